What follows belongs to an exercise in optimizing a design on an open flow for small area, a short achievable clock period and few clock cycles; a production flow would make more cautious choices.
RTL that was checked went through simulation tests only; none was proved equivalent to the original.
The runs stand in the order in which they began. Some may have run side by side, so a run need not build on the results above it, and the first need not be the original design.
The series may have gaps, and a smaller design here may also do less where the tests do not look.
For runs 2 to 8, 13 to 15, 18, 21, 22, 26 to 28, 30, 32, 34 to 37, 41, 44, 48 and 49, only the layout was checked, not whether the RTL still works.
No activity file was given, so power comes from the tool's default toggle rates.

## design/flow/run.sh

```bash
#!/bin/bash
# synth_recipe.tcl (not shown) runs the flow's synth.tcl, then flattens the netlist and writes it again
# the make line also repeats each setting of config.mk as NAME=value (left out here)
make -C /OpenROAD-flow-scripts/flow DESIGN_CONFIG=/design/flow/config.mk WORK_HOME=/design/flow/orfs CLKGATE_MAP_FILE= SYNTH_SCRIPT=/design/flow/synth_recipe.tcl finish
```

## design/flow/config.mk

```make
export PLATFORM = sky130hd
export DESIGN_NAME = rs_cudu_v2
export DESIGN_NICKNAME = rs_cudu_v2
export VERILOG_FILES = /design/flow/design.v
export SDC_FILE = /design/flow/constraint.sdc
export NUM_CORES = 4
export LEC_CHECK = 0
export CAP_MARGIN = 20
export CORE_MARGIN = 2
export CORE_UTILIZATION = 40
export SLEW_MARGIN = 20
```

## design/flow/constraint.sdc

```tcl
create_clock -name core_clock -period 5.0 [get_ports {clock}]
set_input_delay 1.0000 -clock core_clock [delete_from_list [all_inputs] [get_ports {clock}]]
set_output_delay 1.0000 -clock core_clock [all_outputs]
set_load 0.01 [all_outputs]
```

## design/flow/design.v

```verilog
module rs_cu_v1(
						input 		clock,reset, 		 
						input 		start,		 		 
						output reg 	done,					 
						input 		bsign,neq0,			 
						output reg 	ldn,lda,ldt,ldp,
										ldb,ldq,selq,ldm,
										selm,decn,ldo,		 
						output[3:0] state					 
);
reg [3:0] ps,ns;
parameter [3:0] 	s0=0,s1=1,s2=2,s3=3,s4=4,
						s5=5,s6=6,s7=7,s8=8;
assign state=ps;
always@(*)
	case(ps)
		s0	:	if(start) 
				ns<=s1;
				else 
				ns<=s0;
		s1	:	ns<=s2;
		s2	:	ns<=s3;
		s3	:	ns<=s4;	 
		s4	:	ns<=s5;
		s5	:	ns<=s6;
		s6	:	ns<=s7;	 
		s7	:	ns<=s8;
		s8	:	if(neq0) 
				ns<=s0;
				else 
				ns<=s4;
		default	:	ns<=s0;
	endcase
always@(posedge clock,posedge reset)
if(reset) ps<=s0;else ps<=ns;
always@(*)
	begin
		{ldn,decn,lda,ldt,ldp,ldb,ldq,selq,ldm,selm,ldo}=0;
		done=0;
		case(ps)
			s1	:	begin ldn=1;lda=1;ldt=1;ldp=1;	end
			s2	:	begin ldb=1;							end
			s3	:	if(bsign) 
					begin ldq=1;selq=1;ldm=1;selm=1;	end
					else 
					begin ldq=1;selq=0;ldm=1;selm=0;	end
			s4	:	begin decn=1;							end
			s5	:	begin ldt=1;ldp=1;					end
			s6	:	begin ldb=1;							end
			s7	:	if(bsign) 
					begin ldq=1;selq=1;ldm=1;selm=1;	end
					else 
					begin ldq=1;selq=0;ldm=1;selm=0;	end
			s8	:	if(neq0) 
					begin done=1;ldo=1;					end
		endcase
	end
endmodule
module rs_du_v2(	
						input clock,reset,					 
						input ldn,lda,ldt,ldp,
								ldb,ldq,selq,ldm,
								selm,decn,ldo,		 			 
						output bsign,neq0,					 
						input  [19:0] data_in,				 
						output reg [9:0] data_out			 
);	
reg [19:0] a,p,b,m;
reg [10:0] t;
reg [9:0] q,out;
reg [3:0] n;
reg bneg;	 
assign bsign	=	bneg;
assign neq0		=	(n==0);
always@(posedge clock,posedge reset)
	begin
		if(reset)a<=0;
		else if(lda)a<=data_in;
		else a<=a;
	end
always@(posedge clock,posedge reset)
	if(reset)n<=9;
	else if(ldn)n<=9;
	else if(decn)n<=n-1;
	else	n<=n;
always@(posedge clock,posedge reset)
	if(reset)t<=0;
	else if(ldt)
			begin
				case(n)
					9	:	t[1 :0]			<={			2'b01};
					8	:	t[2 :0]			<={q[9:9],	2'b01};
					7	:	t[3 :0]			<={q[9:8],	2'b01};
					6	:	t[4 :0]			<={q[9:7],	2'b01};
					5	:	t[5 :0]			<={q[9:6],	2'b01};
					4	:	t[6 :0]			<={q[9:5],	2'b01};
					3	:	t[7 :0]			<={q[9:4],	2'b01};
					2	:	t[8 :0]			<={q[9:3],	2'b01};
					1	:	t[9 :0]			<={q[9:2],	2'b01};
					0	:	t[10:0]			<={q[9:1],	2'b01};
				endcase
			end
	else t<=t;
always@(posedge clock,posedge reset)
	if(reset)p<=0;
	else if(ldp)
			begin
				case(n)
					9	:	p[19:18]		<={			data_in[19:18]};
					8	:	p[19:16]		<={m[19:18],		a[17:16]};
					7	:	p[19:14]		<={m[19:16],		a[15:14]};
					6	:	p[19:12]		<={m[19:14],		a[13:12]};
					5	:	p[19:10]		<={m[19:12],		a[11:10]};
					4	:	p[19: 8]		<={m[19:10],		a[9 : 8]};
					3	:	p[19: 6]		<={m[19: 8],		a[7 : 6]};
					2	:	p[19: 4]		<={m[19: 6],		a[5 : 4]};
					1	:	p[19: 2]		<={m[19: 4],		a[3 : 2]};
					0	:	p[19: 0]		<={m[19: 2],		a[1 : 0]};
				endcase
			end
	else	p<=p;
always@(posedge clock,posedge reset)
	if(reset)begin b<=0;bneg<=0;end
	else if(ldb)
			begin
				case(n)
					9	:	{bneg,b[19:18]}	<=	{1'b0,{			data_in[19:18]}}	-	{1'b0,{			2'b01}};
					8	:	{bneg,b[19:16]}	<=	{1'b0,{m[19:18],		a[17:16]}}	-	{1'b0,{q[9:9],	2'b01}};
					7	:	{bneg,b[19:14]}	<=	{1'b0,{m[19:16],		a[15:14]}}	-	{1'b0,{q[9:8],	2'b01}};
					6	:	{bneg,b[19:12]}	<=	{1'b0,{m[19:14],		a[13:12]}}	-	{1'b0,{q[9:7],	2'b01}};
					5	:	{bneg,b[19:10]}	<=	{1'b0,{m[19:12],		a[11:10]}}	-	{1'b0,{q[9:6],	2'b01}};
					4	:	{bneg,b[19: 8]}	<=	{1'b0,{m[19:10],		a[9 : 8]}}	-	{1'b0,{q[9:5],	2'b01}};
					3	:	{bneg,b[19: 6]}	<=	{1'b0,{m[19: 8],		a[7 : 6]}}	-	{1'b0,{q[9:4],	2'b01}};
					2	:	{bneg,b[19: 4]}	<=	{1'b0,{m[19: 6],		a[5 : 4]}}	-	{1'b0,{q[9:3],	2'b01}};
					1	:	{bneg,b[19: 2]}	<=	{1'b0,{m[19: 4],		a[3 : 2]}}	-	{1'b0,{q[9:2],	2'b01}};
					0	:	{bneg,b[19: 0]}	<=	{1'b0,{m[19: 2],		a[1 : 0]}}	-	{1'b0,{q[9:1],	2'b01}};
				endcase
			end
	else	b<=b;
always@(posedge clock,posedge reset)
	if(reset)m<=0;
	else if(ldm)
			begin
				case(selm)
					1	:	case(n)
								9	:	m[19:18]<=p[19:18];
								8	:	m[19:16]<=p[19:16];
								7	:	m[19:14]<=p[19:14];
								6	:	m[19:12]<=p[19:12];
								5	:	m[19:10]<=p[19:10];
								4	:	m[19: 8]<=p[19: 8];
								3	:	m[19: 6]<=p[19: 6];
								2	:	m[19: 4]<=p[19: 4];
								1	:	m[19: 2]<=p[19: 2];
								0	:	m[19: 0]<=p[19: 0];
							endcase
					0	:	case(n)
								9	:	m[19:18]<=b[19:18];
								8	:	m[19:16]<=b[19:16];
								7	:	m[19:14]<=b[19:14];
								6	:	m[19:12]<=b[19:12];
								5	:	m[19:10]<=b[19:10];
								4	:	m[19: 8]<=b[19: 8];
								3	:	m[19: 6]<=b[19: 6];
								2	:	m[19: 4]<=b[19: 4];
								1	:	m[19: 2]<=b[19: 2];
								0	:	m[19: 0]<=b[19: 0];
							endcase
				endcase
			end
always@(posedge clock,posedge reset)
	begin
		if(reset)q<=0;
		else if(ldq)
			case(selq)
				1	:	q[n]<=0;
				0	:	q[n]<=1;
				endcase
		else q<=q;
	end
always@(posedge clock,posedge reset)
	begin
		if(reset)data_out<=0;
		else if(ldo) data_out<=q;
	end
endmodule
module rs_cudu_v2(	
							input clock,reset,
							input sqrt_start,input  [19:0] data_in,
							output sqrt_done,output [9:0] data_out
);
wire ldn,lda,ldt,ldp,ldb,ldq,selq,ldm,selm,decn,ldo; 
wire bsign,neq0; 
rs_cu_v1	u1	(
						.clock(clock),.reset(reset),.start(sqrt_start),.done(sqrt_done),.state(),
						.bsign(bsign),.neq0(neq0),.ldn(ldn),.lda(lda),.ldt(ldt),.ldp(ldp),
						.ldb(ldb),.ldq(ldq),.selq(selq),.ldm(ldm),.selm(selm),.decn(decn),.ldo(ldo)
);
rs_du_v2	u2	(
						.clock(clock),.reset(reset),
						.bsign(bsign),.neq0(neq0),.ldn(ldn),.lda(ldn),.ldt(ldt),.ldp(ldp),
						.ldb(ldb),.ldq(ldq),.selq(selq),.ldm(ldm),.selm(selm),.decn(decn),.ldo(ldo),
						.data_in(data_in),.data_out(data_out)						
);
endmodule
```

==> results.rst, run 1 <==
.. list-table::
   :header-rows: 1

   * - Metric
     - Value
   * - Relative area change from synthesis to final layout
     - 10.6%
   * - Clock tree from TritonCTS
     - built
   * - Width of the chip
     - about 150 um
   * - Initial Util
     - between 40% and 50%
   * - Finish-stage setup viols
     - 0
   * - RSZ-0062 raised after global routing
     - false
   * - Yosys warnings
     - 2
   * - Antenna violations before repair
     - 0
   * - Clk Tree Root Cell
     - sky130_fd_sc_hd__clkbuf_16
   * - Top FF cell, synth
     - sky130_fd_sc_hd__dfrtp_1
   * - Count of buffering cells on the critical path with inverters included
     - 3
   * - Final core occ
     - roughly 45%
   * - Flip-flop and latch count after synthesis
     - roughly 100
   * - Post-synthesis cell count
     - roughly 1000
   * - Worst setup SP type
     - flop
   * - Worst-case setup slack after placement
     - just over 1 ns
   * - GRT met2 Usage
     - between 30% and 40%
   * - Number of max-cap violations
     - 0
   * - # fillers
     - ~2000
   * - Count of nets after finishing
     - ~1100
   * - Mean post-synth cell area
     - between 8 and 9 um^2
   * - Maximum clock rate
     - about 230 MHz
   * - Buffers from clock root to sink, at most
     - 2
   * - # resized after CTS
     - 0
   * - PnR worst setup slack
     - 0.633 ns
   * - Die area
     - 21500 um^2
   * - Dpl hpwl
     - 18.3 mm
   * - Final Hold Vio Count
     - 0
   * - Clock sink count
     - about 100
   * - Drt wl/cell
     - 19.2 um
   * - Placeable core region
     - between 20000 and 25000 um^2
   * - Met1 Resource Use GR
     - roughly 33%
   * - Per-cell via count in the routed design
     - ~6
   * - CP peak stage delay
     - between 0.8 and 0.9 ns
   * - Total clock buffers created by CTS
     - 9
   * - Share of flip-flops with an asynchronous set or reset after synthesis
     - 100%
   * - Number of core rows
     - 52
   * - Drc violations
     - 0
   * - Worst rel slew slack
     - between 20% and 30%
   * - Transition at the pin with the smallest max-transition slack
     - 1.08 ns
   * - Initial DRC count
     - 656
   * - Worst EP required
     - approximately 4.0 ns
   * - Total routing resource utilization after global routing
     - 23.0%
   * - Post-synthesis net count
     - ~1100
   * - Wire length of the first global-routing pass
     - slightly below 40 mm
   * - Crit path arrival time
     - roughly 3.4 ns
   * - Post-Route Hold Slack
     - about 0.49 ns
   * - Aggregate negative setup slack
     - 0 ns
   * - CP cell instances
     - inv_1 > ha_1 > nand2_1 > or4_1 > inv_1 > clkdlybuf4s50_1
   * - Critical path endpoint category
     - output pin
   * - Buffers inserted by post-CTS timing repair
     - 0
   * - Count of antenna diodes in the layout
     - 0
   * - Total via count in the routed design
     - roughly 7500
   * - Result of the run
     - complete, no violations
   * - Seq/Total Area, Yosys
     - ~31%
   * - Count of different cell masters after synthesis
     - just over 80
   * - Fraction of final layout cells sized beyond drive strength 1
     - approximately 6%
   * - Post-route antenna net violation count
     - 0
   * - Final cycle utilization of the critical path
     - between 80 and 90%
   * - Vert. Die Dim
     - approximately 150 um
   * - Standard cell with the maximum stage delay on the critical path
     - sky130_fd_sc_hd__or4_1
   * - Final count of pins violating max slew
     - 0
   * - Minimum clock period
     - 4.37 ns
   * - Routing layer with the top usage in global route
     - met2
   * - DRT Pass-1 Iters
     - 5
   * - Fraction of met3 tracks used by global routing
     - just under 4%
   * - Netlist area before placement
     - ~8100 um^2
   * - Total Routed Length
     - 24.6 mm
   * - H-tree depth reported by CTS
     - 3
   * - Vias in the first global route
     - roughly 7200
   * - Number of enable-type register cells in the synthesized netlist
     - 0
   * - Skew-Pair Late Insertion Delay
     - approximately 0.37 ns
   * - Most common cell type on the critical path
     - sky130_fd_sc_hd__inv_1
   * - Cell family contributing the most delay on the critical path
     - simple AND/OR/NAND/NOR gates
   * - WS Path Type
     - reg -> out
   * - CP max FO
     - 20
   * - Hold-fix buffers, CTS
     - 0
   * - Number of input and output port buffers inserted
     - 33
   * - Clock input transition at the sequential cells of the worst setup and hold paths
     - approximately 0.090 ns
   * - GP Congestion
     - 0.951
   * - Worst min-delay path category
     - reg -> reg
   * - Overflow left after global routing
     - 0
   * - Fin Clk Skew
     - 0.0136 ns
   * - Number of primary I/O pins
     - 34
   * - Largest net degree at the start of global routing
     - 47
## layout by cell type (no fill, tap or decap), drive strengths merged, types with 6 or more instances in the layout
cell type	count
nor4	12
xor2	15
clkbuf	9
a211oi	16
or3	9
a221oi	10
buf	7
xnor2	34
nand2	103
mux2i	24
ha	58
o21a	17
nor2b	8
o211ai	10
clkdlybuf4s50	33
or2	7
nand3	18
nand4	7
o21bai	6
o21ai	84
nand2b	12
or4	7
and2	12
a21oi	90
a31oi	9
nor3	29
inv	47
a21o	8
nor2	103
dfrtp	99
o22ai	15
## cell usage after synthesis (9+ instances only)
library cell | number | area share, %
sky130_fd_sc_hd__nor2_1 | 102 | 4.7
sky130_fd_sc_hd__nand2_1 | 100 | 4.6
sky130_fd_sc_hd__dfrtp_1 | 99 | 30
sky130_fd_sc_hd__a21oi_1 | 90 | 5.5
sky130_fd_sc_hd__o21ai_0 | 78 | 4.8
sky130_fd_sc_hd__ha_1 | 58 | 8.9
sky130_fd_sc_hd__inv_1 | 43 | 2.0
sky130_fd_sc_hd__clkbuf_1 | 34 | 1.6
sky130_fd_sc_hd__xnor2_1 | 34 | 3.7
sky130_fd_sc_hd__nor3_1 | 28 | 1.7
sky130_fd_sc_hd__mux2i_1 | 24 | 3.0
sky130_fd_sc_hd__nand3_1 | 17 | 1.0
sky130_fd_sc_hd__o21a_1 | 17 | 1.6
sky130_fd_sc_hd__o22ai_1 | 15 | 1.2
sky130_fd_sc_hd__xor2_1 | 15 | 1.6
sky130_fd_sc_hd__a211oi_1 | 14 | 1.3
sky130_fd_sc_hd__nand2b_1 | 12 | 0.92
sky130_fd_sc_hd__and2_1 | 11 | 0.85
sky130_fd_sc_hd__nor4_1 | 11 | 0.85
sky130_fd_sc_hd__o211ai_1 | 10 | 0.92
sky130_fd_sc_hd__a221oi_1 | 9 | 0.97
sky130_fd_sc_hd__a31oi_1 | 9 | 0.69
sky130_fd_sc_hd__or3_1 | 9 | 0.69
## flip-flops by register name (all words and copies together) (netlist names), named ones only
| name | flops |
|---|---|
| u1.ps | 4 |
| u2.a | 18 |
| u2.m | 18 |
| u2.n | 4 |
| u2.data_out | 10 |
| u2.p | 18 |
| u2.b | 18 |
| u2.bneg | 1 |
## cells by family (layout without fill, tap and decap cells)
logic type / after synthesis / after routing / synth area share, %
and+or+nand+nor: 344 / 344 / 20.2
adders and majority gates: 58 / 58 / 8.93
DFF: 101 / 101 / 31.1
buffers and inverters: 87 / 100 / 4.19
muxes: 28 / 28 / 3.51
AOI/OAI and AO/OA: 329 / 329 / 26.8
xor gates and xnor gates: 49 / 49 / 5.28
## cell type report
cell class              instances  area (um^2)  share of cell area (%)
multi-input cells             808         5260                    58.5
flip-flops and latches        101         2530                    28.1
repair buffers                 40          383                    4.26
well taps                     270          338                    3.76
clock buffers                   9          225                    2.50
inverters                      44          168                    1.86
clock inverters                 7         86.3                   0.960
## worst register-to-register path, cell delays in order (launching register included)
cell,delay (ns)
sky130_fd_sc_hd__dfstp_2,0.60
sky130_fd_sc_hd__inv_1,0.08
sky130_fd_sc_hd__ha_1,0.36
sky130_fd_sc_hd__o31ai_2,0.92
sky130_fd_sc_hd__nand2_1,0.40
sky130_fd_sc_hd__a221o_1,0.43
sky130_fd_sc_hd__o41ai_1,0.29
sky130_fd_sc_hd__a41oi_1,0.08
## per-layer routing
| metal | vias to the layer above | routed length (um) |
|---|---|---|
| met1 | 3633 | 11600 |
| met4 | 0 | 308 |
| met2 | 209 | 11300 |
| li1 | 3671 | - |
| met3 | 25 | 1340 |
| met5 | - | 0 |
## final timing paths
kind / startpoint / to / slack, ns / cells after the start
min in group asynchronous: reset / u2.a[0]$_DFFE_PP0P_ / 1.05 / 2
hold / removal: u2.data_out[3]$_DFFE_PP0P_ / u2.data_out[3]$_DFFE_PP0P_ / 0.49 / 2
max in group asynchronous: reset / u2.m[11]$_DFFE_PP0P_ / 3.10 / 3
setup reg to reg: u2.n[0]$_DFFE_PP1P_ / u2.b[16]$_DFFE_PP0P_ / 1.73 / 7
setup / recovery: u2.n[1]$_DFFE_PP0P_ / sqrt_done / 0.63 / 6
hold reg to reg: u2.data_out[3]$_DFFE_PP0P_ / u2.data_out[3]$_DFFE_PP0P_ / 0.49 / 2
## metrics by stage
stage / instance area [um^2] / std cells
2_1_floorplan: 8130 / 996
3_3_place_gp: 8680 / 1263
3_5_place_dp: 8680 / 1263
4_1_cts: 8990 / 1279
5_1_grt: 8990 / 1279
6_report: 8990 / 1279
Testbench counts, summed over its fixed seeds: cycles 196,008.
Power of run 1 is not shown: the default activity estimate is doubtful for this run.
==> run 2, diff against run 1 <==
==> design/flow/design.v (replaced) <==
module rs_cudu_v2(
	input clock, reset,
	input sqrt_start, input [19:0] data_in,
	output sqrt_done, output [9:0] data_out
);
reg [2:0] cnt;		 
reg [9:0] q;		 
reg [10:0] r;		 
reg [1:0] pr;		 
assign sqrt_done = (cnt == 3'd7);
assign data_out = q;
function [6:0] seed;
	input [5:0] d;
	case (d)
		6'd0: seed = {3'd0, 4'd0};
		6'd1: seed = {3'd1, 4'd0};
		6'd2: seed = {3'd1, 4'd1};
		6'd3: seed = {3'd1, 4'd2};
		6'd4: seed = {3'd2, 4'd0};
		6'd5: seed = {3'd2, 4'd1};
		6'd6: seed = {3'd2, 4'd2};
		6'd7: seed = {3'd2, 4'd3};
		6'd8: seed = {3'd2, 4'd4};
		6'd9: seed = {3'd3, 4'd0};
		6'd10: seed = {3'd3, 4'd1};
		6'd11: seed = {3'd3, 4'd2};
		6'd12: seed = {3'd3, 4'd3};
		6'd13: seed = {3'd3, 4'd4};
		6'd14: seed = {3'd3, 4'd5};
		6'd15: seed = {3'd3, 4'd6};
		6'd16: seed = {3'd4, 4'd0};
		6'd17: seed = {3'd4, 4'd1};
		6'd18: seed = {3'd4, 4'd2};
		6'd19: seed = {3'd4, 4'd3};
		6'd20: seed = {3'd4, 4'd4};
		6'd21: seed = {3'd4, 4'd5};
		6'd22: seed = {3'd4, 4'd6};
		6'd23: seed = {3'd4, 4'd7};
		6'd24: seed = {3'd4, 4'd8};
		6'd25: seed = {3'd5, 4'd0};
		6'd26: seed = {3'd5, 4'd1};
		6'd27: seed = {3'd5, 4'd2};
		6'd28: seed = {3'd5, 4'd3};
		6'd29: seed = {3'd5, 4'd4};
		6'd30: seed = {3'd5, 4'd5};
		6'd31: seed = {3'd5, 4'd6};
		6'd32: seed = {3'd5, 4'd7};
		6'd33: seed = {3'd5, 4'd8};
		6'd34: seed = {3'd5, 4'd9};
		6'd35: seed = {3'd5, 4'd10};
		6'd36: seed = {3'd6, 4'd0};
		6'd37: seed = {3'd6, 4'd1};
		6'd38: seed = {3'd6, 4'd2};
		6'd39: seed = {3'd6, 4'd3};
		6'd40: seed = {3'd6, 4'd4};
		6'd41: seed = {3'd6, 4'd5};
		6'd42: seed = {3'd6, 4'd6};
		6'd43: seed = {3'd6, 4'd7};
		6'd44: seed = {3'd6, 4'd8};
		6'd45: seed = {3'd6, 4'd9};
		6'd46: seed = {3'd6, 4'd10};
		6'd47: seed = {3'd6, 4'd11};
		6'd48: seed = {3'd6, 4'd12};
		6'd49: seed = {3'd7, 4'd0};
		6'd50: seed = {3'd7, 4'd1};
		6'd51: seed = {3'd7, 4'd2};
		6'd52: seed = {3'd7, 4'd3};
		6'd53: seed = {3'd7, 4'd4};
		6'd54: seed = {3'd7, 4'd5};
		6'd55: seed = {3'd7, 4'd6};
		6'd56: seed = {3'd7, 4'd7};
		6'd57: seed = {3'd7, 4'd8};
		6'd58: seed = {3'd7, 4'd9};
		6'd59: seed = {3'd7, 4'd10};
		6'd60: seed = {3'd7, 4'd11};
		6'd61: seed = {3'd7, 4'd12};
		6'd62: seed = {3'd7, 4'd13};
		6'd63: seed = {3'd7, 4'd14};
	endcase
endfunction
wire [2:0] q0;
wire [3:0] r0;
assign {q0, r0} = seed(data_in[19:14]);
wire neg = r[10];
wire [9:0] hi = r[9:0] + ({1'b0, q[8:0]} ^ {10{~neg}}) + {9'd0, |pr};
wire [11:0] sum = {hi, pr - 2'd1};
always @(posedge clock, posedge reset)
	if (reset) cnt <= 3'd0;
	else if (sqrt_start) cnt <= 3'd1;
	else if (cnt == 3'd7) cnt <= 3'd0;
	else if (cnt != 3'd0) cnt <= cnt + 3'd1;
always @(posedge clock) begin
	if (sqrt_start) begin
		q <= {7'd0, q0};
		r <= {7'd0, r0};
	end else begin
		if (cnt != 3'd0) q <= {q[8:0], ~sum[11]};
		r <= sum[10:0];
	end
	case (cnt)
		3'd0: pr <= data_in[13:12];
		3'd1: pr <= data_in[11:10];
		3'd2: pr <= data_in[9:8];
		3'd3: pr <= data_in[7:6];
		3'd4: pr <= data_in[5:4];
		3'd5: pr <= data_in[3:2];
		default: pr <= data_in[1:0];
	endcase
end
endmodule
==> results.rst, run 2 <==
.. list-table::
   :header-rows: 1

   * - Metric
     - Value
   * - Finish-stage setup viols
     - 0 (unchanged)
   * - Transition at the pin with the smallest max-transition slack
     - 0.794 ns (-0.284 ns)
   * - Total clock buffers created by CTS
     - 3 (-6)
   * - Largest registers
     - r (11), q (10), cnt (3)
   * - Worst Hold Path EP
     - q[9]$_SDFFE_PP0N_
   * - Netlist area before placement
     - 1820 um^2 (-78%)
   * - Critical path endpoint category
     - flop
   * - Cells on Worst Hold Path
     - 2 (unchanged)
   * - GP Congestion
     - 0.804 (-15%)
   * - Overflow left after global routing
     - 0 (unchanged)
   * - Count of antenna diodes in the layout
     - 0 (unchanged)
   * - Clock input transition at the sequential cells of the worst setup and hold paths
     - 0.10 ns (about the same)
   * - Most frequent cells in the layout
     - sky130_fd_sc_hd__clkdlybuf4s50_1, sky130_fd_sc_hd__dfxtp_1, sky130_fd_sc_hd__inv_1, sky130_fd_sc_hd__ha_1, sky130_fd_sc_hd__a21oi_1
   * - Routed length on met3
     - 159 um (-88%)
   * - Largest reg by FF count
     - r
   * - WS Path Type
     - reg -> reg
   * - Met1 Resource Use GR
     - 22.8% (-9.7 points)
   * - FF-to-FF path depth
     - 9 (+2)
   * - Placeable core region
     - 4380 um^2 (-78%)
   * - Hold-fix buffers, CTS
     - 0 (unchanged)
   * - Clock tree from TritonCTS
     - built
   * - RSZ-0062 raised after global routing
     - false
   * - Initial Util
     - 41.5% (+1.1 points)
   * - Number of input and output port buffers inserted
     - 33 (unchanged)
   * - Total routing resource utilization after global routing
     - 16.1% (-7.0 points)
   * - Crit path arrival time
     - 3.17 ns (-0.20 ns)
   * - Number of max-cap violations
     - 0 (unchanged)
   * - Mean post-synth cell area
     - 8.55 um^2 (+4.7%)
   * - Flip-flop and latch count after synthesis
     - 26 (-74%)
   * - Top FF cell, synth
     - sky130_fd_sc_hd__dfxtp_1
   * - PnR worst setup slack
     - 2.00 ns (+1.36 ns)
   * - Post-synthesis cell count
     - 213 (-79%)
   * - Worst setup SP type
     - flop
   * - CP max FO
     - 10 (-50%)
   * - Drt wl/cell
     - 12.9 um (-33%)
   * - Aggregate negative setup slack
     - 0 ns (unchanged)
   * - Dpl hpwl
     - 2.90 mm (-84%)
   * - Routing layer with the top usage in global route
     - met2
   * - Area of placed instances
     - 2180 um^2 (-75%)
   * - Total area of sequential cells
     - 566 um^2 (-78%)
   * - Count of nets after finishing
     - 286 (-74%)
   * - Fraction of post-synthesis cell area in the top cell type by area
     - 22.0% (-8.5 points)
   * - DP Cell Count
     - 289 (-77%)
   * - Max reg flops
     - 11
   * - Worst-case setup slack after placement
     - 2.01 ns (+0.977 ns)
   * - Biggest area consumer among synthesized cells
     - sky130_fd_sc_hd__dfxtp_1
   * - Post-route standard cell area excluding fillers
     - 2250 um^2 (-75%)
   * - Final core occ
     - 51.3% (+6.6 points)
   * - Vias in the first global route
     - 1552 (-78%)
   * - Per-cell via count in the routed design
     - 5.41 (-8.2%)
   * - Drc violations
     - 0 (unchanged)
   * - Post-synthesis net count
     - 257 (-76%)
   * - Wire length of the first global-routing pass
     - 6.76 mm (-83%)
   * - Die area
     - 5110 um^2 (-76%)
   * - Worst rel slew slack
     - 46.9% (+19 points)
   * - Final cycle utilization of the critical path
     - 60.1% (-27 points)
   * - # fillers
     - 433 (-78%)
   * - Total Routed Length
     - 3.77 mm (-85%)
   * - Skew-Pair Late Insertion Delay
     - 0.27 ns (-0.10 ns)
   * - Fraction of final layout cells sized beyond drive strength 1
     - 4.15% (-1.7 points)
   * - Result of the run
     - complete, no violations
   * - Number of core rows
     - 24 (-54%)
   * - Final count of pins violating max slew
     - 0 (unchanged)
   * - Cell with the most instances after synthesis
     - sky130_fd_sc_hd__dfxtp_1
   * - Fraction of met3 tracks used by global routing
     - 3.94% (+0.094 points)
   * - H-tree depth reported by CTS
     - 1 (-2)
   * - Width of the chip
     - 71.5 um (-51%)
   * - Relative area change from synthesis to final layout
     - 23.5%
   * - Buffers inserted by post-CTS timing repair
     - 0 (unchanged)
   * - Area of combinational cells with multiple inputs
     - 1140 um^2 (-78%)
   * - Minimum clock period
     - 3.00 ns (-1.36 ns)
==> run 2: changes by cell type after synthesis, moves of 39 or more <==
cell / before / now
sky130_fd_sc_hd__dfrtp_1: 99 / 3
sky130_fd_sc_hd__nor2_1: 102 / 13
sky130_fd_sc_hd__nand2_1: 100 / 17
sky130_fd_sc_hd__a21oi_1: 90 / 18
sky130_fd_sc_hd__o21ai_0: 78 / 11
sky130_fd_sc_hd__ha_1: 58 / 19
==> run 2: how the worst max path moves through the flow <==
| stage | startpoint | to | slack [ns] | depth (start not counted) |
|---|---|---|---|---|
| final | r[10]$_SDFF_PP0_ | r[10]$_SDFF_PP0_ | 2.00 | 9 |
| after global routing | r[10]$_SDFF_PP0_ | r[10]$_SDFF_PP0_ | 1.76 | 9 |
| after CTS | r[10]$_SDFF_PP0_ | r[10]$_SDFF_PP0_ | 2.00 | 9 |
| after detailed placement | sqrt_start | q[0]$_DFFE_PP_ | 2.01 | 4 |
| after global placement | data_in[15] | r[1]$_DFF_P_ | 1.98 | 7 |
| after floorplan | r[10]$_SDFF_PP0_ | r[10]$_SDFF_PP0_ | 2.33 | 10 |
==> run 2: logic make-up after synthesis <==
| kind of cell | synth area share, % |
|---|---|
| AOI/OAI and AO/OA | 21.2 |
| xor gates and xnor gates | 6.73 |
| adders and majority gates | 15.3 |
| buffers and inverters | 6.19 |
| DFF | 31.1 |
| muxes | 4.12 |
| and+or+nand+nor | 15.5 |
==> run 2: worst max-delay path, cell delays in order (launching register included) <==
cell	delay, ns
sky130_fd_sc_hd__dfxtp_1	0.68
sky130_fd_sc_hd__xnor2_1	0.18
sky130_fd_sc_hd__fa_1	0.46
sky130_fd_sc_hd__inv_1	0.09
sky130_fd_sc_hd__fa_1	0.23
sky130_fd_sc_hd__nor2b_4	0.06
sky130_fd_sc_hd__o31a_1	0.26
sky130_fd_sc_hd__or4_1	0.41
sky130_fd_sc_hd__a31oi_1	0.21
sky130_fd_sc_hd__mux2_1	0.33
==> run 2: power breakdown <==
group          switching [mW]  leakage [nW]  total, mW  internal [mW]
clock                  0.0711        0.0339      0.158         0.0872
combinational           0.428         0.637      0.827          0.398
sequential             0.0650         0.234      0.363          0.298
==> run 2: cell type report <==
cell class | instances | area share, %
well taps | 52 | 2.89
repair buffers | 34 | 15.0
clock buffers | 4 | 2.95
multi-input cells | 158 | 50.8
flip-flops and latches | 26 | 25.2
inverters | 19 | 3.17
==> run 3, diff against run 2 <==
--- a/design/flow/config.mk
+++ b/design/flow/config.mk
@@ -10,2 +10,3 @@
 export CORE_UTILIZATION = 40
+export SETUP_SLACK_MARGIN = 2.5
 export SLEW_MARGIN = 20
==> results.rst, run 3 <==
.. list-table::
   :header-rows: 1

   * - Metric
     - Value
   * - Flip-flop and latch count after synthesis
     - 26 (unchanged)
   * - Post-route standard cell area excluding fillers
     - 2270 um^2 (+1.0%)
   * - Total area of sequential cells
     - 569 um^2 (+0.66%)
   * - Final count of pins violating max slew
     - 0 (unchanged)
   * - Overflow left after global routing
     - 0 (unchanged)
   * - Synth Area in Compound Gates
     - 21.2% (unchanged)
   * - Hold-fix buffers, CTS
     - 0 (unchanged)
   * - Worst setup SP type
     - flop
   * - Die area
     - 5110 um^2 (unchanged)
   * - H-tree depth reported by CTS
     - 1 (unchanged)
   * - Wire length of the first global-routing pass
     - 6.82 mm (+0.92%)
   * - Finish-stage setup viols
     - 0 (unchanged)
   * - Total clock buffers created by CTS
     - 3 (unchanged)
   * - Cell with the most instances after synthesis
     - sky130_fd_sc_hd__dfxtp_1
   * - Fraction of synthesized area in multiplexers
     - 4.12% (unchanged)
   * - Minimum clock period
     - 2.60 ns (-0.402 ns)
   * - Top FF cell, synth
     - sky130_fd_sc_hd__dfxtp_1
   * - Worst setup path startpoint
     - q[0]$_DFFE_PP_
   * - Area of placed instances
     - 2190 um^2 (+0.57%)
   * - Post-synthesis cell count
     - 213 (unchanged)
   * - Dpl hpwl
     - 2.85 mm (-1.4%)
   * - Initial Util
     - 41.5% (unchanged)
   * - Clk Tree Root Cell
     - sky130_fd_sc_hd__clkbuf_8
   * - RSZ-0062 raised after global routing
     - true
   * - Mean post-synth cell area
     - 8.55 um^2 (unchanged)
   * - Drt wl/cell
     - 13.0 um (+1.4%)
   * - GP Congestion
     - 0.795 (-1.2%)
   * - Number of core rows
     - 24 (unchanged)
   * - Placeable core region
     - 4380 um^2 (unchanged)
   * - Number of input and output port buffers inserted
     - 33 (unchanged)
   * - Biggest area consumer among synthesized cells
     - sky130_fd_sc_hd__dfxtp_1
   * - Standard cell with the maximum stage delay on the critical path
     - sky130_fd_sc_hd__edfxtp_1
   * - Fraction of final layout cells sized beyond drive strength 1
     - 7.85% (+3.7 points)
   * - CP cell instances
     - xnor2_2 > fa_2 > inv_2 > fa_2 > nor2b_4 > o31a_1 > or4_1 > a31oi_1 > mux2_1
   * - Per-cell via count in the routed design
     - 5.34 (-1.2%)
   * - Total Routed Length
     - 3.83 mm (+1.7%)
   * - Drc violations
     - 0 (unchanged)
   * - CP max FO
     - 3 (-7)
   * - Clock input transition at the sequential cells of the worst setup and hold paths
     - 0.09 ns (about the same)
   * - FF-to-FF path depth
     - 9 (unchanged)
   * - Critical path endpoint category
     - flop
   * - Netlist area before placement
     - 1820 um^2 (unchanged)
   * - Width of the chip
     - 71.5 um (unchanged)
   * - Post-synthesis net count
     - 257 (unchanged)
   * - PnR worst setup slack
     - 2.40 ns (+0.402 ns)
   * - Skew-Pair Late Insertion Delay
     - 0.27 ns (about the same)
   * - Post-synthesis share of cell area spent on full adders, half adders and majority gates
     - 15.3% (unchanged)
   * - Fraction of post-synthesis cell area in the top cell type by area
     - 22.0% (unchanged)
   * - Endpoint of the most critical setup path
     - r[10]$_SDFF_PP0_
   * - Result of the run
     - complete, no violations
   * - Vias in the first global route
     - 1591 (+2.5%)
   * - Aggregate negative setup slack
     - 0 ns (unchanged)
   * - Largest registers
     - r (11), q (10), cnt (3)
   * - Largest reg by FF count
     - r
   * - Crit path arrival time
     - 2.77 ns (-0.40 ns)
   * - Clock tree from TritonCTS
     - built
   * - # fillers
     - 438 (+1.2%)
   * - Area of combinational cells with multiple inputs
     - 1170 um^2 (+2.1%)
   * - Most frequent cells in the layout
     - sky130_fd_sc_hd__clkdlybuf4s50_1, sky130_fd_sc_hd__ha_1, sky130_fd_sc_hd__dfxtp_1, sky130_fd_sc_hd__a21oi_1
   * - Total routing resource utilization after global routing
     - 16.3% (+0.23 points)
   * - Xor/xnor cell area share of the yosys netlist
     - 6.74% (unchanged)
   * - WS Path Type
     - reg -> reg
   * - Relative area change from synthesis to final layout
     - 24.7%
   * - Number of max-cap violations
     - 0 (unchanged)
   * - CP peak stage delay
     - 0.44 ns (-0.24 ns)
   * - Transition at the pin with the smallest max-transition slack
     - 0.778 ns (-0.0161 ns)
   * - Final cycle utilization of the critical path
     - 52.0% (-8.0 points)
   * - Main combinational cell family by area after synthesis
     - compound AO/OA/AOI/OAI gates
   * - Max reg flops
     - 11 (unchanged)
   * - Worst rel slew slack
     - 48.0% (+1.1 points)
   * - Most common cell type on the critical path
     - sky130_fd_sc_hd__fa_2
## run 3: kinds of logic after synthesis
family / Yosys count
xor gates and xnor gates: 14
adders and majority gates: 21
AOI/OAI and AO/OA: 60
and+or+nand+nor: 56
buffers and inverters: 29
muxes: 7
DFF: 26
## run 3: layer usage
layer	GRT usage [%]	wire length (um)	vias to the layer above
met5	0	0	-
met4	1.89	0	0
met3	3.38	92	0
met2	26.2	1740	19
met1	23.3	2010	738
li1	-	-	814
## run 3: layout make-up
cell class	instances	share of cell area, %
inverters	19	3.14
well taps	52	2.87
clock buffers	4	2.42
multi-input cells	158	51.3
repair buffers	35	15.2
flip-flops and latches	26	25.1
## run 3: report_power, final
group	internal, mW	switching (mW)	total (mW)
clock network	0.0704	0.0656	0.136
registers	0.300	0.0659	0.366
logic	0.413	0.430	0.843
total	0.784	0.561	1.34
## run 3: metrics by stage
stage / utilization, % / instances
after floorplan: - / 213
after global placement: 50.1 / 289
after detailed placement: 50.1 / 289
after CTS: 51.6 / 294
after global routing: 51.8 / 294
final: 51.8 / 294
## run 3: how the worst min path moves through the flow
stage                       from                 to  depth (start not counted)
2_1_floorplan  q[9]$_SDFFE_PP0N_  q[9]$_SDFFE_PP0N_                          2
3_3_place_gp   q[9]$_SDFFE_PP0N_  q[9]$_SDFFE_PP0N_                          2
3_5_place_dp   q[9]$_SDFFE_PP0N_  q[9]$_SDFFE_PP0N_                          2
4_1_cts        q[9]$_SDFFE_PP0N_  q[9]$_SDFFE_PP0N_                          2
5_1_grt        q[9]$_SDFFE_PP0N_  q[9]$_SDFFE_PP0N_                          2
6_report       q[9]$_SDFFE_PP0N_  q[9]$_SDFFE_PP0N_                          2
## run 3: worst max-delay path, delay by kind of cell (launching register included)
family,cells,cell delay (ns)
XOR/XNOR,1,0.17
buffers and inverters,1,0.06
adder cells (fa/ha/maj),2,0.57
flip-flops,1,0.44
AND/OR/NAND/NOR,2,0.45
multiplexers,1,0.33
AO/OA/AOI/OAI,2,0.47
## run 3: repair_timing
| item | 4_1_cts | 5_1_grt |
|---|---|---|
| setup buffers | 1 | 0 |
| gates resized for setup | 10 | 3 |
| pin swaps | 0 | 2 |
| endpoints found under the setup margin | 4 | 2 |
==> run 4, diff against run 3 <==
--- a/design/flow/config.mk
+++ b/design/flow/config.mk
@@ -10,3 +10,3 @@
 export CORE_UTILIZATION = 40
-export SETUP_SLACK_MARGIN = 2.5
+export SETUP_SLACK_MARGIN = 3.0
 export SLEW_MARGIN = 20
==> results.rst, run 4 <==
.. list-table::
   :header-rows: 1

   * - Metric
     - Value
   * - Overflow left after global routing
     - 0 (unchanged)
   * - Final Hold Vio Count
     - 0
   * - Post-synthesis cell count
     - 213 (unchanged)
   * - Final cycle utilization of the critical path
     - 52.1% (about the same)
   * - Relative area change from synthesis to final layout
     - 37.9%
   * - CP peak stage delay
     - 0.46 ns (+0.02 ns)
   * - Width of the chip
     - 71.5 um (unchanged)
   * - Post-synthesis net count
     - 257 (unchanged)
   * - Final core occ
     - 57.3% (+5.5 points)
   * - Minimum clock period
     - 2.60 ns (+0.00182 ns)
   * - H-tree depth reported by CTS
     - 1 (unchanged)
   * - Largest reg by FF count
     - r
   * - Worst min-delay path category
     - reg -> reg
   * - Dpl hpwl
     - 2.87 mm (+0.37%)
   * - Total clock buffers created by CTS
     - 3 (unchanged)
   * - Finish-stage setup viols
     - 0 (unchanged)
   * - Count of different cell masters after synthesis
     - 42
   * - Fraction of final layout cells sized beyond drive strength 1
     - 25.1% (+17 points)
   * - Top FF cell, synth
     - sky130_fd_sc_hd__dfxtp_1
   * - Clock input transition at the sequential cells of the worst setup and hold paths
     - 0.10 ns (about the same)
   * - Mean post-synth cell area
     - 8.55 um^2 (unchanged)
   * - CP cell instances
     - xnor2_2 > fa_2 > inv_2 > fa_2 > nor2b_4 > o31a_1 > or4_1 > a31oi_1 > mux2_1
   * - Vias in the first global route
     - 1499 (-5.8%)
   * - # fillers
     - 403 (-8.0%)
   * - Critical path endpoint category
     - flop
   * - Fraction of post-synthesis cell area in the top cell type by area
     - 22.0% (unchanged)
   * - Worst setup SP type
     - flop
   * - Clk Tree Root Cell
     - sky130_fd_sc_hd__clkbuf_8
   * - Largest cells by area after synthesis
     - sky130_fd_sc_hd__dfxtp_1, sky130_fd_sc_hd__ha_1, sky130_fd_sc_hd__a21oi_1
   * - Standard cell with the maximum stage delay on the critical path
     - sky130_fd_sc_hd__edfxtp_1
   * - Wire length of the first global-routing pass
     - 6.71 mm (-1.7%)
   * - GP Congestion
     - 0.834 (+4.9%)
   * - PnR worst setup slack
     - 2.40 ns (-0.00182 ns)
   * - Most frequent cells in the layout
     - sky130_fd_sc_hd__nand2_1, sky130_fd_sc_hd__inv_1, sky130_fd_sc_hd__a21oi_1, sky130_fd_sc_hd__ha_1, sky130_fd_sc_hd__clkdlybuf4s50_1
   * - Worst setup path startpoint
     - q[0]$_DFFE_PP_
   * - Biggest area consumer among synthesized cells
     - sky130_fd_sc_hd__dfxtp_1
   * - Skew-Pair Late Insertion Delay
     - 0.28 ns (about the same)
   * - Crit path arrival time
     - 2.78 ns (about the same)
   * - Total Routed Length
     - 4.05 mm (+5.7%)
   * - Drt wl/cell
     - 13.2 um (+1.2%)
   * - CP max FO
     - 2 (-1)
   * - WS Path Type
     - reg -> reg
   * - Hold-fix buffers, CTS
     - 0 (unchanged)
   * - Number of max-cap violations
     - 0 (unchanged)
   * - Netlist area before placement
     - 1820 um^2 (unchanged)
   * - Drc violations
     - 0 (unchanged)
   * - Per-cell via count in the routed design
     - 5.40 (+1.1%)
   * - Endpoint of the most critical setup path
     - r[10]$_SDFF_PP0_
   * - FF-to-FF path depth
     - 9 (unchanged)
   * - Most common cell type on the critical path
     - sky130_fd_sc_hd__fa_2
   * - Clock tree from TritonCTS
     - built
   * - Clock sink count
     - 26
   * - Final count of pins violating max slew
     - 0 (unchanged)
   * - Non-Filler Instances
     - 307 (+4.4%)
   * - Die area
     - 5110 um^2 (unchanged)
   * - Largest registers
     - r (11), q (10), cnt (3)
   * - Worst rel slew slack
     - 60.9% (+13 points)
   * - Initial Util
     - 41.5% (unchanged)
   * - RSZ-0062 raised after global routing
     - true
   * - Number of core rows
     - 24 (unchanged)
   * - Result of the run
     - complete, no violations
   * - DP Cell Count
     - 289 (unchanged)
   * - Total routing resource utilization after global routing
     - 16.3% (about the same)
   * - Flip-flop and latch count after synthesis
     - 26 (unchanged)
   * - Number of input and output port buffers inserted
     - 33 (unchanged)
   * - Placeable core region
     - 4380 um^2 (unchanged)
   * - Worst-case setup slack after placement
     - about 2.1 ns
   * - Aggregate negative setup slack
     - 0 ns (unchanged)
   * - Number of enable-type register cells in the synthesized netlist
     - 3
   * - R2r startpoint
     - q[0]$_DFFE_PP_
   * - Transition at the pin with the smallest max-transition slack
     - 0.571 ns (-0.207 ns)
==> run 4: worst max-delay path: cells and delay by family (launching register included) <==
family,cells,cell delay [ns]
flops,1,0.46
buf+inv,1,0.06
mux,1,0.34
xor+xnor,1,0.17
simple gates,2,0.44
compound gates,2,0.46
fa+ha+maj,2,0.56
==> run 4: per-layer routing <==
metal | global-route usage (%) | wire [um] | vias up
met5 | 0 | 0 | -
met4 | 4.40 | 42 | 0
met2 | 26.5 | 1890 | 33
met1 | 22.3 | 1980 | 775
met3 | 2.95 | 147 | 6
li1 | - | - | 845
==> run 4: logic make-up (layout without fill, tap and decap cells) <==
logic type	after synthesis	after routing	share of synthesized area, %
compound gates	60	60	21.2
simple gates	56	56	15.5
buf+inv	29	71	6.19
flops	26	26	31.1
fa+ha+maj	21	21	15.3
xor+xnor	14	14	6.73
mux	7	7	4.12
==> run 4: area by class of cell <==
cell class / instances / area (um^2) / share of cell area [%]
Multi-Input combinational cell: 158 / 1280 / 50.8
Sequential cell: 26 / 578 / 23.0
Timing Repair Buffer: 48 / 437 / 17.4
Inverter: 19 / 88.8 / 3.54
Clock buffer: 4 / 66.3 / 2.64
Tap cell: 52 / 65.1 / 2.59
==> run 4: repair_timing <==
| action | in CTS | in global routing |
|---|---|---|
| setup endpoints to repair | 27 | 16 |
| pin swaps | 6 | 10 |
| buffers inserted | 8 | 6 |
| resized for setup | 59 | 21 |
==> run 4: stage by stage <==
stage	total power, mW	area [um^2]	hold WS (ns)
6_report	1.58	2510	0.460
5_1_grt	1.73	2510	0.489
3_3_place_gp	1.22	2260	0.446
2_1_floorplan	1.02	1930	0.476
4_1_cts	1.46	2430	0.464
3_5_place_dp	1.21	2260	0.447
==> run 4: where the power goes <==
group	leakage (nW)	switching, mW	internal (mW)
logic	0.777	0.504	0.545
clock network	0.0339	0.0718	0.0872
registers	0.236	0.0668	0.302
==> run 4: how the worst min path moves through the flow <==
stage	startpoint	end	slack (ns)	depth (start not counted)
2_1_floorplan	q[9]$_SDFFE_PP0N_	q[9]$_SDFFE_PP0N_	0.48	2
3_3_place_gp	q[9]$_SDFFE_PP0N_	q[9]$_SDFFE_PP0N_	0.45	2
3_5_place_dp	q[9]$_SDFFE_PP0N_	q[9]$_SDFFE_PP0N_	0.45	2
4_1_cts	q[9]$_SDFFE_PP0N_	q[9]$_SDFFE_PP0N_	0.46	2
5_1_grt	q[9]$_SDFFE_PP0N_	q[9]$_SDFFE_PP0N_	0.49	2
6_report	q[9]$_SDFFE_PP0N_	q[9]$_SDFFE_PP0N_	0.46	2
==> run 5, diff against run 4 <==
--- a/design/flow/config.mk
+++ b/design/flow/config.mk
@@ -7,2 +7,3 @@
 export LEC_CHECK = 0
+export ABC_CLOCK_PERIOD_IN_PS = 2000
 export CAP_MARGIN = 20
@@ -10,3 +11,3 @@
 export CORE_UTILIZATION = 40
-export SETUP_SLACK_MARGIN = 3.0
+export SETUP_SLACK_MARGIN = 2.5
 export SLEW_MARGIN = 20
==> results.rst, run 5 <==
.. list-table::
   :header-rows: 1

   * - Metric
     - Value
   * - Number of enable-type register cells in the synthesized netlist
     - 3 (unchanged)
   * - Fraction of met3 tracks used by global routing
     - 3.38% (+0.42 points)
   * - Met1 layer wirelength in the final routing
     - 2.01 mm (+1.4%)
   * - Hold Startpoint
     - q[9]$_SDFFE_PP0N_
   * - Crit path arrival time
     - 2.77 ns (about the same)
   * - Final count of pins violating max slew
     - 0 (unchanged)
   * - Netlist area before placement
     - 1820 um^2 (unchanged)
   * - Per-cell via count in the routed design
     - 5.34 (-1.1%)
   * - Vias in the first global route
     - 1591 (+6.1%)
   * - PnR worst setup slack
     - 2.40 ns (+0.00182 ns)
   * - Top FF cell, synth
     - sky130_fd_sc_hd__dfxtp_1
   * - FF-to-FF path depth
     - 9 (unchanged)
   * - Largest cells by area after synthesis
     - sky130_fd_sc_hd__dfxtp_1, sky130_fd_sc_hd__ha_1, sky130_fd_sc_hd__a21oi_1
   * - Fraction of post-synthesis cell area in the top cell type by area
     - 22.0% (unchanged)
   * - Flip-flop and latch count after synthesis
     - 26 (unchanged)
   * - WS Path Type
     - reg -> reg
   * - Most frequent cells in the layout
     - sky130_fd_sc_hd__clkdlybuf4s50_1, sky130_fd_sc_hd__ha_1, sky130_fd_sc_hd__dfxtp_1, sky130_fd_sc_hd__a21oi_1
   * - Routed length on met3
     - 92 um (-37%)
   * - Skew-Pair Late Insertion Delay
     - 0.27 ns (about the same)
   * - Width of the chip
     - 71.5 um (unchanged)
   * - R2r startpoint
     - q[0]$_DFFE_PP_
   * - Post-synthesis cell count
     - 213 (unchanged)
   * - Post-Route Hold Slack
     - 0.457 ns (-0.00310 ns)
   * - Post-synthesis net count
     - 257 (unchanged)
   * - Placeable core region
     - 4380 um^2 (unchanged)
   * - Aggregate negative setup slack
     - 0 ns (unchanged)
   * - Net Switching
     - 0.561 mW (-13%)
   * - Clock tree from TritonCTS
     - built
   * - Critical path endpoint category
     - flop
   * - Hold-fix buffers, CTS
     - 0 (unchanged)
   * - Top routing layer used
     - met3
   * - Total Routed Length
     - 3.83 mm (-5.4%)
   * - GP Congestion
     - 0.795 (-4.7%)
   * - # fillers
     - 438 (+8.7%)
   * - Internal portion of total power
     - 0.784 mW (-16%)
   * - Overflow left after global routing
     - 0 (unchanged)
   * - Transition at the pin with the smallest max-transition slack
     - 0.778 ns (+0.207 ns)
   * - GRT met2 Usage
     - 26.2% (-0.31 points)
   * - RSZ-0062 raised after global routing
     - true
   * - Dpl hpwl
     - 2.85 mm (-0.37%)
   * - Largest reg by FF count
     - r
   * - Biggest area consumer among synthesized cells
     - sky130_fd_sc_hd__dfxtp_1
   * - Worst setup path startpoint
     - q[0]$_DFFE_PP_
   * - Relative contribution of the clock network to total power
     - 10.1% (about the same)
   * - Fraction of power consumed by combinational cells
     - 62.7% (-3.8 points)
   * - Total clock buffers created by CTS
     - 3 (unchanged)
   * - Wire length of the first global-routing pass
     - 6.82 mm (+1.8%)
   * - Worst-case setup slack after placement
     - 2.07 ns (-0.0421 ns)
   * - Die area
     - 5110 um^2 (unchanged)
   * - Finish-stage setup viols
     - 0 (unchanged)
   * - Final core occ
     - 51.8% (-5.5 points)
   * - Result of the run
     - complete, no violations
   * - Number of max-cap violations
     - 0 (unchanged)
   * - Mean post-synth cell area
     - 8.55 um^2 (unchanged)
   * - Drt wl/cell
     - 13.0 um (-1.2%)
   * - Worst rel slew slack
     - 48.0% (-13 points)
   * - Worst EP required
     - 5.17 ns
   * - Relative area change from synthesis to final layout
     - 24.7%
   * - Cells on Worst Hold Path
     - 2 (unchanged)
   * - Final cycle utilization of the critical path
     - 52.0% (about the same)
   * - Largest registers
     - r (11), q (10), cnt (3)
   * - Fraction of final layout cells sized beyond drive strength 1
     - 7.85% (-17 points)
   * - Clock input transition at the sequential cells of the worst setup and hold paths
     - 0.09 ns (about the same)
   * - Number of input and output port buffers inserted
     - 33 (unchanged)
   * - Drc violations
     - 0 (unchanged)
   * - Clk Tree Root Cell
     - sky130_fd_sc_hd__clkbuf_8
   * - Clock sink count
     - 26 (unchanged)
   * - Count of different cell masters after synthesis
     - 42 (unchanged)
   * - Final Hold Vio Count
     - 0 (unchanged)
   * - Number of core rows
     - 24 (unchanged)
   * - H-tree depth reported by CTS
     - 1 (unchanged)
==> run 5: per-stage QoR <==
step           instances  cell area [um^2]
4_1_cts              294              2260
3_3_place_gp         289              2190
5_1_grt              294              2270
6_report             294              2270
2_1_floorplan        213              1840
3_5_place_dp         289              2190
==> run 5: kinds of logic (layout without fill, tap and decap cells) <==
| group | Yosys count | after routing | share of synthesized area [%] |
|---|---|---|---|
| AOI/OAI and AO/OA | 60 | 60 | 21.2 |
| xor gates and xnor gates | 14 | 14 | 6.73 |
| adders and majority gates | 21 | 21 | 15.3 |
| buffers and inverters | 29 | 58 | 6.19 |
| DFF | 26 | 26 | 31.1 |
| muxes | 7 | 7 | 4.12 |
| and+or+nand+nor | 56 | 56 | 15.5 |
==> run 5: area by class of cell <==
cell class	count	area [um^2]	share of cell area (%)
Clock buffer	4	55.1	2.42
Inverter	19	71.3	3.14
Multi-Input combinational cell	158	1170	51.3
Sequential cell	26	569	25.1
Tap cell	52	65.1	2.87
Timing Repair Buffer	35	344	15.2
==> run 5: worst max-delay path by stage <==
stage | endpoint | slack, ns | depth (start not counted)
after floorplan | r[10]$_SDFF_PP0_ | 2.42 | 9
final | r[10]$_SDFF_PP0_ | 2.40 | 9
after detailed placement | r[1]$_DFF_P_ | 2.07 | 7
after global routing | r[10]$_SDFF_PP0_ | 2.29 | 11
after CTS | r[10]$_SDFF_PP0_ | 2.37 | 9
after global placement | r[1]$_DFF_P_ | 2.12 | 7
==> run 5: repair_timing <==
item	in CTS	in global routing
gates cloned	0	0
setup endpoints to repair	4	2
gates resized for setup	10	3
pin swaps	0	2
setup buffers	1	0
==> run 5: power by group through the flow <==
stage	Sequential (mW)	Combinational, mW	Clock, mW
2_1_floorplan	0.347	0.670	0
4_1_cts	0.366	0.847	0.141
3_3_place_gp	0.372	0.834	0
6_report	0.366	0.843	0.136
5_1_grt	0.377	0.959	0.148
3_5_place_dp	0.371	0.833	0
==> run 5: worst max-delay path, stage by stage, from the launching register on <==
cell and delay (ns):
sky130_fd_sc_hd__edfxtp_1 0.44, sky130_fd_sc_hd__xnor2_2 0.17, sky130_fd_sc_hd__fa_2 0.36, sky130_fd_sc_hd__inv_2 0.06, sky130_fd_sc_hd__fa_2 0.21, sky130_fd_sc_hd__nor2b_4 0.05, sky130_fd_sc_hd__o31a_1 0.26, sky130_fd_sc_hd__or4_1 0.40
sky130_fd_sc_hd__a31oi_1 0.21, sky130_fd_sc_hd__mux2_1 0.33
==> run 6, diff against run 5 <==
--- a/design/flow/design.v
+++ b/design/flow/design.v
@@ -9,3 +9,4 @@
 reg [1:0] pr;		 
-assign sqrt_done = (cnt == 3'd7);
+reg done;
+assign sqrt_done = done;
 assign data_out = q;
@@ -84,3 +85,24 @@
 wire neg = r[10];
-wire [9:0] hi = r[9:0] + ({1'b0, q[8:0]} ^ {10{~neg}}) + {9'd0, |pr};
+wire [9:0] ha = r[9:0];
+wire [9:0] hb = {1'b0, q[8:0]} ^ {10{~neg}};
+wire [9:0] hp = ha ^ hb;
+wire [9:0] gg [0:4];
+wire [9:0] pp [0:4];
+assign gg[0] = (ha & hb) | {9'd0, hp[0] & (|pr)};
+assign pp[0] = hp;
+genvar l, i;
+generate
+	for (l = 0; l < 4; l = l + 1) begin : lvl
+		for (i = 0; i < 10; i = i + 1) begin : bitn
+			if (i >= (1 << l)) begin : m
+				assign gg[l+1][i] = gg[l][i] | (pp[l][i] & gg[l][i-(1<<l)]);
+				assign pp[l+1][i] = pp[l][i] & pp[l][i-(1<<l)];
+			end else begin : k
+				assign gg[l+1][i] = gg[l][i];
+				assign pp[l+1][i] = pp[l][i];
+			end
+		end
+	end
+endgenerate
+wire [9:0] hi = hp ^ {gg[4][8:0], |pr};
 wire [11:0] sum = {hi, pr - 2'd1};
@@ -91,2 +113,5 @@
 	else if (cnt != 3'd0) cnt <= cnt + 3'd1;
+always @(posedge clock, posedge reset)
+	if (reset) done <= 1'b0;
+	else done <= (cnt == 3'd6);
 always @(posedge clock) begin
==> results.rst, run 6 <==
.. list-table::
   :header-rows: 1

   * - Metric
     - Value
   * - Most frequent cells in the layout
     - sky130_fd_sc_hd__clkdlybuf4s50_1, sky130_fd_sc_hd__nand2_1, sky130_fd_sc_hd__a21oi_1, sky130_fd_sc_hd__ha_1, sky130_fd_sc_hd__dfxtp_1
   * - Post-route standard cell area excluding fillers
     - 2320 um^2 (+2.1%)
   * - Netlist area before placement
     - 1920 um^2 (+5.4%)
   * - Biggest area consumer among synthesized cells
     - sky130_fd_sc_hd__dfxtp_1
   * - Wire length of the first global-routing pass
     - 7.18 mm (+5.2%)
   * - Post-synthesis net count
     - 274 (+6.6%)
   * - Worst rel slew slack
     - 49.6% (+1.6 points)
   * - Placeable core region
     - 4660 um^2 (+6.3%)
   * - Largest cells by area after synthesis
     - sky130_fd_sc_hd__dfxtp_1, sky130_fd_sc_hd__ha_1, sky130_fd_sc_hd__a21oi_1
   * - Die area
     - 5360 um^2 (+5.1%)
   * - Clock input transition at the sequential cells of the worst setup and hold paths
     - 0.09 ns (about the same)
   * - Drc violations
     - 0 (unchanged)
   * - Fraction of synthesized area in multiplexers
     - 2.67% (-1.4 points)
   * - Area of placed instances
     - 2260 um^2 (+2.9%)
   * - Clock sink count
     - 27 (+3.8%)
   * - Worst setup path startpoint
     - r[10]$_SDFF_PP0_
   * - Transition at the pin with the smallest max-transition slack
     - 0.754 ns (-0.0245 ns)
   * - Overflow left after global routing
     - 0 (unchanged)
   * - Dpl hpwl
     - 3.01 mm (+5.5%)
   * - Skew-Pair Late Insertion Delay
     - 0.27 ns (about the same)
   * - Number of max-cap violations
     - 0 (unchanged)
   * - Main combinational cell family by area after synthesis
     - compound AO/OA/AOI/OAI gates
   * - Fraction of final layout cells sized beyond drive strength 1
     - 2.73% (-5.1 points)
   * - Per-cell via count in the routed design
     - 5.26 (-1.5%)
   * - Relative area change from synthesis to final layout
     - 20.9%
   * - Xor/xnor cell area share of the yosys netlist
     - 6.39% (-0.34 points)
   * - Buffers from clock root to sink, at most
     - 2
   * - Count of different cell masters after synthesis
     - 47 (+12%)
   * - Endpoint of the most critical setup path
     - r[10]$_SDFF_PP0_
   * - Vias in the first global route
     - 1617 (+1.6%)
   * - Met2 routed WL
     - around 1.8 mm
   * - RSZ-0062 raised after global routing
     - false
   * - Number of input and output port buffers inserted
     - 33 (unchanged)
   * - Synth Area in Compound Gates
     - 20.2% (-1.0 points)
   * - Final core occ
     - 49.8% (-2.0 points)
   * - Final count of pins violating max slew
     - 0 (unchanged)
   * - Critical path endpoint category
     - flop
   * - Drt wl/cell
     - 12.9 um (-0.81%)
   * - Mean post-synth cell area
     - 8.34 um^2 (-2.4%)
   * - WS Path Type
     - reg -> reg
   * - Net Switching
     - 0.578 mW (+3.1%)
   * - Flip-flop and latch count after synthesis
     - 27 (+3.8%)
   * - Relative contribution of the clock network to total power
     - 9.3% (-0.8 points)
   * - Fraction of power consumed by combinational cells
     - 62.2% (-0.5 points)
   * - Met1 layer wirelength in the final routing
     - 2.04 mm (+1.6%)
   * - R2r startpoint
     - r[10]$_SDFF_PP0_
   * - Crit path arrival time
     - 2.48 ns (-0.29 ns)
   * - Result of the run
     - complete, no violations
   * - Post-Synth Simple-Gate Area
     - 18.3% (+2.8 points)
   * - Internal portion of total power
     - 0.745 mW (-4.9%)
   * - Non-Filler Instances
     - 310 (+5.4%)
   * - Finish-stage setup viols
     - 0 (unchanged)
   * - Number of enable-type register cells in the synthesized netlist
     - 3 (unchanged)
   * - Clk Tree Root Cell
     - sky130_fd_sc_hd__clkbuf_8
   * - Total clock buffers created by CTS
     - 3 (unchanged)
   * - Buffers inserted by post-CTS timing repair
     - 0 (-1)
   * - Largest registers
     - r (11), q (10), cnt (3)
   * - Fraction of post-synthesis cell area in the top cell type by area
     - 20.9% (-1.1 points)
   * - Post-synthesis cell count
     - 230 (+8.0%)
   * - Number of core rows
     - 25 (+4.2%)
   * - Final Hold Vio Count
     - 0 (unchanged)
   * - Clock tree from TritonCTS
     - built
   * - Aggregate negative setup slack
     - 0 ns (unchanged)
   * - Width of the chip
     - 73.2 um (+2.5%)
   * - Top FF cell, synth
     - sky130_fd_sc_hd__dfxtp_1
   * - FF-to-FF path depth
     - 9 (unchanged)
   * - GP Congestion
     - 0.821 (+3.3%)
   * - H-tree depth reported by CTS
     - 1 (unchanged)
   * - DP Cell Count
     - 306 (+5.9%)
   * - Final cycle utilization of the critical path
     - 46.3% (-5.8 points)
   * - Total Routed Length
     - 4.01 mm (+4.6%)
-- run 6: power by group through the flow --
stage | logic (mW) | registers (mW) | clock network [mW]
floorplan | 0.658 | 0.355 | 0
detailed placement | 0.823 | 0.380 | 0
finish | 0.823 | 0.377 | 0.124
global placement | 0.815 | 0.383 | 0
CTS | 0.835 | 0.378 | 0.130
global route | 0.962 | 0.391 | 0.136
-- run 6: critical path, cell delays in order, from the launching register on --
cell and delay, ns:
sky130_fd_sc_hd__dfxtp_2 0.54, sky130_fd_sc_hd__xnor2_1 0.16, sky130_fd_sc_hd__fa_1 0.43, sky130_fd_sc_hd__inv_1 0.09, sky130_fd_sc_hd__fa_1 0.17, sky130_fd_sc_hd__nor2b_1 0.07, sky130_fd_sc_hd__o31a_1 0.27, sky130_fd_sc_hd__o21ai_0 0.26
sky130_fd_sc_hd__xor2_1 0.17, sky130_fd_sc_hd__nor2_1 0.05
-- run 6: final cells by class --
| cell class | instances | area (um^2) |
|---|---|---|
| flip-flops and latches | 27 | 592 |
| well taps | 54 | 67.6 |
| multi-input cells | 174 | 1200 |
| fillers | 459 | 2340 |
| repair buffers | 34 | 352 |
| clock buffers | 4 | 45.0 |
| inverters | 17 | 63.8 |
-- run 6: through the flow --
step | hold WS, ns | worst slack (ns)
final | 0.455 | 2.69
after global routing | 0.486 | 2.52
after detailed placement | 0.442 | 2.12
after global placement | 0.441 | 2.17
after floorplan | 0.421 | 2.89
after CTS | 0.456 | 2.47
-- run 6: how the worst min path moves through the flow --
stage	start	to	cells past startpoint
after floorplan	pr[0]$_DFF_P_	r[0]$_DFF_P_	1
after global placement	q[9]$_SDFFE_PP0N_	q[9]$_SDFFE_PP0N_	2
final	q[9]$_SDFFE_PP0N_	q[9]$_SDFFE_PP0N_	2
after CTS	pr[0]$_DFF_P_	r[0]$_DFF_P_	1
after global routing	pr[0]$_DFF_P_	r[0]$_DFF_P_	1
after detailed placement	pr[0]$_DFF_P_	r[0]$_DFF_P_	1
-- run 6: per-layer routing --
metal	up-vias	GRT usage [%]
met4	0	3.50
met2	27	26.8
met5	-	0
li1	865	-
met3	2	3.45
met1	737	23.1
-- run 6: timing repair --
item / 4_1_cts / 5_1_grt
setup endpoints to repair: 6 / 8
resized for setup: 3 / 6
pin swaps: 1 / 1
hold buffers: 0 / 0
==> run 7, diff against run 6 <==
--- a/design/flow/design.v
+++ b/design/flow/design.v
@@ -1 +1,11 @@
+module nr_step(
+	input [10:0] r, input [9:0] q, input [1:0] p,
+	output [10:0] r_n, output [9:0] q_n
+);
+wire neg = r[10];
+wire ci = |p;
+wire [9:0] hi = r[9:0] + ({1'b0, q[8:0]} ^ {10{~neg}}) + {9'd0, ci};
+assign r_n = {hi[8:0], p - 2'd1};
+assign q_n = {q[8:0], ~hi[9]};
+endmodule
 module rs_cudu_v2(
@@ -6,2 +16,3 @@
 reg [2:0] cnt;		 
+reg done;
 reg [9:0] q;		 
@@ -9,3 +20,2 @@
 reg [1:0] pr;		 
-reg done;
 assign sqrt_done = done;
@@ -84,26 +94,12 @@
 assign {q0, r0} = seed(data_in[19:14]);
-wire neg = r[10];
-wire [9:0] ha = r[9:0];
-wire [9:0] hb = {1'b0, q[8:0]} ^ {10{~neg}};
-wire [9:0] hp = ha ^ hb;
-wire [9:0] gg [0:4];
-wire [9:0] pp [0:4];
-assign gg[0] = (ha & hb) | {9'd0, hp[0] & (|pr)};
-assign pp[0] = hp;
-genvar l, i;
-generate
-	for (l = 0; l < 4; l = l + 1) begin : lvl
-		for (i = 0; i < 10; i = i + 1) begin : bitn
-			if (i >= (1 << l)) begin : m
-				assign gg[l+1][i] = gg[l][i] | (pp[l][i] & gg[l][i-(1<<l)]);
-				assign pp[l+1][i] = pp[l][i] & pp[l][i-(1<<l)];
-			end else begin : k
-				assign gg[l+1][i] = gg[l][i];
-				assign pp[l+1][i] = pp[l][i];
-			end
-		end
-	end
-endgenerate
-wire [9:0] hi = hp ^ {gg[4][8:0], |pr};
-wire [11:0] sum = {hi, pr - 2'd1};
+wire [10:0] ss [0:1];
+wire [9:0] sq [0:1];
+assign ss[0] = {7'd0, r0};
+assign sq[0] = {7'd0, q0};
+nr_step t0 (.r(ss[0]), .q(sq[0]), .p(data_in[13:12]), .r_n(ss[1]), .q_n(sq[1]));
+wire [10:0] rs [0:1];
+wire [9:0] qs [0:1];
+assign rs[0] = r;
+assign qs[0] = q;
+nr_step s0 (.r(rs[0]), .q(qs[0]), .p(pr[1:0]), .r_n(rs[1]), .q_n(qs[1]));
 always @(posedge clock, posedge reset)
@@ -111,3 +107,3 @@
 	else if (sqrt_start) cnt <= 3'd1;
-	else if (cnt == 3'd7) cnt <= 3'd0;
+	else if (cnt == 3'd6) cnt <= 3'd0;
 	else if (cnt != 3'd0) cnt <= cnt + 3'd1;
@@ -115,18 +111,17 @@
 	if (reset) done <= 1'b0;
-	else done <= (cnt == 3'd6);
+	else done <= (cnt == 3'd5);
 always @(posedge clock) begin
 	if (sqrt_start) begin
-		q <= {7'd0, q0};
-		r <= {7'd0, r0};
+		q <= sq[1];
+		r <= ss[1];
 	end else begin
-		if (cnt != 3'd0) q <= {q[8:0], ~sum[11]};
-		r <= sum[10:0];
+		if (cnt != 3'd0) q <= qs[1];
+		r <= rs[1];
 	end
 	case (cnt)
-		3'd0: pr <= data_in[13:12];
-		3'd1: pr <= data_in[11:10];
-		3'd2: pr <= data_in[9:8];
-		3'd3: pr <= data_in[7:6];
-		3'd4: pr <= data_in[5:4];
-		3'd5: pr <= data_in[3:2];
+		3'd0: pr <= data_in[11:10];
+		3'd1: pr <= data_in[9:8];
+		3'd2: pr <= data_in[7:6];
+		3'd3: pr <= data_in[5:4];
+		3'd4: pr <= data_in[3:2];
 		default: pr <= data_in[1:0];
--- a/design/flow/config.mk
+++ b/design/flow/config.mk
@@ -7,3 +7,2 @@
 export LEC_CHECK = 0
-export ABC_CLOCK_PERIOD_IN_PS = 2000
 export CAP_MARGIN = 20
==> results.rst, run 7 <==
.. list-table::
   :header-rows: 1

   * - Metric
     - Value
   * - Count of buffering cells on the critical path with inverters included
     - 2 (+1)
   * - DRT Pass-1 Iters
     - 4
   * - Netlist area before placement
     - 2040 um^2 (+6.6%)
   * - Transition at the pin with the smallest max-transition slack
     - 0.883 ns (+0.130 ns)
   * - CP cell instances
     - buf_12 > nor2b_4 > a21o_1 > nand2_2 > buf_6 > o221ai_4 > a21oi_2 > ha_1 > a21o_1 > a21oi_4 > and3_1 > a31oi_1
   * - Number of enable-type register cells in the synthesized netlist
     - 4 (+1)
   * - DP Cell Count
     - 332 (+8.5%)
   * - WS Path Type
     - in -> reg
   * - GP Congestion
     - 0.836 (+1.9%)
   * - Number of core rows
     - 26 (+4.0%)
   * - Die area
     - 5700 um^2 (+6.2%)
   * - Relative area change from synthesis to final layout
     - 44.7%
   * - Cells on Worst Hold Path
     - 2 (unchanged)
   * - Clk Tree Root Cell
     - sky130_fd_sc_hd__clkbuf_8
   * - Cell family contributing the most delay on the critical path
     - compound AO/OA/AOI/OAI gates
   * - Wire length of the first global-routing pass
     - 7.65 mm (+6.4%)
   * - CP peak stage delay
     - 0.31 ns (-0.23 ns)
   * - # fillers
     - 465 (+1.3%)
   * - Drc violations
     - 0 (unchanged)
   * - Critical path endpoint category
     - flop
   * - # resized after CTS
     - 83 (+80)
   * - Share of flip-flops with an asynchronous set or reset after synthesis
     - between 10 and 15%
   * - Drt wl/cell
     - 14.4 um (+11%)
   * - Flip-flop and latch count after synthesis
     - 27 (unchanged)
   * - Total via count in the routed design
     - between 1500 and 2000
   * - Buffers from clock root to sink, at most
     - 2 (unchanged)
   * - Count of nets after finishing
     - roughly 330
   * - Clock sink count
     - 27 (unchanged)
   * - Clock tree from TritonCTS
     - built
   * - Aggregate negative setup slack
     - 0 ns (unchanged)
   * - Vias in the first global route
     - 1632 (+0.93%)
   * - Count of different cell masters after synthesis
     - 47 (unchanged)
   * - Number of max-cap violations
     - 0 (unchanged)
   * - Buffers inserted by post-CTS timing repair
     - 16 (+16)
   * - Skew-Pair Late Insertion Delay
     - 0.27 ns (about the same)
   * - Finish-stage setup viols
     - 0 (unchanged)
   * - Top cells by instance count after synthesis
     - sky130_fd_sc_hd__nand2_1, sky130_fd_sc_hd__a21oi_1, sky130_fd_sc_hd__nor2_1
   * - Largest registers
     - r (11), q (10), cnt (3)
   * - Total clock buffers created by CTS
     - 3 (unchanged)
   * - Standard cell with the maximum stage delay on the critical path
     - sky130_fd_sc_hd__ha_1
   * - Most common cell type on the critical path
     - sky130_fd_sc_hd__a21o_1
   * - Depth of the critical timing path with buffers and inverters included
     - 12 (+3)
   * - H-tree depth reported by CTS
     - 1 (unchanged)
   * - Overflow left after global routing
     - 0 (unchanged)
   * - Post-synthesis cell count
     - 241 (+4.8%)
   * - RSZ-0062 raised after global routing
     - true
   * - Non-Filler Instances
     - 359 (+16%)
   * - Most frequent cells in the layout
     - sky130_fd_sc_hd__clkdlybuf4s50_1, sky130_fd_sc_hd__nand2_1, sky130_fd_sc_hd__nor2_1, sky130_fd_sc_hd__buf_4, sky130_fd_sc_hd__dfxtp_1
   * - Clock input transition at the sequential cells of the worst setup and hold paths
     - 0.09 ns (about the same)
   * - Final Hold Vio Count
     - 0 (unchanged)
   * - Fraction of post-synthesis cell area in the top cell type by area
     - 18.6% (-2.3 points)
   * - Total Routed Length
     - 5.18 mm (+29%)
   * - Mean post-synth cell area
     - 8.48 um^2 (+1.7%)
   * - Placeable core region
     - 5010 um^2 (+7.5%)
   * - Crit path arrival time
     - 2.73 ns (+0.25 ns)
   * - Width of the chip
     - 75.5 um (+3.1%)
   * - Per-cell via count in the routed design
     - 5.18 (-1.5%)
   * - Dpl hpwl
     - 3.42 mm (+13%)
   * - Post-synthesis net count
     - 284 (+3.6%)
   * - Result of the run
     - complete, no violations
   * - Largest cells by area after synthesis
     - sky130_fd_sc_hd__dfxtp_1, sky130_fd_sc_hd__ha_1, sky130_fd_sc_hd__edfxtp_1
   * - Biggest area consumer among synthesized cells
     - sky130_fd_sc_hd__dfxtp_1
   * - Number of input and output port buffers inserted
     - 33 (unchanged)
   * - Top FF cell, synth
     - sky130_fd_sc_hd__dfxtp_1
   * - FF-to-FF path depth
     - 8 (-1)
   * - Hold-fix buffers, CTS
     - 0 (unchanged)
   * - Final cycle utilization of the critical path
     - 54.2% (+7.9 points)
   * - Final count of pins violating max slew
     - 0 (unchanged)
   * - Worst rel slew slack
     - 41.1% (-8.5 points)
   * - Fraction of final layout cells sized beyond drive strength 1
     - 26.0% (+23 points)
   * - Total routing resource utilization after global routing
     - between 10% and 20%
[run 7: cell count changes after synthesis, moves of 4 or more]
cell / previous run / this run
sky130_fd_sc_hd__mux2i_1: 4 / 11
sky130_fd_sc_hd__nor2_1: 16 / 21
sky130_fd_sc_hd__nor2b_1: 7 / 1
sky130_fd_sc_hd__a21o_1: 0 / 4
[run 7: cells by family after synthesis]
group | Yosys count | share of synthesized area (%)
AOI/OAI and AO/OA | 66 | 22.2
xor gates and xnor gates | 13 | 5.57
adders and majority gates | 20 | 13.7
buffers and inverters | 31 | 6.43
DFF | 27 | 29.4
muxes | 12 | 5.94
and+or+nand+nor | 72 | 16.8
[run 7: area by class of cell]
type / count / area [um^2] / area share (%)
tap: 70 / 87.6 / 2.96
timing repair buffer: 57 / 629 / 21.3
inverter: 18 / 80.1 / 2.71
sequential: 27 / 604 / 20.4
clock buffer: 4 / 45.0 / 1.52
multi-input combinational: 183 / 1510 / 51.1
[run 7: power by group]
part | internal, mW | switching (mW) | total, mW
sequential | 0.290 | 0.0570 | 0.347
combinational | 0.413 | 0.455 | 0.868
clock | 0.0572 | 0.0694 | 0.127
[run 7: per-stage QoR]
| step | hold slack (ns) | instance area (um^2) | setup WS, ns | utilization [%] |
|---|---|---|---|---|
| 2_1_floorplan | 0.452 | 2130 | 2.19 | - |
| 3_3_place_gp | 0.485 | 2460 | 1.32 | 49.2 |
| 3_5_place_dp | 0.485 | 2460 | 1.29 | 49.2 |
| 4_1_cts | 0.507 | 2810 | 2.33 | 56.1 |
| 5_1_grt | 0.534 | 2960 | 2.21 | 59.1 |
| 6_report | 0.500 | 2960 | 2.29 | 59.1 |
[run 7: per-layer routing]
metal  wire (um)  vias to the layer above  share of wire, %  global-route usage [%]
met4          21                        0              0.41                    2.92
met3         214                        5               4.1                    3.70
met1        2370                      865                46                    25.4
li1            -                      945                 -                       -
met5           0                        -                 0                       0
met2        2570                       45                50                    27.8
[run 7: worst paths after layout]
| check | startpoint | end | slack, ns |
|---|---|---|---|
| worst max-delay path | data_in[17] | q[0]$_DFFE_PP_ | 2.29 |
| worst min-delay path | q[9]$_SDFFE_PP0P_ | q[9]$_SDFFE_PP0P_ | 0.50 |
| worst max register to register | q[0]$_DFFE_PP_ | r[10]$_DFF_P_ | 2.39 |
| worst min register to register | q[9]$_SDFFE_PP0P_ | q[9]$_SDFFE_PP0P_ | 0.50 |
| max in group asynchronous | reset | cnt[2]$_DFFE_PP0P_ | 3.96 |
| min in group asynchronous | reset | done$_DFF_PP0_ | 0.89 |
==> run 8, diff against run 7 <==
==> design/flow/design.v (replaced) <==
module nr_step(
	input [10:0] r, input [9:0] q, input [1:0] p,
	output [10:0] r_n, output [9:0] q_n
);
wire neg = r[10];
wire ci = |p;
wire [9:0] hi = r[9:0] + ({1'b0, q[8:0]} ^ {10{~neg}}) + {9'd0, ci};
assign r_n = {hi[8:0], p - 2'd1};
assign q_n = {q[8:0], ~hi[9]};
endmodule
module rs_cudu_v2(
	input clock, reset,
	input sqrt_start, input [19:0] data_in,
	output sqrt_done, output [9:0] data_out
);
reg [2:0] cnt;		 
reg done;
reg [9:0] q;		 
reg [10:0] r;		 
reg [1:0] pr;		 
assign sqrt_done = done;
assign data_out = q;
function [4:0] seed;
	input [3:0] d;
	case (d)
		4'd0: seed = {2'd0, 3'd0};
		4'd1: seed = {2'd1, 3'd0};
		4'd2: seed = {2'd1, 3'd1};
		4'd3: seed = {2'd1, 3'd2};
		4'd4: seed = {2'd2, 3'd0};
		4'd5: seed = {2'd2, 3'd1};
		4'd6: seed = {2'd2, 3'd2};
		4'd7: seed = {2'd2, 3'd3};
		4'd8: seed = {2'd2, 3'd4};
		4'd9: seed = {2'd3, 3'd0};
		4'd10: seed = {2'd3, 3'd1};
		4'd11: seed = {2'd3, 3'd2};
		4'd12: seed = {2'd3, 3'd3};
		4'd13: seed = {2'd3, 3'd4};
		4'd14: seed = {2'd3, 3'd5};
		4'd15: seed = {2'd3, 3'd6};
	endcase
endfunction
wire [1:0] q0;
wire [2:0] r0;
assign {q0, r0} = seed(data_in[19:16]);
wire [10:0] ss [0:2];
wire [9:0] sq [0:2];
assign ss[0] = {8'd0, r0};
assign sq[0] = {8'd0, q0};
nr_step t0 (.r(ss[0]), .q(sq[0]), .p(data_in[15:14]), .r_n(ss[1]), .q_n(sq[1]));
nr_step t1 (.r(ss[1]), .q(sq[1]), .p(data_in[13:12]), .r_n(ss[2]), .q_n(sq[2]));
wire [10:0] rs [0:1];
wire [9:0] qs [0:1];
assign rs[0] = r;
assign qs[0] = q;
nr_step s0 (.r(rs[0]), .q(qs[0]), .p(pr[1:0]), .r_n(rs[1]), .q_n(qs[1]));
always @(posedge clock, posedge reset)
	if (reset) cnt <= 3'd0;
	else if (sqrt_start) cnt <= 3'd1;
	else if (cnt == 3'd6) cnt <= 3'd0;
	else if (cnt != 3'd0) cnt <= cnt + 3'd1;
always @(posedge clock, posedge reset)
	if (reset) done <= 1'b0;
	else done <= (cnt == 3'd5);
always @(posedge clock) begin
	if (sqrt_start) begin
		q <= sq[2];
		r <= ss[2];
	end else begin
		if (cnt != 3'd0) q <= qs[1];
		r <= rs[1];
	end
	case (cnt)
		3'd0: pr <= data_in[11:10];
		3'd1: pr <= data_in[9:8];
		3'd2: pr <= data_in[7:6];
		3'd3: pr <= data_in[5:4];
		3'd4: pr <= data_in[3:2];
		default: pr <= data_in[1:0];
	endcase
end
endmodule
==> results.rst, run 8 <==
.. list-table::
   :header-rows: 1

   * - Metric
     - Value
   * - Clk Tree Root Cell
     - sky130_fd_sc_hd__clkbuf_8
   * - Post-synthesis cell count
     - 219 (-9.1%)
   * - Count of different cell masters after synthesis
     - 45 (-4.3%)
   * - Sequential share of power
     - 24.9% (-1.0 points)
   * - Aggregate negative setup slack
     - 0 ns (unchanged)
   * - Clock input transition at the sequential cells of the worst setup and hold paths
     - 0.10 ns (about the same)
   * - Clock tree from TritonCTS
     - built
   * - DRT Pass-1 Iters
     - 4 (unchanged)
   * - Number of max-cap violations
     - 0 (unchanged)
   * - Number of enable-type register cells in the synthesized netlist
     - 4 (unchanged)
   * - Count of nets after finishing
     - 315 (-5.4%)
   * - Dpl hpwl
     - 3.50 mm (+2.3%)
   * - Skew-Pair Late Insertion Delay
     - 0.27 ns (about the same)
   * - Top FF cell, synth
     - sky130_fd_sc_hd__dfxtp_1
   * - Worst rel slew slack
     - 58.0% (+17 points)
   * - Relative contribution of the clock network to total power
     - 8.9% (-0.5 points)
   * - Placeable core region
     - 4790 um^2 (-4.5%)
   * - Finish-stage setup viols
     - 0 (unchanged)
   * - Netlist area before placement
     - 2010 um^2 (-1.8%)
   * - Share of flip-flops with an asynchronous set or reset after synthesis
     - 14.8% (unchanged)
   * - Largest power group
     - combinational cells
   * - Relative area change from synthesis to final layout
     - 37.4%
   * - Post-Route Hold Slack
     - 0.488 ns (-0.0120 ns)
   * - Biggest area consumer among synthesized cells
     - sky130_fd_sc_hd__dfxtp_1
   * - Flip-flop and latch count after synthesis
     - 27 (unchanged)
   * - Reported clock group power
     - 0.126 mW (about the same)
   * - Most frequent cells in the layout
     - sky130_fd_sc_hd__clkdlybuf4s50_1, sky130_fd_sc_hd__nor2_1, sky130_fd_sc_hd__dfxtp_1, sky130_fd_sc_hd__nand2_1, sky130_fd_sc_hd__buf_4
   * - Result of the run
     - complete, no violations
   * - Net Sw Frac
     - 42.3% (-1.0 points)
   * - Number of primary I/O pins
     - 34
   * - Total via count in the routed design
     - 1642 (-12%)
   * - Buffers from clock root to sink, at most
     - 2 (unchanged)
   * - Final cycle utilization of the critical path
     - 79.2% (+25 points)
   * - WS Path Type
     - in -> reg
   * - Fraction of post-synthesis cell area in the top cell type by area
     - 18.9% (+0.34 points)
   * - CP cell instances
     - buf_12 > inv_8 > ha_4 > mux2i_4 > fa_2 > inv_2 > fa_2 > nor2_4 > inv_2 > ha_4 > inv_4 > fa_2 > fa_2 > a21o_1 > a21oi_2 > a21oi_1 > or3_4 > o31ai_1
   * - Total routing resource utilization after global routing
     - 17.7% (+0.043 points)
   * - Internal portion of total power
     - 0.816 mW (+7.4%)
   * - Vias in the first global route
     - 1617 (-0.92%)
   * - Lkg Pwr
     - between 1 and 1.5 nW
   * - Largest registers
     - r (11), q (10), cnt (3)
   * - Post-synthesis net count
     - 267 (-6.0%)
   * - Overflow left after global routing
     - 0 (unchanged)
   * - Drc violations
     - 0 (unchanged)
   * - Width of the chip
     - 74.9 um (-0.84%)
   * - Top cells by instance count after synthesis
     - sky130_fd_sc_hd__nor2_1, sky130_fd_sc_hd__dfxtp_1, sky130_fd_sc_hd__ha_1
   * - Combinational gate power
     - 0.936 mW (+7.8%)
   * - H-tree depth reported by CTS
     - 1 (unchanged)
   * - Critical path endpoint category
     - flop
   * - Clock sink count
     - 27 (unchanged)
   * - CP peak stage delay
     - 0.41 ns (+0.10 ns)
   * - Number of input and output port buffers inserted
     - 33 (unchanged)
   * - Vert. Die Dim
     - between 70 and 80 um
   * - Fraction of power consumed by combinational cells
     - 66.2% (+1.5 points)
   * - Fraction of final layout cells sized beyond drive strength 1
     - 23.7% (-2.3 points)
   * - Total clock buffers created by CTS
     - 3 (unchanged)
   * - Power density of the placed cells
     - between 500 and 600 nW/um^2
   * - Largest cells by area after synthesis
     - sky130_fd_sc_hd__dfxtp_1, sky130_fd_sc_hd__ha_1, sky130_fd_sc_hd__mux2i_1
   * - Most common cell type on the critical path
     - sky130_fd_sc_hd__fa_2
   * - Crit path arrival time
     - 4.15 ns (+1.42 ns)
   * - Standard cell with the maximum stage delay on the critical path
     - sky130_fd_sc_hd__fa_2
   * - Mean post-synth cell area
     - 9.17 um^2 (+8.1%)
   * - Largest reg by FF count
     - r
   * - RSZ-0062 raised after global routing
     - true
   * - Net Switching
     - 0.598 mW (+2.9%)
   * - Hold-fix buffers, CTS
     - 0 (unchanged)
   * - Final count of pins violating max slew
     - 0 (unchanged)
   * - Transition at the pin with the smallest max-transition slack
     - 0.629 ns (-0.255 ns)
   * - Wire length of the first global-routing pass
     - 7.52 mm (-1.6%)
   * - Total Routed Length
     - 4.52 mm (-13%)
   * - Number of core rows
     - 25 (-3.8%)
==> run 8: changes by cell type after synthesis, sizes merged, moves of 4 or more <==
cell | previous run | this run
a21oi | 22 | 11
nand2 | 22 | 17
xor2 | 2 | 7
a21boi | 0 | 4
buf | 7 | 3
mux2i | 11 | 15
nand2b | 5 | 1
nor3 | 8 | 4
==> run 8: through the flow <==
stage | utilization, % | setup WS, ns | area (um^2) | instances
finish | 57.7 | 1.04 | 2760 | 333
floorplan | - | 0.807 | 2100 | 219
global placement | 52.2 | 0.0919 | 2500 | 315
CTS | 56.6 | 0.982 | 2710 | 330
detailed placement | 52.2 | 0.0274 | 2500 | 315
global route | 57.7 | 0.939 | 2760 | 333
==> run 8: per-layer routing <==
metal | routed length (um) | track usage (%) | share of wire, %
met1 | 2180 | 24.9 | 48
met2 | 2180 | 28.8 | 48
met3 | 94 | 1.20 | 2.1
met4 | 67 | 6.55 | 1.5
met5 | 0 | 0 | 0
==> run 8: what timing repair did <==
action,in CTS,in global routing
buffers inserted,11,3
resized for setup,41,6
pin swaps,21,10
hold endpoints to repair,0,0
setup endpoints to repair,11,11
==> run 8: final timing paths <==
check	endpoint	from	cells past startpoint	slack, ns
hold reg to reg	r[0]$_DFF_P_	pr[0]$_DFF_P_	1	0.49
min in group asynchronous	done$_DFF_PP0_	reset	2	0.90
setup reg to reg	r[10]$_DFF_P_	r[10]$_DFF_P_	8	2.31
setup / recovery	r[8]$_DFF_P_	data_in[16]	18	1.04
max in group asynchronous	cnt[0]$_DFFE_PP0P_	reset	2	3.94
hold / removal	r[0]$_DFF_P_	pr[0]$_DFF_P_	1	0.49
==> run 8: final cells by class <==
cell class	count	area, um^2
flip-flops and latches	27	601
multi-input cells	168	1480
clock inverters	1	5.00
clock buffers	3	41.3
well taps	67	83.8
repair buffers	51	475
inverters	16	75.1
fillers	425	2030
==> run 8: worst max-delay path: cells and delay by family <==
kind                     cells  cell delay, ns
adder cells (fa/ha/maj)      6            1.77
AO/OA/AOI/OAI                4            0.46
AND/OR/NAND/NOR              2            0.46
buffers and inverters        5            0.29
multiplexers                 1            0.16
==> run 8: kinds of logic (layout without fill, tap and decap cells) <==
kind of cell	after synthesis	after routing	synth area share (%)
XOR/XNOR	21	21	9.16
AO/OA/AOI/OAI	48	48	16.3
buffers and inverters	24	71	4.67
multiplexers	17	17	8.60
adder cells (fa/ha/maj)	25	25	17.8
flip-flops	27	27	29.9
AND/OR/NAND/NOR	57	57	13.6
==> run 9, diff against run 8 <==
==> design/flow/design.v (replaced) <==
module nr_step(
	input [10:0] r, input [9:0] q, input [1:0] p,
	output [10:0] r_n, output [9:0] q_n
);
wire neg = r[10];
wire ci = |p;
wire [9:0] hi = r[9:0] + ({1'b0, q[8:0]} ^ {10{~neg}}) + {9'd0, ci};
assign r_n = {hi[8:0], p - 2'd1};
assign q_n = {q[8:0], ~hi[9]};
endmodule
module rs_cudu_v2(
	input clock, reset,
	input sqrt_start, input [19:0] data_in,
	output sqrt_done, output [9:0] data_out
);
reg [2:0] cnt;		 
reg done;
reg [9:0] q;		 
reg [10:0] r;		 
reg [1:0] pr;		 
assign sqrt_done = done;
assign data_out = q;
function [6:0] seed;
	input [5:0] d;
	case (d)
		6'd0: seed = {3'd0, 4'd0};
		6'd1: seed = {3'd1, 4'd0};
		6'd2: seed = {3'd1, 4'd1};
		6'd3: seed = {3'd1, 4'd2};
		6'd4: seed = {3'd2, 4'd0};
		6'd5: seed = {3'd2, 4'd1};
		6'd6: seed = {3'd2, 4'd2};
		6'd7: seed = {3'd2, 4'd3};
		6'd8: seed = {3'd2, 4'd4};
		6'd9: seed = {3'd3, 4'd0};
		6'd10: seed = {3'd3, 4'd1};
		6'd11: seed = {3'd3, 4'd2};
		6'd12: seed = {3'd3, 4'd3};
		6'd13: seed = {3'd3, 4'd4};
		6'd14: seed = {3'd3, 4'd5};
		6'd15: seed = {3'd3, 4'd6};
		6'd16: seed = {3'd4, 4'd0};
		6'd17: seed = {3'd4, 4'd1};
		6'd18: seed = {3'd4, 4'd2};
		6'd19: seed = {3'd4, 4'd3};
		6'd20: seed = {3'd4, 4'd4};
		6'd21: seed = {3'd4, 4'd5};
		6'd22: seed = {3'd4, 4'd6};
		6'd23: seed = {3'd4, 4'd7};
		6'd24: seed = {3'd4, 4'd8};
		6'd25: seed = {3'd5, 4'd0};
		6'd26: seed = {3'd5, 4'd1};
		6'd27: seed = {3'd5, 4'd2};
		6'd28: seed = {3'd5, 4'd3};
		6'd29: seed = {3'd5, 4'd4};
		6'd30: seed = {3'd5, 4'd5};
		6'd31: seed = {3'd5, 4'd6};
		6'd32: seed = {3'd5, 4'd7};
		6'd33: seed = {3'd5, 4'd8};
		6'd34: seed = {3'd5, 4'd9};
		6'd35: seed = {3'd5, 4'd10};
		6'd36: seed = {3'd6, 4'd0};
		6'd37: seed = {3'd6, 4'd1};
		6'd38: seed = {3'd6, 4'd2};
		6'd39: seed = {3'd6, 4'd3};
		6'd40: seed = {3'd6, 4'd4};
		6'd41: seed = {3'd6, 4'd5};
		6'd42: seed = {3'd6, 4'd6};
		6'd43: seed = {3'd6, 4'd7};
		6'd44: seed = {3'd6, 4'd8};
		6'd45: seed = {3'd6, 4'd9};
		6'd46: seed = {3'd6, 4'd10};
		6'd47: seed = {3'd6, 4'd11};
		6'd48: seed = {3'd6, 4'd12};
		6'd49: seed = {3'd7, 4'd0};
		6'd50: seed = {3'd7, 4'd1};
		6'd51: seed = {3'd7, 4'd2};
		6'd52: seed = {3'd7, 4'd3};
		6'd53: seed = {3'd7, 4'd4};
		6'd54: seed = {3'd7, 4'd5};
		6'd55: seed = {3'd7, 4'd6};
		6'd56: seed = {3'd7, 4'd7};
		6'd57: seed = {3'd7, 4'd8};
		6'd58: seed = {3'd7, 4'd9};
		6'd59: seed = {3'd7, 4'd10};
		6'd60: seed = {3'd7, 4'd11};
		6'd61: seed = {3'd7, 4'd12};
		6'd62: seed = {3'd7, 4'd13};
		6'd63: seed = {3'd7, 4'd14};
	endcase
endfunction
wire [2:0] q0;
wire [3:0] r0;
assign {q0, r0} = seed(data_in[19:14]);
wire [10:0] rs [0:1];
wire [9:0] qs [0:1];
assign rs[0] = r;
assign qs[0] = q;
nr_step s0 (.r(rs[0]), .q(qs[0]), .p(pr[1:0]), .r_n(rs[1]), .q_n(qs[1]));
always @(posedge clock, posedge reset)
	if (reset) cnt <= 3'd0;
	else if (sqrt_start) cnt <= 3'd1;
	else if (cnt == 3'd7) cnt <= 3'd0;
	else if (cnt != 3'd0) cnt <= cnt + 3'd1;
always @(posedge clock, posedge reset)
	if (reset) done <= 1'b0;
	else done <= (cnt == 3'd6);
always @(posedge clock) begin
	if (sqrt_start) begin
		q <= {7'd0, q0};
		r <= {7'd0, r0};
	end else begin
		if (cnt != 3'd0) q <= qs[1];
		r <= rs[1];
	end
	case (cnt)
		3'd0: pr <= data_in[13:12];
		3'd1: pr <= data_in[11:10];
		3'd2: pr <= data_in[9:8];
		3'd3: pr <= data_in[7:6];
		3'd4: pr <= data_in[5:4];
		3'd5: pr <= data_in[3:2];
		default: pr <= data_in[1:0];
	endcase
end
endmodule
==> results.rst, run 9 <==
.. list-table::
   :header-rows: 1

   * - Metric
     - Value
   * - Result of the run
     - complete, no violations
   * - Vert. Die Dim
     - 71.8 um (-4.1%)
   * - Clock tree from TritonCTS
     - built
   * - H-tree depth reported by CTS
     - 1 (unchanged)
   * - Standard cell with the maximum stage delay on the critical path
     - sky130_fd_sc_hd__clkdlybuf4s50_1
   * - Post-route antenna net violation count
     - 0
   * - Largest cells by area after synthesis
     - sky130_fd_sc_hd__dfxtp_1, sky130_fd_sc_hd__ha_1, sky130_fd_sc_hd__xnor2_1
   * - CP peak stage delay
     - 0.72 ns (+0.31 ns)
   * - Vias in the first global route
     - 1535 (-5.1%)
   * - CP cell instances
     - clkdlybuf4s50_1 > nand2b_1 > a21oi_1 > a211oi_1 > a211o_1 > o21ai_1
   * - Aggregate negative setup slack
     - 0 ns (unchanged)
   * - Fraction of post-synthesis cell area in the top cell type by area
     - 21.8% (+2.9 points)
   * - Skew-Pair Late Insertion Delay
     - 0.27 ns (about the same)
   * - WS Path Type
     - in -> reg
   * - Relative area change from synthesis to final layout
     - 21.9%
   * - Flip-flop and latch count after synthesis
     - 27 (unchanged)
   * - Count of nets after finishing
     - 288 (-8.6%)
   * - Post-synthesis net count
     - 259 (-3.0%)
   * - Maximum vdd ir drop
     - about 0.26 mV
   * - Critical R2R Capture
     - r[8]$_SDFF_PP0_
   * - FF-to-FF path depth
     - 9 (+1)
   * - Maximum clock rate
     - between 400 and 500 MHz
   * - Initial Util
     - approximately two fifths
   * - Post-route standard cell area excluding fillers
     - 2240 um^2 (-19%)
   * - Most common cell after layout, fill and taps aside
     - sky130_fd_sc_hd__clkdlybuf4s50_1
   * - DRT Pass-1 Iters
     - 4 (unchanged)
   * - Buffers from clock root to sink, at most
     - 2 (unchanged)
   * - R2r startpoint
     - q[0]$_DFFE_PP_
   * - Placeable core region
     - 4380 um^2 (-8.4%)
   * - Largest reg by FF count
     - r
   * - Total routing resource utilization after global routing
     - 16.6% (-1.1 points)
   * - RSZ-0062 raised after global routing
     - true
   * - Final cycle utilization of the critical path
     - 47.5% (-32 points)
   * - Biggest area consumer among synthesized cells
     - sky130_fd_sc_hd__dfxtp_1
   * - Yosys warnings
     - 1
   * - Power density of the placed cells
     - 600 nW/um^2 (+17%)
   * - Number of core rows
     - 24 (-4.0%)
   * - Reg2reg setup slack
     - 2.76 ns (+0.45 ns)
   * - Largest net degree at the start of global routing
     - 27
   * - Netlist area before placement
     - 1840 um^2 (-8.5%)
   * - Largest registers
     - r (11), q (10), cnt (3)
   * - Mean post-synth cell area
     - 8.54 um^2 (-6.8%)
   * - DP Cell Count
     - 291 (-7.6%)
   * - Final count of pins violating max slew
     - 0 (unchanged)
   * - Clock sink count
     - 27 (unchanged)
   * - Hold Startpoint
     - pr[0]$_DFF_P_
   * - Count of different cell masters after synthesis
     - 50 (+11%)
   * - Area of placed instances
     - 2190 um^2 (-12%)
   * - Worst rel slew slack
     - 36.6% (-21 points)
   * - Transition at the pin with the smallest max-transition slack
     - 0.951 ns (+0.322 ns)
   * - Total clock buffers created by CTS
     - 3 (unchanged)
   * - Non-Filler Instances
     - 295 (-11%)
   * - Width of the chip
     - 71.8 um (-4.1%)
   * - Drc violations
     - 0 (unchanged)
   * - Buffers inserted by post-CTS timing repair
     - 0 (-11)
   * - Most frequent cells in the layout
     - sky130_fd_sc_hd__clkdlybuf4s50_1, sky130_fd_sc_hd__nand2_1, sky130_fd_sc_hd__ha_1, sky130_fd_sc_hd__dfxtp_1
   * - Crit path arrival time
     - 2.51 ns (-1.64 ns)
   * - Number of input and output port buffers inserted
     - 33 (unchanged)
   * - Wire length of the first global-routing pass
     - 6.90 mm (-8.3%)
   * - Number of enable-type register cells in the synthesized netlist
     - 3 (-1)
   * - Number of max-cap violations
     - 0 (unchanged)
   * - Overflow left after global routing
     - 0 (unchanged)
   * - Top FF cell, synth
     - sky130_fd_sc_hd__dfxtp_1
   * - Lkg Pwr
     - 0.914 nW (-20%)
   * - Dpl hpwl
     - 3.07 mm (-12%)
   * - Total via count in the routed design
     - 1574 (-4.1%)
   * - Fraction of final layout cells sized beyond drive strength 1
     - 4.12% (-20 points)
   * - Worst Hold Path EP
     - r[0]$_DFF_P_
   * - Top cells by instance count after synthesis
     - sky130_fd_sc_hd__nand2_1, sky130_fd_sc_hd__dfxtp_1, sky130_fd_sc_hd__ha_1
   * - Finish-stage setup viols
     - 0 (unchanged)
   * - Number of primary I/O pins
     - 34 (unchanged)
[run 9: worst max-delay path by stage]
stage | from | end | slack, ns | depth (start not counted)
2_1_floorplan | q[0]$_DFFE_PP_ | r[8]$_SDFF_PP0_ | 2.93 | 9
3_3_place_gp | sqrt_start | q[2]$_DFFE_PP_ | 2.08 | 3
3_5_place_dp | sqrt_start | q[2]$_DFFE_PP_ | 2.03 | 3
4_1_cts | data_in[19] | r[0]$_DFF_P_ | 2.54 | 6
5_1_grt | data_in[17] | r[0]$_DFF_P_ | 2.47 | 6
6_report | data_in[17] | r[0]$_DFF_P_ | 2.62 | 6
[run 9: final cells by class]
cell class,instances,area [um^2]
sequential,27,594
tap,52,65.1
timing repair buffer,33,332
fill,436,2150
inverter,19,71.3
clock buffer,4,45.0
multi-input combinational,160,1130
[run 9: where the power goes]
part / switching [mW] / internal, mW / leakage (nW) / total, mW
sequential: 0.0655 / 0.308 / 0.248 / 0.373
combinational: 0.446 / 0.399 / 0.643 / 0.845
clock: 0.0678 / 0.0571 / 0.0228 / 0.125
total: 0.579 / 0.764 / 0.914 / 1.34
[run 9: cell families (layout without fill, tap and decap cells)]
kind of cell               count (synthesis)  after routing  synth area share, %
AOI/OAI and AO/OA                         62             62                 22.7
xor gates and xnor gates                  16             16                 7.63
adders and majority gates                 21             21                 15.1
buffers and inverters                     28             56                 6.27
DFF                                       27             27                 32.2
muxes                                      2              2                 1.16
and+or+nand+nor                           59             59                 15.0
[run 9: what timing repair did]
action / 4_1_cts / 5_1_grt
hold buffers: 0 / 0
gates resized for setup: 2 / 2
pin swaps: 0 / 0
setup endpoints to repair: 7 / 7
cloned: 0 / 0
[run 9: worst max-delay path, delay by kind of cell]
kind	cells	cell delay (ns)
AO/OA/AOI/OAI	4	0.56
buffers and inverters	1	0.72
AND/OR/NAND/NOR	1	0.23
[run 9: per-stage QoR]
stage                     total power [mW]  hold slack (ns)  setup slack (ns)  utilization [%]
final                                 1.34            0.421              2.62             51.1
after global routing                  1.50            0.449              2.47             51.1
after CTS                             1.36            0.426              2.54             50.9
after detailed placement              1.23            0.413              2.03             49.9
after global placement                1.23            0.412              2.08             49.9
after floorplan                       1.02            0.404              2.93                -
[run 9: routing by layer]
layer  routed length (um)  global-route usage (%)
met5                    0                       0
met1                 1990                    23.4
met4                   43                    3.98
met2                 1760                    26.1
met3                  126                    3.38
Testbench counts for the RTL of run 9, summed over its fixed seeds: cycles 32,008.
==> run 10, diff against run 9 <==
==> design/flow/flow/run.sh (new file) <==
#!/bin/bash
# The standard layout, with plain buf_1 cells as the port buffers.
set -euo pipefail
export BUFFER_PORTS_ARGS="-buffer_cell sky130_fd_sc_hd__buf_1"
bash standard.sh > make_finish.log 2>&1
==> design/flow/standard.sh (new file) <==
#!/bin/bash
# synth_recipe.tcl (not shown) runs the flow's synth.tcl, then flattens the netlist and writes it again
# the make line also repeats each setting of config.mk as NAME=value (left out here)
make -C /OpenROAD-flow-scripts/flow DESIGN_CONFIG=/design/flow/config.mk WORK_HOME=/design/flow/orfs CLKGATE_MAP_FILE= SYNTH_SCRIPT=/design/flow/synth_recipe.tcl "${@:-finish}"
removed: design/flow/run.sh
==> results.rst, run 10 <==
.. list-table::
   :header-rows: 1

   * - Metric
     - Value
   * - Result of the run
     - complete, no violations
   * - Worst Hold Path EP
     - r[0]$_DFF_P_
   * - Fraction of post-synthesis cell area in the top cell type by area
     - 21.8% (unchanged)
   * - Total via count in the routed design
     - 1557 (-1.1%)
   * - Count of buffering cells on the critical path with inverters included
     - 1 (unchanged)
   * - Relative area change from synthesis to final layout
     - 11.1%
   * - Count of different cell masters after synthesis
     - 50 (unchanged)
   * - Final count of pins violating max slew
     - 0 (unchanged)
   * - Reg2reg setup slack
     - 2.78 ns (+0.02 ns)
   * - DP Cell Count
     - 292 (+0.34%)
   * - Most common cell after layout, fill and taps aside
     - sky130_fd_sc_hd__buf_1
   * - Transition at the pin with the smallest max-transition slack
     - 0.780 ns (-0.170 ns)
   * - Non-Filler Instances
     - 296 (+0.34%)
   * - Routed length on met3
     - 144 um (+14%)
   * - Routing layer with the top usage in global route
     - met2
   * - Total clock buffers created by CTS
     - 3 (unchanged)
   * - Worst-case setup slack after placement
     - 2.59 ns (+0.561 ns)
   * - Number of max-cap violations
     - 0 (unchanged)
   * - Clock sink count
     - 27 (unchanged)
   * - Total power draw
     - 1.32 mW (-1.6%)
   * - Number of primary I/O pins
     - 34 (unchanged)
   * - # resized after CTS
     - 0 (-2)
   * - Count of nets after finishing
     - 289 (+0.35%)
   * - Area of placed instances
     - 1990 um^2 (-9.1%)
   * - Sequential share of power
     - 28.2% (+0.4 points)
   * - Met2 routed WL
     - 1.80 mm (+2.0%)
   * - Top FF cell, synth
     - sky130_fd_sc_hd__dfxtp_1
   * - Top routing layer used
     - met4
   * - Net Switching
     - 0.592 mW (+2.2%)
   * - Power density of the placed cells
     - 648 nW/um^2 (+7.9%)
   * - Vert. Die Dim
     - 71.8 um (unchanged)
   * - R2r startpoint
     - r[10]$_SDFF_PP0_
   * - Number of core rows
     - 24 (unchanged)
   * - CP cell instances
     - xnor2_1 > fa_1 > inv_1 > fa_1 > nor2b_1 > o31a_1 > o21a_1 > o21a_1 > nor3_1
   * - Critical R2R Capture
     - r[8]$_SDFF_PP0_
   * - Number of input and output port buffers inserted
     - 33 (unchanged)
   * - Number of enable-type register cells in the synthesized netlist
     - 3 (unchanged)
   * - Relative contribution of the clock network to total power
     - 10.0% (+0.7 points)
   * - Top cells by instance count after synthesis
     - sky130_fd_sc_hd__nand2_1, sky130_fd_sc_hd__dfxtp_1, sky130_fd_sc_hd__ha_1
   * - Final core occ
     - 46.5% (-4.5 points)
   * - FF-to-FF path depth
     - 9 (unchanged)
   * - Final cycle utilization of the critical path
     - 44.4% (-3.1 points)
   * - DRT Pass-1 Iters
     - 6 (+2)
   * - Post-Route Hold Slack
     - 0.430 ns (+0.00857 ns)
   * - Maximum clock rate
     - 450 MHz (+7.0%)
   * - RSZ-0062 raised after global routing
     - false
   * - Post-synthesis net count
     - 259 (unchanged)
   * - Internal portion of total power
     - 0.729 mW (-4.5%)
   * - Vias in the first global route
     - 1534 (-0.065%)
   * - Fraction of power consumed by combinational cells
     - 61.8% (-1.1 points)
   * - Clock tree from TritonCTS
     - built
   * - Dpl hpwl
     - 3.00 mm (-2.5%)
   * - H-tree depth reported by CTS
     - 1 (unchanged)
   * - Aggregate negative setup slack
     - 0 ns (unchanged)
   * - Crit path arrival time
     - 2.42 ns (-0.09 ns)
   * - Buffers inserted by post-CTS timing repair
     - 0 (unchanged)
   * - Wire length of the first global-routing pass
     - 6.80 mm (-1.5%)
   * - Initial Util
     - 41.9% (unchanged)
   * - Flip-flop and latch count after synthesis
     - 27 (unchanged)
   * - Mean post-synth cell area
     - 8.54 um^2 (unchanged)
   * - Yosys warnings
     - 1 (unchanged)
   * - Largest reg by FF count
     - r
   * - Fraction of met3 tracks used by global routing
     - 3.23% (-0.14 points)
   * - Fraction of final layout cells sized beyond drive strength 1
     - 4.92% (+0.80 points)
   * - Post-route standard cell area excluding fillers
     - 2040 um^2 (-8.8%)
   * - Lkg Pwr
     - 0.825 nW (-9.8%)
   * - CP peak stage delay
     - 0.51 ns (-0.21 ns)
   * - Drc violations
     - 0 (unchanged)
   * - Post-route antenna net violation count
     - 0 (unchanged)
   * - Netlist area before placement
     - 1840 um^2 (unchanged)
   * - Largest registers
     - r (11), q (10), cnt (3)
-- run 10: cell types whose count changed in the layout (fill, tap and decap cells not counted) --
cell,change
sky130_fd_sc_hd__dlymetal6s2s_1,-1
sky130_fd_sc_hd__buf_1,+33
sky130_fd_sc_hd__dlygate4sd2_1,-1
sky130_fd_sc_hd__inv_6,+1
sky130_fd_sc_hd__dfxtp_4,-1
sky130_fd_sc_hd__clkbuf_1,-1
sky130_fd_sc_hd__dfxtp_2,+1
sky130_fd_sc_hd__buf_4,+1
sky130_fd_sc_hd__clkdlybuf4s50_1,-31
-- run 10: worst register-to-register path, cell delays in order, from the launching register on --
cell and delay [ns]:
sky130_fd_sc_hd__dfxtp_2 0.51, sky130_fd_sc_hd__xnor2_1 0.15, sky130_fd_sc_hd__fa_1 0.42, sky130_fd_sc_hd__inv_1 0.09
sky130_fd_sc_hd__fa_1 0.17, sky130_fd_sc_hd__nor2b_1 0.06, sky130_fd_sc_hd__o31a_1 0.27, sky130_fd_sc_hd__o21a_1 0.19
sky130_fd_sc_hd__o21a_1 0.16, sky130_fd_sc_hd__nor3_1 0.12
-- run 10: worst max path at each step --
stage	from	endpoint	slack, ns	cells after the start
after CTS	r[10]$_SDFF_PP0_	r[8]$_SDFF_PP0_	2.56	9
after floorplan	q[0]$_DFFE_PP_	r[8]$_SDFF_PP0_	2.93	9
after detailed placement	data_in[19]	q[0]$_DFFE_PP_	2.59	6
final	r[10]$_SDFF_PP0_	r[8]$_SDFF_PP0_	2.78	9
after global routing	r[10]$_SDFF_PP0_	r[8]$_SDFF_PP0_	2.57	9
after global placement	data_in[19]	r[0]$_DFF_P_	2.63	6
-- run 10: cells by family after synthesis --
group                    count (synthesis)  share of synthesized area [%]
adder cells (fa/ha/maj)                 21                           15.1
buffers and inverters                   28                           6.27
AO/OA/AOI/OAI                           62                           22.7
flip-flops                              27                           32.2
AND/OR/NAND/NOR                         59                           15.0
multiplexers                             2                           1.16
XOR/XNOR                                16                           7.63
-- run 10: power by group through the flow --
stage,logic [mW],registers (mW),clock network [mW]
2_1_floorplan,0.664,0.357,0
3_3_place_gp,0.811,0.379,0
3_5_place_dp,0.815,0.377,0
4_1_cts,0.826,0.373,0.137
5_1_grt,0.939,0.384,0.143
6_report,0.817,0.372,0.133
-- run 10: final cells by class --
class                   count  area (um^2)  share of cell area (%)
flip-flops and latches     27          592                    29.0
inverters                  19         71.3                    3.49
well taps                  52         65.1                    3.19
multi-input cells         160         1130                    55.4
repair buffers             34          131                    6.44
clock inverters             1         8.76                   0.429
clock buffers               3         41.3                    2.02
==> run 11, diff against run 10 <==
--- a/design/flow/config.mk
+++ b/design/flow/config.mk
@@ -10,3 +10,3 @@
 export CORE_UTILIZATION = 40
-export SETUP_SLACK_MARGIN = 2.5
+export SETUP_SLACK_MARGIN = 3.1
 export SLEW_MARGIN = 20
==> results.rst, run 11 <==
.. list-table::
   :header-rows: 1

   * - Metric
     - Value
   * - Result of the run
     - complete, no violations
   * - Maximum clock rate
     - 462 MHz (+2.5%)
   * - Aggregate negative setup slack
     - 0 ns (unchanged)
   * - Combinational gate power
     - 0.893 mW (+9.3%)
   * - Total area of sequential cells
     - 601 um^2 (+1.5%)
   * - Initial Util
     - 41.9% (unchanged)
   * - RSZ-0062 raised after global routing
     - true
   * - Max reg flops
     - 11
   * - FF-to-FF path depth
     - 9 (unchanged)
   * - Most common cell after layout, fill and taps aside
     - sky130_fd_sc_hd__buf_1
   * - Flop+latch power
     - 0.376 mW (+1%)
   * - Number of core rows
     - 24 (unchanged)
   * - Share of flip-flops with an asynchronous set or reset after synthesis
     - around 15%
   * - Internal portion of total power
     - 0.786 mW (+7.7%)
   * - Total via count in the routed design
     - 1573 (+1.0%)
   * - Fraction of final layout cells sized beyond drive strength 1
     - 15.3% (+10 points)
   * - R2r startpoint
     - q[0]$_DFFE_PP_
   * - Relative area change from synthesis to final layout
     - 17.1%
   * - Critical R2R Capture
     - r[8]$_SDFF_PP0_
   * - Largest registers
     - r (11), q (10), cnt (3)
   * - Worst Hold Path EP
     - r[0]$_DFF_P_
   * - Seq/Total Area, Yosys
     - roughly a third
   * - H-tree depth reported by CTS
     - 1 (unchanged)
   * - Yosys warnings
     - 1 (unchanged)
   * - Clk Tree Root Cell
     - sky130_fd_sc_hd__clkbuf_8
   * - DP Cell Count
     - 292 (unchanged)
   * - Worst min-delay path category
     - reg -> reg
   * - Final count of pins violating max slew
     - 0 (unchanged)
   * - Vias in the first global route
     - 1537 (+0.20%)
   * - Number of input and output port buffers inserted
     - 33 (unchanged)
   * - Number of max-cap violations
     - 0 (unchanged)
   * - Sequential share of power
     - 26.8% (-1.4 points)
   * - Number of primary I/O pins
     - 34 (unchanged)
   * - Top cells by instance count after synthesis
     - sky130_fd_sc_hd__nand2_1, sky130_fd_sc_hd__dfxtp_1, sky130_fd_sc_hd__ha_1
   * - Count of nets after finishing
     - 293 (+1.4%)
   * - Final cycle utilization of the critical path
     - 43.3% (-1.1 points)
   * - Largest reg by FF count
     - r
   * - Count of different cell masters after synthesis
     - 50 (unchanged)
   * - Reported clock group power
     - 0.133 mW (about the same)
   * - Non-Filler Instances
     - 300 (+1.4%)
   * - Dpl hpwl
     - 2.92 mm (-2.7%)
   * - Vert. Die Dim
     - 71.8 um (unchanged)
   * - Post-route antenna net violation count
     - 0 (unchanged)
   * - Crit path arrival time
     - 2.37 ns (-0.05 ns)
   * - Area of combinational cells with multiple inputs
     - 1190 um^2 (+5.3%)
   * - Per-cell via count in the routed design
     - roughly 5.2
   * - Fraction of post-synthesis cell area in the top cell type by area
     - 21.8% (unchanged)
   * - DRT Pass-1 Iters
     - 6 (unchanged)
   * - Number of enable-type register cells in the synthesized netlist
     - 3 (unchanged)
   * - Flip-flop and latch count after synthesis
     - 27 (unchanged)
   * - Lkg Pwr
     - 0.878 nW (+6.4%)
   * - Wire length of the first global-routing pass
     - 6.82 mm (+0.41%)
   * - Clock tree from TritonCTS
     - built
   * - Final Hold Vio Count
     - 0
   * - Total clock buffers created by CTS
     - 3 (unchanged)
   * - Post-synthesis net count
     - 259 (unchanged)
   * - Power density of the placed cells
     - 652 nW/um^2 (+0.69%)
   * - Clock sink count
     - 27 (unchanged)
   * - Top FF cell, synth
     - sky130_fd_sc_hd__dfxtp_1
   * - Net Sw Frac
     - 44.0%
   * - Net Switching
     - 0.617 mW (+4.2%)
   * - Initial DRC count
     - 42
   * - Netlist area before placement
     - 1840 um^2 (unchanged)
   * - Largest power group
     - combinational cells
   * - Transition at the pin with the smallest max-transition slack
     - 0.481 ns (-0.299 ns)
   * - Drc violations
     - 0 (unchanged)
   * - Fraction of power consumed by combinational cells
     - 63.7% (+1.9 points)
   * - Relative contribution of the clock network to total power
     - 9.5% (-0.5 points)
   * - Reg2reg setup slack
     - 2.83 ns (+0.05 ns)
   * - Total routing resource utilization after global routing
     - 16.3%
   * - Mean post-synth cell area
     - 8.54 um^2 (unchanged)
-- run 11: stage by stage --
step                hold WS [ns]  power [mW]  instance area, um^2  util [%]  worst slack, ns
global placement           0.416        1.20                 2020      46.1             2.58
finish                     0.441        1.40                 2150      49.1             2.83
floorplan                  0.404        1.03                 1880         -             2.95
global route               0.460        1.55                 2150      49.1             2.75
CTS                        0.435        1.37                 2110      48.1             2.87
detailed placement         0.420        1.20                 2020      46.1             2.60
-- run 11: what timing repair did --
item | CTS | global route
endpoints found under the setup margin | 18 | 19
resized for setup | 10 | 14
buffers inserted | 3 | 1
hold buffers | 0 | 0
endpoints found under the hold margin | 0 | 0
-- run 11: worst max path at each step --
stage                   start          endpoint  cells after the start
6_report       q[0]$_DFFE_PP_   r[8]$_SDFF_PP0_                      9
5_1_grt        q[0]$_DFFE_PP_   r[8]$_SDFF_PP0_                      9
4_1_cts        q[0]$_DFFE_PP_  r[10]$_SDFF_PP0_                      9
3_5_place_dp      data_in[19]    q[0]$_DFFE_PP_                      6
3_3_place_gp      data_in[18]    q[0]$_DFFE_PP_                      6
2_1_floorplan  q[0]$_DFFE_PP_   r[8]$_SDFF_PP0_                      9
-- run 11: worst max-delay path, cell delays in order (launching register included) --
cell	delay (ns)
sky130_fd_sc_hd__edfxtp_1	0.46
sky130_fd_sc_hd__xnor2_2	0.18
sky130_fd_sc_hd__fa_2	0.38
sky130_fd_sc_hd__inv_2	0.07
sky130_fd_sc_hd__fa_2	0.20
sky130_fd_sc_hd__nor2b_2	0.05
sky130_fd_sc_hd__o31a_1	0.29
sky130_fd_sc_hd__o21a_1	0.20
sky130_fd_sc_hd__o21a_1	0.16
sky130_fd_sc_hd__nor3_1	0.12
-- run 11: area by class of cell --
class / count / share of cell area (%)
sequential: 27 / 27.9
inverter: 19 / 3.32
tap: 52 / 3.03
clock buffer: 3 / 1.92
clock inverter: 1 / 0.407
timing repair buffer: 38 / 8.03
multi-input combinational: 160 / 55.4
-- run 11: cell families after synthesis --
logic type | after synthesis | share of synthesized area, %
flops | 27 | 32.2
xor+xnor | 16 | 7.63
buf+inv | 28 | 6.27
mux | 2 | 1.16
compound gates | 62 | 22.7
fa+ha+maj | 21 | 15.1
simple gates | 59 | 15.0
-- run 11: layer usage --
layer  part of all wire, %  GRT usage (%)  up-vias
met5                     0              0        -
met4                  0.46           2.94        0
met3                   3.4           3.52        2
met2                    44           25.0       34
li1                      -              -      827
met1                    52           23.9      710
==> run 12, diff against run 11 <==
--- a/design/flow/config.mk
+++ b/design/flow/config.mk
@@ -10,3 +10,3 @@
 export CORE_UTILIZATION = 40
-export SETUP_SLACK_MARGIN = 3.1
+export SETUP_SLACK_MARGIN = 2.8
 export SLEW_MARGIN = 20
==> results.rst, run 12 <==
.. list-table::
   :header-rows: 1

   * - Metric
     - Value
   * - Result of the run
     - complete, no violations
   * - Synth Area in Compound Gates
     - 22.7% (unchanged)
   * - Fraction of post-synthesis cell area in the top cell type by area
     - 21.8% (unchanged)
   * - Seq/Total Area, Yosys
     - 32.2% (unchanged)
   * - Dpl hpwl
     - 3.00 mm (+2.8%)
   * - Top routing layer used
     - met4
   * - Count of different cell masters after synthesis
     - 50 (unchanged)
   * - Total clock buffers created by CTS
     - 3 (unchanged)
   * - GRT met2 Usage
     - 27.8% (+2.8 points)
   * - Fraction of final layout cells sized beyond drive strength 1
     - 8.94% (-6.4 points)
   * - Per-cell via count in the routed design
     - 5.28 (+0.74%)
   * - Post-route antenna net violation count
     - 0 (unchanged)
   * - Xor/xnor cell area share of the yosys netlist
     - 7.63% (unchanged)
   * - Worst min-delay path category
     - reg -> reg
   * - Max reg flops
     - 11 (unchanged)
   * - Fraction of power consumed by combinational cells
     - 63.0% (-0.7 points)
   * - Mean post-synth cell area
     - 8.54 um^2 (unchanged)
   * - DRT Pass-1 Iters
     - 4 (-2)
   * - Yosys warnings
     - 1 (unchanged)
   * - Post-Synth Simple-Gate Area
     - 15.0% (unchanged)
   * - Worst Hold Path EP
     - r[0]$_DFF_P_
   * - Count of nets after finishing
     - 291 (-0.68%)
   * - Flop+latch power
     - 0.374 mW (about the same)
   * - Met1 layer wirelength in the final routing
     - 1.98 mm (-2.7%)
   * - Vert. Die Dim
     - 71.8 um (unchanged)
   * - Reported clock group power
     - 0.132 mW (about the same)
   * - Lkg Pwr
     - 0.843 nW (-3.9%)
   * - Maximum clock rate
     - 467 MHz (+1.1%)
   * - Largest reg by FF count
     - r
   * - Hold-fix buffers, CTS
     - 0 (unchanged)
   * - Largest registers
     - r (11), q (10), cnt (3)
   * - Clock tree from TritonCTS
     - built
   * - Routed length on met3
     - 129 um (-2.3%)
   * - Relative contribution of the clock network to total power
     - 9.7% (+0.2 points)
   * - Most common cell after layout, fill and taps aside
     - sky130_fd_sc_hd__buf_1
   * - Top cells by instance count after synthesis
     - sky130_fd_sc_hd__nand2_1, sky130_fd_sc_hd__dfxtp_1, sky130_fd_sc_hd__ha_1
   * - Top FF cell, synth
     - sky130_fd_sc_hd__dfxtp_1
   * - Crit path arrival time
     - 2.35 ns (-0.02 ns)
   * - Total power draw
     - 1.37 mW (-2.3%)
   * - Main combinational cell family by area after synthesis
     - compound AO/OA/AOI/OAI gates
   * - Wire length of the first global-routing pass
     - 6.84 mm (+0.19%)
   * - Power density of the placed cells
     - 658 nW/um^2 (+0.85%)
   * - Drc violations
     - 0 (unchanged)
   * - Number of input and output port buffers inserted
     - 33 (unchanged)
   * - Number of enable-type register cells in the synthesized netlist
     - 3 (unchanged)
   * - H-tree depth reported by CTS
     - 1 (unchanged)
   * - Total routing resource utilization after global routing
     - 16.4% (+0.079 points)
   * - Combinational gate power
     - 0.864 mW (-3.2%)
   * - Clk Tree Root Cell
     - sky130_fd_sc_hd__clkbuf_8
   * - Net Switching
     - 0.613 mW (-0.67%)
   * - Aggregate negative setup slack
     - 0 ns (unchanged)
   * - R2r startpoint
     - q[0]$_DFFE_PP_
   * - Relative area change from synthesis to final layout
     - 13.5%
   * - Critical R2R Capture
     - r[8]$_SDFF_PP0_
   * - Flip-flop and latch count after synthesis
     - 27 (unchanged)
   * - RSZ-0062 raised after global routing
     - true
   * - Final count of pins violating max slew
     - 0 (unchanged)
   * - Fraction of met3 tracks used by global routing
     - 3.23% (-0.28 points)
   * - Vias in the first global route
     - 1538 (+0.065%)
   * - Number of primary I/O pins
     - 34 (unchanged)
   * - FF-to-FF path depth
     - 9 (unchanged)
   * - Met2 routed WL
     - 1.81 mm (+4.2%)
   * - Post-synthesis net count
     - 259 (unchanged)
   * - Fraction of synthesized area in multiplexers
     - 1.16% (unchanged)
   * - Number of core rows
     - 24 (unchanged)
   * - Largest power group
     - combinational cells
   * - Met1 Resource Use GR
     - 22.1% (-1.8 points)
   * - Net Sw Frac
     - 44.7% (+0.72 points)
   * - Total via count in the routed design
     - 1574 (+0.064%)
   * - Routing layer with the top usage in global route
     - met2
   * - Post-synthesis share of cell area spent on full adders, half adders and majority gates
     - 15.1% (unchanged)
-- run 12: layout make-up --
cell class	count	area, um^2	area share, %
well taps	52	65.1	3.12
inverters	19	71.3	3.42
repair buffers	36	148	7.08
multi-input cells	160	1160	55.5
flip-flops and latches	27	594	28.5
clock inverters	1	8.76	0.420
clock buffers	3	41.3	1.98
-- run 12: worst max-delay path by stage --
| stage | startpoint | to | slack [ns] | cells past startpoint |
|---|---|---|---|---|
| 6_report | q[0]$_DFFE_PP_ | r[8]$_SDFF_PP0_ | 2.86 | 9 |
| 5_1_grt | pr[0]$_DFF_P_ | r[8]$_SDFF_PP0_ | 2.73 | 11 |
| 4_1_cts | q[0]$_DFFE_PP_ | r[8]$_SDFF_PP0_ | 2.83 | 9 |
| 3_5_place_dp | data_in[19] | q[0]$_DFFE_PP_ | 2.59 | 6 |
| 3_3_place_gp | data_in[19] | r[0]$_DFF_P_ | 2.63 | 6 |
| 2_1_floorplan | q[0]$_DFFE_PP_ | r[8]$_SDFF_PP0_ | 2.93 | 9 |
-- run 12: metrics by stage --
step           hold slack [ns]  setup WS [ns]  area, um^2  cells  util (%)
3_5_place_dp             0.416           2.59        1990    292      45.4
4_1_cts                  0.432           2.83        2050    297      46.8
6_report                 0.430           2.86        2080    298      47.5
2_1_floorplan            0.404           2.93        1840    215         -
5_1_grt                  0.454           2.73        2080    298      47.5
3_3_place_gp             0.416           2.63        1990    292      45.4
-- run 12: what timing repair did --
item                                    4_1_cts  5_1_grt
pin swaps                                     0        1
endpoints found under the setup margin        3        4
resized for setup                             2        8
buffers inserted                              1        1
gates cloned                                  0        0
-- run 12: cells by family (layout without fill, tap and decap cells) --
kind of cell / count (synthesis) / count (layout)
AO/OA/AOI/OAI: 62 / 62
AND/OR/NAND/NOR: 59 / 59
XOR/XNOR: 16 / 16
buffers and inverters: 28 / 59
flip-flops: 27 / 27
adder cells (fa/ha/maj): 21 / 21
multiplexers: 2 / 2
-- run 12: critical path, cell delays in order, from the launching register on --
cell	delay [ns]
sky130_fd_sc_hd__edfxtp_1	0.43
sky130_fd_sc_hd__xnor2_1	0.17
sky130_fd_sc_hd__fa_2	0.38
sky130_fd_sc_hd__inv_2	0.07
sky130_fd_sc_hd__fa_2	0.19
sky130_fd_sc_hd__nor2b_2	0.05
sky130_fd_sc_hd__o31a_1	0.33
sky130_fd_sc_hd__o21a_1	0.20
sky130_fd_sc_hd__o21a_1	0.18
sky130_fd_sc_hd__nor3_2	0.09
==> run 13, diff against run 12 <==
==> design/flow/design.v (replaced) <==
module nr_step(
	input [9:0] r, input [9:0] q, input [1:0] p,
	output [9:0] r_n, output [9:0] q_n
);
wire [9:0] a = r;
wire [9:0] b = {q[0], q[8:1] ^ {8{q[0]}}, 1'b0};
wire ci = |p;
wire [9:0] hi = a + b + {9'd0, ci};
assign r_n = {hi[7:0], p - 2'd1};
assign q_n = {q[8:0], ~hi[9]};
endmodule
module rs_cudu_v2(
	input clock, reset,
	input sqrt_start, input [19:0] data_in,
	output sqrt_done, output [9:0] data_out
);
reg [2:0] cnt;		 
reg [9:0] q;		 
reg [9:0] r;		 
reg [1:0] pr;		 
assign sqrt_done = (cnt == 3'd7);
assign data_out = q;
function [12:0] seed;
	input [5:0] d;
	case (d)
		6'd0: seed = {3'd0, 10'd1023};
		6'd1: seed = {3'd1, 10'd0};
		6'd2: seed = {3'd1, 10'd1};
		6'd3: seed = {3'd1, 10'd2};
		6'd4: seed = {3'd2, 10'd1019};
		6'd5: seed = {3'd2, 10'd1020};
		6'd6: seed = {3'd2, 10'd1021};
		6'd7: seed = {3'd2, 10'd1022};
		6'd8: seed = {3'd2, 10'd1023};
		6'd9: seed = {3'd3, 10'd0};
		6'd10: seed = {3'd3, 10'd1};
		6'd11: seed = {3'd3, 10'd2};
		6'd12: seed = {3'd3, 10'd3};
		6'd13: seed = {3'd3, 10'd4};
		6'd14: seed = {3'd3, 10'd5};
		6'd15: seed = {3'd3, 10'd6};
		6'd16: seed = {3'd4, 10'd1015};
		6'd17: seed = {3'd4, 10'd1016};
		6'd18: seed = {3'd4, 10'd1017};
		6'd19: seed = {3'd4, 10'd1018};
		6'd20: seed = {3'd4, 10'd1019};
		6'd21: seed = {3'd4, 10'd1020};
		6'd22: seed = {3'd4, 10'd1021};
		6'd23: seed = {3'd4, 10'd1022};
		6'd24: seed = {3'd4, 10'd1023};
		6'd25: seed = {3'd5, 10'd0};
		6'd26: seed = {3'd5, 10'd1};
		6'd27: seed = {3'd5, 10'd2};
		6'd28: seed = {3'd5, 10'd3};
		6'd29: seed = {3'd5, 10'd4};
		6'd30: seed = {3'd5, 10'd5};
		6'd31: seed = {3'd5, 10'd6};
		6'd32: seed = {3'd5, 10'd7};
		6'd33: seed = {3'd5, 10'd8};
		6'd34: seed = {3'd5, 10'd9};
		6'd35: seed = {3'd5, 10'd10};
		6'd36: seed = {3'd6, 10'd1011};
		6'd37: seed = {3'd6, 10'd1012};
		6'd38: seed = {3'd6, 10'd1013};
		6'd39: seed = {3'd6, 10'd1014};
		6'd40: seed = {3'd6, 10'd1015};
		6'd41: seed = {3'd6, 10'd1016};
		6'd42: seed = {3'd6, 10'd1017};
		6'd43: seed = {3'd6, 10'd1018};
		6'd44: seed = {3'd6, 10'd1019};
		6'd45: seed = {3'd6, 10'd1020};
		6'd46: seed = {3'd6, 10'd1021};
		6'd47: seed = {3'd6, 10'd1022};
		6'd48: seed = {3'd6, 10'd1023};
		6'd49: seed = {3'd7, 10'd0};
		6'd50: seed = {3'd7, 10'd1};
		6'd51: seed = {3'd7, 10'd2};
		6'd52: seed = {3'd7, 10'd3};
		6'd53: seed = {3'd7, 10'd4};
		6'd54: seed = {3'd7, 10'd5};
		6'd55: seed = {3'd7, 10'd6};
		6'd56: seed = {3'd7, 10'd7};
		6'd57: seed = {3'd7, 10'd8};
		6'd58: seed = {3'd7, 10'd9};
		6'd59: seed = {3'd7, 10'd10};
		6'd60: seed = {3'd7, 10'd11};
		6'd61: seed = {3'd7, 10'd12};
		6'd62: seed = {3'd7, 10'd13};
		6'd63: seed = {3'd7, 10'd14};
	endcase
endfunction
wire [2:0] q0;
wire [9:0] r0;
assign {q0, r0} = seed(data_in[19:14]);
wire [9:0] r_n, q_n;
nr_step s0 (.r(r), .q(q), .p(pr), .r_n(r_n), .q_n(q_n));
always @(posedge clock, posedge reset)
	if (reset) cnt <= 3'd0;
	else if (sqrt_start) cnt <= 3'd1;
	else if (cnt == 3'd7) cnt <= 3'd0;
	else if (cnt != 3'd0) cnt <= cnt + 3'd1;
always @(posedge clock) begin
	if (sqrt_start) begin
		q <= {7'd0, q0};
		r <= r0;
	end else begin
		if (cnt != 3'd0) q <= q_n;
		r <= r_n;
	end
	case (cnt)
		3'd0: pr <= data_in[13:12];
		3'd1: pr <= data_in[11:10];
		3'd2: pr <= data_in[9:8];
		3'd3: pr <= data_in[7:6];
		3'd4: pr <= data_in[5:4];
		3'd5: pr <= data_in[3:2];
		default: pr <= data_in[1:0];
	endcase
end
endmodule
==> results.rst, run 13 <==
.. list-table::
   :header-rows: 1

   * - Metric
     - Value
   * - Mean post-synth cell area
     - 8.90 um^2 (+4.1%)
   * - Wire length of the first global-routing pass
     - 5.79 mm (-15%)
   * - Count of antenna diodes in the layout
     - 0
   * - Count of buffering cells on the critical path with inverters included
     - 2 (+1)
   * - Post-route standard cell area excluding fillers
     - 1990 um^2 (-4.3%)
   * - Cell family contributing the most delay on the critical path
     - compound AO/OA/AOI/OAI gates
   * - Placeable core region
     - between 4000 and 5000 um^2
   * - Netlist area before placement
     - around 1700 um^2
   * - Vias in the first global route
     - 1356 (-12%)
   * - Number of enable-type register cells in the synthesized netlist
     - 3 (unchanged)
   * - Worst-case setup slack after placement
     - 2.63 ns (+0.0393 ns)
   * - DRT Pass-1 Iters
     - 4 (unchanged)
   * - Final count of pins violating max slew
     - 0 (unchanged)
   * - RSZ-0062 raised after global routing
     - true
   * - Post-Route Hold Slack
     - 0.439 ns (+0.00941 ns)
   * - Non-Filler Instances
     - 279 (-6.4%)
   * - Lkg Pwr
     - 0.848 nW (+0.64%)
   * - Largest cells by area after synthesis
     - sky130_fd_sc_hd__dfxtp_1, sky130_fd_sc_hd__ha_1, sky130_fd_sc_hd__xor2_1
   * - Finish-stage setup viols
     - 0
   * - Yosys warnings
     - 1 (unchanged)
   * - Vert. Die Dim
     - 69.0 um (-3.8%)
   * - Worst rel slew slack
     - roughly 66%
   * - Largest registers
     - q (10), r (10), cnt (3)
   * - Number of primary I/O pins
     - 34 (unchanged)
   * - H-tree depth reported by CTS
     - 1 (unchanged)
   * - Top cells by instance count after synthesis
     - sky130_fd_sc_hd__nand2_1, sky130_fd_sc_hd__dfxtp_1, sky130_fd_sc_hd__ha_1
   * - Final core occ
     - 49.5% (+2.0 points)
   * - Clk Tree Root Cell
     - sky130_fd_sc_hd__clkbuf_8
   * - Worst min-delay path category
     - reg -> reg
   * - Total clock buffers created by CTS
     - 3 (unchanged)
   * - Hold-fix buffers, CTS
     - 0 (unchanged)
   * - Cell with the most instances after synthesis
     - sky130_fd_sc_hd__nand2_1
   * - Per-cell via count in the routed design
     - 5.05 (-4.4%)
   * - Relative area change from synthesis to final layout
     - 18.0%
   * - Seq/Total Area, Yosys
     - 32.3% (+0.12 points)
   * - Post-synthesis net count
     - 232 (-10%)
   * - PnR worst setup slack
     - 2.77 ns (-0.0841 ns)
   * - Antenna violations before repair
     - 0
   * - Flip-flop and latch count after synthesis
     - 25 (-7.4%)
   * - Minimum clock period
     - about 2.2 ns
   * - Worst EP required
     - just over 5 ns
   * - Count of nets after finishing
     - 272 (-6.5%)
   * - Most common cell after layout, fill and taps aside
     - sky130_fd_sc_hd__buf_1
   * - Power density of the placed cells
     - 659 nW/um^2 (+0.24%)
   * - Worst setup SP type
     - flop
   * - Aggregate negative setup slack
     - 0 ns (unchanged)
   * - CP cell instances
     - buf_4 > xor2_1 > ha_1 > a211oi_1 > o21bai_1 > buf_4 > o21ai_0 > xor2_1 > o21ai_1
   * - Dpl hpwl
     - 2.50 mm (-17%)
   * - Result of the run
     - complete, no violations
   * - Number of core rows
     - 23 (-4.2%)
   * - Fin Clk Skew
     - ~0.0038 ns
   * - Fraction of post-synthesis cell area in the top cell type by area
     - 22.5% (+0.70 points)
   * - Top FF cell, synth
     - sky130_fd_sc_hd__dfxtp_1
   * - Total routing resource utilization after global routing
     - 14.5% (-1.9 points)
   * - Total power draw
     - 1.31 mW (-4.1%)
   * - Skew-Pair Late Insertion Delay
     - 0.27 ns
   * - Number of input and output port buffers inserted
     - 33 (unchanged)
   * - Overflow left after global routing
     - 0
   * - Post-route antenna net violation count
     - 0 (unchanged)
   * - Drc violations
     - 0 (unchanged)
   * - Count of different cell masters after synthesis
     - 47 (-6.0%)
   * - Crit path arrival time
     - 2.38 ns (+0.03 ns)
   * - Maximum clock rate
     - 449 MHz (-3.8%)
   * - Fraction of final layout cells sized beyond drive strength 1
     - 12.7% (+3.7 points)
   * - DP Cell Count
     - 266 (-8.9%)
   * - Clock tree from TritonCTS
     - built
   * - CP peak stage delay
     - 0.43 ns (about the same)
   * - Buffers from clock root to sink, at most
     - 2
   * - Total via count in the routed design
     - 1409 (-10%)
   * - Area of placed instances
     - 1840 um^2 (-7.6%)
   * - Standard cell with the maximum stage delay on the critical path
     - sky130_fd_sc_hd__edfxtp_1
==> run 13: cell types whose count changed after synthesis, moves of 3 or more <==
| cell | change |
|---|---|
| sky130_fd_sc_hd__xnor2_1 | -12 |
| sky130_fd_sc_hd__xor2_1 | +11 |
| sky130_fd_sc_hd__nor2_1 | -5 |
| sky130_fd_sc_hd__nand2b_1 | +4 |
| sky130_fd_sc_hd__nor3_1 | -4 |
| sky130_fd_sc_hd__a21oi_1 | -3 |
| sky130_fd_sc_hd__inv_1 | -3 |
==> run 13: metal layers <==
metal	share of wire (%)	GRT usage (%)	wire, um	vias to the layer above
met5	0	0	0	-
met4	1.2	4.58	41	0
met3	4.0	2.78	134	4
met2	49	25.9	1630	25
met1	46	17.6	1540	637
li1	-	-	-	743
==> run 13: path summary, 6_finish.rpt <==
| path | start | endpoint | slack [ns] | depth (start not counted) |
|---|---|---|---|---|
| min in group asynchronous | reset | cnt[2]$_DFFE_PP0P_ | 0.54 | 2 |
| setup / recovery | q[0]$_DFFE_PP_ | r[9]$_DFF_P_ | 2.77 | 9 |
| setup reg to reg | q[0]$_DFFE_PP_ | r[9]$_DFF_P_ | 2.77 | 9 |
| hold reg to reg | pr[0]$_DFF_P_ | r[0]$_DFF_P_ | 0.44 | 1 |
| max in group asynchronous | reset | cnt[2]$_DFFE_PP0P_ | 4.33 | 2 |
| hold / removal | pr[0]$_DFF_P_ | r[0]$_DFF_P_ | 0.44 | 1 |
==> run 13: final cells by class <==
type	instances	area [um^2]	share of cell area, %
clock buffer	3	41.3	2.07
clock inverter	1	5.00	0.251
inverter	15	56.3	2.82
multi-input combinational	142	1080	54.0
sequential	25	547	27.4
tap	50	62.6	3.14
timing repair buffer	43	206	10.4
==> run 13: cell families (layout without fill, tap and decap cells) <==
| family | Yosys count | count (layout) | synth area share (%) |
|---|---|---|---|
| xor+xnor | 15 | 15 | 7.77 |
| flops | 25 | 25 | 32.3 |
| buf+inv | 23 | 62 | 6.07 |
| fa+ha+maj | 19 | 19 | 14.5 |
| mux | 3 | 3 | 1.85 |
| compound gates | 52 | 52 | 21.4 |
| simple gates | 53 | 53 | 16.1 |
==> run 13: report_power, final <==
group | switching (mW) | leakage [nW] | internal, mW
clock network | 0.0661 | 0.0255 | 0.0559
registers | 0.0545 | 0.225 | 0.290
logic | 0.449 | 0.598 | 0.399
total | 0.570 | 0.848 | 0.745
==> run 13: what timing repair did <==
action	in CTS	in global routing
pin swaps	0	3
gates resized for setup	3	8
buffers inserted	5	4
setup endpoints to repair	4	6
==> run 14, diff against run 13 <==
--- a/design/flow/design.v
+++ b/design/flow/design.v
@@ -20,3 +20,4 @@
 reg [1:0] pr;		 
-assign sqrt_done = (cnt == 3'd7);
+reg done;
+assign sqrt_done = done;
 assign data_out = q;
@@ -101,2 +102,5 @@
 	else if (cnt != 3'd0) cnt <= cnt + 3'd1;
+always @(posedge clock, posedge reset)
+	if (reset) done <= 1'b0;
+	else done <= (cnt == 3'd6);
 always @(posedge clock) begin
==> results.rst, run 14 <==
.. list-table::
   :header-rows: 1

   * - Metric
     - Value
   * - Result of the run
     - complete, no violations
   * - Sequential share of power
     - 25.9% (-0.3 points)
   * - Total area of sequential cells
     - 571 um^2 (+4.3%)
   * - Worst setup SP type
     - flop
   * - Worst EP required
     - 5.21 ns (+0.05 ns)
   * - Synth Area in Compound Gates
     - 22.1% (+0.70 points)
   * - Top cells by instance count after synthesis
     - sky130_fd_sc_hd__nand2_1, sky130_fd_sc_hd__dfxtp_1, sky130_fd_sc_hd__ha_1
   * - Total power draw
     - 1.36 mW (+3.5%)
   * - Critical R2R Capture
     - r[8]$_DFF_P_
   * - Total via count in the routed design
     - 1403 (-0.43%)
   * - Buffers from clock root to sink, at most
     - 2 (unchanged)
   * - Power density of the placed cells
     - 677 nW/um^2 (+2.6%)
   * - Cell with the most instances after synthesis
     - sky130_fd_sc_hd__nand2_1
   * - Total routing resource utilization after global routing
     - 15.4% (+0.87 points)
   * - Aggregate negative setup slack
     - 0 ns (unchanged)
   * - Wire length of the first global-routing pass
     - 6.11 mm (+5.5%)
   * - Number of enable-type register cells in the synthesized netlist
     - 3 (unchanged)
   * - Drc violations
     - 0 (unchanged)
   * - PnR worst setup slack
     - 2.81 ns (+0.0362 ns)
   * - Main combinational cell family by area after synthesis
     - compound AO/OA/AOI/OAI gates
   * - Worst-case setup slack after placement
     - 2.61 ns (-0.0179 ns)
   * - Clock tree from TritonCTS
     - built
   * - Area of combinational cells with multiple inputs
     - 1060 um^2 (-1.0%)
   * - Count of antenna diodes in the layout
     - 0 (unchanged)
   * - Hold-fix buffers, CTS
     - 0 (unchanged)
   * - Number of primary I/O pins
     - 34 (unchanged)
   * - Number of input and output port buffers inserted
     - 33 (unchanged)
   * - Post-synthesis net count
     - 230 (-0.86%)
   * - Fraction of post-synthesis cell area in the top cell type by area
     - 22.2% (-0.26 points)
   * - Vert. Die Dim
     - 69.4 um (+0.56%)
   * - Final count of pins violating max slew
     - 0 (unchanged)
   * - FF-to-FF path depth
     - 8 (-1)
   * - RSZ-0062 raised after global routing
     - true
   * - Yosys warnings
     - 1 (unchanged)
   * - Seq/Total Area, Yosys
     - 33.4% (+1.1 points)
   * - Worst rel slew slack
     - 54.2% (-12 points)
   * - Skew-Pair Late Insertion Delay
     - 0.28 ns (about the same)
   * - Fraction of synthesized area in multiplexers
     - 1.83% (-0.022 points)
   * - Largest cells by area after synthesis
     - sky130_fd_sc_hd__dfxtp_1, sky130_fd_sc_hd__ha_1, sky130_fd_sc_hd__xor2_1
   * - Count of nets after finishing
     - 269 (-1.1%)
   * - DP Cell Count
     - 265 (-0.38%)
   * - H-tree depth reported by CTS
     - 1 (unchanged)
   * - Count of different cell masters after synthesis
     - 50 (+6.4%)
   * - Per-cell via count in the routed design
     - 5.08 (+0.66%)
   * - Post-Synth Simple-Gate Area
     - 15.0% (-1.1 points)
   * - Number of core rows
     - 23 (unchanged)
   * - Net Switching
     - 0.572 mW (+0.37%)
   * - Fraction of final layout cells sized beyond drive strength 1
     - 11.1% (-1.6 points)
   * - Flip-flop and latch count after synthesis
     - 26 (+4.0%)
   * - Post-synthesis share of cell area spent on full adders, half adders and majority gates
     - 14.3% (-0.17 points)
   * - Relative contribution of the clock network to total power
     - 11.6% (+2.3 points)
   * - Reg2reg setup slack
     - 2.81 ns (+0.04 ns)
   * - Mean post-synth cell area
     - 9.10 um^2 (+2.3%)
   * - Cells on Worst Hold Path
     - 1 (unchanged)
   * - Total clock buffers created by CTS
     - 3 (unchanged)
   * - Worst Hold Path EP
     - r[0]$_DFF_P_
   * - Netlist area before placement
     - 1710 um^2 (+1.2%)
   * - Clock input transition at the sequential cells of the worst setup and hold paths
     - approximately 0.090 ns
   * - Clk Tree Root Cell
     - sky130_fd_sc_hd__clkbuf_8
   * - Initial DRC count
     - 83
   * - Minimum clock period
     - 2.19 ns (-0.0362 ns)
   * - Finish-stage setup viols
     - 0 (unchanged)
   * - Most common cell type on the critical path
     - sky130_fd_sc_hd__o21a_1
   * - Worst min-delay path category
     - reg -> reg
   * - Standard cell with the maximum stage delay on the critical path
     - sky130_fd_sc_hd__edfxtp_1
   * - CP cell instances
     - buf_6 > xor2_1 > ha_1 > nor2b_4 > o31a_1 > o21a_1 > o21a_1 > o31ai_2
   * - Top FF cell, synth
     - sky130_fd_sc_hd__dfxtp_1
   * - Post-route antenna net violation count
     - 0 (unchanged)
   * - Overflow left after global routing
     - 0 (unchanged)
   * - Largest registers
     - q (10), r (10), cnt (3)
   * - Antenna violations before repair
     - 0 (unchanged)
-- run 14: worst max path at each step --
stage              startpoint             end  slack (ns)  cells after the start
6_report       q[0]$_DFFE_PP_    r[8]$_DFF_P_        2.81                      8
5_1_grt        q[0]$_DFFE_PP_    r[8]$_DFF_P_        2.71                      8
4_1_cts        q[0]$_DFFE_PP_  q[0]$_DFFE_PP_        2.80                      7
3_5_place_dp   q[0]$_DFFE_PP_  q[0]$_DFFE_PP_        2.61                      7
3_3_place_gp      data_in[14]  q[0]$_DFFE_PP_        2.67                      7
2_1_floorplan  q[0]$_DFFE_PP_  q[0]$_DFFE_PP_        2.83                      8
-- run 14: per-layer routing --
layer	wire, um	share of wire, %	up-vias	track usage, %
li1	-	-	737	-
met1	1630	48	630	20.6
met2	1540	46	31	25.3
met3	156	4.6	5	2.33
met4	46	1.4	0	5.23
met5	0	0	-	0
-- run 14: repair_timing --
item | 4_1_cts | 5_1_grt
buffers inserted | 3 | 4
pin swaps | 0 | 5
resized for setup | 0 | 9
endpoints found under the setup margin | 5 | 6
-- run 14: per-stage QoR --
stage	instance area (um^2)	util, %	hold slack [ns]
floorplan	1710	-	0.411
global placement	1860	45.9	0.440
detailed placement	1860	45.9	0.432
CTS	1950	48.1	0.445
global route	2010	49.6	0.456
finish	2010	49.6	0.438
-- run 14: final cells by class --
class | instances | area share [%]
clock buffer | 4 | 3.30
inverter | 15 | 2.80
multi-input combinational | 140 | 52.9
sequential | 26 | 28.4
tap | 50 | 3.11
timing repair buffer | 41 | 9.51
-- run 14: power groups by stage --
| stage | combinational, mW | sequential (mW) | clock, mW |
|---|---|---|---|
| final | 0.851 | 0.353 | 0.157 |
| after global routing | 0.976 | 0.364 | 0.169 |
| after CTS | 0.783 | 0.349 | 0.159 |
| after floorplan | 0.627 | 0.346 | 0 |
| after detailed placement | 0.745 | 0.368 | 0 |
| after global placement | 0.748 | 0.367 | 0 |
-- run 14: logic make-up (layout without fill, tap and decap cells) --
logic type | after synthesis | in the layout
buffers and inverters | 22 | 60
muxes | 3 | 3
and+or+nand+nor | 49 | 49
adders and majority gates | 19 | 19
AOI/OAI and AO/OA | 54 | 54
xor gates and xnor gates | 15 | 15
DFF | 26 | 26
-- run 14: worst max-delay path, delay by kind of cell (launching register included) --
family          cells  cell delay, ns
simple gates        1            0.15
fa+ha+maj           1            0.35
xor+xnor            1            0.13
flops               1            0.51
buf+inv             1            0.17
compound gates      4            0.81
==> run 15, diff against run 14 <==
--- a/design/flow/design.v
+++ b/design/flow/design.v
@@ -7,3 +7,4 @@
 wire ci = |p;
-wire [9:0] hi = a + b + {9'd0, ci};
+wire [10:0] s = {a, ci} + {b, ci};	 
+wire [9:0] hi = s[10:1];
 assign r_n = {hi[7:0], p - 2'd1};
==> results.rst, run 15 <==
.. list-table::
   :header-rows: 1

   * - Metric
     - Value
   * - Initial DRC count
     - 68 (-18%)
   * - Routing layer with the top usage in global route
     - met2
   * - Top FF cell, synth
     - sky130_fd_sc_hd__dfxtp_1
   * - Count of buffering cells on the critical path with inverters included
     - 1 (unchanged)
   * - Largest registers
     - q (10), r (10), cnt (3)
   * - Number of input and output port buffers inserted
     - 33 (unchanged)
   * - Overflow left after global routing
     - 0 (unchanged)
   * - Vert. Die Dim
     - 67.9 um (-2.1%)
   * - Reg2reg setup slack
     - 2.81 ns (about the same)
   * - Fraction of met3 tracks used by global routing
     - 2.63% (+0.31 points)
   * - Yosys warnings
     - 1 (unchanged)
   * - CP cell instances
     - buf_4 > xor2_1 > ha_1 > a211oi_2 > o21bai_2 > a21oi_2 > or4_1 > and3_1
   * - Sequential share of power
     - 25.5% (-0.4 points)
   * - RSZ-0062 raised after global routing
     - true
   * - Netlist area before placement
     - 1630 um^2 (-4.5%)
   * - Buffers from clock root to sink, at most
     - 2 (unchanged)
   * - Flip-flop and latch count after synthesis
     - 26 (unchanged)
   * - Top cells by instance count after synthesis
     - sky130_fd_sc_hd__nand2_1, sky130_fd_sc_hd__dfxtp_1, sky130_fd_sc_hd__a21oi_1, sky130_fd_sc_hd__ha_1, sky130_fd_sc_hd__xor2_1
   * - Total via count in the routed design
     - 1388 (-1.1%)
   * - Per-cell via count in the routed design
     - 5.10 (+0.39%)
   * - Largest cells by area after synthesis
     - sky130_fd_sc_hd__dfxtp_1, sky130_fd_sc_hd__ha_1, sky130_fd_sc_hd__xor2_1
   * - Cells on Worst Hold Path
     - 1 (unchanged)
   * - Cell family contributing the most delay on the critical path
     - simple AND/OR/NAND/NOR gates
   * - Worst min-delay path category
     - reg -> reg
   * - Most frequent cells in the layout
     - sky130_fd_sc_hd__buf_1, sky130_fd_sc_hd__nand2_1, sky130_fd_sc_hd__dfxtp_1, sky130_fd_sc_hd__a21oi_1, sky130_fd_sc_hd__ha_1
   * - Seq/Total Area, Yosys
     - 34.9% (+1.6 points)
   * - GRT met2 Usage
     - 26.0% (+0.66 points)
   * - Aggregate negative setup slack
     - 0 ns (unchanged)
   * - Result of the run
     - complete, no violations
   * - Post-synthesis net count
     - 225 (-2.2%)
   * - Final count of pins violating max slew
     - 0 (unchanged)
   * - Post-route antenna net violation count
     - 0 (unchanged)
   * - Worst setup SP type
     - flop
   * - Clk Tree Root Cell
     - sky130_fd_sc_hd__clkbuf_8
   * - Fraction of power consumed by combinational cells
     - between 60 and 70%
   * - Hold-fix buffers, CTS
     - 0 (unchanged)
   * - Wire length of the first global-routing pass
     - 5.87 mm (-3.8%)
   * - Cell with the most instances after synthesis
     - sky130_fd_sc_hd__nand2_1
   * - Fraction of final layout cells sized beyond drive strength 1
     - 8.56% (-2.5 points)
   * - Power density of the placed cells
     - 712 nW/um^2 (+5.2%)
   * - Maximum vdd ir drop
     - ~0.33 mV
   * - Finish-stage setup viols
     - 0 (unchanged)
   * - Antenna violations before repair
     - 0 (unchanged)
   * - Standard cell with the maximum stage delay on the critical path
     - sky130_fd_sc_hd__edfxtp_1
   * - Total clock buffers created by CTS
     - 3 (unchanged)
   * - Worst EP required
     - 5.03 ns (-0.18 ns)
   * - Share of flip-flops with an asynchronous set or reset after synthesis
     - between 10% and 20%
   * - Count of different cell masters after synthesis
     - 41 (-18%)
   * - FF-to-FF path depth
     - 8 (unchanged)
   * - Clock input transition at the sequential cells of the worst setup and hold paths
     - 0.08 ns (about the same)
   * - Drc violations
     - 0 (unchanged)
   * - Depth of the critical timing path with buffers and inverters included
     - 8 (unchanged)
   * - Clock tree from TritonCTS
     - built
   * - Count of antenna diodes in the layout
     - 0 (unchanged)
   * - Minimum clock period
     - 2.19 ns (-0.00378 ns)
   * - Relative contribution of the clock network to total power
     - 11.1% (-0.5 points)
   * - Mean post-synth cell area
     - 8.88 um^2 (-2.4%)
   * - WS Path Type
     - reg -> reg
   * - Total power draw
     - 1.37 mW (+0.51%)
   * - Worst rel slew slack
     - 60.7% (+6.4 points)
   * - Number of enable-type register cells in the synthesized netlist
     - 3 (unchanged)
   * - Count of nets after finishing
     - 264 (-1.9%)
   * - Net Switching
     - 0.579 mW (+1.2%)
   * - H-tree depth reported by CTS
     - 1 (unchanged)
   * - Worst Hold Path EP
     - r[0]$_DFF_P_
   * - Fin Clk Skew
     - a little under 0.01 ns
   * - Number of core rows
     - 23 (unchanged)
   * - Skew-Pair Late Insertion Delay
     - 0.27 ns (about the same)
   * - Met1 Resource Use GR
     - 22.6% (+2.0 points)
   * - Fraction of post-synthesis cell area in the top cell type by area
     - 23.3% (+1.0 points)
   * - Critical R2R Capture
     - q[0]$_DFFE_PP_
-- run 15: changes by cell type after synthesis, sizes merged, moves of 3 or more --
cell    delta
a211oi     +3
a31oi      +3
o21a       -4
nand2b     -3
inv        -4
a21oi      +3
-- run 15: final cells by class --
class | instances | area (um^2)
inverter | 11 | 41.3
tap | 50 | 62.6
fill | 405 | 2050
multi-input combinational | 141 | 1000
clock buffer | 4 | 66.3
timing repair buffer | 40 | 176
sequential | 26 | 571
-- run 15: layer usage --
layer	share of wire [%]	wire, um
met1	48	1580
met2	48	1580
met3	3.4	111
met4	0.82	27
met5	0	0
-- run 15: cells by family (layout without fill, tap and decap cells) --
group | Yosys count | count (layout) | synth area share, %
AO/OA/AOI/OAI | 53 | 53 | 21.0
XOR/XNOR | 18 | 18 | 9.65
flip-flops | 26 | 26 | 34.9
buffers and inverters | 17 | 55 | 4.06
multiplexers | 5 | 5 | 3.22
AND/OR/NAND/NOR | 47 | 47 | 13.4
adder cells (fa/ha/maj) | 18 | 18 | 13.8
-- run 15: power groups by stage --
stage / clock network, mW / registers [mW] / logic (mW)
2_1_floorplan: 0 / 0.350 / 0.653
3_3_place_gp: 0 / 0.373 / 0.780
3_5_place_dp: 0 / 0.373 / 0.773
4_1_cts: 0.157 / 0.350 / 0.854
5_1_grt: 0.166 / 0.361 / 0.999
6_report: 0.152 / 0.349 / 0.867
-- run 15: metrics by stage --
step / setup WS (ns) / cell area [um^2] / hold slack, ns / instances / utilization (%)
after floorplan: 2.81 / 1650 / 0.411 / 184 / -
after global placement: 2.56 / 1810 / 0.432 / 262 / 45.5
after detailed placement: 2.50 / 1810 / 0.433 / 262 / 45.5
after CTS: 2.81 / 1910 / 0.445 / 271 / 48.1
after global routing: 2.68 / 1920 / 0.478 / 272 / 48.4
final: 2.81 / 1920 / 0.438 / 272 / 48.4
-- run 15: worst max-delay path by stage --
stage / from / to / slack [ns]
final: q[0]$_DFFE_PP_ / q[0]$_DFFE_PP_ / 2.81
after floorplan: q[0]$_DFFE_PP_ / q[0]$_DFFE_PP_ / 2.81
after global placement: data_in[14] / r[6]$_DFF_P_ / 2.56
after CTS: data_in[14] / r[5]$_DFF_P_ / 2.81
after global routing: q[0]$_DFFE_PP_ / q[0]$_DFFE_PP_ / 2.68
after detailed placement: data_in[14] / r[5]$_DFF_P_ / 2.50
-- run 15: what timing repair did --
action	in CTS	in global routing
resized for setup	0	2
pin swaps	2	2
endpoints found under the setup margin	2	10
buffers inserted	5	1
==> run 16, diff against run 15 <==
--- a/design/flow/design.v
+++ b/design/flow/design.v
@@ -7,4 +7,13 @@
 wire ci = |p;
-wire [10:0] s = {a, ci} + {b, ci};	 
-wire [9:0] hi = s[10:1];
+wire [9:0] h = a ^ b;
+wire [9:0] g0 = (a & b) | {9'd0, h[0] & ci};
+wire [9:0] p0 = h;
+wire [9:0] g1 = g0 | (p0 & {g0[8:0], 1'b0});
+wire [9:0] p1 = p0 & {p0[8:0], 1'b0};
+wire [9:0] g2 = g1 | (p1 & {g1[7:0], 2'b0});
+wire [9:0] p2 = p1 & {p1[7:0], 2'b0};
+wire [9:0] g3 = g2 | (p2 & {g2[5:0], 4'b0});
+wire [9:0] p3 = p2 & {p2[5:0], 4'b0};
+wire [9:0] g4 = g3 | (p3 & {g3[1:0], 8'b0});
+wire [9:0] hi = h ^ {g4[8:0], ci};
 assign r_n = {hi[7:0], p - 2'd1};
==> results.rst, run 16 <==
.. list-table::
   :header-rows: 1

   * - Metric
     - Value
   * - Flip-flop and latch count after synthesis
     - 26 (unchanged)
   * - Maximum vdd ir drop
     - 0.336 mV (+1.3%)
   * - Post-Route Hold Slack
     - 0.435 ns (-0.00305 ns)
   * - Overflow left after global routing
     - 0 (unchanged)
   * - Finish-stage setup viols
     - 0 (unchanged)
   * - Clk Tree Root Cell
     - sky130_fd_sc_hd__clkbuf_8
   * - Mean post-synth cell area
     - 8.91 um^2 (+0.35%)
   * - Worst rel slew slack
     - 50.5% (-10 points)
   * - Power density of the placed cells
     - 689 nW/um^2 (-3.2%)
   * - Post-route standard cell area excluding fillers
     - 1940 um^2 (+0.78%)
   * - Depth of the critical timing path with buffers and inverters included
     - 8 (unchanged)
   * - Share of flip-flops with an asynchronous set or reset after synthesis
     - 15.4% (unchanged)
   * - Total Routed Length
     - 3.40 mm
   * - Worst setup path startpoint
     - q[0]$_DFFE_PP_
   * - GP Congestion
     - 0.820
   * - Final cycle utilization of the critical path
     - a little over two fifths
   * - Standard cell with the maximum stage delay on the critical path
     - sky130_fd_sc_hd__edfxtp_1
   * - Post-route antenna net violation count
     - 0 (unchanged)
   * - Drc violations
     - 0 (unchanged)
   * - Biggest area consumer among synthesized cells
     - sky130_fd_sc_hd__dfxtp_1
   * - FF-to-FF path depth
     - 8 (unchanged)
   * - RSZ-0062 raised after global routing
     - true
   * - Vias in the first global route
     - roughly 1300
   * - Post-synthesis share of cell area spent on full adders, half adders and majority gates
     - 14.7% (+0.93 points)
   * - Fraction of post-synthesis cell area in the top cell type by area
     - 22.8% (-0.45 points)
   * - Largest registers
     - q (10), r (10), cnt (3)
   * - Synth Area in Compound Gates
     - 21.2% (+0.19 points)
   * - Skew-Pair Late Insertion Delay
     - 0.27 ns (about the same)
   * - Main combinational cell family by area after synthesis
     - compound AO/OA/AOI/OAI gates
   * - Critical R2R Capture
     - q[0]$_DFFE_PP_
   * - Total clock buffers created by CTS
     - 3 (unchanged)
   * - Largest cells by area after synthesis
     - sky130_fd_sc_hd__dfxtp_1, sky130_fd_sc_hd__ha_1, sky130_fd_sc_hd__xor2_1
   * - Buffers from clock root to sink, at most
     - 2 (unchanged)
   * - Number of core rows
     - 23 (unchanged)
   * - Area of placed instances
     - 1830 um^2 (+1.2%)
   * - Worst min-delay path category
     - reg -> reg
   * - Top cells by instance count after synthesis
     - sky130_fd_sc_hd__nand2_1, sky130_fd_sc_hd__dfxtp_1, sky130_fd_sc_hd__ha_1
   * - Clock input transition at the sequential cells of the worst setup and hold paths
     - 0.09 ns (about the same)
   * - Fin Clk Skew
     - 0.0125 ns (+0.00266 ns)
   * - Post-Synth Simple-Gate Area
     - 14.0% (+0.56 points)
   * - Cell family contributing the most delay on the critical path
     - compound AO/OA/AOI/OAI gates
   * - Non-Filler Instances
     - 273 (+0.37%)
   * - Initial DRC count
     - 57 (-16%)
   * - Count of different cell masters after synthesis
     - 42 (+2.4%)
   * - Count of antenna diodes in the layout
     - 0 (unchanged)
   * - Count of nets after finishing
     - 266 (+0.76%)
   * - # fillers
     - 398 (-1.7%)
   * - Fraction of synthesized area in multiplexers
     - 3.08% (-0.14 points)
   * - Result of the run
     - complete, no violations
   * - WS Path Type
     - reg -> reg
   * - Xor/xnor cell area share of the yosys netlist
     - 7.88% (-1.8 points)
   * - Number of input and output port buffers inserted
     - 33 (unchanged)
   * - CP cell instances
     - buf_4 > xor2_1 > ha_1 > a21oi_2 > o21ai_0 > nor3b_1 > o21a_1 > nor3_2
   * - Number of enable-type register cells in the synthesized netlist
     - 3 (unchanged)
   * - Minimum clock period
     - 2.11 ns (-0.0743 ns)
   * - DP Cell Count
     - 265 (+1.1%)
   * - Vert. Die Dim
     - 68.6 um (+0.93%)
   * - Seq/Total Area, Yosys
     - 34.2% (-0.68 points)
   * - Hold-fix buffers, CTS
     - 0 (unchanged)
   * - Area of combinational cells with multiple inputs
     - 1020 um^2 (+1.9%)
   * - Total via count in the routed design
     - 1399 (+0.79%)
   * - Per-cell via count in the routed design
     - 5.12 (+0.42%)
   * - Post-synthesis net count
     - 229 (+1.8%)
   * - Most frequent cells in the layout
     - sky130_fd_sc_hd__buf_1, sky130_fd_sc_hd__nand2_1, sky130_fd_sc_hd__dfxtp_1, sky130_fd_sc_hd__ha_1, sky130_fd_sc_hd__a21oi_1
   * - Reg2reg setup slack
     - 2.89 ns (+0.07 ns)
   * - Netlist area before placement
     - 1670 um^2 (+2.0%)
   * - Clock tree from TritonCTS
     - built
   * - Total area of sequential cells
     - 571 um^2 (unchanged)
   * - Count of buffering cells on the critical path with inverters included
     - 1 (unchanged)
   * - Top FF cell, synth
     - sky130_fd_sc_hd__dfxtp_1
   * - Fraction of final layout cells sized beyond drive strength 1
     - 7.17% (-1.4 points)
==> run 16: changes by cell type after synthesis, moves of 3 or more <==
cell                      change
sky130_fd_sc_hd__nor3_1       +3
sky130_fd_sc_hd__inv_1        +3
sky130_fd_sc_hd__a22oi_1      +3
sky130_fd_sc_hd__o21a_1       +5
sky130_fd_sc_hd__o21ai_0      -5
==> run 16: report_power, final <==
part / internal [mW] / switching, mW / total [mW]
logic: 0.374 / 0.455 / 0.828
registers: 0.298 / 0.0522 / 0.350
clock network: 0.0870 / 0.0687 / 0.156
total: 0.759 / 0.576 / 1.33
==> run 16: cell families (layout without fill, tap and decap cells) <==
| kind of cell | after synthesis | in the layout |
|---|---|---|
| compound gates | 54 | 54 |
| xor+xnor | 15 | 15 |
| fa+ha+maj | 19 | 19 |
| buf+inv | 20 | 56 |
| flops | 26 | 26 |
| mux | 5 | 5 |
| simple gates | 48 | 48 |
==> run 16: how the worst min path moves through the flow <==
stage	start	endpoint	cells after the start
finish	pr[0]$_DFF_P_	r[0]$_DFF_P_	1
global route	pr[0]$_DFF_P_	r[0]$_DFF_P_	1
CTS	pr[0]$_DFF_P_	r[0]$_DFF_P_	1
detailed placement	pr[0]$_DFF_P_	r[0]$_DFF_P_	1
global placement	pr[0]$_DFF_P_	r[0]$_DFF_P_	1
floorplan	pr[0]$_DFF_P_	r[0]$_DFF_P_	1
==> run 16: what timing repair did <==
action | CTS | global route
buffers inserted | 4 | 0
resized for setup | 0 | 4
endpoints found under the setup margin | 2 | 4
pin swaps | 0 | 0
==> run 16: routing by layer <==
layer,wire [um],global-route usage (%),share of wire (%),up-vias
met1,1620,20.8,48,641
met5,0,0,0,-
li1,-,-,-,728
met2,1610,27.2,47,28
met4,21,3.00,0.62,0
met3,145,2.76,4.3,2
==> run 16: metrics by stage <==
stage | worst slack (ns) | power, mW
after floorplan | 2.93 | 0.979
after global placement | 2.76 | 1.13
after detailed placement | 2.77 | 1.14
after CTS | 2.89 | 1.31
after global routing | 2.71 | 1.47
final | 2.89 | 1.33
==> run 16: final cells by class <==
type | count | area share (%)
inverters | 14 | 2.71
flip-flops and latches | 26 | 29.5
multi-input cells | 141 | 52.8
repair buffers | 38 | 8.33
well taps | 50 | 3.23
clock buffers | 4 | 3.42
Testbench counts for the RTL of run 16, summed over its fixed seeds: cycles 32,008.
==> run 17, diff against run 16 <==
==> design/flow/flow/run.sh (replaced) <==
#!/bin/bash
# The standard layout, with plain buf_1 cells as the port buffers and no
# half/full adder cells, so that ABC maps the adders itself.
set -euo pipefail
export BUFFER_PORTS_ARGS="-buffer_cell sky130_fd_sc_hd__buf_1"
export DONT_USE_CELLS="sky130_fd_sc_hd__ha_1 sky130_fd_sc_hd__ha_2 sky130_fd_sc_hd__ha_4 sky130_fd_sc_hd__fa_1 sky130_fd_sc_hd__fa_2 sky130_fd_sc_hd__fa_4 sky130_fd_sc_hd__fah_1 sky130_fd_sc_hd__fahcin_1 sky130_fd_sc_hd__fahcon_1"
bash standard.sh > make_finish.log 2>&1
==> results.rst, run 17 <==
.. list-table::
   :header-rows: 1

   * - Metric
     - Value
   * - Final core occ
     - 48.4%
   * - Post-synthesis net count
     - 229 (unchanged)
   * - Biggest area consumer among synthesized cells
     - sky130_fd_sc_hd__dfxtp_1
   * - Largest cells by area after synthesis
     - sky130_fd_sc_hd__dfxtp_1, sky130_fd_sc_hd__ha_1, sky130_fd_sc_hd__xor2_1
   * - Drc violations
     - 0 (unchanged)
   * - # fillers
     - 398 (unchanged)
   * - Top FF cell, synth
     - sky130_fd_sc_hd__dfxtp_1
   * - Minimum clock period
     - 2.11 ns (unchanged)
   * - Top cells by instance count after synthesis
     - sky130_fd_sc_hd__nand2_1, sky130_fd_sc_hd__dfxtp_1, sky130_fd_sc_hd__ha_1
   * - Number of input and output port buffers inserted
     - 33 (unchanged)
   * - Fin Clk Skew
     - 0.0125 ns (unchanged)
   * - WS Path Type
     - reg -> reg
   * - RSZ-0062 raised after global routing
     - true
   * - Number of enable-type register cells in the synthesized netlist
     - 3 (unchanged)
   * - Mean post-synth cell area
     - 8.91 um^2 (unchanged)
   * - Count of antenna diodes in the layout
     - 0 (unchanged)
   * - Finish-stage setup viols
     - 0 (unchanged)
   * - Count of buffering cells on the critical path with inverters included
     - 1 (unchanged)
   * - Width of the chip
     - a little under 70 um
   * - Result of the run
     - complete, no violations
   * - Per-cell via count in the routed design
     - 5.12 (unchanged)
   * - CP cell instances
     - buf_4 > xor2_1 > ha_1 > a21oi_2 > o21ai_0 > nor3b_1 > o21a_1 > nor3_2
   * - Total Routed Length
     - 3.40 mm (unchanged)
   * - Worst-case setup slack after placement
     - 2.77 ns (unchanged)
   * - Area of placed instances
     - 1830 um^2 (unchanged)
   * - GP Congestion
     - 0.820 (unchanged)
   * - Most frequent cells in the layout
     - sky130_fd_sc_hd__buf_1, sky130_fd_sc_hd__nand2_1, sky130_fd_sc_hd__dfxtp_1, sky130_fd_sc_hd__ha_1, sky130_fd_sc_hd__a21oi_1
   * - Maximum vdd ir drop
     - 0.336 mV (unchanged)
   * - Yosys warnings
     - 1
   * - Total clock buffers created by CTS
     - 3 (unchanged)
   * - Count of nets after finishing
     - 266 (unchanged)
   * - Post-route antenna net violation count
     - 0 (unchanged)
   * - Skew-Pair Late Insertion Delay
     - 0.27 ns (about the same)
   * - Final count of pins violating max slew
     - 0
   * - Hold-fix buffers, CTS
     - 0 (unchanged)
   * - Netlist area before placement
     - 1670 um^2 (unchanged)
   * - Clock tree from TritonCTS
     - built
   * - Cell family contributing the most delay on the critical path
     - compound AO/OA/AOI/OAI gates
   * - Critical path endpoint category
     - flop
   * - Number of core rows
     - 23 (unchanged)
   * - Post-route standard cell area excluding fillers
     - 1940 um^2 (unchanged)
   * - Total power draw
     - 1.33 mW (unchanged)
   * - Fraction of final layout cells sized beyond drive strength 1
     - 7.17% (unchanged)
   * - Vias in the first global route
     - 1295 (unchanged)
   * - Largest registers
     - q (10), r (10), cnt (3)
   * - Fraction of post-synthesis cell area in the top cell type by area
     - 22.8% (unchanged)
   * - Worst min-delay path category
     - reg -> reg
   * - Clock sink count
     - 26
   * - Worst rel slew slack
     - 50.5% (unchanged)
   * - Number of max-cap violations
     - 0
   * - Share of flip-flops with an asynchronous set or reset after synthesis
     - 15.4% (unchanged)
   * - Clock input transition at the sequential cells of the worst setup and hold paths
     - 0.09 ns (about the same)
   * - Initial DRC count
     - 57 (unchanged)
   * - Count of different cell masters after synthesis
     - 42 (unchanged)
   * - Drt wl/cell
     - around 12 um
   * - Seq/Total Area, Yosys
     - 34.2% (unchanged)
   * - Transition at the pin with the smallest max-transition slack
     - about 0.74 ns
   * - Overflow left after global routing
     - 0 (unchanged)
   * - Total area of sequential cells
     - 571 um^2 (unchanged)
   * - Final cycle utilization of the critical path
     - 42.2% (unchanged)
   * - Clk Tree Root Cell
     - sky130_fd_sc_hd__clkbuf_8
   * - Maximum clock rate
     - 473 MHz
   * - Area of combinational cells with multiple inputs
     - 1020 um^2 (unchanged)
   * - Placeable core region
     - 4000 um^2
   * - Buffers from clock root to sink, at most
     - 2 (unchanged)
   * - Total via count in the routed design
     - 1399 (unchanged)
   * - PnR worst setup slack
     - 2.89 ns (unchanged)
   * - Flip-flop and latch count after synthesis
     - 26 (unchanged)
   * - Standard cell with the maximum stage delay on the critical path
     - sky130_fd_sc_hd__edfxtp_1
   * - Vert. Die Dim
     - 68.6 um (unchanged)
   * - Power density of the placed cells
     - 689 nW/um^2 (unchanged)
[run 17: cell counts after synthesis]
Identical to the previous run, type by type.
[run 17: final timing paths]
| check | slack (ns) | start | depth (start not counted) | to |
|---|---|---|---|---|
| setup reg to reg | 2.89 | q[0]$_DFFE_PP_ | 8 | q[0]$_DFFE_PP_ |
| setup / recovery | 2.89 | q[0]$_DFFE_PP_ | 8 | q[0]$_DFFE_PP_ |
| max in group asynchronous | 4.30 | reset | 2 | cnt[1]$_DFFE_PP0P_ |
| hold reg to reg | 0.43 | pr[0]$_DFF_P_ | 1 | r[0]$_DFF_P_ |
| hold / removal | 0.43 | pr[0]$_DFF_P_ | 1 | r[0]$_DFF_P_ |
| min in group asynchronous | 0.56 | reset | 2 | done$_DFF_PP0_ |
[run 17: per-stage QoR]
step	std cells	hold slack [ns]
2_1_floorplan	187	0.411
3_3_place_gp	265	0.418
3_5_place_dp	265	0.427
4_1_cts	273	0.440
5_1_grt	273	0.486
6_report	273	0.435
[run 17: timing repair]
item | CTS | global route
setup buffers | 4 | 0
gates cloned | 0 | 0
resized for setup | 0 | 4
endpoints found under the setup margin | 2 | 4
[run 17: cells by family (layout without fill, tap and decap cells)]
| group | Yosys count | after routing | share of synthesized area [%] |
|---|---|---|---|
| AO/OA/AOI/OAI | 54 | 54 | 21.2 |
| XOR/XNOR | 15 | 15 | 7.88 |
| flip-flops | 26 | 26 | 34.2 |
| adder cells (fa/ha/maj) | 19 | 19 | 14.7 |
| multiplexers | 5 | 5 | 3.08 |
| AND/OR/NAND/NOR | 48 | 48 | 14.0 |
| buffers and inverters | 20 | 56 | 4.96 |
[run 17: report_power, final]
part	switching (mW)	internal (mW)	leakage [nW]
Combinational	0.455	0.374	0.558
Clock	0.0687	0.0870	0.0339
Sequential	0.0522	0.298	0.239
Total	0.576	0.759	0.831
[run 17: final cells by class]
cell class / instances / share of cell area, %
Multi-Input combinational cell: 141 / 52.8
Sequential cell: 26 / 29.5
Timing Repair Buffer: 38 / 8.33
Clock buffer: 4 / 3.42
Tap cell: 50 / 3.23
Inverter: 14 / 2.71
[run 17: layer usage]
| layer | part of all wire [%] | up-vias | wire (um) | global-route usage, % |
|---|---|---|---|---|
| met3 | 4.3 | 2 | 145 | 2.76 |
| met4 | 0.62 | 0 | 21 | 3.00 |
| li1 | - | 728 | - | - |
| met2 | 47 | 28 | 1610 | 27.2 |
| met1 | 48 | 641 | 1620 | 20.8 |
| met5 | 0 | - | 0 | 0 |
==> run 18, diff against run 17 <==
--- a/design/flow/design.v
+++ b/design/flow/design.v
@@ -1,3 +1,3 @@
 module nr_step(
-	input [9:0] r, input [9:0] q, input [1:0] p,
+	input [9:0] r, input [9:0] q, input [1:0] p, input neg,
 	output [9:0] r_n, output [9:0] q_n
@@ -5,3 +5,3 @@
 wire [9:0] a = r;
-wire [9:0] b = {q[0], q[8:1] ^ {8{q[0]}}, 1'b0};
+wire [9:0] b = {~neg, q[8:1] ^ {8{~neg}}, 1'b0};
 wire ci = |p;
@@ -30,4 +30,4 @@
 reg [1:0] pr;		 
-reg done;
-assign sqrt_done = done;
+reg neg;		 
+assign sqrt_done = (cnt == 3'd7);
 assign data_out = q;
@@ -106,3 +106,3 @@
 wire [9:0] r_n, q_n;
-nr_step s0 (.r(r), .q(q), .p(pr), .r_n(r_n), .q_n(q_n));
+nr_step s0 (.r(r), .q(q), .p(pr), .neg(neg), .r_n(r_n), .q_n(q_n));
 always @(posedge clock, posedge reset)
@@ -112,5 +112,2 @@
 	else if (cnt != 3'd0) cnt <= cnt + 3'd1;
-always @(posedge clock, posedge reset)
-	if (reset) done <= 1'b0;
-	else done <= (cnt == 3'd6);
 always @(posedge clock) begin
@@ -119,2 +116,3 @@
 		r <= r0;
+		neg <= ~q0[0];
 	end else begin
@@ -122,2 +120,3 @@
 		r <= r_n;
+		neg <= ~q_n[0];
 	end
==> design/flow/flow/run.sh (replaced) <==
#!/bin/bash
# The standard layout, with plain buf_1 cells as the port buffers.
set -euo pipefail
export BUFFER_PORTS_ARGS="-buffer_cell sky130_fd_sc_hd__buf_1"
bash standard.sh > make_finish.log 2>&1
==> results.rst, run 18 <==
.. list-table::
   :header-rows: 1

   * - Metric
     - Value
   * - Critical path endpoint category
     - output pin
   * - Skew-Pair Late Insertion Delay
     - 0.27 ns (about the same)
   * - Post-route antenna net violation count
     - 0 (unchanged)
   * - Count of different cell masters after synthesis
     - 47 (+12%)
   * - Initial DRC count
     - 66 (+16%)
   * - Total power draw
     - 1.37 mW (+2.8%)
   * - WS Path Type
     - reg -> out
   * - FF-to-FF path depth
     - 7 (-1)
   * - Worst-case setup slack after placement
     - 2.68 ns (-0.0904 ns)
   * - Non-Filler Instances
     - 269 (-1.5%)
   * - Clock sink count
     - 26 (unchanged)
   * - Internal portion of total power
     - 0.791 mW (+4.2%)
   * - Cells on Worst Hold Path
     - 1 (unchanged)
   * - Worst rel slew slack
     - 57.8% (+7.3 points)
   * - Per-cell via count in the routed design
     - 5.21 (+1.6%)
   * - PnR worst setup slack
     - 2.83 ns (-0.0621 ns)
   * - Hold Startpoint
     - pr[0]$_DFF_P_
   * - CP cell instances
     - ha_4 > ha_4 > buf_6
   * - Share of flip-flops with an asynchronous set or reset after synthesis
     - 11.5% (-3.8 points)
   * - DP Cell Count
     - 261 (-1.5%)
   * - Maximum clock rate
     - 460 MHz (-2.9%)
   * - Fraction of final layout cells sized beyond drive strength 1
     - 12.3% (+5.2 points)
   * - Final core occ
     - 49.1% (+0.71 points)
   * - Count of nets after finishing
     - 262 (-1.5%)
   * - Power density of the placed cells
     - 693 nW/um^2 (+0.59%)
   * - Worst Hold Path EP
     - r[0]$_DFF_P_
   * - Maximum vdd ir drop
     - 0.348 mV (+3.4%)
   * - Yosys warnings
     - 1 (unchanged)
   * - Number of enable-type register cells in the synthesized netlist
     - 3 (unchanged)
   * - Minimum clock period
     - 2.17 ns (+0.0621 ns)
   * - RSZ-0062 raised after global routing
     - true
   * - Number of max-cap violations
     - 0 (unchanged)
   * - Vias in the first global route
     - 1339 (+3.4%)
   * - Total clock buffers created by CTS
     - 3 (unchanged)
   * - Aggregate negative setup slack
     - 0 ns
   * - Final cycle utilization of the critical path
     - 43.5% (+1.2 points)
   * - Result of the run
     - complete, no violations
   * - Seq/Total Area, Yosys
     - 33.7% (-0.58 points)
   * - Net Switching
     - 0.581 mW (+0.94%)
   * - Netlist area before placement
     - 1680 um^2 (+0.83%)
   * - Top FF cell, synth
     - sky130_fd_sc_hd__dfxtp_1
   * - # fillers
     - 404 (+1.5%)
   * - Drt wl/cell
     - 12.5 um (+0.47%)
   * - Reg2reg setup slack
     - 2.97 ns (+0.08 ns)
   * - Net Sw Frac
     - 42.4% (-0.78 points)
   * - Post-route standard cell area excluding fillers
     - 1980 um^2 (+2.2%)
   * - R2r startpoint
     - q[2]$_DFFE_PP_
   * - Fraction of power consumed by combinational cells
     - 61.3% (-0.8 points)
   * - Hold-fix buffers, CTS
     - 0 (unchanged)
   * - Mean post-synth cell area
     - 9.13 um^2 (+2.5%)
   * - GP Congestion
     - 0.830 (+1.3%)
   * - Drc violations
     - 0 (unchanged)
   * - Total area of sequential cells
     - 569 um^2 (-0.22%)
   * - Number of input and output port buffers inserted
     - 33 (unchanged)
   * - Sequential share of power
     - 27.5% (+1.2 points)
   * - Area of placed instances
     - 1830 um^2 (+0.14%)
   * - Standard cell with the maximum stage delay on the critical path
     - sky130_fd_sc_hd__dfrtp_1
   * - Post-synthesis net count
     - 226 (-1.3%)
   * - Most frequent cells in the layout
     - sky130_fd_sc_hd__buf_1, sky130_fd_sc_hd__nand2_1, sky130_fd_sc_hd__dfxtp_1, sky130_fd_sc_hd__ha_1
   * - Fraction of post-synthesis cell area in the top cell type by area
     - 23.8% (+1.0 points)
   * - Total Routed Length
     - 3.37 mm (-1.0%)
   * - Fin Clk Skew
     - 0.0105 ns (-0.00201 ns)
   * - Clock tree from TritonCTS
     - built
   * - Final count of pins violating max slew
     - 0 (unchanged)
   * - Biggest area consumer among synthesized cells
     - sky130_fd_sc_hd__dfxtp_1
   * - Count of antenna diodes in the layout
     - 0 (unchanged)
   * - Area of combinational cells with multiple inputs
     - 1050 um^2 (+3.1%)
   * - Vert. Die Dim
     - 68.8 um (+0.39%)
   * - Buffers from clock root to sink, at most
     - 2 (unchanged)
   * - Width of the chip
     - 68.8 um (+0.39%)
   * - Top cells by instance count after synthesis
     - sky130_fd_sc_hd__dfxtp_1, sky130_fd_sc_hd__nand2_1, sky130_fd_sc_hd__ha_1
-- run 18: changes by cell type after synthesis, moves of 2 or more --
cell / change
sky130_fd_sc_hd__o21ai_0: -6
sky130_fd_sc_hd__a221oi_1: +3
sky130_fd_sc_hd__a22oi_1: -4
sky130_fd_sc_hd__a31oi_1: -2
sky130_fd_sc_hd__nand2_1: -2
sky130_fd_sc_hd__xnor2_1: +8
sky130_fd_sc_hd__a211oi_2: +2
sky130_fd_sc_hd__a21oi_1: -3
sky130_fd_sc_hd__o21ai_1: +9
sky130_fd_sc_hd__xor2_1: -8
sky130_fd_sc_hd__a21o_1: -2
-- run 18: layer usage --
layer / GRT usage (%) / wire (um)
met5: 0 / 0
met3: 2.92 / 136
met1: 21.6 / 1610
met4: 3.68 / 21
met2: 26.1 / 1600
-- run 18: worst max path at each step --
stage / cells after the start / startpoint / end
final: 3 / cnt[0]$_DFFE_PP0P_ / sqrt_done
after global routing: 3 / cnt[0]$_DFFE_PP0P_ / sqrt_done
after CTS: 3 / cnt[0]$_DFFE_PP0P_ / sqrt_done
after detailed placement: 6 / data_in[18] / q[0]$_DFFE_PP_
after global placement: 6 / data_in[18] / q[0]$_DFFE_PP_
after floorplan: 7 / data_in[14] / q[0]$_DFFE_PP_
-- run 18: cell type report --
cell class	count	area share (%)
repair buffers	38	8.60
clock buffers	4	3.35
well taps	50	3.16
multi-input cells	136	53.3
inverters	15	2.84
flip-flops and latches	26	28.8
-- run 18: cells by family after synthesis --
| logic type | count (synthesis) | synth area share (%) |
|---|---|---|
| adders and majority gates | 19 | 14.6 |
| muxes | 5 | 3.05 |
| AOI/OAI and AO/OA | 54 | 22.6 |
| and+or+nand+nor | 43 | 12.4 |
| xor gates and xnor gates | 15 | 7.82 |
| DFF | 26 | 33.7 |
| buffers and inverters | 22 | 5.81 |
-- run 18: power by group through the flow --
stage               combinational [mW]  sequential, mW  clock [mW]
floorplan                        0.679           0.352           0
global placement                 0.808           0.374           0
detailed placement               0.811           0.375           0
CTS                              0.831           0.368       0.157
global route                     0.958           0.388       0.165
finish                           0.841           0.378       0.153
-- run 18: timing repair --
| item | 4_1_cts | 5_1_grt |
|---|---|---|
| setup endpoints to repair | 3 | 11 |
| pin swaps | 0 | 1 |
| setup buffers | 2 | 2 |
| gates resized for setup | 2 | 11 |
-- run 18: critical path, delay by kind of cell (launching register included) --
family | cells | cell delay [ns]
adder cells (fa/ha/maj) | 2 | 0.35
flip-flops | 1 | 0.44
buffers and inverters | 1 | 0.11
==> run 19, diff against run 18 <==
--- a/design/flow/design.v
+++ b/design/flow/design.v
@@ -31,3 +31,4 @@
 reg neg;		 
-assign sqrt_done = (cnt == 3'd7);
+reg done;
+assign sqrt_done = done;
 assign data_out = q;
@@ -112,2 +113,5 @@
 	else if (cnt != 3'd0) cnt <= cnt + 3'd1;
+always @(posedge clock, posedge reset)
+	if (reset) done <= 1'b0;
+	else done <= (cnt == 3'd6);
 always @(posedge clock) begin
--- a/design/flow/config.mk
+++ b/design/flow/config.mk
@@ -10,3 +10,3 @@
 export CORE_UTILIZATION = 40
-export SETUP_SLACK_MARGIN = 2.8
+export SETUP_SLACK_MARGIN = 3.0
 export SLEW_MARGIN = 20
==> results.rst, run 19 <==
.. list-table::
   :header-rows: 1

   * - Metric
     - Value
   * - Result of the run
     - complete, no violations
   * - Final cycle utilization of the critical path
     - 40.2% (-3.3 points)
   * - Minimum clock period
     - 2.01 ns (-0.165 ns)
   * - RSZ-0062 raised after global routing
     - true
   * - Post-synthesis net count
     - 232 (+2.7%)
   * - Post-Synth Simple-Gate Area
     - 13.1% (+0.67 points)
   * - Seq/Total Area, Yosys
     - 34.8% (+1.1 points)
   * - GP Congestion
     - 0.811 (-2.3%)
   * - Count of buffering cells on the critical path with inverters included
     - 0 (-1)
   * - Total clock buffers created by CTS
     - 3 (unchanged)
   * - Xor/xnor cell area share of the yosys netlist
     - 7.73% (-0.086 points)
   * - CP cell instances
     - xnor2_1 > ha_1 > o21ai_1 > o21bai_1 > a21oi_2 > o311a_1 > and2_1
   * - Internal portion of total power
     - 0.810 mW (+2.5%)
   * - # fillers
     - 384 (-5.0%)
   * - Power density of the placed cells
     - 681 nW/um^2 (-1.7%)
   * - Netlist area before placement
     - 1700 um^2 (+1.1%)
   * - Fraction of final layout cells sized beyond drive strength 1
     - 16.1% (+3.8 points)
   * - Fraction of post-synthesis cell area in the top cell type by area
     - 23.6% (-0.26 points)
   * - Synth Area in Compound Gates
     - 21.6% (-1.1 points)
   * - Vert. Die Dim
     - 69.2 um (+0.52%)
   * - Initial DRC count
     - 60 (-9.1%)
   * - Hold-fix buffers, CTS
     - 0 (unchanged)
   * - Share of flip-flops with an asynchronous set or reset after synthesis
     - 14.8% (+3.3 points)
   * - Worst rel slew slack
     - 78.2% (+20 points)
   * - Yosys warnings
     - 1 (unchanged)
   * - DRT Pass-1 Iters
     - 4
   * - Total via count in the routed design
     - ~1500
   * - Relative contribution of the clock network to total power
     - around 9.1%
   * - Sequential share of power
     - 27.6% (about the same)
   * - Post-synthesis share of cell area spent on full adders, half adders and majority gates
     - 14.4% (-0.16 points)
   * - Count of antenna diodes in the layout
     - 0 (unchanged)
   * - Net Sw Frac
     - 42.1% (-0.21 points)
   * - Count of nets after finishing
     - 273 (+4.2%)
   * - Skew-Pair Late Insertion Delay
     - 0.28 ns (about the same)
   * - Number of enable-type register cells in the synthesized netlist
     - 3 (unchanged)
   * - Net Switching
     - 0.590 mW (+1.6%)
   * - Fin Clk Skew
     - 0.00553 ns (-0.00498 ns)
   * - Crit path arrival time
     - ~2.1 ns
   * - Standard cell with the maximum stage delay on the critical path
     - sky130_fd_sc_hd__edfxtp_1
   * - Maximum vdd ir drop
     - 0.252 mV (-27%)
   * - Per-cell via count in the routed design
     - 5.21 (about the same)
   * - Final count of pins violating max slew
     - 0 (unchanged)
   * - Cell family contributing the most delay on the critical path
     - compound AO/OA/AOI/OAI gates
   * - Post-route antenna net violation count
     - 0 (unchanged)
   * - CP max FO
     - 4
   * - Width of the chip
     - 69.2 um (+0.52%)
   * - Biggest area consumer among synthesized cells
     - sky130_fd_sc_hd__dfxtp_1
   * - Number of input and output port buffers inserted
     - 33 (unchanged)
   * - Total Routed Length
     - 3.56 mm (+5.8%)
   * - Most frequent cells in the layout
     - sky130_fd_sc_hd__buf_1, sky130_fd_sc_hd__nand2_1, sky130_fd_sc_hd__dfxtp_1, sky130_fd_sc_hd__ha_1, sky130_fd_sc_hd__a21oi_1
   * - Number of max-cap violations
     - 0 (unchanged)
   * - CP peak stage delay
     - roughly 0.45 ns
   * - Maximum clock rate
     - 498 MHz (+8.2%)
   * - Vias in the first global route
     - 1447 (+8.1%)
   * - Critical path endpoint category
     - flop
   * - Mean post-synth cell area
     - 8.94 um^2 (-2.1%)
   * - Clock tree from TritonCTS
     - built
   * - Largest cells by area after synthesis
     - sky130_fd_sc_hd__dfxtp_1, sky130_fd_sc_hd__ha_1, sky130_fd_sc_hd__dfrtp_1
   * - Top FF cell, synth
     - sky130_fd_sc_hd__dfxtp_1
   * - Drt wl/cell
     - 12.7 um (+1.6%)
   * - Worst EP required
     - around 5.0 ns
   * - Fraction of synthesized area in multiplexers
     - 3.02% (-0.034 points)
   * - Fraction of power consumed by combinational cells
     - 63.3% (+2.0 points)
   * - Main combinational cell family by area after synthesis
     - compound AO/OA/AOI/OAI gates
   * - WS Path Type
     - reg -> reg
   * - Drc violations
     - 0 (unchanged)
   * - Count of different cell masters after synthesis
     - 43 (-8.5%)
   * - Top cells by instance count after synthesis
     - sky130_fd_sc_hd__nand2_1, sky130_fd_sc_hd__dfxtp_1, sky130_fd_sc_hd__ha_1
   * - Buffers from clock root to sink, at most
     - 2 (unchanged)
   * - Clock sink count
     - 27 (+3.8%)
   * - Aggregate negative setup slack
     - 0 ns (unchanged)
==> run 19: changes by cell type after synthesis, moves of 2 or more <==
cell,change
sky130_fd_sc_hd__a211oi_2,-2
sky130_fd_sc_hd__a31oi_1,+2
sky130_fd_sc_hd__o21ai_0,+7
sky130_fd_sc_hd__a211oi_1,+2
sky130_fd_sc_hd__a221oi_1,-2
sky130_fd_sc_hd__a22oi_1,+4
sky130_fd_sc_hd__o21ai_1,-8
sky130_fd_sc_hd__nand2b_1,+2
==> run 19: stage by stage <==
step           setup WS, ns  cell area, um^2  power [mW]  cells  util, %
2_1_floorplan          3.00             1730        1.02    190        -
3_3_place_gp           2.68             1880        1.16    267     46.3
3_5_place_dp           2.63             1880        1.16    267     46.3
4_1_cts                3.00             2010        1.39    278     49.5
5_1_grt                2.88             2060        1.54    280     50.7
6_report               2.99             2060        1.40    280     50.7
==> run 19: cell type report <==
cell class | count | area, um^2 | share of cell area (%)
clock inverters | 1 | 6.26 | 0.304
clock buffers | 3 | 41.3 | 2.01
inverters | 15 | 56.3 | 2.74
repair buffers | 43 | 213 | 10.3
multi-input cells | 141 | 1080 | 52.6
well taps | 50 | 62.6 | 3.04
flip-flops and latches | 27 | 596 | 29.0
==> run 19: final timing paths <==
kind / depth (start not counted) / to / slack (ns) / startpoint
min in group asynchronous: 2 / done$_DFF_PP0_ / 0.56 / reset
hold / removal: 1 / r[0]$_DFF_P_ / 0.43 / pr[0]$_DFF_P_
hold reg to reg: 1 / r[0]$_DFF_P_ / 0.43 / pr[0]$_DFF_P_
setup / recovery: 7 / q[0]$_DFFE_PP_ / 2.99 / q[2]$_DFFE_PP_
setup reg to reg: 7 / q[0]$_DFFE_PP_ / 2.99 / q[2]$_DFFE_PP_
max in group asynchronous: 2 / cnt[2]$_DFFE_PP0P_ / 4.30 / reset
==> run 19: power by group through the flow <==
stage	Sequential [mW]	Clock (mW)	Combinational [mW]
2_1_floorplan	0.362	0	0.655
3_3_place_gp	0.386	0	0.776
3_5_place_dp	0.384	0	0.780
4_1_cts	0.386	0.133	0.875
5_1_grt	0.399	0.141	1.00
6_report	0.386	0.128	0.887
==> run 19: what timing repair did <==
item                       in CTS  in global routing
setup buffers                   7                  2
gates resized for setup        12                  9
setup endpoints to repair      16                  6
cloned                          0                  0
pin swaps                       9                  4
==> run 19: routing by layer <==
layer	vias up	GRT usage [%]	wire [um]	share of wire (%)
li1	746	-	-	-
met1	670	19.9	1590	45
met2	35	27.8	1760	50
met3	7	2.03	130	3.6
met4	0	6.54	74	2.1
met5	-	0	0	0
Testbench counts for the RTL of run 19, summed over its fixed seeds: cycles 32,008.
==> run 20, diff against run 19 <==
--- a/design/flow/config.mk
+++ b/design/flow/config.mk
@@ -10,3 +10,3 @@
 export CORE_UTILIZATION = 40
-export SETUP_SLACK_MARGIN = 3.0
+export SETUP_SLACK_MARGIN = 2.8
 export SLEW_MARGIN = 20
==> results.rst, run 20 <==
.. list-table::
   :header-rows: 1

   * - Metric
     - Value
   * - Result of the run
     - complete, no violations
   * - Final count of pins violating max slew
     - 0 (unchanged)
   * - Top cells by instance count after synthesis
     - sky130_fd_sc_hd__nand2_1, sky130_fd_sc_hd__dfxtp_1, sky130_fd_sc_hd__ha_1
   * - Count of nets after finishing
     - 264 (-3.3%)
   * - Sequential share of power
     - 29.9% (+2.3 points)
   * - Clock sink count
     - 27 (unchanged)
   * - RSZ-0062 raised after global routing
     - true
   * - # resized after CTS
     - 2 (-10)
   * - Net Switching
     - 0.552 mW (-6.5%)
   * - CP peak stage delay
     - 0.35 ns (-0.10 ns)
   * - Top FF cell, synth
     - sky130_fd_sc_hd__dfxtp_1
   * - Minimum clock period
     - 2.09 ns (+0.0770 ns)
   * - Fraction of post-synthesis cell area in the top cell type by area
     - 23.6% (unchanged)
   * - Drc violations
     - 0 (unchanged)
   * - Number of input and output port buffers inserted
     - 33 (unchanged)
   * - CP cell instances
     - buf_1 > nor3_1 > a211oi_1 > o21ai_1 > o311a_1 > and2_1
   * - Drt wl/cell
     - 12.3 um (-3.5%)
   * - Total clock buffers created by CTS
     - 3 (unchanged)
   * - Buffers from clock root to sink, at most
     - 2 (unchanged)
   * - Cell family contributing the most delay on the critical path
     - compound AO/OA/AOI/OAI gates
   * - Maximum vdd ir drop
     - 0.280 mV (+11%)
   * - Fin Clk Skew
     - 0.00360 ns (-0.00193 ns)
   * - Internal portion of total power
     - 0.732 mW (-9.7%)
   * - Combinational gate power
     - 0.774 mW (-13%)
   * - Number of max-cap violations
     - 0 (unchanged)
   * - Initial DRC count
     - 68 (+13%)
   * - Clock tree from TritonCTS
     - built
   * - Seq/Total Area, Yosys
     - 34.8% (unchanged)
   * - Post-route antenna net violation count
     - 0 (unchanged)
   * - Wire length of the first global-routing pass
     - approximately 6 mm
   * - Fraction of power consumed by combinational cells
     - 60.3% (-3.0 points)
   * - Total Routed Length
     - 3.33 mm (-6.6%)
   * - Buffers inserted by post-CTS timing repair
     - 0 (-7)
   * - Most frequent cells in the layout
     - sky130_fd_sc_hd__buf_1, sky130_fd_sc_hd__nand2_1, sky130_fd_sc_hd__dfxtp_1, sky130_fd_sc_hd__ha_1, sky130_fd_sc_hd__inv_1
   * - Standard cell with the maximum stage delay on the critical path
     - sky130_fd_sc_hd__a211oi_1
   * - Skew-Pair Late Insertion Delay
     - 0.28 ns (about the same)
   * - Net Sw Frac
     - 43.0% (+0.83 points)
   * - Worst EP required
     - 5.04 ns (about the same)
   * - CP max FO
     - 7 (+3)
   * - Yosys warnings
     - 1 (unchanged)
   * - Post-synthesis net count
     - 232 (unchanged)
   * - Relative contribution of the clock network to total power
     - 9.8% (+0.7 points)
   * - Biggest area consumer among synthesized cells
     - sky130_fd_sc_hd__dfxtp_1
   * - Aggregate negative setup slack
     - 0 ns (unchanged)
   * - Count of antenna diodes in the layout
     - 0 (unchanged)
   * - Fraction of final layout cells sized beyond drive strength 1
     - 5.88% (-10 points)
   * - Largest power group
     - combinational cells
   * - # fillers
     - 396 (+3.1%)
   * - Mean post-synth cell area
     - 8.94 um^2 (unchanged)
   * - Largest cells by area after synthesis
     - sky130_fd_sc_hd__dfxtp_1, sky130_fd_sc_hd__ha_1, sky130_fd_sc_hd__dfrtp_1
   * - Worst rel slew slack
     - 67.1% (-11 points)
   * - Hold-fix buffers, CTS
     - 0 (unchanged)
   * - Final cycle utilization of the critical path
     - 41.7% (+1.5 points)
   * - DRT Pass-1 Iters
     - 4 (unchanged)
   * - Critical path endpoint category
     - flop
   * - Count of different cell masters after synthesis
     - 43 (unchanged)
   * - Count of buffering cells on the critical path with inverters included
     - 1 (+1)
   * - Power density of the placed cells
     - 671 nW/um^2 (-1.6%)
   * - GP Congestion
     - 0.887 (+9.4%)
   * - Vias in the first global route
     - 1318 (-8.9%)
   * - Width of the chip
     - 69.2 um (unchanged)
   * - Total via count in the routed design
     - 1409 (-3.4%)
   * - Share of flip-flops with an asynchronous set or reset after synthesis
     - 14.8% (unchanged)
   * - Maximum clock rate
     - 479 MHz (-3.7%)
   * - Flop+latch power
     - 0.384 mW (about the same)
   * - Reported clock group power
     - 0.126 mW (about the same)
   * - Final core occ
     - 47.2% (-3.5 points)
   * - Vert. Die Dim
     - 69.2 um (unchanged)
   * - Per-cell via count in the routed design
     - 5.20 (-0.15%)
   * - WS Path Type
     - in -> reg
   * - Crit path arrival time
     - 2.13 ns (+0.08 ns)
run 20: cell counts after synthesis:
No cell type changed its count.
run 20: area by class of cell:
type	count	area [um^2]	share of cell area (%)
multi-input cells	141	1020	53.5
flip-flops and latches	27	594	31.0
repair buffers	34	131	6.86
well taps	50	62.6	3.27
inverters	15	56.3	2.94
clock buffers	3	41.3	2.16
clock inverters	1	5.00	0.261
run 20: logic make-up (layout without fill, tap and decap cells):
logic type / after synthesis / after routing / share of synthesized area [%]
xor+xnor: 15 / 15 / 7.73
buf+inv: 22 / 53 / 5.38
simple gates: 47 / 47 / 13.1
mux: 5 / 5 / 3.02
fa+ha+maj: 19 / 19 / 14.4
flops: 27 / 27 / 34.8
compound gates: 55 / 55 / 21.6
run 20: final timing paths:
path | start | end | slack (ns) | cells past startpoint
max | data_in[16] | q[0]$_DFFE_PP_ | 2.91 | 6
min | pr[0]$_DFF_P_ | r[0]$_DFF_P_ | 0.43 | 1
max reg2reg | q[2]$_DFFE_PP_ | q[0]$_DFFE_PP_ | 2.92 | 7
min reg2reg | pr[0]$_DFF_P_ | r[0]$_DFF_P_ | 0.43 | 1
max in group asynchronous | reset | cnt[0]$_DFFE_PP0P_ | 4.30 | 2
min in group asynchronous | reset | done$_DFF_PP0_ | 0.55 | 2
run 20: routing by layer:
layer | wire length, um | global-route usage, %
met1 | 1590 | 19.3
met2 | 1560 | 23.8
met3 | 135 | 2.47
met4 | 44 | 5.01
met5 | 0 | 0
run 20: worst reg2reg max path, stage by stage, from the launching register on:
cell and delay, ns:
sky130_fd_sc_hd__edfxtp_1 0.44, sky130_fd_sc_hd__xnor2_1 0.16, sky130_fd_sc_hd__ha_1 0.34, sky130_fd_sc_hd__o21ai_0 0.10, sky130_fd_sc_hd__o21bai_1 0.21, sky130_fd_sc_hd__a21oi_2 0.11, sky130_fd_sc_hd__o311a_1 0.34, sky130_fd_sc_hd__and2_1 0.14
run 20: stage by stage:
| stage | cell area (um^2) | cells | setup WS [ns] | hold WS [ns] | total power [mW] |
|---|---|---|---|---|---|
| finish | 1910 | 271 | 2.91 | 0.430 | 1.28 |
| floorplan | 1700 | 190 | 2.88 | 0.411 | 1.01 |
| global placement | 1860 | 267 | 2.68 | 0.421 | 1.16 |
| global route | 1910 | 271 | 2.76 | 0.446 | 1.42 |
| CTS | 1910 | 271 | 2.88 | 0.436 | 1.30 |
| detailed placement | 1860 | 267 | 2.62 | 0.422 | 1.16 |
==> run 21, diff against run 20 <==
--- a/design/flow/design.v
+++ b/design/flow/design.v
@@ -8,12 +8,24 @@
 wire [9:0] h = a ^ b;
-wire [9:0] g0 = (a & b) | {9'd0, h[0] & ci};
-wire [9:0] p0 = h;
-wire [9:0] g1 = g0 | (p0 & {g0[8:0], 1'b0});
-wire [9:0] p1 = p0 & {p0[8:0], 1'b0};
-wire [9:0] g2 = g1 | (p1 & {g1[7:0], 2'b0});
-wire [9:0] p2 = p1 & {p1[7:0], 2'b0};
-wire [9:0] g3 = g2 | (p2 & {g2[5:0], 4'b0});
-wire [9:0] p3 = p2 & {p2[5:0], 4'b0};
-wire [9:0] g4 = g3 | (p3 & {g3[1:0], 8'b0});
-wire [9:0] hi = h ^ {g4[8:0], ci};
+wire [9:0] g = a & b;
+wire G0_m = g[0] | (h[0] & ci);
+wire G1_m = g[1] | (h[1] & G0_m);
+wire G2_m = g[2] | (h[2] & G1_m);
+wire G4_3 = g[4] | (h[4] & g[3]);
+wire P4_3 = h[4] & h[3];
+wire G3_m = g[3] | (h[3] & G2_m);
+wire G4_m = G4_3 | (P4_3 & G2_m);
+wire G6_5 = g[6] | (h[6] & g[5]);
+wire P6_5 = h[6] & h[5];
+wire G8_7 = g[8] | (h[8] & g[7]);
+wire P8_7 = h[8] & h[7];
+wire G7_5 = g[7] | (h[7] & G6_5);
+wire P7_5 = h[7] & P6_5;
+wire G8_5 = G8_7 | (P8_7 & G6_5);
+wire P8_5 = P8_7 & P6_5;
+wire G5_m = g[5] | (h[5] & G4_m);
+wire G6_m = G6_5 | (P6_5 & G4_m);
+wire G7_m = G7_5 | (P7_5 & G4_m);
+wire G8_m = G8_5 | (P8_5 & G4_m);
+wire [9:0] cy = {G8_m, G7_m, G6_m, G5_m, G4_m, G3_m, G2_m, G1_m, G0_m, ci};
+wire [9:0] hi = h ^ cy;
 assign r_n = {hi[7:0], p - 2'd1};
==> results.rst, run 21 <==
.. list-table::
   :header-rows: 1

   * - Metric
     - Value
   * - Count of antenna diodes in the layout
     - 0 (unchanged)
   * - Final cycle utilization of the critical path
     - 49.4% (+7.6 points)
   * - Net Sw Frac
     - 42.8% (-0.22 points)
   * - Per-cell via count in the routed design
     - 5.12 (-1.6%)
   * - Skew-Pair Late Insertion Delay
     - 0.28 ns (about the same)
   * - Total Routed Length
     - 3.25 mm (-2.3%)
   * - # fillers
     - 416 (+5.1%)
   * - Number of input and output port buffers inserted
     - 33 (unchanged)
   * - GP Congestion
     - 0.775 (-13%)
   * - Maximum clock rate
     - 405 MHz (-15%)
   * - CP peak stage delay
     - 0.51 ns (+0.16 ns)
   * - Top cells by instance count after synthesis
     - sky130_fd_sc_hd__dfxtp_1, sky130_fd_sc_hd__inv_1, sky130_fd_sc_hd__nand2_1
   * - Worst rel slew slack
     - 52.6% (-14 points)
   * - Drc violations
     - 0 (unchanged)
   * - Number of max-cap violations
     - 0 (unchanged)
   * - Yosys warnings
     - 1 (unchanged)
   * - Fraction of power consumed by combinational cells
     - 58.2% (-2.1 points)
   * - Total clock buffers created by CTS
     - 3 (unchanged)
   * - Fraction of final layout cells sized beyond drive strength 1
     - 12.7% (+6.8 points)
   * - Count of nets after finishing
     - 257 (-2.7%)
   * - Flop+latch power
     - 0.385 mW (about the same)
   * - Clock tree from TritonCTS
     - built
   * - Finish-stage setup viols
     - 0
   * - PnR worst setup slack
     - 2.53 ns (-0.382 ns)
   * - Largest cells by area after synthesis
     - sky130_fd_sc_hd__dfxtp_1, sky130_fd_sc_hd__ha_1, sky130_fd_sc_hd__dfrtp_1
   * - Final core occ
     - 47.8% (+0.62 points)
   * - Fin Clk Skew
     - 0.00123 ns (-0.00237 ns)
   * - Relative contribution of the clock network to total power
     - 10.8% (+1.0 points)
   * - Aggregate negative setup slack
     - 0 ns (unchanged)
   * - Result of the run
     - complete, no violations
   * - Vias in the first global route
     - 1279 (-3.0%)
   * - Minimum clock period
     - 2.47 ns (+0.382 ns)
   * - CP cell instances
     - inv_2 > ha_4 > inv_2 > ha_4 > inv_2 > fa_2 > fa_2 > nand3b_1 > and2_4 > fa_2 > o21ai_1
   * - Top FF cell, synth
     - sky130_fd_sc_hd__dfxtp_1
   * - DRT Pass-1 Iters
     - 5 (+1)
   * - Combinational gate power
     - 0.719 mW (-7.1%)
   * - Fraction of post-synthesis cell area in the top cell type by area
     - 23.9% (+0.30 points)
   * - Wire length of the first global-routing pass
     - 5.58 mm (-4.7%)
   * - Most frequent cells in the layout
     - sky130_fd_sc_hd__buf_1, sky130_fd_sc_hd__nand2_1, sky130_fd_sc_hd__dfxtp_1, sky130_fd_sc_hd__inv_1, sky130_fd_sc_hd__ha_1
   * - Crit path arrival time
     - 2.63 ns (+0.50 ns)
   * - H-tree depth reported by CTS
     - 1
   * - Vert. Die Dim
     - 68.8 um (-0.59%)
   * - Total power draw
     - 1.24 mW (-3.6%)
   * - Count of different cell masters after synthesis
     - 41 (-4.7%)
   * - Width of the chip
     - 68.8 um (-0.59%)
   * - Largest power group
     - combinational cells
   * - CP max FO
     - 2 (-5)
   * - Cell family contributing the most delay on the critical path
     - adder cells
   * - Final count of pins violating max slew
     - 0 (unchanged)
   * - Worst-case setup slack after placement
     - 2.43 ns (-0.192 ns)
   * - Reg2reg setup slack
     - 2.53 ns (-0.39 ns)
   * - Net Switching
     - 0.529 mW (-4.1%)
   * - Post-Route Hold Slack
     - 0.438 ns (+0.00770 ns)
   * - Power density of the placed cells
     - 642 nW/um^2 (-4.2%)
   * - Mean post-synth cell area
     - 9.17 um^2 (+2.5%)
   * - Sequential share of power
     - 31.1% (+1.2 points)
   * - WS Path Type
     - reg -> reg
   * - Clock sink count
     - 27 (unchanged)
   * - Seq/Total Area, Yosys
     - 35.2% (+0.44 points)
   * - Standard cell with the maximum stage delay on the critical path
     - sky130_fd_sc_hd__fa_2
   * - Drt wl/cell
     - 12.4 um (+0.66%)
   * - Initial DRC count
     - 46 (-32%)
   * - Internal portion of total power
     - 0.708 mW (-3.3%)
   * - RSZ-0062 raised after global routing
     - true
   * - Count of buffering cells on the critical path with inverters included
     - 3 (+2)
   * - Post-synthesis net count
     - 226 (-2.6%)
   * - Total via count in the routed design
     - 1346 (-4.5%)
   * - Maximum vdd ir drop
     - 0.312 mV (+11%)
   * - Critical path endpoint category
     - flop
   * - Post-route antenna net violation count
     - 0 (unchanged)
   * - Worst EP required
     - 5.16 ns (+0.12 ns)
run 21: cells by family (layout without fill, tap and decap cells):
family          count (synthesis)  count (layout)  synth area share [%]
mux                             6               6                  3.73
buf+inv                        29              59                  7.61
flops                          27              27                  35.2
xor+xnor                       13              13                  6.79
simple gates                   45              45                  12.2
compound gates                 43              43                  17.8
fa+ha+maj                      20              20                  16.7
run 21: path summary, 6_finish.rpt:
kind	end	start	cells past startpoint
worst max-delay path	r[7]$_DFF_P_	pr[0]$_DFF_P_	11
worst min-delay path	r[0]$_DFF_P_	pr[0]$_DFF_P_	1
worst max register to register	r[7]$_DFF_P_	pr[0]$_DFF_P_	11
worst min register to register	r[0]$_DFF_P_	pr[0]$_DFF_P_	1
max in group asynchronous	cnt[0]$_DFFE_PP0P_	reset	2
min in group asynchronous	cnt[2]$_DFFE_PP0P_	reset	2
run 21: routing by layer:
metal	track usage, %	up-vias	part of all wire, %
li1	-	687	-
met1	20.2	614	47
met2	25.8	40	46
met3	4.38	5	6.1
met4	3.68	0	0.95
met5	0	-	0
run 21: worst register-to-register path, stage by stage (launching register included):
cell and delay [ns]:
sky130_fd_sc_hd__dfxtp_2 0.34, sky130_fd_sc_hd__inv_2 0.04, sky130_fd_sc_hd__ha_4 0.15, sky130_fd_sc_hd__inv_2 0.06, sky130_fd_sc_hd__ha_4 0.12, sky130_fd_sc_hd__inv_2 0.03, sky130_fd_sc_hd__fa_2 0.33, sky130_fd_sc_hd__fa_2 0.35
sky130_fd_sc_hd__nand3b_1 0.20, sky130_fd_sc_hd__and2_4 0.17, sky130_fd_sc_hd__fa_2 0.51, sky130_fd_sc_hd__o21ai_1 0.06
run 21: area by class of cell:
type | instances | area [um^2] | area share, %
clock inverters | 1 | 8.76 | 0.455
well taps | 50 | 62.6 | 3.25
clock buffers | 3 | 41.3 | 2.14
repair buffers | 35 | 139 | 7.21
multi-input cells | 127 | 1010 | 52.2
inverters | 20 | 75.1 | 3.90
flip-flops and latches | 27 | 593 | 30.8
run 21: through the flow:
| step | instances | cell area [um^2] |
|---|---|---|
| 2_1_floorplan | 183 | 1690 |
| 3_3_place_gp | 258 | 1830 |
| 3_5_place_dp | 258 | 1830 |
| 4_1_cts | 263 | 1930 |
| 5_1_grt | 263 | 1930 |
| 6_report | 263 | 1930 |
run 21: repair_timing:
item | in CTS | in global routing
resized for setup | 13 | 0
buffers inserted | 1 | 0
hold buffers | 0 | 0
pin swaps | 3 | 1
endpoints found under the setup margin | 6 | 6
==> run 22, diff against run 21 <==
--- a/design/flow/design.v
+++ b/design/flow/design.v
@@ -11,19 +11,17 @@
 wire G1_m = g[1] | (h[1] & G0_m);
+wire G3_2 = g[3] | (h[3] & g[2]);
+wire P3_2 = h[3] & h[2];
+wire G5_4 = g[5] | (h[5] & g[4]);
+wire P5_4 = h[5] & h[4];
+wire G7_6 = g[7] | (h[7] & g[6]);
+wire P7_6 = h[7] & h[6];
+wire G3_m = G3_2 | (P3_2 & G1_m);
+wire G7_4 = G7_6 | (P7_6 & G5_4);
+wire P7_4 = P7_6 & P5_4;
+wire G7_m = G7_4 | (P7_4 & G3_m);
+wire G5_m = G5_4 | (P5_4 & G3_m);
 wire G2_m = g[2] | (h[2] & G1_m);
-wire G4_3 = g[4] | (h[4] & g[3]);
-wire P4_3 = h[4] & h[3];
-wire G3_m = g[3] | (h[3] & G2_m);
-wire G4_m = G4_3 | (P4_3 & G2_m);
-wire G6_5 = g[6] | (h[6] & g[5]);
-wire P6_5 = h[6] & h[5];
-wire G8_7 = g[8] | (h[8] & g[7]);
-wire P8_7 = h[8] & h[7];
-wire G7_5 = g[7] | (h[7] & G6_5);
-wire P7_5 = h[7] & P6_5;
-wire G8_5 = G8_7 | (P8_7 & G6_5);
-wire P8_5 = P8_7 & P6_5;
-wire G5_m = g[5] | (h[5] & G4_m);
-wire G6_m = G6_5 | (P6_5 & G4_m);
-wire G7_m = G7_5 | (P7_5 & G4_m);
-wire G8_m = G8_5 | (P8_5 & G4_m);
+wire G4_m = g[4] | (h[4] & G3_m);
+wire G6_m = g[6] | (h[6] & G5_m);
+wire G8_m = g[8] | (h[8] & G7_m);
 wire [9:0] cy = {G8_m, G7_m, G6_m, G5_m, G4_m, G3_m, G2_m, G1_m, G0_m, ci};
==> results.rst, run 22 <==
.. list-table::
   :header-rows: 1

   * - Metric
     - Value
   * - RSZ-0062 raised after global routing
     - true
   * - PnR worst setup slack
     - 2.86 ns (+0.330 ns)
   * - Worst min-delay path category
     - reg -> reg
   * - Post-route standard cell area excluding fillers
     - 1950 um^2 (+1.4%)
   * - Worst EP required
     - 5.17 ns (about the same)
   * - Number of input and output port buffers inserted
     - 33 (unchanged)
   * - Fraction of synthesized area in multiplexers
     - 3.67% (-0.063 points)
   * - Xor/xnor cell area share of the yosys netlist
     - 6.67% (-0.11 points)
   * - Result of the run
     - complete, no violations
   * - CP max FO
     - 2 (unchanged)
   * - H-tree depth reported by CTS
     - 1 (unchanged)
   * - Number of max-cap violations
     - 0 (unchanged)
   * - Vias in the first global route
     - 1314 (+2.7%)
   * - Count of antenna diodes in the layout
     - 0 (unchanged)
   * - Standard cell with the maximum stage delay on the critical path
     - sky130_fd_sc_hd__fa_1
   * - Clock tree from TritonCTS
     - built
   * - Wire length of the first global-routing pass
     - 5.76 mm (+3.2%)
   * - Skew-Pair Late Insertion Delay
     - 0.28 ns (about the same)
   * - WS Path Type
     - reg -> reg
   * - Synth Area in Compound Gates
     - 15.8% (-2.1 points)
   * - Total via count in the routed design
     - 1343 (-0.22%)
   * - Aggregate negative setup slack
     - 0 ns (unchanged)
   * - Total Routed Length
     - 3.13 mm (-3.7%)
   * - Largest cells by area after synthesis
     - sky130_fd_sc_hd__dfxtp_1, sky130_fd_sc_hd__ha_1, sky130_fd_sc_hd__dfrtp_1
   * - Finish-stage setup viols
     - 0 (unchanged)
   * - Minimum clock period
     - 2.14 ns (-0.330 ns)
   * - Area of placed instances
     - 1850 um^2 (+1.4%)
   * - Fraction of final layout cells sized beyond drive strength 1
     - 12.4% (-0.23 points)
   * - GP Congestion
     - 0.763 (-1.5%)
   * - Final cycle utilization of the critical path
     - 42.8% (-6.6 points)
   * - Final count of pins violating max slew
     - 0 (unchanged)
   * - Post-synthesis net count
     - 229 (+1.3%)
   * - DRT Pass-1 Iters
     - 5 (unchanged)
   * - Fraction of post-synthesis cell area in the top cell type by area
     - 23.5% (-0.40 points)
   * - Mean post-synth cell area
     - 9.23 um^2 (+0.62%)
   * - Post-Synth Simple-Gate Area
     - 15.7% (+3.5 points)
   * - Total clock buffers created by CTS
     - 3 (unchanged)
   * - CP peak stage delay
     - 0.40 ns (-0.11 ns)
   * - Top FF cell, synth
     - sky130_fd_sc_hd__dfxtp_1
   * - FF-to-FF path depth
     - 12 (+1)
   * - Worst-case setup slack after placement
     - 2.69 ns (+0.262 ns)
   * - Count of nets after finishing
     - 262 (+1.9%)
   * - Crit path arrival time
     - 2.30 ns (-0.33 ns)
   * - Worst rel slew slack
     - 67.6% (+15 points)
   * - Fin Clk Skew
     - 0.00534 ns (+0.00411 ns)
   * - Yosys warnings
     - 1 (unchanged)
   * - Reg2reg setup slack
     - 2.86 ns (+0.33 ns)
   * - Initial DRC count
     - 50 (+8.7%)
   * - Most frequent cells in the layout
     - sky130_fd_sc_hd__buf_1, sky130_fd_sc_hd__nand2_1, sky130_fd_sc_hd__dfxtp_1, sky130_fd_sc_hd__inv_1, sky130_fd_sc_hd__ha_1
   * - Main combinational cell family by area after synthesis
     - adder cells
   * - Vert. Die Dim
     - 69.3 um (+0.81%)
   * - Seq/Total Area, Yosys
     - 34.6% (-0.59 points)
   * - Maximum clock rate
     - 468 MHz (+15%)
   * - Post-Route Hold Slack
     - 0.427 ns (-0.0105 ns)
   * - Initial Util
     - between 40% and 50%
   * - Width of the chip
     - 69.3 um (+0.81%)
   * - R2r startpoint
     - pr[0]$_DFF_P_
   * - Count of different cell masters after synthesis
     - 39 (-4.9%)
   * - Per-cell via count in the routed design
     - 5.03 (-1.7%)
   * - Clock sink count
     - 27 (unchanged)
   * - Drc violations
     - 0 (unchanged)
   * - Cells on Worst Hold Path
     - 1 (unchanged)
   * - Top cells by instance count after synthesis
     - sky130_fd_sc_hd__nand2_1, sky130_fd_sc_hd__dfxtp_1, sky130_fd_sc_hd__ha_1, sky130_fd_sc_hd__inv_1, sky130_fd_sc_hd__a21oi_1
   * - Drt wl/cell
     - 11.7 um (-5.1%)
   * - Hold Startpoint
     - pr[0]$_DFF_P_
   * - Power density of the placed cells
     - 649 nW/um^2 (+1.1%)
   * - Critical R2R Capture
     - r[8]$_DFF_P_
   * - Worst Hold Path EP
     - r[0]$_DFF_P_
   * - Total power draw
     - 1.27 mW (+2.5%)
   * - CP cell instances
     - inv_1 > ha_2 > inv_2 > ha_2 > inv_2 > fa_2 > nand2b_4 > a21oi_4 > nand2b_4 > fa_1 > inv_1 > o21ai_0
   * - Post-route antenna net violation count
     - 0 (unchanged)
-- run 22: cell types whose count changed after synthesis, sizes merged, moves of 3 or more --
cell	before	now
a21o	0	3
buf	8	5
nand2	20	24
nand3	1	4
inv	20	17
nand2b	1	9
-- run 22: critical path: cells and delay by family, from the launching register on --
family / cells / cell delay (ns)
buffers and inverters: 4 / 0.18
AND/OR/NAND/NOR: 2 / 0.29
flip-flops: 1 / 0.33
AO/OA/AOI/OAI: 2 / 0.18
adder cells (fa/ha/maj): 4 / 1.05
-- run 22: area by class of cell --
cell class | instances | area [um^2]
Inverter | 17 | 63.8
Tap cell | 50 | 62.6
Clock buffer | 3 | 41.3
Clock inverter | 1 | 5.00
Sequential cell | 27 | 596
Multi-Input combinational cell | 134 | 1050
Fill cell | 409 | 2100
Timing Repair Buffer | 35 | 139
-- run 22: through the flow --
step           cells  utilization, %
5_1_grt          267            48.1
4_1_cts          266            47.3
2_1_floorplan    185               -
6_report         267            48.1
3_3_place_gp     262            45.7
3_5_place_dp     262            45.7
-- run 22: kinds of logic after synthesis --
kind of cell	Yosys count
AO/OA/AOI/OAI	39
XOR/XNOR	13
adder cells (fa/ha/maj)	21
buffers and inverters	24
flip-flops	27
multiplexers	6
AND/OR/NAND/NOR	55
-- run 22: routing by layer --
layer  global-route usage (%)  share of wire, %  vias up
met5                        0                 0        -
met4                     7.19               2.3        0
met1                     18.4                46      616
met2                     24.6                48       33
li1                         -                 -      689
met3                     2.03               3.8        5
-- run 22: worst max path at each step --
| stage | startpoint | to | slack (ns) | cells past startpoint |
|---|---|---|---|---|
| after CTS | pr[0]$_DFF_P_ | r[8]$_DFF_P_ | 2.81 | 12 |
| after floorplan | pr[0]$_DFF_P_ | r[8]$_DFF_P_ | 2.88 | 12 |
| after global placement | neg$_DFF_P_ | r[8]$_DFF_P_ | 2.73 | 8 |
| after detailed placement | neg$_DFF_P_ | r[8]$_DFF_P_ | 2.69 | 8 |
| after global routing | q[2]$_DFFE_PP_ | r[7]$_DFF_P_ | 2.73 | 8 |
| final | pr[0]$_DFF_P_ | r[8]$_DFF_P_ | 2.86 | 12 |
-- run 22: where the power goes --
group / internal [mW] / switching, mW
combinational: 0.362 / 0.388
clock: 0.0560 / 0.0712
sequential: 0.316 / 0.0751
total: 0.734 / 0.535
-- run 22: repair_timing --
| item | CTS | global route |
|---|---|---|
| buffers inserted | 0 | 1 |
| hold endpoints to repair | 0 | 0 |
| setup endpoints to repair | 5 | 9 |
| gates resized for setup | 5 | 8 |
| hold buffers | 0 | 0 |
| pin swaps | 1 | 3 |
==> run 23, diff against run 22 <==
--- a/design/flow/design.v
+++ b/design/flow/design.v
@@ -8,22 +8,12 @@
 wire [9:0] h = a ^ b;
-wire [9:0] g = a & b;
-wire G0_m = g[0] | (h[0] & ci);
-wire G1_m = g[1] | (h[1] & G0_m);
-wire G3_2 = g[3] | (h[3] & g[2]);
-wire P3_2 = h[3] & h[2];
-wire G5_4 = g[5] | (h[5] & g[4]);
-wire P5_4 = h[5] & h[4];
-wire G7_6 = g[7] | (h[7] & g[6]);
-wire P7_6 = h[7] & h[6];
-wire G3_m = G3_2 | (P3_2 & G1_m);
-wire G7_4 = G7_6 | (P7_6 & G5_4);
-wire P7_4 = P7_6 & P5_4;
-wire G7_m = G7_4 | (P7_4 & G3_m);
-wire G5_m = G5_4 | (P5_4 & G3_m);
-wire G2_m = g[2] | (h[2] & G1_m);
-wire G4_m = g[4] | (h[4] & G3_m);
-wire G6_m = g[6] | (h[6] & G5_m);
-wire G8_m = g[8] | (h[8] & G7_m);
-wire [9:0] cy = {G8_m, G7_m, G6_m, G5_m, G4_m, G3_m, G2_m, G1_m, G0_m, ci};
-wire [9:0] hi = h ^ cy;
+wire [9:0] g0 = (a & b) | {9'd0, h[0] & ci};
+wire [9:0] p0 = h;
+wire [9:0] g1 = g0 | (p0 & {g0[8:0], 1'b0});
+wire [9:0] p1 = p0 & {p0[8:0], 1'b0};
+wire [9:0] g2 = g1 | (p1 & {g1[7:0], 2'b0});
+wire [9:0] p2 = p1 & {p1[7:0], 2'b0};
+wire [9:0] g3 = g2 | (p2 & {g2[5:0], 4'b0});
+wire [9:0] p3 = p2 & {p2[5:0], 4'b0};
+wire [9:0] g4 = g3 | (p3 & {g3[1:0], 8'b0});
+wire [9:0] hi = h ^ {g4[8:0], ci};
 assign r_n = {hi[7:0], p - 2'd1};
--- a/design/flow/config.mk
+++ b/design/flow/config.mk
@@ -7,2 +7,3 @@
 export LEC_CHECK = 0
+export ABC_AREA = 1
 export CAP_MARGIN = 20
==> results.rst, run 23 <==
.. list-table::
   :header-rows: 1

   * - Metric
     - Value
   * - RSZ-0062 raised after global routing
     - false
   * - Post-synthesis cell count
     - between 200 and 250
   * - Clock tree from TritonCTS
     - built
   * - Post-synthesis net count
     - 279 (+22%)
   * - Non-Filler Instances
     - 321 (+20%)
   * - Sequential share of power
     - 29.7% (-1.1 points)
   * - Lkg Pwr
     - 0.929 nW
   * - Largest cells by area after synthesis
     - sky130_fd_sc_hd__dfxtp_1, sky130_fd_sc_hd__ha_1, sky130_fd_sc_hd__nand2_1
   * - Combinational gate power
     - 0.829 mW (+11%)
   * - Dpl hpwl
     - around 3 mm
   * - Fraction of power consumed by combinational cells
     - 61.3% (+2.1 points)
   * - Number of input and output port buffers inserted
     - 33 (unchanged)
   * - Fraction of post-synthesis cell area in the top cell type by area
     - 22.1% (-1.3 points)
   * - Area of placed instances
     - 1950 um^2 (+5.4%)
   * - Hold-fix buffers, CTS
     - 0 (unchanged)
   * - Area of combinational cells with multiple inputs
     - 1050 um^2 (+0.48%)
   * - Drt wl/cell
     - 11.5 um (-1.6%)
   * - Yosys warnings
     - 1 (unchanged)
   * - Post-route antenna net violation count
     - 0 (unchanged)
   * - # fillers
     - 458 (+12%)
   * - H-tree depth reported by CTS
     - 1 (unchanged)
   * - Final core occ
     - 45.9% (-2.2 points)
   * - Count of antenna diodes in the layout
     - 0 (unchanged)
   * - Worst EP required
     - 5.02 ns (-0.15 ns)
   * - Skew-Pair Late Insertion Delay
     - 0.27 ns (about the same)
   * - Net Sw Frac
     - 47.0% (+4.8 points)
   * - Mean post-synth cell area
     - 7.63 um^2 (-17%)
   * - Fin Clk Skew
     - 0.00710 ns (+0.00176 ns)
   * - Wire length of the first global-routing pass
     - 6.55 mm (+14%)
   * - Largest power group
     - combinational cells
   * - Number of max-cap violations
     - 0 (unchanged)
   * - PnR worst setup slack
     - 3.02 ns (+0.160 ns)
   * - Top cells by instance count after synthesis
     - sky130_fd_sc_hd__nand2_1, sky130_fd_sc_hd__inv_1, sky130_fd_sc_hd__nand3_1, sky130_fd_sc_hd__nor2_1, sky130_fd_sc_hd__dfxtp_1
   * - Worst min-delay path category
     - reg -> reg
   * - Flop+latch power
     - 0.401 mW (+3%)
   * - WS Path Type
     - reg -> reg
   * - CP max FO
     - 9 (+7)
   * - Clock sink count
     - 27 (unchanged)
   * - Final count of pins violating max slew
     - 0 (unchanged)
   * - Top FF cell, synth
     - sky130_fd_sc_hd__dfxtp_1
   * - Result of the run
     - complete, no violations
   * - Maximum clock rate
     - 505 MHz (+8.1%)
   * - Total area of sequential cells
     - 592 um^2 (-0.63%)
   * - GP Congestion
     - 0.786 (+3.1%)
   * - Width of the chip
     - 71.2 um (+2.8%)
   * - Fraction of final layout cells sized beyond drive strength 1
     - 8.18% (-4.3 points)
   * - Drc violations
     - 0 (unchanged)
   * - Internal portion of total power
     - 0.717 mW (-2.3%)
   * - Seq/Total Area, Yosys
     - 32.7% (-1.9 points)
   * - Most frequent cells in the layout
     - sky130_fd_sc_hd__nand2_1, sky130_fd_sc_hd__buf_1, sky130_fd_sc_hd__inv_1, sky130_fd_sc_hd__nor2_1, sky130_fd_sc_hd__nand3_1
   * - Minimum clock period
     - 1.98 ns (-0.160 ns)
   * - Worst-case setup slack after placement
     - 2.84 ns (+0.150 ns)
   * - Net Switching
     - 0.635 mW (+19%)
   * - Total Routed Length
     - 3.71 mm (+18%)
   * - Initial Util
     - 41.5% (-0.54 points)
   * - Vias in the first global route
     - 1472 (+12%)
   * - Initial DRC count
     - 56 (+12%)
   * - Worst rel slew slack
     - 69.2% (+1.7 points)
   * - Reported clock group power
     - 0.122 mW (-4%)
   * - Vert. Die Dim
     - 71.2 um (+2.8%)
   * - Post-route standard cell area excluding fillers
     - 2000 um^2 (+2.4%)
   * - Crit path arrival time
     - 2.00 ns (-0.30 ns)
   * - Relative contribution of the clock network to total power
     - 9.0% (-1.0 points)
   * - Per-cell via count in the routed design
     - 4.91 (-2.5%)
   * - Finish-stage setup viols
     - 0 (unchanged)
   * - Final cycle utilization of the critical path
     - 39.6% (-3.2 points)
   * - DRT Pass-1 Iters
     - 4 (-1)
   * - Aggregate negative setup slack
     - 0 ns (unchanged)
   * - Total clock buffers created by CTS
     - 3 (unchanged)
   * - Power density of the placed cells
     - 676 nW/um^2 (+4.0%)
   * - Total via count in the routed design
     - 1575 (+17%)
-- run 23: per-stage QoR --
| stage | hold WS, ns | total power [mW] |
|---|---|---|
| 2_1_floorplan | 0.411 | 1.07 |
| 3_3_place_gp | 0.425 | 1.22 |
| 3_5_place_dp | 0.432 | 1.23 |
| 4_1_cts | 0.443 | 1.36 |
| 5_1_grt | 0.452 | 1.52 |
| 6_report | 0.442 | 1.35 |
-- run 23: timing repair --
item | 4_1_cts | 5_1_grt
resized for setup | 0 | 1
setup endpoints to repair | 0 | 2
buffers inserted | 0 | 0
-- run 23: critical path, stage by stage, from the launching register on --
cell	delay, ns
sky130_fd_sc_hd__dfxtp_2	0.49
sky130_fd_sc_hd__xor2_1	0.28
sky130_fd_sc_hd__inv_1	0.07
sky130_fd_sc_hd__ha_1	0.29
sky130_fd_sc_hd__nand2_1	0.05
sky130_fd_sc_hd__nor2_1	0.09
sky130_fd_sc_hd__nand3_1	0.12
sky130_fd_sc_hd__nand3_1	0.12
sky130_fd_sc_hd__nand2_1	0.06
sky130_fd_sc_hd__nand3_1	0.09
sky130_fd_sc_hd__nand2_1	0.06
-- run 23: path summary, 6_finish.rpt --
kind / slack, ns / to / depth (start not counted) / start
max: 3.02 / q[0]$_DFFE_PP_ / 10 / neg$_DFF_P_
min: 0.44 / r[0]$_DFF_P_ / 1 / pr[0]$_DFF_P_
max reg2reg: 3.02 / q[0]$_DFFE_PP_ / 10 / neg$_DFF_P_
min reg2reg: 0.44 / r[0]$_DFF_P_ / 1 / pr[0]$_DFF_P_
max in group asynchronous: 4.29 / done$_DFF_PP0_ / 2 / reset
min in group asynchronous: 0.57 / cnt[1]$_DFFE_PP0P_ / 2 / reset
-- run 23: logic make-up (layout without fill, tap and decap cells) --
logic type               count (synthesis)  in the layout  share of synthesized area, %
AND/OR/NAND/NOR                        110            110                          27.7
flip-flops                              27             27                          32.7
XOR/XNOR                                11             11                          5.33
buffers and inverters                   35             67                          9.20
AO/OA/AOI/OAI                           34             34                          11.0
multiplexers                             1              1                         0.554
adder cells (fa/ha/maj)                 19             19                          13.6
-- run 23: metal layers --
metal	share of wire (%)	vias to the layer above	GRT usage, %
li1	-	841	-
met1	49	706	21.8
met2	47	26	26.6
met3	3.1	2	2.95
met4	0.22	0	1.26
met5	0	-	0
-- run 23: final cells by class --
type	instances	share of cell area [%]
flip-flops and latches	27	29.6
multi-input cells	175	52.5
well taps	52	3.25
clock buffers	4	2.25
repair buffers	34	6.57
inverters	29	5.82
Testbench counts for the RTL of run 23, summed over its fixed seeds: cycles 32,008.
==> run 24, diff against run 23 <==
--- a/design/flow/config.mk
+++ b/design/flow/config.mk
@@ -11,3 +11,3 @@
 export CORE_UTILIZATION = 40
-export SETUP_SLACK_MARGIN = 2.8
+export SETUP_SLACK_MARGIN = 2.6
 export SLEW_MARGIN = 20
==> results.rst, run 24 <==
.. list-table::
   :header-rows: 1

   * - Metric
     - Value
   * - Worst-case setup slack after placement
     - 2.84 ns (unchanged)
   * - Fraction of power consumed by combinational cells
     - 61.3% (about the same)
   * - Top FF cell, synth
     - sky130_fd_sc_hd__dfxtp_1
   * - Initial Util
     - 41.5% (unchanged)
   * - CP cell instances
     - xor2_1 > inv_1 > ha_1 > nand2_1 > nor2_1 > nand3_1 > nand3_1 > nand2_1 > nand3_1 > nand2_1
   * - # fillers
     - 458 (unchanged)
   * - Dpl hpwl
     - 3.00 mm (unchanged)
   * - Drt wl/cell
     - 11.5 um (unchanged)
   * - R2r startpoint
     - neg$_DFF_P_
   * - Cells on Worst Hold Path
     - 1 (unchanged)
   * - Finish-stage setup viols
     - 0 (unchanged)
   * - Per-cell via count in the routed design
     - 4.91 (unchanged)
   * - Largest net degree at the start of global routing
     - 19
   * - Total clock buffers created by CTS
     - 3 (unchanged)
   * - Crit path arrival time
     - 2.16 ns (+0.16 ns)
   * - H-tree depth reported by CTS
     - 1 (unchanged)
   * - Minimum clock period
     - 2.13 ns (+0.156 ns)
   * - Power density of the placed cells
     - 675 nW/um^2 (about the same)
   * - GP Congestion
     - 0.786 (unchanged)
   * - CP peak stage delay
     - 0.64 ns (+0.15 ns)
   * - Width of the chip
     - 71.2 um (unchanged)
   * - Worst rel slew slack
     - 67.5% (-1.8 points)
   * - Wire length of the first global-routing pass
     - 6.55 mm (unchanged)
   * - Routed length on met3
     - 116 um (unchanged)
   * - Total via count in the routed design
     - 1575 (unchanged)
   * - Reg2reg setup slack
     - 2.87 ns (-0.16 ns)
   * - Clock sink count
     - 27 (unchanged)
   * - Result of the run
     - complete, no violations
   * - Fraction of final layout cells sized beyond drive strength 1
     - 7.81% (-0.37 points)
   * - Post-route standard cell area excluding fillers
     - 2000 um^2 (about the same)
   * - PnR worst setup slack
     - 2.87 ns (-0.156 ns)
   * - Fin Clk Skew
     - 0.00710 ns (unchanged)
   * - Met1 layer wirelength in the final routing
     - 1.82 mm (unchanged)
   * - Net Switching
     - 0.635 mW (unchanged)
   * - CP max FO
     - 9 (unchanged)
   * - Number of max-cap violations
     - 0 (unchanged)
   * - Total Routed Length
     - 3.71 mm (unchanged)
   * - Worst Hold Path EP
     - r[0]$_DFF_P_
   * - FF-to-FF path depth
     - 10 (unchanged)
   * - Seq/Total Area, Yosys
     - 32.7% (unchanged)
   * - RSZ-0062 raised after global routing
     - false
   * - Fraction of post-synthesis cell area in the top cell type by area
     - 22.1% (unchanged)
   * - Initial DRC count
     - 56 (unchanged)
   * - Sequential share of power
     - 29.6% (about the same)
   * - Count of antenna diodes in the layout
     - 0 (unchanged)
   * - Lkg Pwr
     - 0.929 nW (about the same)
   * - Post-route antenna net violation count
     - 0 (unchanged)
   * - Net Sw Frac
     - 47.0% (+0.050 points)
   * - Internal portion of total power
     - 0.715 mW (-0.20%)
   * - Yosys warnings
     - 1 (unchanged)
   * - Number of input and output port buffers inserted
     - 33 (unchanged)
   * - Met2 routed WL
     - 1.76 mm (unchanged)
   * - DRT Pass-1 Iters
     - 4 (unchanged)
   * - Mean post-synth cell area
     - 7.63 um^2 (unchanged)
   * - Final cycle utilization of the critical path
     - 42.7% (+3.1 points)
   * - Hold-fix buffers, CTS
     - 0 (unchanged)
   * - Final count of pins violating max slew
     - 0 (unchanged)
   * - Hold Startpoint
     - pr[0]$_DFF_P_
   * - Top routing layer used
     - met4
   * - Area of placed instances
     - 1950 um^2 (unchanged)
   * - Relative contribution of the clock network to total power
     - 9.0% (about the same)
   * - Most frequent cells in the layout
     - sky130_fd_sc_hd__nand2_1, sky130_fd_sc_hd__buf_1, sky130_fd_sc_hd__inv_1, sky130_fd_sc_hd__nor2_1, sky130_fd_sc_hd__nand3_1
   * - Aggregate negative setup slack
     - 0 ns (unchanged)
   * - Skew-Pair Late Insertion Delay
     - 0.27 ns (about the same)
   * - Top cells by instance count after synthesis
     - sky130_fd_sc_hd__nand2_1, sky130_fd_sc_hd__inv_1, sky130_fd_sc_hd__nand3_1, sky130_fd_sc_hd__nor2_1, sky130_fd_sc_hd__dfxtp_1
   * - Vert. Die Dim
     - 71.2 um (unchanged)
   * - Drc violations
     - 0 (unchanged)
   * - Worst EP required
     - 5.02 ns (about the same)
   * - Maximum clock rate
     - 468 MHz (-7.3%)
   * - WS Path Type
     - reg -> reg
   * - Standard cell with the maximum stage delay on the critical path
     - sky130_fd_sc_hd__dfxtp_1
==> run 24: changes by cell type in the layout (fill, tap and decap cells not counted) <==
cell                      change
sky130_fd_sc_hd__dfxtp_1      +1
sky130_fd_sc_hd__dfxtp_2      -1
==> run 24: worst max-delay path by stage <==
stage	start	to	slack (ns)
2_1_floorplan	data_in[14]	q[0]$_DFFE_PP_	3.00
3_3_place_gp	data_in[14]	q[0]$_DFFE_PP_	2.87
3_5_place_dp	data_in[14]	q[0]$_DFFE_PP_	2.84
4_1_cts	neg$_DFF_P_	q[0]$_DFFE_PP_	2.83
5_1_grt	neg$_DFF_P_	q[0]$_DFFE_PP_	2.70
6_report	neg$_DFF_P_	q[0]$_DFFE_PP_	2.87
==> run 24: metrics by stage <==
| stage | std cells | utilization [%] | hold slack (ns) | total power, mW |
|---|---|---|---|---|
| floorplan | 237 | - | 0.411 | 1.07 |
| global placement | 317 | 44.9 | 0.425 | 1.22 |
| detailed placement | 317 | 44.9 | 0.432 | 1.23 |
| CTS | 321 | 45.9 | 0.443 | 1.36 |
| global route | 321 | 45.9 | 0.452 | 1.52 |
| finish | 321 | 45.9 | 0.442 | 1.35 |
==> run 24: kinds of logic after synthesis <==
group / share of synthesized area, %
muxes: 0.554
xor gates and xnor gates: 5.33
AOI/OAI and AO/OA: 11.0
adders and majority gates: 13.6
and+or+nand+nor: 27.7
DFF: 32.7
buffers and inverters: 9.20
==> run 24: metal layers <==
layer,GRT usage [%],up-vias
met3,2.95,2
met1,21.8,706
met2,26.6,26
met5,0,-
li1,-,841
met4,1.26,0
==> run 24: power by group through the flow <==
stage	Sequential [mW]	Combinational, mW	Clock [mW]
floorplan	0.379	0.690	0
global placement	0.406	0.817	0
detailed placement	0.406	0.826	0
CTS	0.401	0.833	0.127
global route	0.416	0.965	0.135
finish	0.400	0.828	0.122
==> run 24: cell type report <==
cell class                 count  area, um^2  area share, %
sequential                    27         591           29.5
inverter                      29         116           5.82
clock buffer                   4        45.0           2.25
timing repair buffer          34         131           6.57
tap                           52        65.1           3.25
multi-input combinational    175        1050           52.6
==> run 24: critical path, delay by kind of cell (launching register included) <==
kind | cells | cell delay [ns]
buf+inv | 1 | 0.07
simple gates | 7 | 0.59
flops | 1 | 0.64
fa+ha+maj | 1 | 0.29
xor+xnor | 1 | 0.30
==> run 25, diff against run 24 <==
==> design/flow/flow/run.sh (replaced) <==
#!/bin/bash
# The standard layout, with plain buf_1 cells as the port buffers and no
# half/full adder cells (added to the platform's don't-use list), so that
# ABC maps the adders from plain gates.
set -euo pipefail
export BUFFER_PORTS_ARGS="-buffer_cell sky130_fd_sc_hd__buf_1"
DU="sky130_fd_sc_hd__probe_p_8 sky130_fd_sc_hd__probec_p_8 sky130_fd_sc_hd__lpflow_bleeder_1 sky130_fd_sc_hd__lpflow_clkbufkapwr_1 sky130_fd_sc_hd__lpflow_clkbufkapwr_16 sky130_fd_sc_hd__lpflow_clkbufkapwr_2 sky130_fd_sc_hd__lpflow_clkbufkapwr_4 sky130_fd_sc_hd__lpflow_clkbufkapwr_8 sky130_fd_sc_hd__lpflow_clkinvkapwr_1 sky130_fd_sc_hd__lpflow_clkinvkapwr_16 sky130_fd_sc_hd__lpflow_clkinvkapwr_2 sky130_fd_sc_hd__lpflow_clkinvkapwr_4 sky130_fd_sc_hd__lpflow_clkinvkapwr_8 sky130_fd_sc_hd__lpflow_decapkapwr_12 sky130_fd_sc_hd__lpflow_decapkapwr_3 sky130_fd_sc_hd__lpflow_decapkapwr_4 sky130_fd_sc_hd__lpflow_decapkapwr_6 sky130_fd_sc_hd__lpflow_decapkapwr_8 sky130_fd_sc_hd__lpflow_inputiso0n_1 sky130_fd_sc_hd__lpflow_inputiso0p_1 sky130_fd_sc_hd__lpflow_inputiso1n_1 sky130_fd_sc_hd__lpflow_inputiso1p_1 sky130_fd_sc_hd__lpflow_inputisolatch_1 sky130_fd_sc_hd__lpflow_isobufsrc_1 sky130_fd_sc_hd__lpflow_isobufsrc_16 sky130_fd_sc_hd__lpflow_isobufsrc_2 sky130_fd_sc_hd__lpflow_isobufsrc_4 sky130_fd_sc_hd__lpflow_isobufsrc_8 sky130_fd_sc_hd__lpflow_isobufsrckapwr_16 sky130_fd_sc_hd__lpflow_lsbuf_lh_hl_isowell_tap_1 sky130_fd_sc_hd__lpflow_lsbuf_lh_hl_isowell_tap_2 sky130_fd_sc_hd__lpflow_lsbuf_lh_hl_isowell_tap_4 sky130_fd_sc_hd__lpflow_lsbuf_lh_isowell_4 sky130_fd_sc_hd__lpflow_lsbuf_lh_isowell_tap_1 sky130_fd_sc_hd__lpflow_lsbuf_lh_isowell_tap_2 sky130_fd_sc_hd__lpflow_lsbuf_lh_isowell_tap_4 sky130_fd_sc_hd__ha_1 sky130_fd_sc_hd__ha_2 sky130_fd_sc_hd__ha_4 sky130_fd_sc_hd__fa_1 sky130_fd_sc_hd__fa_2 sky130_fd_sc_hd__fa_4"
bash standard.sh "DONT_USE_CELLS=$DU" finish > make_finish.log 2>&1
--- a/design/flow/config.mk
+++ b/design/flow/config.mk
@@ -7,3 +7,2 @@
 export LEC_CHECK = 0
-export ABC_AREA = 1
 export CAP_MARGIN = 20
@@ -11,3 +10,3 @@
 export CORE_UTILIZATION = 40
-export SETUP_SLACK_MARGIN = 2.6
+export SETUP_SLACK_MARGIN = 2.8
 export SLEW_MARGIN = 20
==> results.rst, run 25 <==
.. list-table::
   :header-rows: 1

   * - Metric
     - Value
   * - Result of the run
     - complete, no violations
   * - Post-Synth Simple-Gate Area
     - 16.8% (-11 points)
   * - RSZ-0062 raised after global routing
     - true
   * - Count of different cell masters after synthesis
     - between 40 and 50
   * - PnR worst setup slack
     - 2.73 ns (-0.132 ns)
   * - Top FF cell, synth
     - sky130_fd_sc_hd__dfxtp_1
   * - Post-synthesis share of cell area spent on full adders, half adders and majority gates
     - 1.27% (-12 points)
   * - Fraction of final layout cells sized beyond drive strength 1
     - 11.5% (+3.7 points)
   * - WS Path Type
     - reg -> reg
   * - Power density of the placed cells
     - 596 nW/um^2 (-12%)
   * - Wire length of the first global-routing pass
     - 6.58 mm (+0.41%)
   * - # fillers
     - 434 (-5.2%)
   * - Count of antenna diodes in the layout
     - 0 (unchanged)
   * - CP peak stage delay
     - 0.44 ns (-0.20 ns)
   * - Number of max-cap violations
     - 0 (unchanged)
   * - Width of the chip
     - 70.5 um (-1.0%)
   * - Cell with the most instances after synthesis
     - sky130_fd_sc_hd__nand2_1
   * - Total area of sequential cells
     - 597 um^2 (+1.1%)
   * - Initial DRC count
     - 52 (-7.1%)
   * - Total via count in the routed design
     - 1558 (-1.1%)
   * - Worst EP required
     - 5.03 ns (about the same)
   * - Post-route antenna net violation count
     - 0 (unchanged)
   * - Count of buffering cells on the critical path with inverters included
     - 1 (unchanged)
   * - Xor/xnor cell area share of the yosys netlist
     - 15.1% (+9.8 points)
   * - Total clock buffers created by CTS
     - 3 (unchanged)
   * - CP cell instances
     - xnor2_2 > maj3_2 > maj3_2 > a222oi_1 > buf_4 > o2bb2ai_2 > xnor2_2 > o21a_1
   * - Total Routed Length
     - 3.79 mm (+2.2%)
   * - Main combinational cell family by area after synthesis
     - compound AO/OA/AOI/OAI gates
   * - Cell family contributing the most delay on the critical path
     - adder cells
   * - Initial Util
     - 41.2% (-0.32 points)
   * - Skew-Pair Late Insertion Delay
     - 0.28 ns (about the same)
   * - Post-route standard cell area excluding fillers
     - 2060 um^2 (+3.0%)
   * - Most frequent cells in the layout
     - sky130_fd_sc_hd__buf_1, sky130_fd_sc_hd__nand2_1, sky130_fd_sc_hd__nor2_1, sky130_fd_sc_hd__xnor2_1, sky130_fd_sc_hd__dfxtp_1
   * - FF-to-FF path depth
     - 8 (-2)
   * - Endpoint of the most critical setup path
     - q[0]$_DFFE_PP_
   * - Seq/Total Area, Yosys
     - 33.4% (+0.72 points)
   * - Maximum clock rate
     - 441 MHz (-5.8%)
   * - Per-cell via count in the routed design
     - 5.11 (+4.1%)
   * - Fraction of post-synthesis cell area in the top cell type by area
     - 22.6% (+0.49 points)
   * - Worst-case setup slack after placement
     - 1.89 ns (-0.950 ns)
   * - Synth Area in Compound Gates
     - 20.7% (+9.7 points)
   * - R2r startpoint
     - q[1]$_DFFE_PP_
   * - Fraction of synthesized area in multiplexers
     - 7.00% (+6.4 points)
   * - Area of placed instances
     - 1890 um^2 (-3.3%)
   * - Largest net degree at the start of global routing
     - 32 (+13)
   * - Depth of the critical timing path with buffers and inverters included
     - 8 (-2)
   * - Yosys warnings
     - 1 (unchanged)
   * - Aggregate negative setup slack
     - 0 ns (unchanged)
   * - Area of combinational cells with multiple inputs
     - 1120 um^2 (+6.3%)
   * - CP max FO
     - 2 (-7)
   * - Vert. Die Dim
     - 70.5 um (-1.0%)
   * - Flip-flop and latch count after synthesis
     - 27
   * - Final cycle utilization of the critical path
     - 45.3% (+2.6 points)
   * - DRT Pass-1 Iters
     - 4 (unchanged)
   * - Drc violations
     - 0 (unchanged)
   * - Minimum clock period
     - 2.27 ns (+0.132 ns)
   * - Worst rel slew slack
     - 37.0% (-30 points)
   * - GP Congestion
     - 0.758 (-3.6%)
   * - Clock sink count
     - 27 (unchanged)
   * - H-tree depth reported by CTS
     - 1 (unchanged)
   * - Mean post-synth cell area
     - 7.90 um^2 (+3.5%)
   * - Worst setup path startpoint
     - q[1]$_DFFE_PP_
   * - Total power draw
     - 1.23 mW (-9.1%)
   * - Finish-stage setup viols
     - 0 (unchanged)
   * - Dpl hpwl
     - 2.59 mm (-14%)
   * - Clock input transition at the sequential cells of the worst setup and hold paths
     - 0.10 ns
   * - Top cells by instance count after synthesis
     - sky130_fd_sc_hd__nand2_1, sky130_fd_sc_hd__dfxtp_1, sky130_fd_sc_hd__nor2_1
   * - Fin Clk Skew
     - 0.00964 ns (+0.00254 ns)
   * - Crit path arrival time
     - 2.30 ns (+0.14 ns)
   * - Lkg Pwr
     - 0.788 nW (-15%)
   * - Hold-fix buffers, CTS
     - 0 (unchanged)
-- run 25: cell types whose count changed after synthesis, sizes merged, moves of 6 or more --
cell    previous run  this run
xor2               3         9
xnor2              8        19
clkbuf             0        18
a21oi              9        16
mux2i              1         9
inv               29         7
nand3             23         4
nand4              7         0
ha                18         0
nand2             51        32
-- run 25: per-stage QoR --
step / cells / util, % / hold WS, ns
final: 305 / 48.0 / 0.457
after global routing: 305 / 48.0 / 0.510
after CTS: 302 / 46.8 / 0.457
after detailed placement: 291 / 44.0 / 0.442
after global placement: 291 / 44.0 / 0.438
after floorplan: 224 / - / 0.461
-- run 25: worst min-delay path by stage --
stage               depth (start not counted)         startpoint  slack, ns                 to
floorplan                                   1      pr[0]$_DFF_P_       0.46       r[0]$_DFF_P_
global placement                            2  q[9]$_SDFFE_PP0P_       0.44  q[9]$_SDFFE_PP0P_
detailed placement                          2  q[9]$_SDFFE_PP0P_       0.44  q[9]$_SDFFE_PP0P_
CTS                                         2  q[9]$_SDFFE_PP0P_       0.46  q[9]$_SDFFE_PP0P_
global route                                2  q[9]$_SDFFE_PP0P_       0.51  q[9]$_SDFFE_PP0P_
finish                                      2  q[9]$_SDFFE_PP0P_       0.46  q[9]$_SDFFE_PP0P_
-- run 25: kinds of logic (layout without fill, tap and decap cells) --
logic type / Yosys count / after routing
compound gates: 59 / 59
xor+xnor: 29 / 29
fa+ha+maj: 2 / 2
buf+inv: 26 / 55
flops: 27 / 27
mux: 11 / 11
simple gates: 70 / 70
-- run 25: final cells by class --
cell class | instances | area share (%)
Clock buffer | 3 | 2.00
Tap cell | 52 | 3.16
Clock inverter | 1 | 0.304
Multi-Input combinational cell | 171 | 54.3
Timing Repair Buffer | 44 | 10.0
Sequential cell | 27 | 29.0
Inverter | 7 | 1.28
-- run 25: report_power, final --
group	internal, mW	switching (mW)
combinational	0.379	0.342
clock	0.0570	0.0706
sequential	0.288	0.0898
-- run 25: what timing repair did --
item                                    in CTS  in global routing
endpoints found under the setup margin       7                  5
setup buffers                                7                  3
gates cloned                                 0                  0
pin swaps                                    5                  3
resized for setup                            6                  8
-- run 25: layer usage --
layer	GRT usage [%]	share of wire (%)	routed length (um)	vias to the layer above
met2	27.3	47	1770	32
met3	1.44	2.9	110	4
met1	21.4	49	1870	694
li1	-	-	-	828
met5	0	0	0	-
met4	5.13	1.0	38	0
==> run 26, diff against run 25 <==
--- a/design/flow/design.v
+++ b/design/flow/design.v
@@ -1,22 +1 @@
-module nr_step(
-	input [9:0] r, input [9:0] q, input [1:0] p, input neg,
-	output [9:0] r_n, output [9:0] q_n
-);
-wire [9:0] a = r;
-wire [9:0] b = {~neg, q[8:1] ^ {8{~neg}}, 1'b0};
-wire ci = |p;
-wire [9:0] h = a ^ b;
-wire [9:0] g0 = (a & b) | {9'd0, h[0] & ci};
-wire [9:0] p0 = h;
-wire [9:0] g1 = g0 | (p0 & {g0[8:0], 1'b0});
-wire [9:0] p1 = p0 & {p0[8:0], 1'b0};
-wire [9:0] g2 = g1 | (p1 & {g1[7:0], 2'b0});
-wire [9:0] p2 = p1 & {p1[7:0], 2'b0};
-wire [9:0] g3 = g2 | (p2 & {g2[5:0], 4'b0});
-wire [9:0] p3 = p2 & {p2[5:0], 4'b0};
-wire [9:0] g4 = g3 | (p3 & {g3[1:0], 8'b0});
-wire [9:0] hi = h ^ {g4[8:0], ci};
-assign r_n = {hi[7:0], p - 2'd1};
-assign q_n = {q[8:0], ~hi[9]};
-endmodule
 module rs_cudu_v2(
@@ -106,4 +85,17 @@
 assign {q0, r0} = seed(data_in[19:14]);
-wire [9:0] r_n, q_n;
-nr_step s0 (.r(r), .q(q), .p(pr), .neg(neg), .r_n(r_n), .q_n(q_n));
+wire [9:0] b = {~neg, q[8:1] ^ {8{~neg}}, 1'b0};
+wire ci = |pr;
+wire [9:0] h = r ^ b;
+wire [9:0] g0 = (r & b) | {9'd0, h[0] & ci};
+wire [9:0] p0 = h;
+wire [9:0] g1 = g0 | (p0 & {g0[8:0], 1'b0});
+wire [9:0] p1 = p0 & {p0[8:0], 1'b0};
+wire [9:0] g2 = g1 | (p1 & {g1[7:0], 2'b0});
+wire [9:0] p2 = p1 & {p1[7:0], 2'b0};
+wire [9:0] g3 = g2 | (p2 & {g2[5:0], 4'b0});
+wire [9:0] p3 = p2 & {p2[5:0], 4'b0};
+wire [9:0] g4 = g3 | (p3 & {g3[1:0], 8'b0});
+wire [9:0] hi = h ^ {g4[8:0], ci};
+wire [9:0] r_n = {hi[7:0], pr - 2'd1};
+wire [9:0] q_n = {q[8:0], ~hi[9]};
 always @(posedge clock, posedge reset)
==> design/flow/run.sh (new file) <==
#!/bin/bash
# synth_recipe.tcl (not shown) runs the flow's synth.tcl, then flattens the netlist and writes it again
# the make line also repeats each setting of config.mk as NAME=value (left out here)
make -C /OpenROAD-flow-scripts/flow DESIGN_CONFIG=/design/flow/config.mk WORK_HOME=/design/flow/orfs CLKGATE_MAP_FILE= SYNTH_SCRIPT=/design/flow/synth_recipe.tcl finish
removed: design/flow/flow/run.sh
removed: design/flow/standard.sh
==> results.rst, run 26 <==
.. list-table::
   :header-rows: 1

   * - Metric
     - Value
   * - Top cells by instance count after synthesis
     - sky130_fd_sc_hd__nand2_1, sky130_fd_sc_hd__dfxtp_1, sky130_fd_sc_hd__ha_1
   * - Seq/Total Area, Yosys
     - 32.8% (-0.63 points)
   * - Relative contribution of the clock network to total power
     - 9.4% (-1.0 points)
   * - Relative area change from synthesis to final layout
     - 27.6%
   * - Internal portion of total power
     - 0.777 mW (+7.2%)
   * - FF-to-FF path depth
     - 6 (-2)
   * - Drc violations
     - 0 (unchanged)
   * - Minimum clock period
     - 2.20 ns (-0.0678 ns)
   * - Net Sw Frac
     - 43.9% (+3.0 points)
   * - Clock input transition at the sequential cells of the worst setup and hold paths
     - 0.11 ns (about the same)
   * - Top FF cell, synth
     - sky130_fd_sc_hd__dfxtp_1
   * - Per-cell via count in the routed design
     - 5.34 (+4.6%)
   * - Result of the run
     - complete, no violations
   * - Worst Hold Path EP
     - r[0]$_DFF_P_
   * - DP Cell Count
     - 285 (-2.1%)
   * - Final core occ
     - 52.8% (+4.9 points)
   * - RSZ-0062 raised after global routing
     - true
   * - Net Switching
     - 0.608 mW (+21%)
   * - Final cycle utilization of the critical path
     - 44.0% (-1.4 points)
   * - Cell with the most instances after synthesis
     - sky130_fd_sc_hd__nand2_1
   * - # fillers
     - 429 (-1.2%)
   * - Area of placed instances
     - 2150 um^2 (+14%)
   * - Non-Filler Instances
     - 291 (-4.6%)
   * - Hold Startpoint
     - pr[0]$_DFF_P_
   * - Total Routed Length
     - 3.83 mm (+1.0%)
   * - Reg2reg setup slack
     - between 2 and 3 ns
   * - Worst-case setup slack after placement
     - 2.12 ns (+0.232 ns)
   * - Most frequent cells in the layout
     - sky130_fd_sc_hd__nand2_1, sky130_fd_sc_hd__clkdlybuf4s50_1, sky130_fd_sc_hd__ha_1, sky130_fd_sc_hd__nor2_1, sky130_fd_sc_hd__dfxtp_1
   * - Sequential share of power
     - 28.1% (-2.7 points)
   * - Total clock buffers created by CTS
     - 3 (unchanged)
   * - Initial Util
     - 41.4% (+0.21 points)
   * - Worst EP required
     - 5.05 ns (+0.02 ns)
   * - Aggregate negative setup slack
     - 0 ns (unchanged)
   * - Finish-stage setup viols
     - 0 (unchanged)
   * - Largest net degree at the start of global routing
     - 34 (+6.3%)
   * - Post-route standard cell area excluding fillers
     - 2300 um^2 (+12%)
   * - Crit path arrival time
     - 2.25 ns (-0.05 ns)
   * - Cells on Worst Hold Path
     - 1 (-1)
   * - Skew-Pair Late Insertion Delay
     - 0.28 ns (about the same)
   * - Fin Clk Skew
     - 0.0128 ns (+0.00313 ns)
   * - Lkg Pwr
     - 1.01 nW (+28%)
   * - Count of different cell masters after synthesis
     - 49 (+20%)
   * - Flip-flop and latch count after synthesis
     - 27 (unchanged)
   * - Total via count in the routed design
     - 1555 (-0.19%)
   * - Width of the chip
     - 71.1 um (+0.89%)
   * - Count of nets after finishing
     - 282
   * - Fraction of post-synthesis cell area in the top cell type by area
     - 22.2% (-0.42 points)
   * - Wire length of the first global-routing pass
     - 6.65 mm (+1.2%)
   * - R2r startpoint
     - neg$_DFF_P_
   * - Dpl hpwl
     - 2.83 mm (+9.1%)
   * - Clock sink count
     - 27 (unchanged)
   * - Fraction of final layout cells sized beyond drive strength 1
     - 15.1% (+3.6 points)
   * - Vert. Die Dim
     - 71.1 um (+0.89%)
   * - Yosys warnings
     - 1 (unchanged)
   * - Number of max-cap violations
     - 0 (unchanged)
   * - WS Path Type
     - in -> reg
   * - Total area of sequential cells
     - 602 um^2 (+0.84%)
   * - PnR worst setup slack
     - 2.80 ns (+0.0678 ns)
   * - Fraction of power consumed by combinational cells
     - 62.4% (+3.6 points)
   * - CP max FO
     - 5 (+3)
   * - Count of antenna diodes in the layout
     - 0 (unchanged)
   * - Initial DRC count
     - 58 (+12%)
   * - Total power draw
     - 1.38 mW (+13%)
   * - Post-Route Hold Slack
     - 0.444 ns (-0.0129 ns)
   * - DRT Pass-1 Iters
     - 4 (unchanged)
   * - Maximum clock rate
     - 455 MHz (+3.1%)
   * - Post-route antenna net violation count
     - 0 (unchanged)
   * - Hold-fix buffers, CTS
     - 0 (unchanged)
   * - Area of combinational cells with multiple inputs
     - 1170 um^2 (+4.5%)
   * - GP Congestion
     - 0.817 (+7.7%)
   * - H-tree depth reported by CTS
     - 1 (unchanged)
## run 26: critical path, cell delays in order
cell	delay (ns)
sky130_fd_sc_hd__clkdlybuf4s50_1	0.41
sky130_fd_sc_hd__inv_2	0.10
sky130_fd_sc_hd__ha_4	0.16
sky130_fd_sc_hd__o211ai_1	0.09
sky130_fd_sc_hd__a32o_1	0.27
sky130_fd_sc_hd__a211o_1	0.22
## run 26: worst max path at each step
| stage | start | to | slack (ns) | depth (start not counted) |
|---|---|---|---|---|
| after floorplan | data_in[17] | q[0]$_DFFE_PP_ | 2.83 | 5 |
| after global placement | data_in[19] | q[0]$_DFFE_PP_ | 2.14 | 5 |
| after detailed placement | data_in[19] | q[0]$_DFFE_PP_ | 2.12 | 5 |
| after CTS | data_in[19] | q[0]$_DFFE_PP_ | 2.74 | 5 |
| after global routing | data_in[15] | q[0]$_DFFE_PP_ | 2.76 | 6 |
| final | data_in[15] | q[0]$_DFFE_PP_ | 2.80 | 6 |
## run 26: cells by family (layout without fill, tap and decap cells)
group | count (synthesis) | after routing | synth area share (%)
muxes | 6 | 6 | 3.54
DFF | 27 | 27 | 32.8
buffers and inverters | 23 | 54 | 6.04
adders and majority gates | 19 | 19 | 13.6
AOI/OAI and AO/OA | 54 | 54 | 20.3
xor gates and xnor gates | 13 | 13 | 6.32
and+or+nand+nor | 66 | 66 | 17.5
## run 26: power groups by stage
stage               sequential (mW)  clock, mW  combinational (mW)
floorplan                     0.362          0               0.674
global placement              0.391          0               0.841
detailed placement            0.391          0               0.843
CTS                           0.388      0.136               0.838
global route                  0.406      0.145               0.998
finish                        0.390      0.130               0.865
## run 26: repair_timing
item / 4_1_cts / 5_1_grt
pin swaps: 1 / 1
endpoints found under the setup margin: 18 / 14
cloned: 0 / 1
buffers inserted: 1 / 0
gates resized for setup: 23 / 25
## run 26: area by class of cell
| cell class | count | share of cell area [%] |
|---|---|---|
| multi-input cells | 158 | 50.7 |
| flip-flops and latches | 27 | 26.2 |
| well taps | 52 | 2.83 |
| clock buffers | 3 | 1.79 |
| clock inverters | 1 | 0.272 |
| repair buffers | 36 | 15.9 |
| inverters | 14 | 2.28 |
## run 26: metal layers
layer / part of all wire (%) / vias up / GRT usage (%)
met5: 0 / - / 0
met4: 0.65 / 0 / 3.77
met3: 4.3 / 2 / 3.13
met2: 47 / 33 / 27.2
met1: 48 / 722 / 21.6
li1: - / 798 / -
==> run 27, diff against run 26 <==
==> design/flow/flow/run.sh (new file) <==
#!/bin/bash
# The standard layout, with plain buf_1 cells as the port buffers.
set -euo pipefail
export BUFFER_PORTS_ARGS="-buffer_cell sky130_fd_sc_hd__buf_1"
bash standard.sh > make_finish.log 2>&1
==> design/flow/standard.sh (new file) <==
#!/bin/bash
# synth_recipe.tcl (not shown) runs the flow's synth.tcl, then flattens the netlist and writes it again
# the make line also repeats each setting of config.mk as NAME=value (left out here)
make -C /OpenROAD-flow-scripts/flow DESIGN_CONFIG=/design/flow/config.mk WORK_HOME=/design/flow/orfs CLKGATE_MAP_FILE= SYNTH_SCRIPT=/design/flow/synth_recipe.tcl "${@:-finish}"
removed: design/flow/run.sh
==> results.rst, run 27 <==
.. list-table::
   :header-rows: 1

   * - Metric
     - Value
   * - Post-route standard cell area excluding fillers
     - 2000 um^2 (-13%)
   * - Endpoint of the most critical setup path
     - q[0]$_DFFE_PP_
   * - CP max FO
     - 8 (+3)
   * - Yosys warnings
     - 1 (unchanged)
   * - Final Hold Vio Count
     - 0
   * - Skew-Pair Late Insertion Delay
     - 0.27 ns (about the same)
   * - Worst min-delay path category
     - reg -> reg
   * - WS Path Type
     - in -> reg
   * - Fin Clk Skew
     - 0.00848 ns (-0.00429 ns)
   * - Area of placed instances
     - 1940 um^2 (-9.6%)
   * - Worst EP required
     - 5.03 ns (-0.02 ns)
   * - Worst setup path startpoint
     - data_in[17]
   * - Cell with the most instances after synthesis
     - sky130_fd_sc_hd__nand2_1
   * - Seq/Total Area, Yosys
     - 32.8% (unchanged)
   * - Dpl hpwl
     - 2.74 mm (-3.1%)
   * - Non-Filler Instances
     - 289 (-0.69%)
   * - Top FF cell, synth
     - sky130_fd_sc_hd__dfxtp_1
   * - Wire length of the first global-routing pass
     - 6.31 mm (-5.2%)
   * - Post-route antenna net violation count
     - 0 (unchanged)
   * - Top cells by instance count after synthesis
     - sky130_fd_sc_hd__nand2_1, sky130_fd_sc_hd__dfxtp_1, sky130_fd_sc_hd__ha_1
   * - Buffers inserted by post-CTS timing repair
     - 0 (-1)
   * - Total power draw
     - 1.33 mW (-4.0%)
   * - Post-synthesis cell count
     - between 200 and 250
   * - Flip-flop and latch count after synthesis
     - 27 (unchanged)
   * - Drc violations
     - 0 (unchanged)
   * - Relative area change from synthesis to final layout
     - 11.0%
   * - Number of enable-type register cells in the synthesized netlist
     - 3
   * - Initial Util
     - 41.4% (unchanged)
   * - Standard cell with the maximum stage delay on the critical path
     - sky130_fd_sc_hd__o32a_1
   * - Worst-case setup slack after placement
     - 2.44 ns (+0.315 ns)
   * - Clock sink count
     - 27 (unchanged)
   * - Number of primary I/O pins
     - 34
   * - Total Routed Length
     - 3.55 mm (-7.3%)
   * - Result of the run
     - complete, no violations
   * - Clock tree from TritonCTS
     - built
   * - Maximum clock rate
     - 470 MHz (+3.4%)
   * - Largest registers
     - q (10), r (10), cnt (3)
   * - Fraction of post-synthesis cell area in the top cell type by area
     - 22.2% (unchanged)
   * - Largest net degree at the start of global routing
     - 34 (unchanged)
   * - H-tree depth reported by CTS
     - 1 (unchanged)
   * - CP peak stage delay
     - 0.30 ns (-0.11 ns)
   * - Vert. Die Dim
     - 71.1 um (unchanged)
   * - FF-to-FF path depth
     - 6 (unchanged)
   * - Fraction of final layout cells sized beyond drive strength 1
     - 6.75% (-8.3 points)
   * - Crit path arrival time
     - 2.15 ns (-0.10 ns)
   * - Lkg Pwr
     - 0.806 nW (-20%)
   * - Per-cell via count in the routed design
     - 5.19 (-2.8%)
   * - Reg2reg setup slack
     - 2.91 ns (-0.04 ns)
   * - Power density of the placed cells
     - about 660 nW/um^2
   * - Final core occ
     - 45.9% (-6.9 points)
   * - Initial DRC count
     - 65 (+12%)
   * - Most frequent cells in the layout
     - sky130_fd_sc_hd__buf_1, sky130_fd_sc_hd__nand2_1, sky130_fd_sc_hd__dfxtp_1, sky130_fd_sc_hd__ha_1, sky130_fd_sc_hd__nor2_1
   * - Number of max-cap violations
     - 0 (unchanged)
   * - Number of input and output port buffers inserted
     - 33
   * - DP Cell Count
     - 285 (unchanged)
   * - PnR worst setup slack
     - 2.87 ns (+0.0724 ns)
   * - Width of the chip
     - 71.1 um (unchanged)
   * - CP cell instances
     - buf_1 > nor2_1 > o32a_1 > a32o_1 > a211o_1
   * - RSZ-0062 raised after global routing
     - true
   * - Hold-fix buffers, CTS
     - 0 (unchanged)
   * - DRT Pass-1 Iters
     - 4 (unchanged)
   * - Count of nets after finishing
     - 280 (-0.71%)
   * - GP Congestion
     - 0.799 (-2.3%)
   * - Clock input transition at the sequential cells of the worst setup and hold paths
     - 0.09 ns (-0.02 ns)
   * - Total via count in the routed design
     - 1501 (-3.5%)
   * - Post-Route Hold Slack
     - 0.438 ns (-0.00624 ns)
   * - Total clock buffers created by CTS
     - 3 (unchanged)
   * - Count of antenna diodes in the layout
     - 0 (unchanged)
   * - Finish-stage setup viols
     - 0 (unchanged)
   * - Final cycle utilization of the critical path
     - 42.5% (-1.4 points)
   * - Minimum clock period
     - 2.13 ns (-0.0724 ns)
-- run 27: cell counts after synthesis --
No cell type changed its count.
-- run 27: cell families (layout without fill, tap and decap cells) --
| kind of cell | after synthesis | after routing | synth area share, % |
|---|---|---|---|
| simple gates | 66 | 66 | 17.5 |
| fa+ha+maj | 19 | 19 | 13.6 |
| compound gates | 54 | 54 | 20.3 |
| mux | 6 | 6 | 3.54 |
| xor+xnor | 13 | 13 | 6.32 |
| buf+inv | 23 | 52 | 6.04 |
| flops | 27 | 27 | 32.8 |
-- run 27: cell type report --
type                    count  area (um^2)
multi-input cells         158         1110
well taps                  52         65.1
repair buffers             34          133
inverters                  14         52.6
fillers                   431         2350
flip-flops and latches     27          594
clock buffers               4         45.0
-- run 27: critical path: cells and delay by family --
| family | cells | cell delay (ns) |
|---|---|---|
| AO/OA/AOI/OAI | 3 | 0.79 |
| AND/OR/NAND/NOR | 1 | 0.11 |
| buffers and inverters | 1 | 0.26 |
-- run 27: where the power goes --
part           switching [mW]  internal [mW]
sequential             0.0706          0.314
combinational           0.446          0.373
clock                  0.0680         0.0571
-- run 27: repair_timing --
action,in CTS,in global routing
setup endpoints to repair,1,4
gates resized for setup,3,2
endpoints found under the hold margin,0,0
-- run 27: worst min path at each step --
stage / from / to / slack [ns] / cells after the start
floorplan: pr[0]$_DFF_P_ / r[0]$_DFF_P_ / 0.41 / 1
global placement: pr[0]$_DFF_P_ / r[0]$_DFF_P_ / 0.42 / 1
detailed placement: pr[0]$_DFF_P_ / r[0]$_DFF_P_ / 0.43 / 1
CTS: pr[0]$_DFF_P_ / r[0]$_DFF_P_ / 0.44 / 1
global route: pr[0]$_DFF_P_ / r[0]$_DFF_P_ / 0.46 / 1
finish: pr[0]$_DFF_P_ / r[0]$_DFF_P_ / 0.44 / 1
-- run 27: routing by layer --
metal	share of wire [%]	track usage (%)
met5	0	0
met4	0.34	1.89
met3	4.1	3.85
met2	48	25.9
met1	48	20.6
==> run 28, diff against run 27 <==
==> design/flow/design.v (replaced) <==
module nr_step(
	input [9:0] r, input [9:0] q, input [1:0] p, input neg,
	output [9:0] r_n, output [9:0] q_n
);
wire [9:0] a = r;
wire [9:0] b = {~neg, q[8:1] ^ {8{~neg}}, 1'b0};
wire ci = |p;
wire [9:0] h = a ^ b;
wire [9:0] g0 = (a & b) | {9'd0, h[0] & ci};
wire [9:0] p0 = h;
wire [9:0] g1 = g0 | (p0 & {g0[8:0], 1'b0});
wire [9:0] p1 = p0 & {p0[8:0], 1'b0};
wire [9:0] g2 = g1 | (p1 & {g1[7:0], 2'b0});
wire [9:0] p2 = p1 & {p1[7:0], 2'b0};
wire [9:0] g3 = g2 | (p2 & {g2[5:0], 4'b0});
wire [9:0] p3 = p2 & {p2[5:0], 4'b0};
wire [9:0] g4 = g3 | (p3 & {g3[1:0], 8'b0});
wire [9:0] hi = h ^ {g4[8:0], ci};
assign r_n = {hi[7:0], p - 2'd1};
assign q_n = {q[8:0], ~hi[9]};
endmodule
module rs_cudu_v2(
	input clock, reset,
	input sqrt_start, input [19:0] data_in,
	output sqrt_done, output [9:0] data_out
);
reg [3:0] cnt;		 
reg [9:0] q;		 
reg [9:0] r;		 
reg [1:0] pr;		 
reg neg;		 
reg done;
assign sqrt_done = done;
assign data_out = q;
function [11:0] seed;
	input [3:0] d;
	case (d)
		4'd0: seed = {2'd0, 10'd1023};
		4'd1: seed = {2'd1, 10'd0};
		4'd2: seed = {2'd1, 10'd1};
		4'd3: seed = {2'd1, 10'd2};
		4'd4: seed = {2'd2, 10'd1019};
		4'd5: seed = {2'd2, 10'd1020};
		4'd6: seed = {2'd2, 10'd1021};
		4'd7: seed = {2'd2, 10'd1022};
		4'd8: seed = {2'd2, 10'd1023};
		4'd9: seed = {2'd3, 10'd0};
		4'd10: seed = {2'd3, 10'd1};
		4'd11: seed = {2'd3, 10'd2};
		4'd12: seed = {2'd3, 10'd3};
		4'd13: seed = {2'd3, 10'd4};
		4'd14: seed = {2'd3, 10'd5};
		4'd15: seed = {2'd3, 10'd6};
	endcase
endfunction
wire [1:0] q0;
wire [9:0] r0;
assign {q0, r0} = seed(data_in[19:16]);
wire [9:0] r_n, q_n;
nr_step s0 (.r(r), .q(q), .p(pr), .neg(neg), .r_n(r_n), .q_n(q_n));
always @(posedge clock, posedge reset)
	if (reset) cnt <= 4'd0;
	else if (sqrt_start) cnt <= 4'd1;
	else if (cnt == 4'd8) cnt <= 4'd0;
	else if (cnt != 4'd0) cnt <= cnt + 4'd1;
always @(posedge clock, posedge reset)
	if (reset) done <= 1'b0;
	else done <= (cnt == 4'd7);
always @(posedge clock) begin
	if (sqrt_start) begin
		q <= {8'd0, q0};
		r <= r0;
		neg <= ~q0[0];
	end else begin
		if (cnt != 4'd0) q <= q_n;
		r <= r_n;
		neg <= ~q_n[0];
	end
	case (cnt)
		4'd0: pr <= data_in[15:14];
		4'd1: pr <= data_in[13:12];
		4'd2: pr <= data_in[11:10];
		4'd3: pr <= data_in[9:8];
		4'd4: pr <= data_in[7:6];
		4'd5: pr <= data_in[5:4];
		4'd6: pr <= data_in[3:2];
		default: pr <= data_in[1:0];
	endcase
end
endmodule
--- a/design/flow/config.mk
+++ b/design/flow/config.mk
@@ -10,3 +10,3 @@
 export CORE_UTILIZATION = 40
-export SETUP_SLACK_MARGIN = 2.8
+export SETUP_SLACK_MARGIN = 3.0
 export SLEW_MARGIN = 20
==> results.rst, run 28 <==
.. list-table::
   :header-rows: 1

   * - Metric
     - Value
   * - Result of the run
     - complete, no violations
   * - Dpl hpwl
     - 2.67 mm (-2.7%)
   * - Top FF cell, synth
     - sky130_fd_sc_hd__dfxtp_1
   * - Crit path arrival time
     - 2.15 ns (about the same)
   * - Final count of pins violating max slew
     - 0
   * - Total via count in the routed design
     - 1491 (-0.67%)
   * - GP Congestion
     - 0.870 (+8.9%)
   * - Total clock buffers created by CTS
     - 3 (unchanged)
   * - Initial DRC count
     - 43 (-34%)
   * - Minimum clock period
     - 2.11 ns (-0.0126 ns)
   * - Clock input transition at the sequential cells of the worst setup and hold paths
     - 0.09 ns (about the same)
   * - Total area of sequential cells
     - 611 um^2 (+2.7%)
   * - Worst-case setup slack after placement
     - 2.56 ns (+0.122 ns)
   * - Post-Route Hold Slack
     - 0.433 ns (-0.00424 ns)
   * - Largest cells by area after synthesis
     - sky130_fd_sc_hd__dfxtp_1, sky130_fd_sc_hd__ha_1, sky130_fd_sc_hd__dfrtp_1
   * - Number of input and output port buffers inserted
     - 33 (unchanged)
   * - Relative area change from synthesis to final layout
     - 20.4%
   * - PnR worst setup slack
     - 2.89 ns (+0.0126 ns)
   * - Yosys warnings
     - 1 (unchanged)
   * - Fraction of final layout cells sized beyond drive strength 1
     - 13.5% (+6.8 points)
   * - Most frequent cells in the layout
     - sky130_fd_sc_hd__buf_1, sky130_fd_sc_hd__nand2_1, sky130_fd_sc_hd__dfxtp_1, sky130_fd_sc_hd__a21oi_1, sky130_fd_sc_hd__inv_1
   * - Clock sink count
     - 28 (+3.7%)
   * - Count of antenna diodes in the layout
     - 0 (unchanged)
   * - Worst min-delay path category
     - reg -> reg
   * - Maximum clock rate
     - 473 MHz (+0.60%)
   * - Area of combinational cells with multiple inputs
     - 1060 um^2 (-5.0%)
   * - Drc violations
     - 0 (unchanged)
   * - Final Hold Vio Count
     - 0 (unchanged)
   * - H-tree depth reported by CTS
     - 1 (unchanged)
   * - Number of enable-type register cells in the synthesized netlist
     - 2 (-1)
   * - Top cells by instance count after synthesis
     - sky130_fd_sc_hd__nand2_1, sky130_fd_sc_hd__dfxtp_1, sky130_fd_sc_hd__a21oi_1
   * - Post-route antenna net violation count
     - 0 (unchanged)
   * - Total routing resource utilization after global routing
     - roughly 15%
   * - Finish-stage setup viols
     - 0 (unchanged)
   * - Per-cell via count in the routed design
     - 5.20 (about the same)
   * - Final core occ
     - 50.7% (+4.8 points)
   * - Post-route standard cell area excluding fillers
     - 2040 um^2 (+2.2%)
   * - Post-synthesis cell count
     - 199 (-4.3%)
   * - Area of placed instances
     - 1870 um^2 (-3.5%)
   * - Clock tree from TritonCTS
     - built
   * - FF-to-FF path depth
     - 6 (unchanged)
   * - Fraction of post-synthesis cell area in the top cell type by area
     - 24.8% (+2.6 points)
   * - Skew-Pair Late Insertion Delay
     - 0.27 ns (about the same)
   * - CP max FO
     - 9 (+1)
   * - Non-Filler Instances
     - 287 (-0.69%)
   * - Worst setup path startpoint
     - neg$_DFF_P_
   * - Final cycle utilization of the critical path
     - 42.3% (-0.25 points)
   * - Flip-flop and latch count after synthesis
     - 28 (+3.7%)
   * - Initial Util
     - 42.1% (+0.73 points)
   * - Lkg Pwr
     - 0.844 nW (+4.8%)
   * - Total Routed Length
     - 3.52 mm (-0.87%)
   * - Count of nets after finishing
     - 277 (-1.1%)
   * - Width of the chip
     - 69.2 um (-2.8%)
   * - Endpoint of the most critical setup path
     - q[0]$_DFFE_PP_
   * - Worst EP required
     - 5.03 ns (about the same)
   * - RSZ-0062 raised after global routing
     - true
   * - WS Path Type
     - reg -> reg
   * - Seq/Total Area, Yosys
     - 35.7% (+2.9 points)
   * - Largest net degree at the start of global routing
     - 21 (-38%)
   * - Total power draw
     - 1.36 mW (+2.6%)
   * - Vert. Die Dim
     - 69.2 um (-2.8%)
   * - DP Cell Count
     - 276 (-3.2%)
   * - Power density of the placed cells
     - 667 nW/um^2 (+0.38%)
   * - # fillers
     - 410 (-4.9%)
   * - Cell with the most instances after synthesis
     - sky130_fd_sc_hd__nand2_1
   * - Clk Tree Root Cell
     - sky130_fd_sc_hd__clkbuf_8
   * - Wire length of the first global-routing pass
     - 5.96 mm (-5.5%)
   * - Number of max-cap violations
     - 0 (unchanged)
   * - Vias in the first global route
     - approximately 1400
   * - Largest registers
     - q (10), r (10), cnt (4)
   * - DRT Pass-1 Iters
     - 4 (unchanged)
[run 28: what timing repair did]
item | 4_1_cts | 5_1_grt
endpoints found under the setup margin | 7 | 9
gates cloned | 0 | 0
pin swaps | 5 | 1
setup buffers | 6 | 1
gates resized for setup | 10 | 11
hold buffers | 0 | 0
[run 28: cell families (layout without fill, tap and decap cells)]
kind of cell,count (synthesis),count (layout),synth area share (%)
compound gates,55,55,20.9
xor+xnor,11,11,5.67
fa+ha+maj,16,16,12.2
buf+inv,24,62,5.53
flops,28,28,35.7
mux,5,5,3.17
simple gates,60,60,16.8
[run 28: metal layers]
| layer | track usage, % | part of all wire, % | vias to the layer above | wire length (um) |
|---|---|---|---|---|
| met2 | 25.2 | 46 | 41 | 1620 |
| met1 | 19.1 | 47 | 675 | 1640 |
| met3 | 2.92 | 5.4 | 6 | 190 |
| li1 | - | - | 769 | - |
| met4 | 4.14 | 1.7 | 0 | 59 |
| met5 | 0 | 0 | - | 0 |
[run 28: critical path: stages (launching register included)]
cell	delay, ns
sky130_fd_sc_hd__dfxtp_4	0.41
sky130_fd_sc_hd__xnor2_1	0.14
sky130_fd_sc_hd__ha_1	0.36
sky130_fd_sc_hd__nand4_1	0.14
sky130_fd_sc_hd__or4_4	0.53
sky130_fd_sc_hd__a21bo_1	0.20
sky130_fd_sc_hd__o211a_1	0.11
[run 28: how the worst min path moves through the flow]
stage             startpoint           end  slack [ns]  cells after the start
5_1_grt        pr[0]$_DFF_P_  r[0]$_DFF_P_        0.45                      1
3_3_place_gp   pr[0]$_DFF_P_  r[0]$_DFF_P_        0.43                      1
3_5_place_dp   pr[0]$_DFF_P_  r[0]$_DFF_P_        0.43                      1
4_1_cts        pr[0]$_DFF_P_  r[0]$_DFF_P_        0.45                      1
2_1_floorplan  pr[0]$_DFF_P_  r[0]$_DFF_P_        0.41                      1
6_report       pr[0]$_DFF_P_  r[0]$_DFF_P_        0.43                      1
[run 28: final cells by class]
class                   count  share of cell area, %
well taps                  50                   3.06
inverters                  17                   3.12
multi-input cells         147                   51.7
clock buffers               4                   2.69
flip-flops and latches     28                   29.9
repair buffers             41                   9.61
[run 28: power by group]
group	internal, mW	leakage [nW]	switching (mW)
logic	0.404	0.556	0.444
clock network	0.0704	0.0288	0.0680
registers	0.313	0.259	0.0640
total	0.787	0.844	0.576
==> run 29, diff against run 28 <==
==> design/flow/design.v: back to that of run 19 <==
--- a/design/flow/config.mk
+++ b/design/flow/config.mk
@@ -10,3 +10,3 @@
 export CORE_UTILIZATION = 40
-export SETUP_SLACK_MARGIN = 3.0
+export SETUP_SLACK_MARGIN = 2.9
 export SLEW_MARGIN = 20
==> results.rst, run 29 <==
.. list-table::
   :header-rows: 1

   * - Metric
     - Value
   * - Clock sink count
     - 27 (-3.6%)
   * - Initial Util
     - 41.9% (-0.27 points)
   * - Flip-flop and latch count after synthesis
     - 27 (-3.6%)
   * - Number of input and output port buffers inserted
     - 33 (unchanged)
   * - Clock input transition at the sequential cells of the worst setup and hold paths
     - 0.10 ns (about the same)
   * - Count of antenna diodes in the layout
     - 0 (unchanged)
   * - Fraction of met3 tracks used by global routing
     - 2.33% (-0.60 points)
   * - Cell with the most instances after synthesis
     - sky130_fd_sc_hd__nand2_1
   * - Fraction of power consumed by combinational cells
     - 62.6% (+0.4 points)
   * - Total via count in the routed design
     - 1428 (-4.2%)
   * - Maximum clock rate
     - 480 MHz (+1.4%)
   * - Top FF cell, synth
     - sky130_fd_sc_hd__dfxtp_1
   * - Worst EP required
     - 5.21 ns (+0.18 ns)
   * - Largest registers
     - q (10), r (10), cnt (3)
   * - CP cell instances
     - xnor2_1 > ha_1 > buf_4 > nor2b_4 > o31a_1 > o21a_1 > o21a_1 > o31ai_2
   * - Vert. Die Dim
     - 69.2 um (about the same)
   * - Power density of the placed cells
     - 694 nW/um^2 (+4.0%)
   * - Internal portion of total power
     - 0.781 mW (-0.77%)
   * - Worst min-delay path category
     - reg -> reg
   * - Final cycle utilization of the critical path
     - 41.7% (-0.58 points)
   * - Post-route antenna net violation count
     - 0 (unchanged)
   * - Relative contribution of the clock network to total power
     - 9.4% (-0.8 points)
   * - Largest net degree at the start of global routing
     - 31 (+48%)
   * - Top routing layer used
     - met4
   * - Crit path arrival time
     - 2.29 ns (+0.14 ns)
   * - Minimum clock period
     - 2.08 ns (-0.0290 ns)
   * - Largest cells by area after synthesis
     - sky130_fd_sc_hd__dfxtp_1, sky130_fd_sc_hd__ha_1, sky130_fd_sc_hd__dfrtp_1
   * - CP peak stage delay
     - 0.45 ns (-0.08 ns)
   * - Total clock buffers created by CTS
     - 3 (unchanged)
   * - Overflow left after global routing
     - 0
   * - Routing layer with the top usage in global route
     - met2
   * - Number of enable-type register cells in the synthesized netlist
     - 3 (+1)
   * - Vias in the first global route
     - 1364 (-1.9%)
   * - Most frequent cells in the layout
     - sky130_fd_sc_hd__buf_1, sky130_fd_sc_hd__nand2_1, sky130_fd_sc_hd__dfxtp_1, sky130_fd_sc_hd__ha_1, sky130_fd_sc_hd__inv_1
   * - Top cells by instance count after synthesis
     - sky130_fd_sc_hd__nand2_1, sky130_fd_sc_hd__dfxtp_1, sky130_fd_sc_hd__ha_1
   * - Lkg Pwr
     - 0.805 nW (-4.7%)
   * - Dpl hpwl
     - 2.61 mm (-2.1%)
   * - Relative area change from synthesis to final layout
     - 16.2%
   * - Fraction of final layout cells sized beyond drive strength 1
     - 10.2% (-3.3 points)
   * - Initial DRC count
     - 87 (+100%)
   * - Net Switching
     - 0.588 mW (+2.2%)
   * - Final count of pins violating max slew
     - 0 (unchanged)
   * - GRT met2 Usage
     - 25.6% (+0.43 points)
   * - Result of the run
     - complete, no violations
   * - RSZ-0062 raised after global routing
     - true
   * - CP max FO
     - 4 (-5)
   * - Met1 layer wirelength in the final routing
     - 1.69 mm (+2.7%)
   * - DRT Pass-1 Iters
     - 4 (unchanged)
   * - H-tree depth reported by CTS
     - 1 (unchanged)
   * - Wire length of the first global-routing pass
     - 6.04 mm (+1.3%)
   * - Fraction of post-synthesis cell area in the top cell type by area
     - 23.6% (-1.2 points)
   * - Most common cell type on the critical path
     - sky130_fd_sc_hd__o21a_1
   * - Count of buffering cells on the critical path with inverters included
     - 1 (+1)
   * - # fillers
     - 396 (-3.4%)
   * - Total routing resource utilization after global routing
     - 15.1% (+0.25 points)
   * - Clock tree from TritonCTS
     - built
   * - Standard cell with the maximum stage delay on the critical path
     - sky130_fd_sc_hd__edfxtp_1
   * - Total Routed Length
     - 3.53 mm (+0.34%)
   * - GP Congestion
     - 0.850 (-2.3%)
   * - Yosys warnings
     - 1 (unchanged)
   * - Width of the chip
     - 69.2 um (about the same)
   * - Net Sw Frac
     - 43.0% (+0.72 points)
   * - Met2 routed WL
     - 1.70 mm (+4.6%)
   * - Total power draw
     - 1.37 mW (+0.47%)
   * - WS Path Type
     - reg -> reg
   * - Drc violations
     - 0 (unchanged)
   * - Sequential share of power
     - 28.0% (+0.3 points)
   * - Post-synthesis cell count
     - 190 (-4.5%)
   * - Number of max-cap violations
     - 0 (unchanged)
   * - Cell family contributing the most delay on the critical path
     - compound AO/OA/AOI/OAI gates
   * - Count of nets after finishing
     - 268 (-3.2%)
## run 29: kinds of logic after synthesis
family,Yosys count,synth area share (%)
muxes,5,3.02
adders and majority gates,19,14.4
DFF,27,34.8
buffers and inverters,22,5.38
and+or+nand+nor,47,13.1
AOI/OAI and AO/OA,55,21.6
xor gates and xnor gates,15,7.73
## run 29: power groups by stage
| stage | Combinational (mW) | Sequential [mW] | Clock (mW) |
|---|---|---|---|
| after global routing | 0.971 | 0.396 | 0.142 |
| final | 0.857 | 0.384 | 0.128 |
| after floorplan | 0.653 | 0.362 | 0 |
| after global placement | 0.775 | 0.387 | 0 |
| after CTS | 0.786 | 0.383 | 0.132 |
| after detailed placement | 0.779 | 0.386 | 0 |
## run 29: cell type report
cell class / count / area [um^2] / share of cell area, %
Sequential cell: 27 / 594 / 30.1
Tap cell: 50 / 62.6 / 3.17
Inverter: 15 / 56.3 / 2.85
Multi-Input combinational cell: 141 / 1050 / 53.3
Timing Repair Buffer: 38 / 161 / 8.17
Clock inverter: 1 / 6.26 / 0.317
Clock buffer: 3 / 41.3 / 2.09
## run 29: repair_timing
| item | 4_1_cts | 5_1_grt |
|---|---|---|
| buffers inserted | 0 | 4 |
| hold buffers | 0 | 0 |
| gates resized for setup | 2 | 9 |
| endpoints found under the setup margin | 6 | 3 |
| endpoints found under the hold margin | 0 | 0 |
| pin swaps | 0 | 5 |
## run 29: final timing paths
kind,startpoint,to,slack [ns],cells past startpoint
max,q[2]$_DFFE_PP_,r[8]$_DFF_P_,2.92,8
min,pr[0]$_DFF_P_,r[0]$_DFF_P_,0.44,1
max reg2reg,q[2]$_DFFE_PP_,r[8]$_DFF_P_,2.92,8
min reg2reg,pr[0]$_DFF_P_,r[0]$_DFF_P_,0.44,1
max in group asynchronous,reset,cnt[0]$_DFFE_PP0P_,4.31,2
min in group asynchronous,reset,done$_DFF_PP0_,0.55,2
## run 29: through the flow
| step | std cells | hold slack, ns | setup slack [ns] | cell area, um^2 |
|---|---|---|---|---|
| floorplan | 190 | 0.411 | 2.95 | 1700 |
| global placement | 267 | 0.421 | 2.71 | 1860 |
| detailed placement | 267 | 0.431 | 2.71 | 1860 |
| CTS | 271 | 0.444 | 2.89 | 1910 |
| global route | 275 | 0.467 | 2.83 | 1970 |
| finish | 275 | 0.444 | 2.92 | 1970 |
Testbench counts for the RTL of run 29, summed over its fixed seeds: cycles 32,008.
==> run 30, diff against run 29 <==
--- a/design/flow/design.v
+++ b/design/flow/design.v
@@ -111,3 +111,2 @@
 	else if (sqrt_start) cnt <= 3'd1;
-	else if (cnt == 3'd7) cnt <= 3'd0;
 	else if (cnt != 3'd0) cnt <= cnt + 3'd1;
--- a/design/flow/config.mk
+++ b/design/flow/config.mk
@@ -10,3 +10,3 @@
 export CORE_UTILIZATION = 40
-export SETUP_SLACK_MARGIN = 2.9
+export SETUP_SLACK_MARGIN = 2.8
 export SLEW_MARGIN = 20
==> results.rst, run 30 <==
.. list-table::
   :header-rows: 1

   * - Metric
     - Value
   * - WS Path Type
     - reg -> reg
   * - Fraction of final layout cells sized beyond drive strength 1
     - 8.44% (-1.8 points)
   * - DP Cell Count
     - 269 (+0.75%)
   * - Relative area change from synthesis to final layout
     - 14.2%
   * - Clock input transition at the sequential cells of the worst setup and hold paths
     - 0.09 ns (about the same)
   * - Dpl hpwl
     - 2.49 mm (-4.4%)
   * - Largest cells by area after synthesis
     - sky130_fd_sc_hd__dfxtp_1, sky130_fd_sc_hd__ha_1, sky130_fd_sc_hd__dfrtp_1
   * - Total power draw
     - 1.30 mW (-5.2%)
   * - Clock tree from TritonCTS
     - built
   * - Count of nets after finishing
     - 267 (-0.37%)
   * - Total via count in the routed design
     - 1370 (-4.1%)
   * - Seq/Total Area, Yosys
     - 34.8%
   * - Total clock buffers created by CTS
     - 3 (unchanged)
   * - Cell with the most instances after synthesis
     - sky130_fd_sc_hd__nand2_1
   * - Largest registers
     - q (10), r (10), cnt (3)
   * - Worst-case setup slack after placement
     - 2.64 ns (-0.0738 ns)
   * - Worst min-delay path category
     - reg -> reg
   * - Top routing layer used
     - met4
   * - PnR worst setup slack
     - 2.88 ns (-0.0342 ns)
   * - Wire length of the first global-routing pass
     - 5.71 mm (-5.5%)
   * - Post-synthesis cell count
     - 192 (+1.1%)
   * - GP Congestion
     - 0.820 (-3.5%)
   * - Crit path arrival time
     - 2.32 ns (+0.03 ns)
   * - Yosys warnings
     - 1 (unchanged)
   * - Lkg Pwr
     - 0.784 nW (-2.6%)
   * - Buffers inserted by post-CTS timing repair
     - 0 (unchanged)
   * - Non-Filler Instances
     - 275 (unchanged)
   * - Number of enable-type register cells in the synthesized netlist
     - 3 (unchanged)
   * - Vert. Die Dim
     - 69.1 um (-0.10%)
   * - Width of the chip
     - 69.1 um (-0.10%)
   * - Die area
     - about 4800 um^2
   * - Final cycle utilization of the critical path
     - 42.4% (+0.68 points)
   * - Most frequent cells in the layout
     - sky130_fd_sc_hd__buf_1, sky130_fd_sc_hd__nand2_1, sky130_fd_sc_hd__dfxtp_1, sky130_fd_sc_hd__a21oi_1, sky130_fd_sc_hd__ha_1
   * - Power density of the placed cells
     - 671 nW/um^2 (-3.3%)
   * - Overflow left after global routing
     - 0 (unchanged)
   * - Total Routed Length
     - 3.28 mm (-7.1%)
   * - Flip-flop and latch count after synthesis
     - 27 (unchanged)
   * - Final count of pins violating max slew
     - 0 (unchanged)
   * - Met2 routed WL
     - 1.56 mm (-7.9%)
   * - Top FF cell, synth
     - sky130_fd_sc_hd__dfxtp_1
   * - Post-route antenna net violation count
     - 0 (unchanged)
   * - DRT Pass-1 Iters
     - 4 (unchanged)
   * - Initial DRC count
     - 50 (-43%)
   * - Top cells by instance count after synthesis
     - sky130_fd_sc_hd__nand2_1, sky130_fd_sc_hd__dfxtp_1, sky130_fd_sc_hd__a21oi_1
   * - H-tree depth reported by CTS
     - 1 (unchanged)
   * - Netlist area before placement
     - around 1700 um^2
   * - Worst EP required
     - 5.21 ns (about the same)
   * - RSZ-0062 raised after global routing
     - false
   * - Minimum clock period
     - 2.12 ns (+0.0342 ns)
   * - Placeable core region
     - between 4000 and 5000 um^2
   * - Count of antenna diodes in the layout
     - 0 (unchanged)
   * - Result of the run
     - complete, no violations
   * - Reg2reg setup slack
     - 2.88 ns (-0.03 ns)
   * - Maximum clock rate
     - 472 MHz (-1.6%)
   * - Number of core rows
     - 23
   * - Hold-fix buffers, CTS
     - 0 (unchanged)
   * - Number of max-cap violations
     - 0 (unchanged)
   * - Total routing resource utilization after global routing
     - 14.6% (-0.46 points)
   * - Initial Util
     - 42.1% (+0.21 points)
   * - Fraction of post-synthesis cell area in the top cell type by area
     - 23.6% (+0.052 points)
   * - Drc violations
     - 0 (unchanged)
   * - Clk Tree Root Cell
     - sky130_fd_sc_hd__clkbuf_8
   * - Mean post-synth cell area
     - 8.83 um^2
   * - Number of input and output port buffers inserted
     - 33 (unchanged)
   * - # resized after CTS
     - 1 (-1)
   * - Largest net degree at the start of global routing
     - 30 (-3.2%)
   * - Vias in the first global route
     - 1277 (-6.4%)
   * - Finish-stage setup viols
     - 0
   * - CP max FO
     - 3 (-1)
   * - Met1 layer wirelength in the final routing
     - 1.57 mm (-6.9%)
   * - Clock sink count
     - 27 (unchanged)
run 30: cells by family (layout without fill, tap and decap cells):
group                    Yosys count  after routing  synth area share (%)
flip-flops                        27             27                  34.8
multiplexers                       5              5                  3.17
adder cells (fa/ha/maj)           18             18                  13.7
AO/OA/AOI/OAI                     55             55                  20.8
buffers and inverters             22             55                  5.39
AND/OR/NAND/NOR                   51             51                  14.8
XOR/XNOR                          14             14                  7.23
run 30: final cells by class:
| class | instances | area [um^2] |
|---|---|---|
| inverters | 15 | 56.3 |
| fillers | 397 | 2090 |
| clock buffers | 3 | 41.3 |
| clock inverters | 1 | 5.00 |
| repair buffers | 36 | 146 |
| flip-flops and latches | 27 | 594 |
| well taps | 50 | 62.6 |
| multi-input cells | 143 | 1030 |
run 30: power breakdown:
| part | internal (mW) | switching (mW) |
|---|---|---|
| combinational | 0.380 | 0.410 |
| sequential | 0.314 | 0.0706 |
| clock | 0.0560 | 0.0681 |
| total | 0.750 | 0.549 |
run 30: worst paths after layout:
kind | from | end | depth (start not counted)
worst min register to register | pr[0]$_DFF_P_ | r[0]$_DFF_P_ | 1
worst min-delay path | pr[0]$_DFF_P_ | r[0]$_DFF_P_ | 1
worst max register to register | q[2]$_DFFE_PP_ | r[8]$_DFF_P_ | 8
worst max-delay path | q[2]$_DFFE_PP_ | r[8]$_DFF_P_ | 8
min in group asynchronous | reset | cnt[1]$_DFFE_PP0P_ | 2
max in group asynchronous | reset | cnt[2]$_DFFE_PP0P_ | 2
run 30: metal layers:
| layer | GRT usage, % | vias to the layer above |
|---|---|---|
| li1 | - | 734 |
| met1 | 18.7 | 608 |
| met5 | 0 | - |
| met2 | 24.7 | 23 |
| met4 | 6.54 | 0 |
| met3 | 1.75 | 5 |
run 30: metrics by stage:
step           area (um^2)  utilization (%)  hold WS [ns]
5_1_grt               1940             48.0         0.452
6_report              1940             48.0         0.442
2_1_floorplan         1700                -         0.411
3_3_place_gp          1850             46.0         0.431
4_1_cts               1900             47.2         0.445
3_5_place_dp          1850             46.0         0.432
run 30: critical path: stages, from the launching register on:
cell and delay (ns):
sky130_fd_sc_hd__edfxtp_1 0.47, sky130_fd_sc_hd__xnor2_1 0.23, sky130_fd_sc_hd__ha_2 0.31, sky130_fd_sc_hd__buf_4 0.15
sky130_fd_sc_hd__nor2b_4 0.12, sky130_fd_sc_hd__o31a_1 0.26, sky130_fd_sc_hd__o21a_1 0.19, sky130_fd_sc_hd__o21a_1 0.18
sky130_fd_sc_hd__o31ai_2 0.15
==> run 31, diff against run 30 <==
--- a/design/flow/design.v
+++ b/design/flow/design.v
@@ -111,2 +111,3 @@
 	else if (sqrt_start) cnt <= 3'd1;
+	else if (cnt == 3'd7) cnt <= 3'd0;
 	else if (cnt != 3'd0) cnt <= cnt + 3'd1;
--- a/design/flow/config.mk
+++ b/design/flow/config.mk
@@ -7,2 +7,3 @@
 export LEC_CHECK = 0
+export ABC_CLOCK_PERIOD_IN_PS = 2000
 export CAP_MARGIN = 20
==> results.rst, run 31 <==
.. list-table::
   :header-rows: 1

   * - Metric
     - Value
   * - FF-to-FF path depth
     - 7 (-1)
   * - Total area of sequential cells
     - 594 um^2 (unchanged)
   * - GRT met2 Usage
     - 23.8% (-0.85 points)
   * - Count of antenna diodes in the layout
     - 0 (unchanged)
   * - Die area
     - 4790 um^2 (+0.20%)
   * - Count of buffering cells on the critical path with inverters included
     - 1 (unchanged)
   * - Result of the run
     - complete, no violations
   * - Mean post-synth cell area
     - 8.94 um^2 (+1.3%)
   * - Number of core rows
     - 23 (unchanged)
   * - Lkg Pwr
     - 0.773 nW (-1.3%)
   * - Standard cell with the maximum stage delay on the critical path
     - sky130_fd_sc_hd__a211oi_1
   * - Final count of pins violating max slew
     - 0 (unchanged)
   * - # fillers
     - 396 (-0.25%)
   * - Maximum vdd ir drop
     - 0.280 mV
   * - Finish-stage setup viols
     - 0 (unchanged)
   * - Number of input and output port buffers inserted
     - 33 (unchanged)
   * - H-tree depth reported by CTS
     - 1 (unchanged)
   * - CP max FO
     - 7 (+4)
   * - WS Path Type
     - in -> reg
   * - CP peak stage delay
     - 0.35 ns (-0.12 ns)
   * - Vias in the first global route
     - 1318 (+3.2%)
   * - Top FF cell, synth
     - sky130_fd_sc_hd__dfxtp_1
   * - Wire length of the first global-routing pass
     - 5.86 mm (+2.7%)
   * - Flip-flop and latch count after synthesis
     - 27 (unchanged)
   * - Final core occ
     - 47.2% (-0.86 points)
   * - Cell family contributing the most delay on the critical path
     - compound AO/OA/AOI/OAI gates
   * - Depth of the critical timing path with buffers and inverters included
     - 6 (-2)
   * - Cells on Worst Hold Path
     - 1 (unchanged)
   * - Most frequent cells in the layout
     - sky130_fd_sc_hd__buf_1, sky130_fd_sc_hd__nand2_1, sky130_fd_sc_hd__dfxtp_1, sky130_fd_sc_hd__ha_1, sky130_fd_sc_hd__inv_1
   * - Placeable core region
     - 4060 um^2 (+0.71%)
   * - Routing layer with the top usage in global route
     - met2
   * - RSZ-0062 raised after global routing
     - true
   * - Top cells by instance count after synthesis
     - sky130_fd_sc_hd__nand2_1, sky130_fd_sc_hd__dfxtp_1, sky130_fd_sc_hd__ha_1
   * - Worst EP required
     - 5.04 ns (-0.17 ns)
   * - Number of max-cap violations
     - 0 (unchanged)
   * - Crit path arrival time
     - 2.13 ns (-0.19 ns)
   * - Worst min-delay path category
     - reg -> reg
   * - Area of combinational cells with multiple inputs
     - 1020 um^2 (-0.61%)
   * - Total via count in the routed design
     - 1409 (+2.8%)
   * - Clock tree from TritonCTS
     - built
   * - Clock sink count
     - 27 (unchanged)
   * - GP Congestion
     - 0.887 (+8.1%)
   * - Initial Util
     - 41.9% (-0.21 points)
   * - Initial DRC count
     - 68 (+36%)
   * - Critical R2R Capture
     - q[0]$_DFFE_PP_
   * - Yosys warnings
     - 1 (unchanged)
   * - Cell with the most instances after synthesis
     - sky130_fd_sc_hd__nand2_1
   * - Number of enable-type register cells in the synthesized netlist
     - 3 (unchanged)
   * - Dpl hpwl
     - 2.61 mm (+4.7%)
   * - Width of the chip
     - 69.2 um (+0.10%)
   * - Clk Tree Root Cell
     - sky130_fd_sc_hd__clkbuf_8
   * - Fraction of post-synthesis cell area in the top cell type by area
     - 23.6% (-0.052 points)
   * - Worst Hold Path EP
     - r[0]$_DFF_P_
   * - Maximum clock rate
     - 479 MHz (+1.5%)
   * - Worst setup path startpoint
     - data_in[16]
   * - R2r startpoint
     - q[2]$_DFFE_PP_
   * - Post-synthesis cell count
     - 190 (-1.0%)
   * - Total Routed Length
     - 3.33 mm (+1.6%)
   * - Met1 Resource Use GR
     - 19.3% (+0.62 points)
   * - Largest registers
     - q (10), r (10), cnt (3)
   * - Reg2reg setup slack
     - 2.92 ns (+0.04 ns)
   * - Largest cells by area after synthesis
     - sky130_fd_sc_hd__dfxtp_1, sky130_fd_sc_hd__ha_1, sky130_fd_sc_hd__dfrtp_1
   * - Total routing resource utilization after global routing
     - 14.5% (-0.11 points)
   * - Post-route antenna net violation count
     - 0 (unchanged)
   * - Drc violations
     - 0 (unchanged)
   * - Minimum clock period
     - 2.09 ns (-0.0322 ns)
   * - Count of nets after finishing
     - 264 (-1.1%)
   * - Power density of the placed cells
     - 671 nW/um^2 (about the same)
   * - Number of primary I/O pins
     - 34
   * - Overflow left after global routing
     - 0 (unchanged)
   * - Seq/Total Area, Yosys
     - 34.8% (-0.077 points)
-- run 31: changes by cell type in the layout (fill, tap and decap cells not counted), moves of 2 or more --
cell / delta
sky130_fd_sc_hd__nor2_1: +2
sky130_fd_sc_hd__nand2_1: -2
sky130_fd_sc_hd__buf_4: -2
sky130_fd_sc_hd__ha_1: +2
sky130_fd_sc_hd__mux2i_1: +2
sky130_fd_sc_hd__a21oi_1: -4
sky130_fd_sc_hd__mux2_2: -2
sky130_fd_sc_hd__nand2b_1: -5
-- run 31: kinds of logic after synthesis --
group / count (synthesis) / share of synthesized area [%]
mux: 5 / 3.02
flops: 27 / 34.8
xor+xnor: 15 / 7.73
compound gates: 55 / 21.6
simple gates: 47 / 13.1
fa+ha+maj: 19 / 14.4
buf+inv: 22 / 5.38
-- run 31: per-stage QoR --
stage | cell area (um^2) | total power [mW] | worst slack [ns] | hold WS (ns) | instances
after global routing | 1910 | 1.42 | 2.76 | 0.446 | 271
after floorplan | 1700 | 1.01 | 2.88 | 0.411 | 190
after detailed placement | 1860 | 1.16 | 2.62 | 0.422 | 267
final | 1910 | 1.28 | 2.91 | 0.430 | 271
after global placement | 1860 | 1.16 | 2.68 | 0.421 | 267
after CTS | 1910 | 1.30 | 2.88 | 0.436 | 271
-- run 31: power breakdown --
group | total, mW | internal (mW) | switching [mW]
Combinational | 0.774 | 0.362 | 0.412
Sequential | 0.384 | 0.314 | 0.0698
Clock | 0.126 | 0.0560 | 0.0701
-- run 31: worst max-delay path by stage --
stage | end | slack [ns]
2_1_floorplan | q[0]$_DFFE_PP_ | 2.88
3_3_place_gp | q[0]$_DFFE_PP_ | 2.68
3_5_place_dp | q[0]$_DFFE_PP_ | 2.62
4_1_cts | q[0]$_DFFE_PP_ | 2.88
5_1_grt | q[0]$_DFFE_PP_ | 2.76
6_report | q[0]$_DFFE_PP_ | 2.91
-- run 31: final cells by class --
cell class / count / share of cell area [%]
Multi-Input combinational cell: 141 / 53.5
Sequential cell: 27 / 31.0
Timing Repair Buffer: 34 / 6.86
Tap cell: 50 / 3.27
Inverter: 15 / 2.94
Clock buffer: 3 / 2.16
Clock inverter: 1 / 0.261
-- run 31: timing repair --
item,in CTS,in global routing
endpoints found under the setup margin,3,3
buffers inserted,0,0
resized for setup,2,3
-- run 31: metal layers --
layer	vias up	share of wire, %
met5	-	0
met4	0	1.3
met3	4	4.1
met2	30	47
met1	645	48
li1	730	-
Testbench counts for the RTL of run 31, summed over its fixed seeds: cycles 32,008.
==> run 32, diff against run 31 <==
--- a/design/flow/design.v
+++ b/design/flow/design.v
@@ -111,3 +111,2 @@
 	else if (sqrt_start) cnt <= 3'd1;
-	else if (cnt == 3'd7) cnt <= 3'd0;
 	else if (cnt != 3'd0) cnt <= cnt + 3'd1;
@@ -118,3 +117,3 @@
 	if (sqrt_start) begin
-		q <= {7'd0, q0};
+		q <= {q[8], 6'd0, q0};
 		r <= r0;
--- a/design/flow/config.mk
+++ b/design/flow/config.mk
@@ -7,3 +7,2 @@
 export LEC_CHECK = 0
-export ABC_CLOCK_PERIOD_IN_PS = 2000
 export CAP_MARGIN = 20
==> results.rst, run 32 <==
.. list-table::
   :header-rows: 1

   * - Metric
     - Value
   * - RSZ-0062 raised after global routing
     - true
   * - Die area
     - 4790 um^2 (+0.20%)
   * - Vias in the first global route
     - 1278 (-3.0%)
   * - GP Congestion
     - 0.782 (-12%)
   * - Worst min-delay path category
     - reg -> reg
   * - Total routing resource utilization after global routing
     - 15.9% (+1.4 points)
   * - Power density of the placed cells
     - 698 nW/um^2 (+4.1%)
   * - Number of core rows
     - 23 (unchanged)
   * - Initial Util
     - 42.0% (+0.092 points)
   * - Overflow left after global routing
     - 0 (unchanged)
   * - Xor/xnor cell area share of the yosys netlist
     - 6.69% (-1.0 points)
   * - Flip-flop and latch count after synthesis
     - 27 (unchanged)
   * - Largest cells by area after synthesis
     - sky130_fd_sc_hd__dfxtp_1, sky130_fd_sc_hd__ha_1, sky130_fd_sc_hd__edfxtp_1
   * - Vert. Die Dim
     - just under 70 um
   * - Initial DRC count
     - 44 (-35%)
   * - H-tree depth reported by CTS
     - 1 (unchanged)
   * - Total via count in the routed design
     - 1384 (-1.8%)
   * - Antenna violations before repair
     - 0
   * - Worst rel slew slack
     - roughly three fifths
   * - Number of input and output port buffers inserted
     - 33 (unchanged)
   * - Width of the chip
     - 69.2 um (+0.10%)
   * - # resized after CTS
     - 4 (+2)
   * - Top cells by instance count after synthesis
     - sky130_fd_sc_hd__dfxtp_1, sky130_fd_sc_hd__ha_1, sky130_fd_sc_hd__inv_1
   * - Worst setup SP type
     - flop
   * - Number of primary I/O pins
     - 34 (unchanged)
   * - Wire length of the first global-routing pass
     - 6.14 mm (+4.8%)
   * - Result of the run
     - complete, no violations
   * - WS Path Type
     - reg -> reg
   * - Most frequent cells in the layout
     - sky130_fd_sc_hd__buf_1, sky130_fd_sc_hd__dfxtp_1, sky130_fd_sc_hd__ha_1, sky130_fd_sc_hd__inv_1, sky130_fd_sc_hd__nand2_1
   * - Post-synthesis share of cell area spent on full adders, half adders and majority gates
     - 13.7% (-0.77 points)
   * - Maximum clock rate
     - 468 MHz (-2.4%)
   * - Finish-stage setup viols
     - 0 (unchanged)
   * - Fraction of synthesized area in multiplexers
     - 3.31% (+0.29 points)
   * - Cell with the most instances after synthesis
     - sky130_fd_sc_hd__dfxtp_1
   * - Mean post-synth cell area
     - 9.31 um^2 (+4.1%)
   * - Clock tree from TritonCTS
     - built
   * - Clk Tree Root Cell
     - sky130_fd_sc_hd__clkbuf_8
   * - Post-synthesis net count
     - roughly 220
   * - Final core occ
     - 48.9% (+1.7 points)
   * - Placeable core region
     - 4060 um^2 (unchanged)
   * - Worst EP required
     - 5.19 ns (+0.15 ns)
   * - Post-Synth Simple-Gate Area
     - 12.6% (-0.54 points)
   * - Most common cell after layout, fill and taps aside
     - sky130_fd_sc_hd__buf_1
   * - Main combinational cell family by area after synthesis
     - compound AO/OA/AOI/OAI gates
   * - Post-route antenna net violation count
     - 0 (unchanged)
   * - Share of flip-flops with an asynchronous set or reset after synthesis
     - between 10% and 20%
   * - Post-synthesis cell count
     - 183 (-3.7%)
   * - Worst-case setup slack after placement
     - 2.33 ns (-0.294 ns)
   * - Final count of pins violating max slew
     - 0 (unchanged)
   * - Largest registers
     - q (10), r (10), cnt (3)
   * - PnR worst setup slack
     - 2.86 ns (-0.0517 ns)
   * - Count of antenna diodes in the layout
     - 0 (unchanged)
   * - Maximum vdd ir drop
     - 0.221 mV (-21%)
   * - Fraction of post-synthesis cell area in the top cell type by area
     - 22.3% (-1.2 points)
   * - Crit path arrival time
     - 2.33 ns (+0.20 ns)
   * - Synth Area in Compound Gates
     - 23.6% (+2.0 points)
   * - Minimum clock period
     - 2.14 ns (+0.0517 ns)
   * - Number of enable-type register cells in the synthesized netlist
     - 4 (+1)
   * - Count of nets after finishing
     - 261 (-1.1%)
   * - Dpl hpwl
     - 2.88 mm (+10%)
   * - Yosys warnings
     - 1 (unchanged)
   * - Seq/Total Area, Yosys
     - 35.3% (+0.51 points)
   * - Clock sink count
     - 27 (unchanged)
   * - Top FF cell, synth
     - sky130_fd_sc_hd__dfxtp_1
   * - Lkg Pwr
     - 0.829 nW (+7.2%)
   * - Drc violations
     - 0 (unchanged)
   * - CP max FO
     - 3 (-4)
   * - Total Routed Length
     - 3.73 mm (+12%)
   * - Clock input transition at the sequential cells of the worst setup and hold paths
     - 0.09 ns
   * - Buffers inserted by post-CTS timing repair
     - 0 (unchanged)
   * - Number of max-cap violations
     - 0 (unchanged)
run 32: cell count changes in the layout (fill, tap and decap cells not counted), sizes merged, moves of 2 or more:
| cell | change |
|---|---|
| nand2 | -9 |
| a22o | +7 |
| a21oi | -5 |
| buf | +3 |
| xor2 | -3 |
| a21o | +2 |
| and2 | +2 |
| nor2b | +2 |
run 32: layer usage:
layer  global-route usage [%]  part of all wire, %  routed length (um)
met1                     22.0                   48                1800
met2                     25.6                   48                1800
met4                     4.58                 0.56                  21
met5                        0                    0                   0
met3                     2.47                  3.0                 110
run 32: final cells by class:
| type | instances | area [um^2] |
|---|---|---|
| fillers | 388 | 2070 |
| multi-input cells | 136 | 1060 |
| flip-flops and latches | 27 | 604 |
| repair buffers | 37 | 155 |
| well taps | 50 | 62.6 |
| inverters | 15 | 56.3 |
| clock buffers | 3 | 41.3 |
| clock inverters | 1 | 7.51 |
run 32: worst paths after layout:
| path | from | to | slack [ns] | depth (start not counted) |
|---|---|---|---|---|
| max in group asynchronous | reset | cnt[1]$_DFFE_PP0P_ | 4.27 | 2 |
| min | pr[0]$_DFF_P_ | r[0]$_DFF_P_ | 0.44 | 1 |
| min reg2reg | pr[0]$_DFF_P_ | r[0]$_DFF_P_ | 0.44 | 1 |
| max reg2reg | q[1]$_DFFE_PP_ | neg$_DFF_P_ | 2.86 | 7 |
| max | q[1]$_DFFE_PP_ | neg$_DFF_P_ | 2.86 | 7 |
| min in group asynchronous | reset | done$_DFF_PP0_ | 0.57 | 2 |
run 32: per-stage QoR:
| stage | power (mW) | instances | cell area, um^2 | hold WS [ns] |
|---|---|---|---|---|
| final | 1.38 | 269 | 1980 | 0.442 |
| after global routing | 1.52 | 269 | 1980 | 0.457 |
| after CTS | 1.31 | 265 | 1930 | 0.448 |
| after detailed placement | 1.16 | 261 | 1860 | 0.433 |
| after global placement | 1.16 | 261 | 1860 | 0.430 |
| after floorplan | 1.00 | 183 | 1700 | 0.411 |
run 32: critical path, cell delays in order, from the launching register on:
cell	delay (ns)
sky130_fd_sc_hd__edfxtp_1	0.48
sky130_fd_sc_hd__xnor2_2	0.18
sky130_fd_sc_hd__ha_1	0.34
sky130_fd_sc_hd__a211oi_2	0.28
sky130_fd_sc_hd__nor2_2	0.08
sky130_fd_sc_hd__a31oi_4	0.24
sky130_fd_sc_hd__mux2_4	0.32
sky130_fd_sc_hd__a211oi_2	0.13
run 32: where the power goes:
group	internal, mW	switching, mW
sequential	0.316	0.0729
clock	0.0565	0.0694
combinational	0.412	0.458
==> run 33, diff against run 32 <==
--- a/design/flow/design.v
+++ b/design/flow/design.v
@@ -111,2 +111,3 @@
 	else if (sqrt_start) cnt <= 3'd1;
+	else if (cnt == 3'd7) cnt <= 3'd0;
 	else if (cnt != 3'd0) cnt <= cnt + 3'd1;
@@ -117,3 +118,3 @@
 	if (sqrt_start) begin
-		q <= {q[8], 6'd0, q0};
+		q <= {7'd0, q0};
 		r <= r0;
==> design/flow/run.sh (new file) <==
#!/bin/bash
# synth_recipe.tcl (not shown) runs the flow's synth.tcl, then flattens the netlist and writes it again
# the make line also repeats each setting of config.mk as NAME=value (left out here)
make -C /OpenROAD-flow-scripts/flow DESIGN_CONFIG=/design/flow/config.mk WORK_HOME=/design/flow/orfs CLKGATE_MAP_FILE= SYNTH_SCRIPT=/design/flow/synth_recipe.tcl finish
removed: design/flow/flow/run.sh
removed: design/flow/standard.sh
==> results.rst, run 33 <==
.. list-table::
   :header-rows: 1

   * - Metric
     - Value
   * - Top routing layer used
     - met4
   * - Total via count in the routed design
     - 1469 (+6.1%)
   * - FF-to-FF path depth
     - 7 (unchanged)
   * - Count of antenna diodes in the layout
     - 0 (unchanged)
   * - Total Routed Length
     - 3.92 mm (+5.2%)
   * - Reg2reg setup slack
     - 2.88 ns (+0.02 ns)
   * - Result of the run
     - complete, no violations
   * - Relative contribution of the clock network to total power
     - 9.1% (about the same)
   * - CP max FO
     - 30 (+27)
   * - Clock tree from TritonCTS
     - built
   * - Non-Filler Instances
     - 274 (+1.9%)
   * - Routed length on met3
     - 141 um (+28%)
   * - Clock sink count
     - 27 (unchanged)
   * - Width of the chip
     - 69.2 um (-0.10%)
   * - Antenna violations before repair
     - 0 (unchanged)
   * - Crit path arrival time
     - 2.19 ns (-0.14 ns)
   * - Clock input transition at the sequential cells of the worst setup and hold paths
     - 0.10 ns (about the same)
   * - Cell family contributing the most delay on the critical path
     - buffers and inverters
   * - Maximum vdd ir drop
     - 0.225 mV (+1.9%)
   * - GRT met2 Usage
     - 30.6% (+4.9 points)
   * - Placeable core region
     - 4060 um^2 (unchanged)
   * - Post-synthesis net count
     - 232 (+3.6%)
   * - R2r startpoint
     - q[2]$_DFFE_PP_
   * - Power density of the placed cells
     - 630 nW/um^2 (-9.7%)
   * - GP Congestion
     - 0.856 (+9.6%)
   * - Initial DRC count
     - 74 (+68%)
   * - Number of max-cap violations
     - 0 (unchanged)
   * - Net Switching
     - 0.614 mW (+2.4%)
   * - Vert. Die Dim
     - 69.2 um (-0.10%)
   * - Internal portion of total power
     - 0.791 mW (+0.86%)
   * - CP cell instances
     - clkdlybuf4s15_2 > nand2b_1 > o311a_1 > and2_1
   * - Number of enable-type register cells in the synthesized netlist
     - 3 (-1)
   * - Most frequent cells in the layout
     - sky130_fd_sc_hd__nand2_1, sky130_fd_sc_hd__ha_1, sky130_fd_sc_hd__clkdlybuf4s50_1, sky130_fd_sc_hd__a21oi_1, sky130_fd_sc_hd__dfxtp_1
   * - Count of buffering cells on the critical path with inverters included
     - 1 (+1)
   * - Finish-stage setup viols
     - 0 (unchanged)
   * - Worst min-delay path category
     - reg -> reg
   * - Fraction of met3 tracks used by global routing
     - 2.47% (unchanged)
   * - Endpoint of the most critical setup path
     - q[0]$_DFFE_PP_
   * - Drc violations
     - 0 (unchanged)
   * - Top FF cell, synth
     - sky130_fd_sc_hd__dfxtp_1
   * - Post-route antenna net violation count
     - 0 (unchanged)
   * - Dpl hpwl
     - 2.95 mm (+2.4%)
   * - Worst EP required
     - 5.04 ns (-0.15 ns)
   * - Flip-flop and latch count after synthesis
     - 27 (unchanged)
   * - Initial Util
     - 41.9% (-0.092 points)
   * - Net Sw Frac
     - 43.7% (+0.37 points)
   * - RSZ-0062 raised after global routing
     - true
   * - Cell with the most instances after synthesis
     - sky130_fd_sc_hd__nand2_1
   * - Wire length of the first global-routing pass
     - 6.68 mm (+8.8%)
   * - Lkg Pwr
     - 1.01 nW (+22%)
   * - Routing layer with the top usage in global route
     - met2
   * - Top cells by instance count after synthesis
     - sky130_fd_sc_hd__nand2_1, sky130_fd_sc_hd__dfxtp_1, sky130_fd_sc_hd__ha_1
   * - Most common cell after layout, fill and taps aside
     - sky130_fd_sc_hd__nand2_1
   * - Number of input and output port buffers inserted
     - 33 (unchanged)
   * - Standard cell with the maximum stage delay on the critical path
     - sky130_fd_sc_hd__clkdlybuf4s15_2
   * - Minimum clock period
     - 2.15 ns (+0.0117 ns)
   * - Largest registers
     - q (10), r (10), cnt (3)
   * - Worst setup path startpoint
     - sqrt_start
   * - H-tree depth reported by CTS
     - 1 (unchanged)
   * - Vias in the first global route
     - 1485 (+16%)
   * - Post-synthesis cell count
     - 190 (+3.8%)
   * - Number of core rows
     - 23 (unchanged)
   * - Count of nets after finishing
     - 267 (+2.3%)
   * - Critical R2R Capture
     - q[0]$_DFFE_PP_
   * - # fillers
     - 353 (-9.0%)
   * - Sequential share of power
     - 27.5% (-0.6 points)
   * - Largest cells by area after synthesis
     - sky130_fd_sc_hd__dfxtp_1, sky130_fd_sc_hd__ha_1, sky130_fd_sc_hd__dfrtp_1
   * - Worst setup SP type
     - input pin
   * - Worst Hold Path EP
     - r[0]$_DFF_P_
   * - Met2 routed WL
     - 1.97 mm (+9.4%)
   * - Clk Tree Root Cell
     - sky130_fd_sc_hd__clkbuf_8
[run 33: changes by cell type after synthesis, sizes merged, moves of 2 or more]
cell / before / now
clkbuf: 4 / 2
a21o: 3 / 1
nand2: 12 / 21
a21oi: 10 / 15
xor2: 3 / 6
buf: 1 / 5
nor2b: 5 / 3
a22o: 7 / 0
and2: 4 / 2
[run 33: cells by family (layout without fill, tap and decap cells)]
logic type	after synthesis	count (layout)	synth area share (%)
AO/OA/AOI/OAI	55	55	21.6
AND/OR/NAND/NOR	47	47	13.1
flip-flops	27	27	34.8
buffers and inverters	22	56	5.38
adder cells (fa/ha/maj)	19	19	14.4
XOR/XNOR	15	15	7.73
multiplexers	5	5	3.02
[run 33: timing repair]
| action | CTS | global route |
|---|---|---|
| buffers inserted | 3 | 1 |
| pin swaps | 4 | 5 |
| gates resized for setup | 32 | 15 |
| setup endpoints to repair | 30 | 12 |
[run 33: metrics by stage]
step | hold slack, ns | utilization [%] | cell area, um^2 | total power [mW] | setup slack [ns]
2_1_floorplan | 0.411 | - | 1700 | 1.01 | 2.88
3_3_place_gp | 0.421 | 50.7 | 2060 | 1.19 | 1.95
3_5_place_dp | 0.426 | 50.7 | 2060 | 1.23 | 1.90
4_1_cts | 0.441 | 53.6 | 2170 | 1.37 | 2.74
5_1_grt | 0.458 | 54.9 | 2230 | 1.54 | 2.77
6_report | 0.435 | 54.9 | 2230 | 1.41 | 2.85
[run 33: worst reg2reg max path, stage by stage (launching register included)]
cell and delay (ns):
sky130_fd_sc_hd__edfxtp_1 0.46, sky130_fd_sc_hd__xnor2_1 0.16, sky130_fd_sc_hd__ha_1 0.36, sky130_fd_sc_hd__o21ai_0 0.14, sky130_fd_sc_hd__o21bai_2 0.18, sky130_fd_sc_hd__a21oi_2 0.10
sky130_fd_sc_hd__o311a_1 0.34, sky130_fd_sc_hd__and2_1 0.14
[run 33: final cells by class]
type / instances / area, um^2 / share of cell area, %
sequential: 27 / 601 / 26.9
clock inverter: 1 / 7.51 / 0.337
timing repair buffer: 37 / 364 / 16.3
tap: 50 / 62.6 / 2.81
inverter: 15 / 56.3 / 2.53
clock buffer: 3 / 41.3 / 1.85
multi-input combinational: 141 / 1100 / 49.2
[run 33: power groups by stage]
stage / clock network, mW / registers [mW] / logic, mW
finish: 0.128 / 0.386 / 0.892
global route: 0.141 / 0.397 / 1.00
CTS: 0.130 / 0.383 / 0.858
detailed placement: 0 / 0.388 / 0.839
global placement: 0 / 0.386 / 0.808
floorplan: 0 / 0.362 / 0.653
Testbench counts for the RTL of run 33, summed over its fixed seeds: cycles 32,008.
==> run 34, diff against run 33 <==
==> design/flow/design.v (replaced) <==
module nr_step(
	input [9:0] r, input [9:0] q, input [1:0] p, input neg,
	output [9:0] r_n, output [9:0] q_n
);
wire [9:0] a = r;
wire [9:0] b = {~neg, q[8:1] ^ {8{~neg}}, 1'b0};
wire ci = |p;
wire [9:0] h = a ^ b;
wire [9:0] g0 = (a & b) | {9'd0, h[0] & ci};
wire [9:0] p0 = h;
wire [9:0] g1 = g0 | (p0 & {g0[8:0], 1'b0});
wire [9:0] p1 = p0 & {p0[8:0], 1'b0};
wire [9:0] g2 = g1 | (p1 & {g1[7:0], 2'b0});
wire [9:0] p2 = p1 & {p1[7:0], 2'b0};
wire [9:0] g3 = g2 | (p2 & {g2[5:0], 4'b0});
wire [9:0] p3 = p2 & {p2[5:0], 4'b0};
wire [9:0] g4 = g3 | (p3 & {g3[1:0], 8'b0});
wire [9:0] hi = h ^ {g4[8:0], ci};
assign r_n = {hi[7:0], p - 2'd1};
assign q_n = {q[8:0], ~hi[9]};
endmodule
module rs_cudu_v2(
	input clock, reset,
	input sqrt_start, input [19:0] data_in,
	output sqrt_done, output [9:0] data_out
);
reg [2:0] cnt;		 
reg [9:0] q;		 
reg [9:0] r;		 
reg [3:0] pr;		 
reg neg;		 
reg done;
assign sqrt_done = done;
assign data_out = q;
function [11:0] seed;
	input [3:0] d;
	case (d)
		4'd0: seed = {2'd0, 10'd1023};
		4'd1: seed = {2'd1, 10'd0};
		4'd2: seed = {2'd1, 10'd1};
		4'd3: seed = {2'd1, 10'd2};
		4'd4: seed = {2'd2, 10'd1019};
		4'd5: seed = {2'd2, 10'd1020};
		4'd6: seed = {2'd2, 10'd1021};
		4'd7: seed = {2'd2, 10'd1022};
		4'd8: seed = {2'd2, 10'd1023};
		4'd9: seed = {2'd3, 10'd0};
		4'd10: seed = {2'd3, 10'd1};
		4'd11: seed = {2'd3, 10'd2};
		4'd12: seed = {2'd3, 10'd3};
		4'd13: seed = {2'd3, 10'd4};
		4'd14: seed = {2'd3, 10'd5};
		4'd15: seed = {2'd3, 10'd6};
	endcase
endfunction
wire [1:0] q0;
wire [9:0] r0;
assign {q0, r0} = seed(data_in[19:16]);
wire [9:0] rc [0:2];
wire [9:0] qc [0:2];
assign rc[0] = r;
assign qc[0] = q;
nr_step s0 (.r(rc[0]), .q(qc[0]), .p(pr[3:2]), .neg(neg), .r_n(rc[1]), .q_n(qc[1]));
nr_step s1 (.r(rc[1]), .q(qc[1]), .p(pr[1:0]), .neg(~qc[1][0]), .r_n(rc[2]), .q_n(qc[2]));
wire [9:0] r_n = rc[2];
wire [9:0] q_n = qc[2];
always @(posedge clock, posedge reset)
	if (reset) cnt <= 3'd0;
	else if (sqrt_start) cnt <= 3'd1;
	else if (cnt == 3'd4) cnt <= 3'd0;
	else if (cnt != 3'd0) cnt <= cnt + 3'd1;
always @(posedge clock, posedge reset)
	if (reset) done <= 1'b0;
	else done <= (cnt == 3'd3);
always @(posedge clock) begin
	if (sqrt_start) begin
		q <= {8'd0, q0};
		r <= r0;
		neg <= ~q0[0];
	end else begin
		if (cnt != 3'd0) q <= q_n;
		r <= r_n;
		neg <= ~q_n[0];
	end
	case (cnt)
		3'd0: pr <= data_in[15:12];
		3'd1: pr <= data_in[11:8];
		3'd2: pr <= data_in[7:4];
		default: pr <= data_in[3:0];
	endcase
end
endmodule
==> design/flow/flow/run.sh (new file) <==
#!/bin/bash
# The standard layout, with plain buf_1 cells as the port buffers.
set -euo pipefail
export BUFFER_PORTS_ARGS="-buffer_cell sky130_fd_sc_hd__buf_1"
bash standard.sh > make_finish.log 2>&1
==> design/flow/standard.sh (new file) <==
#!/bin/bash
# synth_recipe.tcl (not shown) runs the flow's synth.tcl, then flattens the netlist and writes it again
# the make line also repeats each setting of config.mk as NAME=value (left out here)
make -C /OpenROAD-flow-scripts/flow DESIGN_CONFIG=/design/flow/config.mk WORK_HOME=/design/flow/orfs CLKGATE_MAP_FILE= SYNTH_SCRIPT=/design/flow/synth_recipe.tcl "${@:-finish}"
--- a/design/flow/config.mk
+++ b/design/flow/config.mk
@@ -10,3 +10,3 @@
 export CORE_UTILIZATION = 40
-export SETUP_SLACK_MARGIN = 2.8
+export SETUP_SLACK_MARGIN = 2.0
 export SLEW_MARGIN = 20
removed: design/flow/run.sh
==> results.rst, run 34 <==
.. list-table::
   :header-rows: 1

   * - Metric
     - Value
   * - Final count of pins violating max slew
     - 0
   * - Post-route antenna net violation count
     - 0 (unchanged)
   * - Vias in the first global route
     - 1663 (+12%)
   * - CP cell instances
     - xnor2_2 > ha_1 > a21o_2 > a2111oi_4 > o21ai_2 > a21oi_4 > xnor2_4 > xor2_1 > ha_1 > a21o_1 > a211oi_2 > o21ai_1 > a31oi_1 > xnor2_1 > xnor2_2 > o21a_1
   * - CP peak stage delay
     - between 0.4 and 0.5 ns
   * - Width of the chip
     - 75.4 um (+9.0%)
   * - Total Routed Length
     - 4.52 mm (+15%)
   * - H-tree depth reported by CTS
     - 2 (+1)
   * - Post-synthesis net count
     - 272 (+17%)
   * - Buffers from clock root to sink, at most
     - 2
   * - Minimum clock period
     - 3.96 ns (+1.81 ns)
   * - Most frequent cells in the layout
     - sky130_fd_sc_hd__buf_1, sky130_fd_sc_hd__ha_1, sky130_fd_sc_hd__inv_1, sky130_fd_sc_hd__dfxtp_1, sky130_fd_sc_hd__nand2_1
   * - DRT Pass-1 Iters
     - 4
   * - Netlist area before placement
     - 2040 um^2
   * - Number of input and output port buffers inserted
     - 33 (unchanged)
   * - Largest registers
     - q (10), r (10), pr (4)
   * - Die area
     - between 5000 and 6000 um^2
   * - Critical path endpoint category
     - flop
   * - Cell family contributing the most delay on the critical path
     - compound AO/OA/AOI/OAI gates
   * - Drt wl/cell
     - approximately 13 um
   * - Fraction of final layout cells sized beyond drive strength 1
     - between 10% and 20%
   * - Vert. Die Dim
     - 75.4 um (+9.0%)
   * - Largest net degree at the start of global routing
     - 29
   * - Cell with the most instances after synthesis
     - sky130_fd_sc_hd__ha_1
   * - Fin Clk Skew
     - about 0.0045 ns
   * - Fraction of post-synthesis cell area in the top cell type by area
     - 22.6%
   * - Clk Tree Root Cell
     - sky130_fd_sc_hd__clkbuf_8
   * - Count of different cell masters after synthesis
     - 37
   * - Count of nets after finishing
     - 323 (+21%)
   * - Top FF cell, synth
     - sky130_fd_sc_hd__dfxtp_1
   * - Clock sink count
     - 29 (+7.4%)
   * - Dpl hpwl
     - 3.12 mm (+5.7%)
   * - Drc violations
     - 0 (unchanged)
   * - Initial DRC count
     - 36 (-51%)
   * - Final cycle utilization of the critical path
     - between 70% and 80%
   * - Total via count in the routed design
     - 1659 (+13%)
   * - Relative area change from synthesis to final layout
     - 23.0%
   * - # fillers
     - 467 (+32%)
   * - Maximum clock rate
     - about 250 MHz
   * - Flip-flop and latch count after synthesis
     - 29 (+7.4%)
   * - Initial Util
     - 42.3% (+0.44 points)
   * - Count of buffering cells on the critical path with inverters included
     - 0 (-1)
   * - Standard cell with the maximum stage delay on the critical path
     - sky130_fd_sc_hd__edfxtp_1
   * - Biggest area consumer among synthesized cells
     - sky130_fd_sc_hd__dfxtp_1
   * - Share of flip-flops with an asynchronous set or reset after synthesis
     - approximately 14%
   * - Finish-stage setup viols
     - 0 (unchanged)
   * - Number of enable-type register cells in the synthesized netlist
     - 2 (-1)
   * - WS Path Type
     - reg -> reg
   * - Post-synthesis cell count
     - 221 (+16%)
   * - Per-cell via count in the routed design
     - between 4 and 5
   * - Final Hold Vio Count
     - 0
   * - Crit path arrival time
     - 4.00 ns (+1.81 ns)
   * - Skew-Pair Late Insertion Delay
     - 0.28 ns
   * - Most common cell after layout, fill and taps aside
     - sky130_fd_sc_hd__buf_1
   * - Overflow left after global routing
     - 0
   * - Worst min-delay path category
     - reg -> reg
   * - RSZ-0062 raised after global routing
     - true
   * - Placeable core region
     - 4820 um^2 (+19%)
   * - Transition at the pin with the smallest max-transition slack
     - roughly 0.64 ns
   * - GP Congestion
     - 0.773 (-9.8%)
   * - Number of max-cap violations
     - 0 (unchanged)
   * - Seq/Total Area, Yosys
     - a little under a third
   * - CP max FO
     - 6 (-80%)
   * - Clock input transition at the sequential cells of the worst setup and hold paths
     - 0.06 ns (-0.04 ns)
   * - Hold-fix buffers, CTS
     - 0
   * - Top cells by instance count after synthesis
     - sky130_fd_sc_hd__ha_1, sky130_fd_sc_hd__dfxtp_1, sky130_fd_sc_hd__inv_1
   * - Total clock buffers created by CTS
     - 5
   * - Worst setup SP type
     - flop
   * - Antenna violations before repair
     - 0 (unchanged)
   * - Number of core rows
     - 25 (+8.7%)
   * - Yosys warnings
     - 1
   * - Aggregate negative setup slack
     - 0 ns
   * - Clock tree from TritonCTS
     - built
   * - Mean post-synth cell area
     - roughly 9.2 um^2
   * - Worst EP required
     - 5.04 ns (about the same)
   * - Total routing resource utilization after global routing
     - ~17%
   * - Largest cells by area after synthesis
     - sky130_fd_sc_hd__dfxtp_1, sky130_fd_sc_hd__ha_1, sky130_fd_sc_hd__xnor2_1
   * - Count of antenna diodes in the layout
     - 0 (unchanged)
   * - Number of primary I/O pins
     - 34
   * - Worst rel slew slack
     - 57.4%
   * - Wire length of the first global-routing pass
     - 7.34 mm (+9.9%)
   * - Result of the run
     - complete, no violations
run 34: changes by cell type in the layout (fill, tap and decap cells not counted), sizes merged, moves of 8 or more:
cell / previous run / this run
dlygate4sd2: 10 / 0
o21ai: 11 / 22
clkdlybuf4s50: 15 / 0
xor2: 6 / 14
xnor2: 9 / 19
buf: 4 / 51
ha: 18 / 26
inv: 15 / 23
run 34: path summary, 6_finish.rpt:
check,from,endpoint,slack [ns],depth (start not counted)
min in group asynchronous,reset,cnt[2]$_DFFE_PP0P_,0.56,2
hold reg to reg,pr[0]$_DFF_P_,r[0]$_DFF_P_,0.44,1
setup / recovery,q[1]$_DFFE_PP_,q[0]$_DFFE_PP_,1.04,16
max in group asynchronous,reset,cnt[0]$_DFFE_PP0P_,4.28,2
setup reg to reg,q[1]$_DFFE_PP_,q[0]$_DFFE_PP_,1.04,16
hold / removal,pr[0]$_DFF_P_,r[0]$_DFF_P_,0.44,1
run 34: final cells by class:
cell class                      count  area [um^2]  share of cell area (%)
Clock inverter                      2         10.0                   0.399
Tap cell                           67         83.8                    3.34
Clock buffer                        6         72.6                    2.89
Inverter                           23         86.3                    3.44
Multi-Input combinational cell    162         1340                    53.6
Timing Repair Buffer               51          283                    11.3
Sequential cell                    29          628                    25.0
run 34: kinds of logic (layout without fill, tap and decap cells):
group / after synthesis / in the layout / synth area share (%)
AOI/OAI and AO/OA: 59 / 59 / 18.8
and+or+nand+nor: 39 / 39 / 9.52
xor gates and xnor gates: 33 / 33 / 15.5
buffers and inverters: 30 / 82 / 6.38
DFF: 29 / 29 / 30.4
adders and majority gates: 28 / 28 / 17.9
muxes: 3 / 3 / 1.47
run 34: per-stage QoR:
stage | cells | setup WS [ns] | utilization [%] | cell area, um^2 | hold slack [ns]
after floorplan | 221 | 1.15 | - | 2040 | 0.411
after global placement | 315 | 0.864 | 46.0 | 2220 | 0.432
after detailed placement | 315 | 0.779 | 46.0 | 2220 | 0.429
after CTS | 335 | 1.22 | 50.2 | 2420 | 0.443
after global routing | 340 | 0.800 | 52.1 | 2510 | 0.489
final | 340 | 1.04 | 52.1 | 2510 | 0.438
run 34: metal layers:
layer	global-route usage, %	vias to the layer above	share of wire (%)
li1	-	854	-
met4	5.85	0	1.4
met5	0	-	0
met3	3.70	7	3.9
met1	22.9	769	47
met2	28.2	29	47
run 34: what timing repair did:
action | 4_1_cts | 5_1_grt
pin swaps | 5 | 8
buffers inserted | 12 | 5
endpoints found under the setup margin | 9 | 9
resized for setup | 9 | 8
Power of run 34 is not shown: default switching activity piles up to over one toggle a cycle in this logic, so the estimate is an artifact.
==> run 35, diff against run 34 <==
--- a/design/flow/config.mk
+++ b/design/flow/config.mk
@@ -10,3 +10,3 @@
 export CORE_UTILIZATION = 40
-export SETUP_SLACK_MARGIN = 2.0
+export SETUP_SLACK_MARGIN = 2.3
 export SLEW_MARGIN = 20
==> results.rst, run 35 <==
.. list-table::
   :header-rows: 1

   * - Metric
     - Value
   * - Result of the run
     - complete, no violations
   * - Initial DRC count
     - 50 (+39%)
   * - Maximum clock rate
     - 262 MHz (+3.7%)
   * - Drt wl/cell
     - 12.8 um (-3.6%)
   * - Vias in the first global route
     - 1671 (+0.48%)
   * - Post-synthesis share of cell area spent on full adders, half adders and majority gates
     - 17.9% (unchanged)
   * - WS Path Type
     - reg -> reg
   * - Biggest area consumer among synthesized cells
     - sky130_fd_sc_hd__dfxtp_1
   * - Final count of pins violating max slew
     - 0 (unchanged)
   * - Clk Tree Root Cell
     - sky130_fd_sc_hd__clkbuf_8
   * - RSZ-0062 raised after global routing
     - true
   * - Number of core rows
     - 25 (unchanged)
   * - Relative area change from synthesis to final layout
     - 21.5%
   * - Synth Area in Compound Gates
     - 18.8% (unchanged)
   * - Netlist area before placement
     - 2040 um^2 (unchanged)
   * - Worst setup path startpoint
     - q[1]$_DFFE_PP_
   * - Worst EP required
     - 5.04 ns (about the same)
   * - Flip-flop and latch count after synthesis
     - 29 (unchanged)
   * - Post-Synth Simple-Gate Area
     - 9.52% (unchanged)
   * - Number of max-cap violations
     - 0 (unchanged)
   * - Most common cell after layout, fill and taps aside
     - sky130_fd_sc_hd__buf_1
   * - GP Congestion
     - 0.780 (+0.92%)
   * - Overflow left after global routing
     - 0 (unchanged)
   * - Initial Util
     - 42.3% (unchanged)
   * - Count of antenna diodes in the layout
     - 0 (unchanged)
   * - Clock tree from TritonCTS
     - built
   * - Hold-fix buffers, CTS
     - 0 (unchanged)
   * - Number of primary I/O pins
     - 34 (unchanged)
   * - Cells on Worst Hold Path
     - 1 (unchanged)
   * - Minimum clock period
     - 3.82 ns (-0.143 ns)
   * - Per-cell via count in the routed design
     - 4.93 (+0.96%)
   * - Die area
     - 5680 um^2 (unchanged)
   * - Buffers from clock root to sink, at most
     - 2 (unchanged)
   * - Number of input and output port buffers inserted
     - 33 (unchanged)
   * - PnR worst setup slack
     - 1.18 ns (+0.143 ns)
   * - Clock input transition at the sequential cells of the worst setup and hold paths
     - 0.06 ns (about the same)
   * - Skew-Pair Late Insertion Delay
     - 0.28 ns (about the same)
   * - Count of nets after finishing
     - 321 (-0.62%)
   * - Drc violations
     - 0 (unchanged)
   * - Critical path endpoint category
     - flop
   * - Total Routed Length
     - 4.33 mm (-4.2%)
   * - Dpl hpwl
     - 3.16 mm (+1.3%)
   * - Top FF cell, synth
     - sky130_fd_sc_hd__dfxtp_1
   * - Share of flip-flops with an asynchronous set or reset after synthesis
     - 13.8% (unchanged)
   * - Total clock buffers created by CTS
     - 5 (unchanged)
   * - Wire length of the first global-routing pass
     - 7.60 mm (+3.5%)
   * - Total area of sequential cells
     - 628 um^2 (unchanged)
   * - Yosys warnings
     - 1 (unchanged)
   * - Aggregate negative setup slack
     - 0 ns (unchanged)
   * - Transition at the pin with the smallest max-transition slack
     - 0.647 ns (+0.00933 ns)
   * - Total via count in the routed design
     - 1665 (+0.36%)
   * - Seq/Total Area, Yosys
     - 30.4% (unchanged)
   * - Width of the chip
     - 75.4 um (unchanged)
   * - R2r startpoint
     - q[1]$_DFFE_PP_
   * - Worst rel slew slack
     - 56.8% (-0.62 points)
   * - Mean post-synth cell area
     - 9.22 um^2 (unchanged)
   * - Fraction of final layout cells sized beyond drive strength 1
     - 18.5% (-0.60 points)
   * - DRT Pass-1 Iters
     - 4 (unchanged)
   * - Most frequent cells in the layout
     - sky130_fd_sc_hd__buf_1, sky130_fd_sc_hd__ha_1, sky130_fd_sc_hd__inv_1, sky130_fd_sc_hd__dfxtp_1
   * - Clock sink count
     - 29 (unchanged)
   * - Count of different cell masters after synthesis
     - 37 (unchanged)
   * - Cell with the most instances after synthesis
     - sky130_fd_sc_hd__ha_1
   * - Area of combinational cells with multiple inputs
     - 1340 um^2 (unchanged)
   * - Final cycle utilization of the critical path
     - 76.4% (-2.9 points)
   * - Hold Startpoint
     - pr[0]$_DFF_P_
   * - Total routing resource utilization after global routing
     - 17.8% (+0.48 points)
   * - Post-route antenna net violation count
     - 0 (unchanged)
   * - CP max FO
     - 7 (+1)
   * - Top cells by instance count after synthesis
     - sky130_fd_sc_hd__ha_1, sky130_fd_sc_hd__dfxtp_1, sky130_fd_sc_hd__inv_1
   * - Worst-case setup slack after placement
     - 0.765 ns (-0.0134 ns)
   * - H-tree depth reported by CTS
     - 2 (unchanged)
==> run 35: stage by stage <==
step | util [%] | area (um^2) | cells | hold WS [ns]
6_report | 51.4 | 2480 | 338 | 0.438
2_1_floorplan | - | 2040 | 221 | 0.411
4_1_cts | 51.0 | 2460 | 337 | 0.440
5_1_grt | 51.4 | 2480 | 338 | 0.475
3_3_place_gp | 46.0 | 2220 | 315 | 0.430
3_5_place_dp | 46.0 | 2220 | 315 | 0.430
==> run 35: worst paths after layout <==
check	slack [ns]	end
min in group asynchronous	0.56	cnt[2]$_DFFE_PP0P_
setup / recovery	1.18	q[0]$_DFFE_PP_
setup reg to reg	1.18	q[0]$_DFFE_PP_
max in group asynchronous	4.29	cnt[0]$_DFFE_PP0P_
hold / removal	0.44	r[0]$_DFF_P_
hold reg to reg	0.44	r[0]$_DFF_P_
==> run 35: area by class of cell <==
cell class | instances | area share, %
multi-input cells | 162 | 54.3
flip-flops and latches | 29 | 25.4
repair buffers | 49 | 10.2
inverters | 23 | 3.49
well taps | 67 | 3.39
clock buffers | 6 | 2.93
clock inverters | 2 | 0.404
==> run 35: cell families after synthesis <==
logic type      Yosys count
xor+xnor                 33
simple gates             39
fa+ha+maj                28
flops                    29
mux                       3
compound gates           59
buf+inv                  30
==> run 35: routing by layer <==
metal,global-route usage (%),vias to the layer above,wire length [um]
li1,-,859,-
met1,22.8,777,2030
met2,29.7,23,2060
met3,3.70,6,162
met4,6.43,0,75
met5,0,-,0
==> run 35: timing repair <==
action                                  CTS  global route
endpoints found under the setup margin    9             9
resized for setup                        16             2
setup buffers                            14             1
pin swaps                                14             4
==> run 35: worst max-delay path, stage by stage (launching register included) <==
cell	delay [ns]
sky130_fd_sc_hd__edfxtp_1	0.46
sky130_fd_sc_hd__xnor2_2	0.18
sky130_fd_sc_hd__ha_1	0.29
sky130_fd_sc_hd__a21o_2	0.22
sky130_fd_sc_hd__a2111oi_4	0.34
sky130_fd_sc_hd__o21ai_2	0.11
sky130_fd_sc_hd__a21oi_4	0.19
sky130_fd_sc_hd__xnor2_4	0.16
sky130_fd_sc_hd__xor2_1	0.19
sky130_fd_sc_hd__ha_1	0.35
sky130_fd_sc_hd__a21o_1	0.19
sky130_fd_sc_hd__a211oi_2	0.21
sky130_fd_sc_hd__o21ai_2	0.10
sky130_fd_sc_hd__a31oi_1	0.16
sky130_fd_sc_hd__xnor2_1	0.13
sky130_fd_sc_hd__xnor2_2	0.15
sky130_fd_sc_hd__o21a_1	0.16
Power of run 35 is left out for the same reason.
==> run 36, diff against run 35 <==
==> design/flow/design.v (replaced) <==
module nr_step(
	input [9:0] r, input [9:0] q, input [1:0] p, input neg,
	output [9:0] r_n, output [9:0] q_n
);
wire [9:0] a = r;
wire [9:0] b = {~neg, q[8:0] ^ {9{~neg}}};
wire ci = |p;
wire [9:0] h = a ^ b;
wire [9:0] g0 = (a & b) | {9'd0, h[0] & ci};
wire [9:0] p0 = h;
wire [9:0] g1 = g0 | (p0 & {g0[8:0], 1'b0});
wire [9:0] p1 = p0 & {p0[8:0], 1'b0};
wire [9:0] g2 = g1 | (p1 & {g1[7:0], 2'b0});
wire [9:0] p2 = p1 & {p1[7:0], 2'b0};
wire [9:0] g3 = g2 | (p2 & {g2[5:0], 4'b0});
wire [9:0] p3 = p2 & {p2[5:0], 4'b0};
wire [9:0] g4 = g3 | (p3 & {g3[1:0], 8'b0});
wire [9:0] hi = h ^ {g4[8:0], ci};
assign r_n = {hi[7:0], p - 2'd1};
assign q_n = {q[8:0], ~hi[9]};
endmodule
module rs_cudu_v2(
	input clock, reset,
	input sqrt_start, input [19:0] data_in,
	output sqrt_done, output [9:0] data_out
);
reg [2:0] cnt;		 
reg [9:0] q;		 
reg [9:0] r;		 
reg [1:0] pr;		 
reg neg;		 
reg done;
assign sqrt_done = done;
assign data_out = q;
function [12:0] seed;
	input [5:0] d;
	case (d)
		6'd0: seed = {3'd0, 10'd0};
		6'd1: seed = {3'd1, 10'd0};
		6'd2: seed = {3'd1, 10'd1};
		6'd3: seed = {3'd1, 10'd2};
		6'd4: seed = {3'd2, 10'd0};
		6'd5: seed = {3'd2, 10'd1};
		6'd6: seed = {3'd2, 10'd2};
		6'd7: seed = {3'd2, 10'd3};
		6'd8: seed = {3'd2, 10'd4};
		6'd9: seed = {3'd3, 10'd0};
		6'd10: seed = {3'd3, 10'd1};
		6'd11: seed = {3'd3, 10'd2};
		6'd12: seed = {3'd3, 10'd3};
		6'd13: seed = {3'd3, 10'd4};
		6'd14: seed = {3'd3, 10'd5};
		6'd15: seed = {3'd3, 10'd6};
		6'd16: seed = {3'd4, 10'd0};
		6'd17: seed = {3'd4, 10'd1};
		6'd18: seed = {3'd4, 10'd2};
		6'd19: seed = {3'd4, 10'd3};
		6'd20: seed = {3'd4, 10'd4};
		6'd21: seed = {3'd4, 10'd5};
		6'd22: seed = {3'd4, 10'd6};
		6'd23: seed = {3'd4, 10'd7};
		6'd24: seed = {3'd4, 10'd8};
		6'd25: seed = {3'd5, 10'd0};
		6'd26: seed = {3'd5, 10'd1};
		6'd27: seed = {3'd5, 10'd2};
		6'd28: seed = {3'd5, 10'd3};
		6'd29: seed = {3'd5, 10'd4};
		6'd30: seed = {3'd5, 10'd5};
		6'd31: seed = {3'd5, 10'd6};
		6'd32: seed = {3'd5, 10'd7};
		6'd33: seed = {3'd5, 10'd8};
		6'd34: seed = {3'd5, 10'd9};
		6'd35: seed = {3'd5, 10'd10};
		6'd36: seed = {3'd6, 10'd0};
		6'd37: seed = {3'd6, 10'd1};
		6'd38: seed = {3'd6, 10'd2};
		6'd39: seed = {3'd6, 10'd3};
		6'd40: seed = {3'd6, 10'd4};
		6'd41: seed = {3'd6, 10'd5};
		6'd42: seed = {3'd6, 10'd6};
		6'd43: seed = {3'd6, 10'd7};
		6'd44: seed = {3'd6, 10'd8};
		6'd45: seed = {3'd6, 10'd9};
		6'd46: seed = {3'd6, 10'd10};
		6'd47: seed = {3'd6, 10'd11};
		6'd48: seed = {3'd6, 10'd12};
		6'd49: seed = {3'd7, 10'd0};
		6'd50: seed = {3'd7, 10'd1};
		6'd51: seed = {3'd7, 10'd2};
		6'd52: seed = {3'd7, 10'd3};
		6'd53: seed = {3'd7, 10'd4};
		6'd54: seed = {3'd7, 10'd5};
		6'd55: seed = {3'd7, 10'd6};
		6'd56: seed = {3'd7, 10'd7};
		6'd57: seed = {3'd7, 10'd8};
		6'd58: seed = {3'd7, 10'd9};
		6'd59: seed = {3'd7, 10'd10};
		6'd60: seed = {3'd7, 10'd11};
		6'd61: seed = {3'd7, 10'd12};
		6'd62: seed = {3'd7, 10'd13};
		6'd63: seed = {3'd7, 10'd14};
	endcase
endfunction
wire [2:0] q0;
wire [9:0] r0;
assign {q0, r0} = seed(data_in[19:14]);
wire [9:0] rc [0:1];
wire [9:0] qc [0:1];
assign rc[0] = r;
assign qc[0] = q;
nr_step s0 (.r(rc[0]), .q(qc[0]), .p(pr[1:0]), .neg(neg), .r_n(rc[1]), .q_n(qc[1]));
wire [9:0] r_n = rc[1];
wire [9:0] q_n = qc[1];
always @(posedge clock, posedge reset)
	if (reset) cnt <= 3'd0;
	else if (sqrt_start) cnt <= 3'd1;
	else if (cnt != 3'd0) cnt <= cnt + 3'd1;
always @(posedge clock, posedge reset)
	if (reset) done <= 1'b0;
	else done <= (cnt == 3'd6);
always @(posedge clock) begin
	if (sqrt_start) begin
		q <= {7'd0, q0};
		r <= r0;
		neg <= 1'b0;
	end else begin
		if (cnt != 3'd0) q <= q_n;
		r <= r_n;
		neg <= ~q_n[0];
	end
	case (cnt)
		3'd0: pr <= data_in[13:12];
		3'd1: pr <= data_in[11:10];
		3'd2: pr <= data_in[9:8];
		3'd3: pr <= data_in[7:6];
		3'd4: pr <= data_in[5:4];
		3'd5: pr <= data_in[3:2];
		default: pr <= data_in[1:0];
	endcase
end
endmodule
--- a/design/flow/config.mk
+++ b/design/flow/config.mk
@@ -10,3 +10,3 @@
 export CORE_UTILIZATION = 40
-export SETUP_SLACK_MARGIN = 2.3
+export SETUP_SLACK_MARGIN = 2.8
 export SLEW_MARGIN = 20
==> results.rst, run 36 <==
.. list-table::
   :header-rows: 1

   * - Metric
     - Value
   * - Met1 Resource Use GR
     - 24.2% (+1.4 points)
   * - Final cycle utilization of the critical path
     - 41.1% (-35 points)
   * - Seq/Total Area, Yosys
     - 31.0% (+0.58 points)
   * - Total Routed Length
     - 4.10 mm (-5.3%)
   * - H-tree depth reported by CTS
     - 1 (-1)
   * - Result of the run
     - complete, no violations
   * - Worst rel slew slack
     - 63.9% (+7.1 points)
   * - GRT met2 Usage
     - 24.8% (-4.8 points)
   * - Worst EP required
     - 5.19 ns (+0.15 ns)
   * - Post-route antenna net violation count
     - 0 (unchanged)
   * - Share of flip-flops with an asynchronous set or reset after synthesis
     - 14.8% (+1.0 points)
   * - Width of the chip
     - 73.0 um (-3.2%)
   * - Vias in the first global route
     - 1491 (-11%)
   * - Die area
     - 5330 um^2 (-6.3%)
   * - Final core occ
     - 45.9% (-5.6 points)
   * - Number of input and output port buffers inserted
     - 33 (unchanged)
   * - Routing layer with the top usage in global route
     - met2
   * - WS Path Type
     - reg -> reg
   * - Critical path endpoint category
     - flop
   * - Flip-flop and latch count after synthesis
     - 27 (-6.9%)
   * - Non-Filler Instances
     - 307 (-9.2%)
   * - GP Congestion
     - 0.791 (+1.4%)
   * - Dpl hpwl
     - 3.01 mm (-4.5%)
   * - Number of max-cap violations
     - 0 (unchanged)
   * - Clock input transition at the sequential cells of the worst setup and hold paths
     - 0.10 ns (+0.04 ns)
   * - Drc violations
     - 0 (unchanged)
   * - Per-cell via count in the routed design
     - 5.34 (+8.3%)
   * - Netlist area before placement
     - 1900 um^2 (-6.6%)
   * - Met2 routed WL
     - 1.82 mm (-12%)
   * - Transition at the pin with the smallest max-transition slack
     - 0.540 ns (-0.107 ns)
   * - Skew-Pair Late Insertion Delay
     - 0.28 ns (about the same)
   * - RSZ-0062 raised after global routing
     - false
   * - Yosys warnings
     - 1 (unchanged)
   * - Routed length on met3
     - 114 um (-30%)
   * - Fraction of final layout cells sized beyond drive strength 1
     - 9.09% (-9.4 points)
   * - CP max FO
     - 3 (-4)
   * - DP Cell Count
     - 300 (-4.8%)
   * - Area of placed instances
     - 2040 um^2 (-7.8%)
   * - Total via count in the routed design
     - 1638 (-1.6%)
   * - Cell with the most instances after synthesis
     - sky130_fd_sc_hd__nand2_1
   * - Buffers from clock root to sink, at most
     - 2 (unchanged)
   * - Top routing layer used
     - met4
   * - Post-route standard cell area excluding fillers
     - 2140 um^2 (-14%)
   * - Clock sink count
     - 27 (-6.9%)
   * - Final count of pins violating max slew
     - 0 (unchanged)
   * - Clock tree from TritonCTS
     - built
   * - Aggregate negative setup slack
     - 0 ns (unchanged)
   * - Worst-case setup slack after placement
     - 2.60 ns (+1.83 ns)
   * - Biggest area consumer among synthesized cells
     - sky130_fd_sc_hd__dfxtp_1
   * - Mean post-synth cell area
     - 8.61 um^2 (-6.6%)
   * - Top cells by instance count after synthesis
     - sky130_fd_sc_hd__nand2_1, sky130_fd_sc_hd__dfxtp_1, sky130_fd_sc_hd__ha_1
   * - Fraction of post-synthesis cell area in the top cell type by area
     - 21.0%
   * - Most frequent cells in the layout
     - sky130_fd_sc_hd__buf_1, sky130_fd_sc_hd__nand2_1, sky130_fd_sc_hd__dfxtp_1, sky130_fd_sc_hd__ha_1, sky130_fd_sc_hd__a21oi_1
   * - Number of core rows
     - 25 (unchanged)
   * - Minimum clock period
     - 2.06 ns (-1.76 ns)
   * - Drt wl/cell
     - 13.3 um (+4.2%)
   * - Maximum clock rate
     - 486 MHz (+86%)
   * - Number of primary I/O pins
     - 34 (unchanged)
   * - Top FF cell, synth
     - sky130_fd_sc_hd__dfxtp_1
   * - Clk Tree Root Cell
     - sky130_fd_sc_hd__clkbuf_8
   * - Most common cell after layout, fill and taps aside
     - sky130_fd_sc_hd__buf_1
   * - Fraction of met3 tracks used by global routing
     - 3.04% (-0.67 points)
   * - PnR worst setup slack
     - 2.94 ns (+1.76 ns)
   * - Total clock buffers created by CTS
     - 3 (-2)
   * - Wire length of the first global-routing pass
     - 6.93 mm (-8.7%)
   * - Count of antenna diodes in the layout
     - 0 (unchanged)
   * - Met1 layer wirelength in the final routing
     - 2.10 mm (+3.5%)
   * - Initial DRC count
     - 114 (+130%)
   * - Count of nets after finishing
     - 297 (-7.5%)
   * - Overflow left after global routing
     - 0 (unchanged)
   * - Initial Util
     - 40.8% (-1.5 points)
-- run 36: worst max-delay path, cell delays in order (launching register included) --
cell and delay [ns]:
sky130_fd_sc_hd__edfxtp_1 0.44, sky130_fd_sc_hd__xnor2_2 0.16, sky130_fd_sc_hd__fa_2 0.38, sky130_fd_sc_hd__inv_1 0.09
sky130_fd_sc_hd__fa_2 0.20, sky130_fd_sc_hd__nor2b_1 0.05, sky130_fd_sc_hd__o21a_1 0.20, sky130_fd_sc_hd__o21a_1 0.21
sky130_fd_sc_hd__o211ai_1 0.23
-- run 36: kinds of logic after synthesis --
| family | count (synthesis) | synth area share (%) |
|---|---|---|
| AOI/OAI and AO/OA | 65 | 24.0 |
| and+or+nand+nor | 74 | 19.5 |
| DFF | 27 | 31.0 |
| adders and majority gates | 20 | 13.9 |
| buffers and inverters | 23 | 5.92 |
| muxes | 1 | 0.592 |
| xor gates and xnor gates | 11 | 5.06 |
-- run 36: cell type report --
class / instances / area [um^2] / share of cell area, %
Timing Repair Buffer: 37 / 158 / 7.38
Multi-Input combinational cell: 171 / 1210 / 56.9
Clock buffer: 3 / 41.3 / 1.93
Tap cell: 54 / 67.6 / 3.16
Sequential cell: 27 / 594 / 27.8
Inverter: 14 / 52.6 / 2.46
Clock inverter: 1 / 8.76 / 0.410
-- run 36: final timing paths --
kind                                    from                  to  slack [ns]  cells past startpoint
min in group asynchronous              reset      done$_DFF_PP0_        0.55                      2
setup / recovery              q[0]$_DFFE_PP_     r[8]$_SDFF_PP0_        2.94                      8
hold reg to reg            q[9]$_SDFFE_PP0P_   q[9]$_SDFFE_PP0P_        0.47                      2
hold / removal             q[9]$_SDFFE_PP0P_   q[9]$_SDFFE_PP0P_        0.47                      2
max in group asynchronous              reset  cnt[0]$_DFFE_PP0P_        4.31                      2
setup reg to reg              q[0]$_DFFE_PP_     r[8]$_SDFF_PP0_        2.94                      8
-- run 36: power groups by stage --
| stage | Sequential, mW | Combinational, mW | Clock, mW |
|---|---|---|---|
| 3_5_place_dp | 0.372 | 0.807 | 0 |
| 6_report | 0.369 | 0.856 | 0.133 |
| 2_1_floorplan | 0.353 | 0.667 | 0 |
| 3_3_place_gp | 0.374 | 0.809 | 0 |
| 5_1_grt | 0.378 | 0.964 | 0.145 |
| 4_1_cts | 0.373 | 0.824 | 0.138 |
-- run 36: timing repair --
item | CTS | global route
endpoints found under the setup margin | 7 | 17
hold endpoints to repair | 0 | 0
setup buffers | 0 | 3
pin swaps | 0 | 3
gates resized for setup | 4 | 5
==> run 37, diff against run 36 <==
--- a/design/flow/design.v
+++ b/design/flow/design.v
@@ -31,4 +31,3 @@
 reg neg;		 
-reg done;
-assign sqrt_done = done;
+assign sqrt_done = (cnt == 3'd7);
 assign data_out = q;
@@ -117,5 +116,2 @@
 	else if (cnt != 3'd0) cnt <= cnt + 3'd1;
-always @(posedge clock, posedge reset)
-	if (reset) done <= 1'b0;
-	else done <= (cnt == 3'd6);
 always @(posedge clock) begin
==> results.rst, run 37 <==
.. list-table::
   :header-rows: 1

   * - Metric
     - Value
   * - Routing layer with the top usage in global route
     - met2
   * - Fraction of post-synthesis cell area in the top cell type by area
     - 21.2% (+0.21 points)
   * - Number of input and output port buffers inserted
     - 33 (unchanged)
   * - Share of flip-flops with an asynchronous set or reset after synthesis
     - 11.5% (-3.3 points)
   * - Dpl hpwl
     - 2.98 mm (-1.1%)
   * - Seq/Total Area, Yosys
     - 30.0% (-1.0 points)
   * - Top cells by instance count after synthesis
     - sky130_fd_sc_hd__nand2_1, sky130_fd_sc_hd__dfxtp_1, sky130_fd_sc_hd__ha_1
   * - FF-to-FF path depth
     - 6 (-2)
   * - CP cell instances
     - ha_4 > ha_2 > buf_2
   * - Biggest area consumer among synthesized cells
     - sky130_fd_sc_hd__dfxtp_1
   * - Clock input transition at the sequential cells of the worst setup and hold paths
     - 0.09 ns (about the same)
   * - Critical path endpoint category
     - output pin
   * - Total via count in the routed design
     - 1635 (-0.18%)
   * - Wire length of the first global-routing pass
     - 6.74 mm (-2.8%)
   * - RSZ-0062 raised after global routing
     - false
   * - Final core occ
     - 48.2% (+2.3 points)
   * - Area of combinational cells with multiple inputs
     - 1230 um^2 (+1.5%)
   * - Aggregate negative setup slack
     - 0 ns (unchanged)
   * - Skew-Pair Late Insertion Delay
     - 0.27 ns (about the same)
   * - Width of the chip
     - 72.6 um (-0.47%)
   * - Final cycle utilization of the critical path
     - 43.2% (+2.1 points)
   * - Critical R2R Capture
     - r[9]$_SDFF_PP0_
   * - Per-cell via count in the routed design
     - 5.36 (+0.47%)
   * - Total clock buffers created by CTS
     - 3 (unchanged)
   * - CP peak stage delay
     - 0.44 ns (about the same)
   * - GP Congestion
     - 0.798 (+0.94%)
   * - GRT met2 Usage
     - 24.9% (+0.10 points)
   * - Top FF cell, synth
     - sky130_fd_sc_hd__dfxtp_1
   * - Initial DRC count
     - 57 (-50%)
   * - R2r startpoint
     - q[1]$_DFFE_PP_
   * - Worst Hold Path EP
     - q[9]$_SDFFE_PP0P_
   * - Depth of the critical timing path with buffers and inverters included
     - 3 (-5)
   * - Most frequent cells in the layout
     - sky130_fd_sc_hd__buf_1, sky130_fd_sc_hd__nand2_1, sky130_fd_sc_hd__dfxtp_1, sky130_fd_sc_hd__ha_1, sky130_fd_sc_hd__a21oi_1
   * - Initial Util
     - 42.4% (+1.6 points)
   * - Number of core rows
     - 24 (-4.0%)
   * - Clock tree from TritonCTS
     - built
   * - Maximum clock rate
     - 463 MHz (-4.8%)
   * - Number of primary I/O pins
     - 34 (unchanged)
   * - Buffers from clock root to sink, at most
     - 2 (unchanged)
   * - Most common cell after layout, fill and taps aside
     - sky130_fd_sc_hd__buf_1
   * - Yosys warnings
     - 1 (unchanged)
   * - Transition at the pin with the smallest max-transition slack
     - 0.603 ns (+0.0633 ns)
   * - Total area of sequential cells
     - 571 um^2 (-4.0%)
   * - Fraction of final layout cells sized beyond drive strength 1
     - 10.3% (+1.2 points)
   * - Result of the run
     - complete, no violations
   * - Cell with the most instances after synthesis
     - sky130_fd_sc_hd__nand2_1
   * - Cells on Worst Hold Path
     - 2 (unchanged)
   * - PnR worst setup slack
     - 2.84 ns (-0.104 ns)
   * - Standard cell with the maximum stage delay on the critical path
     - sky130_fd_sc_hd__dfrtp_2
   * - Count of antenna diodes in the layout
     - 0 (unchanged)
   * - Clk Tree Root Cell
     - sky130_fd_sc_hd__clkbuf_8
   * - Met1 Resource Use GR
     - 22.8% (-1.4 points)
   * - Count of nets after finishing
     - 298 (+0.34%)
   * - WS Path Type
     - reg -> out
   * - DP Cell Count
     - 297 (-1.0%)
   * - Worst EP required
     - 4.00 ns (-1.19 ns)
   * - Flip-flop and latch count after synthesis
     - 26 (-3.7%)
   * - Drt wl/cell
     - 13.2 um (-1.2%)
   * - Total Routed Length
     - 4.02 mm (-1.8%)
   * - Fraction of met3 tracks used by global routing
     - 3.18% (+0.14 points)
   * - Netlist area before placement
     - 1880 um^2 (-0.99%)
   * - Die area
     - 5280 um^2 (-0.93%)
   * - Drc violations
     - 0 (unchanged)
   * - Vias in the first global route
     - 1500 (+0.60%)
   * - Area of placed instances
     - 2020 um^2 (-1.0%)
   * - Hold Startpoint
     - q[9]$_SDFFE_PP0P_
   * - Number of max-cap violations
     - 0 (unchanged)
   * - Overflow left after global routing
     - 0 (unchanged)
   * - Final count of pins violating max slew
     - 0 (unchanged)
   * - Worst rel slew slack
     - 59.8% (-4.1 points)
   * - H-tree depth reported by CTS
     - 1 (unchanged)
[run 37: changes by cell type after synthesis]
cell,before,now
sky130_fd_sc_hd__ha_1,18,19
sky130_fd_sc_hd__dfrtp_1,4,3
sky130_fd_sc_hd__and2_1,1,0
[run 37: logic make-up after synthesis]
kind of cell | synth area share (%)
adder cells (fa/ha/maj) | 14.7
XOR/XNOR | 5.11
flip-flops | 30.0
buffers and inverters | 5.98
AND/OR/NAND/NOR | 19.3
multiplexers | 0.598
AO/OA/AOI/OAI | 24.2
[run 37: worst min-delay path, cell delays in order (launching register included)]
cell and delay (ns):
sky130_fd_sc_hd__dfxtp_1 0.32, sky130_fd_sc_hd__nand2_1 0.05, sky130_fd_sc_hd__a21oi_1 0.05
[run 37: power breakdown]
part / total, mW / switching [mW] / internal, mW
Combinational: 0.868 / 0.469 / 0.399
Sequential: 0.360 / 0.0612 / 0.298
Clock: 0.137 / 0.0666 / 0.0704
[run 37: worst max-delay path by stage]
stage / from / end / slack (ns)
2_1_floorplan: neg$_SDFF_PP0_ / r[9]$_SDFF_PP0_ / 2.87
3_3_place_gp: data_in[15] / r[1]$_DFF_P_ / 2.63
3_5_place_dp: neg$_SDFF_PP0_ / r[9]$_SDFF_PP0_ / 2.59
4_1_cts: q[0]$_DFFE_PP_ / r[9]$_SDFF_PP0_ / 2.81
5_1_grt: q[1]$_DFFE_PP_ / r[9]$_SDFF_PP0_ / 2.79
6_report: cnt[1]$_DFFE_PP0P_ / sqrt_done / 2.84
[run 37: per-layer routing]
metal | share of wire, % | wire length (um) | vias up
met5 | 0 | 0 | -
met4 | 1.0 | 42 | 0
met3 | 6.7 | 270 | 4
met2 | 43 | 1730 | 57
met1 | 49 | 1980 | 728
li1 | - | - | 846
[run 37: cell type report]
class | instances | area share [%]
well taps | 52 | 3.04
repair buffers | 38 | 7.71
clock buffers | 4 | 2.57
flip-flops and latches | 26 | 26.6
inverters | 14 | 2.45
multi-input cells | 171 | 57.6
[run 37: repair_timing]
| item | in CTS | in global routing |
|---|---|---|
| pin swaps | 0 | 2 |
| hold endpoints to repair | 0 | 0 |
| gates resized for setup | 4 | 9 |
| buffers inserted | 2 | 2 |
| endpoints found under the setup margin | 8 | 13 |
==> run 38, diff against run 37 <==
==> design/flow/design.v (replaced) <==
module seed_lut(input [5:0] d, output [2:0] q0, output [9:0] r0);
function [12:0] seed;
	input [5:0] d;
	case (d)
		6'd0: seed = {3'd0, 10'd1023};
		6'd1: seed = {3'd1, 10'd0};
		6'd2: seed = {3'd1, 10'd1};
		6'd3: seed = {3'd1, 10'd2};
		6'd4: seed = {3'd2, 10'd1019};
		6'd5: seed = {3'd2, 10'd1020};
		6'd6: seed = {3'd2, 10'd1021};
		6'd7: seed = {3'd2, 10'd1022};
		6'd8: seed = {3'd2, 10'd1023};
		6'd9: seed = {3'd3, 10'd0};
		6'd10: seed = {3'd3, 10'd1};
		6'd11: seed = {3'd3, 10'd2};
		6'd12: seed = {3'd3, 10'd3};
		6'd13: seed = {3'd3, 10'd4};
		6'd14: seed = {3'd3, 10'd5};
		6'd15: seed = {3'd3, 10'd6};
		6'd16: seed = {3'd4, 10'd1015};
		6'd17: seed = {3'd4, 10'd1016};
		6'd18: seed = {3'd4, 10'd1017};
		6'd19: seed = {3'd4, 10'd1018};
		6'd20: seed = {3'd4, 10'd1019};
		6'd21: seed = {3'd4, 10'd1020};
		6'd22: seed = {3'd4, 10'd1021};
		6'd23: seed = {3'd4, 10'd1022};
		6'd24: seed = {3'd4, 10'd1023};
		6'd25: seed = {3'd5, 10'd0};
		6'd26: seed = {3'd5, 10'd1};
		6'd27: seed = {3'd5, 10'd2};
		6'd28: seed = {3'd5, 10'd3};
		6'd29: seed = {3'd5, 10'd4};
		6'd30: seed = {3'd5, 10'd5};
		6'd31: seed = {3'd5, 10'd6};
		6'd32: seed = {3'd5, 10'd7};
		6'd33: seed = {3'd5, 10'd8};
		6'd34: seed = {3'd5, 10'd9};
		6'd35: seed = {3'd5, 10'd10};
		6'd36: seed = {3'd6, 10'd1011};
		6'd37: seed = {3'd6, 10'd1012};
		6'd38: seed = {3'd6, 10'd1013};
		6'd39: seed = {3'd6, 10'd1014};
		6'd40: seed = {3'd6, 10'd1015};
		6'd41: seed = {3'd6, 10'd1016};
		6'd42: seed = {3'd6, 10'd1017};
		6'd43: seed = {3'd6, 10'd1018};
		6'd44: seed = {3'd6, 10'd1019};
		6'd45: seed = {3'd6, 10'd1020};
		6'd46: seed = {3'd6, 10'd1021};
		6'd47: seed = {3'd6, 10'd1022};
		6'd48: seed = {3'd6, 10'd1023};
		6'd49: seed = {3'd7, 10'd0};
		6'd50: seed = {3'd7, 10'd1};
		6'd51: seed = {3'd7, 10'd2};
		6'd52: seed = {3'd7, 10'd3};
		6'd53: seed = {3'd7, 10'd4};
		6'd54: seed = {3'd7, 10'd5};
		6'd55: seed = {3'd7, 10'd6};
		6'd56: seed = {3'd7, 10'd7};
		6'd57: seed = {3'd7, 10'd8};
		6'd58: seed = {3'd7, 10'd9};
		6'd59: seed = {3'd7, 10'd10};
		6'd60: seed = {3'd7, 10'd11};
		6'd61: seed = {3'd7, 10'd12};
		6'd62: seed = {3'd7, 10'd13};
		6'd63: seed = {3'd7, 10'd14};
	endcase
endfunction
assign {q0, r0} = seed(d);
endmodule
module pair_mux(input [2:0] cnt, input [19:0] d, output reg [1:0] pr);
always @(*)
	case (cnt)
		3'd0: pr = d[13:12];
		3'd1: pr = d[11:10];
		3'd2: pr = d[9:8];
		3'd3: pr = d[7:6];
		3'd4: pr = d[5:4];
		3'd5: pr = d[3:2];
		default: pr = d[1:0];
	endcase
endmodule
module nr_step(
	input [9:0] r, input [9:0] q, input [1:0] p, input neg,
	output [9:0] r_n, output [9:0] q_n
);
wire [9:0] a = r;
wire [9:0] b = {~neg, q[8:1] ^ {8{~neg}}, 1'b0};
wire ci = |p;
wire [9:0] h = a ^ b;
wire [9:0] g0 = (a & b) | {9'd0, h[0] & ci};
wire [9:0] p0 = h;
wire [9:0] g1 = g0 | (p0 & {g0[8:0], 1'b0});
wire [9:0] p1 = p0 & {p0[8:0], 1'b0};
wire [9:0] g2 = g1 | (p1 & {g1[7:0], 2'b0});
wire [9:0] p2 = p1 & {p1[7:0], 2'b0};
wire [9:0] g3 = g2 | (p2 & {g2[5:0], 4'b0});
wire [9:0] p3 = p2 & {p2[5:0], 4'b0};
wire [9:0] g4 = g3 | (p3 & {g3[1:0], 8'b0});
wire [9:0] hi = h ^ {g4[8:0], ci};
assign r_n = {hi[7:0], p - 2'd1};
assign q_n = {q[8:0], ~hi[9]};
endmodule
module rs_cudu_v2(
	input clock, reset,
	input sqrt_start, input [19:0] data_in,
	output sqrt_done, output [9:0] data_out
);
reg [2:0] cnt;		 
reg [9:0] q;		 
reg [9:0] r;		 
reg [1:0] pr;		 
reg neg;		 
reg done;
assign sqrt_done = done;
assign data_out = q;
wire [2:0] q0;
wire [9:0] r0;
seed_lut u_seed (.d(data_in[19:14]), .q0(q0), .r0(r0));
wire [9:0] rc [0:1];
wire [9:0] qc [0:1];
assign rc[0] = r;
assign qc[0] = q;
nr_step s0 (.r(rc[0]), .q(qc[0]), .p(pr[1:0]), .neg(neg), .r_n(rc[1]), .q_n(qc[1]));
wire [9:0] r_n = rc[1];
wire [9:0] q_n = qc[1];
always @(posedge clock, posedge reset)
	if (reset) cnt <= 3'd0;
	else if (sqrt_start) cnt <= 3'd1;
	else if (cnt != 3'd0) cnt <= cnt + 3'd1;
always @(posedge clock, posedge reset)
	if (reset) done <= 1'b0;
	else done <= (cnt == 3'd6);
wire [1:0] pr_n;
pair_mux u_pair (.cnt(cnt), .d(data_in), .pr(pr_n));
always @(posedge clock) begin
	if (sqrt_start) begin
		q <= {7'd0, q0};
		r <= r0;
		neg <= ~q0[0];
	end else begin
		if (cnt != 3'd0) q <= q_n;
		r <= r_n;
		neg <= ~q_n[0];
	end
	pr <= pr_n;
end
endmodule
==> results.rst, run 38 <==
.. list-table::
   :header-rows: 1

   * - Metric
     - Value
   * - Result of the run
     - complete, no violations
   * - Worst EP required
     - 5.03 ns (+1.03 ns)
   * - Post-synthesis net count
     - between 200 and 250
   * - Wire length of the first global-routing pass
     - 5.92 mm (-12%)
   * - Share of flip-flops with an asynchronous set or reset after synthesis
     - 14.8% (+3.3 points)
   * - Count of nets after finishing
     - 261 (-12%)
   * - Transition at the pin with the smallest max-transition slack
     - 0.473 ns (-0.130 ns)
   * - WS Path Type
     - in -> reg
   * - Flip-flop and latch count after synthesis
     - 27 (+3.8%)
   * - Drc violations
     - 0 (unchanged)
   * - Routing layer with the top usage in global route
     - met2
   * - PnR worst setup slack
     - 2.91 ns (+0.0712 ns)
   * - Count of antenna diodes in the layout
     - 0 (unchanged)
   * - Worst rel slew slack
     - 68.3% (+8.5 points)
   * - Final cycle utilization of the critical path
     - 41.8% (-1.4 points)
   * - Clock tree from TritonCTS
     - built
   * - Skew-Pair Late Insertion Delay
     - 0.28 ns (about the same)
   * - Biggest area consumer among synthesized cells
     - sky130_fd_sc_hd__dfxtp_1
   * - Fraction of met3 tracks used by global routing
     - 3.45% (+0.28 points)
   * - Vias in the first global route
     - 1325 (-12%)
   * - DP Cell Count
     - 265 (-11%)
   * - Met1 Resource Use GR
     - 21.9% (-0.87 points)
   * - Critical path endpoint category
     - flop
   * - GP Congestion
     - 0.735 (-7.9%)
   * - Aggregate negative setup slack
     - 0 ns (unchanged)
   * - Final core occ
     - 47.2% (-1.0 points)
   * - Number of max-cap violations
     - 0 (unchanged)
   * - Number of primary I/O pins
     - 34 (unchanged)
   * - Most common cell after layout, fill and taps aside
     - sky130_fd_sc_hd__buf_1
   * - Clk Tree Root Cell
     - sky130_fd_sc_hd__clkbuf_8
   * - Initial DRC count
     - 63 (+11%)
   * - Number of core rows
     - 23 (-4.2%)
   * - Post-route standard cell area excluding fillers
     - between 1500 and 2000 um^2
   * - Width of the chip
     - 68.5 um (-5.7%)
   * - Cell with the most instances after synthesis
     - sky130_fd_sc_hd__nand2_1
   * - RSZ-0062 raised after global routing
     - true
   * - CP max FO
     - 11
   * - Overflow left after global routing
     - 0 (unchanged)
   * - Total routing resource utilization after global routing
     - between 10% and 20%
   * - Netlist area before placement
     - 1660 um^2 (-12%)
   * - Fraction of final layout cells sized beyond drive strength 1
     - 5.94% (-4.3 points)
   * - Number of input and output port buffers inserted
     - 33 (unchanged)
   * - Drt wl/cell
     - 12.6 um (-4.8%)
   * - Total clock buffers created by CTS
     - 3 (unchanged)
   * - Maximum clock rate
     - 479 MHz (+3.4%)
   * - Per-cell via count in the routed design
     - 5.13 (-4.4%)
   * - Yosys warnings
     - 3 (+2)
   * - Top cells by instance count after synthesis
     - sky130_fd_sc_hd__nand2_1, sky130_fd_sc_hd__a21oi_1, sky130_fd_sc_hd__dfxtp_1
   * - Power density of the placed cells
     - between 600 and 700 nW/um^2
   * - Total area of sequential cells
     - 592 um^2 (+3.7%)
   * - Seq/Total Area, Yosys
     - 35.5% (+5.5 points)
   * - Relative area change from synthesis to final layout
     - 13.5%
   * - Dpl hpwl
     - 2.59 mm (-13%)
   * - Worst setup SP type
     - input pin
   * - Total via count in the routed design
     - 1379 (-16%)
   * - Total Routed Length
     - 3.38 mm (-16%)
   * - Largest cells by area after synthesis
     - sky130_fd_sc_hd__dfxtp_1, sky130_fd_sc_hd__ha_1, sky130_fd_sc_hd__a21oi_1
   * - Final count of pins violating max slew
     - 0 (unchanged)
   * - # fillers
     - a little under 400
   * - Top FF cell, synth
     - sky130_fd_sc_hd__dfxtp_1
   * - Fraction of post-synthesis cell area in the top cell type by area
     - 24.1% (+2.8 points)
   * - Area of combinational cells with multiple inputs
     - 1000 um^2 (-19%)
   * - Most frequent cells in the layout
     - sky130_fd_sc_hd__buf_1, sky130_fd_sc_hd__nand2_1, sky130_fd_sc_hd__a21oi_1, sky130_fd_sc_hd__dfxtp_1, sky130_fd_sc_hd__ha_1
   * - Initial Util
     - 41.6% (-0.83 points)
   * - Clock input transition at the sequential cells of the worst setup and hold paths
     - 0.10 ns (about the same)
   * - Mean post-synth cell area
     - just under 9 um^2
   * - Die area
     - 4690 um^2 (-11%)
   * - H-tree depth reported by CTS
     - 1 (unchanged)
   * - Buffers from clock root to sink, at most
     - 2 (unchanged)
   * - GRT met2 Usage
     - 27.5% (+2.6 points)
   * - Area of placed instances
     - 1820 um^2 (-9.7%)
run 38: cell types whose count changed in the layout (fill, tap and decap cells not counted), moves of 5 or more:
cell / delta
sky130_fd_sc_hd__nor2b_1: -9
sky130_fd_sc_hd__a21o_1: -5
sky130_fd_sc_hd__nand2b_1: +5
sky130_fd_sc_hd__xor2_1: +5
sky130_fd_sc_hd__nor3_1: -5
sky130_fd_sc_hd__nor2_1: -7
run 38: per-layer routing:
layer	routed length, um	share of wire (%)
met5	0	0
met4	34	1.0
met3	135	4.0
met2	1590	47
met1	1620	48
run 38: where the power goes:
part           switching (mW)  leakage, nW  internal (mW)
combinational           0.417        0.498          0.336
clock                  0.0745       0.0261         0.0586
sequential             0.0655        0.248          0.311
run 38: worst paths after layout:
| check | startpoint | endpoint | slack, ns | cells past startpoint |
|---|---|---|---|---|
| min in group asynchronous | reset | done$_DFF_PP0_ | 0.55 | 2 |
| setup / recovery | data_in[19] | q[0]$_DFFE_PP_ | 2.91 | 6 |
| hold reg to reg | pr[0]$_DFF_P_ | r[0]$_DFF_P_ | 0.44 | 1 |
| setup reg to reg | pr[0]$_DFF_P_ | r[8]$_DFF_P_ | 2.93 | 11 |
| hold / removal | pr[0]$_DFF_P_ | r[0]$_DFF_P_ | 0.44 | 1 |
| max in group asynchronous | reset | cnt[1]$_DFFE_PP0P_ | 4.31 | 2 |
run 38: cells by family after synthesis:
group,count (synthesis),synth area share [%]
adders and majority gates,18,14.0
and+or+nand+nor,49,14.2
DFF,27,35.5
xor gates and xnor gates,15,7.90
muxes,5,3.09
AOI/OAI and AO/OA,54,20.4
buffers and inverters,19,4.89
run 38: cell type report:
class,instances,area share [%]
Clock inverter,1,0.464
Sequential cell,27,31.3
Clock buffer,3,2.19
Multi-Input combinational cell,141,53.1
Inverter,13,2.58
Timing Repair Buffer,34,6.96
Tap cell,50,3.31
run 38: what timing repair did:
item,4_1_cts,5_1_grt
setup endpoints to repair,3,8
gates resized for setup,1,4
setup buffers,0,0
pin swaps,0,1
run 38: worst max-delay path, cell delays in order:
cell	delay, ns
sky130_fd_sc_hd__buf_1	0.32
sky130_fd_sc_hd__nor2b_1	0.09
sky130_fd_sc_hd__a211oi_1	0.30
sky130_fd_sc_hd__a21oi_1	0.08
sky130_fd_sc_hd__a22oi_1	0.22
sky130_fd_sc_hd__nand3_1	0.11
Testbench counts for the RTL of run 38, summed over its fixed seeds: cycles 32,008.
==> run 39, diff against run 38 <==
--- a/design/flow/config.mk
+++ b/design/flow/config.mk
@@ -9,3 +9,4 @@
 export CORE_MARGIN = 2
-export CORE_UTILIZATION = 40
+export CORE_UTILIZATION = 55
+export CTS_BUF_LIST = sky130_fd_sc_hd__clkbuf_8
 export SETUP_SLACK_MARGIN = 2.8
==> results.rst, run 39 <==
.. list-table::
   :header-rows: 1

   * - Metric
     - Value
   * - Clock tree from TritonCTS
     - built
   * - Xor/xnor cell area share of the yosys netlist
     - 7.90% (unchanged)
   * - Final count of pins violating max slew
     - 0 (unchanged)
   * - Net Switching
     - 0.560 mW (+0.63%)
   * - Internal portion of total power
     - 0.705 mW (-0.13%)
   * - Net Sw Frac
     - 44.3% (+0.19 points)
   * - GP Congestion
     - 0.853 (+16%)
   * - Worst setup path startpoint
     - pr[0]$_DFF_P_
   * - Power density of the placed cells
     - 681 nW/um^2 (+1.8%)
   * - Initial Util
     - 59.3% (+18 points)
   * - R2r startpoint
     - pr[0]$_DFF_P_
   * - Most common cell type on the critical path
     - sky130_fd_sc_hd__inv_1
   * - Clk Tree Root Cell
     - sky130_fd_sc_hd__clkbuf_8
   * - DP Cell Count
     - 246 (-7.2%)
   * - CP cell instances
     - inv_1 > ha_1 > inv_1 > ha_2 > inv_1 > fa_1 > nand2b_1 > a21oi_2 > o21a_1 > nor3_1 > o31ai_1
   * - Count of nets after finishing
     - 261 (unchanged)
   * - Main combinational cell family by area after synthesis
     - compound AO/OA/AOI/OAI gates
   * - Sequential share of power
     - 29.8% (about the same)
   * - WS Path Type
     - reg -> reg
   * - CP peak stage delay
     - 0.39 ns (+0.07 ns)
   * - Most common cell after layout, fill and taps aside
     - sky130_fd_sc_hd__buf_1
   * - Overflow left after global routing
     - 0 (unchanged)
   * - Width of the chip
     - 59.0 um (-14%)
   * - Clock input transition at the sequential cells of the worst setup and hold paths
     - 0.09 ns (about the same)
   * - Cell family contributing the most delay on the critical path
     - adder cells
   * - Total clock buffers created by CTS
     - 3 (unchanged)
   * - Initial DRC count
     - 126 (+100%)
   * - Count of buffering cells on the critical path with inverters included
     - 3 (+2)
   * - Total via count in the routed design
     - 1427 (+3.5%)
   * - Post-synthesis share of cell area spent on full adders, half adders and majority gates
     - 14.0% (unchanged)
   * - Most frequent cells in the layout
     - sky130_fd_sc_hd__buf_1, sky130_fd_sc_hd__nand2_1, sky130_fd_sc_hd__a21oi_1, sky130_fd_sc_hd__dfxtp_1, sky130_fd_sc_hd__ha_1
   * - Wire length of the first global-routing pass
     - 5.69 mm (-4.0%)
   * - Result of the run
     - complete, no violations
   * - Top FF cell, synth
     - sky130_fd_sc_hd__dfxtp_1
   * - Mean post-synth cell area
     - 8.89 um^2 (unchanged)
   * - Worst setup SP type
     - flop
   * - Hold Startpoint
     - pr[0]$_DFF_P_
   * - Cell with the most instances after synthesis
     - sky130_fd_sc_hd__nand2_1
   * - Critical path endpoint category
     - flop
   * - Relative area change from synthesis to final layout
     - 11.7%
   * - Die area
     - 3480 um^2 (-26%)
   * - Top cells by instance count after synthesis
     - sky130_fd_sc_hd__nand2_1, sky130_fd_sc_hd__a21oi_1, sky130_fd_sc_hd__dfxtp_1
   * - Drc violations
     - 0 (unchanged)
   * - Number of input and output port buffers inserted
     - 33 (unchanged)
   * - Number of primary I/O pins
     - 34 (unchanged)
   * - Share of flip-flops with an asynchronous set or reset after synthesis
     - 14.8% (unchanged)
   * - RSZ-0062 raised after global routing
     - true
   * - Total routing resource utilization after global routing
     - 21.9% (+5.2 points)
   * - Seq/Total Area, Yosys
     - 35.5% (unchanged)
   * - Vias in the first global route
     - 1340 (+1.1%)
   * - Buffers from clock root to sink, at most
     - 2 (unchanged)
   * - Dpl hpwl
     - 2.61 mm (+0.77%)
   * - Drt wl/cell
     - 13.3 um (+6.2%)
   * - Number of max-cap violations
     - 0 (unchanged)
   * - CP max FO
     - 3 (-8)
   * - Biggest area consumer among synthesized cells
     - sky130_fd_sc_hd__dfxtp_1
   * - Fraction of post-synthesis cell area in the top cell type by area
     - 24.1% (unchanged)
   * - Final cycle utilization of the critical path
     - 42.0% (+0.18 points)
   * - Aggregate negative setup slack
     - 0 ns (unchanged)
   * - Standard cell with the maximum stage delay on the critical path
     - sky130_fd_sc_hd__fa_1
   * - Worst rel slew slack
     - 68.7% (+0.34 points)
   * - Post-synthesis net count
     - 228 (unchanged)
   * - Worst EP required
     - 5.20 ns (+0.17 ns)
   * - Count of antenna diodes in the layout
     - 0 (unchanged)
   * - DRT Pass-1 Iters
     - 15
   * - Number of core rows
     - 19 (-17%)
   * - Relative contribution of the clock network to total power
     - 9.7% (-0.8 points)
   * - Buffers inserted by post-CTS timing repair
     - 0 (unchanged)
   * - Maximum clock rate
     - 477 MHz (-0.43%)
   * - Skew-Pair Late Insertion Delay
     - 0.27 ns (about the same)
   * - # fillers
     - 252 (-35%)
==> run 39: cell counts after synthesis <==
Identical to the previous run, type by type.
==> run 39: power groups by stage <==
stage,sequential (mW),clock [mW],combinational (mW)
floorplan,0.360,0,0.616
global placement,0.378,0,0.720
detailed placement,0.381,0,0.746
CTS,0.377,0.126,0.755
global route,0.387,0.133,0.875
finish,0.377,0.123,0.765
==> run 39: cells by family after synthesis <==
family / Yosys count
and+or+nand+nor: 49
muxes: 5
adders and majority gates: 18
xor gates and xnor gates: 15
buffers and inverters: 19
DFF: 27
AOI/OAI and AO/OA: 54
==> run 39: path summary, 6_finish.rpt <==
kind                                       to  slack, ns  depth (start not counted)
setup / recovery                 r[8]$_DFF_P_       2.90                         11
min in group asynchronous  cnt[0]$_DFFE_PP0P_       0.57                          2
max in group asynchronous  cnt[2]$_DFFE_PP0P_       4.28                          2
hold reg to reg                  r[0]$_DFF_P_       0.43                          1
setup reg to reg                 r[8]$_DFF_P_       2.90                         11
hold / removal                   r[0]$_DFF_P_       0.43                          1
==> run 39: cell type report <==
| class | count | area, um^2 | share of cell area (%) |
|---|---|---|---|
| repair buffers | 34 | 133 | 7.14 |
| clock buffers | 3 | 41.3 | 2.22 |
| inverters | 13 | 48.8 | 2.63 |
| clock inverters | 1 | 5.00 | 0.269 |
| well taps | 31 | 38.8 | 2.09 |
| multi-input cells | 141 | 1000 | 53.8 |
| flip-flops and latches | 27 | 592 | 31.9 |
==> run 39: metrics by stage <==
step           utilization [%]  hold slack, ns  worst slack, ns  area [um^2]
3_5_place_dp              64.2           0.432             2.62         1800
5_1_grt                   66.2           0.463             2.74         1860
2_1_floorplan                -           0.411             2.99         1660
4_1_cts                   65.9           0.447             2.82         1850
6_report                  66.2           0.435             2.90         1860
3_3_place_gp              64.2           0.417             2.71         1800
==> run 39: routing by layer <==
metal | vias up | routed length [um] | track usage (%)
met5 | - | 0 | 0
met4 | 0 | 50 | 8.77
met3 | 5 | 114 | 4.59
met2 | 35 | 1590 | 37.5
met1 | 668 | 1580 | 26.7
li1 | 719 | - | -
==> run 39: timing repair <==
item,CTS,global route
endpoints found under the hold margin,0,0
cloned,0,0
gates resized for setup,1,4
setup endpoints to repair,3,5
==> run 40, diff against run 39 <==
--- a/design/flow/config.mk
+++ b/design/flow/config.mk
@@ -9,3 +9,3 @@
 export CORE_MARGIN = 2
-export CORE_UTILIZATION = 55
+export CORE_UTILIZATION = 48
 export CTS_BUF_LIST = sky130_fd_sc_hd__clkbuf_8
==> results.rst, run 40 <==
.. list-table::
   :header-rows: 1

   * - Metric
     - Value
   * - Result of the run
     - complete, no violations
   * - Net Switching
     - 0.571 mW (+2.0%)
   * - CP peak stage delay
     - 0.40 ns (about the same)
   * - Maximum clock rate
     - 474 MHz (-0.60%)
   * - Number of primary I/O pins
     - 34 (unchanged)
   * - Worst min-delay path category
     - reg -> reg
   * - # fillers
     - 329 (+31%)
   * - Area of combinational cells with multiple inputs
     - 1010 um^2 (+1.0%)
   * - Met1 layer wirelength in the final routing
     - 1.57 mm (-0.51%)
   * - Aggregate negative setup slack
     - 0 ns (unchanged)
   * - Most common cell type on the critical path
     - sky130_fd_sc_hd__inv_1
   * - DRT Pass-1 Iters
     - 4 (-11)
   * - Power density of the placed cells
     - 687 nW/um^2 (+0.83%)
   * - CP cell instances
     - inv_1 > ha_1 > inv_1 > ha_2 > inv_1 > fa_1 > nand2b_4 > a21oi_2 > o21a_1 > nor3_1 > o31ai_1
   * - Critical path endpoint category
     - flop
   * - Most common cell after layout, fill and taps aside
     - sky130_fd_sc_hd__buf_1
   * - Width of the chip
     - 62.9 um (+6.6%)
   * - Initial Util
     - 49.8% (-9.4 points)
   * - Buffers from clock root to sink, at most
     - 2 (unchanged)
   * - Net Sw Frac
     - 43.9% (-0.39 points)
   * - Internal portion of total power
     - 0.730 mW (+3.6%)
   * - Sequential share of power
     - 29.2% (-0.6 points)
   * - Hold-fix buffers, CTS
     - 0
   * - Top routing layer used
     - met4
   * - Standard cell with the maximum stage delay on the critical path
     - sky130_fd_sc_hd__fa_1
   * - CP max FO
     - 3 (unchanged)
   * - Total via count in the routed design
     - 1411 (-1.1%)
   * - Final cycle utilization of the critical path
     - 42.2% (+0.25 points)
   * - Total clock buffers created by CTS
     - 3 (unchanged)
   * - Overflow left after global routing
     - 0 (unchanged)
   * - PnR worst setup slack
     - 2.89 ns (-0.0126 ns)
   * - Top FF cell, synth
     - sky130_fd_sc_hd__dfxtp_1
   * - RSZ-0062 raised after global routing
     - true
   * - Cells on Worst Hold Path
     - 1 (unchanged)
   * - WS Path Type
     - reg -> reg
   * - Total routing resource utilization after global routing
     - 18.4% (-3.5 points)
   * - Share of flip-flops with an asynchronous set or reset after synthesis
     - 14.8% (unchanged)
   * - Clk Tree Root Cell
     - sky130_fd_sc_hd__clkbuf_8
   * - Worst setup SP type
     - flop
   * - Clock tree from TritonCTS
     - built
   * - Worst EP required
     - 5.19 ns (about the same)
   * - Routed length on met3
     - 125 um (+9.6%)
   * - FF-to-FF path depth
     - 11 (unchanged)
   * - Largest cells by area after synthesis
     - sky130_fd_sc_hd__dfxtp_1, sky130_fd_sc_hd__ha_1, sky130_fd_sc_hd__a21oi_1
   * - Skew-Pair Late Insertion Delay
     - 0.27 ns (about the same)
   * - Most frequent cells in the layout
     - sky130_fd_sc_hd__buf_1, sky130_fd_sc_hd__nand2_1, sky130_fd_sc_hd__a21oi_1, sky130_fd_sc_hd__dfxtp_1, sky130_fd_sc_hd__ha_1
   * - DP Cell Count
     - 261 (+6.1%)
   * - Dpl hpwl
     - 2.73 mm (+4.9%)
   * - Non-Filler Instances
     - approximately 270
   * - R2r startpoint
     - pr[0]$_DFF_P_
   * - Worst Hold Path EP
     - r[0]$_DFF_P_
   * - Vias in the first global route
     - 1331 (-0.67%)
   * - Number of max-cap violations
     - 0 (unchanged)
   * - Wire length of the first global-routing pass
     - 5.89 mm (+3.6%)
   * - Post-synthesis net count
     - 228 (unchanged)
   * - Worst-case setup slack after placement
     - 2.67 ns (+0.0496 ns)
   * - Number of input and output port buffers inserted
     - 33 (unchanged)
   * - GP Congestion
     - 0.791 (-7.2%)
   * - Hold Startpoint
     - pr[0]$_DFF_P_
   * - Met2 routed WL
     - 1.74 mm (+9.1%)
   * - Final count of pins violating max slew
     - 0 (unchanged)
   * - Count of nets after finishing
     - 262 (+0.38%)
   * - Cell family contributing the most delay on the critical path
     - adder cells
   * - Relative area change from synthesis to final layout
     - 14.0%
   * - Critical R2R Capture
     - r[8]$_DFF_P_
   * - Mean post-synth cell area
     - 8.89 um^2 (unchanged)
   * - Depth of the critical timing path with buffers and inverters included
     - 11 (unchanged)
   * - Drc violations
     - 0 (unchanged)
   * - Fraction of post-synthesis cell area in the top cell type by area
     - 24.1% (unchanged)
   * - Count of antenna diodes in the layout
     - 0 (unchanged)
   * - Clock input transition at the sequential cells of the worst setup and hold paths
     - 0.09 ns (about the same)
[run 40: layer usage]
layer / GRT usage (%) / vias up
met5: 0 / -
met1: 22.8 / 657
met3: 2.70 / 2
met2: 33.5 / 31
met4: 4.17 / 0
li1: - / 721
[run 40: worst max path at each step]
stage,from,endpoint,slack (ns)
CTS,pr[0]$_DFF_P_,r[8]$_DFF_P_,2.80
finish,pr[0]$_DFF_P_,r[8]$_DFF_P_,2.89
global placement,data_in[19],q[0]$_DFFE_PP_,2.74
detailed placement,data_in[19],q[0]$_DFFE_PP_,2.67
global route,pr[0]$_DFF_P_,r[8]$_DFF_P_,2.77
floorplan,data_in[19],q[0]$_DFFE_PP_,2.99
[run 40: what timing repair did]
item | CTS | global route
pin swaps | 0 | 2
setup buffers | 0 | 1
resized for setup | 1 | 5
endpoints found under the setup margin | 3 | 3
[run 40: power groups by stage]
stage	Combinational, mW	Clock, mW	Sequential, mW
4_1_cts	0.758	0.129	0.380
6_report	0.798	0.124	0.380
3_5_place_dp	0.750	0	0.384
5_1_grt	0.901	0.136	0.392
3_3_place_gp	0.726	0	0.381
2_1_floorplan	0.616	0	0.360
[run 40: area by class of cell]
class                           instances  share of cell area, %
Clock buffer                            3                   2.18
Clock inverter                          1                  0.264
Inverter                               13                   2.57
Multi-Input combinational cell        141                   53.3
Sequential cell                        27                   31.4
Tap cell                               46                   3.04
Timing Repair Buffer                   35                   7.33
[run 40: cell families (layout without fill, tap and decap cells)]
logic type | count (synthesis) | count (layout) | synth area share, %
buffers and inverters | 19 | 52 | 4.89
muxes | 5 | 5 | 3.09
DFF | 27 | 27 | 35.5
adders and majority gates | 18 | 18 | 14.0
and+or+nand+nor | 49 | 49 | 14.2
AOI/OAI and AO/OA | 54 | 54 | 20.4
xor gates and xnor gates | 15 | 15 | 7.90
[run 40: through the flow]
step                instance area [um^2]  hold WS, ns  util [%]
floorplan                           1660        0.411         -
global placement                    1820        0.416      54.5
detailed placement                  1820        0.432      54.5
CTS                                 1870        0.446      55.9
global route                        1900        0.486      56.8
finish                              1900        0.439      56.8
==> run 41, diff against run 40 <==
--- a/design/flow/design.v
+++ b/design/flow/design.v
@@ -91,2 +91,8 @@
 wire ci = |p;
+wire [9:0] hi;
+ks_add10 u_add (.a(a), .b(b), .ci(ci), .s(hi));
+assign r_n = {hi[7:0], p - 2'd1};
+assign q_n = {q[8:0], ~hi[9]};
+endmodule
+module ks_add10(input [9:0] a, input [9:0] b, input ci, output [9:0] s);
 wire [9:0] h = a ^ b;
@@ -101,5 +107,3 @@
 wire [9:0] g4 = g3 | (p3 & {g3[1:0], 8'b0});
-wire [9:0] hi = h ^ {g4[8:0], ci};
-assign r_n = {hi[7:0], p - 2'd1};
-assign q_n = {q[8:0], ~hi[9]};
+assign s = h ^ {g4[8:0], ci};
 endmodule
--- a/design/flow/config.mk
+++ b/design/flow/config.mk
@@ -9,4 +9,3 @@
 export CORE_MARGIN = 2
-export CORE_UTILIZATION = 48
-export CTS_BUF_LIST = sky130_fd_sc_hd__clkbuf_8
+export CORE_UTILIZATION = 40
 export SETUP_SLACK_MARGIN = 2.8
==> results.rst, run 41 <==
.. list-table::
   :header-rows: 1

   * - Metric
     - Value
   * - CP cell instances
     - xnor2_2 > ha_1 > a211oi_1 > o21bai_1 > a21oi_2 > nor4_1 > or3_1
   * - Total routing resource utilization after global routing
     - 16.4% (-2.0 points)
   * - Drc violations
     - 0 (unchanged)
   * - WS Path Type
     - reg -> reg
   * - Most common cell after layout, fill and taps aside
     - sky130_fd_sc_hd__buf_1
   * - Most frequent cells in the layout
     - sky130_fd_sc_hd__buf_1, sky130_fd_sc_hd__nand2_1, sky130_fd_sc_hd__dfxtp_1, sky130_fd_sc_hd__a21oi_1, sky130_fd_sc_hd__ha_1
   * - Post-synthesis net count
     - 228 (unchanged)
   * - Share of flip-flops with an asynchronous set or reset after synthesis
     - 14.8% (unchanged)
   * - Power density of the placed cells
     - 661 nW/um^2 (-3.7%)
   * - Worst setup SP type
     - flop
   * - Final Hold Vio Count
     - 0
   * - Crit path arrival time
     - 2.24 ns
   * - # fillers
     - 384 (+17%)
   * - Clock tree from TritonCTS
     - built
   * - Number of max-cap violations
     - 0 (unchanged)
   * - CP max FO
     - 3 (unchanged)
   * - Skew-Pair Late Insertion Delay
     - 0.27 ns (about the same)
   * - Worst min-delay path category
     - reg -> reg
   * - Relative area change from synthesis to final layout
     - 16.7%
   * - Clock input transition at the sequential cells of the worst setup and hold paths
     - 0.09 ns (about the same)
   * - Final cycle utilization of the critical path
     - 44.3% (+2.1 points)
   * - Critical path endpoint category
     - flop
   * - Maximum clock rate
     - 452 MHz (-4.7%)
   * - Top cells by instance count after synthesis
     - sky130_fd_sc_hd__dfxtp_1, sky130_fd_sc_hd__nand2_1, sky130_fd_sc_hd__a21oi_1
   * - Top FF cell, synth
     - sky130_fd_sc_hd__dfxtp_1
   * - Cell family contributing the most delay on the critical path
     - compound AO/OA/AOI/OAI gates
   * - Aggregate negative setup slack
     - 0 ns (unchanged)
   * - Initial Util
     - 41.7% (-8.1 points)
   * - Sequential share of power
     - 29.3% (about the same)
   * - Overflow left after global routing
     - 0 (unchanged)
   * - Number of input and output port buffers inserted
     - 33 (unchanged)
   * - Total via count in the routed design
     - 1417 (+0.43%)
   * - DP Cell Count
     - 264 (+1.1%)
   * - Net Sw Frac
     - 42.6% (-1.3 points)
   * - Area of placed instances
     - 1840 um^2 (+1.2%)
   * - Worst-case setup slack after placement
     - 2.43 ns (-0.237 ns)
   * - Net Switching
     - 0.549 mW (-3.9%)
   * - Count of antenna diodes in the layout
     - 0 (unchanged)
   * - Standard cell with the maximum stage delay on the critical path
     - sky130_fd_sc_hd__edfxtp_1
   * - Dpl hpwl
     - 2.56 mm (-6.2%)
   * - Non-Filler Instances
     - 271 (+1.9%)
   * - Internal portion of total power
     - 0.739 mW (+1.2%)
   * - Largest cells by area after synthesis
     - sky130_fd_sc_hd__dfxtp_1, sky130_fd_sc_hd__ha_1, sky130_fd_sc_hd__dfrtp_1
   * - Width of the chip
     - 68.6 um (+9.1%)
   * - Clk Tree Root Cell
     - sky130_fd_sc_hd__clkbuf_8
   * - Buffers from clock root to sink, at most
     - 2 (unchanged)
   * - Vias in the first global route
     - 1334 (+0.23%)
   * - Post-Route Hold Slack
     - 0.437 ns (-0.00258 ns)
   * - Number of primary I/O pins
     - 34 (unchanged)
   * - Final count of pins violating max slew
     - 0 (unchanged)
   * - Final core occ
     - 48.7% (-8.1 points)
   * - DRT Pass-1 Iters
     - 4 (unchanged)
   * - Mean post-synth cell area
     - 8.93 um^2 (+0.38%)
   * - CP peak stage delay
     - 0.48 ns (+0.08 ns)
   * - RSZ-0062 raised after global routing
     - true
   * - Post-synthesis cell count
     - about 190
   * - Total clock buffers created by CTS
     - 3 (unchanged)
   * - Count of buffering cells on the critical path with inverters included
     - 0
   * - Post-route standard cell area excluding fillers
     - 1950 um^2 (+2.8%)
   * - Maximum vdd ir drop
     - around 0.29 mV
   * - PnR worst setup slack
     - 2.79 ns (-0.104 ns)
   * - Area of combinational cells with multiple inputs
     - 1040 um^2 (+3.3%)
   * - Wire length of the first global-routing pass
     - 5.82 mm (-1.2%)
   * - Result of the run
     - complete, no violations
   * - Worst EP required
     - 5.03 ns (-0.16 ns)
   * - Fraction of post-synthesis cell area in the top cell type by area
     - 24.0% (-0.090 points)
   * - Yosys warnings
     - 3
   * - GP Congestion
     - 0.807 (+2.0%)
   * - Relative contribution of the clock network to total power
     - 9.9%
   * - Count of nets after finishing
     - 263 (+0.38%)
   * - Drt wl/cell
     - 12.4 um
run 41: cell count changes in the layout (fill, tap and decap cells not counted), moves of 3 or more:
cell / previous run / this run
sky130_fd_sc_hd__a22oi_1: 5 / 0
sky130_fd_sc_hd__inv_1: 13 / 10
sky130_fd_sc_hd__nand2b_1: 9 / 5
sky130_fd_sc_hd__nand3b_1: 0 / 3
sky130_fd_sc_hd__o21ai_0: 2 / 11
sky130_fd_sc_hd__o21ai_1: 8 / 0
run 41: final timing paths:
| check | to | depth (start not counted) | startpoint |
|---|---|---|---|
| max | q[0]$_DFFE_PP_ | 7 | q[1]$_DFFE_PP_ |
| min | r[0]$_DFF_P_ | 1 | pr[0]$_DFF_P_ |
| max reg2reg | q[0]$_DFFE_PP_ | 7 | q[1]$_DFFE_PP_ |
| min reg2reg | r[0]$_DFF_P_ | 1 | pr[0]$_DFF_P_ |
| max in group asynchronous | cnt[0]$_DFFE_PP0P_ | 2 | reset |
| min in group asynchronous | cnt[2]$_DFFE_PP0P_ | 2 | reset |
run 41: power groups by stage:
stage          Combinational, mW  Sequential (mW)  Clock [mW]
6_report                   0.784            0.377       0.127
5_1_grt                    0.893            0.391       0.145
4_1_cts                    0.736            0.377       0.134
3_5_place_dp               0.718            0.378           0
3_3_place_gp               0.721            0.378           0
2_1_floorplan              0.593            0.358           0
run 41: cell families after synthesis:
kind of cell	share of synthesized area [%]
AOI/OAI and AO/OA	20.5
and+or+nand+nor	15.9
DFF	35.4
buffers and inverters	5.10
adders and majority gates	13.9
xor gates and xnor gates	7.35
muxes	1.87
run 41: area by class of cell:
class,instances,area share [%]
Multi-Input combinational cell,141,53.6
Sequential cell,27,30.5
Timing Repair Buffer,37,7.90
Tap cell,50,3.21
Inverter,12,2.31
Clock buffer,3,2.12
Clock inverter,1,0.385
run 41: per-layer routing:
metal | part of all wire, % | track usage [%] | wire (um) | vias up
met1 | 47 | 20.9 | 1600 | 659
met3 | 2.7 | 2.27 | 90 | 4
met4 | 1.0 | 6.00 | 34 | 0
li1 | - | - | - | 730
met2 | 49 | 28.1 | 1650 | 24
met5 | 0 | 0 | 0 | -
run 41: repair_timing:
item,in CTS,in global routing
setup buffers,0,3
resized for setup,4,5
pin swaps,0,3
cloned,0,0
hold buffers,0,0
endpoints found under the hold margin,0,0
setup endpoints to repair,8,5
==> run 42, diff against run 41 <==
--- a/design/flow/design.v
+++ b/design/flow/design.v
@@ -91,8 +91,2 @@
 wire ci = |p;
-wire [9:0] hi;
-ks_add10 u_add (.a(a), .b(b), .ci(ci), .s(hi));
-assign r_n = {hi[7:0], p - 2'd1};
-assign q_n = {q[8:0], ~hi[9]};
-endmodule
-module ks_add10(input [9:0] a, input [9:0] b, input ci, output [9:0] s);
 wire [9:0] h = a ^ b;
@@ -107,3 +101,5 @@
 wire [9:0] g4 = g3 | (p3 & {g3[1:0], 8'b0});
-assign s = h ^ {g4[8:0], ci};
+wire [9:0] hi = h ^ {g4[8:0], ci};
+assign r_n = {hi[7:0], p - 2'd1};
+assign q_n = {q[8:0], ~hi[9]};
 endmodule
--- a/design/flow/config.mk
+++ b/design/flow/config.mk
@@ -10,3 +10,3 @@
 export CORE_UTILIZATION = 40
-export SETUP_SLACK_MARGIN = 2.8
+export SETUP_SLACK_MARGIN = 2.7
 export SLEW_MARGIN = 20
==> results.rst, run 42 <==
.. list-table::
   :header-rows: 1

   * - Metric
     - Value
   * - Clock tree from TritonCTS
     - built
   * - Total via count in the routed design
     - 1375 (-3.0%)
   * - Total clock buffers created by CTS
     - 3 (unchanged)
   * - Worst EP required
     - 5.20 ns (+0.17 ns)
   * - Buffers inserted by post-CTS timing repair
     - 0 (unchanged)
   * - Drc violations
     - 0 (unchanged)
   * - Fraction of post-synthesis cell area in the top cell type by area
     - 24.1% (+0.090 points)
   * - Hold-fix buffers, CTS
     - 0 (unchanged)
   * - Worst setup SP type
     - flop
   * - Clk Tree Root Cell
     - sky130_fd_sc_hd__clkbuf_8
   * - DRT Pass-1 Iters
     - 5 (+1)
   * - Share of flip-flops with an asynchronous set or reset after synthesis
     - 14.8% (unchanged)
   * - Top cells by instance count after synthesis
     - sky130_fd_sc_hd__nand2_1, sky130_fd_sc_hd__a21oi_1, sky130_fd_sc_hd__dfxtp_1
   * - Standard cell with the maximum stage delay on the critical path
     - sky130_fd_sc_hd__fa_1
   * - Post-route standard cell area excluding fillers
     - 1880 um^2 (-3.6%)
   * - Initial Util
     - 41.6% (-0.16 points)
   * - Post-synthesis cell count
     - 187 (unchanged)
   * - Die area
     - around 4700 um^2
   * - R2r startpoint
     - pr[0]$_DFF_P_
   * - WS Path Type
     - reg -> reg
   * - GRT met2 Usage
     - 27.5% (-0.60 points)
   * - Number of max-cap violations
     - 0 (unchanged)
   * - Count of antenna diodes in the layout
     - 0 (unchanged)
   * - Area of combinational cells with multiple inputs
     - 993 um^2 (-4.8%)
   * - Worst min-delay path category
     - reg -> reg
   * - Hold Startpoint
     - pr[0]$_DFF_P_
   * - Mean post-synth cell area
     - 8.89 um^2 (-0.37%)
   * - Biggest area consumer among synthesized cells
     - sky130_fd_sc_hd__dfxtp_1
   * - Maximum vdd ir drop
     - 0.293 mV (-0.28%)
   * - Maximum clock rate
     - 479 MHz (+6.1%)
   * - Netlist area before placement
     - approximately 1700 um^2
   * - Aggregate negative setup slack
     - 0 ns (unchanged)
   * - Dpl hpwl
     - 2.59 mm (+0.85%)
   * - Number of enable-type register cells in the synthesized netlist
     - 3
   * - RSZ-0062 raised after global routing
     - false
   * - Clock input transition at the sequential cells of the worst setup and hold paths
     - 0.10 ns (about the same)
   * - Crit path arrival time
     - 2.29 ns (+0.05 ns)
   * - Cell with the most instances after synthesis
     - sky130_fd_sc_hd__nand2_1
   * - # fillers
     - 388 (+1.0%)
   * - Number of input and output port buffers inserted
     - 33 (unchanged)
   * - Overflow left after global routing
     - 0 (unchanged)
   * - Non-Filler Instances
     - 269 (-0.74%)
   * - Result of the run
     - complete, no violations
   * - Worst setup path startpoint
     - pr[0]$_DFF_P_
   * - Largest cells by area after synthesis
     - sky130_fd_sc_hd__dfxtp_1, sky130_fd_sc_hd__ha_1, sky130_fd_sc_hd__a21oi_1
   * - Relative area change from synthesis to final layout
     - 12.9%
   * - Cells on Worst Hold Path
     - 1 (unchanged)
   * - Count of nets after finishing
     - 261 (-0.76%)
   * - Yosys warnings
     - 3 (unchanged)
   * - Power density of the placed cells
     - 665 nW/um^2 (+0.67%)
   * - Top FF cell, synth
     - sky130_fd_sc_hd__dfxtp_1
   * - Post-synthesis net count
     - 228 (unchanged)
   * - GP Congestion
     - 0.735 (-8.9%)
   * - FF-to-FF path depth
     - 11 (+4)
   * - Drt wl/cell
     - 12.4 um (-0.54%)
   * - Final cycle utilization of the critical path
     - 41.7% (-2.6 points)
   * - Total routing resource utilization after global routing
     - 16.7% (+0.24 points)
   * - Critical path endpoint category
     - flop
   * - Fraction of met3 tracks used by global routing
     - 3.45% (+1.2 points)
   * - Final Hold Vio Count
     - 0 (unchanged)
   * - Routing layer with the top usage in global route
     - met2
   * - Number of primary I/O pins
     - 34 (unchanged)
   * - CP cell instances
     - inv_1 > ha_1 > inv_1 > ha_2 > inv_1 > fa_1 > nand2b_1 > a21oi_1 > o21a_1 > nor3_1 > o31ai_1
   * - Width of the chip
     - 68.5 um (-0.17%)
   * - Most common cell after layout, fill and taps aside
     - sky130_fd_sc_hd__buf_1
   * - DP Cell Count
     - 265 (+0.38%)
   * - Vias in the first global route
     - 1325 (-0.67%)
   * - Final count of pins violating max slew
     - 0 (unchanged)
   * - Met1 Resource Use GR
     - 21.9% (+0.99 points)
   * - Wire length of the first global-routing pass
     - 5.92 mm (+1.7%)
   * - Buffers from clock root to sink, at most
     - 2 (unchanged)
## run 42: routing by layer
metal | part of all wire [%] | wire (um)
met3 | 4.2 | 141
met1 | 49 | 1620
met2 | 46 | 1530
met5 | 0 | 0
met4 | 1.0 | 34
## run 42: worst max-delay path: cells and delay by family (launching register included)
kind | cells | cell delay (ns)
adders and majority gates | 3 | 0.78
and+or+nand+nor | 2 | 0.23
DFF | 1 | 0.34
AOI/OAI and AO/OA | 3 | 0.52
buffers and inverters | 3 | 0.16
## run 42: logic make-up after synthesis
group / share of synthesized area (%)
compound gates: 20.4
xor+xnor: 7.90
fa+ha+maj: 14.0
buf+inv: 4.89
flops: 35.5
mux: 3.09
simple gates: 14.2
## run 42: final timing paths
check                                     endpoint  slack [ns]
worst max-delay path                  r[8]$_DFF_P_        2.91
min in group asynchronous           done$_DFF_PP0_        0.55
worst min register to register        r[0]$_DFF_P_        0.44
worst min-delay path                  r[0]$_DFF_P_        0.44
max in group asynchronous       cnt[2]$_DFFE_PP0P_        4.30
worst max register to register        r[8]$_DFF_P_        2.91
## run 42: area by class of cell
class | count | share of cell area, %
Clock inverter | 1 | 0.466
Tap cell | 50 | 3.33
Sequential cell | 27 | 31.5
Inverter | 13 | 2.60
Multi-Input combinational cell | 141 | 52.9
Timing Repair Buffer | 34 | 7.00
Clock buffer | 3 | 2.20
## run 42: what timing repair did
item,in CTS,in global routing
hold endpoints to repair,0,0
setup endpoints to repair,0,5
gates resized for setup,0,2
## run 42: metrics by stage
stage | hold WS, ns | setup WS (ns) | total power, mW
4_1_cts | 0.448 | 2.75 | 1.26
3_5_place_dp | 0.433 | 2.68 | 1.12
2_1_floorplan | 0.411 | 2.99 | 0.977
5_1_grt | 0.453 | 2.72 | 1.39
3_3_place_gp | 0.430 | 2.68 | 1.12
6_report | 0.441 | 2.91 | 1.25
## run 42: where the power goes
| group | switching (mW) | internal, mW |
|---|---|---|
| clock | 0.0741 | 0.0586 |
| sequential | 0.0654 | 0.311 |
| combinational | 0.408 | 0.333 |
| total | 0.548 | 0.702 |
Testbench counts for the RTL of run 42, summed over its fixed seeds: cycles 32,008.
==> run 43, diff against run 42 <==
--- a/design/flow/config.mk
+++ b/design/flow/config.mk
@@ -10,3 +10,3 @@
 export CORE_UTILIZATION = 40
-export SETUP_SLACK_MARGIN = 2.7
+export SETUP_SLACK_MARGIN = 2.9
 export SLEW_MARGIN = 20
==> results.rst, run 43 <==
.. list-table::
   :header-rows: 1

   * - Metric
     - Value
   * - Largest cells by area after synthesis
     - sky130_fd_sc_hd__dfxtp_1, sky130_fd_sc_hd__ha_1, sky130_fd_sc_hd__a21oi_1
   * - Fraction of post-synthesis cell area in the top cell type by area
     - 24.1% (unchanged)
   * - Drt wl/cell
     - 12.6 um (+1.6%)
   * - Post-synthesis net count
     - 228 (unchanged)
   * - Maximum clock rate
     - 477 MHz (-0.54%)
   * - Total clock buffers created by CTS
     - 3 (unchanged)
   * - Width of the chip
     - 68.5 um (unchanged)
   * - Top cells by instance count after synthesis
     - sky130_fd_sc_hd__nand2_1, sky130_fd_sc_hd__a21oi_1, sky130_fd_sc_hd__dfxtp_1
   * - Initial Util
     - 41.6% (unchanged)
   * - Total via count in the routed design
     - 1389 (+1.0%)
   * - Critical R2R Capture
     - r[8]$_DFF_P_
   * - GRT met2 Usage
     - 28.1% (+0.60 points)
   * - Hold-fix buffers, CTS
     - 0 (unchanged)
   * - Met1 Resource Use GR
     - 21.8% (-0.10 points)
   * - Post-Synth Simple-Gate Area
     - 14.2% (unchanged)
   * - Xor/xnor cell area share of the yosys netlist
     - 7.90% (unchanged)
   * - Maximum vdd ir drop
     - 0.261 mV (-11%)
   * - Clk Tree Root Cell
     - sky130_fd_sc_hd__clkbuf_8
   * - Relative area change from synthesis to final layout
     - 13.6%
   * - Fraction of met3 tracks used by global routing
     - 3.45% (unchanged)
   * - Final count of pins violating max slew
     - 0 (unchanged)
   * - GP Congestion
     - 0.735 (unchanged)
   * - Number of primary I/O pins
     - 34 (unchanged)
   * - Synth Area in Compound Gates
     - 20.4% (unchanged)
   * - Yosys warnings
     - 3 (unchanged)
   * - Die area
     - 4690 um^2 (unchanged)
   * - Overflow left after global routing
     - 0 (unchanged)
   * - Buffers from clock root to sink, at most
     - 2 (unchanged)
   * - Cell with the most instances after synthesis
     - sky130_fd_sc_hd__nand2_1
   * - FF-to-FF path depth
     - 11 (unchanged)
   * - Power density of the placed cells
     - 668 nW/um^2 (+0.42%)
   * - Main combinational cell family by area after synthesis
     - compound AO/OA/AOI/OAI gates
   * - Biggest area consumer among synthesized cells
     - sky130_fd_sc_hd__dfxtp_1
   * - Critical path endpoint category
     - flop
   * - Final Hold Vio Count
     - 0 (unchanged)
   * - Most common cell after layout, fill and taps aside
     - sky130_fd_sc_hd__buf_1
   * - Number of max-cap violations
     - 0 (unchanged)
   * - Crit path arrival time
     - 2.13 ns (-0.16 ns)
   * - Result of the run
     - complete, no violations
   * - Total routing resource utilization after global routing
     - 16.8% (+0.14 points)
   * - Number of input and output port buffers inserted
     - 33 (unchanged)
   * - Vias in the first global route
     - 1335 (+0.75%)
   * - Post-synthesis cell count
     - 187 (unchanged)
   * - R2r startpoint
     - pr[0]$_DFF_P_
   * - Initial DRC count
     - 66
   * - Worst min-delay path category
     - reg -> reg
   * - Endpoint of the most critical setup path
     - q[0]$_DFFE_PP_
   * - Drc violations
     - 0 (unchanged)
   * - Reg2reg setup slack
     - 2.93 ns (+0.02 ns)
   * - Worst setup SP type
     - input pin
   * - Wire length of the first global-routing pass
     - 5.96 mm (+0.69%)
   * - Number of enable-type register cells in the synthesized netlist
     - 3 (unchanged)
   * - Worst setup path startpoint
     - data_in[19]
   * - Aggregate negative setup slack
     - 0 ns (unchanged)
   * - Netlist area before placement
     - 1660 um^2 (unchanged)
   * - Post-synthesis share of cell area spent on full adders, half adders and majority gates
     - 14.0% (unchanged)
   * - Hold Startpoint
     - pr[0]$_DFF_P_
   * - WS Path Type
     - in -> reg
   * - Buffers inserted by post-CTS timing repair
     - 0 (unchanged)
   * - Count of antenna diodes in the layout
     - 0 (unchanged)
   * - Worst rel slew slack
     - 68.4%
   * - DRT Pass-1 Iters
     - 4 (-1)
   * - Clock input transition at the sequential cells of the worst setup and hold paths
     - 0.10 ns (about the same)
   * - Dpl hpwl
     - 2.59 mm (unchanged)
   * - Mean post-synth cell area
     - 8.89 um^2 (unchanged)
   * - Top FF cell, synth
     - sky130_fd_sc_hd__dfxtp_1
   * - Fraction of synthesized area in multiplexers
     - 3.09% (unchanged)
   * - Fin Clk Skew
     - about 0.0016 ns
   * - Count of nets after finishing
     - 261 (unchanged)
   * - Clock tree from TritonCTS
     - built
   * - Worst EP required
     - 5.03 ns (-0.17 ns)
run 43: layer usage:
metal | vias to the layer above | wire (um)
li1 | 719 | -
met1 | 637 | 1610
met2 | 29 | 1600
met3 | 4 | 136
met4 | 0 | 34
met5 | - | 0
run 43: layout make-up:
cell class | instances | area, um^2 | area share (%)
tap | 50 | 62.6 | 3.31
multi-input combinational | 141 | 1000 | 53.2
inverter | 13 | 48.8 | 2.58
clock buffer | 3 | 41.3 | 2.19
sequential | 27 | 592 | 31.3
timing repair buffer | 34 | 131 | 6.95
clock inverter | 1 | 8.76 | 0.464
run 43: critical path, cell delays in order:
cell                       delay (ns)
sky130_fd_sc_hd__buf_1           0.32
sky130_fd_sc_hd__nor2b_1         0.09
sky130_fd_sc_hd__a211oi_1        0.30
sky130_fd_sc_hd__a21oi_1         0.08
sky130_fd_sc_hd__a22oi_1         0.22
sky130_fd_sc_hd__nand3_1         0.11
run 43: stage by stage:
step                area, um^2  setup WS (ns)  util (%)  hold slack (ns)  cells
global route              1890           2.73      47.2            0.453    269
finish                    1890           2.90      47.2            0.441    269
global placement          1820           2.68      45.6            0.430    265
floorplan                 1660           2.99         -            0.411    187
CTS                       1880           2.90      47.0            0.448    269
detailed placement        1820           2.68      45.6            0.433    265
run 43: what timing repair did:
item,in CTS,in global routing
endpoints found under the setup margin,5,15
gates cloned,0,0
pin swaps,0,1
resized for setup,3,3
run 43: power by group:
group	internal [mW]	switching, mW
logic	0.336	0.417
clock network	0.0586	0.0745
registers	0.311	0.0654
total	0.706	0.557
run 43: how the worst min path moves through the flow:
stage | cells after the start | to | slack, ns
floorplan | 1 | r[0]$_DFF_P_ | 0.41
CTS | 1 | r[0]$_DFF_P_ | 0.45
global route | 1 | r[0]$_DFF_P_ | 0.45
global placement | 1 | r[0]$_DFF_P_ | 0.43
detailed placement | 1 | r[0]$_DFF_P_ | 0.43
finish | 1 | r[0]$_DFF_P_ | 0.44
run 43: logic make-up after synthesis:
logic type / count (synthesis)
simple gates: 49
compound gates: 54
fa+ha+maj: 18
xor+xnor: 15
buf+inv: 19
flops: 27
mux: 5
==> run 44, diff against run 43 <==
--- a/design/flow/design.v
+++ b/design/flow/design.v
@@ -72,13 +72,11 @@
 endmodule
-module pair_mux(input [2:0] cnt, input [19:0] d, output reg [1:0] pr);
-always @(*)
-	case (cnt)
-		3'd0: pr = d[13:12];
-		3'd1: pr = d[11:10];
-		3'd2: pr = d[9:8];
-		3'd3: pr = d[7:6];
-		3'd4: pr = d[5:4];
-		3'd5: pr = d[3:2];
-		default: pr = d[1:0];
-	endcase
+module pair_mux(input [3:0] js, input [19:0] d, output [1:0] pr);
+assign pr =
+	({2{~js[3] & ~js[0]}} & d[13:12]) |	 
+	({2{ js[3] & ~js[2]}} & d[11:10]) |	 
+	({2{ js[2] & ~js[1]}} & d[9:8]) |	 
+	({2{ js[1] & ~js[0]}} & d[7:6]) |	 
+	({2{ js[3] &  js[0]}} & d[5:4]) |	 
+	({2{~js[3] &  js[2]}} & d[3:2]) |	 
+	({2{~js[2] &  js[1]}} & d[1:0]);	 
 endmodule
@@ -110,3 +108,3 @@
 );
-reg [2:0] cnt;		 
+reg [3:0] js;		 
 reg [9:0] q;		 
@@ -115,3 +113,3 @@
 reg neg;		 
-reg done;
+reg done;		 
 assign sqrt_done = done;
@@ -129,10 +127,9 @@
 always @(posedge clock, posedge reset)
-	if (reset) cnt <= 3'd0;
-	else if (sqrt_start) cnt <= 3'd1;
-	else if (cnt != 3'd0) cnt <= cnt + 3'd1;
+	if (reset) js <= 4'd0;
+	else js <= {~js[0] & (sqrt_start | js[3]), js[3:1]};
 always @(posedge clock, posedge reset)
 	if (reset) done <= 1'b0;
-	else done <= (cnt == 3'd6);
+	else done <= js[1] & ~js[2];	 
 wire [1:0] pr_n;
-pair_mux u_pair (.cnt(cnt), .d(data_in), .pr(pr_n));
+pair_mux u_pair (.js(js), .d(data_in), .pr(pr_n));
 always @(posedge clock) begin
@@ -143,3 +140,3 @@
 	end else begin
-		if (cnt != 3'd0) q <= q_n;
+		if (js[3] | js[0]) q <= q_n;	 
 		r <= r_n;
--- a/design/flow/config.mk
+++ b/design/flow/config.mk
@@ -10,3 +10,3 @@
 export CORE_UTILIZATION = 40
-export SETUP_SLACK_MARGIN = 2.9
+export SETUP_SLACK_MARGIN = 2.8
 export SLEW_MARGIN = 20
==> results.rst, run 44 <==
.. list-table::
   :header-rows: 1

   * - Metric
     - Value
   * - FF-to-FF path depth
     - 7 (-4)
   * - Worst EP required
     - 5.04 ns (about the same)
   * - Cell family contributing the most delay on the critical path
     - compound AO/OA/AOI/OAI gates
   * - Largest cells by area after synthesis
     - sky130_fd_sc_hd__dfxtp_1, sky130_fd_sc_hd__ha_1, sky130_fd_sc_hd__dfrtp_1
   * - Maximum vdd ir drop
     - 0.258 mV (-1.3%)
   * - DRT Pass-1 Iters
     - 4 (unchanged)
   * - Top cells by instance count after synthesis
     - sky130_fd_sc_hd__dfxtp_1, sky130_fd_sc_hd__o21ai_0, sky130_fd_sc_hd__a21oi_1
   * - WS Path Type
     - reg -> reg
   * - Biggest area consumer among synthesized cells
     - sky130_fd_sc_hd__dfxtp_1
   * - Clock input transition at the sequential cells of the worst setup and hold paths
     - 0.09 ns (about the same)
   * - CP cell instances
     - xnor2_1 > ha_1 > a211oi_2 > o21bai_1 > a21oi_2 > nor4_1 > or3_1
   * - Post-synthesis net count
     - 216 (-5.3%)
   * - Standard cell with the maximum stage delay on the critical path
     - sky130_fd_sc_hd__edfxtp_1
   * - Worst setup path startpoint
     - q[1]$_DFFE_PP_
   * - Relative area change from synthesis to final layout
     - 18.7%
   * - Area of placed instances
     - 1770 um^2 (-2.9%)
   * - Width of the chip
     - 67.6 um (-1.3%)
   * - Clk Tree Root Cell
     - sky130_fd_sc_hd__clkbuf_8
   * - Number of input and output port buffers inserted
     - 33 (unchanged)
   * - Count of nets after finishing
     - 251 (-3.8%)
   * - Die area
     - 4570 um^2 (-2.6%)
   * - Vias in the first global route
     - 1270 (-4.9%)
   * - Clock tree from TritonCTS
     - built
   * - Drt wl/cell
     - 12.5 um (-0.82%)
   * - Maximum clock rate
     - 468 MHz (-1.8%)
   * - Result of the run
     - complete, no violations
   * - Reg2reg setup slack
     - 2.86 ns (-0.07 ns)
   * - Initial Util
     - 41.0% (-0.57 points)
   * - Worst setup SP type
     - flop
   * - Number of enable-type register cells in the synthesized netlist
     - 3 (unchanged)
   * - Aggregate negative setup slack
     - 0 ns (unchanged)
   * - Wire length of the first global-routing pass
     - 5.53 mm (-7.3%)
   * - Hold Startpoint
     - pr[0]$_DFF_P_
   * - Yosys warnings
     - 2 (-1)
   * - Placeable core region
     - about 4000 um^2
   * - Worst min-delay path category
     - reg -> reg
   * - Number of primary I/O pins
     - 34 (unchanged)
   * - Largest net degree at the start of global routing
     - 29
   * - Buffers from clock root to sink, at most
     - 2 (unchanged)
   * - Dpl hpwl
     - 2.42 mm (-6.4%)
   * - Top FF cell, synth
     - sky130_fd_sc_hd__dfxtp_1
   * - Total via count in the routed design
     - 1366 (-1.7%)
   * - Non-Filler Instances
     - 264 (-1.9%)
   * - Overflow left after global routing
     - 0 (unchanged)
   * - Total clock buffers created by CTS
     - 3 (unchanged)
   * - Fraction of post-synthesis cell area in the top cell type by area
     - 24.8% (+0.69 points)
   * - Post-synthesis cell count
     - 180 (-3.7%)
   * - Final Hold Vio Count
     - 0 (unchanged)
   * - Count of antenna diodes in the layout
     - 0 (unchanged)
   * - Post-route standard cell area excluding fillers
     - 1920 um^2 (+1.5%)
   * - Per-cell via count in the routed design
     - just over 5
   * - Critical path endpoint category
     - flop
   * - Final core occ
     - 48.7% (+1.4 points)
   * - CP peak stage delay
     - 0.44 ns (+0.12 ns)
   * - Critical R2R Capture
     - q[0]$_DFFE_PP_
   * - Cell with the most instances after synthesis
     - sky130_fd_sc_hd__dfxtp_1
   * - R2r startpoint
     - q[1]$_DFFE_PP_
   * - Worst Hold Path EP
     - r[0]$_DFF_P_
   * - Power density of the placed cells
     - 637 nW/um^2 (-4.6%)
   * - Crit path arrival time
     - 2.17 ns (+0.04 ns)
   * - Hold-fix buffers, CTS
     - 0 (unchanged)
   * - Initial DRC count
     - 50 (-24%)
   * - DP Cell Count
     - 256 (-3.4%)
   * - Fin Clk Skew
     - 0.00193 ns (+0.000288 ns)
   * - Cells on Worst Hold Path
     - 1 (unchanged)
   * - Skew-Pair Late Insertion Delay
     - about 0.28 ns
   * - Mean post-synth cell area
     - 8.98 um^2 (+1.0%)
   * - Most common cell after layout, fill and taps aside
     - sky130_fd_sc_hd__buf_1
   * - Total routing resource utilization after global routing
     - 15.9% (-0.92 points)
   * - GP Congestion
     - 0.845 (+15%)
   * - Worst rel slew slack
     - 70.8% (+2.4 points)
[run 44: cell types whose count changed in the layout (fill, tap and decap cells not counted), sizes merged, moves of 4 or more]
cell,previous run,this run
nand2,21,11
o21ai,10,18
ha,17,12
nand2b,10,5
nor2,6,11
a21oi,21,17
[run 44: report_power, final]
part	leakage (nW)	switching (mW)	internal, mW
Sequential	0.258	0.0698	0.313
Combinational	0.483	0.343	0.336
Clock	0.0339	0.0731	0.0873
[run 44: cell type report]
| cell class | count | area, um^2 | share of cell area (%) |
|---|---|---|---|
| Timing Repair Buffer | 38 | 163 | 8.48 |
| Tap cell | 50 | 62.6 | 3.26 |
| Sequential cell | 28 | 621 | 32.4 |
| Inverter | 13 | 48.8 | 2.54 |
| Multi-Input combinational cell | 131 | 957 | 49.9 |
| Clock buffer | 4 | 66.3 | 3.46 |
[run 44: routing by layer]
| metal | part of all wire (%) | GRT usage (%) |
|---|---|---|
| met5 | 0 | 0 |
| met4 | 1.1 | 4.59 |
| met3 | 3.6 | 3.50 |
| met2 | 48 | 26.5 |
| met1 | 48 | 20.5 |
[run 44: timing repair]
action                     4_1_cts  5_1_grt
setup endpoints to repair        2        2
resized for setup                3       12
setup buffers                    0        4
pin swaps                        0        7
[run 44: kinds of logic (layout without fill, tap and decap cells)]
group | Yosys count | count (layout) | synth area share [%]
DFF | 28 | 28 | 38.1
AOI/OAI and AO/OA | 59 | 59 | 23.5
buffers and inverters | 21 | 55 | 5.42
muxes | 4 | 4 | 2.55
xor gates and xnor gates | 14 | 14 | 7.59
adders and majority gates | 13 | 13 | 10.5
and+or+nand+nor | 41 | 41 | 12.3
[run 44: through the flow]
step,setup slack (ns),total power [mW],hold WS [ns]
2_1_floorplan,2.81,0.840,0.408
3_3_place_gp,2.57,0.959,0.428
3_5_place_dp,2.53,0.952,0.439
4_1_cts,2.78,1.13,0.460
5_1_grt,2.76,1.35,0.456
6_report,2.86,1.22,0.435
[run 44: worst max-delay path by stage]
stage	end	cells after the start
2_1_floorplan	q[0]$_DFFE_PP_	5
6_report	q[0]$_DFFE_PP_	7
4_1_cts	q[0]$_DFFE_PP_	7
5_1_grt	q[0]$_DFFE_PP_	7
3_3_place_gp	q[0]$_DFFE_PP_	6
3_5_place_dp	q[0]$_DFFE_PP_	6
==> run 45, diff against run 44 <==
--- a/design/flow/design.v
+++ b/design/flow/design.v
@@ -113,4 +113,3 @@
 reg neg;		 
-reg done;		 
-assign sqrt_done = done;
+assign sqrt_done = js[0] & ~js[1];	 
 assign data_out = q;
@@ -129,5 +128,2 @@
 	else js <= {~js[0] & (sqrt_start | js[3]), js[3:1]};
-always @(posedge clock, posedge reset)
-	if (reset) done <= 1'b0;
-	else done <= js[1] & ~js[2];	 
 wire [1:0] pr_n;
--- a/design/flow/config.mk
+++ b/design/flow/config.mk
@@ -10,3 +10,3 @@
 export CORE_UTILIZATION = 40
-export SETUP_SLACK_MARGIN = 2.8
+export SETUP_SLACK_MARGIN = 3.0
 export SLEW_MARGIN = 20
==> results.rst, run 45 <==
.. list-table::
   :header-rows: 1

   * - Metric
     - Value
   * - Result of the run
     - complete, no violations
   * - Most common cell after layout, fill and taps aside
     - sky130_fd_sc_hd__buf_1
   * - Wire length of the first global-routing pass
     - 5.88 mm (+6.4%)
   * - Top cells by instance count after synthesis
     - sky130_fd_sc_hd__dfxtp_1, sky130_fd_sc_hd__a21oi_1, sky130_fd_sc_hd__o21ai_0
   * - Non-Filler Instances
     - 266 (+0.76%)
   * - Die area
     - 4410 um^2 (-3.5%)
   * - Largest cells by area after synthesis
     - sky130_fd_sc_hd__dfxtp_1, sky130_fd_sc_hd__ha_1, sky130_fd_sc_hd__dfrtp_1
   * - Crit path arrival time
     - 2.25 ns (+0.08 ns)
   * - Vias in the first global route
     - 1343 (+5.7%)
   * - Drc violations
     - 0
   * - DRT Pass-1 Iters
     - 4 (unchanged)
   * - Worst setup SP type
     - flop
   * - Fraction of post-synthesis cell area in the top cell type by area
     - 25.7% (+0.96 points)
   * - Placeable core region
     - 3690 um^2 (-6.4%)
   * - Biggest area consumer among synthesized cells
     - sky130_fd_sc_hd__dfxtp_1
   * - Antenna violations before repair
     - 0
   * - Main combinational cell family by area after synthesis
     - compound AO/OA/AOI/OAI gates
   * - Count of antenna diodes in the layout
     - 0 (unchanged)
   * - Total area of sequential cells
     - 597 um^2 (-3.8%)
   * - Dpl hpwl
     - 2.58 mm (+6.6%)
   * - Number of enable-type register cells in the synthesized netlist
     - 3 (unchanged)
   * - Worst EP required
     - 5.19 ns (+0.15 ns)
   * - Post-synthesis cell count
     - 176 (-2.2%)
   * - Mean post-synth cell area
     - 8.84 um^2 (-1.5%)
   * - Number of input and output port buffers inserted
     - 33 (unchanged)
   * - Width of the chip
     - 66.4 um (-1.8%)
   * - Xor/xnor cell area share of the yosys netlist
     - 7.88% (+0.29 points)
   * - GP Congestion
     - 0.832 (-1.5%)
   * - Drt wl/cell
     - 13.5 um (+8.1%)
   * - Number of primary I/O pins
     - 34 (unchanged)
   * - Total Routed Length
     - 3.59 mm
   * - Worst rel slew slack
     - 69.6% (-1.2 points)
   * - Largest net degree at the start of global routing
     - 29 (unchanged)
   * - Total routing resource utilization after global routing
     - 17.2% (+1.3 points)
   * - Initial DRC count
     - 47 (-6.0%)
   * - Initial Util
     - 42.2% (+1.2 points)
   * - Clock input transition at the sequential cells of the worst setup and hold paths
     - 0.09 ns (about the same)
   * - WS Path Type
     - reg -> reg
   * - Post-Synth Simple-Gate Area
     - 11.1% (-1.2 points)
   * - Worst min-delay path category
     - reg -> reg
   * - Clk Tree Root Cell
     - sky130_fd_sc_hd__clkbuf_8
   * - Largest registers
     - q (10), r (10), js (4)
   * - Total via count in the routed design
     - 1392 (+1.9%)
   * - Skew-Pair Late Insertion Delay
     - 0.27 ns (about the same)
   * - Yosys warnings
     - 2 (unchanged)
   * - Aggregate negative setup slack
     - 0 ns (unchanged)
   * - DP Cell Count
     - 251 (-2.0%)
   * - Overflow left after global routing
     - 0 (unchanged)
   * - Post-synthesis net count
     - 212 (-1.9%)
   * - Power density of the placed cells
     - 644 nW/um^2 (+1.0%)
   * - Clock tree from TritonCTS
     - built
   * - Synth Area in Compound Gates
     - 23.1% (-0.46 points)
   * - Post-route antenna net violation count
     - 0
   * - Cell with the most instances after synthesis
     - sky130_fd_sc_hd__dfxtp_1
   * - Final Hold Vio Count
     - 0 (unchanged)
   * - Buffers from clock root to sink, at most
     - 2 (unchanged)
   * - Maximum clock rate
     - 485 MHz (+3.7%)
   * - Reg2reg setup slack
     - 2.94 ns (+0.08 ns)
   * - Per-cell via count in the routed design
     - 5.23 (+1.1%)
   * - Fin Clk Skew
     - 0.00428 ns (+0.00235 ns)
   * - Area of combinational cells with multiple inputs
     - 940 um^2 (-1.8%)
   * - Top FF cell, synth
     - sky130_fd_sc_hd__dfxtp_1
   * - Total clock buffers created by CTS
     - 3 (unchanged)
   * - Finish-stage setup viols
     - 0
   * - Netlist area before placement
     - approximately 1600 um^2
   * - Post-synthesis share of cell area spent on full adders, half adders and majority gates
     - 10.9% (+0.41 points)
   * - Critical path endpoint category
     - flop
   * - Relative area change from synthesis to final layout
     - 24.2%
   * - Maximum vdd ir drop
     - 0.262 mV (+1.8%)
   * - Count of nets after finishing
     - 255 (+1.6%)
   * - Fraction of synthesized area in multiplexers
     - 3.38% (+0.82 points)
run 45: cell count changes after synthesis, moves of 3 or more:
cell | before | now
sky130_fd_sc_hd__o211ai_1 | 4 | 1
sky130_fd_sc_hd__a221oi_1 | 2 | 6
sky130_fd_sc_hd__a211oi_1 | 1 | 5
sky130_fd_sc_hd__a22o_1 | 3 | 0
run 45: area by class of cell:
class	instances	share of cell area, %
clock buffer	3	2.14
inverter	15	2.91
multi-input combinational	127	48.6
sequential	27	30.9
clock inverter	1	0.388
tap	48	3.11
timing repair buffer	45	12.0
run 45: through the flow:
stage          instance area (um^2)  hold slack [ns]  power (mW)  worst slack [ns]  util [%]
2_1_floorplan                  1560            0.407       0.821              3.01         -
3_3_place_gp                   1720            0.439       0.930              2.66      46.7
3_5_place_dp                   1720            0.441       0.942              2.61      46.7
4_1_cts                        1870            0.440        1.16              2.96      50.7
5_1_grt                        1930            0.466        1.36              2.78      52.4
6_report                       1930            0.435        1.24              2.94      52.4
run 45: worst max-delay path: stages, from the launching register on:
cell	delay, ns
sky130_fd_sc_hd__edfxtp_1	0.47
sky130_fd_sc_hd__xnor2_2	0.19
sky130_fd_sc_hd__inv_1	0.09
sky130_fd_sc_hd__fa_2	0.39
sky130_fd_sc_hd__or2b_1	0.26
sky130_fd_sc_hd__buf_4	0.14
sky130_fd_sc_hd__buf_6	0.11
sky130_fd_sc_hd__nand2b_4	0.05
sky130_fd_sc_hd__a211oi_2	0.07
sky130_fd_sc_hd__o31ai_1	0.21
run 45: final timing paths:
kind	start	endpoint	depth (start not counted)
worst max-delay path	q[1]$_DFFE_PP_	r[6]$_DFF_P_	9
worst max register to register	q[1]$_DFFE_PP_	r[6]$_DFF_P_	9
min in group asynchronous	reset	js[1]$_DFF_PP0_	2
worst min register to register	pr[0]$_DFF_P_	r[0]$_DFF_P_	1
worst min-delay path	pr[0]$_DFF_P_	r[0]$_DFF_P_	1
max in group asynchronous	reset	js[0]$_DFF_PP0_	2
run 45: timing repair:
item / CTS / global route
gates resized for setup: 12 / 14
buffers inserted: 9 / 2
hold buffers: 0 / 0
pin swaps: 10 / 4
setup endpoints to repair: 9 / 11
run 45: layer usage:
metal / vias to the layer above / track usage, % / routed length [um]
met5: - / 0 / 0
met4: 0 / 4.34 / 14
met3: 2 / 2.39 / 115
met2: 29 / 30.0 / 1820
met1: 646 / 22.1 / 1640
li1: 715 / - / -
run 45: power by group:
part           leakage, nW  switching (mW)  internal [mW]
logic                0.517           0.378          0.377
registers            0.244          0.0640          0.302
clock network       0.0217          0.0674         0.0565
Testbench counts for the RTL of run 45, summed over its fixed seeds: cycles 32,008.
==> run 46, diff against run 45 <==
--- a/design/flow/config.mk
+++ b/design/flow/config.mk
@@ -10,3 +10,3 @@
 export CORE_UTILIZATION = 40
-export SETUP_SLACK_MARGIN = 3.0
+export SETUP_SLACK_MARGIN = 2.9
 export SLEW_MARGIN = 20
==> results.rst, run 46 <==
.. list-table::
   :header-rows: 1

   * - Metric
     - Value
   * - Result of the run
     - complete, no violations
   * - Biggest area consumer among synthesized cells
     - sky130_fd_sc_hd__dfxtp_1
   * - Fin Clk Skew
     - 0.00440 ns (+0.000117 ns)
   * - Drt wl/cell
     - 13.5 um (+0.38%)
   * - Post-route antenna net violation count
     - 0 (unchanged)
   * - Buffers from clock root to sink, at most
     - 2 (unchanged)
   * - Critical path endpoint category
     - flop
   * - Relative area change from synthesis to final layout
     - 20.7%
   * - Main combinational cell family by area after synthesis
     - compound AO/OA/AOI/OAI gates
   * - Post-synthesis cell count
     - 176 (unchanged)
   * - Total area of sequential cells
     - 598 um^2 (+0.21%)
   * - Largest cells by area after synthesis
     - sky130_fd_sc_hd__dfxtp_1, sky130_fd_sc_hd__ha_1, sky130_fd_sc_hd__dfrtp_1
   * - Synth Area in Compound Gates
     - 23.1% (unchanged)
   * - Xor/xnor cell area share of the yosys netlist
     - 7.88% (unchanged)
   * - Top cells by instance count after synthesis
     - sky130_fd_sc_hd__dfxtp_1, sky130_fd_sc_hd__a21oi_1, sky130_fd_sc_hd__o21ai_0
   * - Worst min-delay path category
     - reg -> reg
   * - Total Routed Length
     - 3.53 mm (-1.5%)
   * - Fraction of synthesized area in multiplexers
     - 3.38% (unchanged)
   * - Yosys warnings
     - 2 (unchanged)
   * - Worst EP required
     - 5.02 ns (-0.17 ns)
   * - Mean post-synth cell area
     - 8.84 um^2 (unchanged)
   * - Power density of the placed cells
     - 623 nW/um^2 (-3.2%)
   * - CP peak stage delay
     - 0.36 ns (-0.11 ns)
   * - Per-cell via count in the routed design
     - 5.37 (+2.6%)
   * - Fraction of post-synthesis cell area in the top cell type by area
     - 25.7% (unchanged)
   * - Crit path arrival time
     - 2.10 ns (-0.15 ns)
   * - GP Congestion
     - 0.834 (+0.26%)
   * - Initial DRC count
     - 52 (+11%)
   * - Number of max-cap violations
     - 0
   * - Area of combinational cells with multiple inputs
     - 937 um^2 (-0.27%)
   * - Cell with the most instances after synthesis
     - sky130_fd_sc_hd__dfxtp_1
   * - Overflow left after global routing
     - 0 (unchanged)
   * - Cell family contributing the most delay on the critical path
     - compound AO/OA/AOI/OAI gates
   * - Width of the chip
     - 66.4 um (unchanged)
   * - Maximum clock rate
     - 482 MHz (-0.68%)
   * - Worst setup SP type
     - input pin
   * - Finish-stage setup viols
     - 0 (unchanged)
   * - WS Path Type
     - in -> reg
   * - Count of buffering cells on the critical path with inverters included
     - 1 (-2)
   * - Antenna violations before repair
     - 0 (unchanged)
   * - Standard cell with the maximum stage delay on the critical path
     - sky130_fd_sc_hd__a211oi_1
   * - Area of placed instances
     - 1720 um^2 (-0.36%)
   * - Post-route standard cell area excluding fillers
     - 1880 um^2 (-2.8%)
   * - Total clock buffers created by CTS
     - 3 (unchanged)
   * - Netlist area before placement
     - 1560 um^2 (unchanged)
   * - Post-synthesis net count
     - 212 (unchanged)
   * - Aggregate negative setup slack
     - 0 ns (unchanged)
   * - Drc violations
     - 0 (unchanged)
   * - Dpl hpwl
     - 2.64 mm (+2.5%)
   * - Fraction of final layout cells sized beyond drive strength 1
     - around 15%
   * - Clock tree from TritonCTS
     - built
   * - Skew-Pair Late Insertion Delay
     - 0.28 ns (about the same)
   * - Worst rel slew slack
     - 72.2% (+2.6 points)
   * - Most common cell after layout, fill and taps aside
     - sky130_fd_sc_hd__buf_1
   * - Total via count in the routed design
     - 1401 (+0.65%)
   * - Largest net degree at the start of global routing
     - 29 (unchanged)
   * - Number of input and output port buffers inserted
     - 33 (unchanged)
   * - Vert. Die Dim
     - between 60 and 70 um
   * - Number of primary I/O pins
     - 34 (unchanged)
   * - Top FF cell, synth
     - sky130_fd_sc_hd__dfxtp_1
   * - Largest registers
     - q (10), r (10), js (4)
   * - Wire length of the first global-routing pass
     - 5.66 mm (-3.6%)
   * - Post-synthesis share of cell area spent on full adders, half adders and majority gates
     - 10.9% (unchanged)
   * - Die area
     - 4410 um^2 (unchanged)
   * - Clock input transition at the sequential cells of the worst setup and hold paths
     - 0.09 ns (about the same)
   * - Clk Tree Root Cell
     - sky130_fd_sc_hd__clkbuf_8
   * - DRT Pass-1 Iters
     - 4 (unchanged)
   * - Maximum vdd ir drop
     - 0.266 mV (+1.5%)
   * - Final Hold Vio Count
     - 0 (unchanged)
   * - Initial Util
     - 42.2% (unchanged)
   * - CP cell instances
     - buf_1 > nor3_1 > a211oi_1 > a31oi_1 > a22oi_1 > nand3_1
run 46: changes by cell type in the layout (fill, tap and decap cells not counted), moves of 2 or more:
| cell | change |
|---|---|
| sky130_fd_sc_hd__buf_4 | -3 |
| sky130_fd_sc_hd__a211oi_1 | +2 |
| sky130_fd_sc_hd__buf_1 | +2 |
| sky130_fd_sc_hd__a211oi_2 | -2 |
| sky130_fd_sc_hd__inv_2 | +2 |
| sky130_fd_sc_hd__inv_1 | -2 |
| sky130_fd_sc_hd__buf_6 | -3 |
run 46: layout make-up:
type | count | area share, %
Inverter | 15 | 3.00
Tap cell | 48 | 3.20
Clock buffer | 3 | 2.20
Multi-Input combinational cell | 127 | 49.9
Sequential cell | 27 | 31.8
Clock inverter | 1 | 0.400
Timing Repair Buffer | 40 | 9.46
run 46: path summary, 6_finish.rpt:
| path | startpoint | endpoint | slack, ns | cells after the start |
|---|---|---|---|---|
| max in group asynchronous | reset | js[0]$_DFF_PP0_ | 4.29 | 2 |
| worst max register to register | neg$_DFF_P_ | neg$_DFF_P_ | 2.95 | 7 |
| worst max-delay path | data_in[18] | q[0]$_DFFE_PP_ | 2.93 | 6 |
| worst min register to register | pr[0]$_DFF_P_ | r[0]$_DFF_P_ | 0.44 | 1 |
| min in group asynchronous | reset | js[2]$_DFF_PP0_ | 0.56 | 2 |
| worst min-delay path | pr[0]$_DFF_P_ | r[0]$_DFF_P_ | 0.44 | 1 |
run 46: timing repair:
item                                    4_1_cts  5_1_grt
gates resized for setup                       7       16
hold endpoints to repair                      0        0
pin swaps                                     0        8
hold buffers                                  0        0
endpoints found under the setup margin        9        5
buffers inserted                              2        4
gates cloned                                  0        0
run 46: through the flow:
stage | hold slack, ns | power [mW] | cells | util, % | setup slack, ns
3_3_place_gp | 0.434 | 0.923 | 251 | 46.5 | 2.52
5_1_grt | 0.475 | 1.28 | 261 | 50.9 | 2.86
4_1_cts | 0.449 | 1.09 | 257 | 48.6 | 2.86
3_5_place_dp | 0.435 | 0.939 | 251 | 46.5 | 2.54
2_1_floorplan | 0.407 | 0.813 | 176 | - | 2.95
6_report | 0.442 | 1.17 | 261 | 50.9 | 2.93
run 46: per-layer routing:
metal	up-vias	part of all wire, %	GRT usage, %
li1	707	-	-
met1	647	43	19.7
met2	39	50	30.3
met3	8	4.6	4.09
met4	0	2.2	6.63
met5	-	0	0
run 46: report_power, final:
group	switching (mW)	internal [mW]
combinational	0.357	0.319
clock	0.0712	0.0567
sequential	0.0635	0.303
==> run 47, diff against run 46 <==
--- a/design/flow/config.mk
+++ b/design/flow/config.mk
@@ -10,3 +10,3 @@
 export CORE_UTILIZATION = 40
-export SETUP_SLACK_MARGIN = 2.9
+export SETUP_SLACK_MARGIN = 2.8
 export SLEW_MARGIN = 20
==> results.rst, run 47 <==
.. list-table::
   :header-rows: 1

   * - Metric
     - Value
   * - Number of max-cap violations
     - 0 (unchanged)
   * - GP Congestion
     - 0.834 (unchanged)
   * - Clock input transition at the sequential cells of the worst setup and hold paths
     - 0.10 ns (about the same)
   * - Initial Util
     - 42.2% (unchanged)
   * - Largest cells by area after synthesis
     - sky130_fd_sc_hd__dfxtp_1, sky130_fd_sc_hd__ha_1, sky130_fd_sc_hd__dfrtp_1
   * - Per-cell via count in the routed design
     - 5.36 (-0.18%)
   * - Total via count in the routed design
     - 1377 (-1.7%)
   * - Fin Clk Skew
     - 0.00421 ns (-0.000187 ns)
   * - Hold-fix buffers, CTS
     - 0 (unchanged)
   * - Non-Filler Instances
     - 257 (-1.5%)
   * - Wire length of the first global-routing pass
     - 5.63 mm (-0.60%)
   * - Post-Route Hold Slack
     - 0.444 ns (+0.00221 ns)
   * - Critical path endpoint category
     - flop
   * - Worst min-delay path category
     - reg -> reg
   * - Buffers from clock root to sink, at most
     - 2 (unchanged)
   * - Top cells by instance count after synthesis
     - sky130_fd_sc_hd__dfxtp_1, sky130_fd_sc_hd__a21oi_1, sky130_fd_sc_hd__o21ai_0
   * - Worst setup SP type
     - flop
   * - PnR worst setup slack
     - 2.84 ns (-0.0887 ns)
   * - Power density of the placed cells
     - 618 nW/um^2 (-0.71%)
   * - Vert. Die Dim
     - 66.4 um (unchanged)
   * - Overflow left after global routing
     - 0 (unchanged)
   * - Final Hold Vio Count
     - 0 (unchanged)
   * - Drt wl/cell
     - 13.4 um (-1.2%)
   * - Final core occ
     - 48.8% (-2.1 points)
   * - Worst EP required
     - 5.20 ns (+0.18 ns)
   * - Yosys warnings
     - 2 (unchanged)
   * - Initial DRC count
     - 69 (+33%)
   * - Dpl hpwl
     - 2.64 mm (unchanged)
   * - Count of nets after finishing
     - around 250
   * - Crit path arrival time
     - 2.37 ns (+0.27 ns)
   * - Netlist area before placement
     - 1560 um^2 (unchanged)
   * - Fraction of final layout cells sized beyond drive strength 1
     - 7.66% (-7.4 points)
   * - Total Routed Length
     - 3.44 mm (-2.7%)
   * - Total power draw
     - 1.11 mW (-4.8%)
   * - Largest registers
     - q (10), r (10), js (4)
   * - Maximum vdd ir drop
     - 0.267 mV (+0.43%)
   * - Post-synthesis net count
     - 212 (unchanged)
   * - Worst rel slew slack
     - 70.5% (-1.7 points)
   * - Count of different cell masters after synthesis
     - 40
   * - Top FF cell, synth
     - sky130_fd_sc_hd__dfxtp_1
   * - Skew-Pair Late Insertion Delay
     - 0.28 ns (about the same)
   * - Most common cell after layout, fill and taps aside
     - sky130_fd_sc_hd__buf_1
   * - Transition at the pin with the smallest max-transition slack
     - 0.440 ns
   * - Aggregate negative setup slack
     - 0 ns (unchanged)
   * - Post-route standard cell area excluding fillers
     - 1800 um^2 (-4.1%)
   * - Clock tree from TritonCTS
     - built
   * - Mean post-synth cell area
     - 8.84 um^2 (unchanged)
   * - Antenna violations before repair
     - 0 (unchanged)
   * - Total routing resource utilization after global routing
     - between 10% and 20%
   * - Number of primary I/O pins
     - 34 (unchanged)
   * - Die area
     - 4410 um^2 (unchanged)
   * - Post-synthesis cell count
     - 176 (unchanged)
   * - Worst-case setup slack after placement
     - 2.54 ns (unchanged)
   * - Relative area change from synthesis to final layout
     - 15.7%
   * - Fraction of post-synthesis cell area in the top cell type by area
     - 25.7% (unchanged)
   * - Minimum clock period
     - between 2 and 2.5 ns
   * - Total area of sequential cells
     - 596 um^2 (-0.42%)
   * - Result of the run
     - complete, no violations
   * - Number of input and output port buffers inserted
     - 33 (unchanged)
   * - Drc violations
     - 0 (unchanged)
   * - Width of the chip
     - 66.4 um (unchanged)
   * - Cell with the most instances after synthesis
     - sky130_fd_sc_hd__dfxtp_1
   * - Clk Tree Root Cell
     - sky130_fd_sc_hd__clkbuf_8
   * - Biggest area consumer among synthesized cells
     - sky130_fd_sc_hd__dfxtp_1
   * - Total clock buffers created by CTS
     - 3 (unchanged)
   * - Largest net degree at the start of global routing
     - 29 (unchanged)
   * - Maximum clock rate
     - 462 MHz (-4.1%)
   * - WS Path Type
     - reg -> reg
   * - Post-route antenna net violation count
     - 0 (unchanged)
   * - Area of combinational cells with multiple inputs
     - 893 um^2 (-4.7%)
   * - Area of placed instances
     - 1720 um^2 (unchanged)
## run 47: changes by cell type in the layout (fill, tap and decap cells not counted), sizes merged
cell    previous run  this run
clkbuf             4         3
buf               39        36
## run 47: timing repair
| action | CTS | global route |
|---|---|---|
| gates resized for setup | 2 | 7 |
| endpoints found under the setup margin | 4 | 9 |
| buffers inserted | 0 | 2 |
| pin swaps | 0 | 2 |
## run 47: cell families (layout without fill, tap and decap cells)
family	after synthesis	after routing	synth area share, %
xor+xnor	14	14	7.88
buf+inv	22	55	5.71
simple gates	36	36	11.1
flops	27	27	37.9
fa+ha+maj	13	13	10.9
mux	5	5	3.38
compound gates	59	59	23.1
## run 47: worst paths after layout
path | from | end | slack [ns] | depth (start not counted)
worst max-delay path | pr[0]$_DFF_P_ | r[8]$_DFF_P_ | 2.84 | 11
worst min-delay path | pr[0]$_DFF_P_ | r[0]$_DFF_P_ | 0.44 | 1
worst max register to register | pr[0]$_DFF_P_ | r[8]$_DFF_P_ | 2.84 | 11
worst min register to register | pr[0]$_DFF_P_ | r[0]$_DFF_P_ | 0.44 | 1
max in group asynchronous | reset | js[0]$_DFF_PP0_ | 4.29 | 2
min in group asynchronous | reset | js[2]$_DFF_PP0_ | 0.56 | 2
## run 47: worst max-delay path: stages (launching register included)
cell and delay (ns):
sky130_fd_sc_hd__dfxtp_1 0.34, sky130_fd_sc_hd__inv_1 0.04, sky130_fd_sc_hd__ha_1 0.18, sky130_fd_sc_hd__inv_1 0.05, sky130_fd_sc_hd__ha_2 0.20, sky130_fd_sc_hd__inv_1 0.06, sky130_fd_sc_hd__fa_2 0.37, sky130_fd_sc_hd__or2b_1 0.26
sky130_fd_sc_hd__a21oi_2 0.18, sky130_fd_sc_hd__o21a_1 0.15, sky130_fd_sc_hd__nor3_1 0.05, sky130_fd_sc_hd__o31ai_1 0.20
## run 47: layout make-up
cell class              instances  share of cell area [%]
clock buffers                   3                    2.29
clock inverters                 1                   0.417
inverters                      15                    3.13
multi-input cells             127                    49.6
flip-flops and latches         27                    33.1
well taps                      48                    3.34
repair buffers                 36                    8.13
## run 47: per-layer routing
layer | vias up | global-route usage, % | wire, um
li1 | 693 | - | -
met5 | - | 0 | 0
met4 | 0 | 5.87 | 58
met2 | 40 | 30.3 | 1690
met3 | 6 | 4.09 | 156
met1 | 638 | 19.7 | 1540
## run 47: power by group
part | leakage (nW) | switching (mW) | internal [mW]
Combinational | 0.449 | 0.335 | 0.286
Clock | 0.0217 | 0.0720 | 0.0567
Sequential | 0.244 | 0.0635 | 0.301
Total | 0.714 | 0.470 | 0.644
==> run 48, diff against run 47 <==
--- a/design/flow/design.v
+++ b/design/flow/design.v
@@ -84,2 +84,3 @@
 	input [9:0] r, input [9:0] q, input [1:0] p, input neg,
+	input ld, input [9:0] r_ld,	 
 	output [9:0] r_n, output [9:0] q_n
@@ -100,3 +101,3 @@
 wire [9:0] hi = h ^ {g4[8:0], ci};
-assign r_n = {hi[7:0], p - 2'd1};
+assign r_n = ld ? r_ld : {hi[7:0], p - 2'd1};
 assign q_n = {q[8:0], ~hi[9]};
@@ -122,3 +123,3 @@
 assign qc[0] = q;
-nr_step s0 (.r(rc[0]), .q(qc[0]), .p(pr[1:0]), .neg(neg), .r_n(rc[1]), .q_n(qc[1]));
+nr_step s0 (.r(rc[0]), .q(qc[0]), .p(pr[1:0]), .neg(neg), .ld(sqrt_start), .r_ld(r0), .r_n(rc[1]), .q_n(qc[1]));
 wire [9:0] r_n = rc[1];
@@ -133,3 +134,2 @@
 		q <= {7'd0, q0};
-		r <= r0;
 		neg <= ~q0[0];
@@ -137,5 +137,5 @@
 		if (js[3] | js[0]) q <= q_n;	 
-		r <= r_n;
 		neg <= ~q_n[0];
 	end
+	r <= r_n;	 
 	pr <= pr_n;
==> results.rst, run 48 <==
.. list-table::
   :header-rows: 1

   * - Metric
     - Value
   * - Result of the run
     - complete, no violations
   * - Minimum clock period
     - 2.10 ns (-0.0609 ns)
   * - Routed length on met3
     - 142 um (-9.0%)
   * - Fin Clk Skew
     - 0.00369 ns (-0.000524 ns)
   * - Relative contribution of the clock network to total power
     - 11.0% (-0.6 points)
   * - Power density of the placed cells
     - 605 nW/um^2 (-2.1%)
   * - FF-to-FF path depth
     - 6 (-5)
   * - Fraction of final layout cells sized beyond drive strength 1
     - 7.62% (-0.032 points)
   * - Total routing resource utilization after global routing
     - 16.5% (-0.52 points)
   * - Post-Route Hold Slack
     - 0.433 ns (-0.0117 ns)
   * - Clock tree from TritonCTS
     - built
   * - Vert. Die Dim
     - 68.6 um (+3.4%)
   * - Drt wl/cell
     - 13.0 um (-2.7%)
   * - Hold-fix buffers, CTS
     - 0 (unchanged)
   * - Top routing layer used
     - met4
   * - Met1 layer wirelength in the final routing
     - 1.71 mm (+11%)
   * - Post-route standard cell area excluding fillers
     - 1900 um^2 (+5.7%)
   * - Wire length of the first global-routing pass
     - 5.86 mm (+4.0%)
   * - Post-synthesis net count
     - 226 (+6.6%)
   * - Met2 routed WL
     - 1.67 mm (-1.2%)
   * - CP cell instances
     - xnor2_2 > ha_1 > a211oi_2 > nor4_2 > o21ba_2 > a211o_1
   * - Standard cell with the maximum stage delay on the critical path
     - sky130_fd_sc_hd__edfxtp_1
   * - Top cells by instance count after synthesis
     - sky130_fd_sc_hd__dfxtp_1, sky130_fd_sc_hd__a21oi_1, sky130_fd_sc_hd__nor2_1
   * - Largest registers
     - q (10), r (10), js (4)
   * - Number of input and output port buffers inserted
     - 33 (unchanged)
   * - Transition at the pin with the smallest max-transition slack
     - 0.436 ns (-0.00380 ns)
   * - Maximum vdd ir drop
     - 0.258 mV (-3.4%)
   * - Fraction of power consumed by combinational cells
     - 57.5% (+1.8 points)
   * - Width of the chip
     - 68.6 um (+3.4%)
   * - Biggest area consumer among synthesized cells
     - sky130_fd_sc_hd__dfxtp_1
   * - Yosys warnings
     - 2 (unchanged)
   * - Critical R2R Capture
     - q[0]$_DFFE_PP_
   * - Buffers from clock root to sink, at most
     - 2 (unchanged)
   * - Largest cells by area after synthesis
     - sky130_fd_sc_hd__dfxtp_1, sky130_fd_sc_hd__ha_1, sky130_fd_sc_hd__dfrtp_1
   * - Mean post-synth cell area
     - 8.79 um^2 (-0.59%)
   * - Sequential share of power
     - 31.5% (-1.2 points)
   * - Count of buffering cells on the critical path with inverters included
     - 0 (-3)
   * - Dpl hpwl
     - 2.76 mm (+4.3%)
   * - Maximum clock rate
     - 476 MHz (+2.9%)
   * - Hold Startpoint
     - pr[0]$_DFF_P_
   * - Reg2reg setup slack
     - 2.90 ns (+0.06 ns)
   * - Most common cell after layout, fill and taps aside
     - sky130_fd_sc_hd__buf_1
   * - Worst Hold Path EP
     - r[0]$_DFF_P_
   * - Worst setup SP type
     - flop
   * - Cell with the most instances after synthesis
     - sky130_fd_sc_hd__dfxtp_1
   * - Total clock buffers created by CTS
     - 3 (unchanged)
   * - WS Path Type
     - reg -> reg
   * - Worst EP required
     - 5.03 ns (-0.17 ns)
   * - Clock input transition at the sequential cells of the worst setup and hold paths
     - 0.09 ns (about the same)
   * - GP Congestion
     - 0.880 (+5.5%)
   * - Number of primary I/O pins
     - 34 (unchanged)
   * - Antenna violations before repair
     - 0 (unchanged)
   * - Initial Util
     - 41.8% (-0.44 points)
   * - Top FF cell, synth
     - sky130_fd_sc_hd__dfxtp_1
   * - Total Routed Length
     - 3.55 mm (+3.4%)
   * - Overflow left after global routing
     - 0 (unchanged)
   * - Non-Filler Instances
     - 273 (+6.2%)
   * - Die area
     - 4710 um^2 (+6.9%)
   * - CP peak stage delay
     - 0.46 ns (+0.09 ns)
   * - Net Sw Frac
     - 42.7% (+0.50 points)
   * - Count of different cell masters after synthesis
     - 45 (+13%)
   * - Netlist area before placement
     - 1670 um^2 (+7.3%)
   * - Worst min-delay path category
     - reg -> reg
   * - Fraction of post-synthesis cell area in the top cell type by area
     - 24.0% (-1.8 points)
   * - Post-route antenna net violation count
     - 0 (unchanged)
   * - Largest net degree at the start of global routing
     - 27 (-6.9%)
   * - Crit path arrival time
     - 2.13 ns (-0.24 ns)
   * - Count of nets after finishing
     - 260 (+5.7%)
   * - R2r startpoint
     - q[1]$_DFFE_PP_
   * - Number of max-cap violations
     - 0 (unchanged)
   * - Clk Tree Root Cell
     - sky130_fd_sc_hd__clkbuf_8
==> run 48: cell type report <==
cell class	instances	area (um^2)	area share, %
Multi-Input combinational cell	143	1000	52.8
Sequential cell	27	593	31.2
Timing Repair Buffer	36	146	7.69
Tap cell	50	62.6	3.29
Inverter	13	48.8	2.56
Clock buffer	3	41.3	2.17
Clock inverter	1	6.26	0.329
==> run 48: how the worst max path moves through the flow <==
stage	startpoint	to	slack (ns)	cells after the start
final	q[1]$_DFFE_PP_	q[0]$_DFFE_PP_	2.90	6
after detailed placement	sqrt_start	q[0]$_DFFE_PP_	2.65	6
after floorplan	q[1]$_DFFE_PP_	q[0]$_DFFE_PP_	2.93	6
after global placement	sqrt_start	q[0]$_DFFE_PP_	2.66	6
after global routing	q[1]$_DFFE_PP_	q[0]$_DFFE_PP_	2.76	6
after CTS	js[0]$_DFF_PP0_	sqrt_done	2.83	3
==> run 48: routing by layer <==
layer,track usage (%),up-vias
met1,22.7,682
met3,2.60,5
met5,0,-
li1,-,753
met4,4.50,0
met2,26.6,29
==> run 48: repair_timing <==
action / 4_1_cts / 5_1_grt
gates resized for setup: 2 / 1
setup endpoints to repair: 2 / 2
setup buffers: 0 / 2
==> run 48: power groups by stage <==
stage          Clock, mW  Sequential (mW)  Combinational, mW
6_report           0.127            0.363              0.662
5_1_grt            0.138            0.376              0.747
4_1_cts            0.130            0.366              0.653
3_5_place_dp           0            0.369              0.646
3_3_place_gp           0            0.368              0.657
2_1_floorplan          0            0.337              0.542
==> run 48: kinds of logic (layout without fill, tap and decap cells) <==
family / Yosys count / after routing / share of synthesized area (%)
flip-flops: 27 / 27 / 35.4
buffers and inverters: 20 / 53 / 4.94
AND/OR/NAND/NOR: 51 / 51 / 15.1
XOR/XNOR: 12 / 12 / 6.29
multiplexers: 2 / 2 / 1.20
AO/OA/AOI/OAI: 65 / 65 / 27.0
adder cells (fa/ha/maj): 13 / 13 / 10.2
==> run 48: worst reg2reg max path, cell delays in order, from the launching register on <==
cell                       delay, ns
sky130_fd_sc_hd__edfxtp_1       0.46
sky130_fd_sc_hd__xnor2_2        0.19
sky130_fd_sc_hd__ha_1           0.34
sky130_fd_sc_hd__a211oi_2       0.29
sky130_fd_sc_hd__nor4_2         0.10
sky130_fd_sc_hd__o21ba_2        0.23
sky130_fd_sc_hd__a211o_1        0.26
==> run 48: through the flow <==
stage | worst slack (ns) | utilization, %
after floorplan | 2.93 | -
after global placement | 2.66 | 45.8
after detailed placement | 2.65 | 45.8
after CTS | 2.83 | 47.0
after global routing | 2.76 | 47.6
final | 2.90 | 47.6
==> run 49, diff against run 48 <==
--- a/design/flow/design.v
+++ b/design/flow/design.v
@@ -83,4 +83,3 @@
 module nr_step(
-	input [9:0] r, input [9:0] q, input [1:0] p, input neg,
-	input ld, input [9:0] r_ld,	 
+	input [9:0] r, input [9:0] q, input [1:0] p,
 	output [9:0] r_n, output [9:0] q_n
@@ -88,3 +87,3 @@
 wire [9:0] a = r;
-wire [9:0] b = {~neg, q[8:1] ^ {8{~neg}}, 1'b0};
+wire [9:0] b = {q[0], q[8:1] ^ {8{q[0]}}, 1'b0};
 wire ci = |p;
@@ -101,3 +100,3 @@
 wire [9:0] hi = h ^ {g4[8:0], ci};
-assign r_n = ld ? r_ld : {hi[7:0], p - 2'd1};
+assign r_n = {hi[7:0], p - 2'd1};
 assign q_n = {q[8:0], ~hi[9]};
@@ -113,3 +112,2 @@
 reg [1:0] pr;		 
-reg neg;		 
 assign sqrt_done = js[0] & ~js[1];	 
@@ -123,3 +121,3 @@
 assign qc[0] = q;
-nr_step s0 (.r(rc[0]), .q(qc[0]), .p(pr[1:0]), .neg(neg), .ld(sqrt_start), .r_ld(r0), .r_n(rc[1]), .q_n(qc[1]));
+nr_step s0 (.r(rc[0]), .q(qc[0]), .p(pr[1:0]), .r_n(rc[1]), .q_n(qc[1]));
 wire [9:0] r_n = rc[1];
@@ -134,8 +132,7 @@
 		q <= {7'd0, q0};
-		neg <= ~q0[0];
+		r <= r0;
 	end else begin
 		if (js[3] | js[0]) q <= q_n;	 
-		neg <= ~q_n[0];
+		r <= r_n;
 	end
-	r <= r_n;	 
 	pr <= pr_n;
==> results.rst, run 49 <==
.. list-table::
   :header-rows: 1

   * - Metric
     - Value
   * - Result of the run
     - complete, no violations
   * - Top cells by instance count after synthesis
     - sky130_fd_sc_hd__dfxtp_1, sky130_fd_sc_hd__a21oi_1, sky130_fd_sc_hd__inv_1
   * - Post-route standard cell area excluding fillers
     - 1900 um^2 (about the same)
   * - Total routing resource utilization after global routing
     - 17.3% (+0.81 points)
   * - Most common cell after layout, fill and taps aside
     - sky130_fd_sc_hd__buf_1
   * - Reg2reg setup slack
     - 2.86 ns (-0.04 ns)
   * - Wire length of the first global-routing pass
     - 5.92 mm (+1.1%)
   * - CP cell instances
     - buf_4 > xor2_1 > ha_1 > o21ai_1 > o21bai_1 > a21oi_2 > nor4_2 > nor3_2
   * - PnR worst setup slack
     - 2.86 ns (-0.0416 ns)
   * - Post-route antenna net violation count
     - 0 (unchanged)
   * - Final core occ
     - 51.2% (+3.6 points)
   * - Yosys warnings
     - 2 (unchanged)
   * - Non-Filler Instances
     - 265 (-2.9%)
   * - Combinational gate power
     - 0.721 mW (+8.9%)
   * - Total area of sequential cells
     - 572 um^2 (-3.6%)
   * - Net Sw Frac
     - 40.7% (-2.0 points)
   * - Die area
     - 4410 um^2 (-6.3%)
   * - Width of the chip
     - 66.4 um (-3.2%)
   * - Standard cell with the maximum stage delay on the critical path
     - sky130_fd_sc_hd__edfxtp_1
   * - Minimum clock period
     - 2.14 ns (+0.0416 ns)
   * - Count of nets after finishing
     - 254 (-2.3%)
   * - Worst setup SP type
     - flop
   * - Hold-fix buffers, CTS
     - 0 (unchanged)
   * - Transition at the pin with the smallest max-transition slack
     - 0.385 ns (-0.0518 ns)
   * - Total clock buffers created by CTS
     - 3 (unchanged)
   * - Overflow left after global routing
     - 0 (unchanged)
   * - Maximum vdd ir drop
     - 0.260 mV (+0.69%)
   * - Share of flip-flops with an asynchronous set or reset after synthesis
     - about 15%
   * - Vert. Die Dim
     - 66.4 um (-3.2%)
   * - Area of combinational cells with multiple inputs
     - 943 um^2 (-6.1%)
   * - Critical R2R Capture
     - q[0]$_DFFE_PP_
   * - Total Routed Length
     - 3.55 mm (about the same)
   * - Number of input and output port buffers inserted
     - 33 (unchanged)
   * - Cell with the most instances after synthesis
     - sky130_fd_sc_hd__dfxtp_1
   * - Fraction of post-synthesis cell area in the top cell type by area
     - 24.4% (+0.43 points)
   * - Initial Util
     - 42.0% (+0.19 points)
   * - CP peak stage delay
     - 0.45 ns (about the same)
   * - Worst min-delay path category
     - reg -> reg
   * - Number of max-cap violations
     - 0 (unchanged)
   * - Post-synthesis net count
     - 214 (-5.3%)
   * - Largest power group
     - combinational cells
   * - Count of different cell masters after synthesis
     - 42 (-6.7%)
   * - Fraction of power consumed by combinational cells
     - 58.5% (+1.0 points)
   * - Flop+latch power
     - 0.337 mW (-7.2%)
   * - Number of primary I/O pins
     - 34 (unchanged)
   * - Worst EP required
     - 5.02 ns (about the same)
   * - Largest cells by area after synthesis
     - sky130_fd_sc_hd__dfxtp_1, sky130_fd_sc_hd__ha_1, sky130_fd_sc_hd__xor2_1
   * - Clock tree from TritonCTS
     - built
   * - R2r startpoint
     - q[0]$_DFFE_PP_
   * - Worst-case setup slack after placement
     - 2.64 ns (-0.00373 ns)
   * - Worst Hold Path EP
     - r[0]$_DFF_P_
   * - Count of buffering cells on the critical path with inverters included
     - 1 (+1)
   * - Dpl hpwl
     - 2.67 mm (-3.3%)
   * - Clk Tree Root Cell
     - sky130_fd_sc_hd__clkbuf_8
   * - Reported clock group power
     - 0.175 mW (+38%)
   * - Antenna violations before repair
     - 0 (unchanged)
   * - Netlist area before placement
     - 1560 um^2 (-6.7%)
   * - Biggest area consumer among synthesized cells
     - sky130_fd_sc_hd__dfxtp_1
   * - Relative contribution of the clock network to total power
     - 14.2% (+3.2 points)
   * - Top FF cell, synth
     - sky130_fd_sc_hd__dfxtp_1
   * - Fin Clk Skew
     - 0.00691 ns (+0.00322 ns)
   * - Maximum clock rate
     - 467 MHz (-1.9%)
   * - Fraction of final layout cells sized beyond drive strength 1
     - 12.4% (+4.8 points)
   * - Largest registers
     - q (10), r (10), js (4)
   * - Crit path arrival time
     - 2.17 ns (+0.04 ns)
   * - Hold Startpoint
     - pr[0]$_DFF_P_
   * - Post-synthesis cell count
     - 178
   * - Power density of the placed cells
     - 648 nW/um^2 (+7.0%)
   * - Drt wl/cell
     - 13.4 um (+3.0%)
   * - GP Congestion
     - 0.852 (-3.2%)
   * - Largest net degree at the start of global routing
     - 29 (+7.4%)
==> run 49: cell count changes after synthesis, moves of 3 or more <==
cell / before / now
sky130_fd_sc_hd__nand2_1: 15 / 12
sky130_fd_sc_hd__nor2_1: 17 / 11
sky130_fd_sc_hd__xnor2_1: 11 / 0
sky130_fd_sc_hd__xor2_1: 1 / 14
sky130_fd_sc_hd__o21ai_1: 1 / 8
==> run 49: worst max-delay path by stage <==
stage	from	to	slack, ns	cells past startpoint
after detailed placement	q[0]$_DFFE_PP_	r[8]$_DFF_P_	2.64	8
after CTS	pr[0]$_DFF_P_	r[8]$_DFF_P_	2.77	11
after floorplan	q[0]$_DFFE_PP_	r[8]$_DFF_P_	2.90	9
after global placement	q[0]$_DFFE_PP_	r[8]$_DFF_P_	2.78	8
final	q[0]$_DFFE_PP_	q[0]$_DFFE_PP_	2.86	8
after global routing	q[0]$_DFFE_PP_	r[8]$_DFF_P_	2.70	9
==> run 49: per-layer routing <==
layer | vias to the layer above | global-route usage, % | wire [um]
met5 | - | 0 | 0
met4 | 0 | 4.85 | 77
met3 | 7 | 3.58 | 140
met2 | 39 | 30.6 | 1750
met1 | 666 | 20.9 | 1590
li1 | 712 | - | -
==> run 49: final cells by class <==
type	count	area share [%]
clock buffer	3	2.17
tap	48	3.16
inverter	15	2.96
timing repair buffer	43	10.5
sequential	26	30.1
multi-input combinational	129	49.6
clock inverter	1	1.58
==> run 49: through the flow <==
stage | hold slack (ns) | total power [mW]
CTS | 0.444 | 1.13
floorplan | 0.405 | 0.811
global placement | 0.418 | 0.913
detailed placement | 0.431 | 0.930
finish | 0.439 | 1.23
global route | 0.454 | 1.33
==> run 49: timing repair <==
action                                  4_1_cts  5_1_grt
pin swaps                                     0        9
gates resized for setup                       1       11
buffers inserted                              4        5
endpoints found under the setup margin        3        3
==> run 49: cells by family (layout without fill, tap and decap cells) <==
| family | Yosys count | in the layout | synth area share [%] |
|---|---|---|---|
| mux | 4 | 4 | 2.65 |
| buf+inv | 23 | 62 | 6.02 |
| simple gates | 37 | 37 | 11.4 |
| xor+xnor | 14 | 14 | 7.87 |
| fa+ha+maj | 13 | 13 | 10.9 |
| compound gates | 61 | 61 | 24.6 |
| flops | 26 | 26 | 36.6 |
==> run 50, diff against run 49 <==
--- a/design/flow/design.v
+++ b/design/flow/design.v
@@ -83,3 +83,3 @@
 module nr_step(
-	input [9:0] r, input [9:0] q, input [1:0] p,
+	input [9:0] r, input [9:0] q, input [1:0] p, input neg,
 	output [9:0] r_n, output [9:0] q_n
@@ -87,3 +87,3 @@
 wire [9:0] a = r;
-wire [9:0] b = {q[0], q[8:1] ^ {8{q[0]}}, 1'b0};
+wire [9:0] b = {~neg, q[8:1] ^ {8{~neg}}, 1'b0};
 wire ci = |p;
@@ -112,2 +112,3 @@
 reg [1:0] pr;		 
+reg neg;		 
 assign sqrt_done = js[0] & ~js[1];	 
@@ -121,3 +122,3 @@
 assign qc[0] = q;
-nr_step s0 (.r(rc[0]), .q(qc[0]), .p(pr[1:0]), .r_n(rc[1]), .q_n(qc[1]));
+nr_step s0 (.r(rc[0]), .q(qc[0]), .p(pr[1:0]), .neg(neg), .r_n(rc[1]), .q_n(qc[1]));
 wire [9:0] r_n = rc[1];
@@ -133,2 +134,3 @@
 		r <= r0;
+		neg <= ~q0[0];
 	end else begin
@@ -136,2 +138,3 @@
 		r <= r_n;
+		neg <= ~q_n[0];
 	end
--- a/design/flow/config.mk
+++ b/design/flow/config.mk
@@ -10,2 +10,5 @@
 export CORE_UTILIZATION = 40
+export CTS_BUF_LIST = sky130_fd_sc_hd__clkbuf_16
+export CTS_CLUSTER_DIAMETER = 100
+export CTS_CLUSTER_SIZE = 30
 export SETUP_SLACK_MARGIN = 2.8
==> results.rst, run 50 <==
.. list-table::
   :header-rows: 1

   * - Metric
     - Value
   * - Count of antenna diodes in the layout
     - 0
   * - Maximum clock rate
     - 457 MHz (-2.1%)
   * - Count of buffering cells on the critical path with inverters included
     - 3 (+2)
   * - DRT Pass-1 Iters
     - 4
   * - Transition at the pin with the smallest max-transition slack
     - 0.438 ns (+0.0537 ns)
   * - Vert. Die Dim
     - 66.4 um (about the same)
   * - Placeable core region
     - around 3700 um^2
   * - RSZ-0062 raised after global routing
     - true
   * - Flip-flop and latch count after synthesis
     - 27
   * - Crit path arrival time
     - 2.37 ns (+0.20 ns)
   * - Overflow left after global routing
     - 0 (unchanged)
   * - Total routing resource utilization after global routing
     - 16.7% (-0.57 points)
   * - Post-synthesis cell count
     - 176 (-1.1%)
   * - CP cell instances
     - inv_1 > ha_1 > inv_1 > ha_2 > inv_1 > fa_1 > or2b_1 > a21oi_2 > o21a_1 > nor3_1 > o31ai_1
   * - Initial Util
     - 42.2% (+0.25 points)
   * - Final count of pins violating max slew
     - 0
   * - Most common cell after layout, fill and taps aside
     - sky130_fd_sc_hd__buf_1
   * - Top FF cell, synth
     - sky130_fd_sc_hd__dfxtp_1
   * - Netlist area before placement
     - 1560 um^2 (-0.16%)
   * - Finish-stage setup viols
     - 0
   * - Top cells by instance count after synthesis
     - sky130_fd_sc_hd__dfxtp_1, sky130_fd_sc_hd__a21oi_1, sky130_fd_sc_hd__o21ai_0
   * - Final Hold Vio Count
     - 0
   * - Maximum vdd ir drop
     - 0.261 mV (+0.24%)
   * - Aggregate negative setup slack
     - 0 ns
   * - GP Congestion
     - 0.834 (-2.1%)
   * - Fraction of final layout cells sized beyond drive strength 1
     - 7.66% (-4.8 points)
   * - Clock sink count
     - 27
   * - WS Path Type
     - reg -> reg
   * - Largest cells by area after synthesis
     - sky130_fd_sc_hd__dfxtp_1, sky130_fd_sc_hd__ha_1, sky130_fd_sc_hd__dfrtp_1
   * - CP max FO
     - 3
   * - Total clock buffers created by CTS
     - 3 (unchanged)
   * - Width of the chip
     - 66.4 um (about the same)
   * - Largest registers
     - q (10), r (10), js (4)
   * - Non-Filler Instances
     - 257 (-3.0%)
   * - Number of input and output port buffers inserted
     - 33 (unchanged)
   * - Fraction of post-synthesis cell area in the top cell type by area
     - 25.7% (+1.3 points)
   * - Clock input transition at the sequential cells of the worst setup and hold paths
     - around 0.07 ns
   * - Number of primary I/O pins
     - 34 (unchanged)
   * - Relative area change from synthesis to final layout
     - 18.2%
   * - Share of flip-flops with an asynchronous set or reset after synthesis
     - 14.8% (-0.57 points)
   * - Count of nets after finishing
     - 246 (-3.1%)
   * - DP Cell Count
     - 251
   * - Worst min-delay path category
     - reg -> reg
   * - Number of enable-type register cells in the synthesized netlist
     - 3
   * - Buffers from clock root to sink, at most
     - 2
   * - Cell with the most instances after synthesis
     - sky130_fd_sc_hd__dfxtp_1
   * - Final cycle utilization of the critical path
     - between 40 and 50%
   * - Result of the run
     - complete, no violations
   * - Clock tree from TritonCTS
     - built
   * - CP peak stage delay
     - 0.42 ns (-0.03 ns)
   * - Drc violations
     - 0
   * - Mean post-synth cell area
     - about 8.8 um^2
   * - Total via count in the routed design
     - about 1400
   * - Fin Clk Skew
     - 0.00362 ns (-0.00329 ns)
   * - Worst EP required
     - 5.18 ns (+0.16 ns)
   * - Cell family contributing the most delay on the critical path
     - adder cells
   * - Seq/Total Area, Yosys
     - between 30% and 40%
   * - Post-synthesis net count
     - 212 (-0.93%)
   * - Standard cell with the maximum stage delay on the critical path
     - sky130_fd_sc_hd__fa_1
   * - Critical path endpoint category
     - flop
   * - Biggest area consumer among synthesized cells
     - sky130_fd_sc_hd__dfxtp_1
   * - Die area
     - 4410 um^2 (-0.15%)
   * - Initial DRC count
     - 77
   * - Power density of the placed cells
     - 634 nW/um^2 (-2.2%)
   * - Yosys warnings
     - 2 (unchanged)
   * - Most frequent cells in the layout
     - sky130_fd_sc_hd__buf_1, sky130_fd_sc_hd__dfxtp_1, sky130_fd_sc_hd__o21ai_0, sky130_fd_sc_hd__inv_1, sky130_fd_sc_hd__a21oi_1
   * - Number of core rows
     - 22
   * - Total Routed Length
     - 3.41 mm (-4.1%)
   * - Minimum clock period
     - 2.19 ns (+0.0466 ns)
   * - H-tree depth reported by CTS
     - 1
   * - Count of different cell masters after synthesis
     - 40 (-4.8%)
   * - Hold-fix buffers, CTS
     - 0 (unchanged)
   * - Per-cell via count in the routed design
     - 5.43
   * - Clk Tree Root Cell
     - sky130_fd_sc_hd__clkbuf_16
   * - Number of max-cap violations
     - 0 (unchanged)
   * - Worst setup SP type
     - flop
   * - Skew-Pair Late Insertion Delay
     - approximately 0.26 ns
   * - Wire length of the first global-routing pass
     - 5.62 mm (-5.1%)
   * - Post-route antenna net violation count
     - 0 (unchanged)
   * - Largest net degree at the start of global routing
     - 29 (unchanged)
   * - Dpl hpwl
     - 2.64 mm (-0.93%)
   * - Worst rel slew slack
     - 70.7%
   * - Drt wl/cell
     - 13.3 um (-1.1%)
   * - Lkg Pwr
     - between 0.7 and 0.8 nW
   * - Antenna violations before repair
     - 0 (unchanged)
   * - Vias in the first global route
     - 1279
   * - Most common cell type on the critical path
     - sky130_fd_sc_hd__inv_1
## run 50: area by class of cell
type / instances / area [um^2]
repair buffers: 36 / 146
fillers: 364 / 1850
multi-input cells: 127 / 898
flip-flops and latches: 27 / 596
inverters: 15 / 56.3
clock inverters: 1 / 7.51
clock buffers: 3 / 75.1
well taps: 48 / 60.1
## run 50: what timing repair did
item                       4_1_cts  5_1_grt
setup endpoints to repair        4        9
pin swaps                        0        1
resized for setup                2        7
setup buffers                    0        2
## run 50: report_power, final
group	switching [mW]	internal [mW]	total [mW]
Clock	0.0758	0.109	0.185
Sequential	0.0641	0.302	0.366
Combinational	0.333	0.282	0.615
## run 50: metal layers
metal	GRT usage [%]	vias up	routed length, um
li1	-	697	-
met2	29.8	53	1660
met5	0	-	0
met4	5.87	0	53
met3	3.07	7	185
met1	19.9	638	1510
## run 50: logic make-up after synthesis
logic type / Yosys count / synth area share [%]
compound gates: 59 / 23.1
simple gates: 36 / 11.1
mux: 5 / 3.38
flops: 27 / 37.9
fa+ha+maj: 13 / 10.9
xor+xnor: 14 / 7.88
buf+inv: 22 / 5.71
## run 50: worst paths after layout
| path | slack (ns) | depth (start not counted) | endpoint | from |
|---|---|---|---|---|
| hold reg to reg | 0.44 | 1 | r[0]$_DFF_P_ | pr[0]$_DFF_P_ |
| hold / removal | 0.44 | 1 | r[0]$_DFF_P_ | pr[0]$_DFF_P_ |
| setup / recovery | 2.81 | 11 | r[8]$_DFF_P_ | pr[0]$_DFF_P_ |
| max in group asynchronous | 4.26 | 2 | js[0]$_DFF_PP0_ | reset |
| setup reg to reg | 2.81 | 11 | r[8]$_DFF_P_ | pr[0]$_DFF_P_ |
| min in group asynchronous | 0.58 | 2 | js[2]$_DFF_PP0_ | reset |
## run 50: stage by stage
step | utilization (%) | cell area [um^2] | hold slack, ns | setup WS (ns) | power [mW]
final | 49.9 | 1840 | 0.440 | 2.81 | 1.17
after global routing | 49.9 | 1840 | 0.482 | 2.60 | 1.27
after CTS | 48.8 | 1800 | 0.445 | 2.75 | 1.13
after detailed placement | 46.5 | 1720 | 0.435 | 2.54 | 0.939
after global placement | 46.5 | 1720 | 0.434 | 2.52 | 0.923
after floorplan | - | 1560 | 0.407 | 2.95 | 0.813
Testbench counts for the RTL of run 50, summed over its fixed seeds: cycles 32,008.
==> run 51, diff against run 50 <==
--- a/design/flow/config.mk
+++ b/design/flow/config.mk
@@ -10,3 +10,3 @@
 export CORE_UTILIZATION = 40
-export CTS_BUF_LIST = sky130_fd_sc_hd__clkbuf_16
+export CTS_BUF_LIST = sky130_fd_sc_hd__clkbuf_8
 export CTS_CLUSTER_DIAMETER = 100
==> results.rst, run 51 <==
.. list-table::
   :header-rows: 1

   * - Metric
     - Value
   * - Total routing resource utilization after global routing
     - 17.0% (+0.29 points)
   * - Number of enable-type register cells in the synthesized netlist
     - 3 (unchanged)
   * - Seq/Total Area, Yosys
     - 37.9% (unchanged)
   * - Crit path arrival time
     - 2.37 ns (about the same)
   * - Routed length on met3
     - 156 um (-16%)
   * - Area of combinational cells with multiple inputs
     - 893 um^2 (-0.56%)
   * - Top FF cell, synth
     - sky130_fd_sc_hd__dfxtp_1
   * - Minimum clock period
     - 2.16 ns (-0.0274 ns)
   * - Placeable core region
     - 3690 um^2 (unchanged)
   * - Width of the chip
     - 66.4 um (unchanged)
   * - Met1 layer wirelength in the final routing
     - 1.54 mm (+1.6%)
   * - H-tree depth reported by CTS
     - 1 (unchanged)
   * - Die area
     - 4410 um^2 (unchanged)
   * - Number of primary I/O pins
     - 34 (unchanged)
   * - Clock input transition at the sequential cells of the worst setup and hold paths
     - 0.10 ns (+0.03 ns)
   * - Fraction of met3 tracks used by global routing
     - 4.09% (+1.0 points)
   * - Final Hold Vio Count
     - 0 (unchanged)
   * - Hold-fix buffers, CTS
     - 0 (unchanged)
   * - Most common cell after layout, fill and taps aside
     - sky130_fd_sc_hd__buf_1
   * - Post-synthesis share of cell area spent on full adders, half adders and majority gates
     - 10.9% (unchanged)
   * - Relative area change from synthesis to final layout
     - 15.7%
   * - Per-cell via count in the routed design
     - 5.36 (-1.3%)
   * - Yosys warnings
     - 2 (unchanged)
   * - Post-Synth Simple-Gate Area
     - 11.1% (unchanged)
   * - # fillers
     - 372 (+2.2%)
   * - Lkg Pwr
     - 0.714 nW (-2.9%)
   * - Initial DRC count
     - 69 (-10%)
   * - Wire length of the first global-routing pass
     - 5.63 mm (+0.25%)
   * - DP Cell Count
     - 251 (unchanged)
   * - Clk Tree Root Cell
     - sky130_fd_sc_hd__clkbuf_8
   * - Fraction of synthesized area in multiplexers
     - 3.38% (unchanged)
   * - Top routing layer used
     - met4
   * - Aggregate negative setup slack
     - 0 ns (unchanged)
   * - Result of the run
     - complete, no violations
   * - Number of input and output port buffers inserted
     - 33 (unchanged)
   * - Worst min-delay path category
     - reg -> reg
   * - Top cells by instance count after synthesis
     - sky130_fd_sc_hd__dfxtp_1, sky130_fd_sc_hd__a21oi_1, sky130_fd_sc_hd__o21ai_0
   * - Non-Filler Instances
     - 257 (unchanged)
   * - Count of nets after finishing
     - 246 (unchanged)
   * - Cell with the most instances after synthesis
     - sky130_fd_sc_hd__dfxtp_1
   * - Total clock buffers created by CTS
     - 3 (unchanged)
   * - Total via count in the routed design
     - 1377 (-1.3%)
   * - Final count of pins violating max slew
     - 0 (unchanged)
   * - Main combinational cell family by area after synthesis
     - compound AO/OA/AOI/OAI gates
   * - Count of different cell masters after synthesis
     - 40 (unchanged)
   * - Routing layer with the top usage in global route
     - met2
   * - Vias in the first global route
     - 1278 (-0.078%)
   * - Fraction of final layout cells sized beyond drive strength 1
     - 7.66% (unchanged)
   * - Xor/xnor cell area share of the yosys netlist
     - 7.88% (unchanged)
   * - Power density of the placed cells
     - 618 nW/um^2 (-2.4%)
   * - Synth Area in Compound Gates
     - 23.1% (unchanged)
   * - Mean post-synth cell area
     - 8.84 um^2 (unchanged)
   * - Post-synthesis cell count
     - 176 (unchanged)
   * - Fin Clk Skew
     - 0.00421 ns (+0.000596 ns)
   * - Worst EP required
     - 5.20 ns (+0.02 ns)
   * - Flip-flop and latch count after synthesis
     - 27 (unchanged)
   * - Dpl hpwl
     - 2.64 mm (unchanged)
   * - Reg2reg setup slack
     - 2.84 ns (+0.03 ns)
   * - CP max FO
     - 3 (unchanged)
   * - Clock tree from TritonCTS
     - built
   * - Post-synthesis net count
     - 212 (unchanged)
   * - Final cycle utilization of the critical path
     - 43.3% (-0.55 points)
   * - Transition at the pin with the smallest max-transition slack
     - 0.440 ns (+0.00187 ns)
   * - GRT met2 Usage
     - 30.3% (+0.50 points)
   * - Total Routed Length
     - 3.44 mm (+0.82%)
   * - Critical path endpoint category
     - flop
   * - Antenna violations before repair
     - 0 (unchanged)
   * - Total area of sequential cells
     - 596 um^2 (unchanged)
   * - Drt wl/cell
     - 13.4 um (+0.82%)
   * - Largest registers
     - q (10), r (10), js (4)
   * - Drc violations
     - 0 (unchanged)
## run 51: cell counts after synthesis
No cell type changed its count.
## run 51: worst paths after layout
check / cells after the start / to / startpoint
setup / recovery: 11 / r[8]$_DFF_P_ / pr[0]$_DFF_P_
hold / removal: 1 / r[0]$_DFF_P_ / pr[0]$_DFF_P_
setup reg to reg: 11 / r[8]$_DFF_P_ / pr[0]$_DFF_P_
min in group asynchronous: 2 / js[2]$_DFF_PP0_ / reset
max in group asynchronous: 2 / js[0]$_DFF_PP0_ / reset
hold reg to reg: 1 / r[0]$_DFF_P_ / pr[0]$_DFF_P_
## run 51: critical path, stage by stage (launching register included)
cell and delay, ns:
sky130_fd_sc_hd__dfxtp_1 0.34, sky130_fd_sc_hd__inv_1 0.04, sky130_fd_sc_hd__ha_1 0.18, sky130_fd_sc_hd__inv_1 0.05, sky130_fd_sc_hd__ha_2 0.20, sky130_fd_sc_hd__inv_1 0.06, sky130_fd_sc_hd__fa_2 0.37, sky130_fd_sc_hd__or2b_1 0.26
sky130_fd_sc_hd__a21oi_2 0.18, sky130_fd_sc_hd__o21a_1 0.15, sky130_fd_sc_hd__nor3_1 0.05, sky130_fd_sc_hd__o31ai_1 0.20
## run 51: where the power goes
group	internal, mW	switching [mW]
combinational	0.286	0.335
sequential	0.301	0.0635
clock	0.0567	0.0720
## run 51: logic make-up after synthesis
group | Yosys count
adders and majority gates | 13
DFF | 27
AOI/OAI and AO/OA | 59
xor gates and xnor gates | 14
muxes | 5
and+or+nand+nor | 36
buffers and inverters | 22
## run 51: what timing repair did
action | CTS | global route
hold endpoints to repair | 0 | 0
pin swaps | 0 | 2
resized for setup | 2 | 7
cloned | 0 | 0
setup endpoints to repair | 4 | 9
buffers inserted | 0 | 2
## run 51: layout make-up
class	count	share of cell area [%]
clock buffer	3	2.29
clock inverter	1	0.417
inverter	15	3.13
multi-input combinational	127	49.6
sequential	27	33.1
tap	48	3.34
timing repair buffer	36	8.13
## run 51: per-stage QoR
stage / setup WS, ns / hold WS [ns] / util (%) / instance area (um^2)
5_1_grt: 2.63 / 0.487 / 48.8 / 1800
3_3_place_gp: 2.52 / 0.434 / 46.5 / 1720
3_5_place_dp: 2.54 / 0.435 / 46.5 / 1720
6_report: 2.84 / 0.444 / 48.8 / 1800
4_1_cts: 2.74 / 0.449 / 47.9 / 1770
2_1_floorplan: 2.95 / 0.407 / - / 1560

separate check: timing with driven ports:
How much do the figures lean on ideal ports? The routed layouts below were timed once more, with nothing changed but the port constraints. Step 1, drivers: a clkbuf_16 drives clock and a buf_2 each remaining input, both assumed. Step 2 moves the port delays by t, midway between the first and last clock arrival at a register: inputs arrive t later, outputs are due t later. That takes back most of the time a late clock gives input paths. a / b / c = no drivers / after step 1 / after step 2; a / b = the first two.
| run | t, ns | slack for setup (ns) | worst setup path after step 2 | worst data-port slew with drivers (ns) |
|---|---|---|---|---|
| run 1 | 0.408 | 0.633 / 0.586 / 0.994 | register to output | 0.03 |
| run 2 | 0.297 | 1.996 / 1.996 / 1.996 | register to register | 0.03 |
| run 3 | 0.291 | 2.398 / 2.398 / 2.373 | input to register | 0.04 |
| run 4 | 0.300 | 2.396 / 2.396 / 2.396 | register to register | 0.04 |
| run 5 | 0.291 | 2.398 / 2.398 / 2.373 | input to register | 0.04 |
| run 6 | 0.294 | 2.687 / 2.687 / 2.409 | input to register | 0.03 |
| run 7 | 0.299 | 2.291 / 2.183 / 1.884 | input to register | 0.13 |
| run 8 | 0.298 | 1.038 / 0.998 / 0.700 | input to register | 0.06 |
| run 9 | 0.297 | 2.623 / 2.628 / 2.331 | input to register | 0.03 |
| run 10 | 0.303 | 2.779 / 2.779 / 2.564 | input to register | 0.03 |
| run 11 | 0.300 | 2.834 / 2.834 / 2.828 | input to register | 0.03 |
| run 12 | 0.302 | 2.857 / 2.857 / 2.572 | input to register | 0.03 |
| run 13 | 0.296 | 2.773 / 2.773 / 2.652 | input to register | 0.03 |
| run 14 | 0.299 | 2.810 / 2.810 / 2.625 | input to register | 0.04 |
| run 15 | 0.290 | 2.813 / 2.813 / 2.600 | input to register | 0.03 |
| run 16 | 0.293 | 2.888 / 2.888 / 2.732 | input to register | 0.03 |
| run 17 | 0.293 | 2.888 / 2.888 / 2.732 | input to register | 0.03 |
| run 18 | 0.292 | 2.826 / 2.799 / 2.662 | input to register | 0.03 |
| run 19 | 0.300 | 2.990 / 2.990 / 2.721 | input to register | 0.03 |
| run 20 | 0.299 | 2.913 / 2.914 / 2.615 | input to register | 0.03 |
| run 21 | 0.300 | 2.531 / 2.531 / 2.531 | register to register | 0.03 |
| run 22 | 0.304 | 2.862 / 2.862 / 2.788 | input to register | 0.03 |
| run 23 | 0.287 | 3.021 / 3.021 / 2.843 | input to register | 0.03 |
| run 24 | 0.287 | 2.865 / 2.865 / 2.843 | input to register | 0.03 |
| run 25 | 0.295 | 2.733 / 2.733 / 2.733 | input to register | 0.04 |
| run 26 | 0.300 | 2.801 / 2.809 / 2.508 | input to register | 0.03 |
| run 27 | 0.295 | 2.874 / 2.877 / 2.582 | input to register | 0.03 |
| run 28 | 0.291 | 2.886 / 2.886 / 2.721 | input to register | 0.03 |
| run 29 | 0.297 | 2.915 / 2.915 / 2.693 | input to register | 0.03 |
| run 30 | 0.300 | 2.881 / 2.881 / 2.609 | input to register | 0.03 |
| run 31 | 0.299 | 2.913 / 2.914 / 2.615 | input to register | 0.03 |
| run 32 | 0.294 | 2.862 / 2.862 / 2.687 | input to register | 0.03 |
| run 33 | 0.295 | 2.850 / 2.854 / 2.558 | input to register | 0.03 |
| run 34 | 0.305 | 1.039 / 1.039 / 1.039 | register to register | 0.03 |
| run 35 | 0.306 | 1.182 / 1.182 / 1.182 | register to register | 0.03 |
| run 36 | 0.300 | 2.944 / 2.944 / 2.657 | input to register | 0.03 |
| run 37 | 0.295 | 2.839 / 2.812 / 2.590 | input to register | 0.03 |
| run 38 | 0.303 | 2.911 / 2.914 / 2.611 | input to register | 0.03 |
| run 39 | 0.299 | 2.901 / 2.901 / 2.679 | input to register | 0.03 |
| run 40 | 0.292 | 2.889 / 2.889 / 2.662 | input to register | 0.03 |
| run 41 | 0.296 | 2.785 / 2.785 / 2.497 | input to register | 0.03 |
| run 42 | 0.302 | 2.913 / 2.913 / 2.687 | input to register | 0.03 |
| run 43 | 0.303 | 2.902 / 2.906 / 2.603 | input to register | 0.03 |
| run 44 | 0.305 | 2.863 / 2.863 / 2.574 | input to register | 0.03 |
| run 45 | 0.290 | 2.940 / 2.940 / 2.754 | input to register | 0.03 |
| run 46 | 0.302 | 2.926 / 2.932 / 2.630 | input to register | 0.03 |
| run 47 | 0.302 | 2.837 / 2.837 / 2.610 | input to register | 0.03 |
| run 48 | 0.298 | 2.898 / 2.897 / 2.638 | input to register | 0.03 |
| run 49 | 0.295 | 2.857 / 2.857 / 2.738 | input to register | 0.03 |
| run 50 | 0.291 | 2.810 / 2.810 / 2.612 | input to register | 0.03 |
| run 51 | 0.302 | 2.837 / 2.837 / 2.610 | input to register | 0.03 |
After both steps every run listed still meets setup and hold. For run 7, which loses most, drivers alone change the setup slack by -0.108 ns; drivers and shift together by -0.407 ns.
